What follows belongs to an exercise in optimizing a design on an open flow for small area, a short achievable clock period and few clock cycles; a production flow would make more cautious choices.
Only simulation tests tie the RTL to the original design; equivalence was not proved.
The runs stand in the order in which they began. Some may have run side by side, so a run need not build on the results above it, and the first need not be the original design.
Some runs may be left out. An edit can pass the tests and still lose a function that they never use.

**design.v**
```verilog
`timescale 1ns / 1ns
module register #(parameter DW = 8) (
	input clk,
	input rst,
	input ld,
	input [DW-1:0] data_in,
	output reg [DW-1:0] data
);
	(*RAM_STYLE="BLOCK"*)
	always @(posedge clk) begin
		if(rst) begin
			data <= {DW{1'd0}};
		end
		else if (ld) begin
	    	data <= data_in;
		end
	end
endmodule
`timescale 1ns / 1ns
module memory #(parameter DW = 8, m = 8 , n = 8) (
		input clk,
		input readEN,
		input writeEN,
		input ramEN,
		input [(m + n)-1:0] addr,
		input [(m + n)-1 :0] data_in,
		output reg [DW-1:0] data_out
    );
	(*RAM_STYLE="BLOCK"*)
  reg [DW-1:0] mat [m*n-1:0];  
    always @(posedge clk) begin
        if (ramEN)
            if (writeEN)
                mat[addr] <= data_in;
            else if(readEN)
                data_out <= mat[addr];
    end
endmodule
`timescale 1ns / 1ns
module memoryFinall #(parameter DW = 8, m = 8 , n = 8) (
		input clk,
		input readEN,
		input writeEN,
		input ramEN,
		input [(m + n)-1:0] addr,
		input [2*DW-1:0] data_in,
		output reg [2*DW-1:0] data_out
    );
	 (*RAM_STYLE="BLOCK"*)
   reg [2*DW-1:0] mat [m*n-1:0];
  always @(posedge clk)
      if (ramEN)
        if (writeEN)
          mat[addr] <= data_in;
        else if(readEN)
            data_out <= mat[addr];
endmodule
`timescale 1ns / 1ns
module datapath #(parameter DATA_WIDTH = 8, m = 8, n = 8) (
		input [DATA_WIDTH-1:0] data_in,
		input clk, rst,
		input m1EN, m2EN, m3EN, m1rEN, m2rEN, m3rEN, m1wEN, m2wEN, m3wEN,
		input mult_ld, mult_rst,
		input [(m+n)-1:0] addr1, addr2, addr3,
		input [1:0] shift_cnt,
		output [2*DATA_WIDTH-1:0] data_out
    );
	wire [DATA_WIDTH-1:0] out1;
	wire [DATA_WIDTH-1:0] out2;
	memory #(DATA_WIDTH,m,n) mat1 (
		.clk(clk), 
		.readEN(m1rEN), 
		.writeEN(m1wEN), 
		.ramEN(m1EN), 
		.addr(addr1), 
		.data_in(data_in), 
		.data_out(out1)
    );
	memory #(DATA_WIDTH,n,m) mat2 (
		.clk(clk), 
		.readEN(m2rEN), 
		.writeEN(m2wEN), 
		.ramEN(m2EN), 
		.addr(addr2), 
		.data_in(data_in), 
		.data_out(out2)
    );
	wire [2*DATA_WIDTH-1:0] mult_reg_out;
	wire [2*DATA_WIDTH-1:0] mult_reg_in;
	wire [2*DATA_WIDTH-1:0] mult_res;
	wire [2*DATA_WIDTH-1:0] result;
    wire overFlow;
	assign mult_res = out1 * out2;
	assign {overFlow,mult_reg_in} = mult_reg_out + mult_res;
	wire ld_rst = rst | mult_rst;
	parameter regPar = 2*DATA_WIDTH+2;
	register #(regPar) ld_reg (
		.clk(clk), 
		.rst(ld_rst), 
		.ld(mult_ld),
		.data_in(mult_reg_in),
		.data(mult_reg_out)
    );
    memoryFinall #(DATA_WIDTH,m,m) mat3 (
		.clk(clk),
		.readEN(m3rEN), 
		.writeEN(m3wEN), 
		.ramEN(m3EN), 
		.addr(addr3), 
		.data_in(mult_reg_out), 
		.data_out(result)
    );
    assign data_out = result;
endmodule
`timescale 1ns / 1ns
module controller #(parameter m = 8 , n = 8)(
		input start,
		input rst, clk,
		output reg m1EN, m2EN, m3EN, m1rEN, m2rEN, m3rEN, m1wEN, m2wEN, m3wEN,
		output reg mult_ld,
		output reg [1:0] shift_cnt,
		output reg mult_rst,
		output reg [(m + n)-1:0] addr1, addr2, addr3,
		output reg done
    );
	 (* FSM_ENCODING="SEQUENTIAL", SAFE_IMPLEMENTATION="NO" *)
	parameter sum_MN = m + n - 1;
	reg [5:0] ps;
	reg [sum_MN:0] readi;
	reg [sum_MN:0] i;
	reg [sum_MN:0] j;
	reg [sum_MN:0] k;
	reg [7:0] outi;
	always @(posedge clk) begin
		if(rst) begin
			ps = 6'd0;
			outi = 8'd0;
			done <= 1'b0;
			shift_cnt <= 2'd0;
			{m1EN, m2EN, m3EN, m1rEN, m2rEN, m3rEN, m1wEN, m2wEN, m3wEN, mult_ld, mult_rst} <= 11'b00000000000;
			readi = {sum_MN{1'b0}};  
			i = {sum_MN{1'b0}};  
			j = {sum_MN{1'b0}};  
			k = {sum_MN{1'b0}};
		end 
		else begin
			{m1EN, m2EN, m3EN, m1rEN, m2rEN, m3rEN, m1wEN, m2wEN, m3wEN, mult_ld, mult_rst} <= 11'b00000000000;
			done <= 1'b0;
			case (ps)
				0: begin 
					ps = start ? 6'd1 : 6'd0;
				end
				1: begin 
					m1EN <= 1'b1;
					m1wEN <= 1'b1;
					addr1 <= readi;
					readi = readi + 1;  
					if(readi >= (m*n) ) begin
						ps = 6'd2;
						readi = 8'd0;
					end
				end
				2: begin 
					m2EN <= 1'b1;
					m2wEN <= 1'b1;
					addr2 <= readi;
					readi = readi + 1; 	 
					if(readi >= (m*n) ) begin
						ps = 6'd3;
						readi = 8'd0;
					end
				end
				3: begin
					addr1 <= (n * i) + k;
					addr2 <= j + (m * k);
					m1rEN <= 1'b1;
					m2rEN <= 1'b1;
					m1EN <= 1'b1;
					m2EN <= 1'b1;
					k = k + 1;
					ps = 6'd4;
				end
				4: begin
					mult_ld <= 1'b1;
					if(k > n-1) begin
						ps = 6'd5;
						k = {sum_MN{1'd0}};
					end
					else begin
						ps = 6'd3;
					end
				end
				5: begin
					mult_rst <= 1'b1;
					m3EN <= 1'b1;
					m3wEN <= 1'b1;
					addr3 <= (m * i) + j;						
					j = j + 1;
					if(j > m-1) begin
						i = i + 1;
						ps = 6'd6;
						j = {sum_MN{1'd0}};
					end 
					else begin
						ps = 6'd3;
					end
				end
				6: begin
					if(i > m-1) begin
						ps = 6'd7;
					end
					else begin
						ps = 6'd3;
					end
				end
				7: begin
					addr3 <= outi;
					m3EN <= 1'b1;
					m3rEN <= 1'b1;
					ps = 6'd8;		
				end
				8: begin
					done <= 1'b1;
					outi = outi + 1;
					if(outi >= m*m) begin
						outi = 8'd0;
						i = {sum_MN{1'b0}};
						ps = 6'd0;
					end
					else begin
						ps = 6'd7;
					end
				end
				default ps=0;
			endcase
		end
	end
endmodule
`timescale 1ns / 1ns
module matrix_mult #(parameter DW = 8, m = 8 , n = 8)(
		input clk,
		input reset,
		input [DW-1:0] data_in,
		input start,
		output [2*DW-1:0] data_out,
		output done
    );
wire [(m+n)-1:0] addr1, addr2, addr3;
wire [1:0] shift_cnt;
datapath #(DW,m,n) mult_dp (
    .data_in(data_in), 
    .clk(clk), 
    .rst(reset), 
    .m1EN(m1EN), 
    .m2EN(m2EN), 
    .m3EN(m3EN), 
    .m1rEN(m1rEN), 
    .m2rEN(m2rEN), 
    .m3rEN(m3rEN), 
    .m1wEN(m1wEN), 
    .m2wEN(m2wEN), 
    .m3wEN(m3wEN), 
    .mult_ld(mult_ld), 
    .mult_rst(mult_rst), 
    .addr1(addr1), 
    .addr2(addr2), 
    .addr3(addr3), 
	.shift_cnt(shift_cnt),
    .data_out(data_out)
    );
controller #(m,n) mult_ctrl (
    .start(start), 
    .rst(reset), 
    .clk(clk), 
    .m1EN(m1EN), 
    .m2EN(m2EN), 
    .m3EN(m3EN), 
    .m1rEN(m1rEN), 
    .m2rEN(m2rEN), 
    .m3rEN(m3rEN), 
    .m1wEN(m1wEN), 
    .m2wEN(m2wEN), 
    .m3wEN(m3wEN), 
    .mult_ld(mult_ld), 
	.shift_cnt(shift_cnt),
    .mult_rst(mult_rst), 
    .addr1(addr1), 
    .addr2(addr2), 
    .addr3(addr3), 
    .done(done)
    );
endmodule
```
**run.sh**
```bash
#!/bin/bash
# synth_recipe.tcl (not shown) runs the flow's synth.tcl, then flattens the netlist and writes it again
# the make line also repeats each setting of config.mk as NAME=value (left out here)
make -C /OpenROAD-flow-scripts/flow DESIGN_CONFIG=/design/flow/config.mk WORK_HOME=/design/flow/orfs CLKGATE_MAP_FILE= SYNTH_SCRIPT=/design/flow/synth_recipe.tcl finish
```
**config.mk**
```make
export PLATFORM = sky130hd
export DESIGN_NAME = matrix_mult
export DESIGN_NICKNAME = matrix_mult
export VERILOG_FILES = /design/flow/design.v
export SDC_FILE = /design/flow/constraint.sdc
export NUM_CORES = 4
export LEC_CHECK = 0
export CAP_MARGIN = 20
export CORE_MARGIN = 2
export CORE_UTILIZATION = 40
export PLACE_DENSITY = 0.6
export SLEW_MARGIN = 20
```
**constraint.sdc**
```tcl
create_clock -name core_clock -period 8.0 [get_ports {clk}]
set_input_delay 1.6000 -clock core_clock [delete_from_list [all_inputs] [get_ports {clk}]]
set_output_delay 1.6000 -clock core_clock [all_outputs]
set_load 0.01 [all_outputs]
```
==> run_results.csv, run 1 <==
group,metric,value,unit
timing,maxSlewViolCount,0,
min_path,hold_path_depth,2,
min_path,min_to,"mult_ctrl.i[1]",
grt,grt_util_all_layers,20.40,%
cts,cts_buffers,213,
timing,maxSlewHeadroom,26.06,%
timing,skew,0.04303,ns
detailed_routing,ant_nets,0,
setup_path,r2r_end,"mult_dp.ld_reg.data[14]",
synth,async_flop_share,0,%
floorplanning,dieArea,211600,µm²
setup_path,reg2reg_depth,16,
timing,max_freq,189.4,MHz
setup_path,arrival,6.00,ns
cts,h-tree-depth,4,
synth,synth_edf_count,2098,
timing,rsz0062_at_grt,"no",
floorplanning,ios,28,
detailed_routing,wl_met2,104000,µm
cts,post-cts-setup-buffers,0,
detailed_routing,num_vias,47320,
cts,tritoncts,"yes",
detailed_routing,wl_met1,89670,µm
detailed_routing,firstDrtPassIters,9,
cells_and_area,drive_gt1_share,10.49,%
cells_and_area,area_growth,12.82,%
synth,ys.flop_type,"edfxtp_1",
timing,hold_ws,0.4851,ns
detailed_routing,wl,218900,µm
min_path,hold_path_class,"reg -> reg",
synth,ys_seq_area_share,78.21,%
detailed_routing,wl_met3,18980,µm
detailed_routing,drc,0,
setup_path,cp-end-kind,"flop",
synth,syn_avg_cell_area,16.75,µm²
detailed_routing,dr.max_layer_used,"met5",
timing,layout_min_cycle_time,5.279,ns
placement,dpl.hpwl,122600,µm
synth,yosys_warnings,19,
floorplanning,die_height,460.0,µm
timing,finalHoldViolations,0,
timing,period_share,65.98,%
cts,clk-insertion-delay-late,0.86,ns
cts,root_buffer,"clkbuf_16",
setup_path,required,8.72,ns
flow_run,drv_cap,0,
cts,clk_pin_slew,0.06,ns
placement,port_buffers,27,
setup_path,worstSetupPathType,"reg -> reg",
placement,gp_congestion,0.8105,
floorplanning,fp-row-count,167,
synth,synth_seq_cells,2200,
grt,grt_pass1_vias,46380,
floorplanning,start_util,40.20,%
cts,clock_path_buffers,3,
floorplanning,core,206900,µm²
synth,synth.distinct_cells,74,
cells_and_area,nNetsFinal,5173,
detailed_routing,viasPerCell,5.952,
setup_path,path_max_fanout,66,
detailed_routing,routedWlPerCell,27.53,µm
timing,setup_viol,0,
grt,grt_max_degree,103,
setup_path,r2r-start,"mult_dp.ld_reg.data[6]",
grt,grt_pass1_wl,319700,µm
timing,final.setup.tns,0,ns
synth,synthCells,4966,
setup_path,startpoint_type,"flop",
run_status,outcome,"no timing/DRC/antenna violations",
cells_and_area,fill_cells,17780,
synth,netlist_area,83160,µm²
cts,hold_buffers,0,
grt,antenna_found_initial,6,
grt,grt_overflow,0,
min_path,worstHoldStart,"mult_ctrl.i[1]",
setup_path,r2r_setup_slack,2.72,ns
detailed_routing,drtIter0Drc,5507,
cts,cts_num_sinks,2200,
timing,worst_pin_slew,1.099,ns
floorplanning,die_w,460.0,µm
cts,post_cts_resized,0,
placement,dpl_worst_slack,2.322,ns
timing,timing.final.ws_setup,2.721,ns
## registers in the layout, summed over array words and instances (netlist names), 4 cells and up
signal	flops
mult_dp.mat3.data_out	16
mult_ctrl.ps	4
mult_ctrl.readi	16
mult_ctrl.addr2	6
mult_ctrl.addr1	6
mult_dp.mat1.mat	512
mult_ctrl.outi	8
mult_dp.mat2.mat	512
mult_ctrl.j	16
mult_dp.ld_reg.data	16
mult_dp.mat1.data_out	8
mult_ctrl.addr3	6
mult_dp.mat3.mat	1024
mult_dp.mat2.data_out	8
mult_ctrl.i	16
mult_ctrl.k	16
## synth_stat cells (8+ instances only)
cell type	number	share of area, %
a221oi_1	182	1.9
nor3b_1	13	0.12
ha_1	45	0.68
or2_2	11	0.083
fa_1	53	1.3
dfxtp_1	102	2.5
o21ai_0	24	0.14
and3_1	44	0.33
and2_1	43	0.32
a22o_1	169	1.8
clkbuf_1	234	1.1
a21oi_1	134	0.81
edfxtp_1	2098	76
o21ai_1	8	0.048
xor2_1	11	0.12
o31ai_1	8	0.072
a31oi_1	160	1.2
xnor2_1	20	0.21
or3_1	19	0.14
mux2i_1	13	0.16
or4_1	12	0.11
nor3_1	28	0.17
nor4_1	28	0.21
nand4_1	100	0.75
nand3_1	59	0.36
buf_2	11	0.066
a22oi_1	627	5.7
buf_1	56	0.25
inv_1	112	0.51
nor2_1	273	1.2
nand3b_1	8	0.072
a222oi_1	25	0.30
nand2_1	139	0.63
## cell type report
class	count	area (µm²)	area share, %
flip-flops and latches	2200	65070	69.36
multi-input cells	2350	16690	17.79
clock buffers	257	5588	5.956
well taps	2704	3383	3.606
repair buffers	185	1573	1.676
clock inverters	139	1089	1.160
inverters	114	427.9	0.4561
diodes	1	2.502	0.002667
## worst max-delay path, cell delays in order (launching register included)
cell and delay [ns]:
dfxtp_4 0.78, inv_1 0.18, fa_1 0.57, inv_1 0.05, fa_1 0.50, inv_1 0.06
fa_1 0.49, fa_1 0.49, inv_1 0.04, ha_1 0.32, o21a_1 0.14, a21oi_1 0.22
o21ai_0 0.17, a2111oi_0 0.67, a21oi_1 0.18, xnor2_1 0.19, o22ai_1 0.11
## metrics by stage
step                instance area [µm²]  util, %  std cells
floorplan                         83160        -       4966
global placement                  87070    42.09       7550
detailed placement                87070    42.09       7550
CTS                               93750    45.32       7946
global route                      93820    45.35       7950
finish                            93820    45.35       7950
## routing by layer
| layer | vias up | GRT usage, % |
|---|---|---|
| li1 | 20540 | - |
| met1 | 24290 | 28.15 |
| met2 | 2100 | 32.56 |
| met3 | 378 | 4.132 |
| met4 | 6 | 6.290 |
| met5 | - | 0 |
## logic make-up after synthesis
logic type | share of synthesized area, %
adders and majority gates | 1.953
and+or+nand+nor | 4.933
AOI/OAI and AO/OA | 12.45
xor gates and xnor gates | 0.3265
DFF | 78.21
muxes | 0.2242
buffers and inverters | 1.903
## placed cells by master, fill, tap and decap left out, types with 57 or more instances in the layout
cell / n
inv_1: 112
nand3_1: 59
clkinv_1: 57
nand2_1: 139
nand4_1: 100
a22o_1: 169
dfxtp_1: 86
a22oi_1: 627
a221oi_1: 182
edfxtp_1: 2098
buf_4: 154
a21oi_1: 134
clkbuf_16: 216
a31oi_1: 160
nor2_1: 259
## how the worst max path moves through the flow
stage | from | endpoint | slack (ns) | cells after the start
6_report | mult_dp.ld_reg.data[6] | mult_dp.ld_reg.data[14] | 2.72 | 16
3_5_place_dp | mult_dp.ld_reg.data[6] | mult_dp.ld_reg.data[14] | 2.32 | 16
4_1_cts | mult_dp.ld_reg.data[6] | mult_dp.ld_reg.data[14] | 2.30 | 16
2_1_floorplan | mult_dp.ld_reg.data[6] | mult_dp.ld_reg.data[14] | 2.85 | 16
5_1_grt | mult_dp.ld_reg.data[6] | mult_dp.ld_reg.data[14] | 2.37 | 16
3_3_place_gp | mult_dp.ld_reg.data[6] | mult_dp.ld_reg.data[14] | 2.40 | 16
Testbench counts, summed over its fixed seeds: cycles 43,304.
Power of run 1 is not shown: the default activity estimate is doubtful for this run.
==> run 2: changes to the inputs <==
==> design.v (replaced) <==
module dot8 (
  input clk,
  input [63:0] a,    
  input [63:0] b,    
  output reg [15:0] dot
);
  wire [63:0] pp0;
  genvar g0, h0;
  generate for (g0 = 0; g0 < 8; g0 = g0 + 1) begin : ppx0
    for (h0 = 0; h0 < 8; h0 = h0 + 1) begin : ppy0
      assign pp0[g0*8+h0] = a[8*0+g0] & b[8*0+h0];
    end
  end endgenerate
  wire [63:0] pp1;
  genvar g1, h1;
  generate for (g1 = 0; g1 < 8; g1 = g1 + 1) begin : ppx1
    for (h1 = 0; h1 < 8; h1 = h1 + 1) begin : ppy1
      assign pp1[g1*8+h1] = a[8*1+g1] & b[8*1+h1];
    end
  end endgenerate
  wire [63:0] pp2;
  genvar g2, h2;
  generate for (g2 = 0; g2 < 8; g2 = g2 + 1) begin : ppx2
    for (h2 = 0; h2 < 8; h2 = h2 + 1) begin : ppy2
      assign pp2[g2*8+h2] = a[8*2+g2] & b[8*2+h2];
    end
  end endgenerate
  wire [63:0] pp3;
  genvar g3, h3;
  generate for (g3 = 0; g3 < 8; g3 = g3 + 1) begin : ppx3
    for (h3 = 0; h3 < 8; h3 = h3 + 1) begin : ppy3
      assign pp3[g3*8+h3] = a[8*3+g3] & b[8*3+h3];
    end
  end endgenerate
  wire [63:0] pp4;
  genvar g4, h4;
  generate for (g4 = 0; g4 < 8; g4 = g4 + 1) begin : ppx4
    for (h4 = 0; h4 < 8; h4 = h4 + 1) begin : ppy4
      assign pp4[g4*8+h4] = a[8*4+g4] & b[8*4+h4];
    end
  end endgenerate
  wire [63:0] pp5;
  genvar g5, h5;
  generate for (g5 = 0; g5 < 8; g5 = g5 + 1) begin : ppx5
    for (h5 = 0; h5 < 8; h5 = h5 + 1) begin : ppy5
      assign pp5[g5*8+h5] = a[8*5+g5] & b[8*5+h5];
    end
  end endgenerate
  wire [63:0] pp6;
  genvar g6, h6;
  generate for (g6 = 0; g6 < 8; g6 = g6 + 1) begin : ppx6
    for (h6 = 0; h6 < 8; h6 = h6 + 1) begin : ppy6
      assign pp6[g6*8+h6] = a[8*6+g6] & b[8*6+h6];
    end
  end endgenerate
  wire [63:0] pp7;
  genvar g7, h7;
  generate for (g7 = 0; g7 < 8; g7 = g7 + 1) begin : ppx7
    for (h7 = 0; h7 < 8; h7 = h7 + 1) begin : ppy7
      assign pp7[g7*8+h7] = a[8*7+g7] & b[8*7+h7];
    end
  end endgenerate
  reg [95:0] st1;
  wire s1, c2, s3, c4, s5, c6, s7, c8, s9, c10, s11, c12, s13, c14, s15, c16;
  wire s17, c18, s19, c20, s21, c22, s23, c24, s25, c26, s27, c28, s29, c30, s31, c32;
  wire s33, c34, s35, c36, s37, c38, s39, c40, s41, c42, s43, c44, s45, c46, s47, c48;
  wire s49, c50, s51, c52, s53, c54, s55, c56, s57, c58, s59, c60, s61, c62, s63, c64;
  wire s65, c66, s67, c68, s69, c70, s71, c72, s73, c74, s75, c76, s77, c78, s79, c80;
  wire s81, c82, s83, c84, s85, c86, s87, c88, s89, c90, s91, c92, s93, c94, s95, c96;
  wire s97, c98, s99, c100, s101, c102, s103, c104, s105, c106, s107, c108, s109, c110, s111, c112;
  wire s113, c114, s115, c116, s117, c118, s119, c120, s121, c122, s123, c124, s125, c126, s127, c128;
  wire s129, c130, s131, c132, s133, c134, s135, c136, s137, c138, s139, c140, s141, c142, s143, c144;
  wire s145, c146, s147, c148, s149, c150, s151, c152, s153, c154, s155, c156, s157, c158, s159, c160;
  wire s161, c162, s163, c164, s165, c166, s167, c168, s169, c170, s171, c172, s173, c174, s175, c176;
  wire s177, c178, s179, c180, s181, c182, s183, c184, s185, c186, s187, c188, s189, c190, s191, c192;
  wire s193, c194, s195, c196, s197, c198, s199, c200, s201, c202, s203, c204, s205, c206, s207, c208;
  wire s209, c210, s211, c212, s213, c214, s215, c216, s217, c218, s219, c220, s221, c222, s223, c224;
  wire s225, c226, s227, c228, s229, c230, s231, c232, s233, c234, s235, c236, s237, c238, s239, c240;
  wire s241, c242, s243, c244, s245, c246, s247, c248, s249, c250, s251, c252, s253, c254, s255, c256;
  wire s257, c258, s259, c260, s261, c262, s263, c264, s265, c266, s267, c268, s269, c270, s271, c272;
  wire s273, c274, s275, c276, s277, c278, s279, c280, s281, c282, s283, c284, s285, c286, s287, c288;
  wire s289, c290, s291, c292, s293, c294, s295, c296, s297, c298, s299, c300, s301, c302, s303, c304;
  wire s305, c306, s307, c308, s309, c310, s311, c312, s313, c314, s315, c316, s317, c318, s319, c320;
  wire s321, c322, s323, c324, s325, c326, s327, c328, s329, c330, s331, c332, s333, c334, s335, c336;
  wire s337, c338, s339, c340, s341, c342, s343, c344, s345, c346, s347, c348, s349, c350, s351, c352;
  wire s353, c354, s355, c356, s357, c358, s359, c360, s361, c362, s363, c364, s365, c366, s367, c368;
  wire s369, c370, s371, c372, s373, c374, s375, c376, s377, c378, s379, c380, s381, c382, s383, c384;
  wire s385, c386, s387, c388, s389, c390, s391, c392, s393, c394, s395, c396, s397, c398, s399, c400;
  wire s401, c402, s403, c404, s405, c406, s407, c408, s409, c410, s411, c412, s413, c414, s415, c416;
  wire s417, c418, s419, c420, s421, c422, s423, c424, s425, c426, s427, c428, s429, c430, s431, c432;
  wire s433, c434, s435, c436, s437, c438, s439, c440, s441, c442, s443, c444, s445, c446, s447, c448;
  wire s449, c450, s451, c452, s453, c454, s455, c456, s457, c458, s459, c460, s461, c462, s463, c464;
  wire s465, c466, s467, c468, s469, c470, s471, c472, s473, c474, s475, c476, s477, c478, s479, c480;
  wire s481, c482, s483, c484, s485, c486, s487, c488, s489, c490, s491, c492, s493, c494, s495, c496;
  wire s497, c498, s499, c500, s501, c502, s503, c504, s505, c506, s507, c508, s509, c510, s511, c512;
  wire s513, c514, s515, c516, s517, c518, s519, c520, s521, c522, s523, c524, s525, c526, s527, c528;
  wire s529, c530, s531, c532, s533, c534, s535, c536, s537, c538, s539, c540, s541, c542, s543, c544;
  wire s545, c546, s547, c548, s549, c550, s551, c552, s553, c554, s555, c556, s557, c558, s559, c560;
  wire s561, c562, s563, c564, s565, c566, s567, c568, s569, c570, s571, c572, s573, c574, s575, c576;
  wire s577, c578, s579, c580, s581, c582, s583, c584, s585, c586, s587, c588, s589, c590, s591, c592;
  wire s593, c594, s595, c596, s597, c598, s599, c600, s601, c602, s603, c604, s605, c606, s607, c608;
  wire s609, c610, s611, c612, s613, c614, s615, c616, s617, c618, s619, c620, s621, c622, s623, c624;
  wire s625, c626, s627, c628, s629, c630, s631, c632, s633, c634, s635, c636, s637, c638, s639, c640;
  wire s641, c642, s643, c644, s645, c646, s647, c648, s649, c650, s651, c652, s653, c654, s655, c656;
  wire s657, c658, s659, c660, s661, c662, s663, c664, s665, c666, s667, c668, s669, c670, s671, c672;
  wire s673, c674, s675, c676, s677, c678, s679, c680, s681, c682, s683, c684, s685, c686, s687, c688;
  wire s689, c690, s691, c692, s693, c694, s695, c696, s697, c698, s699, c700, s701, c702, s703, c704;
  wire s705, c706, s707, c708, s709, c710, s711, c712, s713, c714, s715, c716, s717, c718, s719, c720;
  wire s721, c722, s723, c724, s725, c726, s727, c728, s729, c730, s731, c732, s733, c734, s735, c736;
  wire s737, c738, s739, c740, s741, c742, s743, c744, s745, c746, s747, c748, s749, c750, s751, c752;
  wire s753, c754, s755, c756, s757, c758, s759, c760, s761, c762, s763, c764, s765, c766, s767, c768;
  wire s769, c770, s771, c772, s773, c774, s775, c776, s777, c778, s779, c780, s781, c782, s783, c784;
  wire s785, c786, s787, c788, s789, c790, s791, c792, s793, c794, s795, c796, s797, c798, s799, c800;
  wire s801, c802, s803, c804, s805, c806, s807, c808, s809, c810, s811, c812, s813, c814, s815, c816;
  wire s817, c818, s819, c820, s821, c822, s823, c824, s825, c826, s827, c828, s829, c830, s831, c832;
  wire s833, c834, s835, c836, s837, c838, s839, c840, s841, c842, s843, c844, s845, c846, s847, c848;
  wire s849, c850, s851, c852, s853, c854, s855, s856, s857, c858, s859, c860, s861, c862, s863, c864;
  wire s865, c866, s867, c868, s869, c870, s871, c872, s873, c874, s875, c876, s877, c878, s879, c880;
  wire s881, c882, s883, c884, s885, c886, s887, c888, s889, c890, s891, c892, s893, c894, s895, c896;
  wire s897, c898, s899, c900, s901, c902, s903, c904, s905, c906, s907, c908, s909, c910, s911, c912;
  wire s913, c914, s915, s916, s917, c918, s919, c920, s921, c922, s923, c924, s925, c926, s927, c928;
  wire s929, c930, s931, c932, s933, c934, s935, c936, s937, c938, s939, c940, s941, c942, s943, c944;
  wire s945, c946, s947, s948, c949, s950, c951, s952, c953, s954, c955, s956, c957, s958, c959, s960;
  wire c961, s962, c963, s964, c965, s966, c967, s968, c969, s970, c971, s972, c973, s974, c975, s976;
  wire c977, s978;
  assign s1 = pp0[7] ^ pp0[14];
  assign c2 = pp0[7] & pp0[14];
  assign s3 = pp0[5] ^ pp0[12] ^ pp0[19];
  assign c4 = (pp0[5] & pp0[12]) | (pp0[5] & pp0[19]) | (pp0[12] & pp0[19]);
  assign s5 = pp0[26] ^ pp0[33] ^ pp0[40];
  assign c6 = (pp0[26] & pp0[33]) | (pp0[26] & pp0[40]) | (pp0[33] & pp0[40]);
  assign s7 = pp1[5] ^ pp1[12] ^ pp1[19];
  assign c8 = (pp1[5] & pp1[12]) | (pp1[5] & pp1[19]) | (pp1[12] & pp1[19]);
  assign s9 = pp0[6] ^ pp0[13] ^ pp0[20];
  assign c10 = (pp0[6] & pp0[13]) | (pp0[6] & pp0[20]) | (pp0[13] & pp0[20]);
  assign s11 = pp0[27] ^ pp0[34] ^ pp0[41];
  assign c12 = (pp0[27] & pp0[34]) | (pp0[27] & pp0[41]) | (pp0[34] & pp0[41]);
  assign s13 = pp0[48] ^ pp1[6] ^ pp1[13];
  assign c14 = (pp0[48] & pp1[6]) | (pp0[48] & pp1[13]) | (pp1[6] & pp1[13]);
  assign s15 = pp1[20] ^ pp1[27] ^ pp1[34];
  assign c16 = (pp1[20] & pp1[27]) | (pp1[20] & pp1[34]) | (pp1[27] & pp1[34]);
  assign s17 = pp1[41] ^ pp1[48] ^ pp2[6];
  assign c18 = (pp1[41] & pp1[48]) | (pp1[41] & pp2[6]) | (pp1[48] & pp2[6]);
  assign s19 = pp2[13] ^ pp2[20] ^ pp2[27];
  assign c20 = (pp2[13] & pp2[20]) | (pp2[13] & pp2[27]) | (pp2[20] & pp2[27]);
  assign s21 = pp2[34] ^ pp2[41] ^ pp2[48];
  assign c22 = (pp2[34] & pp2[41]) | (pp2[34] & pp2[48]) | (pp2[41] & pp2[48]);
  assign s23 = pp3[6] ^ pp3[13] ^ pp3[20];
  assign c24 = (pp3[6] & pp3[13]) | (pp3[6] & pp3[20]) | (pp3[13] & pp3[20]);
  assign s25 = pp3[27] ^ pp3[34];
  assign c26 = pp3[27] & pp3[34];
  assign s27 = s1 ^ pp0[21] ^ pp0[28];
  assign c28 = (s1 & pp0[21]) | (s1 & pp0[28]) | (pp0[21] & pp0[28]);
  assign s29 = pp0[35] ^ pp0[42] ^ pp0[49];
  assign c30 = (pp0[35] & pp0[42]) | (pp0[35] & pp0[49]) | (pp0[42] & pp0[49]);
  assign s31 = pp0[56] ^ pp1[7] ^ pp1[14];
  assign c32 = (pp0[56] & pp1[7]) | (pp0[56] & pp1[14]) | (pp1[7] & pp1[14]);
  assign s33 = pp1[21] ^ pp1[28] ^ pp1[35];
  assign c34 = (pp1[21] & pp1[28]) | (pp1[21] & pp1[35]) | (pp1[28] & pp1[35]);
  assign s35 = pp1[42] ^ pp1[49] ^ pp1[56];
  assign c36 = (pp1[42] & pp1[49]) | (pp1[42] & pp1[56]) | (pp1[49] & pp1[56]);
  assign s37 = pp2[7] ^ pp2[14] ^ pp2[21];
  assign c38 = (pp2[7] & pp2[14]) | (pp2[7] & pp2[21]) | (pp2[14] & pp2[21]);
  assign s39 = pp2[28] ^ pp2[35] ^ pp2[42];
  assign c40 = (pp2[28] & pp2[35]) | (pp2[28] & pp2[42]) | (pp2[35] & pp2[42]);
  assign s41 = pp2[49] ^ pp2[56] ^ pp3[7];
  assign c42 = (pp2[49] & pp2[56]) | (pp2[49] & pp3[7]) | (pp2[56] & pp3[7]);
  assign s43 = pp3[14] ^ pp3[21] ^ pp3[28];
  assign c44 = (pp3[14] & pp3[21]) | (pp3[14] & pp3[28]) | (pp3[21] & pp3[28]);
  assign s45 = pp3[35] ^ pp3[42] ^ pp3[49];
  assign c46 = (pp3[35] & pp3[42]) | (pp3[35] & pp3[49]) | (pp3[42] & pp3[49]);
  assign s47 = pp3[56] ^ pp4[7] ^ pp4[14];
  assign c48 = (pp3[56] & pp4[7]) | (pp3[56] & pp4[14]) | (pp4[7] & pp4[14]);
  assign s49 = pp4[21] ^ pp4[28] ^ pp4[35];
  assign c50 = (pp4[21] & pp4[28]) | (pp4[21] & pp4[35]) | (pp4[28] & pp4[35]);
  assign s51 = pp4[42] ^ pp4[49] ^ pp4[56];
  assign c52 = (pp4[42] & pp4[49]) | (pp4[42] & pp4[56]) | (pp4[49] & pp4[56]);
  assign s53 = pp5[7] ^ pp5[14] ^ pp5[21];
  assign c54 = (pp5[7] & pp5[14]) | (pp5[7] & pp5[21]) | (pp5[14] & pp5[21]);
  assign s55 = pp5[28] ^ pp5[35] ^ pp5[42];
  assign c56 = (pp5[28] & pp5[35]) | (pp5[28] & pp5[42]) | (pp5[35] & pp5[42]);
  assign s57 = pp0[15] ^ pp0[22] ^ pp0[29];
  assign c58 = (pp0[15] & pp0[22]) | (pp0[15] & pp0[29]) | (pp0[22] & pp0[29]);
  assign s59 = pp0[36] ^ pp0[43] ^ pp0[50];
  assign c60 = (pp0[36] & pp0[43]) | (pp0[36] & pp0[50]) | (pp0[43] & pp0[50]);
  assign s61 = pp0[57] ^ pp1[15] ^ pp1[22];
  assign c62 = (pp0[57] & pp1[15]) | (pp0[57] & pp1[22]) | (pp1[15] & pp1[22]);
  assign s63 = pp1[29] ^ pp1[36] ^ pp1[43];
  assign c64 = (pp1[29] & pp1[36]) | (pp1[29] & pp1[43]) | (pp1[36] & pp1[43]);
  assign s65 = pp1[50] ^ pp1[57] ^ pp2[15];
  assign c66 = (pp1[50] & pp1[57]) | (pp1[50] & pp2[15]) | (pp1[57] & pp2[15]);
  assign s67 = pp2[22] ^ pp2[29] ^ pp2[36];
  assign c68 = (pp2[22] & pp2[29]) | (pp2[22] & pp2[36]) | (pp2[29] & pp2[36]);
  assign s69 = pp2[43] ^ pp2[50] ^ pp2[57];
  assign c70 = (pp2[43] & pp2[50]) | (pp2[43] & pp2[57]) | (pp2[50] & pp2[57]);
  assign s71 = pp3[15] ^ pp3[22] ^ pp3[29];
  assign c72 = (pp3[15] & pp3[22]) | (pp3[15] & pp3[29]) | (pp3[22] & pp3[29]);
  assign s73 = pp3[36] ^ pp3[43] ^ pp3[50];
  assign c74 = (pp3[36] & pp3[43]) | (pp3[36] & pp3[50]) | (pp3[43] & pp3[50]);
  assign s75 = pp3[57] ^ pp4[15] ^ pp4[22];
  assign c76 = (pp3[57] & pp4[15]) | (pp3[57] & pp4[22]) | (pp4[15] & pp4[22]);
  assign s77 = pp4[29] ^ pp4[36] ^ pp4[43];
  assign c78 = (pp4[29] & pp4[36]) | (pp4[29] & pp4[43]) | (pp4[36] & pp4[43]);
  assign s79 = pp4[50] ^ pp4[57] ^ pp5[15];
  assign c80 = (pp4[50] & pp4[57]) | (pp4[50] & pp5[15]) | (pp4[57] & pp5[15]);
  assign s81 = pp5[22] ^ pp5[29] ^ pp5[36];
  assign c82 = (pp5[22] & pp5[29]) | (pp5[22] & pp5[36]) | (pp5[29] & pp5[36]);
  assign s83 = pp5[43] ^ pp5[50] ^ pp5[57];
  assign c84 = (pp5[43] & pp5[50]) | (pp5[43] & pp5[57]) | (pp5[50] & pp5[57]);
  assign s85 = pp6[15] ^ pp6[22] ^ pp6[29];
  assign c86 = (pp6[15] & pp6[22]) | (pp6[15] & pp6[29]) | (pp6[22] & pp6[29]);
  assign s87 = pp0[23] ^ pp0[30] ^ pp0[37];
  assign c88 = (pp0[23] & pp0[30]) | (pp0[23] & pp0[37]) | (pp0[30] & pp0[37]);
  assign s89 = pp0[44] ^ pp0[51] ^ pp0[58];
  assign c90 = (pp0[44] & pp0[51]) | (pp0[44] & pp0[58]) | (pp0[51] & pp0[58]);
  assign s91 = pp1[23] ^ pp1[30] ^ pp1[37];
  assign c92 = (pp1[23] & pp1[30]) | (pp1[23] & pp1[37]) | (pp1[30] & pp1[37]);
  assign s93 = pp1[44] ^ pp1[51] ^ pp1[58];
  assign c94 = (pp1[44] & pp1[51]) | (pp1[44] & pp1[58]) | (pp1[51] & pp1[58]);
  assign s95 = pp2[23] ^ pp2[30] ^ pp2[37];
  assign c96 = (pp2[23] & pp2[30]) | (pp2[23] & pp2[37]) | (pp2[30] & pp2[37]);
  assign s97 = pp2[44] ^ pp2[51] ^ pp2[58];
  assign c98 = (pp2[44] & pp2[51]) | (pp2[44] & pp2[58]) | (pp2[51] & pp2[58]);
  assign s99 = pp3[23] ^ pp3[30] ^ pp3[37];
  assign c100 = (pp3[23] & pp3[30]) | (pp3[23] & pp3[37]) | (pp3[30] & pp3[37]);
  assign s101 = pp3[44] ^ pp3[51] ^ pp3[58];
  assign c102 = (pp3[44] & pp3[51]) | (pp3[44] & pp3[58]) | (pp3[51] & pp3[58]);
  assign s103 = pp4[23] ^ pp4[30] ^ pp4[37];
  assign c104 = (pp4[23] & pp4[30]) | (pp4[23] & pp4[37]) | (pp4[30] & pp4[37]);
  assign s105 = pp4[44] ^ pp4[51] ^ pp4[58];
  assign c106 = (pp4[44] & pp4[51]) | (pp4[44] & pp4[58]) | (pp4[51] & pp4[58]);
  assign s107 = pp5[23] ^ pp5[30];
  assign c108 = pp5[23] & pp5[30];
  assign s109 = pp0[31] ^ pp0[38] ^ pp0[45];
  assign c110 = (pp0[31] & pp0[38]) | (pp0[31] & pp0[45]) | (pp0[38] & pp0[45]);
  assign s111 = pp0[52] ^ pp0[59] ^ pp1[31];
  assign c112 = (pp0[52] & pp0[59]) | (pp0[52] & pp1[31]) | (pp0[59] & pp1[31]);
  assign s113 = pp1[38] ^ pp1[45] ^ pp1[52];
  assign c114 = (pp1[38] & pp1[45]) | (pp1[38] & pp1[52]) | (pp1[45] & pp1[52]);
  assign s115 = pp1[59] ^ pp2[31] ^ pp2[38];
  assign c116 = (pp1[59] & pp2[31]) | (pp1[59] & pp2[38]) | (pp2[31] & pp2[38]);
  assign s117 = pp2[45] ^ pp2[52];
  assign c118 = pp2[45] & pp2[52];
  assign s119 = pp0[3] ^ pp0[10] ^ pp0[17];
  assign c120 = (pp0[3] & pp0[10]) | (pp0[3] & pp0[17]) | (pp0[10] & pp0[17]);
  assign s121 = pp0[24] ^ pp1[3] ^ pp1[10];
  assign c122 = (pp0[24] & pp1[3]) | (pp0[24] & pp1[10]) | (pp1[3] & pp1[10]);
  assign s123 = pp0[4] ^ pp0[11] ^ pp0[18];
  assign c124 = (pp0[4] & pp0[11]) | (pp0[4] & pp0[18]) | (pp0[11] & pp0[18]);
  assign s125 = pp0[25] ^ pp0[32] ^ pp1[4];
  assign c126 = (pp0[25] & pp0[32]) | (pp0[25] & pp1[4]) | (pp0[32] & pp1[4]);
  assign s127 = pp1[11] ^ pp1[18] ^ pp1[25];
  assign c128 = (pp1[11] & pp1[18]) | (pp1[11] & pp1[25]) | (pp1[18] & pp1[25]);
  assign s129 = pp1[32] ^ pp2[4] ^ pp2[11];
  assign c130 = (pp1[32] & pp2[4]) | (pp1[32] & pp2[11]) | (pp2[4] & pp2[11]);
  assign s131 = pp2[18] ^ pp2[25] ^ pp2[32];
  assign c132 = (pp2[18] & pp2[25]) | (pp2[18] & pp2[32]) | (pp2[25] & pp2[32]);
  assign s133 = pp3[4] ^ pp3[11] ^ pp3[18];
  assign c134 = (pp3[4] & pp3[11]) | (pp3[4] & pp3[18]) | (pp3[11] & pp3[18]);
  assign s135 = pp3[25] ^ pp3[32] ^ pp4[4];
  assign c136 = (pp3[25] & pp3[32]) | (pp3[25] & pp4[4]) | (pp3[32] & pp4[4]);
  assign s137 = s3 ^ s5 ^ s7;
  assign c138 = (s3 & s5) | (s3 & s7) | (s5 & s7);
  assign s139 = pp1[26] ^ pp1[33] ^ pp1[40];
  assign c140 = (pp1[26] & pp1[33]) | (pp1[26] & pp1[40]) | (pp1[33] & pp1[40]);
  assign s141 = pp2[5] ^ pp2[12] ^ pp2[19];
  assign c142 = (pp2[5] & pp2[12]) | (pp2[5] & pp2[19]) | (pp2[12] & pp2[19]);
  assign s143 = pp2[26] ^ pp2[33] ^ pp2[40];
  assign c144 = (pp2[26] & pp2[33]) | (pp2[26] & pp2[40]) | (pp2[33] & pp2[40]);
  assign s145 = pp3[5] ^ pp3[12] ^ pp3[19];
  assign c146 = (pp3[5] & pp3[12]) | (pp3[5] & pp3[19]) | (pp3[12] & pp3[19]);
  assign s147 = pp3[26] ^ pp3[33] ^ pp3[40];
  assign c148 = (pp3[26] & pp3[33]) | (pp3[26] & pp3[40]) | (pp3[33] & pp3[40]);
  assign s149 = pp4[5] ^ pp4[12] ^ pp4[19];
  assign c150 = (pp4[5] & pp4[12]) | (pp4[5] & pp4[19]) | (pp4[12] & pp4[19]);
  assign s151 = pp4[26] ^ pp4[33] ^ pp4[40];
  assign c152 = (pp4[26] & pp4[33]) | (pp4[26] & pp4[40]) | (pp4[33] & pp4[40]);
  assign s153 = pp5[5] ^ pp5[12] ^ pp5[19];
  assign c154 = (pp5[5] & pp5[12]) | (pp5[5] & pp5[19]) | (pp5[12] & pp5[19]);
  assign s155 = pp5[26] ^ pp5[33] ^ pp5[40];
  assign c156 = (pp5[26] & pp5[33]) | (pp5[26] & pp5[40]) | (pp5[33] & pp5[40]);
  assign s157 = pp6[5] ^ pp6[12];
  assign c158 = pp6[5] & pp6[12];
  assign s159 = s9 ^ s11 ^ s13;
  assign c160 = (s9 & s11) | (s9 & s13) | (s11 & s13);
  assign s161 = s15 ^ s17 ^ s19;
  assign c162 = (s15 & s17) | (s15 & s19) | (s17 & s19);
  assign s163 = s21 ^ s23 ^ s25;
  assign c164 = (s21 & s23) | (s21 & s25) | (s23 & s25);
  assign s165 = pp3[41] ^ pp3[48] ^ pp4[6];
  assign c166 = (pp3[41] & pp3[48]) | (pp3[41] & pp4[6]) | (pp3[48] & pp4[6]);
  assign s167 = pp4[13] ^ pp4[20] ^ pp4[27];
  assign c168 = (pp4[13] & pp4[20]) | (pp4[13] & pp4[27]) | (pp4[20] & pp4[27]);
  assign s169 = pp4[34] ^ pp4[41] ^ pp4[48];
  assign c170 = (pp4[34] & pp4[41]) | (pp4[34] & pp4[48]) | (pp4[41] & pp4[48]);
  assign s171 = pp5[6] ^ pp5[13] ^ pp5[20];
  assign c172 = (pp5[6] & pp5[13]) | (pp5[6] & pp5[20]) | (pp5[13] & pp5[20]);
  assign s173 = pp5[27] ^ pp5[34] ^ pp5[41];
  assign c174 = (pp5[27] & pp5[34]) | (pp5[27] & pp5[41]) | (pp5[34] & pp5[41]);
  assign s175 = pp5[48] ^ pp6[6] ^ pp6[13];
  assign c176 = (pp5[48] & pp6[6]) | (pp5[48] & pp6[13]) | (pp6[6] & pp6[13]);
  assign s177 = pp6[20] ^ pp6[27] ^ pp6[34];
  assign c178 = (pp6[20] & pp6[27]) | (pp6[20] & pp6[34]) | (pp6[27] & pp6[34]);
  assign s179 = pp6[41] ^ pp6[48] ^ pp7[6];
  assign c180 = (pp6[41] & pp6[48]) | (pp6[41] & pp7[6]) | (pp6[48] & pp7[6]);
  assign s181 = pp7[13] ^ pp7[20] ^ pp7[27];
  assign c182 = (pp7[13] & pp7[20]) | (pp7[13] & pp7[27]) | (pp7[20] & pp7[27]);
  assign s183 = pp7[34] ^ pp7[41];
  assign c184 = pp7[34] & pp7[41];
  assign s185 = s27 ^ s29 ^ s31;
  assign c186 = (s27 & s29) | (s27 & s31) | (s29 & s31);
  assign s187 = s33 ^ s35 ^ s37;
  assign c188 = (s33 & s35) | (s33 & s37) | (s35 & s37);
  assign s189 = s39 ^ s41 ^ s43;
  assign c190 = (s39 & s41) | (s39 & s43) | (s41 & s43);
  assign s191 = s45 ^ s47 ^ s49;
  assign c192 = (s45 & s47) | (s45 & s49) | (s47 & s49);
  assign s193 = s51 ^ s53 ^ s55;
  assign c194 = (s51 & s53) | (s51 & s55) | (s53 & s55);
  assign s195 = pp5[49] ^ pp5[56] ^ pp6[7];
  assign c196 = (pp5[49] & pp5[56]) | (pp5[49] & pp6[7]) | (pp5[56] & pp6[7]);
  assign s197 = pp6[14] ^ pp6[21] ^ pp6[28];
  assign c198 = (pp6[14] & pp6[21]) | (pp6[14] & pp6[28]) | (pp6[21] & pp6[28]);
  assign s199 = pp6[35] ^ pp6[42] ^ pp6[49];
  assign c200 = (pp6[35] & pp6[42]) | (pp6[35] & pp6[49]) | (pp6[42] & pp6[49]);
  assign s201 = pp6[56] ^ pp7[7] ^ pp7[14];
  assign c202 = (pp6[56] & pp7[7]) | (pp6[56] & pp7[14]) | (pp7[7] & pp7[14]);
  assign s203 = pp7[21] ^ pp7[28] ^ pp7[35];
  assign c204 = (pp7[21] & pp7[28]) | (pp7[21] & pp7[35]) | (pp7[28] & pp7[35]);
  assign s205 = pp7[42] ^ pp7[49] ^ pp7[56];
  assign c206 = (pp7[42] & pp7[49]) | (pp7[42] & pp7[56]) | (pp7[49] & pp7[56]);
  assign s207 = c10 ^ c12 ^ c14;
  assign c208 = (c10 & c12) | (c10 & c14) | (c12 & c14);
  assign s209 = c16 ^ c18 ^ c20;
  assign c210 = (c16 & c18) | (c16 & c20) | (c18 & c20);
  assign s211 = c22 ^ c24;
  assign c212 = c22 & c24;
  assign s213 = s57 ^ s59 ^ s61;
  assign c214 = (s57 & s59) | (s57 & s61) | (s59 & s61);
  assign s215 = s63 ^ s65 ^ s67;
  assign c216 = (s63 & s65) | (s63 & s67) | (s65 & s67);
  assign s217 = s69 ^ s71 ^ s73;
  assign c218 = (s69 & s71) | (s69 & s73) | (s71 & s73);
  assign s219 = s75 ^ s77 ^ s79;
  assign c220 = (s75 & s77) | (s75 & s79) | (s77 & s79);
  assign s221 = s81 ^ s83 ^ s85;
  assign c222 = (s81 & s83) | (s81 & s85) | (s83 & s85);
  assign s223 = pp6[36] ^ pp6[43] ^ pp6[50];
  assign c224 = (pp6[36] & pp6[43]) | (pp6[36] & pp6[50]) | (pp6[43] & pp6[50]);
  assign s225 = pp6[57] ^ pp7[15] ^ pp7[22];
  assign c226 = (pp6[57] & pp7[15]) | (pp6[57] & pp7[22]) | (pp7[15] & pp7[22]);
  assign s227 = pp7[29] ^ pp7[36] ^ pp7[43];
  assign c228 = (pp7[29] & pp7[36]) | (pp7[29] & pp7[43]) | (pp7[36] & pp7[43]);
  assign s229 = pp7[50] ^ pp7[57] ^ c2;
  assign c230 = (pp7[50] & pp7[57]) | (pp7[50] & c2) | (pp7[57] & c2);
  assign s231 = c28 ^ c30 ^ c32;
  assign c232 = (c28 & c30) | (c28 & c32) | (c30 & c32);
  assign s233 = c34 ^ c36 ^ c38;
  assign c234 = (c34 & c36) | (c34 & c38) | (c36 & c38);
  assign s235 = c40 ^ c42 ^ c44;
  assign c236 = (c40 & c42) | (c40 & c44) | (c42 & c44);
  assign s237 = c46 ^ c48 ^ c50;
  assign c238 = (c46 & c48) | (c46 & c50) | (c48 & c50);
  assign s239 = c52 ^ c54 ^ c56;
  assign c240 = (c52 & c54) | (c52 & c56) | (c54 & c56);
  assign s241 = s87 ^ s89 ^ s91;
  assign c242 = (s87 & s89) | (s87 & s91) | (s89 & s91);
  assign s243 = s93 ^ s95 ^ s97;
  assign c244 = (s93 & s95) | (s93 & s97) | (s95 & s97);
  assign s245 = s99 ^ s101 ^ s103;
  assign c246 = (s99 & s101) | (s99 & s103) | (s101 & s103);
  assign s247 = s105 ^ s107 ^ pp5[37];
  assign c248 = (s105 & s107) | (s105 & pp5[37]) | (s107 & pp5[37]);
  assign s249 = pp5[44] ^ pp5[51] ^ pp5[58];
  assign c250 = (pp5[44] & pp5[51]) | (pp5[44] & pp5[58]) | (pp5[51] & pp5[58]);
  assign s251 = pp6[23] ^ pp6[30] ^ pp6[37];
  assign c252 = (pp6[23] & pp6[30]) | (pp6[23] & pp6[37]) | (pp6[30] & pp6[37]);
  assign s253 = pp6[44] ^ pp6[51] ^ pp6[58];
  assign c254 = (pp6[44] & pp6[51]) | (pp6[44] & pp6[58]) | (pp6[51] & pp6[58]);
  assign s255 = pp7[23] ^ pp7[30] ^ pp7[37];
  assign c256 = (pp7[23] & pp7[30]) | (pp7[23] & pp7[37]) | (pp7[30] & pp7[37]);
  assign s257 = pp7[44] ^ pp7[51] ^ pp7[58];
  assign c258 = (pp7[44] & pp7[51]) | (pp7[44] & pp7[58]) | (pp7[51] & pp7[58]);
  assign s259 = c58 ^ c60 ^ c62;
  assign c260 = (c58 & c60) | (c58 & c62) | (c60 & c62);
  assign s261 = c64 ^ c66 ^ c68;
  assign c262 = (c64 & c66) | (c64 & c68) | (c66 & c68);
  assign s263 = c70 ^ c72 ^ c74;
  assign c264 = (c70 & c72) | (c70 & c74) | (c72 & c74);
  assign s265 = c76 ^ c78 ^ c80;
  assign c266 = (c76 & c78) | (c76 & c80) | (c78 & c80);
  assign s267 = c82 ^ c84 ^ c86;
  assign c268 = (c82 & c84) | (c82 & c86) | (c84 & c86);
  assign s269 = s109 ^ s111 ^ s113;
  assign c270 = (s109 & s111) | (s109 & s113) | (s111 & s113);
  assign s271 = s115 ^ s117 ^ pp2[59];
  assign c272 = (s115 & s117) | (s115 & pp2[59]) | (s117 & pp2[59]);
  assign s273 = pp3[31] ^ pp3[38] ^ pp3[45];
  assign c274 = (pp3[31] & pp3[38]) | (pp3[31] & pp3[45]) | (pp3[38] & pp3[45]);
  assign s275 = pp3[52] ^ pp3[59] ^ pp4[31];
  assign c276 = (pp3[52] & pp3[59]) | (pp3[52] & pp4[31]) | (pp3[59] & pp4[31]);
  assign s277 = pp4[38] ^ pp4[45] ^ pp4[52];
  assign c278 = (pp4[38] & pp4[45]) | (pp4[38] & pp4[52]) | (pp4[45] & pp4[52]);
  assign s279 = pp4[59] ^ pp5[31] ^ pp5[38];
  assign c280 = (pp4[59] & pp5[31]) | (pp4[59] & pp5[38]) | (pp5[31] & pp5[38]);
  assign s281 = pp5[45] ^ pp5[52] ^ pp5[59];
  assign c282 = (pp5[45] & pp5[52]) | (pp5[45] & pp5[59]) | (pp5[52] & pp5[59]);
  assign s283 = pp6[31] ^ pp6[38] ^ pp6[45];
  assign c284 = (pp6[31] & pp6[38]) | (pp6[31] & pp6[45]) | (pp6[38] & pp6[45]);
  assign s285 = pp6[52] ^ pp6[59] ^ pp7[31];
  assign c286 = (pp6[52] & pp6[59]) | (pp6[52] & pp7[31]) | (pp6[59] & pp7[31]);
  assign s287 = pp7[38] ^ pp7[45] ^ pp7[52];
  assign c288 = (pp7[38] & pp7[45]) | (pp7[38] & pp7[52]) | (pp7[45] & pp7[52]);
  assign s289 = pp7[59] ^ c88 ^ c90;
  assign c290 = (pp7[59] & c88) | (pp7[59] & c90) | (c88 & c90);
  assign s291 = c92 ^ c94 ^ c96;
  assign c292 = (c92 & c94) | (c92 & c96) | (c94 & c96);
  assign s293 = c98 ^ c100 ^ c102;
  assign c294 = (c98 & c100) | (c98 & c102) | (c100 & c102);
  assign s295 = c104 ^ c106 ^ c108;
  assign c296 = (c104 & c106) | (c104 & c108) | (c106 & c108);
  assign s297 = pp0[39] ^ pp0[46] ^ pp0[53];
  assign c298 = (pp0[39] & pp0[46]) | (pp0[39] & pp0[53]) | (pp0[46] & pp0[53]);
  assign s299 = pp0[60] ^ pp1[39] ^ pp1[46];
  assign c300 = (pp0[60] & pp1[39]) | (pp0[60] & pp1[46]) | (pp1[39] & pp1[46]);
  assign s301 = pp1[53] ^ pp1[60] ^ pp2[39];
  assign c302 = (pp1[53] & pp1[60]) | (pp1[53] & pp2[39]) | (pp1[60] & pp2[39]);
  assign s303 = pp2[46] ^ pp2[53] ^ pp2[60];
  assign c304 = (pp2[46] & pp2[53]) | (pp2[46] & pp2[60]) | (pp2[53] & pp2[60]);
  assign s305 = pp3[39] ^ pp3[46] ^ pp3[53];
  assign c306 = (pp3[39] & pp3[46]) | (pp3[39] & pp3[53]) | (pp3[46] & pp3[53]);
  assign s307 = pp3[60] ^ pp4[39] ^ pp4[46];
  assign c308 = (pp3[60] & pp4[39]) | (pp3[60] & pp4[46]) | (pp4[39] & pp4[46]);
  assign s309 = pp4[53] ^ pp4[60] ^ pp5[39];
  assign c310 = (pp4[53] & pp4[60]) | (pp4[53] & pp5[39]) | (pp4[60] & pp5[39]);
  assign s311 = pp5[46] ^ pp5[53] ^ pp5[60];
  assign c312 = (pp5[46] & pp5[53]) | (pp5[46] & pp5[60]) | (pp5[53] & pp5[60]);
  assign s313 = pp6[39] ^ pp6[46] ^ pp6[53];
  assign c314 = (pp6[39] & pp6[46]) | (pp6[39] & pp6[53]) | (pp6[46] & pp6[53]);
  assign s315 = pp6[60] ^ pp7[39] ^ pp7[46];
  assign c316 = (pp6[60] & pp7[39]) | (pp6[60] & pp7[46]) | (pp7[39] & pp7[46]);
  assign s317 = pp7[53] ^ pp7[60] ^ c110;
  assign c318 = (pp7[53] & pp7[60]) | (pp7[53] & c110) | (pp7[60] & c110);
  assign s319 = c112 ^ c114;
  assign c320 = c112 & c114;
  assign s321 = pp0[47] ^ pp0[54] ^ pp0[61];
  assign c322 = (pp0[47] & pp0[54]) | (pp0[47] & pp0[61]) | (pp0[54] & pp0[61]);
  assign s323 = pp1[47] ^ pp1[54] ^ pp1[61];
  assign c324 = (pp1[47] & pp1[54]) | (pp1[47] & pp1[61]) | (pp1[54] & pp1[61]);
  assign s325 = pp2[47] ^ pp2[54] ^ pp2[61];
  assign c326 = (pp2[47] & pp2[54]) | (pp2[47] & pp2[61]) | (pp2[54] & pp2[61]);
  assign s327 = pp3[47] ^ pp3[54] ^ pp3[61];
  assign c328 = (pp3[47] & pp3[54]) | (pp3[47] & pp3[61]) | (pp3[54] & pp3[61]);
  assign s329 = pp0[2] ^ pp0[9] ^ pp0[16];
  assign c330 = (pp0[2] & pp0[9]) | (pp0[2] & pp0[16]) | (pp0[9] & pp0[16]);
  assign s331 = pp1[2] ^ pp1[9] ^ pp1[16];
  assign c332 = (pp1[2] & pp1[9]) | (pp1[2] & pp1[16]) | (pp1[9] & pp1[16]);
  assign s333 = pp2[2] ^ pp2[9];
  assign c334 = pp2[2] & pp2[9];
  assign s335 = s119 ^ s121 ^ pp1[17];
  assign c336 = (s119 & s121) | (s119 & pp1[17]) | (s121 & pp1[17]);
  assign s337 = pp1[24] ^ pp2[3] ^ pp2[10];
  assign c338 = (pp1[24] & pp2[3]) | (pp1[24] & pp2[10]) | (pp2[3] & pp2[10]);
  assign s339 = pp2[17] ^ pp2[24] ^ pp3[3];
  assign c340 = (pp2[17] & pp2[24]) | (pp2[17] & pp3[3]) | (pp2[24] & pp3[3]);
  assign s341 = pp3[10] ^ pp3[17] ^ pp3[24];
  assign c342 = (pp3[10] & pp3[17]) | (pp3[10] & pp3[24]) | (pp3[17] & pp3[24]);
  assign s343 = pp4[3] ^ pp4[10] ^ pp4[17];
  assign c344 = (pp4[3] & pp4[10]) | (pp4[3] & pp4[17]) | (pp4[10] & pp4[17]);
  assign s345 = pp4[24] ^ pp5[3] ^ pp5[10];
  assign c346 = (pp4[24] & pp5[3]) | (pp4[24] & pp5[10]) | (pp5[3] & pp5[10]);
  assign s347 = s123 ^ s125 ^ s127;
  assign c348 = (s123 & s125) | (s123 & s127) | (s125 & s127);
  assign s349 = s129 ^ s131 ^ s133;
  assign c350 = (s129 & s131) | (s129 & s133) | (s131 & s133);
  assign s351 = s135 ^ pp4[11] ^ pp4[18];
  assign c352 = (s135 & pp4[11]) | (s135 & pp4[18]) | (pp4[11] & pp4[18]);
  assign s353 = pp4[25] ^ pp4[32] ^ pp5[4];
  assign c354 = (pp4[25] & pp4[32]) | (pp4[25] & pp5[4]) | (pp4[32] & pp5[4]);
  assign s355 = pp5[11] ^ pp5[18] ^ pp5[25];
  assign c356 = (pp5[11] & pp5[18]) | (pp5[11] & pp5[25]) | (pp5[18] & pp5[25]);
  assign s357 = pp5[32] ^ pp6[4] ^ pp6[11];
  assign c358 = (pp5[32] & pp6[4]) | (pp5[32] & pp6[11]) | (pp6[4] & pp6[11]);
  assign s359 = pp6[18] ^ pp6[25] ^ pp6[32];
  assign c360 = (pp6[18] & pp6[25]) | (pp6[18] & pp6[32]) | (pp6[25] & pp6[32]);
  assign s361 = pp7[4] ^ pp7[11];
  assign c362 = pp7[4] & pp7[11];
  assign s363 = s137 ^ s139 ^ s141;
  assign c364 = (s137 & s139) | (s137 & s141) | (s139 & s141);
  assign s365 = s143 ^ s145 ^ s147;
  assign c366 = (s143 & s145) | (s143 & s147) | (s145 & s147);
  assign s367 = s149 ^ s151 ^ s153;
  assign c368 = (s149 & s151) | (s149 & s153) | (s151 & s153);
  assign s369 = s155 ^ s157 ^ pp6[19];
  assign c370 = (s155 & s157) | (s155 & pp6[19]) | (s157 & pp6[19]);
  assign s371 = pp6[26] ^ pp6[33] ^ pp6[40];
  assign c372 = (pp6[26] & pp6[33]) | (pp6[26] & pp6[40]) | (pp6[33] & pp6[40]);
  assign s373 = pp7[5] ^ pp7[12] ^ pp7[19];
  assign c374 = (pp7[5] & pp7[12]) | (pp7[5] & pp7[19]) | (pp7[12] & pp7[19]);
  assign s375 = pp7[26] ^ pp7[33] ^ pp7[40];
  assign c376 = (pp7[26] & pp7[33]) | (pp7[26] & pp7[40]) | (pp7[33] & pp7[40]);
  assign s377 = c124 ^ c126 ^ c128;
  assign c378 = (c124 & c126) | (c124 & c128) | (c126 & c128);
  assign s379 = c130 ^ c132;
  assign c380 = c130 & c132;
  assign s381 = s159 ^ s161 ^ s163;
  assign c382 = (s159 & s161) | (s159 & s163) | (s161 & s163);
  assign s383 = s165 ^ s167 ^ s169;
  assign c384 = (s165 & s167) | (s165 & s169) | (s167 & s169);
  assign s385 = s171 ^ s173 ^ s175;
  assign c386 = (s171 & s173) | (s171 & s175) | (s173 & s175);
  assign s387 = s177 ^ s179 ^ s181;
  assign c388 = (s177 & s179) | (s177 & s181) | (s179 & s181);
  assign s389 = s183 ^ pp7[48] ^ c4;
  assign c390 = (s183 & pp7[48]) | (s183 & c4) | (pp7[48] & c4);
  assign s391 = c6 ^ c8 ^ c138;
  assign c392 = (c6 & c8) | (c6 & c138) | (c8 & c138);
  assign s393 = c140 ^ c142 ^ c144;
  assign c394 = (c140 & c142) | (c140 & c144) | (c142 & c144);
  assign s395 = c146 ^ c148 ^ c150;
  assign c396 = (c146 & c148) | (c146 & c150) | (c148 & c150);
  assign s397 = c152 ^ c154 ^ c156;
  assign c398 = (c152 & c154) | (c152 & c156) | (c154 & c156);
  assign s399 = s185 ^ s187 ^ s189;
  assign c400 = (s185 & s187) | (s185 & s189) | (s187 & s189);
  assign s401 = s191 ^ s193 ^ s195;
  assign c402 = (s191 & s193) | (s191 & s195) | (s193 & s195);
  assign s403 = s197 ^ s199 ^ s201;
  assign c404 = (s197 & s199) | (s197 & s201) | (s199 & s201);
  assign s405 = s203 ^ s205 ^ s207;
  assign c406 = (s203 & s205) | (s203 & s207) | (s205 & s207);
  assign s407 = s209 ^ s211 ^ c26;
  assign c408 = (s209 & s211) | (s209 & c26) | (s211 & c26);
  assign s409 = c160 ^ c162 ^ c164;
  assign c410 = (c160 & c162) | (c160 & c164) | (c162 & c164);
  assign s411 = c166 ^ c168 ^ c170;
  assign c412 = (c166 & c168) | (c166 & c170) | (c168 & c170);
  assign s413 = c172 ^ c174 ^ c176;
  assign c414 = (c172 & c174) | (c172 & c176) | (c174 & c176);
  assign s415 = c178 ^ c180 ^ c182;
  assign c416 = (c178 & c180) | (c178 & c182) | (c180 & c182);
  assign s417 = s213 ^ s215 ^ s217;
  assign c418 = (s213 & s215) | (s213 & s217) | (s215 & s217);
  assign s419 = s219 ^ s221 ^ s223;
  assign c420 = (s219 & s221) | (s219 & s223) | (s221 & s223);
  assign s421 = s225 ^ s227 ^ s229;
  assign c422 = (s225 & s227) | (s225 & s229) | (s227 & s229);
  assign s423 = s231 ^ s233 ^ s235;
  assign c424 = (s231 & s233) | (s231 & s235) | (s233 & s235);
  assign s425 = s237 ^ s239 ^ c186;
  assign c426 = (s237 & s239) | (s237 & c186) | (s239 & c186);
  assign s427 = c188 ^ c190 ^ c192;
  assign c428 = (c188 & c190) | (c188 & c192) | (c190 & c192);
  assign s429 = c194 ^ c196 ^ c198;
  assign c430 = (c194 & c196) | (c194 & c198) | (c196 & c198);
  assign s431 = c200 ^ c202 ^ c204;
  assign c432 = (c200 & c202) | (c200 & c204) | (c202 & c204);
  assign s433 = c206 ^ c208 ^ c210;
  assign c434 = (c206 & c208) | (c206 & c210) | (c208 & c210);
  assign s435 = s241 ^ s243 ^ s245;
  assign c436 = (s241 & s243) | (s241 & s245) | (s243 & s245);
  assign s437 = s247 ^ s249 ^ s251;
  assign c438 = (s247 & s249) | (s247 & s251) | (s249 & s251);
  assign s439 = s253 ^ s255 ^ s257;
  assign c440 = (s253 & s255) | (s253 & s257) | (s255 & s257);
  assign s441 = s259 ^ s261 ^ s263;
  assign c442 = (s259 & s261) | (s259 & s263) | (s261 & s263);
  assign s443 = s265 ^ s267 ^ c214;
  assign c444 = (s265 & s267) | (s265 & c214) | (s267 & c214);
  assign s445 = c216 ^ c218 ^ c220;
  assign c446 = (c216 & c218) | (c216 & c220) | (c218 & c220);
  assign s447 = c222 ^ c224 ^ c226;
  assign c448 = (c222 & c224) | (c222 & c226) | (c224 & c226);
  assign s449 = c228 ^ c230 ^ c232;
  assign c450 = (c228 & c230) | (c228 & c232) | (c230 & c232);
  assign s451 = c234 ^ c236 ^ c238;
  assign c452 = (c234 & c236) | (c234 & c238) | (c236 & c238);
  assign s453 = s269 ^ s271 ^ s273;
  assign c454 = (s269 & s271) | (s269 & s273) | (s271 & s273);
  assign s455 = s275 ^ s277 ^ s279;
  assign c456 = (s275 & s277) | (s275 & s279) | (s277 & s279);
  assign s457 = s281 ^ s283 ^ s285;
  assign c458 = (s281 & s283) | (s281 & s285) | (s283 & s285);
  assign s459 = s287 ^ s289 ^ s291;
  assign c460 = (s287 & s289) | (s287 & s291) | (s289 & s291);
  assign s461 = s293 ^ s295 ^ c242;
  assign c462 = (s293 & s295) | (s293 & c242) | (s295 & c242);
  assign s463 = c244 ^ c246 ^ c248;
  assign c464 = (c244 & c246) | (c244 & c248) | (c246 & c248);
  assign s465 = c250 ^ c252 ^ c254;
  assign c466 = (c250 & c252) | (c250 & c254) | (c252 & c254);
  assign s467 = c256 ^ c258 ^ c260;
  assign c468 = (c256 & c258) | (c256 & c260) | (c258 & c260);
  assign s469 = c262 ^ c264 ^ c266;
  assign c470 = (c262 & c264) | (c262 & c266) | (c264 & c266);
  assign s471 = s297 ^ s299 ^ s301;
  assign c472 = (s297 & s299) | (s297 & s301) | (s299 & s301);
  assign s473 = s303 ^ s305 ^ s307;
  assign c474 = (s303 & s305) | (s303 & s307) | (s305 & s307);
  assign s475 = s309 ^ s311 ^ s313;
  assign c476 = (s309 & s311) | (s309 & s313) | (s311 & s313);
  assign s477 = s315 ^ s317 ^ s319;
  assign c478 = (s315 & s317) | (s315 & s319) | (s317 & s319);
  assign s479 = c116 ^ c118 ^ c270;
  assign c480 = (c116 & c118) | (c116 & c270) | (c118 & c270);
  assign s481 = c272 ^ c274 ^ c276;
  assign c482 = (c272 & c274) | (c272 & c276) | (c274 & c276);
  assign s483 = c278 ^ c280 ^ c282;
  assign c484 = (c278 & c280) | (c278 & c282) | (c280 & c282);
  assign s485 = c284 ^ c286 ^ c288;
  assign c486 = (c284 & c286) | (c284 & c288) | (c286 & c288);
  assign s487 = c290 ^ c292 ^ c294;
  assign c488 = (c290 & c292) | (c290 & c294) | (c292 & c294);
  assign s489 = s321 ^ s323 ^ s325;
  assign c490 = (s321 & s323) | (s321 & s325) | (s323 & s325);
  assign s491 = s327 ^ pp4[47] ^ pp4[54];
  assign c492 = (s327 & pp4[47]) | (s327 & pp4[54]) | (pp4[47] & pp4[54]);
  assign s493 = pp4[61] ^ pp5[47] ^ pp5[54];
  assign c494 = (pp4[61] & pp5[47]) | (pp4[61] & pp5[54]) | (pp5[47] & pp5[54]);
  assign s495 = pp5[61] ^ pp6[47] ^ pp6[54];
  assign c496 = (pp5[61] & pp6[47]) | (pp5[61] & pp6[54]) | (pp6[47] & pp6[54]);
  assign s497 = pp6[61] ^ pp7[47] ^ pp7[54];
  assign c498 = (pp6[61] & pp7[47]) | (pp6[61] & pp7[54]) | (pp7[47] & pp7[54]);
  assign s499 = pp7[61] ^ c298 ^ c300;
  assign c500 = (pp7[61] & c298) | (pp7[61] & c300) | (c298 & c300);
  assign s501 = c302 ^ c304 ^ c306;
  assign c502 = (c302 & c304) | (c302 & c306) | (c304 & c306);
  assign s503 = c308 ^ c310 ^ c312;
  assign c504 = (c308 & c310) | (c308 & c312) | (c310 & c312);
  assign s505 = c314 ^ c316 ^ c318;
  assign c506 = (c314 & c316) | (c314 & c318) | (c316 & c318);
  assign s507 = pp0[55] ^ pp0[62] ^ pp1[55];
  assign c508 = (pp0[55] & pp0[62]) | (pp0[55] & pp1[55]) | (pp0[62] & pp1[55]);
  assign s509 = pp1[62] ^ pp2[55] ^ pp2[62];
  assign c510 = (pp1[62] & pp2[55]) | (pp1[62] & pp2[62]) | (pp2[55] & pp2[62]);
  assign s511 = pp3[55] ^ pp3[62] ^ pp4[55];
  assign c512 = (pp3[55] & pp3[62]) | (pp3[55] & pp4[55]) | (pp3[62] & pp4[55]);
  assign s513 = pp4[62] ^ pp5[55] ^ pp5[62];
  assign c514 = (pp4[62] & pp5[55]) | (pp4[62] & pp5[62]) | (pp5[55] & pp5[62]);
  assign s515 = pp6[55] ^ pp6[62] ^ pp7[55];
  assign c516 = (pp6[55] & pp6[62]) | (pp6[55] & pp7[55]) | (pp6[62] & pp7[55]);
  assign s517 = pp0[1] ^ pp0[8] ^ pp1[1];
  assign c518 = (pp0[1] & pp0[8]) | (pp0[1] & pp1[1]) | (pp0[8] & pp1[1]);
  assign s519 = pp1[8] ^ pp2[1];
  assign c520 = pp1[8] & pp2[1];
  assign s521 = s329 ^ s331 ^ s333;
  assign c522 = (s329 & s331) | (s329 & s333) | (s331 & s333);
  assign s523 = pp2[16] ^ pp3[2] ^ pp3[9];
  assign c524 = (pp2[16] & pp3[2]) | (pp2[16] & pp3[9]) | (pp3[2] & pp3[9]);
  assign s525 = pp3[16] ^ pp4[2] ^ pp4[9];
  assign c526 = (pp3[16] & pp4[2]) | (pp3[16] & pp4[9]) | (pp4[2] & pp4[9]);
  assign s527 = pp4[16] ^ pp5[2] ^ pp5[9];
  assign c528 = (pp4[16] & pp5[2]) | (pp4[16] & pp5[9]) | (pp5[2] & pp5[9]);
  assign s529 = s335 ^ s337 ^ s339;
  assign c530 = (s335 & s337) | (s335 & s339) | (s337 & s339);
  assign s531 = s341 ^ s343 ^ s345;
  assign c532 = (s341 & s343) | (s341 & s345) | (s343 & s345);
  assign s533 = pp5[17] ^ pp5[24] ^ pp6[3];
  assign c534 = (pp5[17] & pp5[24]) | (pp5[17] & pp6[3]) | (pp5[24] & pp6[3]);
  assign s535 = pp6[10] ^ pp6[17] ^ pp6[24];
  assign c536 = (pp6[10] & pp6[17]) | (pp6[10] & pp6[24]) | (pp6[17] & pp6[24]);
  assign s537 = pp7[3] ^ pp7[10] ^ pp7[17];
  assign c538 = (pp7[3] & pp7[10]) | (pp7[3] & pp7[17]) | (pp7[10] & pp7[17]);
  assign s539 = s347 ^ s349 ^ s351;
  assign c540 = (s347 & s349) | (s347 & s351) | (s349 & s351);
  assign s541 = s353 ^ s355 ^ s357;
  assign c542 = (s353 & s355) | (s353 & s357) | (s355 & s357);
  assign s543 = s359 ^ s361 ^ pp7[18];
  assign c544 = (s359 & s361) | (s359 & pp7[18]) | (s361 & pp7[18]);
  assign s545 = pp7[25] ^ pp7[32] ^ c120;
  assign c546 = (pp7[25] & pp7[32]) | (pp7[25] & c120) | (pp7[32] & c120);
  assign s547 = c122 ^ c336 ^ c338;
  assign c548 = (c122 & c336) | (c122 & c338) | (c336 & c338);
  assign s549 = c340 ^ c342;
  assign c550 = c340 & c342;
  assign s551 = s363 ^ s365 ^ s367;
  assign c552 = (s363 & s365) | (s363 & s367) | (s365 & s367);
  assign s553 = s369 ^ s371 ^ s373;
  assign c554 = (s369 & s371) | (s369 & s373) | (s371 & s373);
  assign s555 = s375 ^ s377 ^ s379;
  assign c556 = (s375 & s377) | (s375 & s379) | (s377 & s379);
  assign s557 = c134 ^ c136 ^ c348;
  assign c558 = (c134 & c136) | (c134 & c348) | (c136 & c348);
  assign s559 = c350 ^ c352 ^ c354;
  assign c560 = (c350 & c352) | (c350 & c354) | (c352 & c354);
  assign s561 = c356 ^ c358 ^ c360;
  assign c562 = (c356 & c358) | (c356 & c360) | (c358 & c360);
  assign s563 = s381 ^ s383 ^ s385;
  assign c564 = (s381 & s383) | (s381 & s385) | (s383 & s385);
  assign s565 = s387 ^ s389 ^ s391;
  assign c566 = (s387 & s389) | (s387 & s391) | (s389 & s391);
  assign s567 = s393 ^ s395 ^ s397;
  assign c568 = (s393 & s395) | (s393 & s397) | (s395 & s397);
  assign s569 = c158 ^ c364 ^ c366;
  assign c570 = (c158 & c364) | (c158 & c366) | (c364 & c366);
  assign s571 = c368 ^ c370 ^ c372;
  assign c572 = (c368 & c370) | (c368 & c372) | (c370 & c372);
  assign s573 = c374 ^ c376 ^ c378;
  assign c574 = (c374 & c376) | (c374 & c378) | (c376 & c378);
  assign s575 = s399 ^ s401 ^ s403;
  assign c576 = (s399 & s401) | (s399 & s403) | (s401 & s403);
  assign s577 = s405 ^ s407 ^ s409;
  assign c578 = (s405 & s407) | (s405 & s409) | (s407 & s409);
  assign s579 = s411 ^ s413 ^ s415;
  assign c580 = (s411 & s413) | (s411 & s415) | (s413 & s415);
  assign s581 = c184 ^ c382 ^ c384;
  assign c582 = (c184 & c382) | (c184 & c384) | (c382 & c384);
  assign s583 = c386 ^ c388 ^ c390;
  assign c584 = (c386 & c388) | (c386 & c390) | (c388 & c390);
  assign s585 = c392 ^ c394 ^ c396;
  assign c586 = (c392 & c394) | (c392 & c396) | (c394 & c396);
  assign s587 = s417 ^ s419 ^ s421;
  assign c588 = (s417 & s419) | (s417 & s421) | (s419 & s421);
  assign s589 = s423 ^ s425 ^ s427;
  assign c590 = (s423 & s425) | (s423 & s427) | (s425 & s427);
  assign s591 = s429 ^ s431 ^ s433;
  assign c592 = (s429 & s431) | (s429 & s433) | (s431 & s433);
  assign s593 = c212 ^ c400 ^ c402;
  assign c594 = (c212 & c400) | (c212 & c402) | (c400 & c402);
  assign s595 = c404 ^ c406 ^ c408;
  assign c596 = (c404 & c406) | (c404 & c408) | (c406 & c408);
  assign s597 = c410 ^ c412 ^ c414;
  assign c598 = (c410 & c412) | (c410 & c414) | (c412 & c414);
  assign s599 = s435 ^ s437 ^ s439;
  assign c600 = (s435 & s437) | (s435 & s439) | (s437 & s439);
  assign s601 = s441 ^ s443 ^ s445;
  assign c602 = (s441 & s443) | (s441 & s445) | (s443 & s445);
  assign s603 = s447 ^ s449 ^ s451;
  assign c604 = (s447 & s449) | (s447 & s451) | (s449 & s451);
  assign s605 = c240 ^ c418 ^ c420;
  assign c606 = (c240 & c418) | (c240 & c420) | (c418 & c420);
  assign s607 = c422 ^ c424 ^ c426;
  assign c608 = (c422 & c424) | (c422 & c426) | (c424 & c426);
  assign s609 = c428 ^ c430 ^ c432;
  assign c610 = (c428 & c430) | (c428 & c432) | (c430 & c432);
  assign s611 = s453 ^ s455 ^ s457;
  assign c612 = (s453 & s455) | (s453 & s457) | (s455 & s457);
  assign s613 = s459 ^ s461 ^ s463;
  assign c614 = (s459 & s461) | (s459 & s463) | (s461 & s463);
  assign s615 = s465 ^ s467 ^ s469;
  assign c616 = (s465 & s467) | (s465 & s469) | (s467 & s469);
  assign s617 = c268 ^ c436 ^ c438;
  assign c618 = (c268 & c436) | (c268 & c438) | (c436 & c438);
  assign s619 = c440 ^ c442 ^ c444;
  assign c620 = (c440 & c442) | (c440 & c444) | (c442 & c444);
  assign s621 = c446 ^ c448 ^ c450;
  assign c622 = (c446 & c448) | (c446 & c450) | (c448 & c450);
  assign s623 = s471 ^ s473 ^ s475;
  assign c624 = (s471 & s473) | (s471 & s475) | (s473 & s475);
  assign s625 = s477 ^ s479 ^ s481;
  assign c626 = (s477 & s479) | (s477 & s481) | (s479 & s481);
  assign s627 = s483 ^ s485 ^ s487;
  assign c628 = (s483 & s485) | (s483 & s487) | (s485 & s487);
  assign s629 = c296 ^ c454 ^ c456;
  assign c630 = (c296 & c454) | (c296 & c456) | (c454 & c456);
  assign s631 = c458 ^ c460 ^ c462;
  assign c632 = (c458 & c460) | (c458 & c462) | (c460 & c462);
  assign s633 = c464 ^ c466 ^ c468;
  assign c634 = (c464 & c466) | (c464 & c468) | (c466 & c468);
  assign s635 = s489 ^ s491 ^ s493;
  assign c636 = (s489 & s491) | (s489 & s493) | (s491 & s493);
  assign s637 = s495 ^ s497 ^ s499;
  assign c638 = (s495 & s497) | (s495 & s499) | (s497 & s499);
  assign s639 = s501 ^ s503 ^ s505;
  assign c640 = (s501 & s503) | (s501 & s505) | (s503 & s505);
  assign s641 = c320 ^ c472 ^ c474;
  assign c642 = (c320 & c472) | (c320 & c474) | (c472 & c474);
  assign s643 = c476 ^ c478 ^ c480;
  assign c644 = (c476 & c478) | (c476 & c480) | (c478 & c480);
  assign s645 = c482 ^ c484 ^ c486;
  assign c646 = (c482 & c484) | (c482 & c486) | (c484 & c486);
  assign s647 = s507 ^ s509 ^ s511;
  assign c648 = (s507 & s509) | (s507 & s511) | (s509 & s511);
  assign s649 = s513 ^ s515 ^ pp7[62];
  assign c650 = (s513 & s515) | (s513 & pp7[62]) | (s515 & pp7[62]);
  assign s651 = c322 ^ c324 ^ c326;
  assign c652 = (c322 & c324) | (c322 & c326) | (c324 & c326);
  assign s653 = c328 ^ c490 ^ c492;
  assign c654 = (c328 & c490) | (c328 & c492) | (c490 & c492);
  assign s655 = c494 ^ c496 ^ c498;
  assign c656 = (c494 & c496) | (c494 & c498) | (c496 & c498);
  assign s657 = c500 ^ c502 ^ c504;
  assign c658 = (c500 & c502) | (c500 & c504) | (c502 & c504);
  assign s659 = pp0[63] ^ pp1[63] ^ pp2[63];
  assign c660 = (pp0[63] & pp1[63]) | (pp0[63] & pp2[63]) | (pp1[63] & pp2[63]);
  assign s661 = pp3[63] ^ pp4[63] ^ pp5[63];
  assign c662 = (pp3[63] & pp4[63]) | (pp3[63] & pp5[63]) | (pp4[63] & pp5[63]);
  assign s663 = pp6[63] ^ pp7[63] ^ c508;
  assign c664 = (pp6[63] & pp7[63]) | (pp6[63] & c508) | (pp7[63] & c508);
  assign s665 = s517 ^ s519 ^ pp2[8];
  assign c666 = (s517 & s519) | (s517 & pp2[8]) | (s519 & pp2[8]);
  assign s667 = pp3[1] ^ pp3[8] ^ pp4[1];
  assign c668 = (pp3[1] & pp3[8]) | (pp3[1] & pp4[1]) | (pp3[8] & pp4[1]);
  assign s669 = s521 ^ s523 ^ s525;
  assign c670 = (s521 & s523) | (s521 & s525) | (s523 & s525);
  assign s671 = s527 ^ pp5[16] ^ pp6[2];
  assign c672 = (s527 & pp5[16]) | (s527 & pp6[2]) | (pp5[16] & pp6[2]);
  assign s673 = pp6[9] ^ pp6[16] ^ pp7[2];
  assign c674 = (pp6[9] & pp6[16]) | (pp6[9] & pp7[2]) | (pp6[16] & pp7[2]);
  assign s675 = s529 ^ s531 ^ s533;
  assign c676 = (s529 & s531) | (s529 & s533) | (s531 & s533);
  assign s677 = s535 ^ s537 ^ pp7[24];
  assign c678 = (s535 & s537) | (s535 & pp7[24]) | (s537 & pp7[24]);
  assign s679 = c330 ^ c332 ^ c334;
  assign c680 = (c330 & c332) | (c330 & c334) | (c332 & c334);
  assign s681 = c522 ^ c524;
  assign c682 = c522 & c524;
  assign s683 = s539 ^ s541 ^ s543;
  assign c684 = (s539 & s541) | (s539 & s543) | (s541 & s543);
  assign s685 = s545 ^ s547 ^ s549;
  assign c686 = (s545 & s547) | (s545 & s549) | (s547 & s549);
  assign s687 = c344 ^ c346 ^ c530;
  assign c688 = (c344 & c346) | (c344 & c530) | (c346 & c530);
  assign s689 = c532 ^ c534 ^ c536;
  assign c690 = (c532 & c534) | (c532 & c536) | (c534 & c536);
  assign s691 = s551 ^ s553 ^ s555;
  assign c692 = (s551 & s553) | (s551 & s555) | (s553 & s555);
  assign s693 = s557 ^ s559 ^ s561;
  assign c694 = (s557 & s559) | (s557 & s561) | (s559 & s561);
  assign s695 = c362 ^ c540 ^ c542;
  assign c696 = (c362 & c540) | (c362 & c542) | (c540 & c542);
  assign s697 = c544 ^ c546 ^ c548;
  assign c698 = (c544 & c546) | (c544 & c548) | (c546 & c548);
  assign s699 = s563 ^ s565 ^ s567;
  assign c700 = (s563 & s565) | (s563 & s567) | (s565 & s567);
  assign s701 = s569 ^ s571 ^ s573;
  assign c702 = (s569 & s571) | (s569 & s573) | (s571 & s573);
  assign s703 = c380 ^ c552 ^ c554;
  assign c704 = (c380 & c552) | (c380 & c554) | (c552 & c554);
  assign s705 = c556 ^ c558 ^ c560;
  assign c706 = (c556 & c558) | (c556 & c560) | (c558 & c560);
  assign s707 = s575 ^ s577 ^ s579;
  assign c708 = (s575 & s577) | (s575 & s579) | (s577 & s579);
  assign s709 = s581 ^ s583 ^ s585;
  assign c710 = (s581 & s583) | (s581 & s585) | (s583 & s585);
  assign s711 = c398 ^ c564 ^ c566;
  assign c712 = (c398 & c564) | (c398 & c566) | (c564 & c566);
  assign s713 = c568 ^ c570 ^ c572;
  assign c714 = (c568 & c570) | (c568 & c572) | (c570 & c572);
  assign s715 = s587 ^ s589 ^ s591;
  assign c716 = (s587 & s589) | (s587 & s591) | (s589 & s591);
  assign s717 = s593 ^ s595 ^ s597;
  assign c718 = (s593 & s595) | (s593 & s597) | (s595 & s597);
  assign s719 = c416 ^ c576 ^ c578;
  assign c720 = (c416 & c576) | (c416 & c578) | (c576 & c578);
  assign s721 = c580 ^ c582 ^ c584;
  assign c722 = (c580 & c582) | (c580 & c584) | (c582 & c584);
  assign s723 = s599 ^ s601 ^ s603;
  assign c724 = (s599 & s601) | (s599 & s603) | (s601 & s603);
  assign s725 = s605 ^ s607 ^ s609;
  assign c726 = (s605 & s607) | (s605 & s609) | (s607 & s609);
  assign s727 = c434 ^ c588 ^ c590;
  assign c728 = (c434 & c588) | (c434 & c590) | (c588 & c590);
  assign s729 = c592 ^ c594 ^ c596;
  assign c730 = (c592 & c594) | (c592 & c596) | (c594 & c596);
  assign s731 = s611 ^ s613 ^ s615;
  assign c732 = (s611 & s613) | (s611 & s615) | (s613 & s615);
  assign s733 = s617 ^ s619 ^ s621;
  assign c734 = (s617 & s619) | (s617 & s621) | (s619 & s621);
  assign s735 = c452 ^ c600 ^ c602;
  assign c736 = (c452 & c600) | (c452 & c602) | (c600 & c602);
  assign s737 = c604 ^ c606 ^ c608;
  assign c738 = (c604 & c606) | (c604 & c608) | (c606 & c608);
  assign s739 = s623 ^ s625 ^ s627;
  assign c740 = (s623 & s625) | (s623 & s627) | (s625 & s627);
  assign s741 = s629 ^ s631 ^ s633;
  assign c742 = (s629 & s631) | (s629 & s633) | (s631 & s633);
  assign s743 = c470 ^ c612 ^ c614;
  assign c744 = (c470 & c612) | (c470 & c614) | (c612 & c614);
  assign s745 = c616 ^ c618 ^ c620;
  assign c746 = (c616 & c618) | (c616 & c620) | (c618 & c620);
  assign s747 = s635 ^ s637 ^ s639;
  assign c748 = (s635 & s637) | (s635 & s639) | (s637 & s639);
  assign s749 = s641 ^ s643 ^ s645;
  assign c750 = (s641 & s643) | (s641 & s645) | (s643 & s645);
  assign s751 = c488 ^ c624 ^ c626;
  assign c752 = (c488 & c624) | (c488 & c626) | (c624 & c626);
  assign s753 = c628 ^ c630 ^ c632;
  assign c754 = (c628 & c630) | (c628 & c632) | (c630 & c632);
  assign s755 = s647 ^ s649 ^ s651;
  assign c756 = (s647 & s649) | (s647 & s651) | (s649 & s651);
  assign s757 = s653 ^ s655 ^ s657;
  assign c758 = (s653 & s655) | (s653 & s657) | (s655 & s657);
  assign s759 = c506 ^ c636 ^ c638;
  assign c760 = (c506 & c636) | (c506 & c638) | (c636 & c638);
  assign s761 = c640 ^ c642 ^ c644;
  assign c762 = (c640 & c642) | (c640 & c644) | (c642 & c644);
  assign s763 = s659 ^ s661 ^ s663;
  assign c764 = (s659 & s661) | (s659 & s663) | (s661 & s663);
  assign s765 = c510 ^ c512 ^ c514;
  assign c766 = (c510 & c512) | (c510 & c514) | (c512 & c514);
  assign s767 = c516 ^ c648 ^ c650;
  assign c768 = (c516 & c648) | (c516 & c650) | (c648 & c650);
  assign s769 = c652 ^ c654 ^ c656;
  assign c770 = (c652 & c654) | (c652 & c656) | (c654 & c656);
  assign s771 = pp0[0] ^ pp1[0] ^ pp2[0];
  assign c772 = (pp0[0] & pp1[0]) | (pp0[0] & pp2[0]) | (pp1[0] & pp2[0]);
  assign s773 = s665 ^ s667 ^ pp4[8];
  assign c774 = (s665 & s667) | (s665 & pp4[8]) | (s667 & pp4[8]);
  assign s775 = pp5[1] ^ pp5[8] ^ pp6[1];
  assign c776 = (pp5[1] & pp5[8]) | (pp5[1] & pp6[1]) | (pp5[8] & pp6[1]);
  assign s777 = s669 ^ s671 ^ s673;
  assign c778 = (s669 & s671) | (s669 & s673) | (s671 & s673);
  assign s779 = pp7[9] ^ pp7[16] ^ c518;
  assign c780 = (pp7[9] & pp7[16]) | (pp7[9] & c518) | (pp7[16] & c518);
  assign s781 = c520 ^ c666;
  assign c782 = c520 & c666;
  assign s783 = s675 ^ s677 ^ s679;
  assign c784 = (s675 & s677) | (s675 & s679) | (s677 & s679);
  assign s785 = s681 ^ c526 ^ c528;
  assign c786 = (s681 & c526) | (s681 & c528) | (c526 & c528);
  assign s787 = c670 ^ c672 ^ c674;
  assign c788 = (c670 & c672) | (c670 & c674) | (c672 & c674);
  assign s789 = s683 ^ s685 ^ s687;
  assign c790 = (s683 & s685) | (s683 & s687) | (s685 & s687);
  assign s791 = s689 ^ c538 ^ c676;
  assign c792 = (s689 & c538) | (s689 & c676) | (c538 & c676);
  assign s793 = c678 ^ c680 ^ c682;
  assign c794 = (c678 & c680) | (c678 & c682) | (c680 & c682);
  assign s795 = s691 ^ s693 ^ s695;
  assign c796 = (s691 & s693) | (s691 & s695) | (s693 & s695);
  assign s797 = s697 ^ c550 ^ c684;
  assign c798 = (s697 & c550) | (s697 & c684) | (c550 & c684);
  assign s799 = c686 ^ c688 ^ c690;
  assign c800 = (c686 & c688) | (c686 & c690) | (c688 & c690);
  assign s801 = s699 ^ s701 ^ s703;
  assign c802 = (s699 & s701) | (s699 & s703) | (s701 & s703);
  assign s803 = s705 ^ c562 ^ c692;
  assign c804 = (s705 & c562) | (s705 & c692) | (c562 & c692);
  assign s805 = c694 ^ c696 ^ c698;
  assign c806 = (c694 & c696) | (c694 & c698) | (c696 & c698);
  assign s807 = s707 ^ s709 ^ s711;
  assign c808 = (s707 & s709) | (s707 & s711) | (s709 & s711);
  assign s809 = s713 ^ c574 ^ c700;
  assign c810 = (s713 & c574) | (s713 & c700) | (c574 & c700);
  assign s811 = c702 ^ c704 ^ c706;
  assign c812 = (c702 & c704) | (c702 & c706) | (c704 & c706);
  assign s813 = s715 ^ s717 ^ s719;
  assign c814 = (s715 & s717) | (s715 & s719) | (s717 & s719);
  assign s815 = s721 ^ c586 ^ c708;
  assign c816 = (s721 & c586) | (s721 & c708) | (c586 & c708);
  assign s817 = c710 ^ c712 ^ c714;
  assign c818 = (c710 & c712) | (c710 & c714) | (c712 & c714);
  assign s819 = s723 ^ s725 ^ s727;
  assign c820 = (s723 & s725) | (s723 & s727) | (s725 & s727);
  assign s821 = s729 ^ c598 ^ c716;
  assign c822 = (s729 & c598) | (s729 & c716) | (c598 & c716);
  assign s823 = c718 ^ c720 ^ c722;
  assign c824 = (c718 & c720) | (c718 & c722) | (c720 & c722);
  assign s825 = s731 ^ s733 ^ s735;
  assign c826 = (s731 & s733) | (s731 & s735) | (s733 & s735);
  assign s827 = s737 ^ c610 ^ c724;
  assign c828 = (s737 & c610) | (s737 & c724) | (c610 & c724);
  assign s829 = c726 ^ c728 ^ c730;
  assign c830 = (c726 & c728) | (c726 & c730) | (c728 & c730);
  assign s831 = s739 ^ s741 ^ s743;
  assign c832 = (s739 & s741) | (s739 & s743) | (s741 & s743);
  assign s833 = s745 ^ c622 ^ c732;
  assign c834 = (s745 & c622) | (s745 & c732) | (c622 & c732);
  assign s835 = c734 ^ c736 ^ c738;
  assign c836 = (c734 & c736) | (c734 & c738) | (c736 & c738);
  assign s837 = s747 ^ s749 ^ s751;
  assign c838 = (s747 & s749) | (s747 & s751) | (s749 & s751);
  assign s839 = s753 ^ c634 ^ c740;
  assign c840 = (s753 & c634) | (s753 & c740) | (c634 & c740);
  assign s841 = c742 ^ c744 ^ c746;
  assign c842 = (c742 & c744) | (c742 & c746) | (c744 & c746);
  assign s843 = s755 ^ s757 ^ s759;
  assign c844 = (s755 & s757) | (s755 & s759) | (s757 & s759);
  assign s845 = s761 ^ c646 ^ c748;
  assign c846 = (s761 & c646) | (s761 & c748) | (c646 & c748);
  assign s847 = c750 ^ c752 ^ c754;
  assign c848 = (c750 & c752) | (c750 & c754) | (c752 & c754);
  assign s849 = s763 ^ s765 ^ s767;
  assign c850 = (s763 & s765) | (s763 & s767) | (s765 & s767);
  assign s851 = s769 ^ c658 ^ c756;
  assign c852 = (s769 & c658) | (s769 & c756) | (c658 & c756);
  assign s853 = c758 ^ c760 ^ c762;
  assign c854 = (c758 & c760) | (c758 & c762) | (c760 & c762);
  assign s855 = c660 ^ c662 ^ c664;
  assign s856 = c764 ^ c766 ^ c768;
  always @(posedge clk) begin
      st1[0] <= s771;
      st1[1] <= pp3[0];
      st1[2] <= pp4[0];
      st1[3] <= pp5[0];
      st1[4] <= pp6[0];
      st1[5] <= pp7[0];
      st1[6] <= s773;
      st1[7] <= s775;
      st1[8] <= pp6[8];
      st1[9] <= pp7[1];
      st1[10] <= pp7[8];
      st1[11] <= c772;
      st1[12] <= s777;
      st1[13] <= s779;
      st1[14] <= s781;
      st1[15] <= c668;
      st1[16] <= c774;
      st1[17] <= c776;
      st1[18] <= s783;
      st1[19] <= s785;
      st1[20] <= s787;
      st1[21] <= c778;
      st1[22] <= c780;
      st1[23] <= c782;
      st1[24] <= s789;
      st1[25] <= s791;
      st1[26] <= s793;
      st1[27] <= c784;
      st1[28] <= c786;
      st1[29] <= c788;
      st1[30] <= s795;
      st1[31] <= s797;
      st1[32] <= s799;
      st1[33] <= c790;
      st1[34] <= c792;
      st1[35] <= c794;
      st1[36] <= s801;
      st1[37] <= s803;
      st1[38] <= s805;
      st1[39] <= c796;
      st1[40] <= c798;
      st1[41] <= c800;
      st1[42] <= s807;
      st1[43] <= s809;
      st1[44] <= s811;
      st1[45] <= c802;
      st1[46] <= c804;
      st1[47] <= c806;
      st1[48] <= s813;
      st1[49] <= s815;
      st1[50] <= s817;
      st1[51] <= c808;
      st1[52] <= c810;
      st1[53] <= c812;
      st1[54] <= s819;
      st1[55] <= s821;
      st1[56] <= s823;
      st1[57] <= c814;
      st1[58] <= c816;
      st1[59] <= c818;
      st1[60] <= s825;
      st1[61] <= s827;
      st1[62] <= s829;
      st1[63] <= c820;
      st1[64] <= c822;
      st1[65] <= c824;
      st1[66] <= s831;
      st1[67] <= s833;
      st1[68] <= s835;
      st1[69] <= c826;
      st1[70] <= c828;
      st1[71] <= c830;
      st1[72] <= s837;
      st1[73] <= s839;
      st1[74] <= s841;
      st1[75] <= c832;
      st1[76] <= c834;
      st1[77] <= c836;
      st1[78] <= s843;
      st1[79] <= s845;
      st1[80] <= s847;
      st1[81] <= c838;
      st1[82] <= c840;
      st1[83] <= c842;
      st1[84] <= s849;
      st1[85] <= s851;
      st1[86] <= s853;
      st1[87] <= c844;
      st1[88] <= c846;
      st1[89] <= c848;
      st1[90] <= s855;
      st1[91] <= s856;
      st1[92] <= c770;
      st1[93] <= c850;
      st1[94] <= c852;
      st1[95] <= c854;
  end
  assign s857 = st1[0] ^ st1[1] ^ st1[2];
  assign c858 = (st1[0] & st1[1]) | (st1[0] & st1[2]) | (st1[1] & st1[2]);
  assign s859 = st1[6] ^ st1[7] ^ st1[8];
  assign c860 = (st1[6] & st1[7]) | (st1[6] & st1[8]) | (st1[7] & st1[8]);
  assign s861 = st1[9] ^ st1[10];
  assign c862 = st1[9] & st1[10];
  assign s863 = st1[12] ^ st1[13] ^ st1[14];
  assign c864 = (st1[12] & st1[13]) | (st1[12] & st1[14]) | (st1[13] & st1[14]);
  assign s865 = st1[15] ^ st1[16] ^ st1[17];
  assign c866 = (st1[15] & st1[16]) | (st1[15] & st1[17]) | (st1[16] & st1[17]);
  assign s867 = st1[18] ^ st1[19] ^ st1[20];
  assign c868 = (st1[18] & st1[19]) | (st1[18] & st1[20]) | (st1[19] & st1[20]);
  assign s869 = st1[21] ^ st1[22] ^ st1[23];
  assign c870 = (st1[21] & st1[22]) | (st1[21] & st1[23]) | (st1[22] & st1[23]);
  assign s871 = st1[24] ^ st1[25] ^ st1[26];
  assign c872 = (st1[24] & st1[25]) | (st1[24] & st1[26]) | (st1[25] & st1[26]);
  assign s873 = st1[27] ^ st1[28] ^ st1[29];
  assign c874 = (st1[27] & st1[28]) | (st1[27] & st1[29]) | (st1[28] & st1[29]);
  assign s875 = st1[30] ^ st1[31] ^ st1[32];
  assign c876 = (st1[30] & st1[31]) | (st1[30] & st1[32]) | (st1[31] & st1[32]);
  assign s877 = st1[33] ^ st1[34] ^ st1[35];
  assign c878 = (st1[33] & st1[34]) | (st1[33] & st1[35]) | (st1[34] & st1[35]);
  assign s879 = st1[36] ^ st1[37] ^ st1[38];
  assign c880 = (st1[36] & st1[37]) | (st1[36] & st1[38]) | (st1[37] & st1[38]);
  assign s881 = st1[39] ^ st1[40] ^ st1[41];
  assign c882 = (st1[39] & st1[40]) | (st1[39] & st1[41]) | (st1[40] & st1[41]);
  assign s883 = st1[42] ^ st1[43] ^ st1[44];
  assign c884 = (st1[42] & st1[43]) | (st1[42] & st1[44]) | (st1[43] & st1[44]);
  assign s885 = st1[45] ^ st1[46] ^ st1[47];
  assign c886 = (st1[45] & st1[46]) | (st1[45] & st1[47]) | (st1[46] & st1[47]);
  assign s887 = st1[48] ^ st1[49] ^ st1[50];
  assign c888 = (st1[48] & st1[49]) | (st1[48] & st1[50]) | (st1[49] & st1[50]);
  assign s889 = st1[51] ^ st1[52] ^ st1[53];
  assign c890 = (st1[51] & st1[52]) | (st1[51] & st1[53]) | (st1[52] & st1[53]);
  assign s891 = st1[54] ^ st1[55] ^ st1[56];
  assign c892 = (st1[54] & st1[55]) | (st1[54] & st1[56]) | (st1[55] & st1[56]);
  assign s893 = st1[57] ^ st1[58] ^ st1[59];
  assign c894 = (st1[57] & st1[58]) | (st1[57] & st1[59]) | (st1[58] & st1[59]);
  assign s895 = st1[60] ^ st1[61] ^ st1[62];
  assign c896 = (st1[60] & st1[61]) | (st1[60] & st1[62]) | (st1[61] & st1[62]);
  assign s897 = st1[63] ^ st1[64] ^ st1[65];
  assign c898 = (st1[63] & st1[64]) | (st1[63] & st1[65]) | (st1[64] & st1[65]);
  assign s899 = st1[66] ^ st1[67] ^ st1[68];
  assign c900 = (st1[66] & st1[67]) | (st1[66] & st1[68]) | (st1[67] & st1[68]);
  assign s901 = st1[69] ^ st1[70] ^ st1[71];
  assign c902 = (st1[69] & st1[70]) | (st1[69] & st1[71]) | (st1[70] & st1[71]);
  assign s903 = st1[72] ^ st1[73] ^ st1[74];
  assign c904 = (st1[72] & st1[73]) | (st1[72] & st1[74]) | (st1[73] & st1[74]);
  assign s905 = st1[75] ^ st1[76] ^ st1[77];
  assign c906 = (st1[75] & st1[76]) | (st1[75] & st1[77]) | (st1[76] & st1[77]);
  assign s907 = st1[78] ^ st1[79] ^ st1[80];
  assign c908 = (st1[78] & st1[79]) | (st1[78] & st1[80]) | (st1[79] & st1[80]);
  assign s909 = st1[81] ^ st1[82] ^ st1[83];
  assign c910 = (st1[81] & st1[82]) | (st1[81] & st1[83]) | (st1[82] & st1[83]);
  assign s911 = st1[84] ^ st1[85] ^ st1[86];
  assign c912 = (st1[84] & st1[85]) | (st1[84] & st1[86]) | (st1[85] & st1[86]);
  assign s913 = st1[87] ^ st1[88] ^ st1[89];
  assign c914 = (st1[87] & st1[88]) | (st1[87] & st1[89]) | (st1[88] & st1[89]);
  assign s915 = st1[90] ^ st1[91] ^ st1[92];
  assign s916 = st1[93] ^ st1[94] ^ st1[95];
  assign s917 = s857 ^ st1[3];
  assign c918 = s857 & st1[3];
  assign s919 = s859 ^ s861 ^ st1[11];
  assign c920 = (s859 & s861) | (s859 & st1[11]) | (s861 & st1[11]);
  assign s921 = s863 ^ s865 ^ c860;
  assign c922 = (s863 & s865) | (s863 & c860) | (s865 & c860);
  assign s923 = s867 ^ s869 ^ c864;
  assign c924 = (s867 & s869) | (s867 & c864) | (s869 & c864);
  assign s925 = s871 ^ s873 ^ c868;
  assign c926 = (s871 & s873) | (s871 & c868) | (s873 & c868);
  assign s927 = s875 ^ s877 ^ c872;
  assign c928 = (s875 & s877) | (s875 & c872) | (s877 & c872);
  assign s929 = s879 ^ s881 ^ c876;
  assign c930 = (s879 & s881) | (s879 & c876) | (s881 & c876);
  assign s931 = s883 ^ s885 ^ c880;
  assign c932 = (s883 & s885) | (s883 & c880) | (s885 & c880);
  assign s933 = s887 ^ s889 ^ c884;
  assign c934 = (s887 & s889) | (s887 & c884) | (s889 & c884);
  assign s935 = s891 ^ s893 ^ c888;
  assign c936 = (s891 & s893) | (s891 & c888) | (s893 & c888);
  assign s937 = s895 ^ s897 ^ c892;
  assign c938 = (s895 & s897) | (s895 & c892) | (s897 & c892);
  assign s939 = s899 ^ s901 ^ c896;
  assign c940 = (s899 & s901) | (s899 & c896) | (s901 & c896);
  assign s941 = s903 ^ s905 ^ c900;
  assign c942 = (s903 & s905) | (s903 & c900) | (s905 & c900);
  assign s943 = s907 ^ s909 ^ c904;
  assign c944 = (s907 & s909) | (s907 & c904) | (s909 & c904);
  assign s945 = s911 ^ s913 ^ c908;
  assign c946 = (s911 & s913) | (s911 & c908) | (s913 & c908);
  assign s947 = s915 ^ s916 ^ c912;
  assign s948 = s917 ^ st1[4];
  assign c949 = s917 & st1[4];
  assign s950 = s919 ^ c858 ^ c918;
  assign c951 = (s919 & c858) | (s919 & c918) | (c858 & c918);
  assign s952 = s921 ^ c862 ^ c920;
  assign c953 = (s921 & c862) | (s921 & c920) | (c862 & c920);
  assign s954 = s923 ^ c866 ^ c922;
  assign c955 = (s923 & c866) | (s923 & c922) | (c866 & c922);
  assign s956 = s925 ^ c870 ^ c924;
  assign c957 = (s925 & c870) | (s925 & c924) | (c870 & c924);
  assign s958 = s927 ^ c874 ^ c926;
  assign c959 = (s927 & c874) | (s927 & c926) | (c874 & c926);
  assign s960 = s929 ^ c878 ^ c928;
  assign c961 = (s929 & c878) | (s929 & c928) | (c878 & c928);
  assign s962 = s931 ^ c882 ^ c930;
  assign c963 = (s931 & c882) | (s931 & c930) | (c882 & c930);
  assign s964 = s933 ^ c886 ^ c932;
  assign c965 = (s933 & c886) | (s933 & c932) | (c886 & c932);
  assign s966 = s935 ^ c890 ^ c934;
  assign c967 = (s935 & c890) | (s935 & c934) | (c890 & c934);
  assign s968 = s937 ^ c894 ^ c936;
  assign c969 = (s937 & c894) | (s937 & c936) | (c894 & c936);
  assign s970 = s939 ^ c898 ^ c938;
  assign c971 = (s939 & c898) | (s939 & c938) | (c898 & c938);
  assign s972 = s941 ^ c902 ^ c940;
  assign c973 = (s941 & c902) | (s941 & c940) | (c902 & c940);
  assign s974 = s943 ^ c906 ^ c942;
  assign c975 = (s943 & c906) | (s943 & c942) | (c906 & c942);
  assign s976 = s945 ^ c910 ^ c944;
  assign c977 = (s945 & c910) | (s945 & c944) | (c910 & c944);
  assign s978 = s947 ^ c914 ^ c946;
  wire [15:0] row0 = {s978, s976, s974, s972, s970, s968, s966, s964, s962, s960, s958, s956, s954, s952, s950, s948};
  wire [15:0] row1 = {c977, c975, c973, c971, c969, c967, c965, c963, c961, c959, c957, c955, c953, c951, c949, st1[5]};
  always @(posedge clk) dot <= row0 + row1;
endmodule
module matrix_mult #(parameter DW = 8, m = 8, n = 8)(
    input clk,
    input reset,
    input [DW-1:0] data_in,
    input start,
    output [2*DW-1:0] data_out,
    output reg done
);
  localparam S = 2;
  localparam LAST = 186 + S;
  reg [7:0] cnt;
  wire idle = (cnt == 8'd0) || (cnt == LAST);
  always @(posedge clk) begin
    if (reset)
      cnt <= 8'd0;
    else if (idle)
      cnt <= start ? 8'd1 : 8'd0;
    else
      cnt <= cnt + 8'd1;
  end
  always @(posedge clk) begin
    if (reset)
      done <= 1'b0;
    else
      done <= (cnt >= 122 + S) && (cnt <= 185 + S);
  end
  wire load_a = (cnt >= 8'd2) && (cnt <= 8'd65);
  reg [7:0] ar [0:63];
  integer p;
  always @(posedge clk) begin
    ar[0] <= load_a ? data_in : ar[63];
    for (p = 1; p < 64; p = p + 1)
      ar[p] <= ar[p-1];
  end
  reg [63:0] arow;
  wire load_row = (cnt[2:0] == 3'd2);
  integer q;
  always @(posedge clk) begin
    if (load_row)
      for (q = 0; q < 8; q = q + 1)
        arow[8*q +: 8] <= ar[55 - q];
  end
  wire [6:0] bidx = cnt[6:0] - 7'd2;    
  wire load_b_any = (cnt >= 8'd66) && (cnt <= 8'd129);
  reg [7:0] bl [0:63];
  integer k, r;
  always @(posedge clk) begin
    for (k = 0; k < 8; k = k + 1) begin
      bl[8*k] <= (load_b_any && bidx[5:3] == k) ? data_in : bl[8*k+7];
      for (r = 1; r < 8; r = r + 1)
        bl[8*k+r] <= bl[8*k+r-1];
    end
  end
  wire [63:0] bcol;
  genvar g;
  generate for (g = 0; g < 8; g = g + 1) begin : bc
    assign bcol[8*g +: 8] = bl[8*g];
  end endgenerate
  dot8 u_dot (.clk(clk), .a(arow), .b(bcol), .dot(data_out));
endmodule
==> run 2 against run 1 <==
Critical path type unchanged. Cell area shrank 50%. Routed wire length down 63%. Largest cell class unchanged. Clock skew shrank 0.020 ns. Synthesized area shrank 51%.
==> run_results.csv, run 2 <==
group,metric,value,unit
setup_path,cp-startpoint,"arow[0]",
synth,ys.flop_type,"dfxtp_1",
synth,synthCells,2963,
synth,synthTopCellsByArea,"dfxtp_1, fa_1, edfxtp_1",
grt,grt_overflow,0,
floorplanning,fp-row-count,117,
cells_and_area,final_cell_mix,"dfxtp_1, inv_1, fa_1, and2_1, nand2_1",
floorplanning,dieArea,105400,µm²
cells_and_area,fill_cells,9232,
setup_path,required,8.56,ns
cells_and_area,final_common_cell,"dfxtp_1",
synth,ys_seq_area_share,60.44,%
placement,gp_congestion,0.9042,
cts,cts_buffers,110,
detailed_routing,wl,80890,µm
grt,met2_usage,26.50,%
cts,hold_buffers,0,
flow_run,drv_cap,0,
cts,cts_num_sinks,1209,
synth,netlist_area,41110,µm²
synth,ys_top_cells_by_count,"dfxtp_1, inv_1, fa_1",
detailed_routing,drtIter0Drc,966,
timing,period_share,56.94,%
setup_path,cp-end-kind,"flop",
floorplanning,ios,28,
grt,grt_use_met3,2.394,%
min_path,hold_path_class,"reg -> reg",
timing,maxSlewViolCount,0,
grt,grt_max_degree,63,
floorplanning,start_util,40.35,%
floorplanning,core,101900,µm²
setup_path,r2r-start,"arow[0]",
timing,setup_viol,0,
cells_and_area,drive_gt1_share,8.547,%
cts,post-cts-setup-buffers,0,
cells_and_area,diodes,0,
setup_path,reg2reg_depth,12,
detailed_routing,ant_nets,0,
synth,synthMostInstantiatedCell,"dfxtp_1",
timing,worst_pin_slew,0.9721,ns
timing,timing.final.ws_setup,3.445,ns
cts,clock_path_buffers,3,
run_status,outcome,"no timing/DRC/antenna violations",
floorplanning,die_w,324.6,µm
cells_and_area,area_growth,14.04,%
grt,grt_pass1_wl,126400,µm
cts,tritoncts,"yes",
synth,synth_seq_cells,1209,
timing,maxSlewHeadroom,34.51,%
setup_path,startpoint_type,"flop",
cts,h-tree-depth,3,
synth,syn_avg_cell_area,13.87,µm²
timing,rsz0062_at_grt,"no",
setup_path,r2r_end,"u_dot.st1[42]",
detailed_routing,num_vias,19510,
synth,synth_edf_count,64,
synth,async_flop_share,0,%
setup_path,path_max_fanout,8,
cts,clk_pin_slew,0.07,ns
synth,synth_top_cell_by_area,"dfxtp_1",
timing,finalHoldViolations,0,
detailed_routing,viasPerCell,4.276,
placement,dpl.hpwl,61880,µm
timing,skew,0.02261,ns
detailed_routing,firstDrtPassIters,5,
grt,grt_util_all_layers,16.09,%
timing,max_freq,219.5,MHz
detailed_routing,drc,0,
grt,globalRoute.busiestLayer,"met2",
grt,antenna_found_initial,3,
placement,port_buffers,27,
cts,root_buffer,"clkbuf_16",
cells_and_area,reg.largest.list,"ar: 512 flops, bl: 512 flops, u_dot.st1: 96 flops",
cts,post_cts_resized,0,
setup_path,worstSetupPathType,"reg -> reg",
grt,grt_pass1_vias,21190,
cts,clk-insertion-delay-late,0.69,ns
setup_path,r2r_setup_slack,3.44,ns
setup_path,arrival,5.12,ns
synth,synth_top_area_share,55.76,%
cells_and_area,nNetsFinal,3619,
timing,layout_min_cycle_time,4.555,ns
synth,synth.distinct_cells,48,
floorplanning,die_height,324.6,µm
synth,yosys_warnings,4,
grt,gr-usage-met1,21.73,%
placement,dpl_worst_slack,3.415,ns
detailed_routing,routedWlPerCell,17.73,µm
setup_path,endpoint,"u_dot.st1[42]",
timing,final.setup.tns,0,ns
==> run 2: cell count changes after synthesis, moves of 79 or more <==
cell / change
a31oi_1: -159
a21oi_1: -119
nor2_1: -250
nand2_1: +79
inv_1: +396
a22o_1: -169
dfxtp_1: +1043
clkbuf_1: -232
a22oi_1: -627
a221oi_1: -181
edfxtp_1: -2034
and2_1: +261
nand4_1: -97
fa_1: +416
==> run 2: through the flow <==
| step | cell area (µm²) | hold slack (ns) | util (%) | instances |
|---|---|---|---|---|
| 6_report | 46880 | 0.3053 | 46.01 | 4562 |
| 5_1_grt | 46880 | 0.3075 | 46.01 | 4562 |
| 4_1_cts | 46880 | 0.2998 | 46.01 | 4562 |
| 3_5_place_dp | 43120 | 0.3121 | 42.32 | 4358 |
| 3_3_place_gp | 43120 | 0.3095 | 42.32 | 4358 |
| 2_1_floorplan | 41110 | 0.3096 | - | 2963 |
==> run 2: kinds of logic (layout without fill, tap and decap cells) <==
logic type	after synthesis	in the layout	synth area share, %
muxes	75	75	2.045
adders and majority gates	506	506	23.97
xor gates and xnor gates	32	32	0.6818
and+or+nand+nor	583	583	7.451
AOI/OAI and AO/OA	42	42	0.6849
buffers and inverters	516	747	4.736
DFF	1209	1209	60.44
==> run 2: area by class of cell <==
cell class	count	area (µm²)	share of cell area, %
Multi-Input combinational cell	1238	14330	30.56
Timing Repair Buffer	35	330.3	0.7046
Sequential cell	1209	24840	52.99
Clock buffer	154	3227	6.883
Clock inverter	50	536.8	1.145
Tap cell	1368	1712	3.651
Inverter	508	1907	4.067
==> run 2: metal layers <==
metal | vias up | routed length, µm
li1 | 9066 | -
met1 | 9920 | 37090
met2 | 390 | 37820
met3 | 131 | 3541
met4 | 0 | 2436
met5 | - | 0
==> run 2: worst max-delay path, stage by stage (launching register included) <==
cell and delay (ns):
edfxtp_1 0.48, and2_1 0.21, ha_1 0.31, fa_1 0.54, inv_1 0.06, fa_1 0.53
fa_1 0.55, inv_1 0.08, fa_1 0.54, inv_1 0.06, fa_1 0.54, inv_1 0.06
fa_1 0.47
==> run 2: how the worst min path moves through the flow <==
stage	from	endpoint	slack [ns]	cells past startpoint
after CTS	bl[17][3]	bl[18][3]	0.30	0
after global placement	bl[3][2]	bl[4][2]	0.31	0
final	bl[4][5]	bl[5][5]	0.31	0
after floorplan	ar[9][0]	ar[10][0]	0.31	0
after global routing	bl[2][3]	bl[3][3]	0.31	0
after detailed placement	ar[24][7]	ar[25][7]	0.31	0
Testbench counts for the RTL of run 2, summed over its fixed seeds: cycles 6,024.
Power of run 2 is not shown: the default activity estimate is doubtful for this run.
==> run 3: changes to the inputs <==
--- a/design.v
+++ b/design.v
@@ -60,7 +60,8 @@
       assign pp7[g7*8+h7] = a[8*7+g7] & b[8*7+h7];
     end
   end endgenerate
-  reg [95:0] st1;
+  reg [192:0] st1;
+  reg [63:0] st2;
   wire s1, c2, s3, c4, s5, c6, s7, c8, s9, c10, s11, c12, s13, c14, s15, c16;
   wire s17, c18, s19, c20, s21, c22, s23, c24, s25, c26, s27, c28, s29, c30, s31, c32;
   wire s33, c34, s35, c36, s37, c38, s39, c40, s41, c42, s43, c44, s45, c46, s47, c48;
@@ -787,420 +788,583 @@
   assign c662 = (pp3[63] & pp4[63]) | (pp3[63] & pp5[63]) | (pp4[63] & pp5[63]);
   assign s663 = pp6[63] ^ pp7[63] ^ c508;
   assign c664 = (pp6[63] & pp7[63]) | (pp6[63] & c508) | (pp7[63] & c508);
-  assign s665 = s517 ^ s519 ^ pp2[8];
-  assign c666 = (s517 & s519) | (s517 & pp2[8]) | (s519 & pp2[8]);
-  assign s667 = pp3[1] ^ pp3[8] ^ pp4[1];
-  assign c668 = (pp3[1] & pp3[8]) | (pp3[1] & pp4[1]) | (pp3[8] & pp4[1]);
-  assign s669 = s521 ^ s523 ^ s525;
-  assign c670 = (s521 & s523) | (s521 & s525) | (s523 & s525);
-  assign s671 = s527 ^ pp5[16] ^ pp6[2];
-  assign c672 = (s527 & pp5[16]) | (s527 & pp6[2]) | (pp5[16] & pp6[2]);
-  assign s673 = pp6[9] ^ pp6[16] ^ pp7[2];
-  assign c674 = (pp6[9] & pp6[16]) | (pp6[9] & pp7[2]) | (pp6[16] & pp7[2]);
-  assign s675 = s529 ^ s531 ^ s533;
-  assign c676 = (s529 & s531) | (s529 & s533) | (s531 & s533);
-  assign s677 = s535 ^ s537 ^ pp7[24];
-  assign c678 = (s535 & s537) | (s535 & pp7[24]) | (s537 & pp7[24]);
-  assign s679 = c330 ^ c332 ^ c334;
-  assign c680 = (c330 & c332) | (c330 & c334) | (c332 & c334);
-  assign s681 = c522 ^ c524;
-  assign c682 = c522 & c524;
-  assign s683 = s539 ^ s541 ^ s543;
-  assign c684 = (s539 & s541) | (s539 & s543) | (s541 & s543);
-  assign s685 = s545 ^ s547 ^ s549;
-  assign c686 = (s545 & s547) | (s545 & s549) | (s547 & s549);
-  assign s687 = c344 ^ c346 ^ c530;
-  assign c688 = (c344 & c346) | (c344 & c530) | (c346 & c530);
-  assign s689 = c532 ^ c534 ^ c536;
-  assign c690 = (c532 & c534) | (c532 & c536) | (c534 & c536);
-  assign s691 = s551 ^ s553 ^ s555;
-  assign c692 = (s551 & s553) | (s551 & s555) | (s553 & s555);
-  assign s693 = s557 ^ s559 ^ s561;
-  assign c694 = (s557 & s559) | (s557 & s561) | (s559 & s561);
-  assign s695 = c362 ^ c540 ^ c542;
-  assign c696 = (c362 & c540) | (c362 & c542) | (c540 & c542);
-  assign s697 = c544 ^ c546 ^ c548;
-  assign c698 = (c544 & c546) | (c544 & c548) | (c546 & c548);
-  assign s699 = s563 ^ s565 ^ s567;
-  assign c700 = (s563 & s565) | (s563 & s567) | (s565 & s567);
-  assign s701 = s569 ^ s571 ^ s573;
-  assign c702 = (s569 & s571) | (s569 & s573) | (s571 & s573);
-  assign s703 = c380 ^ c552 ^ c554;
-  assign c704 = (c380 & c552) | (c380 & c554) | (c552 & c554);
-  assign s705 = c556 ^ c558 ^ c560;
-  assign c706 = (c556 & c558) | (c556 & c560) | (c558 & c560);
-  assign s707 = s575 ^ s577 ^ s579;
-  assign c708 = (s575 & s577) | (s575 & s579) | (s577 & s579);
-  assign s709 = s581 ^ s583 ^ s585;
-  assign c710 = (s581 & s583) | (s581 & s585) | (s583 & s585);
-  assign s711 = c398 ^ c564 ^ c566;
-  assign c712 = (c398 & c564) | (c398 & c566) | (c564 & c566);
-  assign s713 = c568 ^ c570 ^ c572;
-  assign c714 = (c568 & c570) | (c568 & c572) | (c570 & c572);
-  assign s715 = s587 ^ s589 ^ s591;
-  assign c716 = (s587 & s589) | (s587 & s591) | (s589 & s591);
-  assign s717 = s593 ^ s595 ^ s597;
-  assign c718 = (s593 & s595) | (s593 & s597) | (s595 & s597);
-  assign s719 = c416 ^ c576 ^ c578;
-  assign c720 = (c416 & c576) | (c416 & c578) | (c576 & c578);
-  assign s721 = c580 ^ c582 ^ c584;
-  assign c722 = (c580 & c582) | (c580 & c584) | (c582 & c584);
-  assign s723 = s599 ^ s601 ^ s603;
-  assign c724 = (s599 & s601) | (s599 & s603) | (s601 & s603);
-  assign s725 = s605 ^ s607 ^ s609;
-  assign c726 = (s605 & s607) | (s605 & s609) | (s607 & s609);
-  assign s727 = c434 ^ c588 ^ c590;
-  assign c728 = (c434 & c588) | (c434 & c590) | (c588 & c590);
-  assign s729 = c592 ^ c594 ^ c596;
-  assign c730 = (c592 & c594) | (c592 & c596) | (c594 & c596);
-  assign s731 = s611 ^ s613 ^ s615;
-  assign c732 = (s611 & s613) | (s611 & s615) | (s613 & s615);
-  assign s733 = s617 ^ s619 ^ s621;
-  assign c734 = (s617 & s619) | (s617 & s621) | (s619 & s621);
-  assign s735 = c452 ^ c600 ^ c602;
-  assign c736 = (c452 & c600) | (c452 & c602) | (c600 & c602);
-  assign s737 = c604 ^ c606 ^ c608;
-  assign c738 = (c604 & c606) | (c604 & c608) | (c606 & c608);
-  assign s739 = s623 ^ s625 ^ s627;
-  assign c740 = (s623 & s625) | (s623 & s627) | (s625 & s627);
-  assign s741 = s629 ^ s631 ^ s633;
-  assign c742 = (s629 & s631) | (s629 & s633) | (s631 & s633);
-  assign s743 = c470 ^ c612 ^ c614;
-  assign c744 = (c470 & c612) | (c470 & c614) | (c612 & c614);
-  assign s745 = c616 ^ c618 ^ c620;
-  assign c746 = (c616 & c618) | (c616 & c620) | (c618 & c620);
-  assign s747 = s635 ^ s637 ^ s639;
-  assign c748 = (s635 & s637) | (s635 & s639) | (s637 & s639);
-  assign s749 = s641 ^ s643 ^ s645;
-  assign c750 = (s641 & s643) | (s641 & s645) | (s643 & s645);
-  assign s751 = c488 ^ c624 ^ c626;
-  assign c752 = (c488 & c624) | (c488 & c626) | (c624 & c626);
-  assign s753 = c628 ^ c630 ^ c632;
-  assign c754 = (c628 & c630) | (c628 & c632) | (c630 & c632);
-  assign s755 = s647 ^ s649 ^ s651;
-  assign c756 = (s647 & s649) | (s647 & s651) | (s649 & s651);
-  assign s757 = s653 ^ s655 ^ s657;
-  assign c758 = (s653 & s655) | (s653 & s657) | (s655 & s657);
-  assign s759 = c506 ^ c636 ^ c638;
-  assign c760 = (c506 & c636) | (c506 & c638) | (c636 & c638);
-  assign s761 = c640 ^ c642 ^ c644;
-  assign c762 = (c640 & c642) | (c640 & c644) | (c642 & c644);
-  assign s763 = s659 ^ s661 ^ s663;
-  assign c764 = (s659 & s661) | (s659 & s663) | (s661 & s663);
-  assign s765 = c510 ^ c512 ^ c514;
-  assign c766 = (c510 & c512) | (c510 & c514) | (c512 & c514);
-  assign s767 = c516 ^ c648 ^ c650;
-  assign c768 = (c516 & c648) | (c516 & c650) | (c648 & c650);
-  assign s769 = c652 ^ c654 ^ c656;
-  assign c770 = (c652 & c654) | (c652 & c656) | (c654 & c656);
-  assign s771 = pp0[0] ^ pp1[0] ^ pp2[0];
-  assign c772 = (pp0[0] & pp1[0]) | (pp0[0] & pp2[0]) | (pp1[0] & pp2[0]);
-  assign s773 = s665 ^ s667 ^ pp4[8];
-  assign c774 = (s665 & s667) | (s665 & pp4[8]) | (s667 & pp4[8]);
-  assign s775 = pp5[1] ^ pp5[8] ^ pp6[1];
-  assign c776 = (pp5[1] & pp5[8]) | (pp5[1] & pp6[1]) | (pp5[8] & pp6[1]);
+  always @(posedge clk) begin
+      st1[0] <= pp0[0];
+      st1[1] <= pp1[0];
+      st1[2] <= pp2[0];
+      st1[3] <= pp3[0];
+      st1[4] <= pp4[0];
+      st1[5] <= pp5[0];
+      st1[6] <= pp6[0];
+      st1[7] <= pp7[0];
+      st1[8] <= s517;
+      st1[9] <= s519;
+      st1[10] <= pp2[8];
+      st1[11] <= pp3[1];
+      st1[12] <= pp3[8];
+      st1[13] <= pp4[1];
+      st1[14] <= pp4[8];
+      st1[15] <= pp5[1];
+      st1[16] <= pp5[8];
+      st1[17] <= pp6[1];
+      st1[18] <= pp6[8];
+      st1[19] <= pp7[1];
+      st1[20] <= pp7[8];
+      st1[21] <= s521;
+      st1[22] <= s523;
+      st1[23] <= s525;
+      st1[24] <= s527;
+      st1[25] <= pp5[16];
+      st1[26] <= pp6[2];
+      st1[27] <= pp6[9];
+      st1[28] <= pp6[16];
+      st1[29] <= pp7[2];
+      st1[30] <= pp7[9];
+      st1[31] <= pp7[16];
+      st1[32] <= c518;
+      st1[33] <= c520;
+      st1[34] <= s529;
+      st1[35] <= s531;
+      st1[36] <= s533;
+      st1[37] <= s535;
+      st1[38] <= s537;
+      st1[39] <= pp7[24];
+      st1[40] <= c330;
+      st1[41] <= c332;
+      st1[42] <= c334;
+      st1[43] <= c522;
+      st1[44] <= c524;
+      st1[45] <= c526;
+      st1[46] <= c528;
+      st1[47] <= s539;
+      st1[48] <= s541;
+      st1[49] <= s543;
+      st1[50] <= s545;
+      st1[51] <= s547;
+      st1[52] <= s549;
+      st1[53] <= c344;
+      st1[54] <= c346;
+      st1[55] <= c530;
+      st1[56] <= c532;
+      st1[57] <= c534;
+      st1[58] <= c536;
+      st1[59] <= c538;
+      st1[60] <= s551;
+      st1[61] <= s553;
+      st1[62] <= s555;
+      st1[63] <= s557;
+      st1[64] <= s559;
+      st1[65] <= s561;
+      st1[66] <= c362;
+      st1[67] <= c540;
+      st1[68] <= c542;
+      st1[69] <= c544;
+      st1[70] <= c546;
+      st1[71] <= c548;
+      st1[72] <= c550;
+      st1[73] <= s563;
+      st1[74] <= s565;
+      st1[75] <= s567;
+      st1[76] <= s569;
+      st1[77] <= s571;
+      st1[78] <= s573;
+      st1[79] <= c380;
+      st1[80] <= c552;
+      st1[81] <= c554;
+      st1[82] <= c556;
+      st1[83] <= c558;
+      st1[84] <= c560;
+      st1[85] <= c562;
+      st1[86] <= s575;
+      st1[87] <= s577;
+      st1[88] <= s579;
+      st1[89] <= s581;
+      st1[90] <= s583;
+      st1[91] <= s585;
+      st1[92] <= c398;
+      st1[93] <= c564;
+      st1[94] <= c566;
+      st1[95] <= c568;
+      st1[96] <= c570;
+      st1[97] <= c572;
+      st1[98] <= c574;
+      st1[99] <= s587;
+      st1[100] <= s589;
+      st1[101] <= s591;
+      st1[102] <= s593;
+      st1[103] <= s595;
+      st1[104] <= s597;
+      st1[105] <= c416;
+      st1[106] <= c576;
+      st1[107] <= c578;
+      st1[108] <= c580;
+      st1[109] <= c582;
+      st1[110] <= c584;
+      st1[111] <= c586;
+      st1[112] <= s599;
+      st1[113] <= s601;
+      st1[114] <= s603;
+      st1[115] <= s605;
+      st1[116] <= s607;
+      st1[117] <= s609;
+      st1[118] <= c434;
+      st1[119] <= c588;
+      st1[120] <= c590;
+      st1[121] <= c592;
+      st1[122] <= c594;
+      st1[123] <= c596;
+      st1[124] <= c598;
+      st1[125] <= s611;
+      st1[126] <= s613;
+      st1[127] <= s615;
+      st1[128] <= s617;
+      st1[129] <= s619;
+      st1[130] <= s621;
+      st1[131] <= c452;
+      st1[132] <= c600;
+      st1[133] <= c602;
+      st1[134] <= c604;
+      st1[135] <= c606;
+      st1[136] <= c608;
+      st1[137] <= c610;
+      st1[138] <= s623;
+      st1[139] <= s625;
+      st1[140] <= s627;
+      st1[141] <= s629;
+      st1[142] <= s631;
+      st1[143] <= s633;
+      st1[144] <= c470;
+      st1[145] <= c612;
+      st1[146] <= c614;
+      st1[147] <= c616;
+      st1[148] <= c618;
+      st1[149] <= c620;
+      st1[150] <= c622;
+      st1[151] <= s635;
+      st1[152] <= s637;
+      st1[153] <= s639;
+      st1[154] <= s641;
+      st1[155] <= s643;
+      st1[156] <= s645;
+      st1[157] <= c488;
+      st1[158] <= c624;
+      st1[159] <= c626;
+      st1[160] <= c628;
+      st1[161] <= c630;
+      st1[162] <= c632;
+      st1[163] <= c634;
+      st1[164] <= s647;
+      st1[165] <= s649;
+      st1[166] <= s651;
+      st1[167] <= s653;
+      st1[168] <= s655;
+      st1[169] <= s657;
+      st1[170] <= c506;
+      st1[171] <= c636;
+      st1[172] <= c638;
+      st1[173] <= c640;
+      st1[174] <= c642;
+      st1[175] <= c644;
+      st1[176] <= c646;
+      st1[177] <= s659;
+      st1[178] <= s661;
+      st1[179] <= s663;
+      st1[180] <= c510;
+      st1[181] <= c512;
+      st1[182] <= c514;
+      st1[183] <= c516;
+      st1[184] <= c648;
+      st1[185] <= c650;
+      st1[186] <= c652;
+      st1[187] <= c654;
+      st1[188] <= c656;
+      st1[189] <= c658;
+      st1[190] <= c660;
+      st1[191] <= c662;
+      st1[192] <= c664;
+  end
+  assign s665 = st1[8] ^ st1[9] ^ st1[10];
+  assign c666 = (st1[8] & st1[9]) | (st1[8] & st1[10]) | (st1[9] & st1[10]);
+  assign s667 = st1[11] ^ st1[12] ^ st1[13];
+  assign c668 = (st1[11] & st1[12]) | (st1[11] & st1[13]) | (st1[12] & st1[13]);
+  assign s669 = st1[21] ^ st1[22] ^ st1[23];
+  assign c670 = (st1[21] & st1[22]) | (st1[21] & st1[23]) | (st1[22] & st1[23]);
+  assign s671 = st1[24] ^ st1[25] ^ st1[26];
+  assign c672 = (st1[24] & st1[25]) | (st1[24] & st1[26]) | (st1[25] & st1[26]);
+  assign s673 = st1[27] ^ st1[28] ^ st1[29];
+  assign c674 = (st1[27] & st1[28]) | (st1[27] & st1[29]) | (st1[28] & st1[29]);
+  assign s675 = st1[34] ^ st1[35] ^ st1[36];
+  assign c676 = (st1[34] & st1[35]) | (st1[34] & st1[36]) | (st1[35] & st1[36]);
+  assign s677 = st1[37] ^ st1[38] ^ st1[39];
+  assign c678 = (st1[37] & st1[38]) | (st1[37] & st1[39]) | (st1[38] & st1[39]);
+  assign s679 = st1[40] ^ st1[41] ^ st1[42];
+  assign c680 = (st1[40] & st1[41]) | (st1[40] & st1[42]) | (st1[41] & st1[42]);
+  assign s681 = st1[43] ^ st1[44];
+  assign c682 = st1[43] & st1[44];
+  assign s683 = st1[47] ^ st1[48] ^ st1[49];
+  assign c684 = (st1[47] & st1[48]) | (st1[47] & st1[49]) | (st1[48] & st1[49]);
+  assign s685 = st1[50] ^ st1[51] ^ st1[52];
+  assign c686 = (st1[50] & st1[51]) | (st1[50] & st1[52]) | (st1[51] & st1[52]);
+  assign s687 = st1[53] ^ st1[54] ^ st1[55];
+  assign c688 = (st1[53] & st1[54]) | (st1[53] & st1[55]) | (st1[54] & st1[55]);
+  assign s689 = st1[56] ^ st1[57] ^ st1[58];
+  assign c690 = (st1[56] & st1[57]) | (st1[56] & st1[58]) | (st1[57] & st1[58]);
+  assign s691 = st1[60] ^ st1[61] ^ st1[62];
+  assign c692 = (st1[60] & st1[61]) | (st1[60] & st1[62]) | (st1[61] & st1[62]);
+  assign s693 = st1[63] ^ st1[64] ^ st1[65];
+  assign c694 = (st1[63] & st1[64]) | (st1[63] & st1[65]) | (st1[64] & st1[65]);
+  assign s695 = st1[66] ^ st1[67] ^ st1[68];
+  assign c696 = (st1[66] & st1[67]) | (st1[66] & st1[68]) | (st1[67] & st1[68]);
+  assign s697 = st1[69] ^ st1[70] ^ st1[71];
+  assign c698 = (st1[69] & st1[70]) | (st1[69] & st1[71]) | (st1[70] & st1[71]);
+  assign s699 = st1[73] ^ st1[74] ^ st1[75];
+  assign c700 = (st1[73] & st1[74]) | (st1[73] & st1[75]) | (st1[74] & st1[75]);
+  assign s701 = st1[76] ^ st1[77] ^ st1[78];
+  assign c702 = (st1[76] & st1[77]) | (st1[76] & st1[78]) | (st1[77] & st1[78]);
+  assign s703 = st1[79] ^ st1[80] ^ st1[81];
+  assign c704 = (st1[79] & st1[80]) | (st1[79] & st1[81]) | (st1[80] & st1[81]);
+  assign s705 = st1[82] ^ st1[83] ^ st1[84];
+  assign c706 = (st1[82] & st1[83]) | (st1[82] & st1[84]) | (st1[83] & st1[84]);
+  assign s707 = st1[86] ^ st1[87] ^ st1[88];
+  assign c708 = (st1[86] & st1[87]) | (st1[86] & st1[88]) | (st1[87] & st1[88]);
+  assign s709 = st1[89] ^ st1[90] ^ st1[91];
+  assign c710 = (st1[89] & st1[90]) | (st1[89] & st1[91]) | (st1[90] & st1[91]);
+  assign s711 = st1[92] ^ st1[93] ^ st1[94];
+  assign c712 = (st1[92] & st1[93]) | (st1[92] & st1[94]) | (st1[93] & st1[94]);
+  assign s713 = st1[95] ^ st1[96] ^ st1[97];
+  assign c714 = (st1[95] & st1[96]) | (st1[95] & st1[97]) | (st1[96] & st1[97]);
+  assign s715 = st1[99] ^ st1[100] ^ st1[101];
+  assign c716 = (st1[99] & st1[100]) | (st1[99] & st1[101]) | (st1[100] & st1[101]);
+  assign s717 = st1[102] ^ st1[103] ^ st1[104];
+  assign c718 = (st1[102] & st1[103]) | (st1[102] & st1[104]) | (st1[103] & st1[104]);
+  assign s719 = st1[105] ^ st1[106] ^ st1[107];
+  assign c720 = (st1[105] & st1[106]) | (st1[105] & st1[107]) | (st1[106] & st1[107]);
+  assign s721 = st1[108] ^ st1[109] ^ st1[110];
+  assign c722 = (st1[108] & st1[109]) | (st1[108] & st1[110]) | (st1[109] & st1[110]);
+  assign s723 = st1[112] ^ st1[113] ^ st1[114];
+  assign c724 = (st1[112] & st1[113]) | (st1[112] & st1[114]) | (st1[113] & st1[114]);
+  assign s725 = st1[115] ^ st1[116] ^ st1[117];
+  assign c726 = (st1[115] & st1[116]) | (st1[115] & st1[117]) | (st1[116] & st1[117]);
+  assign s727 = st1[118] ^ st1[119] ^ st1[120];
+  assign c728 = (st1[118] & st1[119]) | (st1[118] & st1[120]) | (st1[119] & st1[120]);
+  assign s729 = st1[121] ^ st1[122] ^ st1[123];
+  assign c730 = (st1[121] & st1[122]) | (st1[121] & st1[123]) | (st1[122] & st1[123]);
+  assign s731 = st1[125] ^ st1[126] ^ st1[127];
+  assign c732 = (st1[125] & st1[126]) | (st1[125] & st1[127]) | (st1[126] & st1[127]);
+  assign s733 = st1[128] ^ st1[129] ^ st1[130];
+  assign c734 = (st1[128] & st1[129]) | (st1[128] & st1[130]) | (st1[129] & st1[130]);
+  assign s735 = st1[131] ^ st1[132] ^ st1[133];
+  assign c736 = (st1[131] & st1[132]) | (st1[131] & st1[133]) | (st1[132] & st1[133]);
+  assign s737 = st1[134] ^ st1[135] ^ st1[136];
+  assign c738 = (st1[134] & st1[135]) | (st1[134] & st1[136]) | (st1[135] & st1[136]);
+  assign s739 = st1[138] ^ st1[139] ^ st1[140];
+  assign c740 = (st1[138] & st1[139]) | (st1[138] & st1[140]) | (st1[139] & st1[140]);
+  assign s741 = st1[141] ^ st1[142] ^ st1[143];
+  assign c742 = (st1[141] & st1[142]) | (st1[141] & st1[143]) | (st1[142] & st1[143]);
+  assign s743 = st1[144] ^ st1[145] ^ st1[146];
+  assign c744 = (st1[144] & st1[145]) | (st1[144] & st1[146]) | (st1[145] & st1[146]);
+  assign s745 = st1[147] ^ st1[148] ^ st1[149];
+  assign c746 = (st1[147] & st1[148]) | (st1[147] & st1[149]) | (st1[148] & st1[149]);
+  assign s747 = st1[151] ^ st1[152] ^ st1[153];
+  assign c748 = (st1[151] & st1[152]) | (st1[151] & st1[153]) | (st1[152] & st1[153]);
+  assign s749 = st1[154] ^ st1[155] ^ st1[156];
+  assign c750 = (st1[154] & st1[155]) | (st1[154] & st1[156]) | (st1[155] & st1[156]);
+  assign s751 = st1[157] ^ st1[158] ^ st1[159];
+  assign c752 = (st1[157] & st1[158]) | (st1[157] & st1[159]) | (st1[158] & st1[159]);
+  assign s753 = st1[160] ^ st1[161] ^ st1[162];
+  assign c754 = (st1[160] & st1[161]) | (st1[160] & st1[162]) | (st1[161] & st1[162]);
+  assign s755 = st1[164] ^ st1[165] ^ st1[166];
+  assign c756 = (st1[164] & st1[165]) | (st1[164] & st1[166]) | (st1[165] & st1[166]);
+  assign s757 = st1[167] ^ st1[168] ^ st1[169];
+  assign c758 = (st1[167] & st1[168]) | (st1[167] & st1[169]) | (st1[168] & st1[169]);
+  assign s759 = st1[170] ^ st1[171] ^ st1[172];
+  assign c760 = (st1[170] & st1[171]) | (st1[170] & st1[172]) | (st1[171] & st1[172]);
+  assign s761 = st1[173] ^ st1[174] ^ st1[175];
+  assign c762 = (st1[173] & st1[174]) | (st1[173] & st1[175]) | (st1[174] & st1[175]);
+  assign s763 = st1[177] ^ st1[178] ^ st1[179];
+  assign c764 = (st1[177] & st1[178]) | (st1[177] & st1[179]) | (st1[178] & st1[179]);
+  assign s765 = st1[180] ^ st1[181] ^ st1[182];
+  assign c766 = (st1[180] & st1[181]) | (st1[180] & st1[182]) | (st1[181] & st1[182]);
+  assign s767 = st1[183] ^ st1[184] ^ st1[185];
+  assign c768 = (st1[183] & st1[184]) | (st1[183] & st1[185]) | (st1[184] & st1[185]);
+  assign s769 = st1[186] ^ st1[187] ^ st1[188];
+  assign c770 = (st1[186] & st1[187]) | (st1[186] & st1[188]) | (st1[187] & st1[188]);
+  assign s771 = st1[0] ^ st1[1] ^ st1[2];
+  assign c772 = (st1[0] & st1[1]) | (st1[0] & st1[2]) | (st1[1] & st1[2]);
+  assign s773 = s665 ^ s667 ^ st1[14];
+  assign c774 = (s665 & s667) | (s665 & st1[14]) | (s667 & st1[14]);
+  assign s775 = st1[15] ^ st1[16] ^ st1[17];
+  assign c776 = (st1[15] & st1[16]) | (st1[15] & st1[17]) | (st1[16] & st1[17]);
   assign s777 = s669 ^ s671 ^ s673;
   assign c778 = (s669 & s671) | (s669 & s673) | (s671 & s673);
-  assign s779 = pp7[9] ^ pp7[16] ^ c518;
-  assign c780 = (pp7[9] & pp7[16]) | (pp7[9] & c518) | (pp7[16] & c518);
-  assign s781 = c520 ^ c666;
-  assign c782 = c520 & c666;
+  assign s779 = st1[30] ^ st1[31] ^ st1[32];
+  assign c780 = (st1[30] & st1[31]) | (st1[30] & st1[32]) | (st1[31] & st1[32]);
+  assign s781 = st1[33] ^ c666;
+  assign c782 = st1[33] & c666;
   assign s783 = s675 ^ s677 ^ s679;
   assign c784 = (s675 & s677) | (s675 & s679) | (s677 & s679);
-  assign s785 = s681 ^ c526 ^ c528;
-  assign c786 = (s681 & c526) | (s681 & c528) | (c526 & c528);
+  assign s785 = s681 ^ st1[45] ^ st1[46];
+  assign c786 = (s681 & st1[45]) | (s681 & st1[46]) | (st1[45] & st1[46]);
   assign s787 = c670 ^ c672 ^ c674;
   assign c788 = (c670 & c672) | (c670 & c674) | (c672 & c674);
   assign s789 = s683 ^ s685 ^ s687;
   assign c790 = (s683 & s685) | (s683 & s687) | (s685 & s687);
-  assign s791 = s689 ^ c538 ^ c676;
-  assign c792 = (s689 & c538) | (s689 & c676) | (c538 & c676);
+  assign s791 = s689 ^ st1[59] ^ c676;
+  assign c792 = (s689 & st1[59]) | (s689 & c676) | (st1[59] & c676);
   assign s793 = c678 ^ c680 ^ c682;
   assign c794 = (c678 & c680) | (c678 & c682) | (c680 & c682);
   assign s795 = s691 ^ s693 ^ s695;
   assign c796 = (s691 & s693) | (s691 & s695) | (s693 & s695);
-  assign s797 = s697 ^ c550 ^ c684;
-  assign c798 = (s697 & c550) | (s697 & c684) | (c550 & c684);
+  assign s797 = s697 ^ st1[72] ^ c684;
+  assign c798 = (s697 & st1[72]) | (s697 & c684) | (st1[72] & c684);
   assign s799 = c686 ^ c688 ^ c690;
   assign c800 = (c686 & c688) | (c686 & c690) | (c688 & c690);
   assign s801 = s699 ^ s701 ^ s703;
   assign c802 = (s699 & s701) | (s699 & s703) | (s701 & s703);
-  assign s803 = s705 ^ c562 ^ c692;
-  assign c804 = (s705 & c562) | (s705 & c692) | (c562 & c692);
+  assign s803 = s705 ^ st1[85] ^ c692;
+  assign c804 = (s705 & st1[85]) | (s705 & c692) | (st1[85] & c692);
   assign s805 = c694 ^ c696 ^ c698;
   assign c806 = (c694 & c696) | (c694 & c698) | (c696 & c698);
   assign s807 = s707 ^ s709 ^ s711;
   assign c808 = (s707 & s709) | (s707 & s711) | (s709 & s711);
-  assign s809 = s713 ^ c574 ^ c700;
-  assign c810 = (s713 & c574) | (s713 & c700) | (c574 & c700);
+  assign s809 = s713 ^ st1[98] ^ c700;
+  assign c810 = (s713 & st1[98]) | (s713 & c700) | (st1[98] & c700);
   assign s811 = c702 ^ c704 ^ c706;
   assign c812 = (c702 & c704) | (c702 & c706) | (c704 & c706);
   assign s813 = s715 ^ s717 ^ s719;
   assign c814 = (s715 & s717) | (s715 & s719) | (s717 & s719);
-  assign s815 = s721 ^ c586 ^ c708;
-  assign c816 = (s721 & c586) | (s721 & c708) | (c586 & c708);
+  assign s815 = s721 ^ st1[111] ^ c708;
+  assign c816 = (s721 & st1[111]) | (s721 & c708) | (st1[111] & c708);
   assign s817 = c710 ^ c712 ^ c714;
   assign c818 = (c710 & c712) | (c710 & c714) | (c712 & c714);
   assign s819 = s723 ^ s725 ^ s727;
   assign c820 = (s723 & s725) | (s723 & s727) | (s725 & s727);
-  assign s821 = s729 ^ c598 ^ c716;
-  assign c822 = (s729 & c598) | (s729 & c716) | (c598 & c716);
+  assign s821 = s729 ^ st1[124] ^ c716;
+  assign c822 = (s729 & st1[124]) | (s729 & c716) | (st1[124] & c716);
   assign s823 = c718 ^ c720 ^ c722;
   assign c824 = (c718 & c720) | (c718 & c722) | (c720 & c722);
   assign s825 = s731 ^ s733 ^ s735;
   assign c826 = (s731 & s733) | (s731 & s735) | (s733 & s735);
-  assign s827 = s737 ^ c610 ^ c724;
-  assign c828 = (s737 & c610) | (s737 & c724) | (c610 & c724);
+  assign s827 = s737 ^ st1[137] ^ c724;
+  assign c828 = (s737 & st1[137]) | (s737 & c724) | (st1[137] & c724);
   assign s829 = c726 ^ c728 ^ c730;
   assign c830 = (c726 & c728) | (c726 & c730) | (c728 & c730);
   assign s831 = s739 ^ s741 ^ s743;
   assign c832 = (s739 & s741) | (s739 & s743) | (s741 & s743);
-  assign s833 = s745 ^ c622 ^ c732;
-  assign c834 = (s745 & c622) | (s745 & c732) | (c622 & c732);
+  assign s833 = s745 ^ st1[150] ^ c732;
+  assign c834 = (s745 & st1[150]) | (s745 & c732) | (st1[150] & c732);
   assign s835 = c734 ^ c736 ^ c738;
   assign c836 = (c734 & c736) | (c734 & c738) | (c736 & c738);
   assign s837 = s747 ^ s749 ^ s751;
   assign c838 = (s747 & s749) | (s747 & s751) | (s749 & s751);
-  assign s839 = s753 ^ c634 ^ c740;
-  assign c840 = (s753 & c634) | (s753 & c740) | (c634 & c740);
+  assign s839 = s753 ^ st1[163] ^ c740;
+  assign c840 = (s753 & st1[163]) | (s753 & c740) | (st1[163] & c740);
   assign s841 = c742 ^ c744 ^ c746;
   assign c842 = (c742 & c744) | (c742 & c746) | (c744 & c746);
   assign s843 = s755 ^ s757 ^ s759;
   assign c844 = (s755 & s757) | (s755 & s759) | (s757 & s759);
-  assign s845 = s761 ^ c646 ^ c748;
-  assign c846 = (s761 & c646) | (s761 & c748) | (c646 & c748);
+  assign s845 = s761 ^ st1[176] ^ c748;
+  assign c846 = (s761 & st1[176]) | (s761 & c748) | (st1[176] & c748);
   assign s847 = c750 ^ c752 ^ c754;
   assign c848 = (c750 & c752) | (c750 & c754) | (c752 & c754);
   assign s849 = s763 ^ s765 ^ s767;
   assign c850 = (s763 & s765) | (s763 & s767) | (s765 & s767);
-  assign s851 = s769 ^ c658 ^ c756;
-  assign c852 = (s769 & c658) | (s769 & c756) | (c658 & c756);
+  assign s851 = s769 ^ st1[189] ^ c756;
+  assign c852 = (s769 & st1[189]) | (s769 & c756) | (st1[189] & c756);
   assign s853 = c758 ^ c760 ^ c762;
   assign c854 = (c758 & c760) | (c758 & c762) | (c760 & c762);
-  assign s855 = c660 ^ c662 ^ c664;
+  assign s855 = st1[190] ^ st1[191] ^ st1[192];
   assign s856 = c764 ^ c766 ^ c768;
+  assign s857 = s771 ^ st1[3] ^ st1[4];
+  assign c858 = (s771 & st1[3]) | (s771 & st1[4]) | (st1[3] & st1[4]);
+  assign s859 = s773 ^ s775 ^ st1[18];
+  assign c860 = (s773 & s775) | (s773 & st1[18]) | (s775 & st1[18]);
+  assign s861 = st1[19] ^ st1[20];
+  assign c862 = st1[19] & st1[20];
+  assign s863 = s777 ^ s779 ^ s781;
+  assign c864 = (s777 & s779) | (s777 & s781) | (s779 & s781);
+  assign s865 = c668 ^ c774 ^ c776;
+  assign c866 = (c668 & c774) | (c668 & c776) | (c774 & c776);
+  assign s867 = s783 ^ s785 ^ s787;
+  assign c868 = (s783 & s785) | (s783 & s787) | (s785 & s787);
+  assign s869 = c778 ^ c780 ^ c782;
+  assign c870 = (c778 & c780) | (c778 & c782) | (c780 & c782);
+  assign s871 = s789 ^ s791 ^ s793;
+  assign c872 = (s789 & s791) | (s789 & s793) | (s791 & s793);
+  assign s873 = c784 ^ c786 ^ c788;
+  assign c874 = (c784 & c786) | (c784 & c788) | (c786 & c788);
+  assign s875 = s795 ^ s797 ^ s799;
+  assign c876 = (s795 & s797) | (s795 & s799) | (s797 & s799);
+  assign s877 = c790 ^ c792 ^ c794;
+  assign c878 = (c790 & c792) | (c790 & c794) | (c792 & c794);
+  assign s879 = s801 ^ s803 ^ s805;
+  assign c880 = (s801 & s803) | (s801 & s805) | (s803 & s805);
+  assign s881 = c796 ^ c798 ^ c800;
+  assign c882 = (c796 & c798) | (c796 & c800) | (c798 & c800);
+  assign s883 = s807 ^ s809 ^ s811;
+  assign c884 = (s807 & s809) | (s807 & s811) | (s809 & s811);
+  assign s885 = c802 ^ c804 ^ c806;
+  assign c886 = (c802 & c804) | (c802 & c806) | (c804 & c806);
+  assign s887 = s813 ^ s815 ^ s817;
+  assign c888 = (s813 & s815) | (s813 & s817) | (s815 & s817);
+  assign s889 = c808 ^ c810 ^ c812;
+  assign c890 = (c808 & c810) | (c808 & c812) | (c810 & c812);
+  assign s891 = s819 ^ s821 ^ s823;
+  assign c892 = (s819 & s821) | (s819 & s823) | (s821 & s823);
+  assign s893 = c814 ^ c816 ^ c818;
+  assign c894 = (c814 & c816) | (c814 & c818) | (c816 & c818);
+  assign s895 = s825 ^ s827 ^ s829;
+  assign c896 = (s825 & s827) | (s825 & s829) | (s827 & s829);
+  assign s897 = c820 ^ c822 ^ c824;
+  assign c898 = (c820 & c822) | (c820 & c824) | (c822 & c824);
+  assign s899 = s831 ^ s833 ^ s835;
+  assign c900 = (s831 & s833) | (s831 & s835) | (s833 & s835);
+  assign s901 = c826 ^ c828 ^ c830;
+  assign c902 = (c826 & c828) | (c826 & c830) | (c828 & c830);
+  assign s903 = s837 ^ s839 ^ s841;
+  assign c904 = (s837 & s839) | (s837 & s841) | (s839 & s841);
+  assign s905 = c832 ^ c834 ^ c836;
+  assign c906 = (c832 & c834) | (c832 & c836) | (c834 & c836);
+  assign s907 = s843 ^ s845 ^ s847;
+  assign c908 = (s843 & s845) | (s843 & s847) | (s845 & s847);
+  assign s909 = c838 ^ c840 ^ c842;
+  assign c910 = (c838 & c840) | (c838 & c842) | (c840 & c842);
+  assign s911 = s849 ^ s851 ^ s853;
+  assign c912 = (s849 & s851) | (s849 & s853) | (s851 & s853);
+  assign s913 = c844 ^ c846 ^ c848;
+  assign c914 = (c844 & c846) | (c844 & c848) | (c846 & c848);
+  assign s915 = s855 ^ s856 ^ c770;
+  assign s916 = c850 ^ c852 ^ c854;
   always @(posedge clk) begin
-      st1[0] <= s771;
-      st1[1] <= pp3[0];
-      st1[2] <= pp4[0];
-      st1[3] <= pp5[0];
-      st1[4] <= pp6[0];
-      st1[5] <= pp7[0];
-      st1[6] <= s773;
-      st1[7] <= s775;
-      st1[8] <= pp6[8];
-      st1[9] <= pp7[1];
-      st1[10] <= pp7[8];
-      st1[11] <= c772;
-      st1[12] <= s777;
-      st1[13] <= s779;
-      st1[14] <= s781;
-      st1[15] <= c668;
-      st1[16] <= c774;
-      st1[17] <= c776;
-      st1[18] <= s783;
-      st1[19] <= s785;
-      st1[20] <= s787;
-      st1[21] <= c778;
-      st1[22] <= c780;
-      st1[23] <= c782;
-      st1[24] <= s789;
-      st1[25] <= s791;
-      st1[26] <= s793;
-      st1[27] <= c784;
-      st1[28] <= c786;
-      st1[29] <= c788;
-      st1[30] <= s795;
-      st1[31] <= s797;
-      st1[32] <= s799;
-      st1[33] <= c790;
-      st1[34] <= c792;
-      st1[35] <= c794;
-      st1[36] <= s801;
-      st1[37] <= s803;
-      st1[38] <= s805;
-      st1[39] <= c796;
-      st1[40] <= c798;
-      st1[41] <= c800;
-      st1[42] <= s807;
-      st1[43] <= s809;
-      st1[44] <= s811;
-      st1[45] <= c802;
-      st1[46] <= c804;
-      st1[47] <= c806;
-      st1[48] <= s813;
-      st1[49] <= s815;
-      st1[50] <= s817;
-      st1[51] <= c808;
-      st1[52] <= c810;
-      st1[53] <= c812;
-      st1[54] <= s819;
-      st1[55] <= s821;
-      st1[56] <= s823;
-      st1[57] <= c814;
-      st1[58] <= c816;
-      st1[59] <= c818;
-      st1[60] <= s825;
-      st1[61] <= s827;
-      st1[62] <= s829;
-      st1[63] <= c820;
-      st1[64] <= c822;
-      st1[65] <= c824;
-      st1[66] <= s831;
-      st1[67] <= s833;
-      st1[68] <= s835;
-      st1[69] <= c826;
-      st1[70] <= c828;
-      st1[71] <= c830;
-      st1[72] <= s837;
-      st1[73] <= s839;
-      st1[74] <= s841;
-      st1[75] <= c832;
-      st1[76] <= c834;
-      st1[77] <= c836;
-      st1[78] <= s843;
-      st1[79] <= s845;
-      st1[80] <= s847;
-      st1[81] <= c838;
-      st1[82] <= c840;
-      st1[83] <= c842;
-      st1[84] <= s849;
-      st1[85] <= s851;
-      st1[86] <= s853;
-      st1[87] <= c844;
-      st1[88] <= c846;
-      st1[89] <= c848;
-      st1[90] <= s855;
-      st1[91] <= s856;
-      st1[92] <= c770;
-      st1[93] <= c850;
-      st1[94] <= c852;
-      st1[95] <= c854;
+      st2[0] <= s857;
+      st2[1] <= st1[5];
+      st2[2] <= st1[6];
+      st2[3] <= st1[7];
+      st2[4] <= s859;
+      st2[5] <= s861;
+      st2[6] <= c772;
+      st2[7] <= c858;
+      st2[8] <= s863;
+      st2[9] <= s865;
+      st2[10] <= c860;
+      st2[11] <= c862;
+      st2[12] <= s867;
+      st2[13] <= s869;
+      st2[14] <= c864;
+      st2[15] <= c866;
+      st2[16] <= s871;
+      st2[17] <= s873;
+      st2[18] <= c868;
+      st2[19] <= c870;
+      st2[20] <= s875;
+      st2[21] <= s877;
+      st2[22] <= c872;
+      st2[23] <= c874;
+      st2[24] <= s879;
+      st2[25] <= s881;
+      st2[26] <= c876;
+      st2[27] <= c878;
+      st2[28] <= s883;
+      st2[29] <= s885;
+      st2[30] <= c880;
+      st2[31] <= c882;
+      st2[32] <= s887;
+      st2[33] <= s889;
+      st2[34] <= c884;
+      st2[35] <= c886;
+      st2[36] <= s891;
+      st2[37] <= s893;
+      st2[38] <= c888;
+      st2[39] <= c890;
+      st2[40] <= s895;
+      st2[41] <= s897;
+      st2[42] <= c892;
+      st2[43] <= c894;
+      st2[44] <= s899;
+      st2[45] <= s901;
+      st2[46] <= c896;
+      st2[47] <= c898;
+      st2[48] <= s903;
+      st2[49] <= s905;
+      st2[50] <= c900;
+      st2[51] <= c902;
+      st2[52] <= s907;
+      st2[53] <= s909;
+      st2[54] <= c904;
+      st2[55] <= c906;
+      st2[56] <= s911;
+      st2[57] <= s913;
+      st2[58] <= c908;
+      st2[59] <= c910;
+      st2[60] <= s915;
+      st2[61] <= s916;
+      st2[62] <= c912;
+      st2[63] <= c914;
   end
-  assign s857 = st1[0] ^ st1[1] ^ st1[2];
-  assign c858 = (st1[0] & st1[1]) | (st1[0] & st1[2]) | (st1[1] & st1[2]);
-  assign s859 = st1[6] ^ st1[7] ^ st1[8];
-  assign c860 = (st1[6] & st1[7]) | (st1[6] & st1[8]) | (st1[7] & st1[8]);
-  assign s861 = st1[9] ^ st1[10];
-  assign c862 = st1[9] & st1[10];
-  assign s863 = st1[12] ^ st1[13] ^ st1[14];
-  assign c864 = (st1[12] & st1[13]) | (st1[12] & st1[14]) | (st1[13] & st1[14]);
-  assign s865 = st1[15] ^ st1[16] ^ st1[17];
-  assign c866 = (st1[15] & st1[16]) | (st1[15] & st1[17]) | (st1[16] & st1[17]);
-  assign s867 = st1[18] ^ st1[19] ^ st1[20];
-  assign c868 = (st1[18] & st1[19]) | (st1[18] & st1[20]) | (st1[19] & st1[20]);
-  assign s869 = st1[21] ^ st1[22] ^ st1[23];
-  assign c870 = (st1[21] & st1[22]) | (st1[21] & st1[23]) | (st1[22] & st1[23]);
-  assign s871 = st1[24] ^ st1[25] ^ st1[26];
-  assign c872 = (st1[24] & st1[25]) | (st1[24] & st1[26]) | (st1[25] & st1[26]);
-  assign s873 = st1[27] ^ st1[28] ^ st1[29];
-  assign c874 = (st1[27] & st1[28]) | (st1[27] & st1[29]) | (st1[28] & st1[29]);
-  assign s875 = st1[30] ^ st1[31] ^ st1[32];
-  assign c876 = (st1[30] & st1[31]) | (st1[30] & st1[32]) | (st1[31] & st1[32]);
-  assign s877 = st1[33] ^ st1[34] ^ st1[35];
-  assign c878 = (st1[33] & st1[34]) | (st1[33] & st1[35]) | (st1[34] & st1[35]);
-  assign s879 = st1[36] ^ st1[37] ^ st1[38];
-  assign c880 = (st1[36] & st1[37]) | (st1[36] & st1[38]) | (st1[37] & st1[38]);
-  assign s881 = st1[39] ^ st1[40] ^ st1[41];
-  assign c882 = (st1[39] & st1[40]) | (st1[39] & st1[41]) | (st1[40] & st1[41]);
-  assign s883 = st1[42] ^ st1[43] ^ st1[44];
-  assign c884 = (st1[42] & st1[43]) | (st1[42] & st1[44]) | (st1[43] & st1[44]);
-  assign s885 = st1[45] ^ st1[46] ^ st1[47];
-  assign c886 = (st1[45] & st1[46]) | (st1[45] & st1[47]) | (st1[46] & st1[47]);
-  assign s887 = st1[48] ^ st1[49] ^ st1[50];
-  assign c888 = (st1[48] & st1[49]) | (st1[48] & st1[50]) | (st1[49] & st1[50]);
-  assign s889 = st1[51] ^ st1[52] ^ st1[53];
-  assign c890 = (st1[51] & st1[52]) | (st1[51] & st1[53]) | (st1[52] & st1[53]);
-  assign s891 = st1[54] ^ st1[55] ^ st1[56];
-  assign c892 = (st1[54] & st1[55]) | (st1[54] & st1[56]) | (st1[55] & st1[56]);
-  assign s893 = st1[57] ^ st1[58] ^ st1[59];
-  assign c894 = (st1[57] & st1[58]) | (st1[57] & st1[59]) | (st1[58] & st1[59]);
-  assign s895 = st1[60] ^ st1[61] ^ st1[62];
-  assign c896 = (st1[60] & st1[61]) | (st1[60] & st1[62]) | (st1[61] & st1[62]);
-  assign s897 = st1[63] ^ st1[64] ^ st1[65];
-  assign c898 = (st1[63] & st1[64]) | (st1[63] & st1[65]) | (st1[64] & st1[65]);
-  assign s899 = st1[66] ^ st1[67] ^ st1[68];
-  assign c900 = (st1[66] & st1[67]) | (st1[66] & st1[68]) | (st1[67] & st1[68]);
-  assign s901 = st1[69] ^ st1[70] ^ st1[71];
-  assign c902 = (st1[69] & st1[70]) | (st1[69] & st1[71]) | (st1[70] & st1[71]);
-  assign s903 = st1[72] ^ st1[73] ^ st1[74];
-  assign c904 = (st1[72] & st1[73]) | (st1[72] & st1[74]) | (st1[73] & st1[74]);
-  assign s905 = st1[75] ^ st1[76] ^ st1[77];
-  assign c906 = (st1[75] & st1[76]) | (st1[75] & st1[77]) | (st1[76] & st1[77]);
-  assign s907 = st1[78] ^ st1[79] ^ st1[80];
-  assign c908 = (st1[78] & st1[79]) | (st1[78] & st1[80]) | (st1[79] & st1[80]);
-  assign s909 = st1[81] ^ st1[82] ^ st1[83];
-  assign c910 = (st1[81] & st1[82]) | (st1[81] & st1[83]) | (st1[82] & st1[83]);
-  assign s911 = st1[84] ^ st1[85] ^ st1[86];
-  assign c912 = (st1[84] & st1[85]) | (st1[84] & st1[86]) | (st1[85] & st1[86]);
-  assign s913 = st1[87] ^ st1[88] ^ st1[89];
-  assign c914 = (st1[87] & st1[88]) | (st1[87] & st1[89]) | (st1[88] & st1[89]);
-  assign s915 = st1[90] ^ st1[91] ^ st1[92];
-  assign s916 = st1[93] ^ st1[94] ^ st1[95];
-  assign s917 = s857 ^ st1[3];
-  assign c918 = s857 & st1[3];
-  assign s919 = s859 ^ s861 ^ st1[11];
-  assign c920 = (s859 & s861) | (s859 & st1[11]) | (s861 & st1[11]);
-  assign s921 = s863 ^ s865 ^ c860;
-  assign c922 = (s863 & s865) | (s863 & c860) | (s865 & c860);
-  assign s923 = s867 ^ s869 ^ c864;
-  assign c924 = (s867 & s869) | (s867 & c864) | (s869 & c864);
-  assign s925 = s871 ^ s873 ^ c868;
-  assign c926 = (s871 & s873) | (s871 & c868) | (s873 & c868);
-  assign s927 = s875 ^ s877 ^ c872;
-  assign c928 = (s875 & s877) | (s875 & c872) | (s877 & c872);
-  assign s929 = s879 ^ s881 ^ c876;
-  assign c930 = (s879 & s881) | (s879 & c876) | (s881 & c876);
-  assign s931 = s883 ^ s885 ^ c880;
-  assign c932 = (s883 & s885) | (s883 & c880) | (s885 & c880);
-  assign s933 = s887 ^ s889 ^ c884;
-  assign c934 = (s887 & s889) | (s887 & c884) | (s889 & c884);
-  assign s935 = s891 ^ s893 ^ c888;
-  assign c936 = (s891 & s893) | (s891 & c888) | (s893 & c888);
-  assign s937 = s895 ^ s897 ^ c892;
-  assign c938 = (s895 & s897) | (s895 & c892) | (s897 & c892);
-  assign s939 = s899 ^ s901 ^ c896;
-  assign c940 = (s899 & s901) | (s899 & c896) | (s901 & c896);
-  assign s941 = s903 ^ s905 ^ c900;
-  assign c942 = (s903 & s905) | (s903 & c900) | (s905 & c900);
-  assign s943 = s907 ^ s909 ^ c904;
-  assign c944 = (s907 & s909) | (s907 & c904) | (s909 & c904);
-  assign s945 = s911 ^ s913 ^ c908;
-  assign c946 = (s911 & s913) | (s911 & c908) | (s913 & c908);
-  assign s947 = s915 ^ s916 ^ c912;
-  assign s948 = s917 ^ st1[4];
-  assign c949 = s917 & st1[4];
-  assign s950 = s919 ^ c858 ^ c918;
-  assign c951 = (s919 & c858) | (s919 & c918) | (c858 & c918);
-  assign s952 = s921 ^ c862 ^ c920;
-  assign c953 = (s921 & c862) | (s921 & c920) | (c862 & c920);
-  assign s954 = s923 ^ c866 ^ c922;
-  assign c955 = (s923 & c866) | (s923 & c922) | (c866 & c922);
-  assign s956 = s925 ^ c870 ^ c924;
-  assign c957 = (s925 & c870) | (s925 & c924) | (c870 & c924);
-  assign s958 = s927 ^ c874 ^ c926;
-  assign c959 = (s927 & c874) | (s927 & c926) | (c874 & c926);
-  assign s960 = s929 ^ c878 ^ c928;
-  assign c961 = (s929 & c878) | (s929 & c928) | (c878 & c928);
-  assign s962 = s931 ^ c882 ^ c930;
-  assign c963 = (s931 & c882) | (s931 & c930) | (c882 & c930);
-  assign s964 = s933 ^ c886 ^ c932;
-  assign c965 = (s933 & c886) | (s933 & c932) | (c886 & c932);
-  assign s966 = s935 ^ c890 ^ c934;
-  assign c967 = (s935 & c890) | (s935 & c934) | (c890 & c934);
-  assign s968 = s937 ^ c894 ^ c936;
-  assign c969 = (s937 & c894) | (s937 & c936) | (c894 & c936);
-  assign s970 = s939 ^ c898 ^ c938;
-  assign c971 = (s939 & c898) | (s939 & c938) | (c898 & c938);
-  assign s972 = s941 ^ c902 ^ c940;
-  assign c973 = (s941 & c902) | (s941 & c940) | (c902 & c940);
-  assign s974 = s943 ^ c906 ^ c942;
-  assign c975 = (s943 & c906) | (s943 & c942) | (c906 & c942);
-  assign s976 = s945 ^ c910 ^ c944;
-  assign c977 = (s945 & c910) | (s945 & c944) | (c910 & c944);
-  assign s978 = s947 ^ c914 ^ c946;
+  assign s917 = st2[0] ^ st2[1];
+  assign c918 = st2[0] & st2[1];
+  assign s919 = st2[4] ^ st2[5] ^ st2[6];
+  assign c920 = (st2[4] & st2[5]) | (st2[4] & st2[6]) | (st2[5] & st2[6]);
+  assign s921 = st2[8] ^ st2[9] ^ st2[10];
+  assign c922 = (st2[8] & st2[9]) | (st2[8] & st2[10]) | (st2[9] & st2[10]);
+  assign s923 = st2[12] ^ st2[13] ^ st2[14];
+  assign c924 = (st2[12] & st2[13]) | (st2[12] & st2[14]) | (st2[13] & st2[14]);
+  assign s925 = st2[16] ^ st2[17] ^ st2[18];
+  assign c926 = (st2[16] & st2[17]) | (st2[16] & st2[18]) | (st2[17] & st2[18]);
+  assign s927 = st2[20] ^ st2[21] ^ st2[22];
+  assign c928 = (st2[20] & st2[21]) | (st2[20] & st2[22]) | (st2[21] & st2[22]);
+  assign s929 = st2[24] ^ st2[25] ^ st2[26];
+  assign c930 = (st2[24] & st2[25]) | (st2[24] & st2[26]) | (st2[25] & st2[26]);
+  assign s931 = st2[28] ^ st2[29] ^ st2[30];
+  assign c932 = (st2[28] & st2[29]) | (st2[28] & st2[30]) | (st2[29] & st2[30]);
+  assign s933 = st2[32] ^ st2[33] ^ st2[34];
+  assign c934 = (st2[32] & st2[33]) | (st2[32] & st2[34]) | (st2[33] & st2[34]);
+  assign s935 = st2[36] ^ st2[37] ^ st2[38];
+  assign c936 = (st2[36] & st2[37]) | (st2[36] & st2[38]) | (st2[37] & st2[38]);
+  assign s937 = st2[40] ^ st2[41] ^ st2[42];
+  assign c938 = (st2[40] & st2[41]) | (st2[40] & st2[42]) | (st2[41] & st2[42]);
+  assign s939 = st2[44] ^ st2[45] ^ st2[46];
+  assign c940 = (st2[44] & st2[45]) | (st2[44] & st2[46]) | (st2[45] & st2[46]);
+  assign s941 = st2[48] ^ st2[49] ^ st2[50];
+  assign c942 = (st2[48] & st2[49]) | (st2[48] & st2[50]) | (st2[49] & st2[50]);
+  assign s943 = st2[52] ^ st2[53] ^ st2[54];
+  assign c944 = (st2[52] & st2[53]) | (st2[52] & st2[54]) | (st2[53] & st2[54]);
+  assign s945 = st2[56] ^ st2[57] ^ st2[58];
+  assign c946 = (st2[56] & st2[57]) | (st2[56] & st2[58]) | (st2[57] & st2[58]);
+  assign s947 = st2[60] ^ st2[61] ^ st2[62];
+  assign s948 = s917 ^ st2[2];
+  assign c949 = s917 & st2[2];
+  assign s950 = s919 ^ st2[7] ^ c918;
+  assign c951 = (s919 & st2[7]) | (s919 & c918) | (st2[7] & c918);
+  assign s952 = s921 ^ st2[11] ^ c920;
+  assign c953 = (s921 & st2[11]) | (s921 & c920) | (st2[11] & c920);
+  assign s954 = s923 ^ st2[15] ^ c922;
+  assign c955 = (s923 & st2[15]) | (s923 & c922) | (st2[15] & c922);
+  assign s956 = s925 ^ st2[19] ^ c924;
+  assign c957 = (s925 & st2[19]) | (s925 & c924) | (st2[19] & c924);
+  assign s958 = s927 ^ st2[23] ^ c926;
+  assign c959 = (s927 & st2[23]) | (s927 & c926) | (st2[23] & c926);
+  assign s960 = s929 ^ st2[27] ^ c928;
+  assign c961 = (s929 & st2[27]) | (s929 & c928) | (st2[27] & c928);
+  assign s962 = s931 ^ st2[31] ^ c930;
+  assign c963 = (s931 & st2[31]) | (s931 & c930) | (st2[31] & c930);
+  assign s964 = s933 ^ st2[35] ^ c932;
+  assign c965 = (s933 & st2[35]) | (s933 & c932) | (st2[35] & c932);
+  assign s966 = s935 ^ st2[39] ^ c934;
+  assign c967 = (s935 & st2[39]) | (s935 & c934) | (st2[39] & c934);
+  assign s968 = s937 ^ st2[43] ^ c936;
+  assign c969 = (s937 & st2[43]) | (s937 & c936) | (st2[43] & c936);
+  assign s970 = s939 ^ st2[47] ^ c938;
+  assign c971 = (s939 & st2[47]) | (s939 & c938) | (st2[47] & c938);
+  assign s972 = s941 ^ st2[51] ^ c940;
+  assign c973 = (s941 & st2[51]) | (s941 & c940) | (st2[51] & c940);
+  assign s974 = s943 ^ st2[55] ^ c942;
+  assign c975 = (s943 & st2[55]) | (s943 & c942) | (st2[55] & c942);
+  assign s976 = s945 ^ st2[59] ^ c944;
+  assign c977 = (s945 & st2[59]) | (s945 & c944) | (st2[59] & c944);
+  assign s978 = s947 ^ st2[63] ^ c946;
   wire [15:0] row0 = {s978, s976, s974, s972, s970, s968, s966, s964, s962, s960, s958, s956, s954, s952, s950, s948};
-  wire [15:0] row1 = {c977, c975, c973, c971, c969, c967, c965, c963, c961, c959, c957, c955, c953, c951, c949, st1[5]};
+  wire [15:0] row1 = {c977, c975, c973, c971, c969, c967, c965, c963, c961, c959, c957, c955, c953, c951, c949, st2[3]};
   always @(posedge clk) dot <= row0 + row1;
 endmodule
 module matrix_mult #(parameter DW = 8, m = 8, n = 8)(
@@ -1211,7 +1375,7 @@
     output [2*DW-1:0] data_out,
     output reg done
 );
-  localparam S = 2;
+  localparam S = 3;
   localparam LAST = 186 + S;
   reg [7:0] cnt;
   wire idle = (cnt == 8'd0) || (cnt == LAST);
--- a/config.mk
+++ b/config.mk
@@ -9,4 +9,5 @@
 export CORE_MARGIN = 2
 export CORE_UTILIZATION = 40
 export PLACE_DENSITY = 0.6
+export SETUP_SLACK_MARGIN = 5
 export SLEW_MARGIN = 20
==> run 3 against run 2 <==
Register-to-register slack better by 1.4 ns. Global-route usage is 0.36 points higher. Non-clock buffer count is 72 higher. Final cell count is 7.0% higher. Synthesized cell count is 3.7% higher. Maximum frequency is 42% higher. Worst hold slack worse by 0.0023 ns. Utilization is 1.3 points higher. Cell area is 10% higher. Via count is 6.6% higher. Highest routed layer unchanged.
==> run_results.csv, run 3 <==
group,metric,value,unit
placement,placedInstanceArea,46390,µm²
detailed_routing,num_vias,20790,
setup_path,startpoint_type,"flop",
placement,place_inst,4581,
setup_path,cp_num_buf_inv,2,
placement,gp_congestion,0.9100,
cts,clk_pin_slew,0.06,ns
setup_path,cpMaxStageDelayCell,"fa_1",
detailed_routing,routedWlPerCell,18.22,µm
detailed_routing,wl_met3,6335,µm
detailed_routing,firstDrtPassIters,5,
cells_and_area,area_growth,16.87,%
setup_path,cp-end-kind,"flop",
timing,setup_viol,0,
cells_and_area,regArea,28120,µm²
timing,maxSlewHeadroom,34.55,%
synth,syn_avg_cell_area,14.39,µm²
synth,yosys_warnings,4,
detailed_routing,drtIter0Drc,1129,
synth,async_flop_share,0,%
detailed_routing,viasPerCell,4.260,
setup_path,worstSetupPathType,"reg -> reg",
cells_and_area,post-route-cell-area,51680,µm²
cts,tritoncts,"yes",
setup_path,r2r_setup_slack,4.80,ns
floorplanning,dieArea,113200,µm²
synth,ys_seq_area_share,63.47,%
cts,cts_num_sinks,1370,
timing,maxSlewViolCount,0,
cts,clock_path_buffers,3,
synth,ys.flop_type,"dfxtp_1",
placement,port_buffers,27,
setup_path,path_depth,8,
detailed_routing,dr.max_layer_used,"met4",
synth,synthCells,3074,
placement,dpl.hpwl,64090,µm
cells_and_area,reg.largest.list,"ar: 512 flops, bl: 512 flops, u_dot.st1: 193 flops",
synth,synthMostInstantiatedCell,"dfxtp_1",
floorplanning,ios,28,
synth,synth_seq_cells,1370,
synth,synthTopCellsByArea,"dfxtp_1, fa_1, edfxtp_1",
timing,layout_min_cycle_time,3.200,ns
floorplanning,core,109300,µm²
synth,ys_top_cells_by_count,"dfxtp_1, fa_1, inv_1",
timing,skew,0.05517,ns
setup_path,arrival,3.80,ns
cts,h-tree-depth,4,
synth,synth_top_cell_by_area,"dfxtp_1",
timing,rsz0062_at_grt,"yes",
cells_and_area,drive_gt1_share,14.90,%
detailed_routing,drc,0,
cts,clk-insertion-delay-late,0.75,ns
run_status,outcome,"no timing/DRC/antenna violations",
grt,grt_pass1_wl,135500,µm
grt,grt_util_all_layers,16.45,%
timing,worst_pin_slew,0.9808,ns
detailed_routing,wl_met2,40640,µm
floorplanning,fp-row-count,121,
synth,synth_edf_count,64,
cells_and_area,final_cell_mix,"dfxtp_1, fa_1, inv_1, and2_1, nand2_1",
setup_path,path_max_fanout,3,
cts,root_buffer,"clkbuf_16",
floorplanning,start_util,40.46,%
grt,grt_pass1_vias,22570,
synth,netlist_area,44220,µm²
cells_and_area,multi_input_area,14580,µm²
cells_and_area,fill_cells,9628,
flow_run,drv_cap,0,
cells_and_area,final_common_cell,"dfxtp_1",
cts,hold_buffers,0,
grt,grt_overflow,0,
min_path,hold_path_depth,0,
setup_path,required,8.60,ns
detailed_routing,wl_met1,39210,µm
setup_path,critical_path.top_delay_family,"adder cells",
detailed_routing,ant_nets,0,
synth,synth_top_area_share,59.12,%
timing,period_share,40.00,%
cts,cts_buffers,131,
grt,grt_max_degree,65,
floorplanning,die_w,336.5,µm
setup_path,path_cells,"and2_4 > ha_4 > fa_2 > fa_1 > inv_2 > fa_2 > inv_2 > fa_1",
min_path,hold_path_class,"reg -> reg",
grt,antenna_found_initial,4,
cells_and_area,stdcell_count,4881,
timing,max_freq,312.5,MHz
detailed_routing,wl,88910,µm
timing,final.setup.tns,0,ns
synth,synth.distinct_cells,50,
setup_path,reg2reg_depth,8,
setup_path,slowest_delay,0.59,ns
floorplanning,die_height,336.5,µm
cells_and_area,nNetsFinal,3822,
timing,finalHoldViolations,0,
[run 3: cell types whose count changed in the layout (fill, tap and decap cells not counted), sizes merged, moves of 6 or more]
| cell | previous run | this run |
|---|---|---|
| buf | 8 | 80 |
| dlygate4sd2 | 0 | 12 |
| nor2 | 26 | 20 |
| dfxtp | 1145 | 1306 |
| clkbuf | 154 | 183 |
| xnor2 | 23 | 16 |
| inv | 517 | 470 |
| clkdlybuf4s50 | 27 | 10 |
[run 3: metrics by stage]
step	setup WS (ns)	utilization [%]	hold slack [ns]
after global routing	4.764	47.28	0.3116
after detailed placement	4.549	42.44	0.3121
final	4.800	47.28	0.3030
after floorplan	5.012	-	0.3096
after global placement	4.538	42.44	0.3097
after CTS	4.776	47.11	0.3060
[run 3: logic make-up (layout without fill, tap and decap cells)]
group / count (synthesis) / after routing / synth area share, %
other: 0 / 3 / 0
AND/OR/NAND/NOR: 573 / 573 / 6.900
flip-flops: 1370 / 1370 / 63.47
XOR/XNOR: 31 / 31 / 0.6451
multiplexers: 75 / 75 / 1.901
adder cells (fa/ha/maj): 506 / 506 / 22.28
buffers and inverters: 469 / 797 / 4.054
AO/OA/AOI/OAI: 50 / 50 / 0.7554
[run 3: routing by layer]
layer	track usage, %	vias to the layer above
li1	-	9654
met1	21.04	10430
met2	26.18	534
met3	4.929	174
met4	6.544	0
met5	0	-
[run 3: path summary, 6_finish.rpt]
| path | startpoint | end |
|---|---|---|
| worst max-delay path | arow[0] | u_dot.st1[86] |
| worst min-delay path | bl[37][1] | bl[38][1] |
| worst max register to register | arow[0] | u_dot.st1[86] |
| worst min register to register | bl[37][1] | bl[38][1] |
[run 3: final cells by class]
cell class              instances  share of cell area, %
clock buffers                 183                  7.403
inverters                     460                  3.341
diodes                          3                0.01453
clock inverters                47                  1.281
multi-input cells            1235                  28.21
well taps                    1476                  3.573
repair buffers                107                  1.782
flip-flops and latches       1370                  54.40
[run 3: what timing repair did]
item                       in CTS  in global routing
pin swaps                      66                 48
hold endpoints to repair        0                  0
setup endpoints to repair      58                 40
resized for setup             118                 51
buffers inserted               58                  9
Testbench counts for the RTL of run 3, summed over its fixed seeds: cycles 6,056.
Power of run 3 is not shown: the default activity estimate is doubtful for this run.
==> run 4: changes to the inputs <==
==> design.v: back to that of run 2 <==
==> run 4 against run 3 <==
Synthesized area fell by 7.0%. Maximum frequency fell by 23%. Utilization rose by 0.44 points. Final cell count fell by 4.5%. Die area fell by 7.0%. Sequential cell count fell by 161. Global-route usage rose by 0.91 points. Clock skew fell by 0.012 ns. Cell area fell by 5.9%. Worst hold slack got worse by 0.0030 ns. Critical endpoint is now u_dot.st1[48].
==> run_results.csv, run 4 <==
group,metric,value,unit
detailed_routing,drc,0,
timing,max_freq,240.4,MHz
floorplanning,start_util,40.35,%
placement,dpl_worst_slack,3.757,ns
grt,grt_max_degree,65,
floorplanning,die_height,324.6,µm
timing,worst_pin_slew,1.007,ns
detailed_routing,viasPerCell,4.319,
setup_path,required,8.63,ns
grt,grt_pass1_wl,135400,µm
cts,root_buffer,"clkbuf_16",
setup_path,path_max_fanout,3,
grt,grt_overflow,0,
cells_and_area,final_cell_mix,"dfxtp_1, inv_1, fa_1, and2_1, nand2_1",
timing,rsz0062_at_grt,"yes",
synth,synthCells,2963,
synth,ys.flop_type,"dfxtp_1",
setup_path,r2r-start,"arow[25]",
timing,maxSlewHeadroom,32.84,%
cts,cts_num_sinks,1209,
detailed_routing,wl,88150,µm
synth,synth_edf_count,64,
grt,grt_pass1_vias,21860,
floorplanning,dieArea,105400,µm²
grt,antenna_found_initial,2,
setup_path,r2r_end,"u_dot.st1[48]",
grt,grt_util_all_layers,17.35,%
cts,clk_pin_slew,0.07,ns
synth,synth_top_area_share,55.76,%
synth,ys_seq_area_share,60.44,%
cells_and_area,nNetsFinal,3711,
synth,synth.distinct_cells,48,
cts,h-tree-depth,3,
synth,synthTopCellsByArea,"dfxtp_1, fa_1, edfxtp_1",
synth,async_flop_share,0,%
synth,netlist_area,41110,µm²
cells_and_area,reg.largest.list,"ar: 512 flops, bl: 512 flops, u_dot.st1: 96 flops",
timing,finalHoldViolations,0,
timing,layout_min_cycle_time,4.159,ns
flow_run,drv_cap,0,
setup_path,worstSetupPathType,"reg -> reg",
cts,clk-insertion-delay-late,0.71,ns
cts,clock_path_buffers,3,
timing,timing.final.ws_setup,3.841,ns
setup_path,reg2reg_depth,12,
cells_and_area,fill_cells,9059,
timing,final.setup.tns,0,ns
setup_path,r2r_setup_slack,3.84,ns
timing,maxSlewViolCount,0,
synth,synth_top_cell_by_area,"dfxtp_1",
setup_path,cp-end-kind,"flop",
floorplanning,fp-row-count,117,
synth,ys_top_cells_by_count,"dfxtp_1, inv_1, fa_1",
placement,place_inst,4361,
placement,gp_congestion,0.9117,
cts,tritoncts,"yes",
setup_path,cp-startpoint,"arow[25]",
detailed_routing,firstDrtPassIters,5,
cells_and_area,final_common_cell,"dfxtp_1",
cells_and_area,area_growth,18.29,%
floorplanning,ios,28,
timing,period_share,51.99,%
detailed_routing,num_vias,20130,
timing,skew,0.04316,ns
cells_and_area,drive_gt1_share,22.42,%
cells_and_area,stdcell_count,4661,
detailed_routing,drtIter0Drc,1050,
cts,hold_buffers,0,
detailed_routing,ant_nets,0,
synth,synthMostInstantiatedCell,"dfxtp_1",
synth,yosys_warnings,4,
placement,port_buffers,27,
run_status,outcome,"no timing/DRC/antenna violations",
setup_path,endpoint,"u_dot.st1[48]",
timing,setup_viol,0,
synth,synth_seq_cells,1209,
synth,syn_avg_cell_area,13.87,µm²
setup_path,startpoint_type,"flop",
cts,cts_buffers,111,
floorplanning,die_w,324.6,µm
detailed_routing,routedWlPerCell,18.91,µm
setup_path,arrival,4.79,ns
floorplanning,core,101900,µm²
min_path,hold_path_class,"reg -> reg",
placement,dpl.hpwl,65740,µm
[run 4: cell count changes after synthesis, moves of 3 or more]
cell     previous run  this run
dfxtp_1          1306      1145
inv_1             460       508
nor3b_1             0         4
buf_2               1         5
nand2_1           224       218
mux2_2             69        72
nor2_1             18        23
mux2_1              3         0
a21o_1              6         2
buf_6               3         0
and2_1            299       304
nor2b_1             2         5
xor2_1             14         9
xnor2_1            16        23
[run 4: worst min-delay path by stage]
stage | endpoint | slack (ns) | startpoint | cells after the start
after CTS | bl[7][2] | 0.30 | bl[6][2] | 0
after detailed placement | ar[11][6] | 0.31 | ar[10][6] | 0
final | bl[7][2] | 0.30 | bl[6][2] | 0
after global routing | ar[2][2] | 0.30 | ar[1][2] | 0
after global placement | bl[60][1] | 0.31 | bl[59][1] | 0
after floorplan | ar[10][0] | 0.31 | ar[9][0] | 0
[run 4: timing repair]
action	CTS	global route
setup endpoints to repair	94	80
pin swaps	84	75
buffers inserted	65	23
gates resized for setup	175	106
[run 4: cells by family after synthesis]
group / after synthesis / share of synthesized area (%)
and+or+nand+nor: 583 / 7.451
xor gates and xnor gates: 32 / 0.6818
adders and majority gates: 506 / 23.97
buffers and inverters: 516 / 4.736
muxes: 75 / 2.045
DFF: 1209 / 60.44
AOI/OAI and AO/OA: 42 / 0.6849
[run 4: metrics by stage]
step | utilization [%] | hold slack (ns) | instance area (µm²)
floorplan | - | 0.3096 | 41520
global placement | 42.73 | 0.3097 | 43540
detailed placement | 42.73 | 0.3121 | 43540
CTS | 47.30 | 0.3022 | 48200
global route | 47.72 | 0.3038 | 48620
finish | 47.72 | 0.2999 | 48630
[run 4: cell type report]
| class | instances | area [µm²] | share of cell area, % |
|---|---|---|---|
| Antenna cell | 1 | 2.502 | 0.005146 |
| Clock buffer | 150 | 3117 | 6.410 |
| Clock inverter | 61 | 732.0 | 1.505 |
| Inverter | 508 | 1907 | 3.921 |
| Multi-Input combinational cell | 1238 | 15170 | 31.19 |
| Sequential cell | 1209 | 24910 | 51.22 |
| Tap cell | 1368 | 1712 | 3.520 |
| Timing Repair Buffer | 126 | 1084 | 2.228 |
[run 4: routing by layer]
layer	vias up	global-route usage, %	part of all wire (%)
li1	9267	-	-
met1	10250	22.97	45
met2	448	28.53	47
met3	160	3.230	4.9
met4	0	6.250	3.7
met5	-	0	0
[run 4: worst max-delay path: stages (launching register included)]
cell	delay (ns)
edfxtp_1	0.52
buf_6	0.18
and2_4	0.14
fa_1	0.50
inv_2	0.04
fa_2	0.42
fa_2	0.62
inv_2	0.05
fa_2	0.52
inv_2	0.04
fa_2	0.50
inv_1	0.05
fa_2	0.50
Testbench counts for the RTL of run 4, summed over its fixed seeds: cycles 6,024.
Power of run 4 is not shown: the default activity estimate is doubtful for this run.
## Run 5: large edit since run 4, in outline
design.v: 1265 -> 951 lines; modules unchanged: 0
  dot8: edited, 1205 -> 883 lines, shown in part
  csa_fa: new, 4 lines
  csa_ha: new, 4 lines
  matrix_mult: edited, 60 -> 60 lines
==> module dot8 as of run 5, first 59 of 883 lines <==
module dot8 (
  input clk,
  input [63:0] a,    
  input [63:0] b,    
  output reg [15:0] dot
);
  wire [63:0] pp0;
  genvar g0, h0;
  generate for (g0 = 0; g0 < 8; g0 = g0 + 1) begin : ppx0
    for (h0 = 0; h0 < 8; h0 = h0 + 1) begin : ppy0
      assign pp0[g0*8+h0] = a[8*0+g0] & b[8*0+h0];
    end
  end endgenerate
  wire [63:0] pp1;
  genvar g1, h1;
  generate for (g1 = 0; g1 < 8; g1 = g1 + 1) begin : ppx1
    for (h1 = 0; h1 < 8; h1 = h1 + 1) begin : ppy1
      assign pp1[g1*8+h1] = a[8*1+g1] & b[8*1+h1];
    end
  end endgenerate
  wire [63:0] pp2;
  genvar g2, h2;
  generate for (g2 = 0; g2 < 8; g2 = g2 + 1) begin : ppx2
    for (h2 = 0; h2 < 8; h2 = h2 + 1) begin : ppy2
      assign pp2[g2*8+h2] = a[8*2+g2] & b[8*2+h2];
    end
  end endgenerate
  wire [63:0] pp3;
  genvar g3, h3;
  generate for (g3 = 0; g3 < 8; g3 = g3 + 1) begin : ppx3
    for (h3 = 0; h3 < 8; h3 = h3 + 1) begin : ppy3
      assign pp3[g3*8+h3] = a[8*3+g3] & b[8*3+h3];
    end
  end endgenerate
  wire [63:0] pp4;
  genvar g4, h4;
  generate for (g4 = 0; g4 < 8; g4 = g4 + 1) begin : ppx4
    for (h4 = 0; h4 < 8; h4 = h4 + 1) begin : ppy4
      assign pp4[g4*8+h4] = a[8*4+g4] & b[8*4+h4];
    end
  end endgenerate
  wire [63:0] pp5;
  genvar g5, h5;
  generate for (g5 = 0; g5 < 8; g5 = g5 + 1) begin : ppx5
    for (h5 = 0; h5 < 8; h5 = h5 + 1) begin : ppy5
      assign pp5[g5*8+h5] = a[8*5+g5] & b[8*5+h5];
    end
  end endgenerate
  wire [63:0] pp6;
  genvar g6, h6;
  generate for (g6 = 0; g6 < 8; g6 = g6 + 1) begin : ppx6
    for (h6 = 0; h6 < 8; h6 = h6 + 1) begin : ppy6
      assign pp6[g6*8+h6] = a[8*6+g6] & b[8*6+h6];
    end
  end endgenerate
  wire [63:0] pp7;
  genvar g7, h7;
  generate for (g7 = 0; g7 < 8; g7 = g7 + 1) begin : ppx7
    for (h7 = 0; h7 < 8; h7 = h7 + 1) begin : ppy7
==> module csa_fa as of run 5 <==
module csa_fa (input a, input b, input c, output s, output co);
  assign s = a ^ b ^ c;
  assign co = (a & b) | (a & c) | (b & c);
endmodule
==> module csa_ha as of run 5 <==
module csa_ha (input a, input b, output s, output co);
  assign s = a ^ b;
  assign co = a & b;
endmodule
==> module matrix_mult, changes in run 5 <==
@@ -6,7 +6,7 @@
     output [2*DW-1:0] data_out,
     output reg done
 );
-  localparam S = 2;
+  localparam S = 3;
   localparam LAST = 186 + S;
   reg [7:0] cnt;
   wire idle = (cnt == 8'd0) || (cnt == LAST);
--- a/config.mk
+++ b/config.mk
@@ -11,3 +11,5 @@
 export PLACE_DENSITY = 0.6
 export SETUP_SLACK_MARGIN = 5
 export SLEW_MARGIN = 20
+export SYNTH_HIERARCHICAL = 1
+export SYNTH_MINIMUM_KEEP_SIZE = 0
==> run 5 against run 4 <==
Utilization shrank 0.74 points. First-iteration DRC count fell by 14%. Still clean on timing, DRC and antenna. Via count fell by 3.0%. Final cell count shrank 6.6%. Highest routed layer is now met5. Clock skew fell by 0.0046 ns. Sequential cell count up 161. Routed wire length is 2.2% higher. Global-route usage down 0.67 points.
==> run_results.csv, run 5 <==
group,metric,value,unit
cts,clk_pin_slew,0.06,ns
cts,h-tree-depth,4,
synth,synth_top_cell_by_area,"dfxtp_1",
cts,root_buffer,"clkbuf_16",
detailed_routing,wl_met1,41250,µm
floorplanning,die_height,332.6,µm
cts,clk-insertion-delay-late,0.74,ns
setup_path,required,8.61,ns
synth,yosys_warnings,10,
cells_and_area,nNetsFinal,3358,
grt,grt_util_all_layers,16.69,%
min_path,hold_path_class,"reg -> reg",
timing,max_freq,332.7,MHz
floorplanning,fp-row-count,120,
synth,synth_top_area_share,60.53,%
cells_and_area,final_util,46.98,%
setup_path,startpoint_type,"flop",
cells_and_area,final_common_cell,"dfxtp_1",
synth,synthCells,2647,
grt,antenna_found_initial,7,
timing,period_share,37.58,%
grt,grt_overflow,0,
timing,final.setup.tns,0,ns
synth,synth_edf_count,64,
cells_and_area,final_cell_mix,"dfxtp_1, and2_1, fa_1, clkbuf_16",
floorplanning,start_util,40.35,%
detailed_routing,num_vias,19530,
cts,cts_buffers,132,
synth,syn_avg_cell_area,16.32,µm²
timing,worst_pin_slew,0.9957,ns
timing,finalHoldViolations,0,
synth,synth_top_family_by_area,"adder cells",
flow_run,drv_cap,0,
timing,maxSlewViolCount,0,
synth,synth_simple_gate_area_share,8.334,%
synth,yosys.area_share.xor_xnor,0.6488,%
floorplanning,ios,28,
synth,ys.flop_type,"dfxtp_1",
cts,cts_num_sinks,1370,
timing,rsz0062_at_grt,"yes",
floorplanning,dieArea,110600,µm²
run_status,outcome,"no timing/DRC/antenna violations",
synth,netlist_area,43200,µm²
detailed_routing,viasPerCell,4.488,
synth,synth_seq_cells,1370,
detailed_routing,dr.max_layer_used,"met5",
floorplanning,die_w,332.6,µm
detailed_routing,wl,90070,µm
synth,synth_fa_ha_area_share,22.84,%
timing,maxSlewHeadroom,33.62,%
cells_and_area,drive_gt1_share,14.49,%
synth,synth.distinct_cells,55,
setup_path,worstSetupPathType,"reg -> reg",
synth,muxShareOfSynthArea,1.993,%
timing,layout_min_cycle_time,3.006,ns
detailed_routing,wl_met3,3940,µm
synth,async_flop_share,0,%
detailed_routing,firstDrtPassIters,5,
synth,ys_top_cells_by_count,"dfxtp_1, and2_1, fa_1",
grt,grt_pass1_vias,21760,
grt,grt_pass1_wl,136100,µm
setup_path,arrival,3.62,ns
synth,ys_seq_area_share,64.98,%
grt,grt_max_degree,39,
cells_and_area,area_growth,16.43,%
cells_and_area,reg.largest.list,"ar: 512 flops, bl: 512 flops, u_dot.st1: 193 flops",
placement,gp_congestion,0.9109,
floorplanning,core,107100,µm²
synth,synth_compound_area_share,0.9964,%
synth,synthMostInstantiatedCell,"dfxtp_1",
detailed_routing,routedWlPerCell,20.70,µm
detailed_routing,wl_met2,42490,µm
detailed_routing,ant_nets,0,
cts,tritoncts,"yes",
setup_path,path_max_fanout,8,
placement,port_buffers,27,
timing,skew,0.03853,ns
detailed_routing,drc,0,
cells_and_area,fill_cells,9070,
synth,synthTopCellsByArea,"dfxtp_1, fa_1, and2_1",
placement,dpl.hpwl,67430,µm
timing,setup_viol,0,
cts,clock_path_buffers,3,
timing,hold_ws,0.2949,ns
detailed_routing,drtIter0Drc,900,
setup_path,cp-end-kind,"flop",
cts,hold_buffers,0,
==> run 5: cell count changes after synthesis, moves of 8 or more <==
cell,change
mux2_4,+8
inv_1,-497
and2_1,+208
mux2_2,-8
nand2_1,-208
dfxtp_1,+161
==> run 5: final cells by class <==
class	count	area (µm²)	area share, %
flip-flops and latches	1370	28100	55.88
inverters	11	41.29	0.08210
multi-input cells	1255	15210	30.24
diodes	3	7.507	0.01493
repair buffers	70	571.8	1.137
well taps	1403	1755	3.490
clock buffers	180	3746	7.449
clock inverters	60	862.1	1.714
==> run 5: modules after synthesis (local to each module, per instance) <==
| module | times used | cell area (µm²) | cells |
|---|---|---|---|
| matrix_mult | 1 | 23980 | 1251 |
| csa_ha | 18 | 12.51 | 1 |
| dot8 | 1 | 9619 | 910 |
| csa_fa | 468 | 20.02 | 1 |
==> run 5: metrics by stage <==
stage,instances,setup slack [ns],cell area [µm²]
6_report,4352,4.994,50290
5_1_grt,4349,4.951,50290
4_1_cts,4332,4.927,50040
3_5_place_dp,4072,4.721,45230
3_3_place_gp,4072,4.730,45230
2_1_floorplan,2647,5.003,43200
==> run 5: path summary, 6_finish.rpt <==
kind | from | endpoint | slack [ns] | cells after the start
worst max-delay path | arow[11] | u_dot.st1[99] | 4.99 | 5
worst min-delay path | bl[10][1] | bl[11][1] | 0.29 | 0
worst max register to register | arow[11] | u_dot.st1[99] | 4.99 | 5
worst min register to register | bl[10][1] | bl[11][1] | 0.29 | 0
==> run 5: repair_timing <==
item                                    CTS  global route
gates resized for setup                  50            45
endpoints found under the setup margin   48            24
pin swaps                                 9            30
buffers inserted                         20            17
==> run 5: kinds of logic (layout without fill, tap and decap cells) <==
| family | Yosys count | in the layout |
|---|---|---|
| xor+xnor | 32 | 32 |
| simple gates | 585 | 585 |
| flops | 1370 | 1370 |
| compound gates | 57 | 57 |
| mux | 74 | 74 |
| buf+inv | 22 | 321 |
| fa+ha+maj | 507 | 507 |
| other cells | 0 | 3 |
==> run 5: per-layer routing <==
layer / GRT usage [%] / vias to the layer above
met5: 0 / -
met2: 27.23 / 463
met1: 22.31 / 10100
li1: - / 8776
met4: 5.803 / 6
met3: 3.166 / 185
==> run 5: critical path, cell delays in order (launching register included) <==
cell	delay, ns
edfxtp_1	0.54
and2_4	0.24
fa_1	0.52
fa_2	0.61
fa_2	0.48
fa_1	0.48
Testbench counts for the RTL of run 5, summed over its fixed seeds: cycles 6,056.
Power of run 5 is not shown: the default activity estimate is doubtful for this run.
==> run 6: changes to the inputs <==
--- a/config.mk
+++ b/config.mk
@@ -8,6 +8,8 @@
 export CAP_MARGIN = 20
 export CORE_MARGIN = 2
 export CORE_UTILIZATION = 40
+export CTS_BUF_LIST = sky130_fd_sc_hd__clkbuf_8
+export CTS_CLUSTER_SIZE = 40
 export PLACE_DENSITY = 0.6
 export SETUP_SLACK_MARGIN = 5
 export SLEW_MARGIN = 20
==> run 6 against run 5 <==
Setup slack worse by 0.00076 ns. Non-clock buffer count is 3 higher. Synthesized cell count stayed put. Routed wire length is 1.4% higher. Via count is 1.8% higher. Critical path depth stayed put. Utilization is 0.24 points lower. Highest routed layer unchanged.
==> run_results.csv, run 6 <==
group,metric,value,unit
run_status,outcome,"no timing/DRC/antenna violations",
detailed_routing,wl,91330,µm
cells_and_area,drive_gt1_share,18.05,%
cells_and_area,final_common_cell,"dfxtp_1",
grt,grt_max_degree,39,
cts,clk-insertion-delay-late,0.90,ns
setup_path,startpoint_type,"flop",
timing,final.setup.tns,0,ns
timing,maxSlewHeadroom,33.14,%
floorplanning,fp-row-count,120,
timing,period_share,37.59,%
detailed_routing,drtIter0Drc,893,
synth,synth.distinct_cells,55,
setup_path,r2r-start,"arow[13]",
cts,clock_path_buffers,3,
timing,layout_min_cycle_time,3.007,ns
setup_path,reg2reg_depth,5,
cells_and_area,post-route-cell-area,50040,µm²
synth,synthTopCellsByArea,"dfxtp_1, fa_1, and2_1",
timing,skew,0.07738,ns
floorplanning,dieArea,110600,µm²
cells_and_area,reg.largest.list,"ar: 512 flops, bl: 512 flops, u_dot.st1: 193 flops",
detailed_routing,routedWlPerCell,20.39,µm
detailed_routing,num_vias,19870,
timing,rsz0062_at_grt,"yes",
grt,grt_util_all_layers,16.91,%
synth,async_flop_share,0,%
synth,ys_top_cells_by_count,"dfxtp_1, and2_1, fa_1",
min_path,worstHoldStart,"bl[1][5]",
synth,ys_seq_area_share,64.98,%
min_path,min_to,"bl[2][5]",
grt,grt_use_met3,3.621,%
floorplanning,core,107100,µm²
detailed_routing,ant_nets,0,
synth,syn_avg_cell_area,16.32,µm²
timing,worst_pin_slew,1.001,ns
synth,ys.flop_type,"dfxtp_1",
floorplanning,start_util,40.35,%
min_path,hold_path_depth,0,
setup_path,worstSetupPathType,"reg -> reg",
setup_path,r2r_end,"u_dot.st1[99]",
setup_path,r2r_setup_slack,4.99,ns
detailed_routing,drc,0,
placement,placedInstanceArea,45230,µm²
synth,synth_top_area_share,60.53,%
cts,clk_pin_slew,0.09,ns
grt,grt_pass1_vias,22390,
timing,maxSlewViolCount,0,
cts,root_buffer,"clkbuf_8",
synth,yosys_warnings,10,
timing,finalHoldViolations,0,
min_path,hold_path_class,"reg -> reg",
synth,synthMostInstantiatedCell,"dfxtp_1",
setup_path,required,8.75,ns
placement,gp_congestion,0.9109,
detailed_routing,viasPerCell,4.436,
grt,grt_pass1_wl,137700,µm
cts,cts_num_sinks,1370,
timing,max_freq,332.6,MHz
synth,synth_top_cell_by_area,"dfxtp_1",
placement,dpl.hpwl,67430,µm
floorplanning,die_w,332.6,µm
grt,gr-usage-met1,22.20,%
grt,antenna_found_initial,5,
timing,setup_viol,0,
setup_path,cp-end-kind,"flop",
cts,h-tree-depth,4,
grt,globalRoute.busiestLayer,"met2",
synth,synth_seq_cells,1370,
detailed_routing,firstDrtPassIters,5,
grt,met2_usage,27.48,%
synth,synthCells,2647,
cts,cts_buffers,200,
flow_run,drv_cap,0,
grt,grt_overflow,0,
cells_and_area,final_cell_mix,"dfxtp_1, and2_1, fa_1, clkbuf_8, inv_1",
cells_and_area,nNetsFinal,3429,
floorplanning,ios,28,
cells_and_area,area_growth,15.84,%
synth,netlist_area,43200,µm²
floorplanning,die_height,332.6,µm
synth,synth_edf_count,64,
placement,port_buffers,27,
cells_and_area,fill_cells,9177,
setup_path,path_max_fanout,8,
setup_path,arrival,3.75,ns
cts,tritoncts,"yes",
## run 6: cell types whose count changed in the layout (fill, tap and decap cells not counted), moves of 17 or more
cell and delta:
buf_2 +17, and2_1 -20, clkbuf_8 +226, clkbuf_1 -24
dlygate4sd2_1 -17, and2_4 +20, clkbuf_16 -134, inv_1 +71
## run 6: worst max path at each step
stage                       from            end  slack [ns]  depth (start not counted)
detailed placement       arow[1]  u_dot.st1[86]        4.72                          6
CTS                 u_dot.dot[0]    data_out[0]        4.98                          1
finish                  arow[13]  u_dot.st1[99]        4.99                          5
global route             arow[7]  u_dot.st1[86]        4.96                          5
floorplan                arow[1]  u_dot.st1[86]        5.00                          6
global placement         arow[1]  u_dot.st1[86]        4.73                          6
## run 6: layout make-up
type | count | area (µm²) | area share [%]
clock buffer | 248 | 3413 | 6.822
timing repair buffer | 73 | 530.5 | 1.060
sequential | 1370 | 28110 | 56.19
multi-input combinational | 1255 | 15240 | 30.47
tap | 1403 | 1755 | 3.508
inverter | 11 | 41.29 | 0.08252
clock inverter | 117 | 930.9 | 1.860
antenna | 3 | 7.507 | 0.01500
## run 6: kinds of logic after synthesis
logic type               Yosys count  share of synthesized area [%]
flip-flops                      1370                          64.98
AND/OR/NAND/NOR                  585                          8.334
adder cells (fa/ha/maj)          507                          22.84
multiplexers                      74                          1.993
AO/OA/AOI/OAI                     57                         0.9964
XOR/XNOR                          32                         0.6488
buffers and inverters             22                         0.2144
## run 6: critical path, cell delays in order, from the launching register on
cell and delay, ns:
edfxtp_1 0.57, and2_4 0.22, fa_1 0.49, fa_2 0.61, fa_2 0.49, fa_1 0.49
## run 6: stage by stage
step / util (%) / hold WS, ns / std cells / worst slack (ns)
after floorplan: - / 0.3096 / 2647 / 5.003
after global placement: 42.25 / 0.3095 / 4072 / 4.730
after detailed placement: 42.25 / 0.3121 / 4072 / 4.721
after CTS: 46.50 / 0.2720 / 4463 / 4.982
after global routing: 46.74 / 0.2797 / 4479 / 4.956
final: 46.74 / 0.2868 / 4480 / 4.993
## run 6: what timing repair did
action,in CTS,in global routing
endpoints found under the hold margin,0,0
gates cloned,0,0
hold buffers,0,0
pin swaps,9,43
gates resized for setup,111,65
setup endpoints to repair,48,31
buffers inserted,26,14
## run 6: Yosys stat by module (local to each module, per instance)
module,copies in the design,cell area [µm²]
dot8,1,9619
csa_fa,468,20.02
matrix_mult,1,23980
csa_ha,18,12.51
## run 6: layer usage
layer | routed length, µm | up-vias
met3 | 4212 | 191
met4 | 2455 | 2
met1 | 41510 | 10250
li1 | - | 8962
met2 | 43140 | 469
met5 | 12 | -
Power of run 6 is not shown: the default activity estimate is doubtful for this run.
## Run 7: large edit since run 6, in outline
design.v: 951 -> 845 lines; modules unchanged: 3
  dot8: edited, 883 -> 777 lines, shown in part
==> module dot8, changes in run 7, first 51 of 1532 lines <==
@@ -4,64 +4,64 @@
   input [63:0] b,    
   output reg [15:0] dot
 );
-  wire [63:0] pp0;
-  genvar g0, h0;
-  generate for (g0 = 0; g0 < 8; g0 = g0 + 1) begin : ppx0
-    for (h0 = 0; h0 < 8; h0 = h0 + 1) begin : ppy0
-      assign pp0[g0*8+h0] = a[8*0+g0] & b[8*0+h0];
+  wire [63:0] pp0;   
+  genvar x0, y0;
+  generate for (x0 = 0; x0 < 8; x0 = x0 + 1) begin : px0
+    for (y0 = 0; y0 < 8; y0 = y0 + 1) begin : py0
+      assign pp0[x0*8+y0] = ~(a[8*0+x0] & b[8*0+y0]);
     end
   end endgenerate
-  wire [63:0] pp1;
-  genvar g1, h1;
-  generate for (g1 = 0; g1 < 8; g1 = g1 + 1) begin : ppx1
-    for (h1 = 0; h1 < 8; h1 = h1 + 1) begin : ppy1
-      assign pp1[g1*8+h1] = a[8*1+g1] & b[8*1+h1];
+  wire [63:0] pp1;   
+  genvar x1, y1;
+  generate for (x1 = 0; x1 < 8; x1 = x1 + 1) begin : px1
+    for (y1 = 0; y1 < 8; y1 = y1 + 1) begin : py1
+      assign pp1[x1*8+y1] = ~(a[8*1+x1] & b[8*1+y1]);
     end
   end endgenerate
-  wire [63:0] pp2;
-  genvar g2, h2;
-  generate for (g2 = 0; g2 < 8; g2 = g2 + 1) begin : ppx2
-    for (h2 = 0; h2 < 8; h2 = h2 + 1) begin : ppy2
-      assign pp2[g2*8+h2] = a[8*2+g2] & b[8*2+h2];
+  wire [63:0] pp2;   
+  genvar x2, y2;
+  generate for (x2 = 0; x2 < 8; x2 = x2 + 1) begin : px2
+    for (y2 = 0; y2 < 8; y2 = y2 + 1) begin : py2
+      assign pp2[x2*8+y2] = ~(a[8*2+x2] & b[8*2+y2]);
     end
   end endgenerate
-  wire [63:0] pp3;
-  genvar g3, h3;
-  generate for (g3 = 0; g3 < 8; g3 = g3 + 1) begin : ppx3
-    for (h3 = 0; h3 < 8; h3 = h3 + 1) begin : ppy3
-      assign pp3[g3*8+h3] = a[8*3+g3] & b[8*3+h3];
+  wire [63:0] pp3;   
+  genvar x3, y3;
+  generate for (x3 = 0; x3 < 8; x3 = x3 + 1) begin : px3
+    for (y3 = 0; y3 < 8; y3 = y3 + 1) begin : py3
+      assign pp3[x3*8+y3] = ~(a[8*3+x3] & b[8*3+y3]);
     end
--- a/config.mk
+++ b/config.mk
@@ -8,8 +8,6 @@
 export CAP_MARGIN = 20
 export CORE_MARGIN = 2
 export CORE_UTILIZATION = 40
-export CTS_BUF_LIST = sky130_fd_sc_hd__clkbuf_8
-export CTS_CLUSTER_SIZE = 40
 export PLACE_DENSITY = 0.6
 export SETUP_SLACK_MARGIN = 5
 export SLEW_MARGIN = 20
==> run 7 against run 6 <==
First-iteration DRC count grew 48%. Critical path depth grew 1. Routed wire length grew 4.4%. Cell area shrank 6.3%. Register-to-register slack gained 0.03 ns. Synthesized cell count grew 1.2%. Final cell count shrank 6.9%. Worst hold slack gained 0.011 ns. Count of clock-buffer cells in the layout shrank 92. Critical path type unchanged. Critical endpoint is now u_dot.st1[52]. Largest cell class unchanged. Highest routed layer is now met4.
==> run_results.csv, run 7 <==
group,metric,value,unit
setup_path,path_common_cell,"fa_1",
floorplanning,core,99860,µm²
setup_path,startpoint_type,"flop",
grt,antenna_found_initial,3,
timing,setup_viol,0,
synth,ys_seq_area_share,64.42,%
detailed_routing,drc,0,
floorplanning,fp-row-count,116,
synth,synth_top_cell_by_area,"dfxtp_1",
synth,synth.distinct_cells,58,
cts,clock_path_buffers,3,
cells_and_area,final_common_cell,"dfxtp_1",
setup_path,r2r_setup_slack,5.02,ns
floorplanning,ios,28,
cells_and_area,final_cell_mix,"dfxtp_1, nand2_1, fa_1, clkbuf_16",
timing,finalHoldViolations,0,
setup_path,cpMaxStageDelayCell,"fa_1",
cts,tritoncts,"yes",
detailed_routing,num_vias,19330,
cts,root_buffer,"clkbuf_16",
grt,grt_pass1_wl,141400,µm
cts,h-tree-depth,3,
cells_and_area,drive_gt1_share,14.71,%
cells_and_area,nNetsFinal,3280,
floorplanning,start_util,40.30,%
grt,grt_pass1_vias,21220,
detailed_routing,firstDrtPassIters,5,
synth,async_flop_share,0,%
setup_path,reg2reg_depth,6,
grt,grt_overflow,0,
detailed_routing,ant_nets,0,
placement,dpl.hpwl,70410,µm
grt,grt_util_all_layers,19.01,%
floorplanning,die_w,321.2,µm
cells_and_area,area_growth,16.51,%
synth,synth_top_area_share,59.65,%
floorplanning,dieArea,103200,µm²
cts,cts_num_sinks,1263,
synth,synth_seq_cells,1263,
detailed_routing,routedWlPerCell,22.87,µm
placement,port_buffers,27,
min_path,worstHoldStart,"bl[5][5]",
detailed_routing,drtIter0Drc,1326,
min_path,hold_path_depth,0,
timing,period_share,37.20,%
timing,worst_pin_slew,1.053,ns
synth,synthCells,2679,
cells_and_area,reg.largest.list,"ar: 512 flops, bl: 512 flops, u_dot.st1: 114 flops",
detailed_routing,wl,95340,µm
setup_path,cp-end-kind,"flop",
min_path,min_to,"bl[6][5]",
cts,clk-insertion-delay-late,0.70,ns
setup_path,path_max_fanout,6,
run_status,outcome,"no timing/DRC/antenna violations",
setup_path,r2r-start,"arow[10]",
setup_path,arrival,3.55,ns
timing,max_freq,336.0,MHz
cts,hold_buffers,0,
timing,final.setup.tns,0,ns
setup_path,path_cells,"buf_12 > nand2_1 > fa_1 > fa_1 > fa_1 > fa_1",
setup_path,r2r_end,"u_dot.st1[52]",
synth,ys.flop_type,"dfxtp_1",
timing,skew,0.03151,ns
timing,maxSlewHeadroom,29.62,%
setup_path,worstSetupPathType,"reg -> reg",
synth,netlist_area,40240,µm²
synth,syn_avg_cell_area,15.02,µm²
synth,synthMostInstantiatedCell,"dfxtp_1",
synth,ys_top_cells_by_count,"dfxtp_1, nand2_1, fa_1",
cts,cts_buffers,115,
flow_run,drv_cap,0,
placement,gp_congestion,0.9788,
timing,layout_min_cycle_time,2.976,ns
synth,yosys_warnings,10,
floorplanning,die_height,321.2,µm
detailed_routing,viasPerCell,4.637,
synth,synthTopCellsByArea,"dfxtp_1, fa_1, edfxtp_1",
synth,synth_edf_count,64,
setup_path,required,8.57,ns
grt,grt_max_degree,65,
timing,rsz0062_at_grt,"yes",
timing,maxSlewViolCount,0,
setup_path,slowest_delay,0.75,ns
cts,clk_pin_slew,0.07,ns
min_path,hold_path_class,"reg -> reg",
run 7: cells by family (layout without fill, tap and decap cells):
family                   after synthesis  in the layout  synth area share, %
other                                  0              2                    0
AO/OA/AOI/OAI                         51             51               0.9453
flip-flops                          1263           1263                64.42
XOR/XNOR                              32             32               0.6965
adder cells (fa/ha/maj)              499            499                24.26
multiplexers                          74             74                2.139
buffers and inverters                182            372                1.716
AND/OR/NAND/NOR                      578            578                5.814
run 7: worst max-delay path by stage:
stage | startpoint | end | cells past startpoint
2_1_floorplan | arow[20] | u_dot.st1[52] | 6
4_1_cts | bl[24][0] | u_dot.st1[41] | 5
5_1_grt | arow[60] | u_dot.st1[87] | 5
6_report | arow[10] | u_dot.st1[52] | 6
3_5_place_dp | bl[32][5] | u_dot.st1[50] | 5
3_3_place_gp | bl[32][5] | u_dot.st1[50] | 5
run 7: metrics by stage:
step	instances	hold WS, ns	instance area (µm²)	worst slack (ns)	util [%]
final	4169	0.2982	46890	5.024	46.95
after global routing	4167	0.3041	46880	4.961	46.95
after CTS	4148	0.2980	46490	5.001	46.56
after detailed placement	3886	0.3121	41720	4.718	41.78
after global placement	3886	0.3096	41720	4.686	41.78
after floorplan	2679	0.3096	40240	5.279	-
run 7: what timing repair did:
item | 4_1_cts | 5_1_grt
endpoints found under the setup margin | 92 | 37
gates resized for setup | 57 | 31
buffers inserted | 46 | 19
pin swaps | 0 | 1
run 7: worst max-delay path: cells and delay by family, from the launching register on:
| kind | cells | cell delay, ns |
|---|---|---|
| simple gates | 1 | 0.08 |
| flops | 1 | 0.37 |
| buf+inv | 1 | 0.14 |
| fa+ha+maj | 4 | 2.26 |
run 7: modules after synthesis, one instance, submodules excluded:
module / copies in the design / area [µm²] / flip-flops and latches
dot8: 1 / 6890 / 166
matrix_mult: 1 / 23980 / 1097
csa_fa: 468 / 20.02 / 0
run 7: cell type report:
class	count	area (µm²)
fill	8625	52970
sequential	1263	26000
multi-input combinational	1234	13680
clock buffer	156	3318
tap	1298	1624
timing repair buffer	98	1245
clock inverter	60	794.5
inverter	58	217.7
antenna	2	5.005
run 7: per-layer routing:
| metal | share of wire (%) | track usage, % |
|---|---|---|
| met4 | 3.5 | 6.968 |
| met3 | 5.4 | 3.450 |
| met1 | 46 | 26.61 |
| met2 | 45 | 29.62 |
| met5 | 0 | 0 |
Testbench counts for the RTL of run 7, summed over its fixed seeds: cycles 6,056.
Power of run 7 is not shown: the default activity estimate is doubtful for this run.
==> run 8: changes to the inputs <==
--- a/config.mk
+++ b/config.mk
@@ -7,8 +7,11 @@
 export LEC_CHECK = 0
 export CAP_MARGIN = 20
 export CORE_MARGIN = 2
-export CORE_UTILIZATION = 40
-export PLACE_DENSITY = 0.6
+export CORE_UTILIZATION = 65
+export CTS_BUF_LIST = sky130_fd_sc_hd__clkbuf_16
+export CTS_CLUSTER_DIAMETER = 80
+export CTS_CLUSTER_SIZE = 30
+export PLACE_DENSITY = 0.75
 export SETUP_SLACK_MARGIN = 5
 export SLEW_MARGIN = 20
 export SYNTH_HIERARCHICAL = 1
==> run 8 against run 7 <==
Worst hold slack got worse by 0.0043 ns. Utilization rose by 25 points. Die area fell by 38%. Highest routed layer unchanged. Clock skew rose by 0.029 ns.
==> run_results.csv, run 8 <==
group,metric,value,unit
grt,antenna_found_initial,4,
placement,gp_congestion,0.9980,
cells_and_area,drive_gt1_share,11.89,%
timing,skew,0.06025,ns
cells_and_area,reg.largest.list,"ar: 512 flops, bl: 512 flops, u_dot.st1: 114 flops",
timing,maxSlewHeadroom,27.55,%
synth,synth_top_area_share,59.65,%
detailed_routing,routedWlPerCell,27.55,µm
grt,grt_util_all_layers,31.06,%
cells_and_area,final_common_cell,"dfxtp_1",
setup_path,path_max_fanout,9,
setup_path,r2r-start,"bl[8][3]",
timing,layout_min_cycle_time,3.035,ns
cells_and_area,area_growth,9.776,%
floorplanning,dieArea,63920,µm²
synth,netlist_area,40240,µm²
detailed_routing,ant_nets,0,
synth,synth.distinct_cells,58,
cts,cts_buffers,55,
cts,tritoncts,"yes",
floorplanning,die_w,252.8,µm
placement,placedInstanceArea,41100,µm²
setup_path,required,8.51,ns
detailed_routing,num_vias,19280,
setup_path,path_common_cell,"fa_1",
setup_path,cp_num_buf_inv,0,
synth,async_flop_share,0,%
min_path,worstHoldStart,"bl[46][4]",
setup_path,startpoint_type,"flop",
grt,grt_pass1_wl,139600,µm
cells_and_area,post-route-cell-area,44170,µm²
timing,max_freq,329.5,MHz
setup_path,arrival,3.55,ns
detailed_routing,drc,0,
timing,worst_pin_slew,1.085,ns
detailed_routing,firstDrtPassIters,5,
setup_path,worstSetupPathType,"reg -> reg",
setup_path,path_cells,"nand2_1 > fa_1 > fa_2 > fa_1 > fa_1",
synth,synth_seq_cells,1263,
cts,cts_num_sinks,1263,
setup_path,critical_path.top_delay_family,"adder cells",
timing,setup_viol,0,
grt,gr-usage-met1,42.74,%
detailed_routing,drtIter0Drc,1851,
flow_run,drv_cap,0,
cells_and_area,final_util,71.85,%
placement,port_buffers,27,
setup_path,cpMaxStageDelayCell,"fa_2",
grt,grt_use_met3,6.600,%
run_status,outcome,"no timing/DRC/antenna violations",
cts,h-tree-depth,2,
synth,synth_top_cell_by_area,"dfxtp_1",
detailed_routing,wl,97540,µm
synth,synth_edf_count,64,
synth,ys_top_cells_by_count,"dfxtp_1, nand2_1, fa_1",
synth,ys.flop_type,"dfxtp_1",
timing,period_share,37.93,%
cells_and_area,stdcell_count,3540,
cts,clk-insertion-delay-late,0.67,ns
grt,globalRoute.busiestLayer,"met2",
placement,place_inst,3376,
grt,grt_pass1_vias,20970,
floorplanning,fp-row-count,91,
detailed_routing,viasPerCell,5.446,
cts,clock_path_buffers,3,
setup_path,cp-startpoint,"bl[8][3]",
grt,grt_overflow,0,
placement,dpl.hpwl,69950,µm
cts,clk_pin_slew,0.11,ns
synth,synthMostInstantiatedCell,"dfxtp_1",
synth,synthTopCellsByArea,"dfxtp_1, fa_1, edfxtp_1",
timing,rsz0062_at_grt,"yes",
timing,finalHoldViolations,0,
cells_and_area,nNetsFinal,3233,
synth,yosys_warnings,10,
floorplanning,ios,28,
floorplanning,start_util,65.45,%
synth,ys_seq_area_share,64.42,%
synth,syn_avg_cell_area,15.02,µm²
floorplanning,die_height,252.8,µm
setup_path,cp-end-kind,"flop",
setup_path,slowest_delay,0.68,ns
min_path,hold_path_class,"reg -> reg",
cts,root_buffer,"clkbuf_16",
timing,final.setup.tns,0,ns
timing,maxSlewViolCount,0,
synth,synthCells,2679,
cells_and_area,diodes,0,
grt,met2_usage,49.98,%
floorplanning,core,61480,µm²
setup_path,r2r_setup_slack,4.97,ns
cells_and_area,final_cell_mix,"dfxtp_1, nand2_1, fa_1, inv_1",
grt,grt_max_degree,65,
## run 8: worst paths after layout
kind         cells past startpoint       endpoint
min reg2reg                      0      bl[47][4]
max                              5  u_dot.st1[52]
max reg2reg                      5  u_dot.st1[52]
min                              0      bl[47][4]
## run 8: logic make-up after synthesis
logic type	share of synthesized area [%]
compound gates	0.9453
mux	2.139
xor+xnor	0.6965
simple gates	5.814
buf+inv	1.716
fa+ha+maj	24.26
flops	64.42
## run 8: worst register-to-register path, stage by stage, from the launching register on
cell     delay, ns
dfxtp_4       0.48
nand2_1       0.17
fa_1          0.62
fa_2          0.69
fa_1          0.47
fa_1          0.47
## run 8: timing repair
action / in CTS / in global routing
setup endpoints to repair: 82 / 33
pin swaps: 0 / 17
resized for setup: 72 / 45
buffers inserted: 45 / 35
hold buffers: 0 / 0
## run 8: modules after synthesis (local to each module, per instance)
| module | cells inside | cell area, µm² | flops+latches | times used |
|---|---|---|---|---|
| dot8 | 960 | 6890 | 166 | 1 |
| csa_fa | 1 | 20.02 | 0 | 468 |
| matrix_mult | 1251 | 23980 | 1097 | 1 |
## run 8: through the flow
stage / setup WS, ns / hold slack (ns)
after detailed placement: 4.721 / 0.3121
after global routing: 4.953 / 0.2915
after CTS: 4.909 / 0.3006
after global placement: 4.737 / 0.3097
after floorplan: 5.279 / 0.3096
final: 4.965 / 0.2939
## run 8: area by class of cell
type	instances	area, µm²
inverters	58	217.7
clock inverters	28	419.2
multi-input cells	1234	13710
fillers	3659	17310
clock buffers	56	1401
flip-flops and latches	1263	26030
well taps	790	988.4
repair buffers	111	1406
## run 8: layer usage
layer	vias to the layer above	routed length, µm
met1	9989	40650
met5	-	0
met4	0	3551
met2	807	46460
met3	190	6881
li1	8294	-
Power of run 8 is not shown: the default activity estimate is doubtful for this run.
==> run 9: too many edits to list; what changed since run 8 <==
design.v: 845 -> 954 lines; modules unchanged: 2
  dot8: edited, 777 -> 860 lines, shown in part
  sel3: new, 3 lines
  matrix_mult: edited, 60 -> 83 lines
==> module dot8 as of run 9, first 30 of 860 lines <==
module dot8 (
  input clk,
  input [63:0] a,    
  input [35:0] ap,   
  input [63:0] b,    
  output reg [15:0] dot
);
  wire [71:0] pq0;   
  wire [8:0] u0 = {1'b0, a[0 +: 8]};
  wire [8:0] v0 = {1'b0, a[8 +: 8]};
  wire [8:0] w0 = ap[0 +: 9];
  wire e0_0_1 = b[0] & ~b[8];
  wire e0_0_2 = ~b[0] & b[8];
  wire e0_0_3 = b[0] & b[8];
  sel3 u_sel0_0_0 (.s1(e0_0_1), .s2(e0_0_2), .s3(e0_0_3), .u(u0[0]), .v(v0[0]), .w(w0[0]), .y(pq0[0]));
  sel3 u_sel0_0_1 (.s1(e0_0_1), .s2(e0_0_2), .s3(e0_0_3), .u(u0[1]), .v(v0[1]), .w(w0[1]), .y(pq0[1]));
  sel3 u_sel0_0_2 (.s1(e0_0_1), .s2(e0_0_2), .s3(e0_0_3), .u(u0[2]), .v(v0[2]), .w(w0[2]), .y(pq0[2]));
  sel3 u_sel0_0_3 (.s1(e0_0_1), .s2(e0_0_2), .s3(e0_0_3), .u(u0[3]), .v(v0[3]), .w(w0[3]), .y(pq0[3]));
  sel3 u_sel0_0_4 (.s1(e0_0_1), .s2(e0_0_2), .s3(e0_0_3), .u(u0[4]), .v(v0[4]), .w(w0[4]), .y(pq0[4]));
  sel3 u_sel0_0_5 (.s1(e0_0_1), .s2(e0_0_2), .s3(e0_0_3), .u(u0[5]), .v(v0[5]), .w(w0[5]), .y(pq0[5]));
  sel3 u_sel0_0_6 (.s1(e0_0_1), .s2(e0_0_2), .s3(e0_0_3), .u(u0[6]), .v(v0[6]), .w(w0[6]), .y(pq0[6]));
  sel3 u_sel0_0_7 (.s1(e0_0_1), .s2(e0_0_2), .s3(e0_0_3), .u(u0[7]), .v(v0[7]), .w(w0[7]), .y(pq0[7]));
  sel3 u_sel0_0_8 (.s1(e0_0_1), .s2(e0_0_2), .s3(e0_0_3), .u(u0[8]), .v(v0[8]), .w(w0[8]), .y(pq0[8]));
  wire e0_1_1 = b[1] & ~b[9];
  wire e0_1_2 = ~b[1] & b[9];
  wire e0_1_3 = b[1] & b[9];
  sel3 u_sel0_1_0 (.s1(e0_1_1), .s2(e0_1_2), .s3(e0_1_3), .u(u0[0]), .v(v0[0]), .w(w0[0]), .y(pq0[9]));
  sel3 u_sel0_1_1 (.s1(e0_1_1), .s2(e0_1_2), .s3(e0_1_3), .u(u0[1]), .v(v0[1]), .w(w0[1]), .y(pq0[10]));
  sel3 u_sel0_1_2 (.s1(e0_1_1), .s2(e0_1_2), .s3(e0_1_3), .u(u0[2]), .v(v0[2]), .w(w0[2]), .y(pq0[11]));
  sel3 u_sel0_1_3 (.s1(e0_1_1), .s2(e0_1_2), .s3(e0_1_3), .u(u0[3]), .v(v0[3]), .w(w0[3]), .y(pq0[12]));
==> module sel3 as of run 9 <==
module sel3 (input s1, input s2, input s3, input u, input v, input w, output y);
  assign y = ~((s1 & u) | (s2 & v) | (s3 & w));
endmodule
==> module matrix_mult as of run 9 <==
module matrix_mult #(parameter DW = 8, m = 8, n = 8)(
    input clk,
    input reset,
    input [DW-1:0] data_in,
    input start,
    output [2*DW-1:0] data_out,
    output reg done
);
  localparam S = 3;
  localparam LAST = 186 + S;
  reg [7:0] cnt;
  wire idle = (cnt == 8'd0) || (cnt == LAST);
  always @(posedge clk) begin
    if (reset)
      cnt <= 8'd0;
    else if (idle)
      cnt <= start ? 8'd1 : 8'd0;
    else
      cnt <= cnt + 8'd1;
  end
  always @(posedge clk) begin
    if (reset)
      done <= 1'b0;
    else
      done <= (cnt >= 122 + S) && (cnt <= 185 + S);
  end
  reg load_a, load_row;
  reg [7:0] load_b;
  wire [6:0] bidx = cnt[6:0] - 7'd1;    
  integer lb;
  always @(posedge clk) begin
    load_a <= (cnt >= 8'd1) && (cnt <= 8'd64);
    load_row <= (cnt[2:0] == 3'd1);
    for (lb = 0; lb < 8; lb = lb + 1)
      load_b[lb] <= (cnt >= 8'd65) && (cnt <= 8'd128) && (bidx[5:3] == lb);
  end
  reg [7:0] ar [0:63];
  integer p;
  always @(posedge clk) begin
    ar[0] <= load_a ? data_in : ar[63];
    for (p = 1; p < 64; p = p + 1)
      ar[p] <= ar[p-1];
  end
  wire [8:0] psum [0:3];
  genvar pg, pb;
  generate for (pg = 0; pg < 4; pg = pg + 1) begin : pa
    wire [7:0] x = ar[55 - 2*pg];
    wire [7:0] y = ar[54 - 2*pg];
    wire [8:0] c;
    assign c[0] = 1'b0;
    csa_ha u_h0 (.a(x[0]), .b(y[0]), .s(psum[pg][0]), .co(c[1]));
    for (pb = 1; pb < 8; pb = pb + 1) begin : fb
      csa_fa u_f (.a(x[pb]), .b(y[pb]), .c(c[pb]), .s(psum[pg][pb]), .co(c[pb+1]));
    end
    assign psum[pg][8] = c[8];
  end endgenerate
  reg [63:0] arow;
  reg [35:0] arowp;
  integer q;
  always @(posedge clk) begin
    if (load_row) begin
      for (q = 0; q < 8; q = q + 1)
        arow[8*q +: 8] <= ar[55 - q];
      for (q = 0; q < 4; q = q + 1)
        arowp[9*q +: 9] <= psum[q];
    end
  end
  reg [7:0] bl [0:63];
  integer k, r;
  always @(posedge clk) begin
    for (k = 0; k < 8; k = k + 1) begin
      bl[8*k] <= load_b[k] ? data_in : bl[8*k+7];
      for (r = 1; r < 8; r = r + 1)
        bl[8*k+r] <= bl[8*k+r-1];
    end
  end
  wire [63:0] bcol;
  genvar g;
  generate for (g = 0; g < 8; g = g + 1) begin : bc
    assign bcol[8*g +: 8] = bl[8*g];
  end endgenerate
  dot8 u_dot (.clk(clk), .a(arow), .ap(arowp), .b(bcol), .dot(data_out));
endmodule
--- a/config.mk
+++ b/config.mk
@@ -10,7 +10,7 @@
 export CORE_UTILIZATION = 65
 export CTS_BUF_LIST = sky130_fd_sc_hd__clkbuf_16
 export CTS_CLUSTER_DIAMETER = 80
-export CTS_CLUSTER_SIZE = 30
+export CTS_CLUSTER_SIZE = 25
 export PLACE_DENSITY = 0.75
 export SETUP_SLACK_MARGIN = 5
 export SLEW_MARGIN = 20
==> run 9 against run 8 <==
Count of clock-buffer cells in the layout is 3 higher. Sequential cell count increased by 39. Register-to-register slack worse by 0.30 ns. Sequential share of layout area rose by 5.3 points. Utilization fell by 0.27 points. Clock skew is 0.0024 ns higher. Setup slack got worse by 0.30 ns. Critical endpoint is now arowp[34]. Largest cell class unchanged. Highest routed layer unchanged.
==> run_results.csv, run 9 <==
group,metric,value,unit
setup_path,arrival,3.76,ns
placement,gp_congestion,0.9975,
grt,met2_usage,48.28,%
synth,synth.distinct_cells,64,
cts,hold_buffers,0,
synth,synth_edf_count,100,
setup_path,reg2reg_depth,8,
synth,synth_top_family_by_area,"adder cells",
setup_path,path_max_fanout,2,
placement,port_buffers,27,
grt,gr-usage-met1,42.23,%
floorplanning,start_util,65.65,%
synth,synthCells,2307,
cells_and_area,area_growth,9.019,%
synth,synthTopCellsByArea,"dfxtp_1, fa_1, edfxtp_1",
synth,synth_simple_gate_area_share,2.497,%
synth,netlist_area,38680,µm²
timing,finalHoldViolations,0,
detailed_routing,routedWlPerCell,28.04,µm
synth,async_flop_share,0,%
timing,setup_viol,0,
grt,grt_util_all_layers,30.19,%
cts,clk-insertion-delay-late,0.69,ns
grt,grt_overflow,0,
setup_path,cp-startpoint,"ar[49][0]",
cts,clock_path_buffers,3,
setup_path,r2r_setup_slack,4.67,ns
synth,synth_compound_area_share,8.599,%
cells_and_area,reg.largest.list,"ar: 512 flops, bl: 512 flops, u_dot.st1: 107 flops",
grt,antenna_found_initial,3,
grt,grt_use_met3,4.704,%
grt,grt_max_degree,52,
cts,root_buffer,"clkbuf_16",
cts,clk_pin_slew,0.10,ns
synth,synth_seq_cells,1302,
flow_run,drv_cap,0,
setup_path,cp-end-kind,"flop",
grt,grt_pass1_wl,133900,µm
floorplanning,core,58910,µm²
cells_and_area,nNetsFinal,2773,
setup_path,required,8.43,ns
cts,cts_num_sinks,1302,
cells_and_area,final_cell_mix,"dfxtp_1, a222oi_1, fa_1, edfxtp_1, inv_1",
min_path,hold_path_depth,0,
setup_path,startpoint_type,"flop",
synth,syn_avg_cell_area,16.76,µm²
synth,synth_top_area_share,62.22,%
detailed_routing,drtIter0Drc,3554,
synth,synth_fa_ha_area_share,15.17,%
min_path,min_to,"bl[22][6]",
timing,maxSlewViolCount,0,
cells_and_area,drive_gt1_share,11.17,%
min_path,hold_path_class,"reg -> reg",
synth,ys_top_cells_by_count,"dfxtp_1, a222oi_1, fa_1",
grt,globalRoute.busiestLayer,"met2",
run_status,outcome,"no timing/DRC/antenna violations",
synth,synthMostInstantiatedCell,"dfxtp_1",
timing,skew,0.06268,ns
floorplanning,die_w,247.9,µm
cts,tritoncts,"yes",
floorplanning,dieArea,61470,µm²
setup_path,worstSetupPathType,"reg -> reg",
detailed_routing,num_vias,19910,
floorplanning,ios,28,
cells_and_area,stdcell_count,3254,
synth,yosys.area_share.xor_xnor,0.7020,%
synth,ys.flop_type,"dfxtp_1",
timing,max_freq,300.1,MHz
synth,yosys_warnings,12,
grt,grt_pass1_vias,20440,
timing,final.setup.tns,0,ns
cts,cts_buffers,59,
detailed_routing,firstDrtPassIters,17,
cts,h-tree-depth,2,
detailed_routing,viasPerCell,6.119,
setup_path,r2r-start,"ar[49][0]",
floorplanning,die_height,247.9,µm
synth,synth_top_cell_by_area,"dfxtp_1",
cells_and_area,final_common_cell,"dfxtp_1",
placement,dpl.hpwl,65110,µm
timing,worst_pin_slew,1.016,ns
placement,place_inst,3158,
timing,layout_min_cycle_time,3.333,ns
synth,muxShareOfSynthArea,2.148,%
synth,ys_seq_area_share,69.98,%
setup_path,r2r_end,"arowp[34]",
detailed_routing,ant_nets,0,
timing,maxSlewHeadroom,32.25,%
detailed_routing,drc,0,
timing,period_share,41.66,%
timing,rsz0062_at_grt,"yes",
min_path,worstHoldStart,"bl[21][6]",
detailed_routing,wl,91240,µm
floorplanning,fp-row-count,89,
==> run 9: worst max-delay path, cell delays in order, from the launching register on <==
cell	delay, ns
dfxtp_4	0.37
ha_4	0.15
fa_2	0.37
fa_2	0.36
fa_2	0.34
fa_2	0.36
fa_2	0.35
fa_2	0.35
fa_2	0.42
==> run 9: per-stage QoR <==
| stage | hold WS (ns) | instance area, µm² | worst slack [ns] | utilization [%] |
|---|---|---|---|---|
| final | 0.3015 | 42160 | 4.667 | 71.58 |
| after global routing | 0.2997 | 42160 | 4.632 | 71.58 |
| after CTS | 0.2950 | 42030 | 4.673 | 71.35 |
| after floorplan | 0.3096 | 38990 | 4.839 | - |
| after global placement | 0.3095 | 40180 | 4.675 | 68.21 |
| after detailed placement | 0.3121 | 40180 | 4.621 | 68.21 |
==> run 9: modules after synthesis (local to each module, per instance) <==
module | cells inside | flip-flops and latches
csa_fa | 1 | 0
csa_ha | 1 | 0
sel3 | 1 | 0
dot8 | 438 | 159
matrix_mult | 1305 | 1143
==> run 9: how the worst max path moves through the flow <==
stage                     end  slack [ns]  depth (start not counted)
floorplan           arowp[16]        4.84                          8
CTS                 arowp[25]        4.67                          8
global route        arowp[25]        4.63                          8
global placement    arowp[25]        4.68                          8
finish              arowp[34]        4.67                          8
detailed placement   arowp[7]        4.62                          8
==> run 9: cell families after synthesis <==
logic type | after synthesis
AO/OA/AOI/OAI | 346
AND/OR/NAND/NOR | 159
buffers and inverters | 89
XOR/XNOR | 31
multiplexers | 74
flip-flops | 1302
other | 1
adder cells (fa/ha/maj) | 305
==> run 9: cell type report <==
| class | count | area, µm² |
|---|---|---|
| inverters | 76 | 285.3 |
| fillers | 3516 | 16740 |
| well taps | 773 | 967.2 |
| clock inverters | 25 | 203.9 |
| flip-flops and latches | 1302 | 27090 |
| clock buffers | 59 | 1476 |
| repair buffers | 39 | 339.1 |
| diodes | 1 | 2.502 |
| multi-input cells | 979 | 11800 |
==> run 9: repair_timing <==
| action | CTS | global route |
|---|---|---|
| gates resized for setup | 64 | 43 |
| setup endpoints to repair | 61 | 55 |
| pin swaps | 3 | 15 |
| setup buffers | 8 | 3 |
==> run 9: metal layers <==
layer  wire (µm)  part of all wire [%]
met2       42150                    46
met3        7758                   8.5
met5           0                     0
met4        3733                   4.1
met1       37590                    41
Testbench counts for the RTL of run 9, summed over its fixed seeds: cycles 6,056.
Power of run 9 is not shown: the default activity estimate is doubtful for this run.
--- run 10: outline of the changes from run 9 ---
design.v: 954 -> 984 lines; modules unchanged: 4
  dot8: edited, 860 -> 890 lines, shown in part
==> module dot8 as of run 10, first 30 of 890 lines <==
module dot8 (
  input clk,
  input [63:0] a,    
  input [35:0] ap,   
  input [63:0] b,    
  output reg [15:0] dot
);
  wire [71:0] pq0;   
  wire [8:0] u0 = {1'b0, a[0 +: 8]};
  wire [8:0] v0 = {1'b0, a[8 +: 8]};
  wire [8:0] w0 = ap[0 +: 9];
  wire e0_0_1 = b[0] & ~b[8];
  wire e0_0_2 = ~b[0] & b[8];
  wire e0_0_3 = b[0] & b[8];
  sel3 u_sel0_0_0 (.s1(e0_0_1), .s2(e0_0_2), .s3(e0_0_3), .u(u0[0]), .v(v0[0]), .w(w0[0]), .y(pq0[0]));
  sel3 u_sel0_0_1 (.s1(e0_0_1), .s2(e0_0_2), .s3(e0_0_3), .u(u0[1]), .v(v0[1]), .w(w0[1]), .y(pq0[1]));
  sel3 u_sel0_0_2 (.s1(e0_0_1), .s2(e0_0_2), .s3(e0_0_3), .u(u0[2]), .v(v0[2]), .w(w0[2]), .y(pq0[2]));
  sel3 u_sel0_0_3 (.s1(e0_0_1), .s2(e0_0_2), .s3(e0_0_3), .u(u0[3]), .v(v0[3]), .w(w0[3]), .y(pq0[3]));
  sel3 u_sel0_0_4 (.s1(e0_0_1), .s2(e0_0_2), .s3(e0_0_3), .u(u0[4]), .v(v0[4]), .w(w0[4]), .y(pq0[4]));
  sel3 u_sel0_0_5 (.s1(e0_0_1), .s2(e0_0_2), .s3(e0_0_3), .u(u0[5]), .v(v0[5]), .w(w0[5]), .y(pq0[5]));
  sel3 u_sel0_0_6 (.s1(e0_0_1), .s2(e0_0_2), .s3(e0_0_3), .u(u0[6]), .v(v0[6]), .w(w0[6]), .y(pq0[6]));
  sel3 u_sel0_0_7 (.s1(e0_0_1), .s2(e0_0_2), .s3(e0_0_3), .u(u0[7]), .v(v0[7]), .w(w0[7]), .y(pq0[7]));
  sel3 u_sel0_0_8 (.s1(e0_0_1), .s2(e0_0_2), .s3(e0_0_3), .u(u0[8]), .v(v0[8]), .w(w0[8]), .y(pq0[8]));
  wire e0_1_1 = b[1] & ~b[9];
  wire e0_1_2 = ~b[1] & b[9];
  wire e0_1_3 = b[1] & b[9];
  sel3 u_sel0_1_0 (.s1(e0_1_1), .s2(e0_1_2), .s3(e0_1_3), .u(u0[0]), .v(v0[0]), .w(w0[0]), .y(pq0[9]));
  sel3 u_sel0_1_1 (.s1(e0_1_1), .s2(e0_1_2), .s3(e0_1_3), .u(u0[1]), .v(v0[1]), .w(w0[1]), .y(pq0[10]));
  sel3 u_sel0_1_2 (.s1(e0_1_1), .s2(e0_1_2), .s3(e0_1_3), .u(u0[2]), .v(v0[2]), .w(w0[2]), .y(pq0[11]));
  sel3 u_sel0_1_3 (.s1(e0_1_1), .s2(e0_1_2), .s3(e0_1_3), .u(u0[3]), .v(v0[3]), .w(w0[3]), .y(pq0[12]));
==> run 10 against run 9 <==
Still clean on timing, DRC and antenna. Utilization fell by 0.24 points. Maximum frequency down 0.48%. First-iteration DRC count grew 17%. Sequential share of layout area grew 0.29 points. Sequential cell count grew 30. Non-clock buffer count shrank 8. Routed wire length rose by 4.9%. Final cell count grew 1.7%. Die area rose by 1.7%. Setup slack lost 0.016 ns. Synthesized area grew 1.8%. Critical endpoint unchanged.
==> run_results.csv, run 10 <==
group,metric,value,unit
synth,synth_simple_gate_area_share,2.645,%
setup_path,cp-end-kind,"flop",
placement,port_buffers,27,
synth,muxShareOfSynthArea,2.191,%
synth,synth_edf_count,100,
cts,cts_num_sinks,1332,
run_status,outcome,"no timing/DRC/antenna violations",
cts,clock_path_buffers,3,
setup_path,required,8.40,ns
cells_and_area,nNetsFinal,2818,
timing,period_share,41.86,%
detailed_routing,ant_nets,0,
grt,grt_pass1_vias,20680,
min_path,worstHoldStart,"ar[20][0]",
setup_path,r2r-start,"ar[49][0]",
cts,hold_buffers,0,
cts,root_buffer,"clkbuf_16",
min_path,hold_path_class,"reg -> reg",
cells_and_area,fill_cells,3682,
setup_path,path_max_fanout,2,
synth,synth_compound_area_share,8.441,%
synth,synthCells,2354,
setup_path,cp-startpoint,"ar[49][0]",
cells_and_area,regArea,27690,µm²
floorplanning,die_w,250.1,µm
placement,dpl.hpwl,66860,µm
synth,synth_seq_cells,1332,
timing,layout_min_cycle_time,3.349,ns
floorplanning,dieArea,62530,µm²
cells_and_area,multi_input_area,11690,µm²
placement,gp_congestion,0.9419,
synth,async_flop_share,0,%
synth,yosys.area_share.xor_xnor,0.6009,%
synth,ys_seq_area_share,70.30,%
detailed_routing,drtIter0Drc,4145,
cts,tritoncts,"yes",
grt,grt_pass1_wl,140600,µm
synth,synth_top_cell_by_area,"dfxtp_1",
grt,antenna_found_initial,7,
synth,synth_top_family_by_area,"adder cells",
detailed_routing,viasPerCell,6.170,
cells_and_area,final_cell_mix,"dfxtp_1, a222oi_1, fa_1, edfxtp_1, inv_1",
cts,clk_pin_slew,0.10,ns
cts,clk-insertion-delay-late,0.65,ns
floorplanning,die_height,250.1,µm
setup_path,worstSetupPathType,"reg -> reg",
cts,h-tree-depth,3,
min_path,hold_path_depth,0,
cts,cts_buffers,66,
flow_run,drv_cap,0,
synth,netlist_area,39360,µm²
synth,ys_top_cells_by_count,"dfxtp_1, a222oi_1, fa_1",
detailed_routing,wl,95670,µm
timing,maxSlewHeadroom,27.43,%
cells_and_area,final_util,71.34,%
timing,maxSlewViolCount,0,
setup_path,arrival,3.74,ns
floorplanning,core,60130,µm²
timing,worst_pin_slew,1.086,ns
detailed_routing,firstDrtPassIters,15,
cells_and_area,reg.largest.list,"ar: 512 flops, bl: 512 flops, u_dot.st1: 135 flops",
floorplanning,ios,28,
timing,finalHoldViolations,0,
cells_and_area,diodes,0,
timing,timing.final.ws_setup,4.651,ns
detailed_routing,routedWlPerCell,28.92,µm
grt,grt_util_all_layers,31.06,%
grt,grt_max_degree,52,
placement,dpl_worst_slack,4.668,ns
synth,yosys_warnings,12,
grt,grt_overflow,0,
cells_and_area,final_common_cell,"dfxtp_1",
synth,syn_avg_cell_area,16.72,µm²
synth,synthMostInstantiatedCell,"dfxtp_1",
synth,synth_top_area_share,62.67,%
floorplanning,fp-row-count,90,
setup_path,reg2reg_depth,8,
synth,ys.flop_type,"dfxtp_1",
synth,synth.distinct_cells,64,
setup_path,startpoint_type,"flop",
synth,synth_fa_ha_area_share,14.90,%
timing,rsz0062_at_grt,"yes",
cells_and_area,area_growth,9.004,%
timing,max_freq,298.6,MHz
detailed_routing,drc,0,
floorplanning,start_util,65.45,%
timing,skew,0.03236,ns
timing,setup_viol,0,
detailed_routing,num_vias,20410,
synth,synthTopCellsByArea,"dfxtp_1, fa_1, edfxtp_1",
cells_and_area,drive_gt1_share,8.472,%
timing,final.setup.tns,0,ns
run 10: cell types whose count changed after synthesis, moves of 2 or more:
| cell | change |
|---|---|
| and2_2 | -2 |
| a21oi_1 | +8 |
| nand3_1 | +2 |
| a22oi_1 | +2 |
| mux2i_1 | +2 |
| o21ai_0 | -2 |
| inv_1 | +2 |
| dfxtp_1 | +30 |
| nor2_1 | +2 |
| xnor2_1 | -4 |
run 10: worst max-delay path, stage by stage, from the launching register on:
cell and delay (ns):
dfxtp_2 0.35, ha_4 0.16, fa_2 0.35, fa_2 0.38, fa_2 0.36, fa_2 0.36
fa_2 0.37, fa_2 0.37, fa_2 0.40
run 10: metal layers:
layer	vias up	wire length [µm]	GRT usage, %
met3	198	9111	8.376
met2	1181	45210	50.39
met4	6	3317	9.564
li1	8766	-	-
met5	-	35	0
met1	10260	37990	41.32
run 10: worst paths after layout:
path | endpoint | slack [ns]
worst min-delay path | ar[21][0] | 0.31
worst min register to register | ar[21][0] | 0.31
worst max-delay path | arowp[34] | 4.65
worst max register to register | arowp[34] | 4.65
run 10: through the flow:
| step | hold slack (ns) | std cells | area (µm²) |
|---|---|---|---|
| floorplan | 0.3096 | 2417 | 39670 |
| global placement | 0.3095 | 3213 | 40870 |
| detailed placement | 0.3121 | 3213 | 40870 |
| CTS | 0.3043 | 3308 | 42890 |
| global route | 0.3234 | 3308 | 42900 |
| finish | 0.3053 | 3308 | 42900 |
run 10: modules after synthesis, one instance, submodules excluded:
| module | area [µm²] | copies in the design |
|---|---|---|
| matrix_mult | 25310 | 1 |
| csa_fa | 20.02 | 272 |
| csa_ha | 12.51 | 4 |
| dot8 | 5672 | 1 |
| sel3 | 10.01 | 288 |
run 10: cells by family after synthesis:
logic type / Yosys count
compound gates: 349
xor+xnor: 27
fa+ha+maj: 305
buf+inv: 92
flops: 1332
mux: 77
other cells: 1
simple gates: 171
run 10: layout make-up:
cell class              count  area share [%]
flip-flops and latches   1332           64.54
multi-input cells         993           27.25
clock buffers              68           3.967
well taps                 782           2.281
inverters                  78          0.6825
repair buffers             31          0.6504
clock inverters            24          0.6329
run 10: timing repair:
item | 4_1_cts | 5_1_grt
buffers inserted | 3 | 0
endpoints found under the setup margin | 26 | 10
resized for setup | 30 | 2
Testbench counts for the RTL of run 10, summed over its fixed seeds: cycles 6,056.
Power of run 10 is not shown: the default activity estimate is doubtful for this run.
==> run 11: changes to the inputs <==
--- a/design.v
+++ b/design.v
@@ -406,7 +406,7 @@
   sel3 u_sel3_7_7 (.s1(e3_7_1), .s2(e3_7_2), .s3(e3_7_3), .u(u3[7]), .v(v3[7]), .w(w3[7]), .y(pq3[70]));
   sel3 u_sel3_7_8 (.s1(e3_7_1), .s2(e3_7_2), .s3(e3_7_3), .u(u3[8]), .v(v3[8]), .w(w3[8]), .y(pq3[71]));
   reg [134:0] st1;
-  reg [37:0] st2;
+  reg [31:0] st2;
   wire s1, c2, s3, c4, s5, c6, s7, c8, s9, c10, s11, c12, s13, c14, s15, c16;
   wire s17, c18, s19, c20, s21, c22, s23, c24, s25, c26, s27, c28, s29, c30, s31, c32;
   wire s33, c34, s35, c36, s37, c38, s39, c40, s41, c42, s43, c44, s45, c46, s47, c48;
@@ -438,7 +438,7 @@
   wire s449, c450, s451, c452, s453, c454, s455, c456, s457, c458, s459, c460, s461, c462, s463, c464;
   wire s465, c466, s467, c468, s469, c470, s471, c472, s473, c474, s475, c476, s477, c478, s479, c480;
   wire s481, c482, s483, c484, s485, c486, s487, c488, s489, c490, s491, c492, s493, c494, s495, c496;
-  wire s497, s498, s499, s500, s501, c502, s503, c504, s505, c506, s507, c508, s509, c510, s511, c512;
+  wire s497, c498, s499, c500, s501, c502, s503, c504, s505, c506, s507, c508, s509, s510, s511, s512;
   csa_fa u_s1 (.a(pq0[0]), .b(pq1[0]), .c(pq2[0]), .s(s1), .co(c2));
   assign s3 = ~(pq0[1] ^ pq0[9]);
   assign c4 = pq0[1] | pq0[9];
@@ -796,48 +796,54 @@
   csa_fa u_s415 (.a(s407), .b(c388), .c(c390), .s(s415), .co(c416));
   csa_fa u_s417 (.a(c392), .b(s409), .c(s411), .s(s417), .co(c418));
   csa_fa u_s419 (.a(s413), .b(c394), .c(s415), .s(s419), .co(c420));
-  csa_fa u_s421 (.a(st1[84]), .b(st1[85]), .c(st1[86]), .s(s421), .co(c422));
-  csa_fa u_s423 (.a(st1[87]), .b(st1[88]), .c(st1[89]), .s(s423), .co(c424));
-  csa_fa u_s425 (.a(st1[90]), .b(st1[91]), .c(st1[92]), .s(s425), .co(c426));
-  csa_fa u_s427 (.a(st1[93]), .b(st1[94]), .c(st1[95]), .s(s427), .co(c428));
-  csa_fa u_s429 (.a(c400), .b(c402), .c(c404), .s(s429), .co(c430));
-  csa_fa u_s431 (.a(c406), .b(c408), .c(s421), .s(s431), .co(c432));
-  csa_fa u_s433 (.a(s423), .b(s425), .c(s427), .s(s433), .co(c434));
-  csa_fa u_s435 (.a(c410), .b(c412), .c(c414), .s(s435), .co(c436));
-  csa_fa u_s437 (.a(s429), .b(s431), .c(s433), .s(s437), .co(c438));
-  csa_fa u_s439 (.a(c416), .b(c418), .c(s435), .s(s439), .co(c440));
-  csa_fa u_s441 (.a(st1[100]), .b(st1[101]), .c(st1[102]), .s(s441), .co(c442));
-  csa_fa u_s443 (.a(st1[103]), .b(st1[104]), .c(st1[105]), .s(s443), .co(c444));
-  csa_fa u_s445 (.a(st1[106]), .b(st1[96]), .c(st1[97]), .s(s445), .co(c446));
-  csa_fa u_s447 (.a(st1[98]), .b(st1[99]), .c(c422), .s(s447), .co(c448));
-  csa_fa u_s449 (.a(c424), .b(c426), .c(c428), .s(s449), .co(c450));
-  csa_fa u_s451 (.a(s441), .b(s443), .c(s445), .s(s451), .co(c452));
-  csa_fa u_s453 (.a(c430), .b(c432), .c(c434), .s(s453), .co(c454));
-  csa_fa u_s455 (.a(s447), .b(s449), .c(s451), .s(s455), .co(c456));
-  csa_fa u_s457 (.a(c436), .b(c438), .c(s453), .s(s457), .co(c458));
-  csa_fa u_s459 (.a(st1[107]), .b(st1[108]), .c(st1[109]), .s(s459), .co(c460));
-  csa_fa u_s461 (.a(st1[110]), .b(st1[111]), .c(st1[112]), .s(s461), .co(c462));
-  csa_fa u_s463 (.a(st1[113]), .b(st1[114]), .c(st1[115]), .s(s463), .co(c464));
-  csa_fa u_s465 (.a(st1[116]), .b(c442), .c(c444), .s(s465), .co(c466));
-  csa_fa u_s467 (.a(c446), .b(s459), .c(s461), .s(s467), .co(c468));
-  csa_fa u_s469 (.a(s463), .b(c448), .c(c450), .s(s469), .co(c470));
-  csa_fa u_s471 (.a(c452), .b(s465), .c(s467), .s(s471), .co(c472));
-  csa_fa u_s473 (.a(c454), .b(s469), .c(c456), .s(s473), .co(c474));
-  csa_fa u_s475 (.a(st1[117]), .b(st1[118]), .c(st1[119]), .s(s475), .co(c476));
-  csa_fa u_s477 (.a(st1[120]), .b(st1[121]), .c(st1[122]), .s(s477), .co(c478));
-  csa_fa u_s479 (.a(st1[123]), .b(c460), .c(c462), .s(s479), .co(c480));
-  csa_fa u_s481 (.a(c464), .b(s475), .c(s477), .s(s481), .co(c482));
-  csa_fa u_s483 (.a(c466), .b(c468), .c(s479), .s(s483), .co(c484));
-  csa_fa u_s485 (.a(s481), .b(c470), .c(c472), .s(s485), .co(c486));
-  csa_fa u_s487 (.a(st1[124]), .b(st1[125]), .c(st1[126]), .s(s487), .co(c488));
-  csa_fa u_s489 (.a(st1[127]), .b(st1[128]), .c(st1[129]), .s(s489), .co(c490));
-  csa_fa u_s491 (.a(st1[130]), .b(c476), .c(c478), .s(s491), .co(c492));
-  csa_fa u_s493 (.a(s487), .b(s489), .c(c480), .s(s493), .co(c494));
-  csa_fa u_s495 (.a(c482), .b(s491), .c(c484), .s(s495), .co(c496));
-  assign s497 = st1[131] ^ st1[132] ^ st1[133];
-  assign s498 = st1[134] ^ c488 ^ c490;
-  assign s499 = s497 ^ c492 ^ s498;
-  assign s500 = c494 ^ s499 ^ c496;
+  csa_fa u_s421 (.a(s417), .b(c396), .c(s419), .s(s421), .co(c422));
+  csa_fa u_s423 (.a(st1[84]), .b(st1[85]), .c(st1[86]), .s(s423), .co(c424));
+  csa_fa u_s425 (.a(st1[87]), .b(st1[88]), .c(st1[89]), .s(s425), .co(c426));
+  csa_fa u_s427 (.a(st1[90]), .b(st1[91]), .c(st1[92]), .s(s427), .co(c428));
+  csa_fa u_s429 (.a(st1[93]), .b(st1[94]), .c(st1[95]), .s(s429), .co(c430));
+  csa_fa u_s431 (.a(c400), .b(c402), .c(c404), .s(s431), .co(c432));
+  csa_fa u_s433 (.a(c406), .b(c408), .c(s423), .s(s433), .co(c434));
+  csa_fa u_s435 (.a(s425), .b(s427), .c(s429), .s(s435), .co(c436));
+  csa_fa u_s437 (.a(c410), .b(c412), .c(c414), .s(s437), .co(c438));
+  csa_fa u_s439 (.a(s431), .b(s433), .c(s435), .s(s439), .co(c440));
+  csa_fa u_s441 (.a(c416), .b(c418), .c(s437), .s(s441), .co(c442));
+  csa_fa u_s443 (.a(s439), .b(c420), .c(s441), .s(s443), .co(c444));
+  csa_fa u_s445 (.a(st1[100]), .b(st1[101]), .c(st1[102]), .s(s445), .co(c446));
+  csa_fa u_s447 (.a(st1[103]), .b(st1[104]), .c(st1[105]), .s(s447), .co(c448));
+  csa_fa u_s449 (.a(st1[106]), .b(st1[96]), .c(st1[97]), .s(s449), .co(c450));
+  csa_fa u_s451 (.a(st1[98]), .b(st1[99]), .c(c424), .s(s451), .co(c452));
+  csa_fa u_s453 (.a(c426), .b(c428), .c(c430), .s(s453), .co(c454));
+  csa_fa u_s455 (.a(s445), .b(s447), .c(s449), .s(s455), .co(c456));
+  csa_fa u_s457 (.a(c432), .b(c434), .c(c436), .s(s457), .co(c458));
+  csa_fa u_s459 (.a(s451), .b(s453), .c(s455), .s(s459), .co(c460));
+  csa_fa u_s461 (.a(c438), .b(c440), .c(s457), .s(s461), .co(c462));
+  csa_fa u_s463 (.a(s459), .b(c442), .c(s461), .s(s463), .co(c464));
+  csa_fa u_s465 (.a(st1[107]), .b(st1[108]), .c(st1[109]), .s(s465), .co(c466));
+  csa_fa u_s467 (.a(st1[110]), .b(st1[111]), .c(st1[112]), .s(s467), .co(c468));
+  csa_fa u_s469 (.a(st1[113]), .b(st1[114]), .c(st1[115]), .s(s469), .co(c470));
+  csa_fa u_s471 (.a(st1[116]), .b(c446), .c(c448), .s(s471), .co(c472));
+  csa_fa u_s473 (.a(c450), .b(s465), .c(s467), .s(s473), .co(c474));
+  csa_fa u_s475 (.a(s469), .b(c452), .c(c454), .s(s475), .co(c476));
+  csa_fa u_s477 (.a(c456), .b(s471), .c(s473), .s(s477), .co(c478));
+  csa_fa u_s479 (.a(c458), .b(s475), .c(c460), .s(s479), .co(c480));
+  csa_fa u_s481 (.a(s477), .b(c462), .c(s479), .s(s481), .co(c482));
+  csa_fa u_s483 (.a(st1[117]), .b(st1[118]), .c(st1[119]), .s(s483), .co(c484));
+  csa_fa u_s485 (.a(st1[120]), .b(st1[121]), .c(st1[122]), .s(s485), .co(c486));
+  csa_fa u_s487 (.a(st1[123]), .b(c466), .c(c468), .s(s487), .co(c488));
+  csa_fa u_s489 (.a(c470), .b(s483), .c(s485), .s(s489), .co(c490));
+  csa_fa u_s491 (.a(c472), .b(c474), .c(s487), .s(s491), .co(c492));
+  csa_fa u_s493 (.a(s489), .b(c476), .c(c478), .s(s493), .co(c494));
+  csa_fa u_s495 (.a(s491), .b(c480), .c(s493), .s(s495), .co(c496));
+  csa_fa u_s497 (.a(st1[124]), .b(st1[125]), .c(st1[126]), .s(s497), .co(c498));
+  csa_fa u_s499 (.a(st1[127]), .b(st1[128]), .c(st1[129]), .s(s499), .co(c500));
+  csa_fa u_s501 (.a(st1[130]), .b(c484), .c(c486), .s(s501), .co(c502));
+  csa_fa u_s503 (.a(s497), .b(s499), .c(c488), .s(s503), .co(c504));
+  csa_fa u_s505 (.a(c490), .b(s501), .c(c492), .s(s505), .co(c506));
+  csa_fa u_s507 (.a(s503), .b(c494), .c(s505), .s(s507), .co(c508));
+  assign s509 = st1[131] ^ st1[132] ^ st1[133];
+  assign s510 = st1[134] ^ c498 ^ c500;
+  assign s511 = s509 ^ c502 ^ s510;
+  assign s512 = c504 ^ s511 ^ c506;
   always @(posedge clk) begin
       st2[0] <= st1[0];
       st2[1] <= st1[1];
@@ -857,35 +863,23 @@
       st2[15] <= s375;
       st2[16] <= c376;
       st2[17] <= s397;
-      st2[18] <= s417;
-      st2[19] <= c396;
-      st2[20] <= s419;
-      st2[21] <= c398;
-      st2[22] <= s437;
-      st2[23] <= c420;
-      st2[24] <= s439;
-      st2[25] <= s455;
-      st2[26] <= c440;
-      st2[27] <= s457;
-      st2[28] <= s471;
-      st2[29] <= c458;
-      st2[30] <= s473;
-      st2[31] <= s483;
-      st2[32] <= c474;
-      st2[33] <= s485;
-      st2[34] <= s493;
-      st2[35] <= c486;
-      st2[36] <= s495;
-      st2[37] <= s500;
+      st2[18] <= c398;
+      st2[19] <= s421;
+      st2[20] <= c422;
+      st2[21] <= s443;
+      st2[22] <= c444;
+      st2[23] <= s463;
+      st2[24] <= c464;
+      st2[25] <= s481;
+      st2[26] <= c482;
+      st2[27] <= s495;
+      st2[28] <= c496;
+      st2[29] <= s507;
+      st2[30] <= c508;
+      st2[31] <= s512;
   end
-  csa_fa u_s501 (.a(st2[18]), .b(st2[19]), .c(st2[20]), .s(s501), .co(c502));
-  csa_fa u_s503 (.a(st2[22]), .b(st2[23]), .c(st2[24]), .s(s503), .co(c504));
-  csa_fa u_s505 (.a(st2[25]), .b(st2[26]), .c(st2[27]), .s(s505), .co(c506));
-  csa_fa u_s507 (.a(st2[28]), .b(st2[29]), .c(st2[30]), .s(s507), .co(c508));
-  csa_fa u_s509 (.a(st2[31]), .b(st2[32]), .c(st2[33]), .s(s509), .co(c510));
-  csa_fa u_s511 (.a(st2[34]), .b(st2[35]), .c(st2[36]), .s(s511), .co(c512));
-  wire [15:0] row0 = {st2[37], c510, c508, c506, c504, c502, st2[21], st2[16], st2[14], st2[12], st2[10], st2[8], st2[6], st2[4], st2[2], st2[0]};
-  wire [15:0] row1 = {c512, s511, s509, s507, s505, s503, s501, st2[17], st2[15], st2[13], st2[11], st2[9], st2[7], st2[5], st2[3], st2[1]};
+  wire [15:0] row0 = {st2[30], st2[28], st2[26], st2[24], st2[22], st2[20], st2[18], st2[16], st2[14], st2[12], st2[10], st2[8], st2[6], st2[4], st2[2], st2[0]};
+  wire [15:0] row1 = {st2[31], st2[29], st2[27], st2[25], st2[23], st2[21], st2[19], st2[17], st2[15], st2[13], st2[11], st2[9], st2[7], st2[5], st2[3], st2[1]};
   always @(posedge clk) dot <= ~row0 + ~row1;
 endmodule
 module csa_fa (input a, input b, input c, output s, output co);
@@ -943,17 +937,9 @@
       ar[p] <= ar[p-1];
   end
   wire [8:0] psum [0:3];
-  genvar pg, pb;
+  genvar pg;
   generate for (pg = 0; pg < 4; pg = pg + 1) begin : pa
-    wire [7:0] x = ar[55 - 2*pg];
-    wire [7:0] y = ar[54 - 2*pg];
-    wire [8:0] c;
-    assign c[0] = 1'b0;
-    csa_ha u_h0 (.a(x[0]), .b(y[0]), .s(psum[pg][0]), .co(c[1]));
-    for (pb = 1; pb < 8; pb = pb + 1) begin : fb
-      csa_fa u_f (.a(x[pb]), .b(y[pb]), .c(c[pb]), .s(psum[pg][pb]), .co(c[pb+1]));
-    end
-    assign psum[pg][8] = c[8];
+    add8 u_add (.x(ar[55 - 2*pg]), .y(ar[54 - 2*pg]), .s(psum[pg]));
   end endgenerate
   reg [63:0] arow;
   reg [35:0] arowp;
@@ -982,3 +968,6 @@
   end endgenerate
   dot8 u_dot (.clk(clk), .a(arow), .ap(arowp), .b(bcol), .dot(data_out));
 endmodule
+module add8 (input [7:0] x, input [7:0] y, output [8:0] s);
+  assign s = {1'b0, x} + {1'b0, y};
+endmodule
--- a/config.mk
+++ b/config.mk
@@ -7,11 +7,11 @@
 export LEC_CHECK = 0
 export CAP_MARGIN = 20
 export CORE_MARGIN = 2
-export CORE_UTILIZATION = 65
+export CORE_UTILIZATION = 60
 export CTS_BUF_LIST = sky130_fd_sc_hd__clkbuf_16
 export CTS_CLUSTER_DIAMETER = 80
 export CTS_CLUSTER_SIZE = 25
-export PLACE_DENSITY = 0.75
+export PLACE_DENSITY = 0.65
 export SETUP_SLACK_MARGIN = 5
 export SLEW_MARGIN = 20
 export SYNTH_HIERARCHICAL = 1
==> run 11 against run 10 <==
Register-to-register slack improved by 0.39 ns. Synthesized cell count up 5.6%. Still clean. Critical path type unchanged. Worst hold slack better by 0.013 ns. Cell area rose by 1.0%. Sequential share of layout area shrank 0.95 points. Final cell count rose by 6.5%.
==> run_results.csv, run 11 <==
group,metric,value,unit
cts,hold_buffers,0,
timing,maxSlewHeadroom,27.10,%
detailed_routing,drc,0,
cells_and_area,final_common_cell,"dfxtp_1",
timing,finalHoldViolations,0,
timing,rsz0062_at_grt,"yes",
timing,worst_pin_slew,1.091,ns
synth,synth_fa_ha_area_share,14.39,%
setup_path,worstSetupPathType,"reg -> reg",
cts,clk-insertion-delay-late,0.64,ns
grt,grt_util_all_layers,27.73,%
floorplanning,die_w,261.8,µm
cts,cts_buffers,66,
min_path,hold_path_class,"reg -> reg",
detailed_routing,drtIter0Drc,3599,
timing,layout_min_cycle_time,2.962,ns
synth,synth_top_family_by_area,"adder cells",
floorplanning,die_height,261.8,µm
run_status,outcome,"no timing/DRC/antenna violations",
synth,synthTopCellsByArea,"dfxtp_1, fa_1, edfxtp_1",
timing,hold_ws,0.3188,ns
timing,final.setup.tns,0,ns
timing,skew,0.03808,ns
grt,grt_max_degree,63,
synth,synthCells,2485,
floorplanning,dieArea,68520,µm²
cts,clock_path_buffers,3,
synth,synth_top_area_share,61.57,%
placement,dpl.hpwl,68520,µm
synth,muxShareOfSynthArea,2.238,%
detailed_routing,firstDrtPassIters,17,
timing,max_freq,337.6,MHz
synth,yosys.area_share.xor_xnor,0.9668,%
setup_path,path_max_fanout,9,
cells_and_area,fill_cells,4555,
cts,root_buffer,"clkbuf_16",
synth,synth_compound_area_share,9.178,%
synth,yosys_warnings,12,
cts,post-cts-setup-buffers,0,
placement,gp_congestion,0.9901,
synth,synth_edf_count,100,
placement,port_buffers,27,
timing,setup_viol,0,
cells_and_area,final_util,65.90,%
synth,synthMostInstantiatedCell,"dfxtp_1",
cells_and_area,drive_gt1_share,6.438,%
floorplanning,core,65750,µm²
grt,antenna_found_initial,6,
cts,cts_num_sinks,1326,
grt,grt_pass1_wl,137500,µm
timing,maxSlewViolCount,0,
grt,grt_pass1_vias,21090,
placement,place_inst,3426,
synth,syn_avg_cell_area,16.04,µm²
detailed_routing,routedWlPerCell,26.59,µm
cells_and_area,regArea,27550,µm²
synth,ys_top_cells_by_count,"dfxtp_1, a222oi_1, fa_1",
cts,tritoncts,"yes",
setup_path,startpoint_type,"flop",
floorplanning,fp-row-count,94,
cts,h-tree-depth,3,
setup_path,required,8.51,ns
detailed_routing,wl,93630,µm
setup_path,arrival,3.48,ns
cells_and_area,nNetsFinal,2950,
synth,synth.distinct_cells,64,
detailed_routing,num_vias,21230,
synth,synth_top_cell_by_area,"dfxtp_1",
timing,period_share,37.02,%
flow_run,drv_cap,0,
synth,ys.flop_type,"dfxtp_1",
floorplanning,ios,28,
cells_and_area,stdcell_count,3522,
synth,synth_simple_gate_area_share,3.129,%
cts,clk_pin_slew,0.09,ns
synth,async_flop_share,0,%
cells_and_area,final_cell_mix,"dfxtp_1, a222oi_1, fa_1, edfxtp_1, inv_1",
setup_path,cp-end-kind,"flop",
synth,synth_seq_cells,1326,
synth,ys_seq_area_share,69.10,%
synth,netlist_area,39860,µm²
floorplanning,start_util,60.63,%
cells_and_area,multi_input_area,12180,µm²
detailed_routing,viasPerCell,6.028,
cells_and_area,area_growth,8.692,%
cells_and_area,reg.largest.list,"ar: 512 flops, bl: 512 flops, u_dot.st1: 135 flops",
detailed_routing,ant_nets,0,
grt,grt_overflow,0,
## run 11: metrics by stage
stage               area [µm²]  worst slack (ns)
finish                   43330             5.038
floorplan                40100             5.073
global route             43320             4.980
detailed placement       41400             4.902
CTS                      43310             4.971
global placement         41400             4.920
## run 11: path summary, 6_finish.rpt
check | cells after the start | startpoint | slack [ns] | end
worst max-delay path | 4 | bl[48][6] | 5.04 | u_dot.st1[123]
worst min-delay path | 0 | bl[38][0] | 0.32 | bl[39][0]
worst max register to register | 4 | bl[48][6] | 5.04 | u_dot.st1[123]
worst min register to register | 0 | bl[38][0] | 0.32 | bl[39][0]
## run 11: final cells by class
class | count | share of cell area, %
Clock inverter | 28 | 0.6267
Tap cell | 864 | 2.495
Antenna cell | 2 | 0.01155
Clock buffer | 66 | 3.812
Timing Repair Buffer | 28 | 0.5920
Inverter | 88 | 0.7624
Multi-Input combinational cell | 1120 | 28.11
Sequential cell | 1326 | 63.59
## run 11: kinds of logic (layout without fill, tap and decap cells)
logic type                 count (synthesis)  count (layout)
adders and majority gates                309             309
buffers and inverters                    102             210
muxes                                     80              80
and+or+nand+nor                          222             222
DFF                                     1326            1326
xor gates and xnor gates                  44              44
AOI/OAI and AO/OA                        401             401
other                                      1              66
## run 11: critical path: stages, from the launching register on
cell and delay (ns):
dfxtp_1 0.60, nor2b_1 0.80, a222oi_1 0.29, fa_1 0.69, fa_1 0.45
## run 11: timing repair
action,4_1_cts,5_1_grt
resized for setup,18,4
setup endpoints to repair,18,2
pin swaps,0,2
## run 11: metal layers
| layer | GRT usage, % | vias to the layer above | wire, µm |
|---|---|---|---|
| met5 | 0 | - | 10 |
| met4 | 10.45 | 2 | 3964 |
| met3 | 5.498 | 210 | 8886 |
| met2 | 42.63 | 1222 | 40940 |
| met1 | 39.31 | 10500 | 39840 |
| li1 | - | 9298 | - |
## run 11: modules after synthesis, one instance, submodules excluded
| module | copies in the design | cells inside | flops+latches | cell area, µm² |
|---|---|---|---|---|
| dot8 | 1 | 479 | 183 | 5552 |
| sel3 | 288 | 1 | 0 | 10.01 |
| matrix_mult | 1 | 1306 | 1143 | 25250 |
| add8 | 4 | 42 | 0 | 324.1 |
| csa_fa | 244 | 1 | 0 | 20.02 |
Testbench counts for the RTL of run 11, summed over its fixed seeds: cycles 6,056.
Power of run 11 is not shown: the default activity estimate is doubtful for this run.
## Run 12: large edit since run 11, in outline
design.v: 973 -> 935 lines; modules unchanged: 5
  dot8: edited, 884 -> 846 lines, shown in part
==> module dot8 as of run 12, first 30 of 846 lines <==
module dot8 (
  input clk,
  input [63:0] a,    
  input [35:0] ap,   
  input [63:0] b,    
  output reg [15:0] dot
);
  wire [71:0] pq0;   
  wire [8:0] u0 = {1'b0, a[0 +: 8]};
  wire [8:0] v0 = {1'b0, a[8 +: 8]};
  wire [8:0] w0 = ap[0 +: 9];
  wire e0_0_1 = b[0] & ~b[8];
  wire e0_0_2 = ~b[0] & b[8];
  wire e0_0_3 = b[0] & b[8];
  sel3 u_sel0_0_0 (.s1(e0_0_1), .s2(e0_0_2), .s3(e0_0_3), .u(u0[0]), .v(v0[0]), .w(w0[0]), .y(pq0[0]));
  sel3 u_sel0_0_1 (.s1(e0_0_1), .s2(e0_0_2), .s3(e0_0_3), .u(u0[1]), .v(v0[1]), .w(w0[1]), .y(pq0[1]));
  sel3 u_sel0_0_2 (.s1(e0_0_1), .s2(e0_0_2), .s3(e0_0_3), .u(u0[2]), .v(v0[2]), .w(w0[2]), .y(pq0[2]));
  sel3 u_sel0_0_3 (.s1(e0_0_1), .s2(e0_0_2), .s3(e0_0_3), .u(u0[3]), .v(v0[3]), .w(w0[3]), .y(pq0[3]));
  sel3 u_sel0_0_4 (.s1(e0_0_1), .s2(e0_0_2), .s3(e0_0_3), .u(u0[4]), .v(v0[4]), .w(w0[4]), .y(pq0[4]));
  sel3 u_sel0_0_5 (.s1(e0_0_1), .s2(e0_0_2), .s3(e0_0_3), .u(u0[5]), .v(v0[5]), .w(w0[5]), .y(pq0[5]));
  sel3 u_sel0_0_6 (.s1(e0_0_1), .s2(e0_0_2), .s3(e0_0_3), .u(u0[6]), .v(v0[6]), .w(w0[6]), .y(pq0[6]));
  sel3 u_sel0_0_7 (.s1(e0_0_1), .s2(e0_0_2), .s3(e0_0_3), .u(u0[7]), .v(v0[7]), .w(w0[7]), .y(pq0[7]));
  assign pq0[8] = ~(e0_0_3 & w0[8]);
  wire e0_1_1 = b[1] & ~b[9];
  wire e0_1_2 = ~b[1] & b[9];
  wire e0_1_3 = b[1] & b[9];
  sel3 u_sel0_1_0 (.s1(e0_1_1), .s2(e0_1_2), .s3(e0_1_3), .u(u0[0]), .v(v0[0]), .w(w0[0]), .y(pq0[9]));
  sel3 u_sel0_1_1 (.s1(e0_1_1), .s2(e0_1_2), .s3(e0_1_3), .u(u0[1]), .v(v0[1]), .w(w0[1]), .y(pq0[10]));
  sel3 u_sel0_1_2 (.s1(e0_1_1), .s2(e0_1_2), .s3(e0_1_3), .u(u0[2]), .v(v0[2]), .w(w0[2]), .y(pq0[11]));
  sel3 u_sel0_1_3 (.s1(e0_1_1), .s2(e0_1_2), .s3(e0_1_3), .u(u0[3]), .v(v0[3]), .w(w0[3]), .y(pq0[12]));
==> run 12 against run 11 <==
Non-clock buffer count rose by 25. Clock skew is 0.016 ns higher. Setup slack lost 0.18 ns. Critical path depth unchanged. Via count is 3.1% lower. Worst hold slack got worse by 0.023 ns. Cell area is 2.4% lower. Highest routed layer unchanged.
==> run_results.csv, run 12 <==
group,metric,value,unit
detailed_routing,firstDrtPassIters,13,
synth,async_flop_share,0,%
cts,h-tree-depth,2,
setup_path,reg2reg_depth,4,
placement,port_buffers,27,
detailed_routing,viasPerCell,6.061,
setup_path,path_depth,4,
floorplanning,start_util,60.44,%
placement,gp_congestion,0.9393,
cells_and_area,multi_input_area,11890,µm²
min_path,hold_path_depth,0,
setup_path,cpMaxStageDelayCell,"a222oi_1",
synth,yosys_warnings,12,
grt,antenna_found_initial,7,
cells_and_area,drive_gt1_share,11.19,%
detailed_routing,wl_met3,7716,µm
timing,maxSlewHeadroom,29.55,%
timing,rsz0062_at_grt,"yes",
synth,ys_seq_area_share,68.99,%
min_path,hold_path_class,"reg -> reg",
floorplanning,core,64230,µm²
setup_path,arrival,3.70,ns
timing,period_share,39.25,%
synth,synth_seq_cells,1288,
run_status,outcome,"no timing/DRC/antenna violations",
timing,layout_min_cycle_time,3.140,ns
detailed_routing,wl_met2,44410,µm
detailed_routing,routedWlPerCell,28.51,µm
synth,synthMostInstantiatedCell,"dfxtp_1",
floorplanning,die_w,258.4,µm
timing,maxSlewViolCount,0,
setup_path,path_max_fanout,8,
cts,clock_path_buffers,3,
detailed_routing,wl_met1,41010,µm
cells_and_area,final_cell_mix,"dfxtp_1, a222oi_1, fa_1, edfxtp_1, inv_1",
cts,cts_buffers,60,
setup_path,worstSetupPathType,"reg -> reg",
cells_and_area,area_growth,8.869,%
synth,synth_edf_count,100,
floorplanning,die_height,258.4,µm
cells_and_area,reg.largest.list,"ar: 512 flops, bl: 512 flops, u_dot.st1: 97 flops",
synth,netlist_area,38820,µm²
setup_path,required,8.57,ns
detailed_routing,drtIter0Drc,3199,
detailed_routing,wl,96760,µm
synth,synth.distinct_cells,60,
synth,synthCells,2419,
cells_and_area,final_common_cell,"dfxtp_1",
grt,grt_pass1_wl,141900,µm
setup_path,slowest_delay,0.98,ns
floorplanning,fp-row-count,93,
grt,grt_max_degree,68,
grt,grt_util_all_layers,29.27,%
detailed_routing,drc,0,
setup_path,critical_path.top_delay_family,"adder cells",
cells_and_area,fill_cells,4316,
setup_path,cp_num_buf_inv,0,
setup_path,startpoint_type,"flop",
timing,finalHoldViolations,0,
cts,clk-insertion-delay-late,0.69,ns
cts,tritoncts,"yes",
setup_path,r2r_setup_slack,4.86,ns
detailed_routing,ant_nets,0,
timing,skew,0.05396,ns
floorplanning,dieArea,66760,µm²
flow_run,drv_cap,0,
synth,synth_top_area_share,61.26,%
placement,dpl.hpwl,70640,µm
setup_path,cp-end-kind,"flop",
synth,ys_top_cells_by_count,"dfxtp_1, a222oi_1, fa_1",
cts,hold_buffers,0,
detailed_routing,dr.max_layer_used,"met5",
cts,root_buffer,"clkbuf_16",
setup_path,path_cells,"a222oi_1 > fa_1 > fa_2 > fa_1",
cells_and_area,regArea,26820,µm²
detailed_routing,num_vias,20570,
timing,final.setup.tns,0,ns
grt,grt_overflow,0,
cells_and_area,nNetsFinal,2838,
timing,max_freq,318.5,MHz
synth,ys.flop_type,"dfxtp_1",
cts,cts_num_sinks,1288,
setup_path,path_common_cell,"fa_1",
timing,worst_pin_slew,1.057,ns
synth,synth_top_cell_by_area,"dfxtp_1",
timing,setup_viol,0,
floorplanning,ios,28,
grt,grt_pass1_vias,21110,
synth,synthTopCellsByArea,"dfxtp_1, fa_1, edfxtp_1",
synth,syn_avg_cell_area,16.05,µm²
cts,clk_pin_slew,0.10,ns
## run 12: changes by cell type in the layout (fill, tap and decap cells not counted), moves of 30 or more
cell / delta
a222oi_1: -32
nand2_1: +30
nor2b_1: -51
conb_1: -64
nor2b_2: +44
dfxtp_1: -53
## run 12: metrics by stage
| step | util, % | cells | hold WS [ns] | instance area (µm²) | worst slack, ns |
|---|---|---|---|---|---|
| 2_1_floorplan | - | 2419 | 0.3096 | 38820 | 5.073 |
| 3_3_place_gp | 62.43 | 3286 | 0.3095 | 40100 | 4.716 |
| 3_5_place_dp | 62.43 | 3286 | 0.3121 | 40100 | 4.796 |
| 4_1_cts | 65.42 | 3379 | 0.2710 | 42020 | 4.864 |
| 5_1_grt | 65.80 | 3392 | 0.2937 | 42260 | 4.865 |
| 6_report | 65.80 | 3394 | 0.2958 | 42270 | 4.860 |
## run 12: repair_timing
item                                    in CTS  in global routing
pin swaps                                   20                 35
endpoints found under the setup margin      55                 44
buffers inserted                            12                 12
gates resized for setup                     72                 61
hold endpoints to repair                     0                  0
## run 12: final timing paths
path                                start            end
worst min-delay path            bl[46][7]      bl[47][7]
worst max register to register   arow[16]  u_dot.st1[14]
worst max-delay path             arow[16]  u_dot.st1[14]
worst min register to register  bl[46][7]      bl[47][7]
## run 12: worst register-to-register path, stage by stage (launching register included)
cell,delay (ns)
edfxtp_1,0.55
a222oi_1,0.98
fa_1,0.57
fa_2,0.54
fa_1,0.41
## run 12: logic make-up after synthesis
family                     synth area share, %
DFF                                      68.99
AOI/OAI and AO/OA                        8.563
adders and majority gates                14.77
and+or+nand+nor                          3.355
buffers and inverters                   0.9894
muxes                                    2.221
xor gates and xnor gates                 1.105
## run 12: per-layer routing
| metal | track usage (%) | vias to the layer above |
|---|---|---|
| met1 | 41.29 | 10490 |
| met4 | 8.783 | 2 |
| met2 | 46.92 | 983 |
| met3 | 5.008 | 185 |
| met5 | 0 | - |
| li1 | - | 8910 |
## run 12: layout make-up
type                    count  area share, %
well taps                 855          2.531
diodes                      2        0.01184
clock buffers              60          3.552
repair buffers             53          1.051
multi-input cells        1032          28.12
inverters                  83         0.7371
clock inverters            21         0.5476
flip-flops and latches   1288          63.45
## run 12: modules after synthesis (local to each module, per instance)
module       cell area [µm²]  copies in the design  cells
matrix_mult            25230                     1   1296
dot8                    4848                     1    455
add8                   324.1                     4     42
csa_fa                 20.02                   244      1
sel3                   10.01                   256      1
Testbench counts for the RTL of run 12, summed over its fixed seeds: cycles 6,056.
Power of run 12 is not shown: the default activity estimate is doubtful for this run.
==> run 13: changes to the inputs <==
--- a/design.v
+++ b/design.v
@@ -405,7 +405,7 @@
   sel3 u_sel3_7_6 (.s1(e3_7_1), .s2(e3_7_2), .s3(e3_7_3), .u(u3[6]), .v(v3[6]), .w(w3[6]), .y(pq3[69]));
   sel3 u_sel3_7_7 (.s1(e3_7_1), .s2(e3_7_2), .s3(e3_7_3), .u(u3[7]), .v(v3[7]), .w(w3[7]), .y(pq3[70]));
   assign pq3[71] = ~(e3_7_3 & w3[8]);
-  reg [96:0] st1;
+  reg [106:0] st1;
   reg [31:0] st2;
   wire s1, c2, s3, c4, s5, c6, s7, c8, s9, c10, s11, c12, s13, c14, s15, c16;
   wire s17, c18, s19, c20, s21, c22, s23, c24, s25, c26, s27, c28, s29, c30, s31, c32;
@@ -430,8 +430,8 @@
   wire s321, c322, s323, c324, s325, c326, s327, c328, s329, c330, s331, c332, s333, c334, s335, c336;
   wire s337, c338, s339, c340, s341, c342, s343, c344, s345, c346, s347, c348, s349, c350, s351, c352;
   wire s353, c354, s355, c356, s357, c358, s359, c360, s361, c362, s363, c364, s365, c366, s367, c368;
-  wire s369, c370, s371, c372, s373, c374, s375, c376, s377, c378, s379, c380, s381, c382, s383, c384;
-  wire s385, c386, s387, c388, s389, s390, s391, s392, c393, s394, c395, s396, c397, s398, c399, s400;
+  wire s369, s370, s371, s372, c373, s374, c375, s376, c377, s378, c379, s380, c381, s382, c383, s384;
+  wire c385, s386, c387, s388, c389, s390, c391, s392, c393, s394, c395, s396, c397, s398, c399, s400;
   wire c401, s402, c403, s404, c405, s406, c407, s408, c409, s410, c411, s412, c413, s414, c415, s416;
   wire c417, s418, c419, s420, c421, s422, c423, s424, c425, s426, c427, s428, c429, s430, c431, s432;
   wire c433, s434, c435, s436, c437, s438, c439, s440, c441, s442, c443, s444, c445, s446, c447, s448;
@@ -476,175 +476,165 @@
   csa_fa u_s63 (.a(s47), .b(s49), .c(s51), .s(s63), .co(c64));
   csa_fa u_s65 (.a(s53), .b(s55), .c(s57), .s(s65), .co(c66));
   csa_fa u_s67 (.a(c36), .b(c38), .c(c40), .s(s67), .co(c68));
-  csa_fa u_s69 (.a(s59), .b(s61), .c(s63), .s(s69), .co(c70));
-  assign s71 = ~(pq0[13] ^ pq0[21]);
-  assign c72 = pq0[13] | pq0[21];
-  csa_fa u_s73 (.a(pq0[29]), .b(pq0[37]), .c(pq0[45]), .s(s73), .co(c74));
-  csa_fa u_s75 (.a(pq0[5]), .b(pq1[13]), .c(pq1[21]), .s(s75), .co(c76));
-  csa_fa u_s77 (.a(pq1[29]), .b(pq1[37]), .c(pq1[45]), .s(s77), .co(c78));
-  csa_fa u_s79 (.a(pq1[5]), .b(pq2[13]), .c(pq2[21]), .s(s79), .co(c80));
-  csa_fa u_s81 (.a(pq2[29]), .b(pq2[37]), .c(pq2[45]), .s(s81), .co(c82));
-  csa_fa u_s83 (.a(pq2[5]), .b(pq3[13]), .c(pq3[21]), .s(s83), .co(c84));
-  csa_fa u_s85 (.a(pq3[29]), .b(pq3[37]), .c(pq3[45]), .s(s85), .co(c86));
-  csa_fa u_s87 (.a(pq3[5]), .b(c46), .c(s71), .s(s87), .co(c88));
-  csa_fa u_s89 (.a(c48), .b(c50), .c(c52), .s(s89), .co(c90));
-  csa_fa u_s91 (.a(c54), .b(c56), .c(c58), .s(s91), .co(c92));
-  csa_fa u_s93 (.a(s73), .b(s75), .c(s77), .s(s93), .co(c94));
-  csa_fa u_s95 (.a(s79), .b(s81), .c(s83), .s(s95), .co(c96));
-  csa_fa u_s97 (.a(s85), .b(s87), .c(c60), .s(s97), .co(c98));
-  csa_fa u_s99 (.a(c62), .b(c64), .c(c66), .s(s99), .co(c100));
-  csa_fa u_s101 (.a(s89), .b(s91), .c(s93), .s(s101), .co(c102));
-  assign s103 = ~(pq0[14] ^ pq0[22]);
-  assign c104 = pq0[14] | pq0[22];
-  csa_fa u_s105 (.a(pq0[30]), .b(pq0[38]), .c(pq0[46]), .s(s105), .co(c106));
-  csa_fa u_s107 (.a(pq0[54]), .b(pq0[6]), .c(pq1[14]), .s(s107), .co(c108));
-  csa_fa u_s109 (.a(pq1[22]), .b(pq1[30]), .c(pq1[38]), .s(s109), .co(c110));
-  csa_fa u_s111 (.a(pq1[46]), .b(pq1[54]), .c(pq1[6]), .s(s111), .co(c112));
-  csa_fa u_s113 (.a(pq2[14]), .b(pq2[22]), .c(pq2[30]), .s(s113), .co(c114));
-  csa_fa u_s115 (.a(pq2[38]), .b(pq2[46]), .c(pq2[54]), .s(s115), .co(c116));
-  csa_fa u_s117 (.a(pq2[6]), .b(pq3[14]), .c(pq3[22]), .s(s117), .co(c118));
-  csa_fa u_s119 (.a(pq3[30]), .b(pq3[38]), .c(pq3[46]), .s(s119), .co(c120));
-  csa_fa u_s121 (.a(pq3[54]), .b(pq3[6]), .c(c72), .s(s121), .co(c122));
-  csa_fa u_s123 (.a(s103), .b(c74), .c(c76), .s(s123), .co(c124));
-  csa_fa u_s125 (.a(c78), .b(c80), .c(c82), .s(s125), .co(c126));
-  csa_fa u_s127 (.a(c84), .b(c86), .c(s105), .s(s127), .co(c128));
-  csa_fa u_s129 (.a(s107), .b(s109), .c(s111), .s(s129), .co(c130));
-  csa_fa u_s131 (.a(s113), .b(s115), .c(s117), .s(s131), .co(c132));
-  csa_fa u_s133 (.a(s119), .b(c88), .c(s121), .s(s133), .co(c134));
-  csa_fa u_s135 (.a(c90), .b(c92), .c(c94), .s(s135), .co(c136));
-  csa_fa u_s137 (.a(c96), .b(s123), .c(s125), .s(s137), .co(c138));
-  csa_fa u_s139 (.a(s127), .b(s129), .c(s131), .s(s139), .co(c140));
-  assign s141 = ~(pq0[15] ^ pq0[23]);
-  assign c142 = pq0[15] | pq0[23];
-  csa_fa u_s143 (.a(pq0[31]), .b(pq0[39]), .c(pq0[47]), .s(s143), .co(c144));
-  csa_fa u_s145 (.a(pq0[55]), .b(pq0[63]), .c(pq0[7]), .s(s145), .co(c146));
-  csa_fa u_s147 (.a(pq1[15]), .b(pq1[23]), .c(pq1[31]), .s(s147), .co(c148));
-  csa_fa u_s149 (.a(pq1[39]), .b(pq1[47]), .c(pq1[55]), .s(s149), .co(c150));
-  csa_fa u_s151 (.a(pq1[63]), .b(pq1[7]), .c(pq2[15]), .s(s151), .co(c152));
-  csa_fa u_s153 (.a(pq2[23]), .b(pq2[31]), .c(pq2[39]), .s(s153), .co(c154));
-  csa_fa u_s155 (.a(pq2[47]), .b(pq2[55]), .c(pq2[63]), .s(s155), .co(c156));
-  csa_fa u_s157 (.a(pq2[7]), .b(pq3[15]), .c(pq3[23]), .s(s157), .co(c158));
-  csa_fa u_s159 (.a(pq3[31]), .b(pq3[39]), .c(pq3[47]), .s(s159), .co(c160));
-  csa_fa u_s161 (.a(pq3[55]), .b(pq3[63]), .c(pq3[7]), .s(s161), .co(c162));
-  csa_fa u_s163 (.a(c104), .b(s141), .c(c106), .s(s163), .co(c164));
-  csa_fa u_s165 (.a(c108), .b(c110), .c(c112), .s(s165), .co(c166));
-  csa_fa u_s167 (.a(c114), .b(c116), .c(c118), .s(s167), .co(c168));
-  csa_fa u_s169 (.a(c120), .b(s143), .c(s145), .s(s169), .co(c170));
-  csa_fa u_s171 (.a(s147), .b(s149), .c(s151), .s(s171), .co(c172));
-  csa_fa u_s173 (.a(s153), .b(s155), .c(s157), .s(s173), .co(c174));
-  csa_fa u_s175 (.a(s159), .b(s161), .c(c122), .s(s175), .co(c176));
-  csa_fa u_s177 (.a(c124), .b(c126), .c(c128), .s(s177), .co(c178));
-  csa_fa u_s179 (.a(c130), .b(c132), .c(s163), .s(s179), .co(c180));
-  csa_fa u_s181 (.a(s165), .b(s167), .c(s169), .s(s181), .co(c182));
-  assign s183 = ~(pq0[16] ^ pq0[24]);
-  assign c184 = pq0[16] | pq0[24];
-  csa_fa u_s185 (.a(pq0[32]), .b(pq0[40]), .c(pq0[48]), .s(s185), .co(c186));
-  csa_fa u_s187 (.a(pq0[56]), .b(pq0[64]), .c(pq0[8]), .s(s187), .co(c188));
-  csa_fa u_s189 (.a(pq1[16]), .b(pq1[24]), .c(pq1[32]), .s(s189), .co(c190));
-  csa_fa u_s191 (.a(pq1[40]), .b(pq1[48]), .c(pq1[56]), .s(s191), .co(c192));
-  csa_fa u_s193 (.a(pq1[64]), .b(pq1[8]), .c(pq2[16]), .s(s193), .co(c194));
-  csa_fa u_s195 (.a(pq2[24]), .b(pq2[32]), .c(pq2[40]), .s(s195), .co(c196));
-  csa_fa u_s197 (.a(pq2[48]), .b(pq2[56]), .c(pq2[64]), .s(s197), .co(c198));
-  csa_fa u_s199 (.a(pq2[8]), .b(pq3[16]), .c(pq3[24]), .s(s199), .co(c200));
-  csa_fa u_s201 (.a(pq3[32]), .b(pq3[40]), .c(pq3[48]), .s(s201), .co(c202));
-  csa_fa u_s203 (.a(pq3[56]), .b(pq3[64]), .c(pq3[8]), .s(s203), .co(c204));
-  csa_fa u_s205 (.a(c142), .b(s183), .c(c144), .s(s205), .co(c206));
-  csa_fa u_s207 (.a(c146), .b(c148), .c(c150), .s(s207), .co(c208));
-  csa_fa u_s209 (.a(c152), .b(c154), .c(c156), .s(s209), .co(c210));
-  csa_fa u_s211 (.a(c158), .b(c160), .c(c162), .s(s211), .co(c212));
-  csa_fa u_s213 (.a(s185), .b(s187), .c(s189), .s(s213), .co(c214));
-  csa_fa u_s215 (.a(s191), .b(s193), .c(s195), .s(s215), .co(c216));
-  csa_fa u_s217 (.a(s197), .b(s199), .c(s201), .s(s217), .co(c218));
-  csa_fa u_s219 (.a(s203), .b(c164), .c(c166), .s(s219), .co(c220));
-  csa_fa u_s221 (.a(c168), .b(c170), .c(c172), .s(s221), .co(c222));
-  csa_fa u_s223 (.a(c174), .b(s205), .c(s207), .s(s223), .co(c224));
-  csa_fa u_s225 (.a(s209), .b(s211), .c(s213), .s(s225), .co(c226));
-  csa_fa u_s227 (.a(s215), .b(s217), .c(c176), .s(s227), .co(c228));
-  assign s229 = ~(pq0[17] ^ pq0[25]);
-  assign c230 = pq0[17] | pq0[25];
-  csa_fa u_s231 (.a(pq0[33]), .b(pq0[41]), .c(pq0[49]), .s(s231), .co(c232));
-  csa_fa u_s233 (.a(pq0[57]), .b(pq0[65]), .c(pq1[17]), .s(s233), .co(c234));
-  csa_fa u_s235 (.a(pq1[25]), .b(pq1[33]), .c(pq1[41]), .s(s235), .co(c236));
-  csa_fa u_s237 (.a(pq1[49]), .b(pq1[57]), .c(pq1[65]), .s(s237), .co(c238));
-  csa_fa u_s239 (.a(pq2[17]), .b(pq2[25]), .c(pq2[33]), .s(s239), .co(c240));
-  csa_fa u_s241 (.a(pq2[41]), .b(pq2[49]), .c(pq2[57]), .s(s241), .co(c242));
-  csa_fa u_s243 (.a(pq2[65]), .b(pq3[17]), .c(pq3[25]), .s(s243), .co(c244));
-  csa_fa u_s245 (.a(pq3[33]), .b(pq3[41]), .c(pq3[49]), .s(s245), .co(c246));
-  csa_fa u_s247 (.a(pq3[57]), .b(pq3[65]), .c(c184), .s(s247), .co(c248));
-  csa_fa u_s249 (.a(s229), .b(c186), .c(c188), .s(s249), .co(c250));
-  csa_fa u_s251 (.a(c190), .b(c192), .c(c194), .s(s251), .co(c252));
-  csa_fa u_s253 (.a(c196), .b(c198), .c(c200), .s(s253), .co(c254));
-  csa_fa u_s255 (.a(c202), .b(c204), .c(s231), .s(s255), .co(c256));
-  csa_fa u_s257 (.a(s233), .b(s235), .c(s237), .s(s257), .co(c258));
-  csa_fa u_s259 (.a(s239), .b(s241), .c(s243), .s(s259), .co(c260));
-  csa_fa u_s261 (.a(s245), .b(s247), .c(c206), .s(s261), .co(c262));
-  csa_fa u_s263 (.a(c208), .b(c210), .c(c212), .s(s263), .co(c264));
-  csa_fa u_s265 (.a(c214), .b(c216), .c(c218), .s(s265), .co(c266));
-  csa_fa u_s267 (.a(s249), .b(s251), .c(s253), .s(s267), .co(c268));
-  csa_fa u_s269 (.a(s255), .b(s257), .c(s259), .s(s269), .co(c270));
-  csa_fa u_s271 (.a(pq0[26]), .b(pq0[34]), .c(pq0[42]), .s(s271), .co(c272));
-  csa_fa u_s273 (.a(pq0[50]), .b(pq0[58]), .c(pq0[66]), .s(s273), .co(c274));
-  csa_fa u_s275 (.a(pq1[26]), .b(pq1[34]), .c(pq1[42]), .s(s275), .co(c276));
-  csa_fa u_s277 (.a(pq1[50]), .b(pq1[58]), .c(pq1[66]), .s(s277), .co(c278));
-  csa_fa u_s279 (.a(pq2[26]), .b(pq2[34]), .c(pq2[42]), .s(s279), .co(c280));
-  csa_fa u_s281 (.a(pq2[50]), .b(pq2[58]), .c(pq2[66]), .s(s281), .co(c282));
-  csa_fa u_s283 (.a(pq3[26]), .b(pq3[34]), .c(pq3[42]), .s(s283), .co(c284));
-  csa_fa u_s285 (.a(pq3[50]), .b(pq3[58]), .c(pq3[66]), .s(s285), .co(c286));
-  csa_fa u_s287 (.a(c230), .b(c232), .c(c234), .s(s287), .co(c288));
-  csa_fa u_s289 (.a(c236), .b(c238), .c(c240), .s(s289), .co(c290));
-  csa_fa u_s291 (.a(c242), .b(c244), .c(c246), .s(s291), .co(c292));
-  csa_fa u_s293 (.a(s271), .b(s273), .c(s275), .s(s293), .co(c294));
-  csa_fa u_s295 (.a(s277), .b(s279), .c(s281), .s(s295), .co(c296));
-  csa_fa u_s297 (.a(s283), .b(s285), .c(c248), .s(s297), .co(c298));
-  csa_fa u_s299 (.a(c250), .b(c252), .c(c254), .s(s299), .co(c300));
-  csa_fa u_s301 (.a(c256), .b(c258), .c(c260), .s(s301), .co(c302));
-  csa_fa u_s303 (.a(s287), .b(s289), .c(s291), .s(s303), .co(c304));
-  assign s305 = ~(pq0[35] ^ pq0[43]);
-  assign c306 = pq0[35] | pq0[43];
-  csa_fa u_s307 (.a(pq0[51]), .b(pq0[59]), .c(pq0[67]), .s(s307), .co(c308));
-  csa_fa u_s309 (.a(pq1[35]), .b(pq1[43]), .c(pq1[51]), .s(s309), .co(c310));
-  csa_fa u_s311 (.a(pq1[59]), .b(pq1[67]), .c(pq2[35]), .s(s311), .co(c312));
-  csa_fa u_s313 (.a(pq2[43]), .b(pq2[51]), .c(pq2[59]), .s(s313), .co(c314));
-  csa_fa u_s315 (.a(pq2[67]), .b(pq3[35]), .c(pq3[43]), .s(s315), .co(c316));
-  csa_fa u_s317 (.a(pq3[51]), .b(pq3[59]), .c(pq3[67]), .s(s317), .co(c318));
-  csa_fa u_s319 (.a(s305), .b(c272), .c(c274), .s(s319), .co(c320));
-  csa_fa u_s321 (.a(c276), .b(c278), .c(c280), .s(s321), .co(c322));
-  csa_fa u_s323 (.a(c282), .b(c284), .c(c286), .s(s323), .co(c324));
-  csa_fa u_s325 (.a(s307), .b(s309), .c(s311), .s(s325), .co(c326));
-  csa_fa u_s327 (.a(s313), .b(s315), .c(s317), .s(s327), .co(c328));
-  csa_fa u_s329 (.a(c288), .b(c290), .c(c292), .s(s329), .co(c330));
-  csa_fa u_s331 (.a(c294), .b(c296), .c(s319), .s(s331), .co(c332));
-  csa_fa u_s333 (.a(s321), .b(s323), .c(s325), .s(s333), .co(c334));
-  csa_fa u_s335 (.a(pq0[44]), .b(pq0[52]), .c(pq0[60]), .s(s335), .co(c336));
-  csa_fa u_s337 (.a(pq0[68]), .b(pq1[44]), .c(pq1[52]), .s(s337), .co(c338));
-  csa_fa u_s339 (.a(pq1[60]), .b(pq1[68]), .c(pq2[44]), .s(s339), .co(c340));
-  csa_fa u_s341 (.a(pq2[52]), .b(pq2[60]), .c(pq2[68]), .s(s341), .co(c342));
-  csa_fa u_s343 (.a(pq3[44]), .b(pq3[52]), .c(pq3[60]), .s(s343), .co(c344));
-  csa_fa u_s345 (.a(pq3[68]), .b(c306), .c(c308), .s(s345), .co(c346));
-  csa_fa u_s347 (.a(c310), .b(c312), .c(c314), .s(s347), .co(c348));
-  csa_fa u_s349 (.a(c316), .b(c318), .c(s335), .s(s349), .co(c350));
-  csa_fa u_s351 (.a(s337), .b(s339), .c(s341), .s(s351), .co(c352));
-  csa_fa u_s353 (.a(s343), .b(c320), .c(c322), .s(s353), .co(c354));
-  csa_fa u_s355 (.a(c324), .b(c326), .c(c328), .s(s355), .co(c356));
-  csa_fa u_s357 (.a(s345), .b(s347), .c(s349), .s(s357), .co(c358));
-  csa_fa u_s359 (.a(pq0[53]), .b(pq0[61]), .c(pq0[69]), .s(s359), .co(c360));
-  csa_fa u_s361 (.a(pq1[53]), .b(pq1[61]), .c(pq1[69]), .s(s361), .co(c362));
-  csa_fa u_s363 (.a(pq2[53]), .b(pq2[61]), .c(pq2[69]), .s(s363), .co(c364));
-  csa_fa u_s365 (.a(pq3[53]), .b(pq3[61]), .c(pq3[69]), .s(s365), .co(c366));
-  csa_fa u_s367 (.a(c336), .b(c338), .c(c340), .s(s367), .co(c368));
-  csa_fa u_s369 (.a(c342), .b(c344), .c(s359), .s(s369), .co(c370));
-  csa_fa u_s371 (.a(s361), .b(s363), .c(s365), .s(s371), .co(c372));
-  csa_fa u_s373 (.a(c346), .b(c348), .c(c350), .s(s373), .co(c374));
-  csa_fa u_s375 (.a(c352), .b(s367), .c(s369), .s(s375), .co(c376));
-  csa_fa u_s377 (.a(pq0[62]), .b(pq0[70]), .c(pq1[62]), .s(s377), .co(c378));
-  csa_fa u_s379 (.a(pq1[70]), .b(pq2[62]), .c(pq2[70]), .s(s379), .co(c380));
-  csa_fa u_s381 (.a(pq3[62]), .b(pq3[70]), .c(c360), .s(s381), .co(c382));
-  csa_fa u_s383 (.a(c362), .b(c364), .c(c366), .s(s383), .co(c384));
-  csa_fa u_s385 (.a(s377), .b(s379), .c(c368), .s(s385), .co(c386));
-  csa_fa u_s387 (.a(c370), .b(c372), .c(s381), .s(s387), .co(c388));
-  assign s389 = pq0[71] ^ pq1[71] ^ pq2[71];
-  assign s390 = pq3[71] ^ c378 ^ c380;
-  assign s391 = s389 ^ c382 ^ c384;
+  assign s69 = ~(pq0[13] ^ pq0[21]);
+  assign c70 = pq0[13] | pq0[21];
+  csa_fa u_s71 (.a(pq0[29]), .b(pq0[37]), .c(pq0[45]), .s(s71), .co(c72));
+  csa_fa u_s73 (.a(pq0[5]), .b(pq1[13]), .c(pq1[21]), .s(s73), .co(c74));
+  csa_fa u_s75 (.a(pq1[29]), .b(pq1[37]), .c(pq1[45]), .s(s75), .co(c76));
+  csa_fa u_s77 (.a(pq1[5]), .b(pq2[13]), .c(pq2[21]), .s(s77), .co(c78));
+  csa_fa u_s79 (.a(pq2[29]), .b(pq2[37]), .c(pq2[45]), .s(s79), .co(c80));
+  csa_fa u_s81 (.a(pq2[5]), .b(pq3[13]), .c(pq3[21]), .s(s81), .co(c82));
+  csa_fa u_s83 (.a(pq3[29]), .b(pq3[37]), .c(pq3[45]), .s(s83), .co(c84));
+  csa_fa u_s85 (.a(pq3[5]), .b(c46), .c(s69), .s(s85), .co(c86));
+  csa_fa u_s87 (.a(c48), .b(c50), .c(c52), .s(s87), .co(c88));
+  csa_fa u_s89 (.a(c54), .b(c56), .c(c58), .s(s89), .co(c90));
+  csa_fa u_s91 (.a(s71), .b(s73), .c(s75), .s(s91), .co(c92));
+  csa_fa u_s93 (.a(s77), .b(s79), .c(s81), .s(s93), .co(c94));
+  csa_fa u_s95 (.a(s83), .b(s85), .c(c60), .s(s95), .co(c96));
+  csa_fa u_s97 (.a(c62), .b(c64), .c(c66), .s(s97), .co(c98));
+  assign s99 = ~(pq0[14] ^ pq0[22]);
+  assign c100 = pq0[14] | pq0[22];
+  csa_fa u_s101 (.a(pq0[30]), .b(pq0[38]), .c(pq0[46]), .s(s101), .co(c102));
+  csa_fa u_s103 (.a(pq0[54]), .b(pq0[6]), .c(pq1[14]), .s(s103), .co(c104));
+  csa_fa u_s105 (.a(pq1[22]), .b(pq1[30]), .c(pq1[38]), .s(s105), .co(c106));
+  csa_fa u_s107 (.a(pq1[46]), .b(pq1[54]), .c(pq1[6]), .s(s107), .co(c108));
+  csa_fa u_s109 (.a(pq2[14]), .b(pq2[22]), .c(pq2[30]), .s(s109), .co(c110));
+  csa_fa u_s111 (.a(pq2[38]), .b(pq2[46]), .c(pq2[54]), .s(s111), .co(c112));
+  csa_fa u_s113 (.a(pq2[6]), .b(pq3[14]), .c(pq3[22]), .s(s113), .co(c114));
+  csa_fa u_s115 (.a(pq3[30]), .b(pq3[38]), .c(pq3[46]), .s(s115), .co(c116));
+  csa_fa u_s117 (.a(pq3[54]), .b(pq3[6]), .c(c70), .s(s117), .co(c118));
+  csa_fa u_s119 (.a(s99), .b(c72), .c(c74), .s(s119), .co(c120));
+  csa_fa u_s121 (.a(c76), .b(c78), .c(c80), .s(s121), .co(c122));
+  csa_fa u_s123 (.a(c82), .b(c84), .c(s101), .s(s123), .co(c124));
+  csa_fa u_s125 (.a(s103), .b(s105), .c(s107), .s(s125), .co(c126));
+  csa_fa u_s127 (.a(s109), .b(s111), .c(s113), .s(s127), .co(c128));
+  csa_fa u_s129 (.a(s115), .b(c86), .c(s117), .s(s129), .co(c130));
+  csa_fa u_s131 (.a(c88), .b(c90), .c(c92), .s(s131), .co(c132));
+  csa_fa u_s133 (.a(c94), .b(s119), .c(s121), .s(s133), .co(c134));
+  assign s135 = ~(pq0[15] ^ pq0[23]);
+  assign c136 = pq0[15] | pq0[23];
+  csa_fa u_s137 (.a(pq0[31]), .b(pq0[39]), .c(pq0[47]), .s(s137), .co(c138));
+  csa_fa u_s139 (.a(pq0[55]), .b(pq0[63]), .c(pq0[7]), .s(s139), .co(c140));
+  csa_fa u_s141 (.a(pq1[15]), .b(pq1[23]), .c(pq1[31]), .s(s141), .co(c142));
+  csa_fa u_s143 (.a(pq1[39]), .b(pq1[47]), .c(pq1[55]), .s(s143), .co(c144));
+  csa_fa u_s145 (.a(pq1[63]), .b(pq1[7]), .c(pq2[15]), .s(s145), .co(c146));
+  csa_fa u_s147 (.a(pq2[23]), .b(pq2[31]), .c(pq2[39]), .s(s147), .co(c148));
+  csa_fa u_s149 (.a(pq2[47]), .b(pq2[55]), .c(pq2[63]), .s(s149), .co(c150));
+  csa_fa u_s151 (.a(pq2[7]), .b(pq3[15]), .c(pq3[23]), .s(s151), .co(c152));
+  csa_fa u_s153 (.a(pq3[31]), .b(pq3[39]), .c(pq3[47]), .s(s153), .co(c154));
+  csa_fa u_s155 (.a(pq3[55]), .b(pq3[63]), .c(pq3[7]), .s(s155), .co(c156));
+  csa_fa u_s157 (.a(c100), .b(s135), .c(c102), .s(s157), .co(c158));
+  csa_fa u_s159 (.a(c104), .b(c106), .c(c108), .s(s159), .co(c160));
+  csa_fa u_s161 (.a(c110), .b(c112), .c(c114), .s(s161), .co(c162));
+  csa_fa u_s163 (.a(c116), .b(s137), .c(s139), .s(s163), .co(c164));
+  csa_fa u_s165 (.a(s141), .b(s143), .c(s145), .s(s165), .co(c166));
+  csa_fa u_s167 (.a(s147), .b(s149), .c(s151), .s(s167), .co(c168));
+  csa_fa u_s169 (.a(s153), .b(s155), .c(c118), .s(s169), .co(c170));
+  csa_fa u_s171 (.a(c120), .b(c122), .c(c124), .s(s171), .co(c172));
+  csa_fa u_s173 (.a(c126), .b(c128), .c(s157), .s(s173), .co(c174));
+  assign s175 = ~(pq0[16] ^ pq0[24]);
+  assign c176 = pq0[16] | pq0[24];
+  csa_fa u_s177 (.a(pq0[32]), .b(pq0[40]), .c(pq0[48]), .s(s177), .co(c178));
+  csa_fa u_s179 (.a(pq0[56]), .b(pq0[64]), .c(pq0[8]), .s(s179), .co(c180));
+  csa_fa u_s181 (.a(pq1[16]), .b(pq1[24]), .c(pq1[32]), .s(s181), .co(c182));
+  csa_fa u_s183 (.a(pq1[40]), .b(pq1[48]), .c(pq1[56]), .s(s183), .co(c184));
+  csa_fa u_s185 (.a(pq1[64]), .b(pq1[8]), .c(pq2[16]), .s(s185), .co(c186));
+  csa_fa u_s187 (.a(pq2[24]), .b(pq2[32]), .c(pq2[40]), .s(s187), .co(c188));
+  csa_fa u_s189 (.a(pq2[48]), .b(pq2[56]), .c(pq2[64]), .s(s189), .co(c190));
+  csa_fa u_s191 (.a(pq2[8]), .b(pq3[16]), .c(pq3[24]), .s(s191), .co(c192));
+  csa_fa u_s193 (.a(pq3[32]), .b(pq3[40]), .c(pq3[48]), .s(s193), .co(c194));
+  csa_fa u_s195 (.a(pq3[56]), .b(pq3[64]), .c(pq3[8]), .s(s195), .co(c196));
+  csa_fa u_s197 (.a(c136), .b(s175), .c(c138), .s(s197), .co(c198));
+  csa_fa u_s199 (.a(c140), .b(c142), .c(c144), .s(s199), .co(c200));
+  csa_fa u_s201 (.a(c146), .b(c148), .c(c150), .s(s201), .co(c202));
+  csa_fa u_s203 (.a(c152), .b(c154), .c(c156), .s(s203), .co(c204));
+  csa_fa u_s205 (.a(s177), .b(s179), .c(s181), .s(s205), .co(c206));
+  csa_fa u_s207 (.a(s183), .b(s185), .c(s187), .s(s207), .co(c208));
+  csa_fa u_s209 (.a(s189), .b(s191), .c(s193), .s(s209), .co(c210));
+  csa_fa u_s211 (.a(s195), .b(c158), .c(c160), .s(s211), .co(c212));
+  csa_fa u_s213 (.a(c162), .b(c164), .c(c166), .s(s213), .co(c214));
+  csa_fa u_s215 (.a(c168), .b(s197), .c(s199), .s(s215), .co(c216));
+  assign s217 = ~(pq0[17] ^ pq0[25]);
+  assign c218 = pq0[17] | pq0[25];
+  csa_fa u_s219 (.a(pq0[33]), .b(pq0[41]), .c(pq0[49]), .s(s219), .co(c220));
+  csa_fa u_s221 (.a(pq0[57]), .b(pq0[65]), .c(pq1[17]), .s(s221), .co(c222));
+  csa_fa u_s223 (.a(pq1[25]), .b(pq1[33]), .c(pq1[41]), .s(s223), .co(c224));
+  csa_fa u_s225 (.a(pq1[49]), .b(pq1[57]), .c(pq1[65]), .s(s225), .co(c226));
+  csa_fa u_s227 (.a(pq2[17]), .b(pq2[25]), .c(pq2[33]), .s(s227), .co(c228));
+  csa_fa u_s229 (.a(pq2[41]), .b(pq2[49]), .c(pq2[57]), .s(s229), .co(c230));
+  csa_fa u_s231 (.a(pq2[65]), .b(pq3[17]), .c(pq3[25]), .s(s231), .co(c232));
+  csa_fa u_s233 (.a(pq3[33]), .b(pq3[41]), .c(pq3[49]), .s(s233), .co(c234));
+  csa_fa u_s235 (.a(pq3[57]), .b(pq3[65]), .c(c176), .s(s235), .co(c236));
+  csa_fa u_s237 (.a(s217), .b(c178), .c(c180), .s(s237), .co(c238));
+  csa_fa u_s239 (.a(c182), .b(c184), .c(c186), .s(s239), .co(c240));
+  csa_fa u_s241 (.a(c188), .b(c190), .c(c192), .s(s241), .co(c242));
+  csa_fa u_s243 (.a(c194), .b(c196), .c(s219), .s(s243), .co(c244));
+  csa_fa u_s245 (.a(s221), .b(s223), .c(s225), .s(s245), .co(c246));
+  csa_fa u_s247 (.a(s227), .b(s229), .c(s231), .s(s247), .co(c248));
+  csa_fa u_s249 (.a(s233), .b(s235), .c(c198), .s(s249), .co(c250));
+  csa_fa u_s251 (.a(c200), .b(c202), .c(c204), .s(s251), .co(c252));
+  csa_fa u_s253 (.a(c206), .b(c208), .c(c210), .s(s253), .co(c254));
+  csa_fa u_s255 (.a(s237), .b(s239), .c(s241), .s(s255), .co(c256));
+  csa_fa u_s257 (.a(pq0[26]), .b(pq0[34]), .c(pq0[42]), .s(s257), .co(c258));
+  csa_fa u_s259 (.a(pq0[50]), .b(pq0[58]), .c(pq0[66]), .s(s259), .co(c260));
+  csa_fa u_s261 (.a(pq1[26]), .b(pq1[34]), .c(pq1[42]), .s(s261), .co(c262));
+  csa_fa u_s263 (.a(pq1[50]), .b(pq1[58]), .c(pq1[66]), .s(s263), .co(c264));
+  csa_fa u_s265 (.a(pq2[26]), .b(pq2[34]), .c(pq2[42]), .s(s265), .co(c266));
+  csa_fa u_s267 (.a(pq2[50]), .b(pq2[58]), .c(pq2[66]), .s(s267), .co(c268));
+  csa_fa u_s269 (.a(pq3[26]), .b(pq3[34]), .c(pq3[42]), .s(s269), .co(c270));
+  csa_fa u_s271 (.a(pq3[50]), .b(pq3[58]), .c(pq3[66]), .s(s271), .co(c272));
+  csa_fa u_s273 (.a(c218), .b(c220), .c(c222), .s(s273), .co(c274));
+  csa_fa u_s275 (.a(c224), .b(c226), .c(c228), .s(s275), .co(c276));
+  csa_fa u_s277 (.a(c230), .b(c232), .c(c234), .s(s277), .co(c278));
+  csa_fa u_s279 (.a(s257), .b(s259), .c(s261), .s(s279), .co(c280));
+  csa_fa u_s281 (.a(s263), .b(s265), .c(s267), .s(s281), .co(c282));
+  csa_fa u_s283 (.a(s269), .b(s271), .c(c236), .s(s283), .co(c284));
+  csa_fa u_s285 (.a(c238), .b(c240), .c(c242), .s(s285), .co(c286));
+  csa_fa u_s287 (.a(c244), .b(c246), .c(c248), .s(s287), .co(c288));
+  csa_fa u_s289 (.a(s273), .b(s275), .c(s277), .s(s289), .co(c290));
+  assign s291 = ~(pq0[35] ^ pq0[43]);
+  assign c292 = pq0[35] | pq0[43];
+  csa_fa u_s293 (.a(pq0[51]), .b(pq0[59]), .c(pq0[67]), .s(s293), .co(c294));
+  csa_fa u_s295 (.a(pq1[35]), .b(pq1[43]), .c(pq1[51]), .s(s295), .co(c296));
+  csa_fa u_s297 (.a(pq1[59]), .b(pq1[67]), .c(pq2[35]), .s(s297), .co(c298));
+  csa_fa u_s299 (.a(pq2[43]), .b(pq2[51]), .c(pq2[59]), .s(s299), .co(c300));
+  csa_fa u_s301 (.a(pq2[67]), .b(pq3[35]), .c(pq3[43]), .s(s301), .co(c302));
+  csa_fa u_s303 (.a(pq3[51]), .b(pq3[59]), .c(pq3[67]), .s(s303), .co(c304));
+  csa_fa u_s305 (.a(s291), .b(c258), .c(c260), .s(s305), .co(c306));
+  csa_fa u_s307 (.a(c262), .b(c264), .c(c266), .s(s307), .co(c308));
+  csa_fa u_s309 (.a(c268), .b(c270), .c(c272), .s(s309), .co(c310));
+  csa_fa u_s311 (.a(s293), .b(s295), .c(s297), .s(s311), .co(c312));
+  csa_fa u_s313 (.a(s299), .b(s301), .c(s303), .s(s313), .co(c314));
+  csa_fa u_s315 (.a(c274), .b(c276), .c(c278), .s(s315), .co(c316));
+  csa_fa u_s317 (.a(c280), .b(c282), .c(s305), .s(s317), .co(c318));
+  csa_fa u_s319 (.a(pq0[44]), .b(pq0[52]), .c(pq0[60]), .s(s319), .co(c320));
+  csa_fa u_s321 (.a(pq0[68]), .b(pq1[44]), .c(pq1[52]), .s(s321), .co(c322));
+  csa_fa u_s323 (.a(pq1[60]), .b(pq1[68]), .c(pq2[44]), .s(s323), .co(c324));
+  csa_fa u_s325 (.a(pq2[52]), .b(pq2[60]), .c(pq2[68]), .s(s325), .co(c326));
+  csa_fa u_s327 (.a(pq3[44]), .b(pq3[52]), .c(pq3[60]), .s(s327), .co(c328));
+  csa_fa u_s329 (.a(pq3[68]), .b(c292), .c(c294), .s(s329), .co(c330));
+  csa_fa u_s331 (.a(c296), .b(c298), .c(c300), .s(s331), .co(c332));
+  csa_fa u_s333 (.a(c302), .b(c304), .c(s319), .s(s333), .co(c334));
+  csa_fa u_s335 (.a(s321), .b(s323), .c(s325), .s(s335), .co(c336));
+  csa_fa u_s337 (.a(s327), .b(c306), .c(c308), .s(s337), .co(c338));
+  csa_fa u_s339 (.a(c310), .b(c312), .c(c314), .s(s339), .co(c340));
+  csa_fa u_s341 (.a(pq0[53]), .b(pq0[61]), .c(pq0[69]), .s(s341), .co(c342));
+  csa_fa u_s343 (.a(pq1[53]), .b(pq1[61]), .c(pq1[69]), .s(s343), .co(c344));
+  csa_fa u_s345 (.a(pq2[53]), .b(pq2[61]), .c(pq2[69]), .s(s345), .co(c346));
+  csa_fa u_s347 (.a(pq3[53]), .b(pq3[61]), .c(pq3[69]), .s(s347), .co(c348));
+  csa_fa u_s349 (.a(c320), .b(c322), .c(c324), .s(s349), .co(c350));
+  csa_fa u_s351 (.a(c326), .b(c328), .c(s341), .s(s351), .co(c352));
+  csa_fa u_s353 (.a(s343), .b(s345), .c(s347), .s(s353), .co(c354));
+  csa_fa u_s355 (.a(c330), .b(c332), .c(c334), .s(s355), .co(c356));
+  csa_fa u_s357 (.a(pq0[62]), .b(pq0[70]), .c(pq1[62]), .s(s357), .co(c358));
+  csa_fa u_s359 (.a(pq1[70]), .b(pq2[62]), .c(pq2[70]), .s(s359), .co(c360));
+  csa_fa u_s361 (.a(pq3[62]), .b(pq3[70]), .c(c342), .s(s361), .co(c362));
+  csa_fa u_s363 (.a(c344), .b(c346), .c(c348), .s(s363), .co(c364));
+  csa_fa u_s365 (.a(s357), .b(s359), .c(c350), .s(s365), .co(c366));
+  csa_fa u_s367 (.a(c352), .b(c354), .c(s361), .s(s367), .co(c368));
+  assign s369 = pq0[71] ^ pq1[71] ^ pq2[71];
+  assign s370 = pq3[71] ^ c358 ^ c360;
+  assign s371 = s369 ^ c362 ^ c364;
   always @(posedge clk) begin
       st1[0] <= pq3[0];
       st1[1] <= s1;
@@ -656,155 +646,175 @@
       st1[7] <= s41;
       st1[8] <= c24;
       st1[9] <= s43;
-      st1[10] <= s65;
-      st1[11] <= c42;
-      st1[12] <= c44;
-      st1[13] <= s67;
-      st1[14] <= s69;
-      st1[15] <= s95;
-      st1[16] <= c68;
-      st1[17] <= s97;
-      st1[18] <= c70;
-      st1[19] <= s99;
-      st1[20] <= s101;
-      st1[21] <= s133;
-      st1[22] <= c98;
-      st1[23] <= c100;
-      st1[24] <= c102;
-      st1[25] <= s135;
-      st1[26] <= s137;
-      st1[27] <= s139;
-      st1[28] <= s171;
-      st1[29] <= s173;
-      st1[30] <= c134;
-      st1[31] <= s175;
-      st1[32] <= c136;
-      st1[33] <= c138;
-      st1[34] <= c140;
-      st1[35] <= s177;
-      st1[36] <= s179;
-      st1[37] <= s181;
-      st1[38] <= c178;
-      st1[39] <= c180;
-      st1[40] <= s219;
-      st1[41] <= c182;
-      st1[42] <= s221;
-      st1[43] <= s223;
-      st1[44] <= s225;
-      st1[45] <= s227;
-      st1[46] <= c220;
-      st1[47] <= c222;
-      st1[48] <= c224;
-      st1[49] <= s261;
-      st1[50] <= s263;
-      st1[51] <= c226;
-      st1[52] <= s265;
-      st1[53] <= s267;
-      st1[54] <= s269;
-      st1[55] <= c228;
-      st1[56] <= s293;
-      st1[57] <= s295;
-      st1[58] <= s297;
-      st1[59] <= c262;
-      st1[60] <= c264;
-      st1[61] <= c266;
-      st1[62] <= c268;
-      st1[63] <= s299;
-      st1[64] <= c270;
-      st1[65] <= s301;
-      st1[66] <= s303;
-      st1[67] <= s327;
-      st1[68] <= c298;
-      st1[69] <= c300;
-      st1[70] <= c302;
-      st1[71] <= c304;
-      st1[72] <= s329;
-      st1[73] <= s331;
-      st1[74] <= s333;
-      st1[75] <= s351;
-      st1[76] <= c330;
-      st1[77] <= c332;
-      st1[78] <= s353;
-      st1[79] <= c334;
-      st1[80] <= s355;
-      st1[81] <= s357;
-      st1[82] <= s371;
-      st1[83] <= c354;
-      st1[84] <= c356;
-      st1[85] <= c358;
-      st1[86] <= s373;
-      st1[87] <= s375;
-      st1[88] <= s383;
-      st1[89] <= c374;
-      st1[90] <= s385;
-      st1[91] <= c376;
-      st1[92] <= s387;
-      st1[93] <= s390;
-      st1[94] <= c386;
-      st1[95] <= c388;
-      st1[96] <= s391;
+      st1[10] <= s59;
+      st1[11] <= s61;
+      st1[12] <= s63;
+      st1[13] <= s65;
+      st1[14] <= c42;
+      st1[15] <= c44;
+      st1[16] <= s67;
+      st1[17] <= s87;
+      st1[18] <= s89;
+      st1[19] <= s91;
+      st1[20] <= s93;
+      st1[21] <= c68;
+      st1[22] <= s95;
+      st1[23] <= s97;
+      st1[24] <= s123;
+      st1[25] <= s125;
+      st1[26] <= s127;
+      st1[27] <= s129;
+      st1[28] <= c96;
+      st1[29] <= c98;
+      st1[30] <= s131;
+      st1[31] <= s133;
+      st1[32] <= s159;
+      st1[33] <= s161;
+      st1[34] <= s163;
+      st1[35] <= s165;
+      st1[36] <= s167;
+      st1[37] <= c130;
+      st1[38] <= s169;
+      st1[39] <= c132;
+      st1[40] <= c134;
+      st1[41] <= s171;
+      st1[42] <= s173;
+      st1[43] <= s201;
+      st1[44] <= s203;
+      st1[45] <= s205;
+      st1[46] <= s207;
+      st1[47] <= s209;
+      st1[48] <= c170;
+      st1[49] <= c172;
+      st1[50] <= c174;
+      st1[51] <= s211;
+      st1[52] <= s213;
+      st1[53] <= s215;
+      st1[54] <= s243;
+      st1[55] <= s245;
+      st1[56] <= s247;
+      st1[57] <= c212;
+      st1[58] <= c214;
+      st1[59] <= c216;
+      st1[60] <= s249;
+      st1[61] <= s251;
+      st1[62] <= s253;
+      st1[63] <= s255;
+      st1[64] <= s279;
+      st1[65] <= s281;
+      st1[66] <= s283;
+      st1[67] <= c250;
+      st1[68] <= c252;
+      st1[69] <= c254;
+      st1[70] <= c256;
+      st1[71] <= s285;
+      st1[72] <= s287;
+      st1[73] <= s289;
+      st1[74] <= s307;
+      st1[75] <= s309;
+      st1[76] <= s311;
+      st1[77] <= s313;
+      st1[78] <= c284;
+      st1[79] <= c286;
+      st1[80] <= c288;
+      st1[81] <= c290;
+      st1[82] <= s315;
+      st1[83] <= s317;
+      st1[84] <= s329;
+      st1[85] <= s331;
+      st1[86] <= s333;
+      st1[87] <= s335;
+      st1[88] <= c316;
+      st1[89] <= c318;
+      st1[90] <= s337;
+      st1[91] <= s339;
+      st1[92] <= c336;
+      st1[93] <= s349;
+      st1[94] <= s351;
+      st1[95] <= s353;
+      st1[96] <= c338;
+      st1[97] <= c340;
+      st1[98] <= s355;
+      st1[99] <= s363;
+      st1[100] <= c356;
+      st1[101] <= s365;
+      st1[102] <= s367;
+      st1[103] <= s370;
+      st1[104] <= c366;
+      st1[105] <= c368;
+      st1[106] <= s371;
   end
-  csa_fa u_s392 (.a(st1[6]), .b(st1[7]), .c(st1[8]), .s(s392), .co(c393));
-  csa_fa u_s394 (.a(st1[10]), .b(st1[11]), .c(st1[12]), .s(s394), .co(c395));
-  csa_fa u_s396 (.a(st1[13]), .b(st1[14]), .c(c393), .s(s396), .co(c397));
-  csa_fa u_s398 (.a(st1[15]), .b(st1[16]), .c(st1[17]), .s(s398), .co(c399));
-  csa_fa u_s400 (.a(st1[18]), .b(st1[19]), .c(st1[20]), .s(s400), .co(c401));
-  csa_fa u_s402 (.a(c395), .b(s398), .c(s400), .s(s402), .co(c403));
-  csa_fa u_s404 (.a(st1[21]), .b(st1[22]), .c(st1[23]), .s(s404), .co(c405));
-  csa_fa u_s406 (.a(st1[24]), .b(st1[25]), .c(st1[26]), .s(s406), .co(c407));
-  csa_fa u_s408 (.a(st1[27]), .b(c399), .c(c401), .s(s408), .co(c409));
-  csa_fa u_s410 (.a(s404), .b(s406), .c(c403), .s(s410), .co(c411));
-  csa_fa u_s412 (.a(st1[28]), .b(st1[29]), .c(st1[30]), .s(s412), .co(c413));
-  csa_fa u_s414 (.a(st1[31]), .b(st1[32]), .c(st1[33]), .s(s414), .co(c415));
-  csa_fa u_s416 (.a(st1[34]), .b(st1[35]), .c(st1[36]), .s(s416), .co(c417));
-  csa_fa u_s418 (.a(st1[37]), .b(c405), .c(c407), .s(s418), .co(c419));
-  csa_fa u_s420 (.a(s412), .b(s414), .c(s416), .s(s420), .co(c421));
-  csa_fa u_s422 (.a(c409), .b(s418), .c(s420), .s(s422), .co(c423));
-  csa_fa u_s424 (.a(st1[38]), .b(st1[39]), .c(st1[40]), .s(s424), .co(c425));
-  csa_fa u_s426 (.a(st1[41]), .b(st1[42]), .c(st1[43]), .s(s426), .co(c427));
-  csa_fa u_s428 (.a(st1[44]), .b(st1[45]), .c(c413), .s(s428), .co(c429));
-  csa_fa u_s430 (.a(c415), .b(c417), .c(s424), .s(s430), .co(c431));
-  csa_fa u_s432 (.a(s426), .b(c419), .c(c421), .s(s432), .co(c433));
-  csa_fa u_s434 (.a(s428), .b(s430), .c(c423), .s(s434), .co(c435));
-  csa_fa u_s436 (.a(st1[46]), .b(st1[47]), .c(st1[48]), .s(s436), .co(c437));
-  csa_fa u_s438 (.a(st1[49]), .b(st1[50]), .c(st1[51]), .s(s438), .co(c439));
-  csa_fa u_s440 (.a(st1[52]), .b(st1[53]), .c(st1[54]), .s(s440), .co(c441));
-  csa_fa u_s442 (.a(st1[55]), .b(c425), .c(c427), .s(s442), .co(c443));
-  csa_fa u_s444 (.a(s436), .b(s438), .c(s440), .s(s444), .co(c445));
-  csa_fa u_s446 (.a(c429), .b(c431), .c(s442), .s(s446), .co(c447));
-  csa_fa u_s448 (.a(s444), .b(c433), .c(s446), .s(s448), .co(c449));
-  csa_fa u_s450 (.a(st1[56]), .b(st1[57]), .c(st1[58]), .s(s450), .co(c451));
-  csa_fa u_s452 (.a(st1[59]), .b(st1[60]), .c(st1[61]), .s(s452), .co(c453));
-  csa_fa u_s454 (.a(st1[62]), .b(st1[63]), .c(st1[64]), .s(s454), .co(c455));
-  csa_fa u_s456 (.a(st1[65]), .b(st1[66]), .c(c437), .s(s456), .co(c457));
-  csa_fa u_s458 (.a(c439), .b(c441), .c(s450), .s(s458), .co(c459));
-  csa_fa u_s460 (.a(s452), .b(s454), .c(c443), .s(s460), .co(c461));
-  csa_fa u_s462 (.a(c445), .b(s456), .c(s458), .s(s462), .co(c463));
-  csa_fa u_s464 (.a(c447), .b(s460), .c(s462), .s(s464), .co(c465));
-  csa_fa u_s466 (.a(st1[67]), .b(st1[68]), .c(st1[69]), .s(s466), .co(c467));
-  csa_fa u_s468 (.a(st1[70]), .b(st1[71]), .c(st1[72]), .s(s468), .co(c469));
-  csa_fa u_s470 (.a(st1[73]), .b(st1[74]), .c(c451), .s(s470), .co(c471));
-  csa_fa u_s472 (.a(c453), .b(c455), .c(s466), .s(s472), .co(c473));
-  csa_fa u_s474 (.a(s468), .b(c457), .c(c459), .s(s474), .co(c475));
-  csa_fa u_s476 (.a(s470), .b(s472), .c(c461), .s(s476), .co(c477));
-  csa_fa u_s478 (.a(c463), .b(s474), .c(s476), .s(s478), .co(c479));
-  csa_fa u_s480 (.a(st1[75]), .b(st1[76]), .c(st1[77]), .s(s480), .co(c481));
-  csa_fa u_s482 (.a(st1[78]), .b(st1[79]), .c(st1[80]), .s(s482), .co(c483));
-  csa_fa u_s484 (.a(st1[81]), .b(c467), .c(c469), .s(s484), .co(c485));
+  csa_fa u_s372 (.a(st1[6]), .b(st1[7]), .c(st1[8]), .s(s372), .co(c373));
+  csa_fa u_s374 (.a(st1[10]), .b(st1[11]), .c(st1[12]), .s(s374), .co(c375));
+  csa_fa u_s376 (.a(st1[13]), .b(st1[14]), .c(st1[15]), .s(s376), .co(c377));
+  csa_fa u_s378 (.a(st1[16]), .b(c373), .c(s374), .s(s378), .co(c379));
+  csa_fa u_s380 (.a(st1[17]), .b(st1[18]), .c(st1[19]), .s(s380), .co(c381));
+  csa_fa u_s382 (.a(st1[20]), .b(st1[21]), .c(st1[22]), .s(s382), .co(c383));
+  csa_fa u_s384 (.a(st1[23]), .b(c375), .c(c377), .s(s384), .co(c385));
+  csa_fa u_s386 (.a(s380), .b(s382), .c(c379), .s(s386), .co(c387));
+  csa_fa u_s388 (.a(st1[24]), .b(st1[25]), .c(st1[26]), .s(s388), .co(c389));
+  csa_fa u_s390 (.a(st1[27]), .b(st1[28]), .c(st1[29]), .s(s390), .co(c391));
+  csa_fa u_s392 (.a(st1[30]), .b(st1[31]), .c(c381), .s(s392), .co(c393));
+  csa_fa u_s394 (.a(c383), .b(s388), .c(s390), .s(s394), .co(c395));
+  csa_fa u_s396 (.a(c385), .b(s392), .c(s394), .s(s396), .co(c397));
+  csa_fa u_s398 (.a(st1[32]), .b(st1[33]), .c(st1[34]), .s(s398), .co(c399));
+  csa_fa u_s400 (.a(st1[35]), .b(st1[36]), .c(st1[37]), .s(s400), .co(c401));
+  csa_fa u_s402 (.a(st1[38]), .b(st1[39]), .c(st1[40]), .s(s402), .co(c403));
+  csa_fa u_s404 (.a(st1[41]), .b(st1[42]), .c(c389), .s(s404), .co(c405));
+  csa_fa u_s406 (.a(c391), .b(s398), .c(s400), .s(s406), .co(c407));
+  csa_fa u_s408 (.a(s402), .b(c393), .c(c395), .s(s408), .co(c409));
+  csa_fa u_s410 (.a(s404), .b(s406), .c(c397), .s(s410), .co(c411));
+  csa_fa u_s412 (.a(st1[43]), .b(st1[44]), .c(st1[45]), .s(s412), .co(c413));
+  csa_fa u_s414 (.a(st1[46]), .b(st1[47]), .c(st1[48]), .s(s414), .co(c415));
+  csa_fa u_s416 (.a(st1[49]), .b(st1[50]), .c(st1[51]), .s(s416), .co(c417));
+  csa_fa u_s418 (.a(st1[52]), .b(st1[53]), .c(c399), .s(s418), .co(c419));
+  csa_fa u_s420 (.a(c401), .b(c403), .c(s412), .s(s420), .co(c421));
+  csa_fa u_s422 (.a(s414), .b(s416), .c(c405), .s(s422), .co(c423));
+  csa_fa u_s424 (.a(c407), .b(s418), .c(s420), .s(s424), .co(c425));
+  csa_fa u_s426 (.a(c409), .b(s422), .c(s424), .s(s426), .co(c427));
+  csa_fa u_s428 (.a(st1[54]), .b(st1[55]), .c(st1[56]), .s(s428), .co(c429));
+  csa_fa u_s430 (.a(st1[57]), .b(st1[58]), .c(st1[59]), .s(s430), .co(c431));
+  csa_fa u_s432 (.a(st1[60]), .b(st1[61]), .c(st1[62]), .s(s432), .co(c433));
+  csa_fa u_s434 (.a(st1[63]), .b(c413), .c(c415), .s(s434), .co(c435));
+  csa_fa u_s436 (.a(c417), .b(s428), .c(s430), .s(s436), .co(c437));
+  csa_fa u_s438 (.a(s432), .b(c419), .c(c421), .s(s438), .co(c439));
+  csa_fa u_s440 (.a(s434), .b(s436), .c(c423), .s(s440), .co(c441));
+  csa_fa u_s442 (.a(c425), .b(s438), .c(s440), .s(s442), .co(c443));
+  csa_fa u_s444 (.a(st1[64]), .b(st1[65]), .c(st1[66]), .s(s444), .co(c445));
+  csa_fa u_s446 (.a(st1[67]), .b(st1[68]), .c(st1[69]), .s(s446), .co(c447));
+  csa_fa u_s448 (.a(st1[70]), .b(st1[71]), .c(st1[72]), .s(s448), .co(c449));
+  csa_fa u_s450 (.a(st1[73]), .b(c429), .c(c431), .s(s450), .co(c451));
+  csa_fa u_s452 (.a(c433), .b(s444), .c(s446), .s(s452), .co(c453));
+  csa_fa u_s454 (.a(s448), .b(c435), .c(c437), .s(s454), .co(c455));
+  csa_fa u_s456 (.a(s450), .b(s452), .c(c439), .s(s456), .co(c457));
+  csa_fa u_s458 (.a(s454), .b(c441), .c(s456), .s(s458), .co(c459));
+  csa_fa u_s460 (.a(st1[74]), .b(st1[75]), .c(st1[76]), .s(s460), .co(c461));
+  csa_fa u_s462 (.a(st1[77]), .b(st1[78]), .c(st1[79]), .s(s462), .co(c463));
+  csa_fa u_s464 (.a(st1[80]), .b(st1[81]), .c(st1[82]), .s(s464), .co(c465));
+  csa_fa u_s466 (.a(st1[83]), .b(c445), .c(c447), .s(s466), .co(c467));
+  csa_fa u_s468 (.a(c449), .b(s460), .c(s462), .s(s468), .co(c469));
+  csa_fa u_s470 (.a(s464), .b(c451), .c(c453), .s(s470), .co(c471));
+  csa_fa u_s472 (.a(s466), .b(s468), .c(c455), .s(s472), .co(c473));
+  csa_fa u_s474 (.a(s470), .b(c457), .c(s472), .s(s474), .co(c475));
+  csa_fa u_s476 (.a(st1[84]), .b(st1[85]), .c(st1[86]), .s(s476), .co(c477));
+  csa_fa u_s478 (.a(st1[87]), .b(st1[88]), .c(st1[89]), .s(s478), .co(c479));
+  csa_fa u_s480 (.a(st1[90]), .b(st1[91]), .c(c461), .s(s480), .co(c481));
+  csa_fa u_s482 (.a(c463), .b(c465), .c(s476), .s(s482), .co(c483));
+  csa_fa u_s484 (.a(s478), .b(c467), .c(c469), .s(s484), .co(c485));
   csa_fa u_s486 (.a(s480), .b(s482), .c(c471), .s(s486), .co(c487));
-  csa_fa u_s488 (.a(c473), .b(s484), .c(c475), .s(s488), .co(c489));
-  csa_fa u_s490 (.a(s486), .b(c477), .c(s488), .s(s490), .co(c491));
-  csa_fa u_s492 (.a(st1[82]), .b(st1[83]), .c(st1[84]), .s(s492), .co(c493));
-  csa_fa u_s494 (.a(st1[85]), .b(st1[86]), .c(st1[87]), .s(s494), .co(c495));
-  csa_fa u_s496 (.a(c481), .b(c483), .c(s492), .s(s496), .co(c497));
-  csa_fa u_s498 (.a(s494), .b(c485), .c(s496), .s(s498), .co(c499));
-  csa_fa u_s500 (.a(c487), .b(s498), .c(c489), .s(s500), .co(c501));
-  csa_fa u_s502 (.a(st1[88]), .b(st1[89]), .c(st1[90]), .s(s502), .co(c503));
-  csa_fa u_s504 (.a(st1[91]), .b(st1[92]), .c(c493), .s(s504), .co(c505));
-  csa_fa u_s506 (.a(c495), .b(s502), .c(c497), .s(s506), .co(c507));
-  csa_fa u_s508 (.a(s504), .b(c499), .c(s506), .s(s508), .co(c509));
-  assign s510 = st1[93] ^ st1[94] ^ st1[95];
-  assign s511 = st1[96] ^ c503 ^ s510;
+  csa_fa u_s488 (.a(s484), .b(c473), .c(s486), .s(s488), .co(c489));
+  csa_fa u_s490 (.a(st1[92]), .b(st1[93]), .c(st1[94]), .s(s490), .co(c491));
+  csa_fa u_s492 (.a(st1[95]), .b(st1[96]), .c(st1[97]), .s(s492), .co(c493));
+  csa_fa u_s494 (.a(st1[98]), .b(c477), .c(c479), .s(s494), .co(c495));
+  csa_fa u_s496 (.a(s490), .b(s492), .c(c481), .s(s496), .co(c497));
+  csa_fa u_s498 (.a(c483), .b(s494), .c(c485), .s(s498), .co(c499));
+  csa_fa u_s500 (.a(s496), .b(c487), .c(s498), .s(s500), .co(c501));
+  csa_fa u_s502 (.a(st1[100]), .b(st1[101]), .c(st1[102]), .s(s502), .co(c503));
+  csa_fa u_s504 (.a(st1[99]), .b(c491), .c(c493), .s(s504), .co(c505));
+  csa_fa u_s506 (.a(s502), .b(c495), .c(s504), .s(s506), .co(c507));
+  csa_fa u_s508 (.a(c497), .b(s506), .c(c499), .s(s508), .co(c509));
+  assign s510 = st1[103] ^ st1[104] ^ st1[105];
+  assign s511 = st1[106] ^ c503 ^ s510;
   assign s512 = c505 ^ s511 ^ c507;
   always @(posedge clk) begin
       st2[0] <= st1[0];
@@ -814,35 +824,90 @@
       st2[4] <= st1[4];
       st2[5] <= st1[5];
       st2[6] <= st1[9];
-      st2[7] <= s392;
-      st2[8] <= s394;
-      st2[9] <= s396;
-      st2[10] <= c397;
-      st2[11] <= s402;
-      st2[12] <= s408;
-      st2[13] <= s410;
-      st2[14] <= c411;
-      st2[15] <= s422;
-      st2[16] <= s432;
-      st2[17] <= s434;
-      st2[18] <= c435;
-      st2[19] <= s448;
-      st2[20] <= c449;
-      st2[21] <= s464;
-      st2[22] <= c465;
-      st2[23] <= s478;
-      st2[24] <= c479;
-      st2[25] <= s490;
-      st2[26] <= c491;
+      st2[7] <= s372;
+      st2[8] <= s376;
+      st2[9] <= s378;
+      st2[10] <= s384;
+      st2[11] <= s386;
+      st2[12] <= c387;
+      st2[13] <= s396;
+      st2[14] <= s408;
+      st2[15] <= s410;
+      st2[16] <= c411;
+      st2[17] <= s426;
+      st2[18] <= c427;
+      st2[19] <= s442;
+      st2[20] <= c443;
+      st2[21] <= s458;
+      st2[22] <= c459;
+      st2[23] <= s474;
+      st2[24] <= c475;
+      st2[25] <= s488;
+      st2[26] <= c489;
       st2[27] <= s500;
-      st2[28] <= s508;
-      st2[29] <= c501;
-      st2[30] <= c509;
-      st2[31] <= s512;
+      st2[28] <= c501;
+      st2[29] <= s508;
+      st2[30] <= s512;
+      st2[31] <= c509;
   end
   wire [15:0] row0 = {st2[30], st2[28], st2[26], st2[24], st2[22], st2[20], st2[18], st2[16], st2[14], st2[12], st2[10], st2[8], st2[6], st2[4], st2[2], st2[0]};
   wire [15:0] row1 = {st2[31], st2[29], st2[27], st2[25], st2[23], st2[21], st2[19], st2[17], st2[15], st2[13], st2[11], st2[9], st2[7], st2[5], st2[3], st2[1]};
-  always @(posedge clk) dot <= ~row0 + ~row1;
+  wire [15:0] g0 = ~(row0 | row1);    
+  wire [15:0] p0 = row0 ^ row1;       
+  wire bgu0_1 = g0[1] | (p0[1] & g0[0]);
+  wire bpu0_1 = p0[1] & p0[0];
+  wire bgu0_3 = g0[3] | (p0[3] & g0[2]);
+  wire bpu0_3 = p0[3] & p0[2];
+  wire bgu0_5 = g0[5] | (p0[5] & g0[4]);
+  wire bpu0_5 = p0[5] & p0[4];
+  wire bgu0_7 = g0[7] | (p0[7] & g0[6]);
+  wire bpu0_7 = p0[7] & p0[6];
+  wire bgu0_9 = g0[9] | (p0[9] & g0[8]);
+  wire bpu0_9 = p0[9] & p0[8];
+  wire bgu0_11 = g0[11] | (p0[11] & g0[10]);
+  wire bpu0_11 = p0[11] & p0[10];
+  wire bgu0_13 = g0[13] | (p0[13] & g0[12]);
+  wire bpu0_13 = p0[13] & p0[12];
+  wire bgu0_15 = g0[15] | (p0[15] & g0[14]);
+  wire bpu0_15 = p0[15] & p0[14];
+  wire bgu1_3 = bgu0_3 | (bpu0_3 & bgu0_1);
+  wire bpu1_3 = bpu0_3 & bpu0_1;
+  wire bgu1_7 = bgu0_7 | (bpu0_7 & bgu0_5);
+  wire bpu1_7 = bpu0_7 & bpu0_5;
+  wire bgu1_11 = bgu0_11 | (bpu0_11 & bgu0_9);
+  wire bpu1_11 = bpu0_11 & bpu0_9;
+  wire bgu1_15 = bgu0_15 | (bpu0_15 & bgu0_13);
+  wire bpu1_15 = bpu0_15 & bpu0_13;
+  wire bgu2_7 = bgu1_7 | (bpu1_7 & bgu1_3);
+  wire bpu2_7 = bpu1_7 & bpu1_3;
+  wire bgu2_15 = bgu1_15 | (bpu1_15 & bgu1_11);
+  wire bpu2_15 = bpu1_15 & bpu1_11;
+  wire bgu3_15 = bgu2_15 | (bpu2_15 & bgu2_7);
+  wire bpu3_15 = bpu2_15 & bpu2_7;
+  wire bgd5_11 = bgu1_11 | (bpu1_11 & bgu2_7);
+  wire bpd5_11 = bpu1_11 & bpu2_7;
+  wire bgd6_5 = bgu0_5 | (bpu0_5 & bgu1_3);
+  wire bpd6_5 = bpu0_5 & bpu1_3;
+  wire bgd6_9 = bgu0_9 | (bpu0_9 & bgu2_7);
+  wire bpd6_9 = bpu0_9 & bpu2_7;
+  wire bgd6_13 = bgu0_13 | (bpu0_13 & bgd5_11);
+  wire bpd6_13 = bpu0_13 & bpd5_11;
+  wire bgd7_2 = g0[2] | (p0[2] & bgu0_1);
+  wire bpd7_2 = p0[2] & bpu0_1;
+  wire bgd7_4 = g0[4] | (p0[4] & bgu1_3);
+  wire bpd7_4 = p0[4] & bpu1_3;
+  wire bgd7_6 = g0[6] | (p0[6] & bgd6_5);
+  wire bpd7_6 = p0[6] & bpd6_5;
+  wire bgd7_8 = g0[8] | (p0[8] & bgu2_7);
+  wire bpd7_8 = p0[8] & bpu2_7;
+  wire bgd7_10 = g0[10] | (p0[10] & bgd6_9);
+  wire bpd7_10 = p0[10] & bpd6_9;
+  wire bgd7_12 = g0[12] | (p0[12] & bgd5_11);
+  wire bpd7_12 = p0[12] & bpd5_11;
+  wire bgd7_14 = g0[14] | (p0[14] & bgd6_13);
+  wire bpd7_14 = p0[14] & bpd6_13;
+  wire [15:0] cy = {bgd7_14, bgd6_13, bgd7_12, bgd5_11, bgd7_10, bgd6_9, bgd7_8, bgu2_7, bgd7_6, bgd6_5, bgd7_4, bgu1_3, bgd7_2, bgu0_1, g0[0], 1'b0};
+  always @(posedge clk) dot <= p0 ^ cy;
 endmodule
 module csa_fa (input a, input b, input c, output s, output co);
   assign s = a ^ b ^ c;
@@ -899,9 +964,27 @@
       ar[p] <= ar[p-1];
   end
   wire [8:0] psum [0:3];
-  genvar pg;
+  reg [4:0] plo [0:3];
+  genvar pg, pb;
   generate for (pg = 0; pg < 4; pg = pg + 1) begin : pa
-    add8 u_add (.x(ar[55 - 2*pg]), .y(ar[54 - 2*pg]), .s(psum[pg]));
+    wire [3:0] xl = ar[54 - 2*pg][3:0];
+    wire [3:0] yl = ar[53 - 2*pg][3:0];
+    wire [3:0] xh = ar[55 - 2*pg][7:4];
+    wire [3:0] yh = ar[54 - 2*pg][7:4];
+    wire [4:0] cl, ch;
+    wire [3:0] sl;
+    csa_ha u_hl (.a(xl[0]), .b(yl[0]), .s(sl[0]), .co(cl[1]));
+    for (pb = 1; pb < 4; pb = pb + 1) begin : fl
+      csa_fa u_f (.a(xl[pb]), .b(yl[pb]), .c(cl[pb]), .s(sl[pb]), .co(cl[pb+1]));
+    end
+    always @(posedge clk)
+      plo[pg] <= {cl[4], sl};
+    assign ch[0] = plo[pg][4];
+    for (pb = 0; pb < 4; pb = pb + 1) begin : fh
+      csa_fa u_f (.a(xh[pb]), .b(yh[pb]), .c(ch[pb]), .s(psum[pg][4+pb]), .co(ch[pb+1]));
+    end
+    assign psum[pg][3:0] = plo[pg][3:0];
+    assign psum[pg][8] = ch[4];
   end endgenerate
   reg [63:0] arow;
   reg [35:0] arowp;
@@ -930,6 +1013,3 @@
   end endgenerate
   dot8 u_dot (.clk(clk), .a(arow), .ap(arowp), .b(bcol), .dot(data_out));
 endmodule
-module add8 (input [7:0] x, input [7:0] y, output [8:0] s);
-  assign s = {1'b0, x} + {1'b0, y};
-endmodule
--- a/config.mk
+++ b/config.mk
@@ -7,11 +7,11 @@
 export LEC_CHECK = 0
 export CAP_MARGIN = 20
 export CORE_MARGIN = 2
-export CORE_UTILIZATION = 60
+export CORE_UTILIZATION = 65
 export CTS_BUF_LIST = sky130_fd_sc_hd__clkbuf_16
 export CTS_CLUSTER_DIAMETER = 80
 export CTS_CLUSTER_SIZE = 25
-export PLACE_DENSITY = 0.65
+export PLACE_DENSITY = 0.75
 export SETUP_SLACK_MARGIN = 5
 export SLEW_MARGIN = 20
 export SYNTH_HIERARCHICAL = 1
==> run 13 against run 12 <==
Final cell count decreased by 6.5%. Maximum frequency increased by 3.7%. Utilization increased by 5.2 points. Critical path depth increased by 1. Critical endpoint is now u_dot.st1[5]. First-iteration DRC count increased by 34%. Clock skew decreased by 0.017 ns. Largest cell class unchanged. Global-route usage increased by 1.1 points. Register-to-register slack improved by 0.11 ns. Synthesized area decreased by 0.49%. Routed wire length decreased by 5.6%. Count of clock-buffer cells in the layout increased by 6.
==> run_results.csv, run 13 <==
group,metric,value,unit
placement,dpl.hpwl,65740,µm
synth,synthTopCellsByArea,"dfxtp_1, fa_1, edfxtp_1",
timing,worst_pin_slew,0.9819,ns
synth,synthCells,2285,
synth,synth_seq_cells,1318,
synth,muxShareOfSynthArea,2.128,%
min_path,worstHoldStart,"ar[7][5]",
detailed_routing,num_vias,19650,
cells_and_area,fill_cells,3584,
floorplanning,ios,28,
setup_path,cp-startpoint,"bl[40][1]",
detailed_routing,routedWlPerCell,28.78,µm
detailed_routing,drtIter0Drc,4285,
floorplanning,dieArea,61400,µm²
timing,maxSlewViolCount,0,
floorplanning,die_height,247.8,µm
timing,finalHoldViolations,0,
cells_and_area,reg.largest.list,"ar: 512 flops, bl: 512 flops, u_dot.st1: 107 flops",
synth,synthMostInstantiatedCell,"dfxtp_1",
synth,yosys.area_share.xor_xnor,0.5894,%
setup_path,reg2reg_depth,5,
flow_run,drv_cap,0,
synth,syn_avg_cell_area,16.91,µm²
timing,final.setup.tns,0,ns
cells_and_area,final_cell_mix,"dfxtp_1, fa_1, a222oi_1, edfxtp_1, inv_1",
grt,grt_pass1_vias,20100,
placement,port_buffers,27,
synth,netlist_area,38630,µm²
timing,rsz0062_at_grt,"yes",
setup_path,path_max_fanout,8,
synth,async_flop_share,0,%
cts,cts_num_sinks,1318,
synth,ys.flop_type,"dfxtp_1",
setup_path,r2r-start,"bl[40][1]",
synth,ys_top_cells_by_count,"dfxtp_1, fa_1, a222oi_1",
synth,synth_compound_area_share,7.368,%
synth,synth_fa_ha_area_share,15.48,%
run_status,outcome,"no timing/DRC/antenna violations",
min_path,min_to,"ar[8][5]",
setup_path,startpoint_type,"flop",
cts,clk_pin_slew,0.10,ns
detailed_routing,wl,91300,µm
timing,setup_viol,0,
cells_and_area,final_common_cell,"dfxtp_1",
synth,synth_top_area_share,63.11,%
cts,clock_path_buffers,3,
grt,grt_overflow,0,
cts,h-tree-depth,3,
synth,ys_seq_area_share,70.89,%
placement,gp_congestion,1.015,
setup_path,path_common_cell,"fa_1",
cells_and_area,nNetsFinal,2687,
grt,grt_pass1_wl,133400,µm
detailed_routing,viasPerCell,6.193,
detailed_routing,firstDrtPassIters,12,
setup_path,worstSetupPathType,"reg -> reg",
timing,period_share,37.84,%
setup_path,path_cells,"nor2b_1 > a222oi_1 > fa_1 > fa_1 > fa_1",
setup_path,path_depth,5,
cts,clk-insertion-delay-late,0.65,ns
floorplanning,start_util,65.58,%
timing,skew,0.03675,ns
synth,synth.distinct_cells,53,
synth,yosys_warnings,14,
min_path,hold_path_depth,0,
floorplanning,die_w,247.8,µm
cells_and_area,area_growth,8.333,%
timing,max_freq,330.4,MHz
grt,grt_max_degree,64,
setup_path,r2r_setup_slack,4.97,ns
setup_path,slowest_delay,0.68,ns
timing,maxSlewHeadroom,34.54,%
setup_path,required,8.53,ns
setup_path,critical_path.top_delay_family,"adder cells",
setup_path,r2r_end,"u_dot.st1[5]",
grt,antenna_found_initial,2,
cts,root_buffer,"clkbuf_16",
synth,synth_edf_count,100,
setup_path,cp-end-kind,"flop",
cts,tritoncts,"yes",
floorplanning,core,58910,µm²
synth,synth_top_family_by_area,"adder cells",
setup_path,arrival,3.56,ns
cts,cts_buffers,66,
synth,synth_simple_gate_area_share,2.584,%
detailed_routing,drc,0,
timing,layout_min_cycle_time,3.027,ns
min_path,hold_path_class,"reg -> reg",
synth,synth_top_cell_by_area,"dfxtp_1",
grt,grt_util_all_layers,30.37,%
detailed_routing,ant_nets,0,
floorplanning,fp-row-count,89,
setup_path,cp_num_buf_inv,0,
cells_and_area,drive_gt1_share,9.057,%
setup_path,cpMaxStageDelayCell,"nor2b_1",
[run 13: cell types whose count changed after synthesis, moves of 18 or more]
| cell | change |
|---|---|
| ha_1 | -30 |
| nand2_1 | -21 |
| nor2_1 | -18 |
| fa_1 | +31 |
| dfxtp_1 | +30 |
| a21oi_1 | -29 |
[run 13: through the flow]
step	cells	hold slack [ns]	util (%)	cell area, µm²	setup WS [ns]
after floorplan	2285	0.3096	-	38630	5.073
after global placement	3068	0.3095	67.54	39790	4.900
after detailed placement	3068	0.3121	67.54	39790	4.881
after CTS	3166	0.3096	70.85	41740	5.003
after global routing	3169	0.3117	71.04	41850	4.977
final	3172	0.3125	71.05	41850	4.973
[run 13: cells by family (layout without fill, tap and decap cells)]
| family | after synthesis | after routing |
|---|---|---|
| flip-flops | 1318 | 1318 |
| adder cells (fa/ha/maj) | 310 | 310 |
| AO/OA/AOI/OAI | 295 | 295 |
| AND/OR/NAND/NOR | 171 | 171 |
| buffers and inverters | 92 | 203 |
| multiplexers | 73 | 73 |
| XOR/XNOR | 26 | 26 |
| other | 0 | 3 |
[run 13: timing repair]
action                     CTS  global route
hold buffers                 0             0
gates resized for setup     31            38
setup buffers                0             3
setup endpoints to repair   46            41
pin swaps                    4            15
cloned                       0             0
[run 13: area by class of cell]
cell class                 count  area [µm²]  area share (%)
sequential                  1318       27390           65.45
multi-input combinational    875       11000           26.28
clock buffer                  66        1652           3.946
tap                          773       967.2           2.311
clock inverter                32       281.5          0.6726
timing repair buffer          31       279.0          0.6666
inverter                      74       277.8          0.6637
antenna                        3       7.507         0.01794
[run 13: how the worst max path moves through the flow]
stage / end / slack (ns)
after floorplan: arow[0] / 5.07
after global placement: u_dot.st1[72] / 4.90
after detailed placement: u_dot.st1[23] / 4.88
after CTS: u_dot.st1[53] / 5.00
after global routing: u_dot.st1[52] / 4.98
final: u_dot.st1[5] / 4.97
[run 13: Yosys stat by module, one instance, submodules excluded]
module       flip-flops and latches  cells inside  cell area, µm²
sel3                              0             1           10.01
csa_ha                            0             1           12.51
csa_fa                            0             1           20.02
dot8                            155           428            4872
matrix_mult                    1163          1325           25700
[run 13: routing by layer]
| layer | routed length [µm] | track usage, % | vias to the layer above |
|---|---|---|---|
| met2 | 42290 | 48.63 | 1188 |
| met5 | 0 | 0 | - |
| met4 | 3634 | 11.11 | 0 |
| met3 | 8653 | 6.856 | 251 |
| li1 | - | - | 8330 |
| met1 | 36720 | 41.02 | 9876 |
Testbench counts for the RTL of run 13, summed over its fixed seeds: cycles 6,056.
Power of run 13 is not shown: the default activity estimate is doubtful for this run.
==> run 14: changes to the inputs <==
==> flow/run.sh (new file) <==
#!/bin/bash
set -euo pipefail
sed 's/SETUP_SLACK_MARGIN=[0-9.]*/SETUP_SLACK_MARGIN=5.15/' standard.sh > standard_tight.sh
grep -q 'SETUP_SLACK_MARGIN=5.15' standard_tight.sh
bash standard_tight.sh > standard_tight.log 2>&1
==> standard.sh (new file) <==
#!/bin/bash
# synth_recipe.tcl (not shown) runs the flow's synth.tcl, then flattens the netlist and writes it again
# the make line also repeats each setting of config.mk as NAME=value (left out here)
make -C /OpenROAD-flow-scripts/flow DESIGN_CONFIG=/design/flow/config.mk WORK_HOME=/design/flow/orfs CLKGATE_MAP_FILE= SYNTH_SCRIPT=/design/flow/synth_recipe.tcl "${@:-finish}"
removed: run.sh
==> run 14 against run 13 <==
Count of clock-buffer cells in the layout down 5. Final cell count up 1.1%. Routed wire length grew 9.2%. Synthesized cell count unchanged. Cell area grew 1.3%. Synthesized area unchanged. Sequential share of layout area fell by 0.75 points. Setup slack got worse by 0.065 ns. Critical path type unchanged. Die area unchanged.
==> run_results.csv, run 14 <==
group,metric,value,unit
floorplanning,die_height,247.8,µm
grt,grt_pass1_wl,141700,µm
cells_and_area,stdcell_count,3208,
synth,synth_edf_count,100,
timing,finalHoldViolations,0,
synth,synth_top_cell_by_area,"dfxtp_1",
setup_path,endpoint,"u_dot.st1[62]",
timing,maxSlewHeadroom,24.18,%
setup_path,cp-startpoint,"bl[32][6]",
cells_and_area,final_util,71.99,%
grt,grt_max_degree,71,
synth,yosys_warnings,14,
floorplanning,fp-row-count,89,
setup_path,arrival,3.60,ns
detailed_routing,num_vias,20060,
detailed_routing,viasPerCell,6.253,
timing,maxSlewViolCount,0,
timing,setup_viol,0,
detailed_routing,drtIter0Drc,4089,
detailed_routing,wl,99690,µm
setup_path,startpoint_type,"flop",
cts,tritoncts,"yes",
synth,netlist_area,38630,µm²
timing,layout_min_cycle_time,3.092,ns
floorplanning,die_w,247.8,µm
setup_path,reg2reg_depth,5,
placement,gp_congestion,1.087,
synth,ys_seq_area_share,70.89,%
setup_path,required,8.51,ns
detailed_routing,firstDrtPassIters,15,
synth,synthCells,2285,
cells_and_area,final_common_cell,"dfxtp_1",
placement,dpl.hpwl,68960,µm
cts,cts_buffers,61,
setup_path,r2r_end,"u_dot.st1[62]",
cells_and_area,drive_gt1_share,15.25,%
timing,period_share,38.65,%
grt,grt_util_all_layers,32.70,%
synth,synth_seq_cells,1318,
synth,ys_top_cells_by_count,"dfxtp_1, fa_1, a222oi_1",
cells_and_area,nNetsFinal,2728,
cts,root_buffer,"clkbuf_16",
synth,syn_avg_cell_area,16.91,µm²
grt,grt_overflow,0,
cells_and_area,area_growth,9.761,%
grt,antenna_found_initial,6,
timing,max_freq,323.4,MHz
min_path,hold_path_class,"reg -> reg",
cells_and_area,multi_input_area,11380,µm²
floorplanning,ios,28,
cts,clock_path_buffers,3,
cells_and_area,regArea,27430,µm²
cts,h-tree-depth,2,
detailed_routing,drc,0,
cts,clk-insertion-delay-late,0.69,ns
setup_path,r2r_setup_slack,4.91,ns
timing,skew,0.07436,ns
setup_path,r2r-start,"bl[32][6]",
timing,final.setup.tns,0,ns
cells_and_area,fill_cells,3434,
timing,rsz0062_at_grt,"yes",
cts,cts_num_sinks,1318,
synth,synthMostInstantiatedCell,"dfxtp_1",
synth,synth.distinct_cells,53,
run_status,outcome,"no timing/DRC/antenna violations",
synth,synthTopCellsByArea,"dfxtp_1, fa_1, edfxtp_1",
setup_path,path_max_fanout,5,
timing,worst_pin_slew,1.137,ns
placement,place_inst,3068,
setup_path,cp-end-kind,"flop",
synth,synth_top_area_share,63.11,%
detailed_routing,routedWlPerCell,31.08,µm
floorplanning,dieArea,61400,µm²
setup_path,worstSetupPathType,"reg -> reg",
cells_and_area,reg.largest.list,"ar: 512 flops, bl: 512 flops, u_dot.st1: 107 flops",
synth,ys.flop_type,"dfxtp_1",
detailed_routing,ant_nets,0,
floorplanning,core,58910,µm²
grt,grt_pass1_vias,20790,
placement,port_buffers,27,
cells_and_area,final_cell_mix,"dfxtp_1, a222oi_1, fa_1, edfxtp_1, inv_1",
cts,clk_pin_slew,0.10,ns
timing,hold_ws,0.3231,ns
floorplanning,start_util,65.58,%
flow_run,drv_cap,0,
synth,async_flop_share,0,%
[run 14: cell counts after synthesis]
No cell type changed its count.
[run 14: kinds of logic after synthesis]
logic type                 after synthesis  share of synthesized area (%)
muxes                                   73                          2.128
xor gates and xnor gates                26                         0.5894
and+or+nand+nor                        171                          2.584
DFF                                   1318                          70.89
buffers and inverters                   92                         0.9651
AOI/OAI and AO/OA                      295                          7.368
adders and majority gates              310                          15.48
[run 14: cell type report]
type                            instances  share of cell area, %
Antenna cell                            3                0.01770
Clock buffer                           61                  3.600
Clock inverter                         27                 0.5163
Inverter                               74                 0.6550
Multi-Input combinational cell        875                  26.85
Sequential cell                      1318                  64.69
Tap cell                              773                  2.281
Timing Repair Buffer                   77                  1.390
[run 14: worst min-delay path by stage]
stage / from / to / slack, ns / depth (start not counted)
global placement: ar[33][7] / ar[34][7] / 0.31 / 0
detailed placement: ar[47][4] / ar[48][4] / 0.31 / 0
floorplan: ar[9][0] / ar[10][0] / 0.31 / 0
global route: u_dot.st1[4] / u_dot.st2[4] / 0.32 / 0
CTS: u_dot.st1[9] / u_dot.st2[6] / 0.33 / 0
finish: bl[10][2] / bl[11][2] / 0.32 / 0
[run 14: per-stage QoR]
| step | worst slack (ns) | instance area (µm²) |
|---|---|---|
| floorplan | 5.405 | 38640 |
| finish | 4.908 | 42410 |
| detailed placement | 4.876 | 39790 |
| global placement | 4.843 | 39790 |
| global route | 4.972 | 42400 |
| CTS | 5.131 | 42020 |
[run 14: timing repair]
item	in CTS	in global routing
hold buffers	0	0
setup endpoints to repair	70	60
gates cloned	0	0
gates resized for setup	172	100
buffers inserted	24	25
pin swaps	69	71
[run 14: Yosys stat by module, one instance, submodules excluded]
| module | area (µm²) | times used | cells |
|---|---|---|---|
| csa_fa | 20.02 | 272 | 1 |
| matrix_mult | 25700 | 1 | 1325 |
| dot8 | 4872 | 1 | 428 |
| sel3 | 10.01 | 256 | 1 |
| csa_ha | 12.51 | 4 | 1 |
[run 14: metal layers]
metal	share of wire [%]	GRT usage, %	vias up
li1	-	-	8405
met1	39	42.31	10140
met2	47	53.22	1234
met3	9.7	8.564	282
met4	4.8	12.50	4
met5	0.027	0	-
[run 14: critical path: stages (launching register included)]
cell      delay [ns]
dfxtp_4         0.39
nor2b_4         0.15
a222oi_1        0.97
fa_1            0.60
fa_2            0.36
fa_1            0.45
Power of run 14 is not shown: the default activity estimate is doubtful for this run.
--- run 15: outline of the changes from run 14 ---
design.v: 1015 -> 1035 lines; modules unchanged: 4
  dot8: edited, 911 -> 931 lines, shown in part
==> module dot8, changes in run 15, first 23 of 852 lines <==
@@ -405,8 +405,8 @@
   sel3 u_sel3_7_6 (.s1(e3_7_1), .s2(e3_7_2), .s3(e3_7_3), .u(u3[6]), .v(v3[6]), .w(w3[6]), .y(pq3[69]));
   sel3 u_sel3_7_7 (.s1(e3_7_1), .s2(e3_7_2), .s3(e3_7_3), .u(u3[7]), .v(v3[7]), .w(w3[7]), .y(pq3[70]));
   assign pq3[71] = ~(e3_7_3 & w3[8]);
-  reg [106:0] st1;
-  reg [31:0] st2;
+  reg [124:0] st1;
+  reg [33:0] st2;
   wire s1, c2, s3, c4, s5, c6, s7, c8, s9, c10, s11, c12, s13, c14, s15, c16;
   wire s17, c18, s19, c20, s21, c22, s23, c24, s25, c26, s27, c28, s29, c30, s31, c32;
   wire s33, c34, s35, c36, s37, c38, s39, c40, s41, c42, s43, c44, s45, c46, s47, c48;
@@ -427,10 +427,10 @@
   wire s273, c274, s275, c276, s277, c278, s279, c280, s281, c282, s283, c284, s285, c286, s287, c288;
   wire s289, c290, s291, c292, s293, c294, s295, c296, s297, c298, s299, c300, s301, c302, s303, c304;
   wire s305, c306, s307, c308, s309, c310, s311, c312, s313, c314, s315, c316, s317, c318, s319, c320;
-  wire s321, c322, s323, c324, s325, c326, s327, c328, s329, c330, s331, c332, s333, c334, s335, c336;
-  wire s337, c338, s339, c340, s341, c342, s343, c344, s345, c346, s347, c348, s349, c350, s351, c352;
-  wire s353, c354, s355, c356, s357, c358, s359, c360, s361, c362, s363, c364, s365, c366, s367, c368;
-  wire s369, s370, s371, s372, c373, s374, c375, s376, c377, s378, c379, s380, c381, s382, c383, s384;
+  wire s321, c322, s323, c324, s325, c326, s327, c328, s329, c330, s331, c332, s333, s334, s335, s336;
+  wire c337, s338, c339, s340, c341, s342, c343, s344, c345, s346, c347, s348, c349, s350, c351, s352;
+  wire c353, s354, c355, s356, c357, s358, c359, s360, c361, s362, c363, s364, c365, s366, c367, s368;
+  wire c369, s370, c371, s372, c373, s374, c375, s376, c377, s378, c379, s380, c381, s382, c383, s384;
removed: flow/run.sh
removed: standard.sh
==> run.sh (new file) <==
#!/bin/bash
# synth_recipe.tcl (not shown) runs the flow's synth.tcl, then flattens the netlist and writes it again
# the make line also repeats each setting of config.mk as NAME=value (left out here)
make -C /OpenROAD-flow-scripts/flow DESIGN_CONFIG=/design/flow/config.mk WORK_HOME=/design/flow/orfs CLKGATE_MAP_FILE= SYNTH_SCRIPT=/design/flow/synth_recipe.tcl finish
==> run 15 against run 14 <==
Still clean on timing, DRC and antenna. Sequential share of layout area rose by 1.2 points. Via count down 1.4%. Synthesized area increased by 1.0%. Non-clock buffer count down 46. Die area grew 1.0%. Utilization shrank 0.80 points. Worst hold slack lost 0.0018 ns. Sequential cell count increased by 20. Count of clock-buffer cells in the layout increased by 6. Cell area down 0.55%. Critical path depth did not move. Critical path type unchanged. Largest cell class unchanged.
==> run_results.csv, run 15 <==
group,metric,value,unit
min_path,min_to,"bl[39][0]",
cells_and_area,reg.largest.list,"ar: 512 flops, bl: 512 flops, u_dot.st1: 125 flops",
timing,maxSlewHeadroom,20.77,%
cells_and_area,fill_cells,3649,
synth,netlist_area,39030,µm²
setup_path,cp-end-kind,"flop",
timing,timing.final.ws_setup,5.000,ns
cts,clk-insertion-delay-late,0.65,ns
timing,layout_min_cycle_time,3.000,ns
detailed_routing,drtIter0Drc,3678,
detailed_routing,routedWlPerCell,29.81,µm
grt,grt_max_degree,67,
synth,synth.distinct_cells,53,
detailed_routing,viasPerCell,6.208,
setup_path,arrival,3.50,ns
floorplanning,die_height,249.1,µm
placement,port_buffers,27,
run_status,outcome,"no timing/DRC/antenna violations",
timing,skew,0.03126,ns
floorplanning,ios,28,
detailed_routing,num_vias,19770,
timing,final.setup.tns,0,ns
synth,synthTopCellsByArea,"dfxtp_1, fa_1, edfxtp_1",
cts,cts_buffers,66,
setup_path,path_common_cell,"fa_1",
setup_path,r2r_end,"u_dot.st1[99]",
cts,root_buffer,"clkbuf_16",
synth,synth_edf_count,100,
cts,post-cts-setup-buffers,0,
detailed_routing,wl,94940,µm
setup_path,path_cells,"nor2b_1 > a222oi_1 > fa_1 > fa_1 > fa_1",
detailed_routing,ant_nets,0,
cts,clock_path_buffers,3,
setup_path,r2r-start,"bl[8][7]",
grt,grt_overflow,0,
floorplanning,die_w,249.1,µm
setup_path,required,8.50,ns
synth,synthCells,2305,
cells_and_area,drive_gt1_share,7.593,%
cts,cts_num_sinks,1338,
min_path,worstHoldStart,"bl[38][0]",
grt,grt_pass1_wl,140000,µm
setup_path,worstSetupPathType,"reg -> reg",
timing,period_share,37.50,%
synth,synth_top_area_share,63.49,%
setup_path,reg2reg_depth,5,
timing,max_freq,333.3,MHz
synth,synthMostInstantiatedCell,"dfxtp_1",
detailed_routing,drc,0,
placement,dpl_worst_slack,4.920,ns
synth,yosys_warnings,14,
cts,h-tree-depth,3,
timing,finalHoldViolations,0,
setup_path,cpMaxStageDelayCell,"nor2b_1",
flow_run,drv_cap,0,
floorplanning,dieArea,62030,µm²
setup_path,path_max_fanout,8,
cells_and_area,final_cell_mix,"dfxtp_1, fa_1, a222oi_1, edfxtp_1, inv_1",
cts,clk_pin_slew,0.09,ns
synth,ys_top_cells_by_count,"dfxtp_1, fa_1, a222oi_1",
synth,async_flop_share,0,%
detailed_routing,firstDrtPassIters,17,
placement,dpl.hpwl,67140,µm
synth,ys_seq_area_share,71.18,%
cts,hold_buffers,0,
min_path,hold_path_class,"reg -> reg",
timing,setup_viol,0,
grt,grt_util_all_layers,31.26,%
cells_and_area,nNetsFinal,2707,
synth,syn_avg_cell_area,16.93,µm²
floorplanning,fp-row-count,89,
cts,post_cts_resized,17,
timing,rsz0062_at_grt,"no",
grt,antenna_found_initial,8,
grt,grt_pass1_vias,20350,
setup_path,slowest_delay,0.61,ns
synth,synth_seq_cells,1338,
timing,maxSlewViolCount,0,
floorplanning,start_util,65.89,%
placement,gp_congestion,1.017,
timing,worst_pin_slew,1.188,ns
setup_path,r2r_setup_slack,5.00,ns
cts,tritoncts,"yes",
synth,synth_top_cell_by_area,"dfxtp_1",
cells_and_area,area_growth,8.042,%
cells_and_area,final_common_cell,"dfxtp_1",
setup_path,startpoint_type,"flop",
min_path,hold_path_depth,0,
synth,ys.flop_type,"dfxtp_1",
floorplanning,core,59240,µm²
run 15: cell types whose count changed in the layout (fill, tap and decap cells not counted), sizes merged:
cell	change
dfxtp	+20
clkinv	-1
dlygate4sd2	+17
clkbuf	-2
inv	-1
buf	-53
diode	-1
clkdlybuf4s15	-2
run 15: stage by stage:
| stage | hold slack, ns | utilization (%) | std cells | area (µm²) |
|---|---|---|---|---|
| global route | 0.3215 | 71.18 | 3183 | 42170 |
| global placement | 0.3097 | 67.88 | 3091 | 40210 |
| detailed placement | 0.3121 | 67.88 | 3091 | 40210 |
| CTS | 0.3162 | 71.11 | 3183 | 42130 |
| finish | 0.3214 | 71.19 | 3185 | 42170 |
| floorplan | 0.3096 | - | 2305 | 39030 |
run 15: routing by layer:
layer  global-route usage, %  share of wire [%]  vias up
li1                        -                  -     8375
met1                   43.25                 41     9985
met2                   50.49                 47     1169
met3                   5.967                8.8      243
met4                   10.28                4.0        0
met5                       0                  0        -
run 15: final cells by class:
cell class | count | area, µm² | area share (%)
Sequential cell | 1338 | 27790 | 65.89
Tap cell | 773 | 967.2 | 2.293
Inverter | 74 | 277.8 | 0.6586
Clock inverter | 25 | 260.3 | 0.6171
Antenna cell | 2 | 5.005 | 0.01187
Clock buffer | 67 | 1677 | 3.975
Multi-Input combinational cell | 875 | 10920 | 25.89
Timing Repair Buffer | 31 | 279.0 | 0.6616
run 15: worst max-delay path by stage:
stage / startpoint / endpoint / slack [ns] / depth (start not counted)
6_report: bl[8][7] / u_dot.st1[99] / 5.00 / 5
5_1_grt: bl[56][2] / u_dot.st1[77] / 5.00 / 5
3_5_place_dp: data_in[3] / bl[0][3] / 4.92 / 2
3_3_place_gp: data_in[3] / bl[0][3] / 4.91 / 2
2_1_floorplan: load_row / arow[0] / 5.07 / 0
4_1_cts: bl[16][2] / u_dot.st1[99] / 5.03 / 5
run 15: Yosys stat by module, one instance, submodules excluded:
| module | cell area, µm² | times used |
|---|---|---|
| csa_ha | 12.51 | 4 |
| dot8 | 5273 | 1 |
| csa_fa | 20.02 | 272 |
| matrix_mult | 25700 | 1 |
| sel3 | 10.01 | 256 |
run 15: cells by family (layout without fill, tap and decap cells):
| logic type | count (synthesis) | in the layout | synth area share (%) |
|---|---|---|---|
| muxes | 73 | 73 | 2.106 |
| and+or+nand+nor | 171 | 171 | 2.558 |
| buffers and inverters | 92 | 197 | 0.9552 |
| adders and majority gates | 310 | 310 | 15.32 |
| other | 0 | 2 | 0 |
| AOI/OAI and AO/OA | 295 | 295 | 7.292 |
| xor gates and xnor gates | 26 | 26 | 0.5834 |
| DFF | 1338 | 1338 | 71.18 |
run 15: worst max-delay path: cells and delay by family, from the launching register on:
family	cells	cell delay [ns]
simple gates	1	0.61
compound gates	1	0.24
fa+ha+maj	3	1.53
flops	1	0.47
Testbench counts for the RTL of run 15, summed over its fixed seeds: cycles 6,056.
Power of run 15 is not shown: the default activity estimate is doubtful for this run.
==> run 16: changes to the inputs <==
==> design.v: back to that of run 13 <==
--- a/config.mk
+++ b/config.mk
@@ -10,7 +10,7 @@
 export CORE_UTILIZATION = 65
 export CTS_BUF_LIST = sky130_fd_sc_hd__clkbuf_16
 export CTS_CLUSTER_DIAMETER = 80
-export CTS_CLUSTER_SIZE = 25
+export CTS_CLUSTER_SIZE = 30
 export PLACE_DENSITY = 0.75
 export SETUP_SLACK_MARGIN = 5
 export SLEW_MARGIN = 20
==> run 16 against run 15 <==
Still clean on timing, DRC and antenna. Worst hold slack worse by 0.0029 ns. Critical path depth unchanged. Maximum frequency down 0.40%. Die area down 1.0%. Critical endpoint is now u_dot.st1[5]. Count of clock-buffer cells in the layout down 11.
==> run_results.csv, run 16 <==
group,metric,value,unit
floorplanning,die_height,247.8,µm
timing,maxSlewViolCount,0,
timing,skew,0.04990,ns
synth,synth_seq_cells,1318,
flow_run,drv_cap,0,
cts,tritoncts,"yes",
setup_path,startpoint_type,"flop",
placement,port_buffers,27,
synth,synth.distinct_cells,53,
detailed_routing,drc,0,
synth,synthCells,2285,
synth,syn_avg_cell_area,16.91,µm²
cells_and_area,final_util,70.71,%
synth,ys.flop_type,"dfxtp_1",
synth,yosys_warnings,14,
cts,clk_pin_slew,0.11,ns
cells_and_area,final_cell_mix,"dfxtp_1, fa_1, a222oi_1, edfxtp_1, inv_1",
floorplanning,ios,28,
detailed_routing,drtIter0Drc,3984,
grt,grt_util_all_layers,30.11,%
detailed_routing,ant_nets,0,
detailed_routing,num_vias,19540,
grt,grt_pass1_wl,132800,µm
cts,cts_buffers,55,
setup_path,required,8.55,ns
cts,cts_num_sinks,1318,
cells_and_area,final_common_cell,"dfxtp_1",
placement,dpl.hpwl,65740,µm
floorplanning,dieArea,61400,µm²
placement,gp_congestion,1.015,
timing,maxSlewHeadroom,34.19,%
cells_and_area,reg.largest.list,"ar: 512 flops, bl: 512 flops, u_dot.st1: 107 flops",
setup_path,path_common_cell,"fa_1",
grt,grt_pass1_vias,19880,
setup_path,endpoint,"u_dot.st1[5]",
cells_and_area,area_growth,7.818,%
cts,clk-insertion-delay-late,0.67,ns
setup_path,arrival,3.57,ns
cells_and_area,fill_cells,3579,
timing,max_freq,332.0,MHz
detailed_routing,routedWlPerCell,28.71,µm
timing,rsz0062_at_grt,"yes",
setup_path,slowest_delay,0.68,ns
synth,ys_top_cells_by_count,"dfxtp_1, fa_1, a222oi_1",
detailed_routing,viasPerCell,6.186,
detailed_routing,firstDrtPassIters,12,
grt,antenna_found_initial,2,
synth,synth_edf_count,100,
synth,synth_top_cell_by_area,"dfxtp_1",
setup_path,reg2reg_depth,5,
setup_path,path_max_fanout,8,
floorplanning,core,58910,µm²
run_status,outcome,"no timing/DRC/antenna violations",
setup_path,worstSetupPathType,"reg -> reg",
timing,finalHoldViolations,0,
timing,period_share,37.65,%
min_path,hold_path_class,"reg -> reg",
setup_path,cp-startpoint,"bl[40][1]",
timing,layout_min_cycle_time,3.012,ns
cells_and_area,nNetsFinal,2676,
timing,worst_pin_slew,0.9871,ns
floorplanning,fp-row-count,89,
grt,grt_overflow,0,
setup_path,cpMaxStageDelayCell,"nor2b_1",
detailed_routing,wl,90670,µm
setup_path,r2r_setup_slack,4.99,ns
floorplanning,die_w,247.8,µm
floorplanning,start_util,65.58,%
cts,clock_path_buffers,3,
synth,ys_seq_area_share,70.89,%
cts,hold_buffers,0,
cts,root_buffer,"clkbuf_16",
setup_path,r2r_end,"u_dot.st1[5]",
setup_path,r2r-start,"bl[40][1]",
cells_and_area,drive_gt1_share,8.938,%
grt,grt_max_degree,64,
synth,synth_top_area_share,63.11,%
synth,async_flop_share,0,%
timing,setup_viol,0,
timing,final.setup.tns,0,ns
cts,h-tree-depth,2,
synth,synthMostInstantiatedCell,"dfxtp_1",
synth,netlist_area,38630,µm²
setup_path,path_cells,"nor2b_1 > a222oi_1 > fa_1 > fa_1 > fa_1",
setup_path,cp-end-kind,"flop",
synth,synthTopCellsByArea,"dfxtp_1, fa_1, edfxtp_1",
[run 16: timing repair]
item                       CTS  global route
hold endpoints to repair     0             0
pin swaps                    3            15
buffers inserted             0             3
resized for setup           40            34
setup endpoints to repair   52            36
[run 16: cell families after synthesis]
logic type,share of synthesized area [%]
flops,70.89
mux,2.128
fa+ha+maj,15.48
simple gates,2.584
xor+xnor,0.5894
buf+inv,0.9651
compound gates,7.368
[run 16: critical path: cells and delay by family (launching register included)]
family,cells,cell delay [ns]
AND/OR/NAND/NOR,1,0.68
adder cells (fa/ha/maj),3,1.50
AO/OA/AOI/OAI,1,0.26
flip-flops,1,0.47
[run 16: layer usage]
metal  share of wire (%)  vias up  global-route usage, %
li1                    -     8309                      -
met1                  40     9808                  40.80
met2                  46     1179                  48.39
met4                 3.6        2                  9.493
met5               0.014        -                      0
met3                 9.9      237                  7.310
[run 16: through the flow]
stage	hold slack (ns)	instances	area [µm²]	setup WS [ns]
finish	0.3184	3158	41660	4.988
global route	0.3294	3156	41650	4.995
CTS	0.3282	3153	41550	5.001
detailed placement	0.3121	3068	39790	4.881
global placement	0.3095	3068	39790	4.900
floorplan	0.3096	2285	38630	5.073
[run 16: modules after synthesis (local to each module, per instance)]
| module | flip-flops and latches | cell area, µm² |
|---|---|---|
| sel3 | 0 | 10.01 |
| csa_ha | 0 | 12.51 |
| csa_fa | 0 | 20.02 |
| dot8 | 155 | 4872 |
| matrix_mult | 1163 | 25700 |
[run 16: worst min-delay path by stage]
stage                          from   endpoint  slack (ns)  cells after the start
after floorplan            ar[9][0]  ar[10][0]        0.31                      0
after global placement     ar[9][6]  ar[10][6]        0.31                      0
after detailed placement  ar[33][3]  ar[34][3]        0.31                      0
after CTS                 ar[36][0]  ar[37][0]        0.33                      0
after global routing       ar[7][5]   ar[8][5]        0.33                      0
final                     bl[58][1]  bl[59][1]        0.32                      0
[run 16: layout make-up]
cell class	instances	area [µm²]	area share (%)
multi-input cells	875	11010	26.43
clock buffers	56	1401	3.364
well taps	773	967.2	2.322
inverters	74	277.8	0.6668
repair buffers	31	279.0	0.6698
flip-flops and latches	1318	27390	65.76
clock inverters	29	324.1	0.7780
diodes	2	5.005	0.01201
Testbench counts for the RTL of run 16, summed over its fixed seeds: cycles 6,056.
Power of run 16 is not shown: the default activity estimate is doubtful for this run.
==> run 17: changes to the inputs <==
==> design.v: back to that of run 15 <==
==> run 17 against run 16 <==
Non-clock buffer count stayed put. Synthesized area is 1.0% higher. First-iteration DRC count is 11% lower. Final cell count is 0.47% higher. Critical path depth stayed put. Utilization hardly changed. Maximum frequency is 0.67% higher. Synthesized cell count is 0.88% higher. Routed wire length is 3.2% higher. Via count hardly changed. Clock skew is 0.016 ns lower. Critical path type unchanged.
==> run_results.csv, run 17 <==
group,metric,value,unit
run_status,outcome,"no timing/DRC/antenna violations",
setup_path,startpoint_type,"flop",
floorplanning,fp-row-count,89,
detailed_routing,firstDrtPassIters,15,
setup_path,cp-startpoint,"bl[32][7]",
cts,root_buffer,"clkbuf_16",
grt,grt_max_degree,67,
detailed_routing,drtIter0Drc,3532,
grt,grt_pass1_wl,138300,µm
setup_path,r2r_end,"u_dot.st1[99]",
placement,port_buffers,27,
timing,hold_ws,0.3265,ns
detailed_routing,routedWlPerCell,29.48,µm
grt,grt_util_all_layers,30.73,%
setup_path,worstSetupPathType,"reg -> reg",
floorplanning,dieArea,62030,µm²
setup_path,cpMaxStageDelayCell,"nor2b_1",
setup_path,r2r-start,"bl[32][7]",
synth,async_flop_share,0,%
cts,cts_num_sinks,1338,
synth,synth_compound_area_share,7.292,%
detailed_routing,ant_nets,0,
synth,synth_fa_ha_area_share,15.32,%
setup_path,reg2reg_depth,5,
timing,skew,0.03344,ns
min_path,min_to,"ar[62][0]",
detailed_routing,wl,93550,µm
timing,rsz0062_at_grt,"no",
timing,setup_viol,0,
floorplanning,start_util,65.89,%
cts,tritoncts,"yes",
setup_path,path_common_cell,"fa_1",
grt,grt_pass1_vias,20260,
synth,netlist_area,39030,µm²
setup_path,required,8.51,ns
timing,max_freq,334.2,MHz
placement,gp_congestion,1.017,
cells_and_area,fill_cells,3695,
timing,worst_pin_slew,1.160,ns
synth,synth_top_area_share,63.49,%
cells_and_area,nNetsFinal,2695,
cts,clk_pin_slew,0.11,ns
placement,place_inst,3091,
setup_path,cp-end-kind,"flop",
timing,final.setup.tns,0,ns
synth,synth_top_family_by_area,"adder cells",
cells_and_area,final_common_cell,"dfxtp_1",
timing,period_share,37.40,%
synth,yosys_warnings,14,
detailed_routing,drc,0,
synth,synth.distinct_cells,53,
synth,ys.flop_type,"dfxtp_1",
setup_path,r2r_setup_slack,5.01,ns
synth,synth_simple_gate_area_share,2.558,%
grt,antenna_found_initial,5,
synth,synthCells,2305,
synth,ys_seq_area_share,71.18,%
cells_and_area,stdcell_count,3173,
synth,synth_top_cell_by_area,"dfxtp_1",
flow_run,drv_cap,0,
setup_path,slowest_delay,0.65,ns
synth,synthTopCellsByArea,"dfxtp_1, fa_1, edfxtp_1",
synth,synth_edf_count,100,
floorplanning,die_height,249.1,µm
synth,synth_seq_cells,1338,
synth,synthMostInstantiatedCell,"dfxtp_1",
detailed_routing,viasPerCell,6.154,
timing,layout_min_cycle_time,2.992,ns
setup_path,path_max_fanout,8,
synth,muxShareOfSynthArea,2.106,%
cts,h-tree-depth,2,
detailed_routing,num_vias,19530,
min_path,hold_path_class,"reg -> reg",
placement,dpl.hpwl,67140,µm
setup_path,path_cells,"nor2b_1 > a222oi_1 > fa_1 > fa_1 > fa_1",
synth,syn_avg_cell_area,16.93,µm²
floorplanning,ios,28,
cts,cts_buffers,54,
cells_and_area,area_growth,7.289,%
cells_and_area,final_cell_mix,"dfxtp_1, fa_1, a222oi_1, edfxtp_1, inv_1",
cells_and_area,drive_gt1_share,7.214,%
min_path,hold_path_depth,0,
timing,finalHoldViolations,0,
floorplanning,core,59240,µm²
timing,maxSlewHeadroom,22.65,%
grt,grt_overflow,0,
synth,yosys.area_share.xor_xnor,0.5834,%
cells_and_area,reg.largest.list,"ar: 512 flops, bl: 512 flops, u_dot.st1: 125 flops",
floorplanning,die_w,249.1,µm
min_path,worstHoldStart,"ar[61][0]",
synth,ys_top_cells_by_count,"dfxtp_1, fa_1, a222oi_1",
setup_path,arrival,3.51,ns
cts,clk-insertion-delay-late,0.66,ns
timing,maxSlewViolCount,0,
cts,clock_path_buffers,3,
run 17: changes by cell type after synthesis:
cell	previous run	this run
dfxtp_1	1218	1238
run 17: cell type report:
type / instances / area [µm²] / share of cell area [%]
inverters: 74 / 277.8 / 0.6632
clock buffers: 55 / 1376 / 3.286
well taps: 773 / 967.2 / 2.309
clock inverters: 25 / 260.3 / 0.6214
repair buffers: 31 / 279.0 / 0.6662
diodes: 2 / 5.005 / 0.01195
flip-flops and latches: 1338 / 27790 / 66.36
multi-input cells: 875 / 10920 / 26.08
run 17: kinds of logic after synthesis:
family	count (synthesis)
AOI/OAI and AO/OA	295
buffers and inverters	92
and+or+nand+nor	171
muxes	73
adders and majority gates	310
DFF	1338
xor gates and xnor gates	26
run 17: how the worst max path moves through the flow:
stage                                to  cells after the start
after floorplan                 arow[0]                      0
after global placement         bl[0][3]                      2
after detailed placement       bl[0][3]                      2
after CTS                 u_dot.st1[99]                      5
after global routing      u_dot.st1[99]                      5
final                     u_dot.st1[99]                      5
run 17: repair_timing:
action | in CTS | in global routing
setup endpoints to repair | 17 | 9
hold buffers | 0 | 0
gates resized for setup | 18 | 19
setup buffers | 0 | 0
cloned | 0 | 0
run 17: per-layer routing:
layer	vias up	global-route usage [%]	wire length, µm
met1	9888	42.46	37810
met4	0	10.10	3841
met5	-	0	0
li1	8341	-	-
met2	1079	49.40	43710
met3	220	6.290	8197
run 17: critical path: cells and delay by family (launching register included):
kind | cells | cell delay [ns]
AO/OA/AOI/OAI | 1 | 0.30
adder cells (fa/ha/maj) | 3 | 1.39
flip-flops | 1 | 0.49
AND/OR/NAND/NOR | 1 | 0.65
run 17: Yosys stat by module, one instance, submodules excluded:
module,flops+latches,cells inside,cell area [µm²]
csa_ha,0,1,12.51
matrix_mult,1163,1325,25700
sel3,0,1,10.01
dot8,175,448,5273
csa_fa,0,1,20.02
run 17: per-stage QoR:
step           instance area (µm²)  utilization [%]  worst slack (ns)
3_3_place_gp                 40210            67.88             4.910
5_1_grt                      41880            70.69             4.996
3_5_place_dp                 40210            67.88             4.920
6_report                     41880            70.69             5.008
2_1_floorplan                39030                -             5.073
4_1_cts                      41830            70.60             5.035
Testbench counts for the RTL of run 17, summed over its fixed seeds: cycles 6,056.
Power of run 17 is not shown: the default activity estimate is doubtful for this run.
==> run 18: changes to the inputs <==
==> design.v: back to that of run 13 <==
--- a/config.mk
+++ b/config.mk
@@ -8,7 +8,7 @@
 export CAP_MARGIN = 20
 export CORE_MARGIN = 2
 export CORE_UTILIZATION = 65
-export CTS_BUF_LIST = sky130_fd_sc_hd__clkbuf_16
+export CTS_BUF_LIST = sky130_fd_sc_hd__clkbuf_8 sky130_fd_sc_hd__clkbuf_16
 export CTS_CLUSTER_DIAMETER = 80
 export CTS_CLUSTER_SIZE = 30
 export PLACE_DENSITY = 0.75
==> run 18 against run 17 <==
Utilization about the same. Cell area decreased by 0.54%. First-iteration DRC count increased by 13%. Die area decreased by 1.0%. Worst hold slack got worse by 0.0081 ns. Via count about the same. Non-clock buffer count unchanged. Synthesized area decreased by 1.0%. Final cell count decreased by 0.47%. Critical path type unchanged. Highest routed layer is now met5.
==> run_results.csv, run 18 <==
group,metric,value,unit
cells_and_area,multi_input_area,11010,µm²
min_path,hold_path_depth,0,
cts,clock_path_buffers,3,
detailed_routing,num_vias,19540,
timing,worst_pin_slew,0.9871,ns
grt,grt_overflow,0,
min_path,hold_path_class,"reg -> reg",
floorplanning,die_height,247.8,µm
cts,root_buffer,"clkbuf_16",
synth,synthCells,2285,
placement,port_buffers,27,
timing,setup_viol,0,
placement,place_inst,3068,
run_status,outcome,"no timing/DRC/antenna violations",
grt,antenna_found_initial,2,
setup_path,path_max_fanout,8,
grt,grt_max_degree,64,
cells_and_area,final_common_cell,"dfxtp_1",
timing,maxSlewHeadroom,34.19,%
setup_path,path_cells,"nor2b_1 > a222oi_1 > fa_1 > fa_1 > fa_1",
setup_path,r2r-start,"bl[40][1]",
synth,synth_seq_cells,1318,
floorplanning,start_util,65.58,%
cts,cts_buffers,55,
setup_path,required,8.55,ns
setup_path,cpMaxStageDelayCell,"nor2b_1",
cells_and_area,post-route-cell-area,41660,µm²
cts,tritoncts,"yes",
cts,clk_pin_slew,0.11,ns
detailed_routing,firstDrtPassIters,12,
timing,finalHoldViolations,0,
detailed_routing,viasPerCell,6.186,
timing,max_freq,332.0,MHz
synth,synth.distinct_cells,53,
synth,synth_compound_area_share,7.368,%
cells_and_area,regArea,27390,µm²
synth,yosys_warnings,14,
synth,synth_fa_ha_area_share,15.48,%
synth,async_flop_share,0,%
timing,layout_min_cycle_time,3.012,ns
synth,ys_top_cells_by_count,"dfxtp_1, fa_1, a222oi_1",
grt,grt_pass1_wl,132800,µm
synth,synth_top_cell_by_area,"dfxtp_1",
placement,dpl.hpwl,65740,µm
setup_path,slowest_delay,0.68,ns
cells_and_area,stdcell_count,3158,
setup_path,cp_num_buf_inv,0,
floorplanning,ios,28,
synth,syn_avg_cell_area,16.91,µm²
flow_run,drv_cap,0,
cts,h-tree-depth,2,
setup_path,reg2reg_depth,5,
synth,synth_top_family_by_area,"adder cells",
setup_path,path_depth,5,
cts,hold_buffers,0,
floorplanning,fp-row-count,89,
setup_path,arrival,3.57,ns
cells_and_area,drive_gt1_share,8.938,%
grt,grt_pass1_vias,19880,
grt,grt_util_all_layers,30.11,%
min_path,worstHoldStart,"bl[58][1]",
setup_path,startpoint_type,"flop",
timing,rsz0062_at_grt,"yes",
timing,skew,0.04990,ns
cts,clk-insertion-delay-late,0.67,ns
detailed_routing,routedWlPerCell,28.71,µm
cells_and_area,fill_cells,3579,
synth,netlist_area,38630,µm²
timing,maxSlewViolCount,0,
synth,ys_seq_area_share,70.89,%
floorplanning,dieArea,61400,µm²
setup_path,path_common_cell,"fa_1",
cells_and_area,reg.largest.list,"ar: 512 flops, bl: 512 flops, u_dot.st1: 107 flops",
setup_path,cp-end-kind,"flop",
synth,ys.flop_type,"dfxtp_1",
cells_and_area,final_cell_mix,"dfxtp_1, fa_1, a222oi_1, edfxtp_1, inv_1",
detailed_routing,drtIter0Drc,3984,
synth,synth_edf_count,100,
detailed_routing,drc,0,
floorplanning,die_w,247.8,µm
setup_path,cp-startpoint,"bl[40][1]",
synth,synthTopCellsByArea,"dfxtp_1, fa_1, edfxtp_1",
cts,cts_num_sinks,1318,
synth,synth_simple_gate_area_share,2.584,%
floorplanning,core,58910,µm²
detailed_routing,wl,90670,µm
timing,period_share,37.65,%
placement,placedInstanceArea,39790,µm²
setup_path,critical_path.top_delay_family,"adder cells",
cells_and_area,nNetsFinal,2676,
synth,synth_top_area_share,63.11,%
cells_and_area,area_growth,7.818,%
synth,muxShareOfSynthArea,2.128,%
setup_path,worstSetupPathType,"reg -> reg",
synth,synthMostInstantiatedCell,"dfxtp_1",
detailed_routing,ant_nets,0,
placement,gp_congestion,1.015,
synth,yosys.area_share.xor_xnor,0.5894,%
timing,final.setup.tns,0,ns
[run 18: per-stage QoR]
step	utilization, %	setup WS, ns	hold WS (ns)
after floorplan	-	5.073	0.3096
after global placement	67.54	4.900	0.3095
after detailed placement	67.54	4.881	0.3121
after CTS	70.53	5.001	0.3282
after global routing	70.70	4.995	0.3294
final	70.71	4.988	0.3184
[run 18: per-layer routing]
layer	GRT usage [%]	share of wire [%]	up-vias
li1	-	-	8309
met1	40.80	40	9808
met5	0	0.014	-
met2	48.39	46	1179
met3	7.310	9.9	237
met4	9.493	3.6	2
[run 18: timing repair]
action / in CTS / in global routing
buffers inserted: 0 / 3
pin swaps: 3 / 15
endpoints found under the hold margin: 0 / 0
resized for setup: 40 / 34
endpoints found under the setup margin: 52 / 36
[run 18: kinds of logic after synthesis]
family | after synthesis
xor gates and xnor gates | 26
AOI/OAI and AO/OA | 295
adders and majority gates | 310
and+or+nand+nor | 171
muxes | 73
buffers and inverters | 92
DFF | 1318
[run 18: path summary, 6_finish.rpt]
path,end,slack [ns]
setup reg to reg,u_dot.st1[5],4.99
hold reg to reg,bl[59][1],0.32
hold / removal,bl[59][1],0.32
setup / recovery,u_dot.st1[5],4.99
[run 18: modules after synthesis (local to each module, per instance)]
| module | area, µm² | cells inside |
|---|---|---|
| dot8 | 4872 | 428 |
| sel3 | 10.01 | 1 |
| csa_fa | 20.02 | 1 |
| csa_ha | 12.51 | 1 |
| matrix_mult | 25700 | 1325 |
[run 18: final cells by class]
cell class / instances / area share [%]
sequential: 1318 / 65.76
multi-input combinational: 875 / 26.43
clock buffer: 56 / 3.364
tap: 773 / 2.322
clock inverter: 29 / 0.7780
timing repair buffer: 31 / 0.6698
inverter: 74 / 0.6668
antenna: 2 / 0.01201
Testbench counts for the RTL of run 18, summed over its fixed seeds: cycles 6,056.
Power of run 18 is not shown: the default activity estimate is doubtful for this run.
==> run 19: changes to the inputs <==
--- a/config.mk
+++ b/config.mk
@@ -7,11 +7,11 @@
 export LEC_CHECK = 0
 export CAP_MARGIN = 20
 export CORE_MARGIN = 2
-export CORE_UTILIZATION = 65
-export CTS_BUF_LIST = sky130_fd_sc_hd__clkbuf_8 sky130_fd_sc_hd__clkbuf_16
+export CORE_UTILIZATION = 70
+export CTS_BUF_LIST = sky130_fd_sc_hd__clkbuf_16
 export CTS_CLUSTER_DIAMETER = 80
 export CTS_CLUSTER_SIZE = 30
-export PLACE_DENSITY = 0.75
+export PLACE_DENSITY = 0.8
 export SETUP_SLACK_MARGIN = 5
 export SLEW_MARGIN = 20
 export SYNTH_HIERARCHICAL = 1
==> run 19 against run 18 <==
Still clean on timing, DRC and antenna. Via count rose by 3.5%. Synthesized cell count unchanged. Setup slack lost 0.16 ns. Register-to-register slack worse by 0.16 ns. Sequential share of layout area rose by 0.22 points. Die area is 7.0% lower. Critical path depth decreased by 1. Sequential cell count unchanged. Final cell count decreased by 2.1%. Critical endpoint is now u_dot.st1[23].
==> run_results.csv, run 19 <==
group,metric,value,unit
cells_and_area,reg.largest.list,"ar: 512 flops, bl: 512 flops, u_dot.st1: 107 flops",
cts,cts_num_sinks,1318,
timing,period_share,39.67,%
synth,synth.distinct_cells,53,
floorplanning,dieArea,57090,µm²
detailed_routing,routedWlPerCell,32.64,µm
setup_path,cp_num_buf_inv,0,
setup_path,path_max_fanout,8,
setup_path,startpoint_type,"flop",
floorplanning,fp-row-count,86,
cells_and_area,drive_gt1_share,9.556,%
floorplanning,ios,28,
cts,h-tree-depth,2,
synth,synth_top_cell_by_area,"dfxtp_1",
grt,grt_max_degree,52,
setup_path,path_common_cell,"fa_1",
synth,synthCells,2285,
timing,max_freq,315.1,MHz
synth,synthTopCellsByArea,"dfxtp_1, fa_1, edfxtp_1",
detailed_routing,num_vias,20210,
setup_path,cpMaxStageDelayCell,"a222oi_1",
run_status,outcome,"no timing/DRC/antenna violations",
timing,layout_min_cycle_time,3.173,ns
timing,rsz0062_at_grt,"yes",
setup_path,path_depth,4,
detailed_routing,firstDrtPassIters,17,
timing,maxSlewViolCount,0,
synth,ys_seq_area_share,70.89,%
cts,root_buffer,"clkbuf_16",
setup_path,reg2reg_depth,4,
cts,clk_pin_slew,0.11,ns
setup_path,arrival,3.69,ns
setup_path,required,8.52,ns
grt,grt_pass1_wl,145900,µm
cells_and_area,final_common_cell,"dfxtp_1",
synth,synth_edf_count,100,
setup_path,worstSetupPathType,"reg -> reg",
detailed_routing,wl,100900,µm
setup_path,slowest_delay,0.97,ns
floorplanning,core,54880,µm²
placement,gp_congestion,1.022,
synth,syn_avg_cell_area,16.91,µm²
setup_path,path_cells,"a222oi_1 > fa_1 > fa_2 > fa_1",
cells_and_area,fill_cells,2939,
setup_path,cp-end-kind,"flop",
timing,maxSlewHeadroom,27.79,%
timing,setup_viol,0,
synth,async_flop_share,0,%
timing,worst_pin_slew,1.083,ns
grt,grt_pass1_vias,21090,
timing,skew,0.05622,ns
detailed_routing,ant_nets,0,
setup_path,r2r-start,"arowp[13]",
synth,yosys_warnings,14,
synth,netlist_area,38630,µm²
cts,clock_path_buffers,3,
detailed_routing,viasPerCell,6.538,
synth,synth_top_area_share,63.11,%
grt,grt_overflow,0,
synth,ys.flop_type,"dfxtp_1",
placement,port_buffers,27,
timing,finalHoldViolations,0,
placement,dpl.hpwl,71330,µm
cells_and_area,area_growth,7.487,%
floorplanning,die_height,238.9,µm
detailed_routing,drtIter0Drc,4339,
grt,antenna_found_initial,3,
cts,clk-insertion-delay-late,0.67,ns
min_path,worstHoldStart,"bl[38][2]",
setup_path,cp-startpoint,"arowp[13]",
flow_run,drv_cap,0,
cells_and_area,nNetsFinal,2683,
cts,tritoncts,"yes",
grt,grt_util_all_layers,36.22,%
cts,cts_buffers,53,
min_path,hold_path_class,"reg -> reg",
synth,ys_top_cells_by_count,"dfxtp_1, fa_1, a222oi_1",
detailed_routing,drc,0,
setup_path,critical_path.top_delay_family,"adder cells",
cells_and_area,final_cell_mix,"dfxtp_1, fa_1, a222oi_1, edfxtp_1, inv_1",
min_path,hold_path_depth,0,
floorplanning,die_w,238.9,µm
floorplanning,start_util,70.40,%
synth,synthMostInstantiatedCell,"dfxtp_1",
timing,final.setup.tns,0,ns
synth,synth_seq_cells,1318,
[run 19: per-module statistics from Yosys, one instance, submodules excluded]
module | cell area (µm²) | flops+latches | cells inside | times used
sel3 | 10.01 | 0 | 1 | 256
csa_fa | 20.02 | 0 | 1 | 272
csa_ha | 12.51 | 0 | 1 | 4
dot8 | 4872 | 155 | 428 | 1
matrix_mult | 25700 | 1163 | 1325 | 1
[run 19: area by class of cell]
cell class,count,area (µm²),share of cell area [%]
inverter,74,277.8,0.6689
timing repair buffer,40,346.6,0.8346
clock inverter,26,261.5,0.6297
multi-input combinational,875,11030,26.57
antenna,1,2.502,0.006026
clock buffer,53,1326,3.194
sequential,1318,27400,65.98
tap,704,880.8,2.121
[run 19: worst reg2reg max path, cell delays in order (launching register included)]
cell and delay, ns:
edfxtp_1 0.60, a222oi_1 0.97, fa_1 0.61, fa_2 0.37, fa_1 0.48
[run 19: final timing paths]
kind / slack (ns) / end
setup / recovery: 4.83 / u_dot.st1[23]
hold reg to reg: 0.30 / bl[39][2]
hold / removal: 0.30 / bl[39][2]
setup reg to reg: 4.83 / u_dot.st1[23]
[run 19: logic make-up (layout without fill, tap and decap cells)]
kind of cell	count (synthesis)	in the layout	synth area share, %
xor+xnor	26	26	0.5894
flops	1318	1318	70.89
simple gates	171	171	2.584
other cells	0	1	0
fa+ha+maj	310	310	15.48
buf+inv	92	193	0.9651
mux	73	73	2.128
compound gates	295	295	7.368
[run 19: metrics by stage]
| stage | instances | setup WS (ns) | util, % | hold slack [ns] | area, µm² |
|---|---|---|---|---|---|
| after floorplan | 2285 | 5.073 | - | 0.3096 | 38630 |
| after global placement | 3001 | 4.748 | 72.37 | 0.3096 | 39720 |
| after detailed placement | 3001 | 4.781 | 72.37 | 0.3121 | 39720 |
| after CTS | 3081 | 4.916 | 75.39 | 0.2963 | 41370 |
| after global routing | 3090 | 4.926 | 75.67 | 0.2993 | 41520 |
| final | 3091 | 4.827 | 75.67 | 0.3024 | 41530 |
[run 19: what timing repair did]
action | in CTS | in global routing
resized for setup | 50 | 39
pin swaps | 6 | 22
hold buffers | 0 | 0
setup endpoints to repair | 32 | 36
buffers inserted | 1 | 9
[run 19: per-layer routing]
metal  vias up  wire length [µm]  GRT usage, %
met3       358             10040         8.141
met5         -                 0             0
met4         0              6576         18.14
li1       8312                 -             -
met1     10100             36490         46.09
met2      1436             47790         59.02
Power of run 19 is not shown: the default activity estimate is doubtful for this run.
==> run 20: changes to the inputs <==
==> design.v: back to that of run 15 <==
==> run 20 against run 19 <==
Largest cell class unchanged. Synthesized area rose by 1.0%. Maximum frequency rose by 5.5%. Synthesized cell count rose by 0.88%. Non-clock buffer count fell by 6. Highest routed layer is now met5. Routed wire length rose by 0.72%. Sequential share of layout area rose by 0.72 points. Critical path depth rose by 1. Register-to-register slack improved by 0.16 ns. Critical endpoint is now u_dot.st1[89]. Clock skew fell by 0.031 ns.
==> run_results.csv, run 20 <==
group,metric,value,unit
run_status,outcome,"no timing/DRC/antenna violations",
setup_path,startpoint_type,"flop",
timing,setup_viol,0,
synth,synthMostInstantiatedCell,"dfxtp_1",
cts,root_buffer,"clkbuf_16",
synth,synthTopCellsByArea,"dfxtp_1, fa_1, edfxtp_1",
cells_and_area,drive_gt1_share,6.633,%
setup_path,required,8.55,ns
cells_and_area,final_common_cell,"dfxtp_1",
placement,port_buffers,27,
synth,syn_avg_cell_area,16.93,µm²
cts,hold_buffers,0,
timing,max_freq,332.3,MHz
cells_and_area,nNetsFinal,2695,
detailed_routing,firstDrtPassIters,15,
cells_and_area,reg.largest.list,"ar: 512 flops, bl: 512 flops, u_dot.st1: 125 flops",
detailed_routing,num_vias,20460,
detailed_routing,ant_nets,0,
setup_path,endpoint,"u_dot.st1[89]",
timing,period_share,37.61,%
synth,synth_simple_gate_area_share,2.558,%
synth,synth_top_family_by_area,"adder cells",
synth,ys_top_cells_by_count,"dfxtp_1, fa_1, a222oi_1",
synth,synth_seq_cells,1338,
timing,maxSlewViolCount,0,
floorplanning,fp-row-count,86,
setup_path,path_max_fanout,8,
synth,synth.distinct_cells,53,
min_path,hold_path_depth,0,
cts,h-tree-depth,2,
grt,grt_util_all_layers,36.36,%
timing,finalHoldViolations,0,
grt,grt_pass1_wl,147400,µm
detailed_routing,drc,0,
cts,cts_buffers,51,
floorplanning,ios,28,
cts,post-cts-setup-buffers,0,
setup_path,r2r_end,"u_dot.st1[89]",
detailed_routing,drtIter0Drc,4422,
placement,dpl.hpwl,72180,µm
timing,maxSlewHeadroom,29.24,%
min_path,hold_path_class,"reg -> reg",
timing,worst_pin_slew,1.061,ns
setup_path,reg2reg_depth,5,
synth,ys.flop_type,"dfxtp_1",
cts,cts_num_sinks,1338,
detailed_routing,wl,101600,µm
setup_path,worstSetupPathType,"reg -> reg",
cts,clk-insertion-delay-late,0.66,ns
synth,yosys_warnings,14,
synth,async_flop_share,0,%
timing,rsz0062_at_grt,"no",
detailed_routing,viasPerCell,6.504,
cts,clk_pin_slew,0.11,ns
synth,synth_compound_area_share,7.292,%
detailed_routing,routedWlPerCell,32.30,µm
synth,yosys.area_share.xor_xnor,0.5834,%
grt,grt_pass1_vias,21500,
synth,synthCells,2305,
setup_path,cp-end-kind,"flop",
cells_and_area,final_cell_mix,"dfxtp_1, fa_1, a222oi_1, edfxtp_1, inv_1",
timing,layout_min_cycle_time,3.009,ns
floorplanning,core,55090,µm²
grt,antenna_found_initial,10,
synth,synth_top_area_share,63.49,%
grt,grt_overflow,0,
timing,final.setup.tns,0,ns
flow_run,drv_cap,0,
synth,synth_edf_count,100,
cells_and_area,fill_cells,3025,
synth,synth_top_cell_by_area,"dfxtp_1",
floorplanning,dieArea,57670,µm²
grt,grt_max_degree,67,
synth,ys_seq_area_share,71.18,%
cells_and_area,area_growth,6.741,%
synth,synth_fa_ha_area_share,15.32,%
setup_path,arrival,3.56,ns
floorplanning,die_height,240.1,µm
cts,tritoncts,"yes",
setup_path,cp-startpoint,"bl[40][3]",
setup_path,r2r_setup_slack,4.99,ns
placement,gp_congestion,1.003,
floorplanning,die_w,240.1,µm
cts,clock_path_buffers,3,
setup_path,r2r-start,"bl[40][3]",
timing,skew,0.02546,ns
synth,muxShareOfSynthArea,2.106,%
synth,netlist_area,39030,µm²
floorplanning,start_util,70.85,%
run 20: cell types whose count changed after synthesis:
cell	delta
dfxtp_1	+20
run 20: critical path, stage by stage (launching register included):
cell and delay, ns:
dfxtp_1 0.45, nor2b_1 0.78, a222oi_1 0.21, fa_1 0.53, fa_1 0.50, fa_1 0.44
run 20: how the worst min path moves through the flow:
stage,from,to,slack (ns)
floorplan,ar[9][0],ar[10][0],0.31
global placement,ar[25][4],ar[26][4],0.31
detailed placement,ar[25][6],ar[26][6],0.31
CTS,ar[23][4],ar[24][4],0.33
global route,ar[31][1],ar[32][1],0.33
finish,ar[2][2],ar[3][2],0.32
run 20: cell families (layout without fill, tap and decap cells):
group                    Yosys count  in the layout
adder cells (fa/ha/maj)          310            310
AND/OR/NAND/NOR                  171            171
buffers and inverters             92            184
AO/OA/AOI/OAI                    295            295
flip-flops                      1338           1338
other                              0              1
XOR/XNOR                          26             26
multiplexers                      73             73
run 20: Yosys stat by module, one instance, submodules excluded:
module / cells inside / flip-flops and latches / cell area [µm²] / times used
matrix_mult: 1325 / 1163 / 25700 / 1
dot8: 448 / 175 / 5273 / 1
csa_fa: 1 / 0 / 20.02 / 272
csa_ha: 1 / 0 / 12.51 / 4
sel3: 1 / 0 / 10.01 / 256
run 20: cell type report:
type / instances / area [µm²] / share of cell area (%)
repair buffers: 34 / 301.5 / 0.7237
multi-input cells: 875 / 10900 / 26.16
clock buffers: 51 / 1276 / 3.063
well taps: 748 / 935.9 / 2.246
flip-flops and latches: 1338 / 27790 / 66.70
clock inverters: 25 / 181.4 / 0.4354
inverters: 74 / 277.8 / 0.6666
diodes: 1 / 2.502 / 0.006006
run 20: repair_timing:
| action | 4_1_cts | 5_1_grt |
|---|---|---|
| gates resized for setup | 17 | 11 |
| gates cloned | 0 | 0 |
| endpoints found under the hold margin | 0 | 0 |
| endpoints found under the setup margin | 17 | 9 |
run 20: layer usage:
| layer | up-vias | track usage, % | share of wire, % |
|---|---|---|---|
| met2 | 1481 | 60.12 | 48 |
| met1 | 10190 | 45.09 | 36 |
| met5 | - | 0 | 0.011 |
| met4 | 2 | 17.86 | 6.3 |
| met3 | 427 | 8.932 | 10 |
| li1 | 8367 | - | - |
run 20: stage by stage:
stage | hold WS, ns | worst slack [ns] | area, µm² | std cells | utilization [%]
finish | 0.3237 | 4.991 | 41670 | 3146 | 75.63
detailed placement | 0.3121 | 4.887 | 40200 | 3069 | 72.97
global placement | 0.3095 | 4.975 | 40200 | 3069 | 72.97
floorplan | 0.3096 | 5.073 | 39030 | 2305 | -
global route | 0.3317 | 5.008 | 41660 | 3145 | 75.62
CTS | 0.3274 | 5.013 | 41640 | 3145 | 75.58
Testbench counts for the RTL of run 20, summed over its fixed seeds: cycles 6,056.
Power of run 20 is not shown: the default activity estimate is doubtful for this run.

[re-timing with driven ports]
How much do the figures lean on ideal ports? The routed layouts below were timed once more, with nothing changed but the port constraints. Step 1 (the two cells are an assumption about what drives the block):
set clk [get_ports {clk}]
set_driving_cell -lib_cell sky130_fd_sc_hd__clkbuf_16 $clk
set_driving_cell -lib_cell sky130_fd_sc_hd__buf_2 [delete_from_list [all_inputs] $clk]
Step 2 times the ports against the registers' clock, not the clock port: input delays grow and output delays shrink by t, the midpoint of the rising clock arrivals with the driver on. Slacks: ideal ports / drivers / drivers and shift; pairs: ideal ports / drivers.
run	shift t [ns]	setup slack, ns	worst slew at a driven data input, ns	pins driven straight from the clock port
run 1	0.922	2.721 / 2.721 / 2.721	0.04	1
run 2	0.739	3.445 / 3.445 / 3.445	0.04	1
run 3	0.789	4.800 / 4.800 / 4.800	0.06	1
run 4	0.748	3.841 / 3.841 / 3.841	0.03	1
run 5	0.795	4.994 / 4.994 / 4.994	0.06	1
run 6	0.921	4.993 / 4.993 / 4.993	0.06	1
run 7	0.744	5.024 / 5.024 / 4.845	0.06	1
run 8	0.704	4.965 / 4.965 / 4.861	0.08	1
run 9	0.716	4.667 / 4.667 / 4.667	0.05	1
run 10	0.701	4.651 / 4.651 / 4.651	0.07	1
run 11	0.688	5.038 / 5.038 / 5.038	0.06	1
run 12	0.728	4.860 / 4.860 / 4.860	0.07	1
run 13	0.695	4.973 / 4.973 / 4.969	0.06	1
run 14	0.720	4.908 / 4.908 / 4.866	0.06	1
run 15	0.698	5.000 / 5.000 / 4.845	0.05	1
run 16	0.708	4.988 / 4.988 / 4.931	0.06	1
run 17	0.709	5.008 / 5.008 / 4.949	0.05	1
run 18	0.708	4.988 / 4.988 / 4.931	0.06	1
run 19	0.713	4.827 / 4.827 / 4.827	0.06	1
run 20	0.710	4.991 / 4.991 / 4.822	0.06	1
After both steps setup and hold are still met in every run listed. For run 7, which loses most, drivers alone change the setup slack by 0.000 ns; drivers and shift together by -0.179 ns.
